This design comes from an exercise in tuning for small area and a short achievable clock period on the open sky130 flow, not from production work.
At most, simulation tests tie the RTL to the original design; equivalence was not proved.
Order is by start time. A run may have started before the one above it ended, and the first run may already hold edits.
Not every run is shown, and edits may drop behaviour that the tests do not exercise.
Function not checked in runs 1 to 10 and 12 to 16: the RTL went through the layout flow alone.
Power and IR drop assume default switching activity.

<file path="flow/design.v">
module Adder (
	input [31:0] in_1, in_2, 
	output[31:0] out
);
  assign out = in_1 + in_2;
endmodule
module MUX(
	input[31:0] in_1, in_2, 
	input select, 
	output[31:0] out
);
  assign out = select ? in_2 : in_1;
endmodule
module Register (
	input clk, rst, write_en, 
	input[31:0] reg_in, 
	output reg[31:0] reg_out
);
  always @ (posedge clk) begin
    if (rst == 1) reg_out <= 0;
    else if (write_en) reg_out <= reg_in;
  end
endmodule
module NegRegister (
	input clk, rst, write_en, 
	input[31:0] reg_in, 
	output reg[31:0] reg_out
);
  always @ (negedge clk) begin
    if (rst == 1) reg_out <= 0;
    else if (write_en) reg_out <= reg_in;
  end
endmodule
module RegisterFile (
  input clk, rst, writeBackEn,
  input [3:0] src1, src2, Dest_wb,
  input [31:0] Result_WB,
  output [31:0] reg1, reg2
  );
  reg [31:0] registerMemory [0:15];
  integer i;
  always @ (negedge clk) begin
    if (rst) begin
      for (i = 0; i < 16; i = i + 1)
        registerMemory[i] <= i[31:0];
	    end
    else if (writeBackEn) registerMemory[Dest_wb] <= Result_WB;
  end
  assign reg1 = (registerMemory[src1]);
  assign reg2 = (registerMemory[src2]);
endmodule
module ConditionCheck (
    input[3:0] cond, 
    input[3:0] nzcv,
    output reg condOut
  );
  always @ ( * ) begin
    case (cond)
        4'b0000: begin   
            if(nzcv[2] == 1)  condOut = 1;
            else condOut = 0; 
        end
        4'b0001: begin  
            if(nzcv[2] == 0)  condOut = 1;
            else condOut = 0; 
        end
        4'b0010: begin  
            if(nzcv[1] == 1)  condOut = 1;
            else condOut = 0; 
        end 
        4'b0011: begin  
            if(nzcv[1] == 0)  condOut = 1;
            else condOut = 0; 
        end 
        4'b0100: begin  
            if(nzcv[3] == 1)  condOut = 1;
            else condOut = 0; 
        end 
        4'b0101: begin  
            if(nzcv[3] == 0)  condOut = 1;
            else condOut = 0; 
        end 
        4'b0110: begin  
            if(nzcv[0] == 1)  condOut = 1;
            else condOut = 0; 
        end 
        4'b0111: begin  
            if(nzcv[0] == 0)  condOut = 1;
            else condOut = 0; 
        end 
        4'b1000: begin  
            if(nzcv[1] == 1 && nzcv[2] == 0)  condOut = 1;
            else condOut = 0; 
        end 
        4'b1001: begin  
            if(nzcv[1] == 0 && nzcv[2] == 1)  condOut = 1;
            else condOut = 0; 
        end 
        4'b1010: begin  
            if(nzcv[3] == nzcv[0])  condOut = 1;
            else condOut = 0; 
        end 
        4'b1011: begin  
            if(nzcv[3] != nzcv[0])  condOut = 1;
            else condOut = 0; 
        end 
        4'b1100: begin  
            if(nzcv[2] == 0 && nzcv[3] == nzcv[0])  condOut = 1;
            else condOut = 0; 
        end 
        4'b1101: begin  
            if(nzcv[2] == 0 || nzcv[3] != nzcv[0])  condOut = 1;
            else condOut = 0; 
        end 
        4'b1110: begin  
            condOut = 1;  
        end 
        4'b1111: begin  
            condOut = 1;
        end
    endcase
  end
endmodule
module ControlUnit (
    input S,
    input [1:0] mode,
    input [3:0] opCode,
    output reg B,
    output reg [3:0] ExecuteCommand,
    output reg S_out, WB_Enable, mem_read, mem_write
  );
  always @ ( * ) begin
    {B, ExecuteCommand, S_out, WB_Enable, mem_read, mem_write} <= 0;
    case (mode)
      2'b00: begin
        S_out <= S;
        case (opCode)
          4'b1101: begin ExecuteCommand <= 4'b1101; WB_Enable <= 1; end
          4'b1111: begin ExecuteCommand <= 4'b1111; WB_Enable <= 1; end
          4'b0100:  begin ExecuteCommand <= 4'b0100;  WB_Enable <= 1; end
          4'b0101: begin ExecuteCommand <= 4'b0101; WB_Enable <= 1; end
          4'b0010: begin ExecuteCommand <= 4'b0010; WB_Enable <= 1; end
          4'b0110: begin ExecuteCommand <= 4'b0110; WB_Enable <= 1; end
          4'b0000: begin ExecuteCommand <= 4'b0000; WB_Enable <= 1; end
          4'b1100: begin ExecuteCommand <= 4'b1100; WB_Enable <= 1; end
          4'b0001: begin ExecuteCommand <= 4'b0001; WB_Enable <= 1; end
          4'b1010: begin ExecuteCommand <= 4'b1010; WB_Enable <= 0; end
          4'b1000: begin ExecuteCommand <= 4'b1000; WB_Enable <= 0; end
      endcase
      end
      2'b01: begin
        case (opCode)
          4'b0100: begin 
            ExecuteCommand <= S ? 4'b0100 : 4'b0100; 
            mem_write <= ~S; 
            WB_Enable <= S;  
            mem_read <= S;
          end
        endcase
      end
      2'b10: begin 
        case (opCode)
          4'b0111: begin ExecuteCommand <= 4'b0000; B <= 1; end
        endcase
      end
    endcase
  end
endmodule
module ALU (
  input [31:0] val1, val2,
  input C,
  input [3:0] exe_cmd,
  output reg[31:0] alu_out,
  output reg[3:0] nzcv
);
  parameter N = 32;
  always @ ( * ) begin
    nzcv = 4'b0;
    case (exe_cmd)
      4'b1101: alu_out = val2;
      4'b1111: alu_out = ~val2;
      4'b0100: begin
        {nzcv[1], alu_out} = val1 + val2;  
        nzcv[0] = ~(val1[N-1]^val2[N-1]) & (val1[N-1]^alu_out[N-1]);
      end
      4'b0101: begin
        {nzcv[1], alu_out} = val1 + val2 + C;  
        nzcv[0] = ~(val1[N-1]^val2[N-1]) & (val1[N-1]^alu_out[N-1]);
      end
      4'b0010: begin
        {nzcv[1], alu_out} = val1 - val2;  
        nzcv[0] = (val1[N-1]^val2[N-1]) & (val1[N-1]^alu_out[N-1]);
      end
      4'b0110: begin
        {nzcv[1], alu_out} = val1 - val2 + C - 1;  
        nzcv[0] = (val1[N-1]^val2[N-1]) & (val1[N-1]^alu_out[N-1]);
      end 
      4'b0000: alu_out = val1 & val2;
      4'b1100: alu_out = val1 | val2;
      4'b0001: alu_out = val1 ^ val2;
      4'b1010: begin
        {nzcv[1], alu_out} = val1 - val2;  
        nzcv[0] = (val1[N-1]^val2[N-1]) & (val1[N-1]^alu_out[N-1]);
      end
      4'b1000: alu_out = val1 & val2;
      4'b0100: {nzcv[1], alu_out} = val1 + val2;
      4'b0100: {nzcv[1], alu_out} = val1 + val2;
      default: alu_out = 0;
    endcase
    nzcv[3] = alu_out[31];
    nzcv[2] = (alu_out == 0);
  end
endmodule
module Val2Generate (
	input[31:0] val_rm,
	input[11:0] shift_operand,
	input los, imm,
	output[31:0] val2
);
	assign val2 = los ? {20'b0, shift_operand} :
				  imm ? {{{24'b0, shift_operand[7:0]},{24'b0, shift_operand[7:0]}} >> {{4'b0000, shift_operand[11:8]} << 1}} :
				  shift_operand[6:5] == 2'b00 ? val_rm << shift_operand[11:7]  :
				  shift_operand[6:5] == 2'b01 ? val_rm >> shift_operand[11:7]  :
				  shift_operand[6:5] == 2'b10 ? val_rm >>> shift_operand[11:7]  :
				  shift_operand[6:5] == 2'b11 ? {val_rm[0], val_rm[30:0]} :
				  32'd0;
endmodule
module ForwardingUnit(
	input [3:0] EX_Rn_in,
	input [3:0] EX_Rm_in,
	input [3:0] MEM_Rd_in,
	input [3:0] WB_Rd_in,
	input WB_EN_MEM,
	input WB_EN_WB,
	input fu_EN,
	output reg [1:0] src1_sel,
	output reg [1:0] src2_sel
);
  always @(*) begin
  		if (~fu_EN) begin
  			src1_sel <= 2'b00;
  		end else if ((WB_EN_WB == 1'b1) &&
				(WB_Rd_in === EX_Rn_in)) begin
			src1_sel <= 2'b01;
		end else if ((WB_EN_MEM == 1'b1) && (MEM_Rd_in === EX_Rn_in)) begin
			src1_sel <= 2'b10;
		end else begin
			src1_sel <= 2'b00;
		end
		if (~fu_EN) begin
  			src2_sel <= 2'b00;
  		end else if ((WB_EN_WB == 1'b1) &&
				(WB_Rd_in === EX_Rm_in)) begin
			src2_sel <= 2'b01;
		end else if ((WB_EN_MEM == 1'b1) && (MEM_Rd_in === EX_Rm_in)) begin
			src2_sel <= 2'b10;
		end else begin
			src2_sel <= 2'b00;
		end
  end
endmodule
module Forward_ALU_Mux(
  input [31:0] reg_ex_in,
  input [31:0] reg_wb_in,
  input [31:0] reg_mem_in,
  input [1:0] forward_control_in,
  output reg [31:0] reg_out
);
	always @(*) begin
		case (forward_control_in)
        2'b01 : reg_out <= reg_wb_in;
        2'b10 : reg_out <= reg_mem_in;
        default : reg_out <= reg_ex_in;
      endcase
	end
endmodule
module HazardDetectionUnit(
	  input [3:0] src1, src2,
	  input [3:0] Exe_Dest, Mem_Dest,
	  input Exe_WB_EN, Mem_WB_EN, is_imm, is_str, 
    input MEM_R_EN_EXE, 
    input fu_EN, 
	  output hazard_detected
  );
  wire src2_is_valid, exe_has_hazard, mem_has_hazard, hazard;
  assign src2_is_valid =  (~is_imm) || is_str;
  assign exe_has_hazard = fu_EN 
                          ?  MEM_R_EN_EXE && (Exe_Dest == src1 || Exe_Dest == src2)
                          : Exe_WB_EN && (src1 == Exe_Dest || (src2_is_valid && src2 == Exe_Dest));
  assign mem_has_hazard = fu_EN ? 1'b0 : Mem_WB_EN && (src1 == Mem_Dest || (src2_is_valid && src2 == Mem_Dest));
  assign hazard = (exe_has_hazard || mem_has_hazard);
  assign hazard_detected = hazard;
endmodule
module IF_Stage (
	input clk, rst, freeze, branch_taken,
	input[31:0] branch_addr,
	input[31:0] imem_data,
	output[31:0] imem_addr,
	output[31:0] pc, instruction
);
	wire[31:0] mux_out, pc_out;
	Register pcReg (
		.clk(clk),
		.rst(rst),
		.write_en(~freeze),
		.reg_in(mux_out),
		.reg_out(pc_out)
	);
	MUX ifMux (
		.in_1(pc),
		.in_2(branch_addr),
		.select(branch_taken),
		.out(mux_out)
	);
	Adder pcInc (
		.in_1(pc_out),
		.in_2(32'd1),
		.out(pc)
	);
	assign imem_addr = pc_out;
	assign instruction = imem_data;
endmodule
module IF_Stage_Reg (
	input clk, rst, freeze, flush,
	input[31:0] pc_in, instuction_in,
	output reg [31:0] pc, instruction
);
	always @ (posedge clk) begin
		if (rst) begin
			pc <= 0;
			instruction <= 0;
		end
		else begin
			if (~freeze) begin
				if (flush) begin
					instruction <= 0;
					pc <= 0;
				end
				else begin
					instruction <= instuction_in;
					pc <= pc_in;
				end
			end
		end
	end
endmodule
module ID_Stage(
	input clk, rst,
	input[31:0] instruction,
	input[31:0] result_wb,
	input write_back_in,
	input[3:0] dest_wb,
	input[3:0] sr,
	input hazard,
	output wb_en, mem_r_en, mem_w_en, b, s,
	output[3:0] exe_cmd,
	output[31:0] val_rn, val_rm,
	output imm,
	output[11:0] shift_operand,
	output[23:0] signed_imm_24,
	output[3:0] dest, src2,
	output is_str
);
	assign src2 = (instruction[24:21] == 4'b0100 && instruction[27:26] == 2'b01) 
		? instruction[15:12] 
		: (imm == 1'b0 && instruction[4] == 0) 
			? instruction[3:0] 
			: 4'b0;
	RegisterFile registerFile (
	  .clk(clk),
	  .rst(rst),
	  .writeBackEn(write_back_in),
	  .src1(instruction[19:16]),
	  .src2(src2),
	  .Dest_wb(dest_wb),
	  .Result_WB(result_wb),
	  .reg1(val_rn),
	  .reg2(val_rm)
  	);
	wire w_condOut;
  	ConditionCheck condtionCheck (
	    .cond(instruction[31:28]), 
	    .nzcv(sr),
	    .condOut(w_condOut)
  	);
	wire w_s, w_b, w_mem_w_en, w_mem_r_en, w_wb_en;
	wire [3:0] w_exe_cmd;
  	ControlUnit controlUnit (
	    .S(instruction[20]),
	    .mode(instruction[27:26]),
	    .opCode(instruction[24:21]),
	    .S_out(w_s),
	    .B(w_b),
	    .ExecuteCommand(w_exe_cmd),
	    .mem_write(w_mem_w_en),
	    .mem_read(w_mem_r_en),
	    .WB_Enable(w_wb_en)
  	);
  	assign {s, b, mem_w_en, mem_r_en, wb_en, exe_cmd} = (~w_condOut || hazard) ? 9'd0 : {w_s, w_b, w_mem_w_en, w_mem_r_en, w_wb_en, w_exe_cmd};
  	assign is_str = w_mem_w_en & w_condOut;
  	assign {imm, signed_imm_24, shift_operand, dest} = {instruction[25], instruction[23:0], instruction[11:0], instruction[15:12]};
endmodule
module ID_Stage_Reg(
	input clk, rst, flush,
	input[31:0] pc_in,
	input wb_en_in, mem_r_en_in, mem_w_en_in, 
	input b_in, s_in,
	input[3:0] exe_cmd_in,
	input[31:0] val_rn_in, val_rm_in,
	input[3:0] src1_in, src2_in,
	input imm_in,
	input[11:0] shift_operand_in,
	input[23:0] signed_imm_24_in,
	input[3:0] dest_in,
	input[3:0] sr_in,
	output reg wb_en, mem_r_en, mem_w_en, 
	output reg b, s,
	output reg[3:0] exe_cmd,
	output reg[31:0] val_rn, val_rm,
	output reg[3:0] src1_out, src2_out,
	output reg imm,
	output reg[11:0] shift_operand,
	output reg[23:0] signed_imm_24,
	output reg[3:0] dest,
	output reg[31:0] pc,
	output reg[3:0] sr
);
	always @ (posedge clk) begin
		if (rst) begin
	  		{wb_en, mem_r_en, mem_w_en, b, s, exe_cmd, val_rn, val_rm, imm, shift_operand, signed_imm_24, pc, sr, src1_out, src2_out} <= 0;
	  		dest <= 4'b1111;
		end
		else begin
			if (flush) begin
				wb_en <= 0;
				mem_r_en <= 0;
				mem_w_en <= 0;
				b <= 0;
				s <= 0;
				exe_cmd <= 0;
				val_rn <= 0;
				val_rm <= 0;
				imm <= 0;
				shift_operand <= 0;
				signed_imm_24 <= 0;
				dest <= 0;
				pc <= 0;
				sr <= 0;
				src1_out <= 0;
				src2_out <= 0;
			end
			else begin
				wb_en <= wb_en_in;
				mem_r_en <= mem_r_en_in;
				mem_w_en <= mem_w_en_in;
				b <= b_in;
				s <= s_in;
				exe_cmd <= exe_cmd_in;
				val_rn <= val_rn_in;
				val_rm <= val_rm_in;
				imm <= imm_in;
				shift_operand <= shift_operand_in;
				signed_imm_24 <= signed_imm_24_in;
				dest <= dest_in;
				pc <= pc_in;
				sr <= sr_in;
				src1_out <= src1_in;
				src2_out <= src2_in;
			end
		end
	end
endmodule
module EXEC_Stage (
	input clk,
	input[31:0] pc_in,
	input[3:0] exe_cmd,
	input mem_r_en, mem_w_en,
	input[31:0] val_rn, val_rm,
	input imm,
	input[11:0] shift_operand,
	input[23:0] signed_imm_24,
	input[3:0] sr,
	input[1:0] src1_sel, src2_sel,
	input[31:0] wb_value, mem_alu_res,
	output[31:0] alu_result, br_addr, val_rm_out,
	output[3:0] status
);
	wire [31:0] alu_1_wire;
	wire[31:0] val2;
	Val2Generate val2_gen (
		.val_rm(val_rm_out),
		.shift_operand(shift_operand),
		.los(mem_r_en | mem_w_en),
		.imm(imm),
		.val2(val2)
	);
	Adder adder (
		.in_1(pc_in),
		.in_2({{8{signed_imm_24[23]}}, signed_imm_24}),
		.out(br_addr)
	);
	ALU alu (
		.val1(alu_1_wire),
		.val2(val2),
		.C(sr[1]),
		.exe_cmd(exe_cmd),
		.alu_out(alu_result),
		.nzcv(status)
	);
	Forward_ALU_Mux lal1 (
		.reg_ex_in(val_rn), 
		.reg_wb_in(wb_value), 
		.reg_mem_in(mem_alu_res), 
		.forward_control_in(src1_sel), 
		.reg_out(alu_1_wire)
	);
	Forward_ALU_Mux lal2 (
		.reg_ex_in(val_rm), 
		.reg_wb_in(wb_value), 
		.reg_mem_in(mem_alu_res), 
		.forward_control_in(src2_sel), 
		.reg_out(val_rm_out)
	);
endmodule
module EXEC_Stage_Reg (
	input clk, rst,
	input wb_en_in, mem_r_en_in, mem_w_en_in,
	input[31:0] alu_result_in, st_val_in,
	input[3:0] dest_in,
	output reg wb_en, mem_r_en, mem_w_en,
	output reg[31:0] alu_result, st_val,
	output reg[3:0] dest
);
	always @ (posedge clk) begin
	    if (rst) begin
	      {wb_en, mem_r_en, mem_w_en, alu_result, st_val, dest} <= 0;
	    end
	    else begin
   			wb_en <= wb_en_in; 
   			mem_r_en <= mem_r_en_in; 
   			mem_w_en <= mem_w_en_in; 
   			alu_result <= alu_result_in; 
   			st_val <= st_val_in; 
   			dest <= dest_in; 
	    end
	end
endmodule
module MEM_Stage (
	input clk, rst, mem_read, mem_write,
	input[31:0] address, data,
	input[31:0] dmem_rdata,
	output[31:0] mem_result
);
	assign mem_result = (mem_read == 1) ? dmem_rdata : 0;
endmodule
module MEM_Stage_Reg (
	input clk, rst, wb_en_in, mem_r_en_in,
	input[31:0] alu_result_in, mem_read_value_in,
	input[3:0] dest_in,
	output reg wb_en, mem_r_en,
	output reg[31:0] alu_result, mem_read_value,
	output reg[3:0] dest
);
	always @ (posedge clk) begin
	    if (rst) begin
	      {wb_en, mem_r_en, alu_result, mem_read_value, dest} <= 0;
	    end
	    else begin
   			wb_en <= wb_en_in;
   			mem_r_en <= mem_r_en_in;
   			alu_result <= alu_result_in;
   			mem_read_value <= mem_read_value_in;
   			dest <= dest_in;
	    end
	end
endmodule
module WB_Stage (
	input[31:0] alu_result, mem_result,
	input mem_r_en,
	output[31:0] out
);
	assign out = (mem_r_en == 0) ? alu_result : mem_result;
endmodule
module ARMSIM(
	input CLOCK_50, rst, fu_EN,
	output[31:0] imem_addr,
	input[31:0] imem_data,
	output dmem_r_en, dmem_w_en,
	output[31:0] dmem_addr, dmem_wdata,
	input[31:0] dmem_rdata,
	output wb_en,
	output[3:0] wb_dest,
	output[31:0] wb_data
);
	wire[31:0] if_pc_out, if_instruction_out;
	wire[31:0] ifreg_instruction_out;
	wire[31:0] ifreg_pc_out;
	wire id_wb_en_out, id_mem_r_en_out, id_mem_w_en_out, id_b_out, id_s_out;
	wire[3:0] id_exe_cmd_out;
	wire[31:0] id_val_rn_out, id_val_rm_out;
	wire id_imm_out;
	wire[11:0] id_shift_operand_out;
	wire[23:0] id_signed_imm_24_out;
	wire[3:0] id_dest_out, id_src2_out;
	wire id_is_str_out;
	wire idreg_wb_en_out, idreg_mem_r_en_out, idreg_mem_w_en_out;
	wire idreg_b_out, idreg_s_out;
	wire[3:0] idreg_exe_cmd_out;
	wire[31:0] idreg_val_rn_out, idreg_val_rm_out;
	wire idreg_imm_out;
	wire[11:0] idreg_shift_operand_out;
	wire[23:0] idreg_signed_imm_24_out;
	wire[3:0] idreg_dest_out;
  	wire[31:0] idreg_pc_out;
  	wire[3:0] idreg_sr_out;
  	wire[3:0] idreg_src1_out, idreg_src2_out;
  	wire[31:0] exec_alu_result_out, exec_br_addr_out, exec_val_rm_out;
 	wire[3:0] exec_status_out;
 	wire execreg_wb_en_out, execreg_mem_r_en_out, execreg_mem_w_en_out;
	wire[31:0] execreg_alu_result_out, execreg_st_val_out;
	wire[3:0] execreg_dest_out;
	wire[31:0] mem_result_out;
	wire memreg_wb_en_out, memreg_mem_r_en_out;
	wire[31:0] memreg_alu_result_out, memreg_mem_read_value_out;
	wire[3:0] memreg_dest_out;
	wire[31:0] wb_out;
	wire[31:0] status_reg_out;
	wire[1:0] fu_src1_sel_out, fu_src2_sel_out;
	wire hazard_detected;
	HazardDetectionUnit hdu(
		.src1(ifreg_instruction_out[19:16]),
		.src2(id_src2_out),
		.Exe_Dest(idreg_dest_out),
		.Mem_Dest(execreg_dest_out),
		.Exe_WB_EN(idreg_wb_en_out),
		.Mem_WB_EN(execreg_wb_en_out),
		.is_imm(ifreg_instruction_out[25]),
		.MEM_R_EN_EXE(idreg_mem_r_en_out),
		.fu_EN(fu_EN), 
		.is_str(id_is_str_out),
 		.hazard_detected(hazard_detected)
	);
	ForwardingUnit fu (
		.EX_Rn_in(idreg_src1_out),
		.EX_Rm_in(idreg_src2_out),
		.MEM_Rd_in(execreg_dest_out),
		.WB_Rd_in(memreg_dest_out),
		.WB_EN_MEM(execreg_wb_en_out),
		.WB_EN_WB(memreg_wb_en_out),
		.fu_EN(fu_EN),
		.src1_sel(fu_src1_sel_out),
		.src2_sel(fu_src2_sel_out)
	);
	IF_Stage ifStage (
		.clk(CLOCK_50),
		.rst(rst),
		.freeze(hazard_detected),
		.branch_taken(idreg_b_out),
		.branch_addr(exec_br_addr_out),
		.imem_data(imem_data),
		.imem_addr(imem_addr),
		.pc(if_pc_out),
		.instruction(if_instruction_out)
	);
	IF_Stage_Reg ifStageReg (
		.clk(CLOCK_50),
		.rst(rst),
		.freeze(hazard_detected),
		.flush(idreg_b_out),
		.pc_in(if_pc_out),
		.instuction_in(if_instruction_out),
		.pc(ifreg_pc_out),
		.instruction(ifreg_instruction_out)
	);
	ID_Stage idStage (
		.clk(CLOCK_50), 
		.rst(rst),
		.instruction(ifreg_instruction_out),
		.result_wb(wb_out),
		.write_back_in(memreg_wb_en_out),
		.dest_wb(memreg_dest_out),
		.sr(status_reg_out[31:28]),
		.hazard(hazard_detected),
		.wb_en(id_wb_en_out),
		.mem_r_en(id_mem_r_en_out),
		.mem_w_en(id_mem_w_en_out),
		.b(id_b_out),
		.s(id_s_out),
		.exe_cmd(id_exe_cmd_out),
		.val_rn(id_val_rn_out),
		.val_rm(id_val_rm_out),
		.imm(id_imm_out),
		.shift_operand(id_shift_operand_out),
		.signed_imm_24(id_signed_imm_24_out),
		.dest(id_dest_out),
		.src2(id_src2_out),
		.is_str(id_is_str_out)
	);
	ID_Stage_Reg idStageReg (
		.clk(CLOCK_50),
		.rst(rst),
		.flush(idreg_b_out),
		.pc_in(ifreg_pc_out),
		.wb_en_in(id_wb_en_out),
		.mem_r_en_in(id_mem_r_en_out),
		.mem_w_en_in(id_mem_w_en_out), 
		.b_in(id_b_out),
		.s_in(id_s_out),
		.exe_cmd_in(id_exe_cmd_out),
		.val_rn_in(id_val_rn_out),
		.val_rm_in(id_val_rm_out),
		.imm_in(id_imm_out),
		.shift_operand_in(id_shift_operand_out),
		.signed_imm_24_in(id_signed_imm_24_out),
		.dest_in(id_dest_out),
		.sr_in(status_reg_out[31:28]),
		.src1_in(ifreg_instruction_out[19:16]),
		.src2_in(id_src2_out),
		.wb_en(idreg_wb_en_out), 
		.b(idreg_b_out),
		.s(idreg_s_out),
		.exe_cmd(idreg_exe_cmd_out),
		.val_rn(idreg_val_rn_out), 
		.val_rm(idreg_val_rm_out),
		.mem_r_en(idreg_mem_r_en_out), 
		.mem_w_en(idreg_mem_w_en_out), 
		.imm(idreg_imm_out),
		.shift_operand(idreg_shift_operand_out),
		.signed_imm_24(idreg_signed_imm_24_out),
		.dest(idreg_dest_out),
		.pc(idreg_pc_out),
		.sr(idreg_sr_out),
		.src1_out(idreg_src1_out),
		.src2_out(idreg_src2_out)
	);
	NegRegister statusReg (
		.clk(CLOCK_50),
		.rst(rst),
		.write_en(idreg_s_out),
		.reg_in({exec_status_out, 28'b0}), 
		.reg_out(status_reg_out)
	);
	EXEC_Stage execStage (
		.clk(CLOCK_50),
		.pc_in(idreg_pc_out),
		.exe_cmd(idreg_exe_cmd_out),
		.val_rn(idreg_val_rn_out),
		.val_rm(idreg_val_rm_out),
		.mem_r_en(idreg_mem_r_en_out),
		.mem_w_en(idreg_mem_w_en_out),
		.imm(idreg_imm_out),
		.shift_operand(idreg_shift_operand_out),
		.signed_imm_24(idreg_signed_imm_24_out),
		.sr(idreg_sr_out),
		.src1_sel(fu_src1_sel_out),
		.src2_sel(fu_src2_sel_out),
		.wb_value(wb_out),
		.mem_alu_res(execreg_alu_result_out),
		.alu_result(exec_alu_result_out),
		.val_rm_out(exec_val_rm_out),
		.br_addr(exec_br_addr_out),
		.status(exec_status_out)
	);
	EXEC_Stage_Reg execStageReg (
		.clk(CLOCK_50),
		.rst(rst),
		.wb_en_in(idreg_wb_en_out),
		.mem_r_en_in(idreg_mem_r_en_out),
		.mem_w_en_in(idreg_mem_w_en_out),
		.alu_result_in(exec_alu_result_out),
		.st_val_in(exec_val_rm_out),
		.dest_in(idreg_dest_out),
		.wb_en(execreg_wb_en_out),
		.mem_r_en(execreg_mem_r_en_out),
		.mem_w_en(execreg_mem_w_en_out),
		.alu_result(execreg_alu_result_out),
		.st_val(execreg_st_val_out),
		.dest(execreg_dest_out)
	);
	MEM_Stage memStage (
		.clk(CLOCK_50), 
		.rst(rst),
		.mem_read(execreg_mem_r_en_out), 
		.mem_write(execreg_mem_w_en_out),
		.address(execreg_alu_result_out), 
		.data(execreg_st_val_out),
		.dmem_rdata(dmem_rdata),
		.mem_result(mem_result_out)
	);
	MEM_Stage_Reg memStageReg (
		.clk(CLOCK_50), 
		.rst(rst), 
		.wb_en_in(execreg_wb_en_out), 
		.mem_r_en_in(execreg_mem_r_en_out),
		.alu_result_in(execreg_alu_result_out), 
		.mem_read_value_in(mem_result_out),
		.dest_in(execreg_dest_out),
		.wb_en(memreg_wb_en_out), 
		.mem_r_en(memreg_mem_r_en_out),
		.alu_result(memreg_alu_result_out), 
		.mem_read_value(memreg_mem_read_value_out),
		.dest(memreg_dest_out)
	);
	WB_Stage wbStage (
		.alu_result(memreg_alu_result_out), 
		.mem_result(memreg_mem_read_value_out),
		.mem_r_en(memreg_mem_r_en_out),
		.out(wb_out)
	);
	assign dmem_r_en = execreg_mem_r_en_out;
	assign dmem_w_en = execreg_mem_w_en_out;
	assign dmem_addr = execreg_alu_result_out;
	assign dmem_wdata = execreg_st_val_out;
	assign wb_en = memreg_wb_en_out;
	assign wb_dest = memreg_dest_out;
	assign wb_data = wb_out;
endmodule
</file>
<file path="flow/run.sh">
#!/bin/bash
# synth_recipe.tcl (not shown) runs the flow's synth.tcl, then flattens the netlist and writes it again
# the make line also repeats each setting of config.mk as NAME=value (left out here)
make -C /OpenROAD-flow-scripts/flow DESIGN_CONFIG=/design/flow/config.mk WORK_HOME=/design/flow/orfs CLKGATE_MAP_FILE= SYNTH_SCRIPT=/design/flow/synth_recipe.tcl finish
</file>
<file path="flow/config.mk">
export PLATFORM = sky130hd
export DESIGN_NAME = ARMSIM
export DESIGN_NICKNAME = ARMSIM
export VERILOG_FILES = /design/flow/design.v
export SDC_FILE = /design/flow/constraint.sdc
export NUM_CORES = 4
export LEC_CHECK = 0
export CAP_MARGIN = 20
export CORE_MARGIN = 2
export CORE_UTILIZATION = 40
export SETUP_SLACK_MARGIN = 0.5
export SLEW_MARGIN = 20
</file>
<file path="flow/constraint.sdc">
create_clock -name core_clock -period 25.0 [get_ports {CLOCK_50}]
set_input_delay 5.0000 -clock core_clock [delete_from_list [all_inputs] [get_ports {CLOCK_50}]]
set_output_delay 5.0000 -clock core_clock [all_outputs]
set_load 0.01 [all_outputs]
</file>
==> impl_results.md, run 1 <==
- Worst endpoint data arrival time: 12.35 ns
- Most instantiated library cell after synthesis: sky130_fd_sc_hd__nor2_1
- Largest net degree at the start of global routing: around 140
- Endpoints failing setup: 0
- EDFF count, synth: 512
- Total Wirelength: 282.8 mm
- Cell area after technology mapping: 55610 µm²
- Post-detailed-route via-to-cell ratio: 6.176
- Post-Layout Inst Area: just over 70000 µm²
- H-Tree Level Count: 3
- Main combinational cell family by area after synthesis: simple AND/OR/NAND/NOR gates
- Synthesis Warnings: 12
- Met2 usage: 0.5943
- Count of buffers from port buffering: approximately 200
- Number of global-route vias before repair: 55.47k
- Data required time at the worst endpoint: 13.11 ns
- Adder-cell area share of the yosys netlist: 0.03078
- Library cell contributing the largest single delay on the critical path: sky130_fd_sc_hd__or4b_4
- Wire length of the first global-routing pass: around 390 mm
- Xor and xnor fraction of the mapped netlist area: 0.02815
- Cell with the most instances on the worst path: sky130_fd_sc_hd__buf_4
- Fraction of layout instances using a drive strength above 1: 0.2267
- CP Class: primary input to register
- Post-synthesis async set-or-reset flop share: 0
- Delay of the slowest cell on the worst path: 0.62 ns
- Global-route usage over all layers: 0.3851
- Top delay family on crit path: compound AO/OA/AOI/OAI gates
- Critical Path Source Type: primary input
- Post-synthesis cell type count: between 100 and 150
- P per Cell Area: 69.57 nW/µm²
- Width of the die: 376.9 µm
- Largest vdd supply drop: 0.07098 mV
- Number of register bits inferred by synthesis: 892
- Fraction of met1 tracks used by global routing: 0.5059
- Antenna viol nets, final: 0
- Area growth from synthesis to layout: 30.81%
- Post-synthesis mux area share: 0.09457
- Worst path buffer plus inverter count: 11
- Overall die area: roughly 140000 µm²
- Setup skew after layout: 0.05829 ns
- Number of buffers created by CTS: 100
- IO Pins: 202
- Drt drc: 0
- Leakage power: between 20 and 30 nW
- Detailed placer's ending HPWL: 199.7 mm
- Clock Path Buffers: 3
- Compound-gate portion of the synthesized area: 0.1675
- Iteration count of the initial detailed-routing pass: 6
- Clock Tree Root: sky130_fd_sc_hd__clkbuf_16
- Flip-flop cell with the highest count after synthesis: sky130_fd_sc_hd__edfxtp_1
- Antenna violations before repair: 25
- Total number of placement rows: roughly 140
- Post-synth net total: 6333
- RSZ-0062 raised after global routing: no
- Run status: finished clean
- Sequential element share of the synthesized area: 0.4133
- Synthesized area per cell: slightly above 9 µm²
- Clock Sinks: 892
- Starting DRT DRC Count: 7353
- Synth top cells by count: sky130_fd_sc_hd__nor2_1, sky130_fd_sc_hd__nand2_1, sky130_fd_sc_hd__edfxtp_1
- Clock transition at the registers of the reported paths: about 0.060 ns
- Minimum setup slack among reg-to-reg paths: around 3.6 ns
- Starting density of the core: 0.4039
- Synthesized instance count: 6131
- TritonCTS clock tree: done
- Met3 routing resource usage after global routing: 0.07074
- Area post-placement: 65290 µm²
- Total core area: ~140000 µm²
- Type of the most critical hold path: register to register
- Clock latency on the worst-skew pair: 0.77 ns
- Cell type with the largest total area after synthesis: sky130_fd_sc_hd__edfxtp_1
- Pins Over Slew Limit: 0
- Remaining max-slew budget at the tightest pin: 0.1372
- DR WL/cell: 30.38 µm
- Area contributors post-synth: sky130_fd_sc_hd__edfxtp_1, sky130_fd_sc_hd__dfxtp_1, sky130_fd_sc_hd__mux4_2
- Cells after DPL: between 8k and 9k
- Routability Congestion: 1.095
- Setup TNS after final layout: 0 ns
- DR vias: 57.50k
- Total global routing overflow: 0
- Non-filler cells, final: 9309
- Top cell type's share of synthesized area: 0.2765
- Simple-Gate Fraction of Synth Area: 0.2167
- Most heavily used metal layer in global routing: met2
- Type of element capturing the critical path: register
- Hold violation total from the final report: 0
- Slew at the pin with the worst max-slew slack: 1.294 ns
- Max cap viols: 0
- Crit Path Max Fanout: 14
- Post-layout net count: 7635
- Chip height: 376.9 µm
- Fin Hold WS: 0.4485 ns
[per-layer routing]
metal | vias to the layer above | part of all wire
met5 | - | 0.00044
met2 | 3496 | 0.44
met4 | 18 | 0.067
met3 | 837 | 0.096
li1 | 25040 | -
met1 | 28100 | 0.39
[worst register-to-register path, delay by kind of cell (launching register included)]
family | cells | cell delay (ns)
buffers and inverters | 8 | 1.82
adder cells (fa/ha/maj) | 1 | 0.31
multiplexers | 2 | 1.30
flip-flops | 1 | 0.71
AND/OR/NAND/NOR | 8 | 2.55
AO/OA/AOI/OAI | 11 | 2.07
[cell families (layout without fill, tap and decap cells)]
logic type,count (synthesis),in the layout
AOI/OAI and AO/OA,1295,1295
other,0,2
DFF,892,892
muxes,294,294
xor gates and xnor gates,177,177
adders and majority gates,135,135
buffers and inverters,681,2063
and+or+nand+nor,2657,2657
[report_power, final]
group	internal (W)	switching (W)
registers	0.00161	0.0000624
logic	0.000640	0.000838
clock network	0.00101	0.000895
[state kept, by name (all words and copies together) (netlist names), 21 cells and up]
signal                               count
ifStageReg.instruction                  32
ifStage.pcReg.reg_out                   32
idStageReg.pc                           32
execStageReg.alu_result                 32
ifStageReg.pc                           32
execStageReg.st_val                     32
idStageReg.val_rn                       32
idStage.registerFile.registerMemory    512
memStageReg.mem_read_value              32
memStageReg.alu_result                  32
idStageReg.val_rm                       32
idStageReg.signed_imm_24                21
[repair_timing]
item | CTS | global route
gates cloned | 0 | 7
hold buffers | 0 | 0
buffers inserted | 5 | 48
setup endpoints to repair | 4 | 4
gates resized for setup | 68 | 201
pin swaps | 10 | 98
[path summary, 6_finish.rpt]
path	start	endpoint	cells past startpoint
worst max-delay path	fu_EN	statusReg.reg_out[30]	35
worst min-delay path	ifStageReg.pc[24]	idStageReg.pc[24]	1
worst max register to register	memStageReg.mem_r_en	statusReg.reg_out[30]	30
worst min register to register	ifStageReg.pc[24]	idStageReg.pc[24]	1
[cell type report]
cell class | instances | area, µm²
fillers | 12780 | 64920
multi-input cells | 4558 | 31630
flip-flops and latches | 892 | 23010
repair buffers | 1185 | 9756
clock buffers | 125 | 2761
clock inverters | 573 | 2655
well taps | 1794 | 2245
inverters | 180 | 679.4
diodes | 2 | 5.005
[cells in the final DEF (no fill, tap or decap), types with 109 or more instances in the layout]
cell,synthesis,layout
sky130_fd_sc_hd__buf_4,14,947
sky130_fd_sc_hd__nor2_1,901,887
sky130_fd_sc_hd__nand2_1,787,759
sky130_fd_sc_hd__inv_1,175,692
sky130_fd_sc_hd__edfxtp_1,512,512
sky130_fd_sc_hd__dfxtp_1,380,368
sky130_fd_sc_hd__nand3_1,272,264
sky130_fd_sc_hd__a21oi_1,233,220
sky130_fd_sc_hd__clkdlybuf4s50_1,0,199
sky130_fd_sc_hd__mux4_2,183,183
sky130_fd_sc_hd__and2_1,149,147
sky130_fd_sc_hd__o21ai_0,163,147
sky130_fd_sc_hd__ha_1,132,122
sky130_fd_sc_hd__nor3_1,131,120
sky130_fd_sc_hd__xnor2_1,121,111
sky130_fd_sc_hd__clkbuf_16,0,111
sky130_fd_sc_hd__and3_1,112,109
[metrics by stage]
step | total power, W | worst slack (ns) | util
floorplan | 0.002426 | 0.6388 | -
global placement | 0.003150 | -0.7347 | 0.4741
detailed placement | 0.003150 | -0.7983 | 0.4743
CTS | 0.004948 | 0.5018 | 0.5163
global route | 0.005253 | 0.5543 | 0.5284
finish | 0.005060 | 0.7582 | 0.5284
==> inputs of run 2 (changes only) <==
==> flow/design.v (replaced) <==
module ARMSIM(
	input CLOCK_50, rst, fu_EN,
	output[31:0] imem_addr,
	input[31:0] imem_data,
	output dmem_r_en, dmem_w_en,
	output[31:0] dmem_addr, dmem_wdata,
	input[31:0] dmem_rdata,
	output wb_en,
	output[3:0] wb_dest,
	output[31:0] wb_data
);
	wire clk = CLOCK_50;
	function cond_ok;
		input [3:0] c;
		input [3:0] f;  
		begin
			case (c)
				4'b0000: cond_ok = f[2];
				4'b0001: cond_ok = ~f[2];
				4'b0010: cond_ok = f[1];
				4'b0011: cond_ok = ~f[1];
				4'b0100: cond_ok = f[3];
				4'b0101: cond_ok = ~f[3];
				4'b0110: cond_ok = f[0];
				4'b0111: cond_ok = ~f[0];
				4'b1000: cond_ok = f[1] & ~f[2];
				4'b1001: cond_ok = ~f[1] & f[2];
				4'b1010: cond_ok = f[3] == f[0];
				4'b1011: cond_ok = f[3] != f[0];
				4'b1100: cond_ok = ~f[2] & (f[3] == f[0]);
				4'b1101: cond_ok = ~f[2] | (f[3] != f[0]);
				default: cond_ok = 1'b1;
			endcase
		end
	endfunction
	reg [31:0] pc;
	reg [31:0] f_ins;           
	reg fu_r;                   
	reg [3:0] sr;               
	reg x_wb, x_mr, x_mw, x_br, x_s;    
	reg [3:0] x_cond, x_dest;
	reg [31:0] x_a;             
	reg [31:0] x_bv;            
	reg [11:0] x_so;
	reg x_los, x_immdp;
	reg x_arith, x_inv, x_cinc, x_cin1;
	reg [3:0] x_tt;             
	reg x_fa_wb, x_fa_mem, x_fb_wb, x_fb_mem;
	reg m_wb, m_mr, m_mw;
	reg [3:0] m_dest;
	reg [31:0] m_alu, m_st;
	reg w_wb;
	reg [3:0] w_dest;
	reg [31:0] w_val;
	reg [31:0] rf [0:15];
	wire x_ok = cond_ok(x_cond, sr);
	wire e_wb = x_wb & x_ok;
	wire e_mr = x_mr & x_ok;
	wire e_mw = x_mw & x_ok;
	wire e_br = x_br & x_ok;
	wire e_s  = x_s & x_ok;
	wire [31:0] opa = x_fa_wb ? w_val : x_fa_mem ? m_alu : x_a;
	wire [31:0] opb = x_fb_wb ? w_val : x_fb_mem ? m_alu : x_bv;
	reg [31:0] shifted;
	always @(*) begin
		case (x_so[6:5])
			2'b00: shifted = opb << x_so[11:7];
			2'b11: shifted = {opb[0], opb[30:0]};
			default: shifted = opb >> x_so[11:7];
		endcase
	end
	wire [31:0] val2 = x_los ? {20'b0, x_so} : x_immdp ? x_bv : shifted;
	wire [31:0] b2 = x_inv ? ~val2 : val2;
	wire cin = x_cin1 | (x_cinc & sr[1]);
	wire [32:0] sum = {1'b0, opa} + {1'b0, b2} + {32'b0, cin};
	reg [31:0] lres;
	integer k;
	always @(*) begin
		for (k = 0; k < 32; k = k + 1)
			lres[k] = x_tt[{opa[k], val2[k]}];
	end
	wire [31:0] alu = x_arith ? sum[31:0] : lres;
	wire f_n = alu[31];
	wire f_z = (alu == 32'b0);
	wire f_c = x_arith & (sum[32] ^ x_inv);
	wire f_v = x_arith & ~(opa[31] ^ b2[31]) & (opa[31] ^ sum[31]);
	wire [3:0] flags = {f_n, f_z, f_c, f_v};
	wire [31:0] ins = f_ins;
	wire [1:0] mode = ins[27:26];
	wire [3:0] op = ins[24:21];
	wire i_s = ins[20];
	wire i_imm = ins[25];
	wire [3:0] src1 = ins[19:16];
	wire is_ls = (op == 4'b0100) && (mode == 2'b01);
	wire [3:0] src2 = is_ls ? ins[15:12] : (!i_imm && !ins[4]) ? ins[3:0] : 4'b0;
	wire dp = (mode == 2'b00);
	reg d_wbop;
	always @(*) begin
		case (op)
			4'b1101, 4'b1111, 4'b0100, 4'b0101, 4'b0010, 4'b0110,
			4'b0000, 4'b1100, 4'b0001: d_wbop = 1'b1;
			default: d_wbop = 1'b0;
		endcase
	end
	wire d_wb = (dp & d_wbop) | (is_ls & i_s);
	wire d_mr = is_ls & i_s;
	wire d_mw = is_ls & ~i_s;
	wire d_br = (mode == 2'b10) && (op == 4'b0111);
	wire d_s  = dp & i_s;
	reg d_arith, d_inv, d_cinc, d_cin1;
	reg [3:0] d_tt;
	always @(*) begin
		d_arith = 1'b0; d_inv = 1'b0; d_cinc = 1'b0; d_cin1 = 1'b0;
		d_tt = 4'b1000;  
		if (dp) begin
			case (op)
				4'b1101: d_tt = 4'b1010;                   
				4'b1111: d_tt = 4'b0101;                   
				4'b0100: d_arith = 1'b1;                   
				4'b0101: begin d_arith = 1'b1; d_cinc = 1'b1; end  
				4'b0010, 4'b1010: begin d_arith = 1'b1; d_inv = 1'b1; d_cin1 = 1'b1; end  
				4'b0110: begin d_arith = 1'b1; d_inv = 1'b1; d_cinc = 1'b1; end  
				4'b1100: d_tt = 4'b1110;                   
				4'b0001: d_tt = 4'b0110;                   
				default: d_tt = 4'b1000;                   
			endcase
		end else begin
			d_arith = 1'b1;  
		end
	end
	wire [31:0] rd1 = (w_wb && w_dest == src1) ? w_val : rf[src1];
	wire [31:0] rd2 = (w_wb && w_dest == src2) ? w_val : rf[src2];
	wire d_immdp = i_imm & ~is_ls;
	wire [63:0] rot2 = {24'b0, ins[7:0], 24'b0, ins[7:0]} >> {ins[11:8], 1'b0};
	wire [31:0] target = pc + {{8{ins[23]}}, ins[23:0]};
	wire x_wb_e = e_wb;
	wire fa_wb_n  = fu_r & m_wb & (m_dest == src1);
	wire fa_mem_n = fu_r & x_wb_e & (x_dest == src1) & ~fa_wb_n;
	wire fb_wb_n  = fu_r & ~d_immdp & m_wb & (m_dest == src2);
	wire fb_mem_n = fu_r & ~d_immdp & x_wb_e & (x_dest == src2) & ~fb_wb_n;
	wire d_ok_late = cond_ok(ins[31:28], e_s ? flags : sr);
	wire ex1 = (x_dest == src1), ex2 = (x_dest == src2);
	wire me1 = (m_dest == src1), me2 = (m_dest == src2);
	wire haz_early = fu_r ? (e_mr & (ex1 | ex2))
	                      : ((x_wb_e & (ex1 | (~i_imm & ex2))) | (m_wb & (me1 | (~i_imm & me2))));
	wire haz_k = ~fu_r & i_imm & d_mw & ((x_wb_e & ex2) | (m_wb & me2));
	wire hazard = haz_early | (haz_k & d_ok_late);
	integer i;
	always @(posedge clk) begin
		fu_r <= fu_EN;
		if (rst) begin
			pc <= 32'b0;
			f_ins <= 32'b0;
		end else if (!hazard) begin
			pc <= e_br ? x_a : pc + 32'd1;
			f_ins <= e_br ? 32'b0 : imem_data;
		end
		if (rst)
			sr <= 4'b0;
		else if (e_s)
			sr <= flags;
		if (rst || e_br || hazard)
			{x_wb, x_mr, x_mw, x_br, x_s} <= 5'b0;
		else
			{x_wb, x_mr, x_mw, x_br, x_s} <= {d_wb, d_mr, d_mw, d_br, d_s};
		x_cond <= ins[31:28];
		x_dest <= ins[15:12];
		x_a <= d_br ? target : rd1;
		x_bv <= d_immdp ? rot2[31:0] : rd2;
		x_so <= ins[11:0];
		x_los <= is_ls;
		x_immdp <= d_immdp;
		{x_arith, x_inv, x_cinc, x_cin1} <= {d_arith, d_inv, d_cinc, d_cin1};
		x_tt <= d_tt;
		{x_fa_wb, x_fa_mem, x_fb_wb, x_fb_mem} <= {fa_wb_n, fa_mem_n, fb_wb_n, fb_mem_n};
		if (rst)
			{m_wb, m_mr, m_mw} <= 3'b0;
		else
			{m_wb, m_mr, m_mw} <= {e_wb, e_mr, e_mw};
		m_dest <= x_dest;
		m_alu <= alu;
		m_st <= opb;
		w_wb <= rst ? 1'b0 : m_wb;
		w_dest <= m_dest;
		w_val <= m_mr ? dmem_rdata : m_alu;
		if (rst) begin
			for (i = 0; i < 16; i = i + 1)
				rf[i] <= i;
		end else if (w_wb)
			rf[w_dest] <= w_val;
	end
	assign imem_addr = pc;
	assign dmem_r_en = m_mr;
	assign dmem_w_en = m_mw;
	assign dmem_addr = m_alu;
	assign dmem_wdata = m_st;
	assign wb_en = w_wb;
	assign wb_dest = w_dest;
	assign wb_data = w_val;
endmodule
==> run 2 against run 1 <==
  * Flip-flop and latch count shrank 95
  * Critical path depth shrank 5
  * First-iteration DRC count decreased by 23%
  * Sequential share of layout area grew 5.3 points
  * Final cell count down 27%
  * Combinational power rose by 16%
  * Register-to-register slack gained 11 ns
  * Hold slack worse by 0.055 ns
  * Still clean on timing, DRC and antenna
  * Critical endpoint is now pc[0]
  * Via count fell by 22%
  * Highest routed layer unchanged
  * Cell area fell by 21%
==> impl_results.md, run 2 <==
- Leakage power: 20.13 nW
- Clock Tree Root: sky130_fd_sc_hd__clkbuf_16
- Post-detailed-route via-to-cell ratio: 6.574
- Iteration count of the initial detailed-routing pass: 8
- Antenna viol nets, final: 0
- Pins Over Slew Limit: 0
- Final cycle utilization of the critical path: 0.4098
- Clock latency on the worst-skew pair: ~0.71 ns
- Synth top cells by count: sky130_fd_sc_hd__nand2_1, sky130_fd_sc_hd__edfxtp_1, sky130_fd_sc_hd__and2_1
- Drt drc: 0
- Sequential element share of the synthesized area: 0.4177
- Total number of placement rows: between 100 and 150
- Endpoint of the worst hold-timing path: m_dest[0]
- H-Tree Level Count: 3
- Endpoints failing setup: 0
- Max cap viols: 0
- Delay of the slowest cell on the worst path: 0.73 ns
- FF-to-FF End: pc[0]
- Number of post-CTS setup repair buffers: 0
- Clock transition at the registers of the reported paths: 0.06 ns
- TritonCTS clock tree: done
- Hold path start: x_dest[0]
- P per Cell Area: 84.79 nW/µm²
- Starting DRT DRC Count: 5667
- Slew at the pin with the worst max-slew slack: 1.198 ns
- Post-synth net total: 5229
- Total Wirelength: between 200 and 250 mm
- Power consumption: 0.004849 W
- Post-synthesis async set-or-reset flop share: 0
- Total global routing overflow: 0
- Total core area: 125400 µm²
- Highest achievable clock rate: 97.61 MHz
- Setup TNS after final layout: 0 ns
- Largest register FFs: 512
- Synthesized area per cell: roughly 10 µm²
- Crit Path Max Fanout: 68
- Overall die area: 129000 µm²
- Post-layout util: 0.4561
- Minimum setup slack among reg-to-reg paths: around 15 ns
- Fraction of layout instances using a drive strength above 1: 0.1377
- Routability Congestion: 1.032
- DR vias: 44.77k
- Chip height: 359.2 µm
- Synthesis Warnings: 1
- Most instantiated library cell after synthesis: sky130_fd_sc_hd__nand2_1
- Critical Path Source Type: register
- Starting density of the core: 0.4024
- RSZ-0062 raised after global routing: no
- EDFF count, synth: a little over 500
- Number of global-route vias before repair: 42.75k
- Global-route usage over all layers: 0.3462
- Post-layout minimum cycle time: slightly above 10 ns
- Hold violation total from the final report: 0
- Hold buffer count at cts: 0
- IO Pins: about 200
- Area post-placement: 54080 µm²
- Detailed placer's ending HPWL: 155.4 mm
- # resized after CTS: 0
- DR WL/cell: approximately 34 µm
- Hold path cells: 0
- Type of the most critical hold path: register to register
- Largest register by flop count: rf
- Remaining max-slew budget at the tightest pin: 0.1788
- Post-layout net count: around 5.2k
- Data required time at the worst endpoint: 25.63 ns
- Width of the die: around 360 µm
- Clock Sinks: 797
- Synthesized instance count: 5090
- Wire length of the first global-routing pass: 323.4 mm
- Top library cells by usage in the layout, fill and taps aside: sky130_fd_sc_hd__nand2_1, sky130_fd_sc_hd__edfxtp_1, sky130_fd_sc_hd__and2_1
- Type of element capturing the critical path: register
- Largest vdd supply drop: 0.04989 mV
- Non-filler cells, final: between 6k and 7k
- Run status: finished clean
- Top cell type's share of synthesized area: 0.3046
- Register-to-Register Path Depth: 30
- Area contributors post-synth: sky130_fd_sc_hd__edfxtp_1, sky130_fd_sc_hd__dfxtp_1, sky130_fd_sc_hd__mux4_2
- Most frequent standard cell in the layout excluding fill and tap cells: sky130_fd_sc_hd__nand2_1
- Number of register bits inferred by synthesis: 797
- Antenna violations before repair: 12
- Area growth from synthesis to layout: 13.33%
- Reg-to-reg critical path startpoint: x_fb_mem
- CP Class: register to register
- Clock Path Buffers: 3
- Number of buffers created by CTS: 91
- Post-Layout Inst Area: 57200 µm²
- Setup skew after layout: roughly 0.038 ns
- Count of buffers from port buffering: 201
- Library cell contributing the largest single delay on the critical path: sky130_fd_sc_hd__dfxtp_2
- Largest net degree at the start of global routing: approximately 210
- Cells after DPL: 6634
- Post-synthesis cell type count: 90
- Worst endpoint data arrival time: 10.87 ns
- Cell type with the largest total area after synthesis: sky130_fd_sc_hd__edfxtp_1
- Cell area after technology mapping: 50470 µm²
- Flip-flop cell with the highest count after synthesis: sky130_fd_sc_hd__edfxtp_1
-- run 2: cell count changes after synthesis, moves of 74 or more --
cell                       previous run  this run
sky130_fd_sc_hd__nor2_1             901       223
sky130_fd_sc_hd__and2_1             149       421
sky130_fd_sc_hd__nand2_1            787       552
sky130_fd_sc_hd__nand3_1            272        57
sky130_fd_sc_hd__a211oi_1            70       231
sky130_fd_sc_hd__dfxtp_1            380       285
sky130_fd_sc_hd__inv_1              175        94
sky130_fd_sc_hd__and3_1             112        34
sky130_fd_sc_hd__mux2_2               9        83
-- run 2: worst max path at each step --
stage                     startpoint       end  slack (ns)  cells past startpoint
after floorplan             x_fb_mem  register       17.71                     32
after global placement       x_so[7]     pc[7]       15.15                     30
after detailed placement     x_so[7]     pc[1]       15.00                     26
after CTS                    x_so[7]    pc[14]       15.00                     26
after global routing         x_so[7]     pc[7]       14.31                     30
final                       x_fb_mem     pc[0]       14.76                     30
-- run 2: critical path, delay by kind of cell, from the launching register on --
kind | cells | cell delay [ns]
mux | 3 | 1.35
compound gates | 12 | 3.65
xor+xnor | 2 | 0.41
buf+inv | 4 | 1.65
flops | 1 | 0.73
fa+ha+maj | 2 | 0.68
simple gates | 7 | 1.60
-- run 2: kinds of logic after synthesis --
family | synth area share
multiplexers | 0.1494
XOR/XNOR | 0.01961
buffers and inverters | 0.04537
AO/OA/AOI/OAI | 0.1656
AND/OR/NAND/NOR | 0.1840
adder cells (fa/ha/maj) | 0.01830
flip-flops | 0.4177
-- run 2: final cells by class --
type,instances,area (µm²)
Antenna cell,4,10.01
Clock buffer,124,2517
Clock inverter,47,559.3
Fill cell,11750,68210
Inverter,113,424.2
Multi-Input combinational cell,3711,27240
Sequential cell,797,21100
Tap cell,1650,2064
Timing Repair Buffer,365,3276
-- run 2: power breakdown --
group          switching, W  total (W)  internal, W
registers          0.000209    0.00173      0.00152
clock network      0.000593    0.00141     0.000813
logic               0.00114    0.00171     0.000579
total               0.00194    0.00485      0.00291
-- run 2: stage by stage --
stage               worst slack, ns  hold slack (ns)
floorplan                     17.71           0.3290
global placement              15.15           0.3792
detailed placement            15.00           0.3849
CTS                           15.00           0.3965
global route                  14.31           0.4075
finish                        14.76           0.3932
-- run 2: per-layer routing --
layer	vias up	wire length, µm	track usage
met5	-	50	0
met4	8	17730	0.2236
met3	685	23220	0.07397
met2	2791	102400	0.5425
met1	22150	86320	0.4335
li1	19140	-	-
==> inputs of run 3 (changes only) <==
--- a/flow/design.v
+++ b/flow/design.v
@@ -47,3 +47,4 @@
 	reg [3:0] x_tt;             
-	reg x_fa_wb, x_fa_mem, x_fb_wb, x_fb_mem;
+	reg x_fa_mem, x_fb_mem;
+	reg x_nh;                   
 	reg m_wb, m_mr, m_mw;
@@ -55,3 +56,4 @@
 	reg [31:0] rf [0:15];
-	wire x_ok = cond_ok(x_cond, sr);
+	reg [15:0] rv;
+	wire x_ok = cond_ok(x_cond, sr) & x_nh;
 	wire e_wb = x_wb & x_ok;
@@ -61,4 +63,4 @@
 	wire e_s  = x_s & x_ok;
-	wire [31:0] opa = x_fa_wb ? w_val : x_fa_mem ? m_alu : x_a;
-	wire [31:0] opb = x_fb_wb ? w_val : x_fb_mem ? m_alu : x_bv;
+	wire [31:0] opa = x_fa_mem ? m_alu : x_a;
+	wire [31:0] opb = x_fb_mem ? m_alu : x_bv;
 	reg [31:0] shifted;
@@ -83,3 +85,4 @@
 	wire f_n = alu[31];
-	wire f_z = (alu == 32'b0);
+	wire z_arith = &(~(opa ^ b2 ^ {opa[30:0] | b2[30:0], cin}));
+	wire f_z = x_arith ? z_arith : (lres == 32'b0);
 	wire f_c = x_arith & (sum[32] ^ x_inv);
@@ -130,4 +133,7 @@
 	end
-	wire [31:0] rd1 = (w_wb && w_dest == src1) ? w_val : rf[src1];
-	wire [31:0] rd2 = (w_wb && w_dest == src2) ? w_val : rf[src2];
+	wire [31:0] rf1 = rv[src1] ? rf[src1] : {28'b0, src1};
+	wire [31:0] rf2 = rv[src2] ? rf[src2] : {28'b0, src2};
+	wire [31:0] rd1 = (w_wb && w_dest == src1) ? w_val : rf1;
+	wire [31:0] rd2 = (w_wb && w_dest == src2) ? w_val : rf2;
+	wire [31:0] wbv_n = m_mr ? dmem_rdata : m_alu;   
 	wire d_immdp = i_imm & ~is_ls;
@@ -147,3 +153,2 @@
 	wire hazard = haz_early | (haz_k & d_ok_late);
-	integer i;
 	always @(posedge clk) begin
@@ -161,3 +166,3 @@
 			sr <= flags;
-		if (rst || e_br || hazard)
+		if (rst || e_br)
 			{x_wb, x_mr, x_mw, x_br, x_s} <= 5'b0;
@@ -167,4 +172,4 @@
 		x_dest <= ins[15:12];
-		x_a <= d_br ? target : rd1;
-		x_bv <= d_immdp ? rot2[31:0] : rd2;
+		x_a <= d_br ? target : fa_wb_n ? wbv_n : rd1;
+		x_bv <= d_immdp ? rot2[31:0] : fb_wb_n ? wbv_n : rd2;
 		x_so <= ins[11:0];
@@ -174,3 +179,4 @@
 		x_tt <= d_tt;
-		{x_fa_wb, x_fa_mem, x_fb_wb, x_fb_mem} <= {fa_wb_n, fa_mem_n, fb_wb_n, fb_mem_n};
+		{x_fa_mem, x_fb_mem} <= {fa_mem_n, fb_mem_n};
+		x_nh <= ~hazard;
 		if (rst)
@@ -184,7 +190,8 @@
 		w_dest <= m_dest;
-		w_val <= m_mr ? dmem_rdata : m_alu;
-		if (rst) begin
-			for (i = 0; i < 16; i = i + 1)
-				rf[i] <= i;
-		end else if (w_wb)
+		w_val <= wbv_n;
+		if (rst)
+			rv <= 16'b0;
+		else if (w_wb)
+			rv[w_dest] <= 1'b1;
+		if (w_wb)
 			rf[w_dest] <= w_val;
--- a/flow/config.mk
+++ b/flow/config.mk
@@ -7,2 +7,3 @@
 export LEC_CHECK = 0
+export ABC_AREA = 1
 export CAP_MARGIN = 20
==> run 3 against run 2 <==
  * Clock-buffer cell count down 10
  * Area after synthesis fell by 4.9%
  * Global-route usage decreased by 2.1 points
  * Sequential share of layout area rose by 2.2 points
  * Sequential power grew 5%
  * Highest routed layer unchanged
  * Wire length down 10%
  * Maximum frequency increased by 29%
  * First-iteration DRC count increased by 7.5%
  * Cell area down 4.3%
==> impl_results.md, run 3 <==
- Crit Path Max Fanout: 76
- Most instantiated library cell after synthesis: sky130_fd_sc_hd__nand2_1
- Synthesized area per cell: about 7.9 µm²
- Sequential element share of the synthesized area: 0.4456
- Clock Path Buffers: 3
- Starting DRT DRC Count: 6092
- Iteration count of the initial detailed-routing pass: 7
- Largest vdd supply drop: 0.06171 mV
- Clock latency on the worst-skew pair: 0.72 ns
- Hold violation total from the final report: 0
- Clock Sinks: roughly 800
- Critical Path Source Type: register
- CP Class: register to register
- Overall die area: roughly 120000 µm²
- Final cycle utilization of the critical path: 0.3166
- Area contributors post-synth: sky130_fd_sc_hd__edfxtp_1, sky130_fd_sc_hd__dfxtp_1, sky130_fd_sc_hd__nand2_1
- Worst endpoint data arrival time: 8.56 ns
- Largest register by flop count: rf
- Endpoints failing setup: 0
- Cell with the most instances on the worst path: sky130_fd_sc_hd__nand2_1
- Top cell type's share of synthesized area: 0.3204
- Total core area: 119500 µm²
- DR WL/cell: 26.54 µm
- Total number of placement rows: 127
- Cell type with the largest total area after synthesis: sky130_fd_sc_hd__edfxtp_1
- H-Tree Level Count: 3
- Synth top cells by count: sky130_fd_sc_hd__nand2_1, sky130_fd_sc_hd__nand3_1, sky130_fd_sc_hd__o21ai_0
- Largest register FFs: 512
- Synthesized instance count: 6061
- Number of buffers created by CTS: 94
- Post-synth net total: between 6k and 7k
- Flip-flop cell with the highest count after synthesis: sky130_fd_sc_hd__edfxtp_1
- Number of filler instances in the final layout: 11.79k
- Number of post-CTS setup repair buffers: 0
- Post-synthesis cell type count: 62
- Pins Over Slew Limit: 0
- Count of buffers from port buffering: around 200
- RSZ-0062 raised after global routing: no
- DR vias: 47.27k
- Number of global-route vias before repair: 43.13k
- EDFF count, synth: 512
- Routability Congestion: 1.059
- Post-layout net count: a little over 6k
- Multi-input gate area: around 23000 µm²
- Antenna violations before repair: 12
- Chip height: 350.4 µm
- Global-route usage over all layers: 0.3253
- Cell area after technology mapping: 47990 µm²
- IO Pins: 202
- Run status: finished clean
- Setup TNS after final layout: 0 ns
- Non-filler cells, final: 7751
- Wire length of the first global-routing pass: 294.9 mm
- Total Wirelength: between 200 and 250 mm
- Post-synthesis async set-or-reset flop share: 0
- Post-layout minimum cycle time: 7.916 ns
- Top library cells by usage in the layout, fill and taps aside: sky130_fd_sc_hd__nand2_1, sky130_fd_sc_hd__nand3_1, sky130_fd_sc_hd__o21ai_0
- Type of the most critical hold path: register to register
- Cells after DPL: 7575
- P per Cell Area: 87.53 nW/µm²
- Width of the die: 350.4 µm
- Detailed placer's ending HPWL: 140.5 mm
- Number of register bits inferred by synthesis: 812
- Leakage power: roughly 21 nW
- Area post-placement: approximately 51000 µm²
- Starting density of the core: 0.4016
- Antenna viol nets, final: 0
- Max cap viols: 0
- Post-detailed-route via-to-cell ratio: slightly above 6
- Clock Tree Root: sky130_fd_sc_hd__clkbuf_16
- Hold buffer count at cts: 0
- # resized after CTS: 0
- Highest achievable clock rate: 126.3 MHz
- Slew at the pin with the worst max-slew slack: 1.284 ns
- Post-Layout Inst Area: around 55000 µm²
- Delay of the slowest cell on the worst path: 0.61 ns
- Largest net degree at the start of global routing: 149
- Fraction of layout instances using a drive strength above 1: 0.07266
- Remaining max-slew budget at the tightest pin: 0.1348
- Most frequent standard cell in the layout excluding fill and tap cells: sky130_fd_sc_hd__nand2_1
- Post-layout util: 0.4580
- Register Area: about 21000 µm²
- Data required time at the worst endpoint: approximately 26 ns
- Total global routing overflow: 0
- Type of element capturing the critical path: register
- Drt drc: 0
- Clock transition at the registers of the reported paths: 0.07 ns
- Library cell contributing the largest single delay on the critical path: sky130_fd_sc_hd__buf_4
- Synthesis Warnings: 1
- Area growth from synthesis to layout: 14.06%
- Setup skew after layout: 0.03903 ns
- TritonCTS clock tree: done
run 3: cell types whose count changed after synthesis, sizes merged, moves of 114 or more:
| cell | delta |
|---|---|
| a211oi | -197 |
| inv | +334 |
| mux2i | -158 |
| nand3 | +654 |
| nor2 | +243 |
| nand2 | +687 |
| nor3 | -148 |
| a21oi | +114 |
| o21ai | +503 |
| mux4 | -218 |
| and2 | -412 |
run 3: critical path, delay by kind of cell, from the launching register on:
kind | cells | cell delay [ns]
AOI/OAI and AO/OA | 9 | 2.02
xor gates and xnor gates | 1 | 0.13
buffers and inverters | 5 | 2.06
DFF | 1 | 0.31
adders and majority gates | 2 | 0.93
and+or+nand+nor | 18 | 2.30
run 3: worst paths after layout:
kind,depth (start not counted),endpoint,start,slack [ns]
worst max-delay path,35,pc[2],x_so[8],17.08
worst min register to register,0,w_dest[3],m_dest[3],0.39
worst max register to register,35,pc[2],x_so[8],17.08
worst min-delay path,0,w_dest[3],m_dest[3],0.39
run 3: per-stage QoR:
stage	power (W)	hold WS (ns)	worst slack, ns
floorplan	0.002541	0.3513	18.80
global placement	0.003281	0.3765	17.55
detailed placement	0.003278	0.3794	17.42
CTS	0.004757	0.3899	17.40
global route	0.004950	0.4003	16.62
finish	0.004791	0.3920	17.08
run 3: layout make-up:
| cell class | instances | area share |
|---|---|---|
| Multi-Input combinational cell | 4390 | 0.4271 |
| Sequential cell | 812 | 0.3910 |
| Timing Repair Buffer | 318 | 0.05304 |
| Clock buffer | 114 | 0.04798 |
| Tap cell | 1612 | 0.03685 |
| Inverter | 443 | 0.03079 |
| Clock inverter | 61 | 0.01314 |
| Antenna cell | 1 | 0.00004572 |
run 3: cell families after synthesis:
logic type | synth area share
DFF | 0.4456
buffers and inverters | 0.07131
muxes | 0.001877
AOI/OAI and AO/OA | 0.2005
adders and majority gates | 0.02863
and+or+nand+nor | 0.2303
xor gates and xnor gates | 0.02190
run 3: layer usage:
metal,GRT usage,wire length (µm)
met2,0.4916,89170
met3,0.05874,20310
met1,0.4388,83010
met5,0,100
met4,0.1826,13090
run 3: power by group:
part | switching, W | total, W | internal [W]
Clock | 0.000611 | 0.00149 | 0.000877
Combinational | 0.00104 | 0.00150 | 0.000455
Sequential | 0.000172 | 0.00181 | 0.00163
==> inputs of run 4 (changes only) <==
--- a/flow/config.mk
+++ b/flow/config.mk
@@ -7,3 +7,2 @@
 export LEC_CHECK = 0
-export ABC_AREA = 1
 export CAP_MARGIN = 20
==> run 4 against run 3 <==
  * First-iteration DRC count fell by 6.2%
  * Sequential power fell by 4%
  * Core utilization rose by 0.070 points
  * Critical path type unchanged
  * Highest routed layer unchanged
  * Non-clock buffer count rose by 16
  * Maximum frequency fell by 19%
==> impl_results.md, run 4 <==
- Run status: finished clean
- Detailed route wirelength on metal3: between 20 and 25 mm
- Clock Sinks: 812
- Top library cells by usage in the layout, fill and taps aside: sky130_fd_sc_hd__nand2_1, sky130_fd_sc_hd__edfxtp_1, sky130_fd_sc_hd__a21oi_1
- Overall die area: 125400 µm²
- Total Wirelength: 207.4 mm
- Final cycle utilization of the critical path: 0.3927
- Synthesis Warnings: 1
- Post-Layout Inst Area: roughly 56000 µm²
- Antenna viol nets, final: 0
- Count of buffers from port buffering: approximately 200
- Top cell type's share of synthesized area: 0.3135
- Starting density of the core: 0.4029
- Endpoints failing setup: 0
- Post-synthesis async set-or-reset flop share: 0
- Post-layout minimum cycle time: 9.818 ns
- Width of the die: around 350 µm
- Type of element capturing the critical path: register
- Cell type with the largest total area after synthesis: sky130_fd_sc_hd__edfxtp_1
- Number of buffers created by CTS: 90
- Reg-to-reg critical path startpoint: x_so[7]
- Synthesized instance count: 4822
- Data required time at the worst endpoint: 25.60 ns
- Worst endpoint data arrival time: 10.42 ns
- IO Pins: 202
- Number of register bits inferred by synthesis: 812
- Area post-placement: 52720 µm²
- Max cap viols: 0
- Largest register by flop count: rf
- Leakage power: 19.76 nW
- Post-synthesis cell type count: 95
- Uppermost routed layer: met5
- Largest net degree at the start of global routing: 153
- Global-route usage over all layers: 0.3206
- Largest register FFs: 512
- Chip height: between 300 and 400 µm
- Remaining max-slew budget at the tightest pin: 0.2200
- Area contributors post-synth: sky130_fd_sc_hd__edfxtp_1, sky130_fd_sc_hd__dfxtp_1, sky130_fd_sc_hd__mux4_2
- EDFF count, synth: 512
- Area growth from synthesis to layout: 13.86%
- TritonCTS clock tree: done
- Post-detailed-route via-to-cell ratio: roughly 6.4
- Clock Path Buffers: 3
- # resized after CTS: 0
- Number of filler instances in the final layout: 11.38k
- Wire length of the first global-routing pass: 293.2 mm
- Setup TNS after final layout: 0 ns
- Total number of placement rows: 128
- Antenna violations before repair: 10
- Routability Congestion: 1.058
- Sequential element share of the synthesized area: 0.4360
- Clock Tree Root: sky130_fd_sc_hd__clkbuf_16
- P per Cell Area: 77.05 nW/µm²
- Crit Path Max Fanout: 120
- Post-synth net total: 4997
- RSZ-0062 raised after global routing: no
- Total core area: 121700 µm²
- Most instantiated library cell after synthesis: sky130_fd_sc_hd__nand2_1
- Clock latency on the worst-skew pair: roughly 0.68 ns
- Hold path start: x_dest[2]
- DR WL/cell: 31.53 µm
- Total global routing overflow: 0
- Hold violation total from the final report: 0
- Cell area after technology mapping: about 49000 µm²
- DR vias: 42.27k
- Length of routed met2 wiring: 91.63 mm
- Synth top cells by count: sky130_fd_sc_hd__nand2_1, sky130_fd_sc_hd__edfxtp_1, sky130_fd_sc_hd__a21oi_1
- Synthesized area per cell: 10.17 µm²
- Most frequent standard cell in the layout excluding fill and tap cells: sky130_fd_sc_hd__nand2_1
- CP Class: register to register
- Starting DRT DRC Count: between 5k and 6k
- Post-layout net count: roughly 5.0k
- H-Tree Level Count: 3
- Critical Path Source Type: register
- Clock transition at the registers of the reported paths: 0.06 ns
- Setup skew after layout: ~0.032 ns
- Flip-flop cell with the highest count after synthesis: sky130_fd_sc_hd__edfxtp_1
- Detailed placer's ending HPWL: about 140 mm
- Fraction of layout instances using a drive strength above 1: 0.1408
- Number of post-CTS setup repair buffers: 0
- Wl on met1: ~80 mm
- Drt drc: 0
- Type of the most critical hold path: register to register
- Number of global-route vias before repair: 39.68k
- Slew at the pin with the worst max-slew slack: 1.161 ns
- Pins Over Slew Limit: 0
- Worst setup path startpoint: x_so[7]
- Hold buffer count at cts: 0
- Iteration count of the initial detailed-routing pass: 8
- Largest vdd supply drop: 0.07099 mV
- Highest achievable clock rate: 101.9 MHz
run 4: cell types whose count changed after synthesis, sizes merged, moves of 97 or more:
cell    before  now
nor2       466  204
mux2         0  102
mux4         0  223
and3         1   99
inv        430  116
nand2     1239  815
nand3      711  207
mux2i        9  173
o21ai      705  186
a311oi       0   97
run 4: critical path: stages (launching register included):
cell and delay (ns):
sky130_fd_sc_hd__dfxtp_4 0.59, sky130_fd_sc_hd__buf_4 0.81, sky130_fd_sc_hd__buf_4 0.77, sky130_fd_sc_hd__mux4_2 0.63
sky130_fd_sc_hd__a22oi_1 0.34, sky130_fd_sc_hd__nand3_1 0.22, sky130_fd_sc_hd__o2111ai_1 0.17, sky130_fd_sc_hd__o31ai_1 0.20
sky130_fd_sc_hd__a31oi_1 0.63, sky130_fd_sc_hd__xnor2_1 0.19, sky130_fd_sc_hd__ha_1 0.42, sky130_fd_sc_hd__nand3_1 0.11
sky130_fd_sc_hd__o211ai_1 0.17, sky130_fd_sc_hd__a211oi_1 0.34, sky130_fd_sc_hd__a31oi_1 0.19, sky130_fd_sc_hd__o311ai_1 0.37
sky130_fd_sc_hd__o211ai_1 0.21, sky130_fd_sc_hd__a2111o_1 0.46, sky130_fd_sc_hd__and2_1 0.19, sky130_fd_sc_hd__o311ai_1 0.65
sky130_fd_sc_hd__xnor2_1 0.22, sky130_fd_sc_hd__xnor2_1 0.16, sky130_fd_sc_hd__a31oi_1 0.19, sky130_fd_sc_hd__o2111ai_1 0.15
sky130_fd_sc_hd__o21a_4 0.26, sky130_fd_sc_hd__buf_6 0.30, sky130_fd_sc_hd__or3_1 0.42, sky130_fd_sc_hd__a31oi_1 0.17
run 4: final cells by class:
type / count / area [µm²] / area share
Multi-Input combinational cell: 3516 / 25790 / 0.4619
Clock buffer: 110 / 2432 / 0.04356
Sequential cell: 812 / 21410 / 0.3834
Inverter: 118 / 442.9 / 0.007933
Antenna cell: 3 / 7.507 / 0.0001345
Clock inverter: 59 / 659.4 / 0.01181
Tap cell: 1625 / 2033 / 0.03641
Timing Repair Buffer: 334 / 3062 / 0.05483
run 4: kinds of logic (layout without fill, tap and decap cells):
kind of cell    Yosys count  after routing  synth area share
fa+ha+maj               108            108           0.02801
flops                   812            812            0.4360
xor+xnor                149            149           0.02661
compound gates         1064           1064            0.1437
mux                     498            498            0.1611
buf+inv                 494            621           0.04294
other cells               0              3                 0
simple gates           1697           1697            0.1616
run 4: metrics by stage:
step / util / hold WS (ns) / power, W / instances / worst slack, ns
floorplan: - / 0.3291 / 0.002298 / 4822 / 18.23
global placement: 0.4330 / 0.3849 / 0.002887 / 6404 / 15.42
detailed placement: 0.4331 / 0.3823 / 0.002881 / 6404 / 15.26
CTS: 0.4585 / 0.3942 / 0.004275 / 6573 / 15.26
global route: 0.4587 / 0.4035 / 0.004417 / 6574 / 14.79
finish: 0.4587 / 0.3972 / 0.004302 / 6577 / 15.18
run 4: path summary, 6_finish.rpt:
check | endpoint | slack, ns | cells after the start
worst max-delay path | pc[0] | 15.18 | 27
worst min-delay path | m_dest[2] | 0.40 | 0
worst max register to register | pc[0] | 15.18 | 27
worst min register to register | m_dest[2] | 0.40 | 0
run 4: power breakdown:
part	switching, W	leakage [nW]	internal (W)
clock	0.000584	1.51	0.000813
combinational	0.000757	11.1	0.000421
sequential	0.000154	7.15	0.00157
total	0.00149	19.8	0.00281
run 4: per-layer routing:
metal  GRT usage  vias up
met5           0        -
met4      0.1736        4
met3     0.07177      614
met2      0.4943     2676
met1      0.4200    20790
li1            -    18190
==> inputs of run 5 (changes only) <==
--- a/flow/config.mk
+++ b/flow/config.mk
@@ -7,3 +7,4 @@
 export LEC_CHECK = 0
-export CAP_MARGIN = 20
+export ABC_AREA = 1
+export CAP_MARGIN = 50
 export CORE_MARGIN = 2
@@ -11,2 +12,2 @@
 export SETUP_SLACK_MARGIN = 0.5
-export SLEW_MARGIN = 20
+export SLEW_MARGIN = 50
==> run 5 against run 4 <==
  * Maximum frequency increased by 28%
  * Clock-buffer cell count grew 13
  * Register-to-register slack improved by 2.2 ns
  * Die area down 2.1%
  * Combinational power grew 28%
  * Via count is 12% higher
  * Final cell count increased by 18%
  * Clock power barely moved
  * Synthesized cell count rose by 26%
  * Cell area is 1.7% lower
  * Critical endpoint is now f_ins[10]
  * Largest cell class unchanged
==> impl_results.md, run 5 <==
- Run status: finished clean
- Width of the die: 350.4 µm
- Cell type with the largest total area after synthesis: sky130_fd_sc_hd__edfxtp_1
- Clock power frac: 0.299
- Data required time at the worst endpoint: 25.55 ns
- Sequential share of power: 0.382
- Switching fraction of total power: 0.3870
- Number of buffers created by CTS: 94
- Clock Tree Root: sky130_fd_sc_hd__clkbuf_16
- Total core area: 119500 µm²
- Cell with the most instances on the worst path: sky130_fd_sc_hd__nand2_1
- Wire length of the first global-routing pass: 295.4 mm
- Clock latency on the worst-skew pair: 0.72 ns
- Remaining max-slew budget at the tightest pin: 0.4474
- Routability Congestion: 1.059
- Largest vdd supply drop: 0.05812 mV
- Reg-to-reg critical path startpoint: x_fb_mem
- Hold violation total from the final report: 0
- Number of global-route vias before repair: 43.09k
- Top cell type's share of synthesized area: 0.3204
- Number of post-CTS setup repair buffers: 0
- Fin Hold WS: between 0.3 and 0.4 ns
- Total Wirelength: 206.3 mm
- Hold path start: m_dest[3]
- Library cell contributing the largest single delay on the critical path: sky130_fd_sc_hd__buf_4
- Largest register by flop count: rf
- TritonCTS clock tree: done
- Synth top cells by count: sky130_fd_sc_hd__nand2_1, sky130_fd_sc_hd__nand3_1, sky130_fd_sc_hd__o21ai_0
- RSZ-0062 raised after global routing: no
- Post-layout net count: 6242
- # resized after CTS: 0
- IO Pins: a little over 200
- Number of register bits inferred by synthesis: 812
- Slew at the pin with the worst max-slew slack: slightly above 0.8 ns
- Area contributors post-synth: sky130_fd_sc_hd__edfxtp_1, sky130_fd_sc_hd__dfxtp_1, sky130_fd_sc_hd__nand2_1
- Global-route usage over all layers: 0.3260
- EDFF count, synth: 512
- Total number of placement rows: between 100 and 150
- FF-to-FF End: f_ins[10]
- Post-layout minimum cycle time: 7.643 ns
- Hold path cells: 0
- Post-synthesis async set-or-reset flop share: 0
- DR WL/cell: 26.57 µm
- Register-to-Register Path Depth: 35
- Setup skew after layout: 0.04264 ns
- Cells after DPL: 7580
- Iteration count of the initial detailed-routing pass: 9
- Starting DRT DRC Count: around 6.4k
- Endpoints failing setup: 0
- Delay of the slowest cell on the worst path: 0.53 ns
- Most frequent standard cell in the layout excluding fill and tap cells: sky130_fd_sc_hd__nand2_1
- Clock Path Buffers: 3
- Post-detailed-route via-to-cell ratio: between 6 and 7
- Antenna viol nets, final: 0
- Largest net degree at the start of global routing: 149
- Antenna violations before repair: 5
- Minimum setup slack among reg-to-reg paths: 17.36 ns
- Type of element capturing the critical path: register
- Overall die area: 122800 µm²
- Drt drc: 0
- Largest register FFs: 512
- Total global routing overflow: 0
- Post-synth net total: between 6k and 7k
- Sequential element share of the synthesized area: 0.4456
- Pins Over Slew Limit: 0
- Endpoint of the worst hold-timing path: w_dest[3]
- Relative contribution of combinational cells to total power: 0.319
- Detailed placer's ending HPWL: 141.2 mm
- Final cycle utilization of the critical path: 0.3057
- CP Class: register to register
- Top library cells by usage in the layout, fill and taps aside: sky130_fd_sc_hd__nand2_1, sky130_fd_sc_hd__nand3_1, sky130_fd_sc_hd__o21ai_0
- Clock Sinks: 812
- Clock transition at the registers of the reported paths: 0.06 ns
- Fraction of layout instances using a drive strength above 1: 0.07497
- Crit Path Max Fanout: 53
- Type of the most critical hold path: register to register
- Hold buffer count at cts: 0
- Worst endpoint data arrival time: 8.20 ns
- Synthesized area per cell: 7.917 µm²
- Setup TNS after final layout: 0 ns
- Starting density of the core: 0.4016
- Critical Path Source Type: register
- Synthesis Warnings: 1
- Highest achievable clock rate: 130.8 MHz
- Max cap viols: 0
- DR vias: 47.50k
- Chip height: 350.4 µm
- Post-layout util: 0.4591
- Count of buffers from port buffering: 201
- Area growth from synthesis to layout: 14.33%
- H-Tree Level Count: 3
- Switching power total: around 0.0018 W
- Most instantiated library cell after synthesis: sky130_fd_sc_hd__nand2_1
- Post-synthesis cell type count: 62
- Flip-flop cell with the highest count after synthesis: sky130_fd_sc_hd__edfxtp_1
- Internal: 0.002903 W
- Leakage power: 21.26 nW
- Non-filler cells, final: 7763
- Cell area after technology mapping: 47990 µm²
- P per Cell Area: 86.31 nW/µm²
- Synthesized instance count: 6061
## run 5: per-layer routing
| layer | global-route usage | wire, µm | up-vias |
|---|---|---|---|
| li1 | - | - | 21340 |
| met1 | 0.4485 | 84180 | 22800 |
| met2 | 0.4940 | 89830 | 2830 |
| met3 | 0.04687 | 19690 | 530 |
| met4 | 0.1774 | 12570 | 6 |
| met5 | 0 | 35 | - |
## run 5: stage by stage
step                worst slack [ns]  instance area (µm²)  power (W)
finish                         17.36                54860   0.004735
global route                   16.90                54860   0.004890
CTS                            17.38                54760   0.004697
detailed placement             17.37                51620   0.003289
global placement               17.55                51380   0.003281
floorplan                      18.80                47990   0.002541
## run 5: critical path: cells and delay by family, from the launching register on
kind                     cells  cell delay [ns]
AND/OR/NAND/NOR             23             3.58
AO/OA/AOI/OAI                6             1.52
adder cells (fa/ha/maj)      2             0.93
buffers and inverters        3             0.91
flip-flops                   1             0.31
XOR/XNOR                     1             0.20
## run 5: cells by family (layout without fill, tap and decap cells)
kind of cell | after synthesis | after routing | synth area share
AND/OR/NAND/NOR | 2550 | 2550 | 0.2303
AO/OA/AOI/OAI | 1603 | 1603 | 0.2005
buffers and inverters | 859 | 947 | 0.07131
flip-flops | 812 | 812 | 0.4456
XOR/XNOR | 120 | 120 | 0.02190
adder cells (fa/ha/maj) | 108 | 108 | 0.02863
multiplexers | 9 | 9 | 0.001877
other | 0 | 2 | 0
## run 5: power by group through the flow
stage               Sequential [W]  Combinational [W]  Clock [W]
floorplan                  0.00180           0.000743          0
global placement           0.00183            0.00145          0
detailed placement         0.00183            0.00146          0
CTS                        0.00180            0.00147    0.00143
global route               0.00181            0.00160    0.00148
finish                     0.00181            0.00151    0.00142
## run 5: layout make-up
class | count | area [µm²]
inverters | 443 | 1693
diodes | 2 | 5.005
clock buffers | 123 | 2590
repair buffers | 326 | 3147
fillers | 11900 | 64630
well taps | 1612 | 2017
multi-input cells | 4390 | 23450
clock inverters | 55 | 550.5
flip-flops and latches | 812 | 21410
## run 5: worst max-delay path by stage
stage,from,to,slack [ns],depth (start not counted)
final,x_fb_mem,f_ins[10],17.36,35
after CTS,x_so[8],pc[2],17.38,35
after floorplan,rst,register,18.80,6
after global placement,x_so[8],pc[2],17.55,39
after detailed placement,x_so[8],pc[2],17.37,35
after global routing,x_so[8],f_ins[10],16.90,39
==> inputs of run 6 (changes only) <==
--- a/flow/config.mk
+++ b/flow/config.mk
@@ -8,3 +8,3 @@
 export ABC_AREA = 1
-export CAP_MARGIN = 50
+export CAP_MARGIN = 75
 export CORE_MARGIN = 2
@@ -12,2 +12,2 @@
 export SETUP_SLACK_MARGIN = 0.5
-export SLEW_MARGIN = 50
+export SLEW_MARGIN = 75
==> run 6 against run 5 <==
  * Die area unchanged
  * Flip-flop and latch count unchanged
  * Maximum frequency up 4.5%
  * Final cell count up 1.0%
  * Synthesized cell count unchanged
  * Via count up 0.71%
==> impl_results.md, run 6 <==
- Run status: finished clean
- Clock transition at the registers of the reported paths: 0.06 ns
- Top library cells by usage in the layout, fill and taps aside: sky130_fd_sc_hd__nand2_1, sky130_fd_sc_hd__nand3_1, sky130_fd_sc_hd__o21ai_0
- Largest vdd supply drop: 0.06479 mV
- # resized after CTS: 0
- Leakage power: 22.27 nW
- Width of the die: between 300 and 400 µm
- Worst path buffer plus inverter count: 4
- Remaining max-slew budget at the tightest pin: 0.7213
- Area contributors post-synth: sky130_fd_sc_hd__edfxtp_1, sky130_fd_sc_hd__dfxtp_1, sky130_fd_sc_hd__nand2_1
- Post-layout net count: 6329
- Antenna viol nets, final: 0
- Switching power total: 0.001880 W
- Wire length of the first global-routing pass: 299.3 mm
- Overall die area: approximately 120000 µm²
- Most frequent standard cell in the layout excluding fill and tap cells: sky130_fd_sc_hd__nand2_1
- Hold buffer count at cts: 0
- Type of element capturing the critical path: output port
- Adder-cell area share of the yosys netlist: 0.02863
- Compound-gate portion of the synthesized area: 0.2005
- Delay of the slowest cell on the worst path: roughly 0.58 ns
- Top cell type's share of synthesized area: 0.3204
- Power consumption: 0.004867 W
- Clock Sinks: a little over 800
- Routability Congestion: 1.059
- WP depth: 4
- Max cap viols: 0
- Endpoints failing setup: 0
- Crit Path Max Fanout: 39
- Clock power frac: 0.294
- Critical Path Source Type: register
- Number of register bits inferred by synthesis: 812
- Global-route usage over all layers: 0.3295
- Xor and xnor fraction of the mapped netlist area: 0.02190
- Register-to-Register Path Depth: 41
- Data required time at the worst endpoint: 20.00 ns
- Post-layout minimum cycle time: 7.311 ns
- Cell type with the largest total area after synthesis: sky130_fd_sc_hd__edfxtp_1
- Synth top cells by count: sky130_fd_sc_hd__nand2_1, sky130_fd_sc_hd__nand3_1, sky130_fd_sc_hd__o21ai_0
- Top delay family on crit path: buffers and inverters
- Pins Over Slew Limit: 0
- Antenna violations before repair: 11
- Sequential share of power: 0.374
- Total core area: between 100000 and 150000 µm²
- Iteration count of the initial detailed-routing pass: 8
- Worst endpoint data arrival time: 2.31 ns
- P per Cell Area: 83.91 nW/µm²
- Synthesized area per cell: slightly below 8 µm²
- Library cell contributing the largest single delay on the critical path: sky130_fd_sc_hd__clkdlybuf4s50_1
- Sequential element share of the synthesized area: 0.4456
- Most instantiated library cell after synthesis: sky130_fd_sc_hd__nand2_1
- Post-layout util: 0.4854
- Number of buffers created by CTS: 94
- Minimum setup slack among reg-to-reg paths: 18.14 ns
- Largest register by flop count: rf
- Drt drc: 0
- Type of the most critical hold path: register to register
- Fraction of layout instances using a drive strength above 1: 0.1188
- Clock Tree Root: sky130_fd_sc_hd__clkbuf_16
- FF-to-FF End: pc[5]
- Post-synthesis mux area share: 0.001877
- Setup TNS after final layout: 0 ns
- Largest net degree at the start of global routing: 76
- Cell with the most instances on the worst path: sky130_fd_sc_hd__buf_12
- Largest register FFs: approximately 510
- DR vias: roughly 48k
- RSZ-0062 raised after global routing: no
- Internal: 0.002987 W
- Detailed placer's ending HPWL: 150.1 mm
- Post-synthesis async set-or-reset flop share: 0
- Highest achievable clock rate: 136.8 MHz
- Chip height: around 350 µm
- Clock Path Buffers: 3
- Hold path cells: 0
- DR WL/cell: 26.49 µm
- Number of post-CTS setup repair buffers: 0
- Post-detailed-route via-to-cell ratio: 6.098
- IO Pins: between 200 and 250
- TritonCTS clock tree: done
- Starting DRT DRC Count: 6333
- Flip-flop cell with the highest count after synthesis: sky130_fd_sc_hd__edfxtp_1
- Synthesis Warnings: 1
- Hold violation total from the final report: 0
- Endpoint of the worst hold-timing path: w_dest[3]
- EDFF count, synth: 512
- H-Tree Level Count: 3
- Simple-Gate Fraction of Synth Area: 0.2303
- Total number of placement rows: 127
- Clock latency on the worst-skew pair: 0.71 ns
- Number of filler instances in the final layout: 11.51k
- Chain of cells forming the critical path: buf_8 -> buf_12 -> buf_12 -> clkdlybuf4s50_1
- Total Wirelength: roughly 210 mm
- Setup skew after layout: 0.05290 ns
- Area growth from synthesis to layout: 20.88%
- Main combinational cell family by area after synthesis: simple AND/OR/NAND/NOR gates
- Relative contribution of combinational cells to total power: 0.332
- Post-synthesis cell type count: 62
- Count of buffers from port buffering: 201
- Switching fraction of total power: 0.3863
- Synthesized instance count: 6061
- Slew at the pin with the worst max-slew slack: 0.4181 ns
- Number of global-route vias before repair: 43.80k
- Total global routing overflow: 0
- CP Class: register to output port
- Final cycle utilization of the critical path: 0.2924
- Hold path start: m_dest[3]
- Cell area after technology mapping: 47990 µm²
- Starting density of the core: 0.4016
- Post-synth net total: 6236
- Reg-to-reg critical path startpoint: x_so[8]
==> run 6: worst reg2reg max path, delay by kind of cell, from the launching register on <==
family / cells / cell delay [ns]
flops: 1 / 0.32
compound gates: 6 / 1.21
fa+ha+maj: 1 / 0.41
buf+inv: 7 / 1.55
simple gates: 25 / 2.88
xor+xnor: 2 / 0.41
==> run 6: worst max-delay path by stage <==
stage	to	start
after global routing	dmem_r_en	m_mr
after CTS	dmem_r_en	m_mr
after detailed placement	register	rst
after floorplan	register	rst
after global placement	pc[2]	x_so[8]
final	dmem_r_en	m_mr
==> run 6: cell type report <==
| class | instances | area, µm² | share of cell area |
|---|---|---|---|
| repair buffers | 413 | 5020 | 0.08654 |
| flip-flops and latches | 812 | 21500 | 0.3706 |
| well taps | 1612 | 2017 | 0.03477 |
| clock inverters | 53 | 578.1 | 0.009966 |
| inverters | 443 | 1750 | 0.03018 |
| clock buffers | 118 | 2606 | 0.04493 |
| multi-input cells | 4390 | 24530 | 0.4229 |
| diodes | 3 | 7.507 | 0.0001294 |
==> run 6: stage by stage <==
| step | hold WS (ns) | instance area [µm²] | cells | setup slack (ns) |
|---|---|---|---|---|
| 3_5_place_dp | 0.3697 | 54500 | 7663 | 18.18 |
| 6_report | 0.3725 | 58000 | 7844 | 17.69 |
| 2_1_floorplan | 0.3513 | 47990 | 6061 | 18.80 |
| 5_1_grt | 0.3922 | 58000 | 7841 | 17.62 |
| 3_3_place_gp | 0.3765 | 51380 | 7575 | 17.55 |
| 4_1_cts | 0.3825 | 57680 | 7834 | 17.67 |
==> run 6: power by group through the flow <==
stage / clock (W) / sequential (W) / combinational (W)
floorplan: 0 / 0.00180 / 0.000743
CTS: 0.00144 / 0.00181 / 0.00156
global route: 0.00149 / 0.00182 / 0.00171
global placement: 0 / 0.00183 / 0.00145
detailed placement: 0 / 0.00184 / 0.00156
finish: 0.00143 / 0.00182 / 0.00162
==> run 6: kinds of logic (layout without fill, tap and decap cells) <==
group	after synthesis	count (layout)
simple gates	2550	2550
fa+ha+maj	108	108
xor+xnor	120	120
buf+inv	859	1027
compound gates	1603	1603
flops	812	812
other cells	0	3
mux	9	9
==> run 6: layer usage <==
layer | wire (µm) | up-vias | global-route usage
met5 | 74 | - | 0
met4 | 11900 | 12 | 0.1704
met3 | 20260 | 501 | 0.06309
met2 | 91560 | 2803 | 0.5038
met1 | 83980 | 23010 | 0.4429
li1 | - | 21510 | -
==> inputs of run 7 (changes only) <==
==> flow/design.v (replaced) <==
module ARMSIM(
	input CLOCK_50, rst, fu_EN,
	output[31:0] imem_addr,
	input[31:0] imem_data,
	output dmem_r_en, dmem_w_en,
	output[31:0] dmem_addr, dmem_wdata,
	input[31:0] dmem_rdata,
	output wb_en,
	output[3:0] wb_dest,
	output[31:0] wb_data
);
	wire clk = CLOCK_50;
	function cond_ok;
		input [3:0] c;
		input [3:0] f;  
		begin
			case (c)
				4'b0000: cond_ok = f[2];
				4'b0001: cond_ok = ~f[2];
				4'b0010: cond_ok = f[1];
				4'b0011: cond_ok = ~f[1];
				4'b0100: cond_ok = f[3];
				4'b0101: cond_ok = ~f[3];
				4'b0110: cond_ok = f[0];
				4'b0111: cond_ok = ~f[0];
				4'b1000: cond_ok = f[1] & ~f[2];
				4'b1001: cond_ok = ~f[1] & f[2];
				4'b1010: cond_ok = f[3] == f[0];
				4'b1011: cond_ok = f[3] != f[0];
				4'b1100: cond_ok = ~f[2] & (f[3] == f[0]);
				4'b1101: cond_ok = ~f[2] | (f[3] != f[0]);
				default: cond_ok = 1'b1;
			endcase
		end
	endfunction
	reg [31:0] pc;
	reg [31:0] f_ins;           
	reg fu_r;                   
	reg [3:0] sr;               
	reg x_wb, x_mr, x_mw, x_br, x_s;    
	reg x_nh;                   
	reg [3:0] x_cond, x_dest;
	reg [31:0] x_a;             
	reg [31:0] x_bv;            
	reg [11:0] x_so;            
	reg [4:0] x_rot;            
	reg x_los;
	reg x_inv, x_cinc, x_cin1;
	reg x_sum, x_and, x_or, x_xor, x_mov;   
	reg x_fa_mem, x_fb_mem, x_fa_ld, x_fb_ld;
	reg m_wb, m_mr, m_mw, m_sel;
	reg [3:0] m_dest;
	reg [31:0] m_alu, m_st;
	reg w_wb;
	reg [3:0] w_dest;
	reg [31:0] w_val;
	reg [31:0] rf [0:15];
	reg [15:0] rv;              
	wire x_ok = cond_ok(x_cond, sr) & x_nh;
	wire e_wb = x_wb & x_ok;
	wire e_mr = x_mr & x_ok;
	wire e_mw = x_mw & x_ok;
	wire e_br = x_br & x_ok;
	wire e_s  = x_s & x_ok;
	wire [31:0] opa = x_fa_ld ? w_val : x_fa_mem ? m_alu : x_a;
	wire [31:0] opb = x_fb_ld ? w_val : x_fb_mem ? m_alu : x_bv;
	wire [63:0] rot2 = {opb, opb} >> x_rot;
	wire [4:0] sh_n = x_so[11:7];
	reg [31:0] keep;
	integer k;
	always @(*) begin
		for (k = 0; k < 32; k = k + 1)
			case (x_so[6:5])
				2'b00: keep[k] = (k >= sh_n);
				2'b11: keep[k] = 1'b1;
				default: keep[k] = (k + sh_n < 32);
			endcase
	end
	wire [31:0] shv = {(x_so[6:5] == 2'b11) ? opb[0] : rot2[31], rot2[30:0]} & keep;
	wire [31:0] val2 = x_los ? {20'b0, x_so} : shv;
	wire [31:0] b2 = x_inv ? ~val2 : val2;
	wire cin = x_cin1 | (x_cinc & sr[1]);
	wire [31:0] pg = opa ^ b2;
	wire [31:0] g0 = opa & b2;
	reg [31:0] gg, pp;
	reg [32:0] c;
	integer l, j;
	always @(*) begin
		gg = g0;
		gg[0] = gg[0] | (pg[0] & cin);
		pp = pg;
		for (l = 0; l < 5; l = l + 1)
			for (j = 0; j < 32; j = j + 1)
				if (j & (1 << l)) begin
					gg[j] = gg[j] | (pp[j] & gg[((j >> l) << l) - 1]);
					pp[j] = pp[j] & pp[((j >> l) << l) - 1];
				end
		c = {gg, cin};
	end
	wire [31:0] sum = pg ^ c[31:0];
	wire [31:0] lres = ({32{x_and}} & g0) | ({32{x_or}} & (g0 | pg))
	                 | ({32{x_xor}} & pg) | ({32{x_mov}} & b2);
	wire [31:0] alu = ({32{x_sum}} & sum) | lres;
	wire z_sum = &(~(pg ^ {opa[30:0] | b2[30:0], cin}));
	wire f_z = x_sum ? z_sum : (lres == 32'b0);
	wire f_c = x_sum & (c[32] ^ x_inv);
	wire f_v = x_sum & (c[32] ^ c[31]);
	wire [3:0] flags = {alu[31], f_z, f_c, f_v};
	wire [31:0] ins = f_ins;
	wire [1:0] mode = ins[27:26];
	wire [3:0] op = ins[24:21];
	wire i_s = ins[20];
	wire i_imm = ins[25];
	wire [3:0] src1 = ins[19:16];
	wire is_ls = (op == 4'b0100) && (mode == 2'b01);
	wire [3:0] src2 = is_ls ? ins[15:12] : (!i_imm && !ins[4]) ? ins[3:0] : 4'b0;
	wire dp = (mode == 2'b00);
	reg d_wbop;
	always @(*) begin
		case (op)
			4'b1101, 4'b1111, 4'b0100, 4'b0101, 4'b0010, 4'b0110,
			4'b0000, 4'b1100, 4'b0001: d_wbop = 1'b1;
			default: d_wbop = 1'b0;
		endcase
	end
	wire d_wb = (dp & d_wbop) | (is_ls & i_s);
	wire d_mr = is_ls & i_s;
	wire d_mw = is_ls & ~i_s;
	wire d_br = (mode == 2'b10) && (op == 4'b0111);
	wire d_s  = dp & i_s;
	reg d_inv, d_cinc, d_cin1, d_sum, d_and, d_or, d_xor, d_mov;
	always @(*) begin
		{d_inv, d_cinc, d_cin1, d_sum, d_and, d_or, d_xor, d_mov} = 8'b0;
		if (dp) begin
			case (op)
				4'b1101: d_mov = 1'b1;                                 
				4'b1111: begin d_mov = 1'b1; d_inv = 1'b1; end         
				4'b0100: d_sum = 1'b1;                                 
				4'b0101: begin d_sum = 1'b1; d_cinc = 1'b1; end        
				4'b0010, 4'b1010: begin d_sum = 1'b1; d_inv = 1'b1; d_cin1 = 1'b1; end  
				4'b0110: begin d_sum = 1'b1; d_inv = 1'b1; d_cinc = 1'b1; end  
				4'b1100: d_or = 1'b1;                                  
				4'b0001: d_xor = 1'b1;                                 
				default: d_and = 1'b1;                                 
			endcase
		end else begin
			d_sum = 1'b1;  
		end
	end
	wire d_immdp = i_imm & ~is_ls & ~d_br;
	wire [63:0] rimm = {24'b0, ins[7:0], 24'b0, ins[7:0]} >> {ins[11:8], 1'b0};
	wire d_sh0 = d_br | d_immdp;      
	wire [11:0] d_so = (d_sh0 & ~is_ls) ? 12'b0 : ins[11:0];
	wire [4:0] d_rot = (d_so[6:5] == 2'b00) ? 5'd0 - d_so[11:7] :
	                   (d_so[6:5] == 2'b11) ? 5'd0 : d_so[11:7];
	wire [31:0] wbv_n = m_sel ? dmem_rdata : m_alu;
	wire use_b = ~d_sh0 | is_ls;
	wire fa_wb_n  = fu_r & ~d_br & m_wb & (m_dest == src1);
	wire fa_mem_n = fu_r & ~d_br & e_wb & (x_dest == src1) & ~fa_wb_n;
	wire fb_wb_n  = fu_r & use_b & m_wb & (m_dest == src2);
	wire fb_mem_n = fu_r & use_b & e_wb & (x_dest == src2) & ~fb_wb_n;
	wire [15:0] dec1 = 16'b1 << src1;
	wire [15:0] dec2 = 16'b1 << src2;
	wire a_rf = ~d_br & ~fa_wb_n;
	wire b_rf = use_b & ~fb_wb_n;
	reg [31:0] a_n, b_n;
	integer r;
	always @(*) begin
		a_n = ({32{d_br}} & pc)
		    | ({32{fa_wb_n & ~m_sel}} & m_alu)
		    | ({32{a_rf & ~|(dec1 & rv)}} & {28'b0, src1});
		b_n = ({32{d_br}} & {{8{ins[23]}}, ins[23:0]})
		    | ({32{d_immdp}} & rimm[31:0])
		    | ({32{fb_wb_n & ~m_sel}} & m_alu)
		    | ({32{b_rf & ~|(dec2 & rv)}} & {28'b0, src2});
		for (r = 0; r < 16; r = r + 1) begin
			a_n = a_n | ({32{a_rf & dec1[r] & rv[r]}} & rf[r]);
			b_n = b_n | ({32{b_rf & dec2[r] & rv[r]}} & rf[r]);
		end
	end
	wire d_ok_late = cond_ok(ins[31:28], e_s ? flags : sr);
	wire ex1 = (x_dest == src1), ex2 = (x_dest == src2);
	wire me1 = (m_dest == src1), me2 = (m_dest == src2);
	wire haz_early = fu_r ? (e_mr & (ex1 | ex2))
	                      : ((e_wb & (ex1 | (~i_imm & ex2))) | (m_wb & (me1 | (~i_imm & me2))));
	wire haz_k = ~fu_r & i_imm & d_mw & ((e_wb & ex2) | (m_wb & me2));
	wire hazard = haz_early | (haz_k & d_ok_late);
	always @(posedge clk) begin
		fu_r <= fu_EN;
		if (rst) begin
			pc <= 32'b0;
			f_ins <= 32'b0;
		end else if (!hazard) begin
			pc <= e_br ? sum : pc + 32'd1;
			f_ins <= e_br ? 32'b0 : imem_data;
		end
		if (rst)
			sr <= 4'b0;
		else if (e_s)
			sr <= flags;
		if (rst || e_br)
			{x_wb, x_mr, x_mw, x_br, x_s} <= 5'b0;
		else
			{x_wb, x_mr, x_mw, x_br, x_s} <= {d_wb, d_mr, d_mw, d_br, d_s};
		x_nh <= ~hazard;
		x_cond <= ins[31:28];
		x_dest <= ins[15:12];
		x_a <= a_n;
		x_bv <= b_n;
		x_so <= d_so;
		x_rot <= d_rot;
		x_los <= is_ls;
		{x_inv, x_cinc, x_cin1} <= {d_inv, d_cinc, d_cin1};
		{x_sum, x_and, x_or, x_xor, x_mov} <= {d_sum, d_and, d_or, d_xor, d_mov};
		{x_fa_mem, x_fb_mem} <= {fa_mem_n, fb_mem_n};
		{x_fa_ld, x_fb_ld} <= {fa_wb_n & m_sel, fb_wb_n & m_sel};
		if (rst)
			{m_wb, m_mr, m_mw} <= 3'b0;
		else
			{m_wb, m_mr, m_mw} <= {e_wb, e_mr, e_mw};
		m_sel <= x_mr;
		m_dest <= x_dest;
		m_alu <= alu;
		m_st <= opb;
		if (rst)
			rv <= 16'b0;
		else if (m_wb)
			rv[m_dest] <= 1'b1;
		if (m_wb)
			rf[m_dest] <= wbv_n;
		w_wb <= rst ? 1'b0 : m_wb;
		w_dest <= m_dest;
		w_val <= wbv_n;
	end
	assign imem_addr = pc;
	assign dmem_r_en = m_mr;
	assign dmem_w_en = m_mw;
	assign dmem_addr = m_alu;
	assign dmem_wdata = m_st;
	assign wb_en = w_wb;
	assign wb_dest = w_dest;
	assign wb_data = w_val;
endmodule
--- a/flow/config.mk
+++ b/flow/config.mk
@@ -8,3 +8,3 @@
 export ABC_AREA = 1
-export CAP_MARGIN = 75
+export CAP_MARGIN = 50
 export CORE_MARGIN = 2
@@ -12,2 +12,2 @@
 export SETUP_SLACK_MARGIN = 0.5
-export SLEW_MARGIN = 75
+export SLEW_MARGIN = 50
==> run 7 against run 6 <==
  * Highest routed layer unchanged
  * Register-to-register slack worse by 1.0 ns
  * Critical endpoint is now pc[9]
  * Flip-flop and latch count is 3 higher
  * Final cell count is 16% lower
  * Non-clock buffer count is 97 lower
  * Cell area is 16% lower
  * Still clean on timing, DRC and antenna
  * Area after synthesis is 12% lower
  * Clock power is 6% lower
  * Largest power group unchanged
  * Power is 15% lower
  * Setup slack worse by 0.55 ns
  * Clock-buffer cell count is 7 higher
  * Via count is 16% lower
==> impl_results.md, run 7 <==
- Post-synth net total: between 5k and 6k
- Pins Over Slew Limit: 0
- Reg-to-reg critical path startpoint: x_fb_ld
- Width of the die: 328.8 µm
- Chip height: 328.8 µm
- Detailed placer's ending HPWL: 150.1 mm
- EDFF count, synth: just over 500
- Post-layout net count: 5249
- Crit Path Max Fanout: 59
- Fraction of layout instances using a drive strength above 1: 0.07201
- Post-detailed-route via-to-cell ratio: 6.141
- Type of element capturing the critical path: register
- Critical Path Source Type: register
- Total core area: 105000 µm²
- Cell area after technology mapping: 42200 µm²
- Post-Layout Inst Area: 49010 µm²
- Largest register by flop count: rf
- Antenna viol nets, final: 0
- Area growth from synthesis to layout: 16.13%
- Non-filler cells, final: 6562
- Data required time at the worst endpoint: 25.58 ns
- Synthesized area per cell: around 8.6 µm²
- Area contributors post-synth: sky130_fd_sc_hd__edfxtp_1, sky130_fd_sc_hd__dfxtp_1, sky130_fd_sc_hd__nand2_1
- Highest achievable clock rate: 127.2 MHz
- Iteration count of the initial detailed-routing pass: 7
- Total Wirelength: 202.6 mm
- Worst endpoint data arrival time: 8.45 ns
- Global-route usage over all layers: 0.3655
- Largest net degree at the start of global routing: 60
- Wire length of the first global-routing pass: around 280 mm
- Post-synthesis cell type count: 62
- IO Pins: between 200 and 250
- Cells after DPL: 6389
- Largest vdd supply drop: 0.04855 mV
- Number of post-CTS setup repair buffers: 0
- Hold buffer count at cts: 0
- Most frequent standard cell in the layout excluding fill and tap cells: sky130_fd_sc_hd__nand2_1
- Delay of the slowest cell on the worst path: 0.66 ns
- Library cell contributing the largest single delay on the critical path: sky130_fd_sc_hd__dfxtp_2
- Max cap viols: 0
- Endpoints failing setup: 0
- Number of global-route vias before repair: 36.93k
- Final cycle utilization of the critical path: 0.3145
- Hold violation total from the final report: 0
- Starting density of the core: 0.4020
- TritonCTS clock tree: done
- Hold path start: x_mr
- Sequential element share of the synthesized area: 0.5081
- Clock Tree Root: sky130_fd_sc_hd__clkbuf_16
- RSZ-0062 raised after global routing: no
- Antenna violations before repair: 16
- Area post-placement: 45990 µm²
- Largest register FFs: roughly 510
- Total global routing overflow: 0
- Run status: finished clean
- DR WL/cell: about 31 µm
- # resized after CTS: 0
- Synthesis Warnings: 1
- Flip-flop cell with the highest count after synthesis: sky130_fd_sc_hd__edfxtp_1
- Clock latency on the worst-skew pair: 0.70 ns
- Worst setup path startpoint: x_fb_ld
- Post-synthesis async set-or-reset flop share: 0
- Count of buffers from port buffering: 201
- Type of the most critical hold path: register to register
- Overall die area: 108100 µm²
- Synthesized instance count: between 4k and 5k
- Most instantiated library cell after synthesis: sky130_fd_sc_hd__nand2_1
- Top cell type's share of synthesized area: 0.3643
- P per Cell Area: between 80 and 90 nW/µm²
- Synth top cells by count: sky130_fd_sc_hd__nand2_1, sky130_fd_sc_hd__edfxtp_1, sky130_fd_sc_hd__nand3_1
- Leakage power: 19.14 nW
- DR vias: 40.30k
- Top library cells by usage in the layout, fill and taps aside: sky130_fd_sc_hd__nand2_1, sky130_fd_sc_hd__edfxtp_1, sky130_fd_sc_hd__nand3_1
- Clock Path Buffers: 3
- Drt drc: 0
- Number of filler instances in the final layout: 10.17k
- Number of buffers created by CTS: 90
- Cell type with the largest total area after synthesis: sky130_fd_sc_hd__edfxtp_1
- CP Class: register to register
- Clock Sinks: just over 800
- Post-layout minimum cycle time: 7.862 ns
- H-Tree Level Count: 3
- Number of register bits inferred by synthesis: about 820
- Starting DRT DRC Count: 6363
- Cell with the most instances on the worst path: sky130_fd_sc_hd__nand2_1
- Clock transition at the registers of the reported paths: 0.06 ns
- Setup TNS after final layout: 0 ns
- Remaining max-slew budget at the tightest pin: 0.4530
- Slew at the pin with the worst max-slew slack: 0.8119 ns
- Total number of placement rows: 119
- Routability Congestion: 1.044
- Setup skew after layout: 0.04038 ns
## run 7: cell types whose count changed after synthesis, moves of 118 or more
cell | before | now
sky130_fd_sc_hd__a221oi_1 | 6 | 124
sky130_fd_sc_hd__nor2_1 | 466 | 261
sky130_fd_sc_hd__a21oi_1 | 386 | 153
sky130_fd_sc_hd__clkbuf_1 | 314 | 150
sky130_fd_sc_hd__nand3_1 | 678 | 498
sky130_fd_sc_hd__o21ai_0 | 673 | 213
## run 7: power breakdown
group	total [W]	internal (W)	switching, W
clock	0.00134	0.000765	0.000577
combinational	0.00105	0.000306	0.000739
sequential	0.00175	0.00160	0.000155
total	0.00414	0.00267	0.00147
## run 7: critical path: cells and delay by family, from the launching register on
| family | cells | cell delay, ns |
|---|---|---|
| compound gates | 4 | 0.76 |
| simple gates | 33 | 4.03 |
| fa+ha+maj | 2 | 0.82 |
| flops | 1 | 0.66 |
| buf+inv | 5 | 1.41 |
## run 7: final timing paths
check / end / slack [ns] / depth (start not counted)
worst min-delay path: m_sel / 0.35 / 0
worst min register to register: m_sel / 0.35 / 0
worst max-delay path: pc[9] / 17.14 / 44
worst max register to register: pc[9] / 17.14 / 44
## run 7: metrics by stage
stage / utilization / hold slack, ns / setup WS (ns) / power (W)
2_1_floorplan: - / 0.3290 / 18.87 / 0.002197
3_3_place_gp: 0.4371 / 0.3396 / 17.12 / 0.002779
3_5_place_dp: 0.4381 / 0.3375 / 17.54 / 0.002779
4_1_cts: 0.4658 / 0.3459 / 17.52 / 0.004099
5_1_grt: 0.4668 / 0.3551 / 16.37 / 0.004242
6_report: 0.4669 / 0.3490 / 17.14 / 0.004139
## run 7: final cells by class
cell class / count / area (µm²) / share of cell area
antenna: 5 / 12.51 / 0.0002553
clock buffer: 125 / 2545 / 0.05193
clock inverter: 40 / 366.6 / 0.007480
inverter: 513 / 1933 / 0.03944
multi-input combinational: 3357 / 18040 / 0.3681
sequential: 815 / 21450 / 0.4377
tap: 1391 / 1740 / 0.03551
timing repair buffer: 316 / 2920 / 0.05959
## run 7: metal layers
metal  part of all wire  global-route usage
met1               0.38              0.4727
met2               0.44              0.5520
met3               0.12             0.08177
met4              0.072              0.2343
met5            0.00043                   0
## run 7: kinds of logic (layout without fill, tap and decap cells)
family,count (synthesis),count (layout),synth area share
AOI/OAI and AO/OA,883,883,0.1419
muxes,1,1,0.0002372
adders and majority gates,89,89,0.02746
and+or+nand+nor,2318,2318,0.2385
buffers and inverters,755,994,0.07015
DFF,815,815,0.5081
other,0,5,0
xor gates and xnor gates,66,66,0.01370
==> inputs of run 8 (changes only) <==
--- a/flow/config.mk
+++ b/flow/config.mk
@@ -8,3 +8,3 @@
 export ABC_AREA = 1
-export CAP_MARGIN = 50
+export CAP_MARGIN = 75
 export CORE_MARGIN = 2
@@ -12,2 +12,2 @@
 export SETUP_SLACK_MARGIN = 0.5
-export SLEW_MARGIN = 50
+export SLEW_MARGIN = 75
==> run 8 against run 7 <==
  * Final cell count rose by 0.90%
  * Global-route usage is 0.33 points higher
  * Area after synthesis unchanged
  * Flip-flop and latch count did not move
  * Core utilization increased by 2.4 points
  * Sequential share of layout area decreased by 2.0 points
  * Wire length up 0.78%
  * Non-clock buffer count up 60
  * Hold slack improved by 0.0043 ns
  * Clock skew about the same
  * Register-to-register slack improved by 0.98 ns
  * Critical path depth shrank 42
  * Highest routed layer unchanged
==> impl_results.md, run 8 <==
- Clock transition at the registers of the reported paths: about 0.06 ns
- Count of buffers from port buffering: 201
- Wire length of the first global-routing pass: between 200 and 300 mm
- Data required time at the worst endpoint: 20.00 ns
- Setup TNS after final layout: 0 ns
- Sequential element share of the synthesized area: 0.5081
- Fraction of met1 tracks used by global routing: 0.4708
- Starting DRT DRC Count: 6246
- Register-to-Register Path Depth: 44
- Synthesized area per cell: 8.565 µm²
- Fraction of layout instances using a drive strength above 1: 0.1333
- Remaining max-slew budget at the tightest pin: 0.7247
- Highest achievable clock rate: 145.2 MHz
- Delay of the slowest cell on the worst path: 0.60 ns
- Iteration count of the initial detailed-routing pass: 6
- Number of register bits inferred by synthesis: 815
- Clock latency on the worst-skew pair: 0.71 ns
- Largest vdd supply drop: approximately 0.052 mV
- Setup skew after layout: 0.03992 ns
- Starting density of the core: 0.4020
- H-Tree Level Count: 3
- Detailed placer's ending HPWL: 152.9 mm
- Hold buffer count at cts: 0
- Synth top cells by count: sky130_fd_sc_hd__nand2_1, sky130_fd_sc_hd__edfxtp_1, sky130_fd_sc_hd__nand3_1
- DR vias: 40.46k
- Internal: 0.002720 W
- # resized after CTS: 0
- Top delay family on crit path: buffers and inverters
- Pins Over Slew Limit: 0
- Slew at the pin with the worst max-slew slack: 0.4105 ns
- Met2 usage: 0.5623
- Clock Sinks: 815
- Post-synthesis cell type count: 62
- Relative contribution of combinational cells to total power: 0.262
- Most heavily used metal layer in global routing: met2
- WP depth: 2
- Largest register FFs: 512
- Library cell contributing the largest single delay on the critical path: sky130_fd_sc_hd__clkdlybuf4s50_1
- Max cap viols: 0
- Total number of placement rows: 119
- Non-filler cells, final: 6621
- Antenna violations before repair: 12
- Chip height: 328.8 µm
- Clock Path Buffers: 3
- Clock Tree Root: sky130_fd_sc_hd__clkbuf_16
- P per Cell Area: 82.46 nW/µm²
- Cells after DPL: 6438
- FF-to-FF End: pc[21]
- Synthesis Warnings: 1
- Post-layout minimum cycle time: 6.889 ns
- Cell type with the largest total area after synthesis: sky130_fd_sc_hd__edfxtp_1
- Routability Congestion: roughly 1.0
- Met3 routing resource usage after global routing: 0.09130
- DR WL/cell: 30.84 µm
- Switching fraction of total power: 0.3602
- Power consumption: 0.004251 W
- Setup slack after placement: 18.24 ns
- Worst setup path startpoint: m_alu[4]
- Capture point of the critical path: dmem_addr[4]
- Hold violation total from the final report: 0
- Antenna viol nets, final: 0
- Total global routing overflow: 0
- Global-route usage over all layers: 0.3687
- Width of the die: 328.8 µm
- Reg-to-reg critical path startpoint: x_fb_ld
- Post-layout net count: 5309
- Critical Path Source Type: register
- Flip-flop cell with the highest count after synthesis: sky130_fd_sc_hd__edfxtp_1
- Area contributors post-synth: sky130_fd_sc_hd__edfxtp_1, sky130_fd_sc_hd__dfxtp_1, sky130_fd_sc_hd__nand2_1
- Post-detailed-route via-to-cell ratio: 6.111
- Largest net degree at the start of global routing: 60
- Post-synthesis async set-or-reset flop share: 0
- Largest register by flop count: rf
- Type of the most critical hold path: register to register
- TritonCTS clock tree: done
- Crit Path Max Fanout: 6
- Number of post-CTS setup repair buffers: 0
- Run status: finished clean
- Post-layout worst setup margin: 18.11 ns
- Drt drc: 0
- Chain of cells forming the critical path: buf_4 -> clkdlybuf4s50_1
- Minimum setup slack among reg-to-reg paths: approximately 18 ns
- Most frequent standard cell in the layout excluding fill and tap cells: sky130_fd_sc_hd__nand2_1
- Total Wirelength: 204.2 mm
- Total core area: 105000 µm²
- Leakage power: roughly 20 nW
- CP Class: register to output port
- Type of element capturing the critical path: output port
- Clock power frac: 0.324
- Area growth from synthesis to layout: 22.17%
- Number of global-route vias before repair: 37.55k
- Endpoints failing setup: 0
- Worst path buffer plus inverter count: 2
- Sequential share of power: 0.415
- Synthesized instance count: 4927
- Overall die area: 108100 µm²
- Switching power total: 0.001531 W
- RSZ-0062 raised after global routing: no
- IO Pins: 202
- Cell area after technology mapping: 42200 µm²
- Number of buffers created by CTS: 90
- Top library cells by usage in the layout, fill and taps aside: sky130_fd_sc_hd__nand2_1, sky130_fd_sc_hd__edfxtp_1, sky130_fd_sc_hd__nand3_1
- Top cell type's share of synthesized area: 0.3643
- Worst endpoint data arrival time: approximately 1.9 ns
- Final cycle utilization of the critical path: 0.2756
- Post-synth net total: 5083
- EDFF count, synth: between 500 and 600
- Most instantiated library cell after synthesis: sky130_fd_sc_hd__nand2_1
## run 8: cell types whose count changed in the layout (fill, tap and decap cells not counted), sizes merged, moves of 4 or more
cell and delta:
buf +45, clkbuf +10, clkdlybuf4s50 +4, dlymetal6s2s +4, inv -4
## run 8: power groups by stage
stage | combinational, W | clock [W] | sequential (W)
floorplan | 0.000503 | 0 | 0.00169
global placement | 0.00101 | 0 | 0.00177
detailed placement | 0.00107 | 0 | 0.00178
CTS | 0.00108 | 0.00139 | 0.00175
global route | 0.00117 | 0.00143 | 0.00175
finish | 0.00111 | 0.00138 | 0.00176
## run 8: worst min path at each step
stage                     cells past startpoint         to      start
final                                         0      m_sel       x_mr
after detailed placement                      0      m_sel       x_mr
after global placement                        0      m_sel       x_mr
after CTS                                     0      m_sel       x_mr
after global routing                          0      m_sel       x_mr
after floorplan                               0  w_dest[2]  m_dest[2]
## run 8: kinds of logic after synthesis
family | synth area share
XOR/XNOR | 0.01370
AO/OA/AOI/OAI | 0.1419
multiplexers | 0.0002372
flip-flops | 0.5081
buffers and inverters | 0.07015
AND/OR/NAND/NOR | 0.2385
adder cells (fa/ha/maj) | 0.02746
## run 8: metrics by stage
step,instance area (µm²),hold slack (ns),utilization
2_1_floorplan,42200,0.3290,-
3_3_place_gp,45880,0.3396,0.4371
3_5_place_dp,48120,0.3374,0.4585
4_1_cts,51170,0.3545,0.4875
5_1_grt,51550,0.3536,0.4911
6_report,51560,0.3533,0.4912
## run 8: cell type report
cell class	count	area, µm²
Inverter	513	2022
Sequential cell	815	21540
Multi-Input combinational cell	3357	19410
Clock buffer	131	2589
Tap cell	1391	1740
Timing Repair Buffer	376	3789
Clock inverter	36	455.4
Fill cell	9915	53410
Antenna cell	2	5.005
## run 8: layer usage
metal / wire, µm / vias to the layer above
met3: 23330 / 545
met4: 14510 / 16
met1: 76830 / 19470
met5: 98 / -
li1: - / 17720
met2: 89440 / 2716
==> inputs of run 9 (changes only) <==
--- a/flow/design.v
+++ b/flow/design.v
@@ -89,3 +89,2 @@
 		gg = g0;
-		gg[0] = gg[0] | (pg[0] & cin);
 		pp = pg;
@@ -97,3 +96,3 @@
 				end
-		c = {gg, cin};
+		c = {gg | (pp & {32{cin}}), cin};
 	end
==> flow/flow/run.sh (new file) <==
#!/bin/bash
# The standard layout (standard.sh, standard synthesis included),
# with plain buffers on the ports instead of the delay cells that
# buffer_ports picks by itself.
set -euo pipefail
export BUFFER_PORTS_ARGS="-buffer_cell sky130_fd_sc_hd__buf_2"
bash standard.sh > standard.log 2>&1
==> flow/standard.sh (new file) <==
#!/bin/bash
# synth_recipe.tcl (not shown) runs the flow's synth.tcl, then flattens the netlist and writes it again
# the make line also repeats each setting of config.mk as NAME=value (left out here)
make -C /OpenROAD-flow-scripts/flow DESIGN_CONFIG=/design/flow/config.mk WORK_HOME=/design/flow/orfs CLKGATE_MAP_FILE= SYNTH_SCRIPT=/design/flow/synth_recipe.tcl "${@:-finish}"
removed: flow/run.sh
==> run 9 against run 8 <==
  * Still clean on timing, DRC and antenna
  * Via count is 0.40% higher
  * Combinational power is 8% lower
  * Core utilization is 0.81 points lower
  * Sequential power is 2% lower
  * Cell area is 1.7% lower
  * Power is 4.0% lower
  * Sequential share of layout area is 0.64 points higher
  * Critical path type is now register to register
  * Critical endpoint is now f_ins[18]
==> impl_results.md, run 9 <==
- Hold path start: f_ins[14]
- Cell area after technology mapping: about 42000 µm²
- Data required time at the worst endpoint: 25.53 ns
- Total core area: ~100000 µm²
- Switching fraction of total power: 0.3563
- Critical Path Source Type: register
- Endpoints failing setup: 0
- Pins Over Slew Limit: 0
- Post-layout minimum cycle time: between 6 and 7 ns
- Overall die area: about 110000 µm²
- Fin Hold WS: 0.3655 ns
- Hold path cells: 0
- Leakage power: around 20 nW
- Flip-flop cell with the highest count after synthesis: sky130_fd_sc_hd__edfxtp_1
- CP Class: register to register
- Number of post-CTS setup repair buffers: 0
- Number of buffers created by CTS: 89
- Worst endpoint data arrival time: 7.23 ns
- Post-synth net total: 5046
- Post-layout worst setup margin: roughly 18 ns
- Reg-to-reg critical path startpoint: x_fb_mem
- Largest net degree at the start of global routing: 58
- Largest register FFs: 512
- Highest achievable clock rate: 149.1 MHz
- Top cell type's share of synthesized area: 0.3644
- Clock Tree Root: sky130_fd_sc_hd__clkbuf_16
- Fraction of layout instances using a drive strength above 1: 0.1737
- Type of element capturing the critical path: register
- Synthesis Warnings: 1
- Switching power total: 0.001454 W
- Antenna violations before repair: 20
- Area growth from synthesis to layout: 20.18%
- Detailed placer's ending HPWL: 150.6 mm
- Slew at the pin with the worst max-slew slack: approximately 0.48 ns
- P per Cell Area: 80.48 nW/µm²
- Register Area: 21510 µm²
- Starting density of the core: 0.4019
- Post-detailed-route via-to-cell ratio: slightly above 6
- Drt drc: 0
- Setup skew after layout: 0.04398 ns
- Clock power frac: 0.327
- IO Pins: 202
- Largest vdd supply drop: 0.06305 mV
- Total number of placement rows: 119
- Width of the die: around 330 µm
- Most frequent standard cell in the layout excluding fill and tap cells: sky130_fd_sc_hd__nand2_1
- Wire length of the first global-routing pass: 278.7 mm
- Cell with the most instances on the worst path: sky130_fd_sc_hd__nand2_1
- Post-synthesis async set-or-reset flop share: 0
- Total global routing overflow: 0
- Global-route usage over all layers: 0.3633
- Delay of the slowest cell on the worst path: about 0.36 ns
- Antenna viol nets, final: 0
- Post-Layout Inst Area: 50700 µm²
- Synthesized area per cell: 8.610 µm²
- Run status: finished clean
- Hold violation total from the final report: 0
- Top library cells by usage in the layout, fill and taps aside: sky130_fd_sc_hd__nand2_1, sky130_fd_sc_hd__edfxtp_1, sky130_fd_sc_hd__nand3_1
- Area contributors post-synth: sky130_fd_sc_hd__edfxtp_1, sky130_fd_sc_hd__dfxtp_1, sky130_fd_sc_hd__nand2_1
- Endpoint of the worst hold-timing path: x_dest[2]
- Type of the most critical hold path: register to register
- Starting DRT DRC Count: 6296
- FF-to-FF End: f_ins[18]
- Remaining max-slew budget at the tightest pin: 0.6804
- DR WL/cell: between 30 and 40 µm
- Post-layout util: 0.4830
- Clock Path Buffers: 3
- H-Tree Level Count: 3
- Number of global-route vias before repair: 37.57k
- Sequential share of power: 0.423
- Worst path buffer plus inverter count: 6
- Iteration count of the initial detailed-routing pass: 8
- Clock latency on the worst-skew pair: 0.70 ns
- Clock Sinks: 815
- Multi-input gate area: 19530 µm²
- Setup slack after placement: 18.45 ns
- DR vias: 40.62k
- # resized after CTS: 0
- Area post-placement: about 47000 µm²
- Crit Path Max Fanout: 36
- Register-to-Register Path Depth: 40
- Total Wirelength: ~200 mm
- Synthesized instance count: 4900
- Relative contribution of combinational cells to total power: 0.251
- Synth top cells by count: sky130_fd_sc_hd__nand2_1, sky130_fd_sc_hd__edfxtp_1, sky130_fd_sc_hd__nand3_1
- Most instantiated library cell after synthesis: sky130_fd_sc_hd__nand2_1
- Chip height: 328.8 µm
- Post-layout net count: between 5k and 6k
- Number of filler instances in the final layout: 9960
- Max cap viols: 0
- Setup TNS after final layout: 0 ns
- Minimum setup slack among reg-to-reg paths: 18.29 ns
- Top delay family on crit path: simple AND/OR/NAND/NOR gates
- Clock transition at the registers of the reported paths: 0.06 ns
- Hold buffer count at cts: 0
- RSZ-0062 raised after global routing: no
- TritonCTS clock tree: done
- Library cell contributing the largest single delay on the critical path: sky130_fd_sc_hd__buf_4
- Count of buffers from port buffering: 201
- Number of register bits inferred by synthesis: 815
- Cell type with the largest total area after synthesis: sky130_fd_sc_hd__edfxtp_1
- Final cycle utilization of the critical path: 0.2684
- Sequential element share of the synthesized area: 0.5082
- EDFF count, synth: 512
- Routability Congestion: 1.039
- Post-synthesis cell type count: 64
- Largest register by flop count: rf
- Internal: 0.002627 W
## run 9: cell count changes in the layout (fill, tap and decap cells not counted), sizes merged, moves of 9 or more
cell           before   now
a211oi             60    75
buf               160   373
clkbuf            135   124
clkdlybuf4s50     204     9
clkinv             38    57
nand2            1251  1182
nand4             105    91
o2111ai            63    75
o21ai             217   239
o221ai             27    18
o22ai              63    76
## run 9: how the worst max path moves through the flow
stage                    from       endpoint  slack, ns  depth (start not counted)
floorplan                 rst         pc[29]      18.83                          6
finish               x_fb_mem      f_ins[18]      18.29                         40
global route          x_so[8]      f_ins[18]      17.80                         37
global placement      x_fb_ld         pc[22]      17.59                         37
detailed placement   x_fb_mem      f_ins[18]      18.45                         40
CTS                 m_alu[29]  dmem_addr[29]      18.40                          2
## run 9: metrics by stage
stage | instances | total power, W
2_1_floorplan | 4900 | 0.002174
4_1_cts | 6595 | 0.004023
5_1_grt | 6608 | 0.004174
3_5_place_dp | 6428 | 0.002710
3_3_place_gp | 6367 | 0.002652
6_report | 6613 | 0.004081
## run 9: layout make-up
class | count | area share
Clock inverter | 47 | 0.008513
Inverter | 513 | 0.03933
Sequential cell | 815 | 0.4242
Clock buffer | 120 | 0.04864
Timing Repair Buffer | 391 | 0.05952
Tap cell | 1391 | 0.03433
Multi-Input combinational cell | 3331 | 0.3852
Antenna cell | 5 | 0.0002468
## run 9: kinds of logic (layout without fill, tap and decap cells)
| logic type | count (synthesis) | count (layout) | share of synthesized area |
|---|---|---|---|
| other | 0 | 5 | 0 |
| buffers and inverters | 754 | 1071 | 0.06951 |
| DFF | 815 | 815 | 0.5082 |
| adders and majority gates | 79 | 79 | 0.02361 |
| xor gates and xnor gates | 78 | 78 | 0.01619 |
| AOI/OAI and AO/OA | 946 | 946 | 0.1531 |
| and+or+nand+nor | 2228 | 2228 | 0.2294 |
## run 9: power groups by stage
stage | clock (W) | combinational, W | sequential [W]
2_1_floorplan | 0 | 0.000485 | 0.00169
3_3_place_gp | 0 | 0.000911 | 0.00174
3_5_place_dp | 0 | 0.000969 | 0.00174
4_1_cts | 0.00134 | 0.000973 | 0.00171
5_1_grt | 0.00139 | 0.00107 | 0.00172
6_report | 0.00133 | 0.00102 | 0.00172
## run 9: metal layers
layer	vias to the layer above	wire, µm	GRT usage
li1	17720	-	-
met1	19490	74000	0.4566
met2	2764	87600	0.5501
met3	632	24100	0.09100
met4	22	15770	0.2478
met5	-	151	0
==> inputs of run 10 (changes only) <==
==> flow/run.sh (new file) <==
#!/bin/bash
# synth_recipe.tcl (not shown) runs the flow's synth.tcl, then flattens the netlist and writes it again
# the make line also repeats each setting of config.mk as NAME=value (left out here)
make -C /OpenROAD-flow-scripts/flow DESIGN_CONFIG=/design/flow/config.mk WORK_HOME=/design/flow/orfs CLKGATE_MAP_FILE= SYNTH_SCRIPT=/design/flow/synth_recipe.tcl finish
removed: flow/flow/run.sh
removed: flow/standard.sh
==> run 10 against run 9 <==
  * Sequential power hardly changed
  * Core utilization is 1.1 points higher
  * Power is 1.2% higher
  * Maximum frequency is 2.4% lower
  * Wire length is 0.43% higher
  * Register-to-register slack better by 0.09 ns
  * Clock-buffer cell count is 7 higher
  * Still clean
  * Final cell count hardly changed
==> impl_results.md, run 10 <==
- Chip height: roughly 330 µm
- Synthesis Warnings: 1
- Post-synthesis cell type count: 64
- Cells after DPL: approximately 6.4k
- Most frequent standard cell in the layout excluding fill and tap cells: sky130_fd_sc_hd__nand2_1
- Largest vdd supply drop: 0.06597 mV
- Largest register FFs: 512
- Post-synthesis async set-or-reset flop share: 0
- Top delay family on crit path: buffers and inverters
- Routability Congestion: around 1.0
- Clock latency on the worst-skew pair: ~0.7 ns
- Library cell contributing the largest single delay on the critical path: sky130_fd_sc_hd__clkdlybuf4s50_1
- Cell type with the largest total area after synthesis: sky130_fd_sc_hd__edfxtp_1
- Number of register bits inferred by synthesis: 815
- Run status: finished clean
- Count of buffers from port buffering: 201
- Largest register by flop count: rf
- Post-detailed-route via-to-cell ratio: just over 6
- Clock transition at the registers of the reported paths: 0.06 ns
- RSZ-0062 raised after global routing: no
- Crit Path Max Fanout: 6
- Max cap viols: 0
- IO Pins: 202
- H-Tree Level Count: 3
- Clock Sinks: around 820
- DR WL/cell: 30.61 µm
- Chain of cells forming the critical path: clkdlybuf4s50_1
- Width of the die: 328.8 µm
- Post-layout net count: 5290
- Type of the most critical hold path: register to register
- Area contributors post-synth: sky130_fd_sc_hd__edfxtp_1, sky130_fd_sc_hd__dfxtp_1, sky130_fd_sc_hd__nand2_1
- # resized after CTS: 0
- Sequential element share of the synthesized area: 0.5082
- Slew at the pin with the worst max-slew slack: 0.4234 ns
- Worst endpoint data arrival time: roughly 1.9 ns
- Flip-flop cell with the highest count after synthesis: sky130_fd_sc_hd__edfxtp_1
- Total core area: 105000 µm²
- Setup skew after layout: 0.03196 ns
- Hold buffer count at cts: 0
- EDFF count, synth: 512
- Synthesized area per cell: 8.610 µm²
- Synthesized instance count: 4900
- Wire length of the first global-routing pass: 280.8 mm
- Post-layout minimum cycle time: 6.875 ns
- Leakage power: 19.78 nW
- Number of global-route vias before repair: 37.66k
- Antenna violations before repair: 18
- Drt drc: 0
- Hold violation total from the final report: 0
- Pins Over Slew Limit: 0
- Setup TNS after final layout: 0 ns
- Post-synth net total: 5046
- Total Wirelength: 202.5 mm
- Data required time at the worst endpoint: 20.00 ns
- Top library cells by usage in the layout, fill and taps aside: sky130_fd_sc_hd__nand2_1, sky130_fd_sc_hd__edfxtp_1, sky130_fd_sc_hd__nand3_1
- Global-route usage over all layers: 0.3657
- Remaining max-slew budget at the tightest pin: 0.7177
- Largest net degree at the start of global routing: 58
- Synth top cells by count: sky130_fd_sc_hd__nand2_1, sky130_fd_sc_hd__edfxtp_1, sky130_fd_sc_hd__nand3_1
- Minimum setup slack among reg-to-reg paths: 18.38 ns
- Delay of the slowest cell on the worst path: 0.61 ns
- Clock Path Buffers: 3
- Detailed placer's ending HPWL: 152.3 mm
- Power consumption: roughly 0.0041 W
- Highest achievable clock rate: 145.4 MHz
- Non-filler cells, final: around 6.6k
- Area growth from synthesis to layout: 22.86%
- Endpoints failing setup: 0
- Cell area after technology mapping: 42190 µm²
- Type of element capturing the critical path: output port
- Starting density of the core: 0.4019
- Overall die area: 108100 µm²
- Post-layout util: 0.4938
- Final cycle utilization of the critical path: 0.2750
- DR vias: 40.65k
- Total number of placement rows: 119
- CP Class: register to output port
- Number of buffers created by CTS: ~90
- P per Cell Area: 79.70 nW/µm²
- Fraction of layout instances using a drive strength above 1: 0.1366
- Top cell type's share of synthesized area: 0.3644
- Worst path buffer plus inverter count: 1
- Clock Tree Root: sky130_fd_sc_hd__clkbuf_16
- Fin Hold WS: roughly 0.35 ns
- Iteration count of the initial detailed-routing pass: 7
- Most instantiated library cell after synthesis: sky130_fd_sc_hd__nand2_1
- Critical Path Source Type: register
- Number of post-CTS setup repair buffers: 0
- Starting DRT DRC Count: 6272
- Antenna viol nets, final: 0
- TritonCTS clock tree: done
- Total global routing overflow: 0
run 10: cell families after synthesis:
kind of cell | Yosys count | share of synthesized area
fa+ha+maj | 79 | 0.02361
buf+inv | 754 | 0.06951
flops | 815 | 0.5082
xor+xnor | 78 | 0.01619
compound gates | 946 | 0.1531
simple gates | 2228 | 0.2294
run 10: area by class of cell:
type / count / area, µm²
fillers: 9885 / 53130
repair buffers: 394 / 4091
flip-flops and latches: 815 / 21520
clock inverters: 40 / 424.2
inverters: 513 / 1987
well taps: 1391 / 1740
clock buffers: 127 / 2536
diodes: 4 / 10.01
multi-input cells: 3331 / 19520
run 10: final timing paths:
kind | from | end | depth (start not counted)
max | m_alu[26] | dmem_addr[26] | 1
min | x_mr | m_sel | 0
max reg2reg | x_so[6] | f_ins[17] | 36
min reg2reg | x_mr | m_sel | 0
run 10: report_power, final:
group / internal [W] / total [W] / switching (W) / leakage [nW]
Combinational: 0.000324 / 0.00106 / 0.000740 / 11.2
Sequential: 0.00159 / 0.00173 / 0.000134 / 7.17
Clock: 0.000763 / 0.00134 / 0.000575 / 1.44
Total: 0.00268 / 0.00413 / 0.00145 / 19.8
run 10: layer usage:
metal | GRT usage | share of wire | routed length (µm)
met1 | 0.4554 | 0.37 | 74750
met2 | 0.5543 | 0.44 | 88810
met3 | 0.1055 | 0.12 | 24220
met4 | 0.2360 | 0.072 | 14570
met5 | 0 | 0.00065 | 131
run 10: metrics by stage:
| step | worst slack (ns) | cell area [µm²] |
|---|---|---|
| 6_report | 18.12 | 51840 |
| 5_1_grt | 17.89 | 51830 |
| 4_1_cts | 18.12 | 51380 |
| 3_5_place_dp | 18.55 | 48420 |
| 3_3_place_gp | 17.53 | 45950 |
| 2_1_floorplan | 18.83 | 42190 |
==> inputs of run 11 (changes only) <==
--- a/flow/design.v
+++ b/flow/design.v
@@ -37,2 +37,4 @@
 	reg [31:0] f_ins;           
+	reg [31:0] f_prev;          
+	reg f_stall;                
 	reg fu_r;                   
@@ -107,3 +109,3 @@
 	wire [3:0] flags = {alu[31], f_z, f_c, f_v};
-	wire [31:0] ins = f_ins;
+	wire [31:0] ins = f_stall ? f_prev : f_ins;
 	wire [1:0] mode = ins[27:26];
@@ -188,9 +190,9 @@
 		fu_r <= fu_EN;
-		if (rst) begin
+		if (rst)
 			pc <= 32'b0;
-			f_ins <= 32'b0;
-		end else if (!hazard) begin
+		else if (!hazard)
 			pc <= e_br ? sum : pc + 32'd1;
-			f_ins <= e_br ? 32'b0 : imem_data;
-		end
+		f_ins <= (rst || e_br) ? 32'b0 : imem_data;
+		f_prev <= ins;
+		f_stall <= ~rst & hazard;
 		if (rst)
==> flow/flow/run.sh (new file) <==
#!/bin/bash
# The standard layout (standard.sh, standard synthesis included),
# with plain buffers on the ports instead of the delay cells that
# buffer_ports picks by itself.
set -euo pipefail
export BUFFER_PORTS_ARGS="-buffer_cell sky130_fd_sc_hd__buf_2"
bash standard.sh > standard.log 2>&1
==> flow/standard.sh (new file) <==
#!/bin/bash
# synth_recipe.tcl (not shown) runs the flow's synth.tcl, then flattens the netlist and writes it again
# the make line also repeats each setting of config.mk as NAME=value (left out here)
make -C /OpenROAD-flow-scripts/flow DESIGN_CONFIG=/design/flow/config.mk WORK_HOME=/design/flow/orfs CLKGATE_MAP_FILE= SYNTH_SCRIPT=/design/flow/synth_recipe.tcl "${@:-finish}"
removed: flow/run.sh
==> run 11 against run 10 <==
  * Clock-buffer cell count down 13
  * Critical path depth grew 1
  * Via count is 3.5% higher
  * Area after synthesis increased by 2.0%
  * Power increased by 10%
  * Core utilization is 0.95 points lower
  * Critical path type unchanged
==> impl_results.md, run 11 <==
- Run status: finished clean
- Worst setup path startpoint: m_alu[14]
- Relative contribution of combinational cells to total power: 0.291
- Flip-flop cell with the highest count after synthesis: sky130_fd_sc_hd__edfxtp_1
- Routability Congestion: 1.041
- Highest achievable clock rate: 151.8 MHz
- H-Tree Level Count: 3
- Worst endpoint data arrival time: 1.59 ns
- Clock Tree Root: sky130_fd_sc_hd__clkbuf_16
- Data required time at the worst endpoint: 20.00 ns
- RSZ-0062 raised after global routing: no
- Clock Sinks: approximately 840
- Post-layout net count: 5503
- Number of global-route vias before repair: 38.62k
- TritonCTS clock tree: done
- Clock latency on the worst-skew pair: 0.70 ns
- Width of the die: roughly 330 µm
- Switching fraction of total power: 0.3797
- Antenna viol nets, final: 0
- Top cell type's share of synthesized area: 0.3573
- Area growth from synthesis to layout: 20.31%
- Largest vdd supply drop: around 0.050 mV
- Chain of cells forming the critical path: buf_4 -> buf_2
- Clock power frac: 0.307
- Remaining max-slew budget at the tightest pin: 0.6807
- Most instantiated library cell after synthesis: sky130_fd_sc_hd__nand2_1
- Synth top cells by count: sky130_fd_sc_hd__nand2_1, sky130_fd_sc_hd__edfxtp_1, sky130_fd_sc_hd__inv_1
- CP Class: register to output port
- P per Cell Area: between 80 and 90 nW/µm²
- Synthesis Warnings: 1
- Antenna violations before repair: 30
- Area contributors post-synth: sky130_fd_sc_hd__edfxtp_1, sky130_fd_sc_hd__dfxtp_1, sky130_fd_sc_hd__nand2_1
- Max cap viols: 0
- Global-route usage over all layers: 0.3799
- Total number of placement rows: 120
- Post-synthesis cell type count: 65
- Type of element capturing the critical path: output port
- Sequential share of power: 0.402
- Synthesized instance count: 5112
- Starting DRT DRC Count: approximately 6.4k
- Number of post-CTS setup repair buffers: 0
- Slew at the pin with the worst max-slew slack: 0.4739 ns
- Endpoints failing setup: 0
- EDFF count, synth: 512
- Largest register FFs: 512
- Setup skew after layout: 0.03656 ns
- Largest register by flop count: rf
- Register-to-Register Path Depth: 37
- Overall die area: 110200 µm²
- Crit Path Max Fanout: 5
- Total core area: 106900 µm²
- Largest net degree at the start of global routing: 58
- Hold buffer count at cts: 0
- Fraction of layout instances using a drive strength above 1: 0.1731
- Detailed placer's ending HPWL: 158.5 mm
- Clock transition at the registers of the reported paths: about 0.060 ns
- Iteration count of the initial detailed-routing pass: 8
- DR vias: 42.06k
- Cell area after technology mapping: 43040 µm²
- Leakage power: 20.90 nW
- FF-to-FF End: f_stall
- Pins Over Slew Limit: 0
- Wire length of the first global-routing pass: 296.0 mm
- Hold violation total from the final report: 0
- Reg-to-reg critical path startpoint: x_so[6]
- Clock Path Buffers: 3
- Delay of the slowest cell on the worst path: roughly 0.4 ns
- Count of buffers from port buffering: roughly 200
- Library cell contributing the largest single delay on the critical path: sky130_fd_sc_hd__dfxtp_1
- Minimum setup slack among reg-to-reg paths: 18.56 ns
- Capture point of the critical path: dmem_addr[14]
- Post-detailed-route via-to-cell ratio: about 6.1
- Switching power total: ~0.0017 W
- Number of register bits inferred by synthesis: 839
- IO Pins: a little over 200
- # resized after CTS: 0
- Sequential element share of the synthesized area: 0.5094
- Final cycle utilization of the critical path: 0.2635
- Number of buffers created by CTS: 92
- Post-Layout Inst Area: between 50000 and 60000 µm²
- Setup TNS after final layout: 0 ns
- Post-synthesis async set-or-reset flop share: 0
- Area post-placement: a little under 50000 µm²
- Total Wirelength: around 220 mm
- Post-layout minimum cycle time: 6.586 ns
- Cell type with the largest total area after synthesis: sky130_fd_sc_hd__edfxtp_1
- Post-synth net total: 5256
- Internal: approximately 0.0028 W
- DR WL/cell: 31.46 µm
- Type of the most critical hold path: register to register
- Top library cells by usage in the layout, fill and taps aside: sky130_fd_sc_hd__nand2_1, sky130_fd_sc_hd__edfxtp_1, sky130_fd_sc_hd__nand3_1
- Total global routing overflow: 0
- Starting density of the core: 0.4026
- Critical Path Source Type: register
- Synthesized area per cell: 8.419 µm²
- Most frequent standard cell in the layout excluding fill and tap cells: sky130_fd_sc_hd__nand2_1
- Chip height: between 300 and 400 µm
- Drt drc: 0
[run 11: changes by cell type after synthesis, sizes merged, moves of 23 or more]
| cell | delta |
|---|---|
| nand2 | +143 |
| inv | +36 |
| clkbuf | -23 |
| a211oi | -30 |
| dfxtp | +24 |
| a221oi | -25 |
| nor2 | +42 |
| a21oi | +39 |
[run 11: kinds of logic after synthesis]
| family | synth area share |
|---|---|
| adders and majority gates | 0.02256 |
| buffers and inverters | 0.07172 |
| AOI/OAI and AO/OA | 0.1381 |
| and+or+nand+nor | 0.2458 |
| DFF | 0.5094 |
| xor gates and xnor gates | 0.01241 |
[run 11: power by group through the flow]
stage | Clock [W] | Sequential, W | Combinational (W)
after floorplan | 0 | 0.00178 | 0.000627
after global placement | 0 | 0.00185 | 0.00119
after detailed placement | 0 | 0.00185 | 0.00127
after CTS | 0.00141 | 0.00182 | 0.00127
after global routing | 0.00146 | 0.00183 | 0.00139
final | 0.00140 | 0.00183 | 0.00133
[run 11: worst min-delay path by stage]
| stage | startpoint | to | slack (ns) | cells after the start |
|---|---|---|---|---|
| floorplan | m_dest[2] | w_dest[2] | 0.33 | 0 |
| global placement | x_mr | m_sel | 0.34 | 0 |
| detailed placement | x_mr | m_sel | 0.34 | 0 |
| CTS | x_mr | m_sel | 0.35 | 0 |
| global route | x_mr | m_sel | 0.36 | 0 |
| finish | x_mr | m_sel | 0.35 | 0 |
[run 11: area by class of cell]
cell class	instances	area, µm²
repair buffers	393	3069
inverters	545	2197
clock buffers	114	2497
clock inverters	56	549.3
flip-flops and latches	839	21990
fillers	10250	55120
multi-input cells	3488	19700
diodes	11	27.53
well taps	1403	1755
[run 11: metrics by stage]
stage / utilization / setup slack, ns / hold slack, ns / instances / total power (W)
after global placement: 0.4272 / 17.22 / 0.3430 / 6579 / 0.003038
after CTS: 0.4807 / 18.42 / 0.3529 / 6831 / 0.004495
after global routing: 0.4841 / 18.05 / 0.3632 / 6839 / 0.004678
final: 0.4844 / 18.41 / 0.3530 / 6849 / 0.004562
after floorplan: - / 18.90 / 0.3290 / 5112 / 0.002403
after detailed placement: 0.4522 / 18.55 / 0.3387 / 6661 / 0.003114
[run 11: worst max-delay path: cells and delay by family (launching register included)]
kind     cells  cell delay (ns)
buf+inv      2             0.49
flops        1             0.40
[run 11: metal layers]
metal,global-route usage,vias up,part of all wire
met5,0,-,0.00047
met4,0.2572,14,0.080
met3,0.1075,676,0.12
met2,0.5760,3030,0.43
met1,0.4703,20070,0.36
li1,-,18270,-
==> inputs of run 12 (changes only) <==
--- a/flow/design.v
+++ b/flow/design.v
@@ -48,2 +48,3 @@
 	reg [4:0] x_rot;            
+	reg x_lsl, x_t11;           
 	reg x_los;
@@ -74,9 +75,5 @@
 		for (k = 0; k < 32; k = k + 1)
-			case (x_so[6:5])
-				2'b00: keep[k] = (k >= sh_n);
-				2'b11: keep[k] = 1'b1;
-				default: keep[k] = (k + sh_n < 32);
-			endcase
-	end
-	wire [31:0] shv = {(x_so[6:5] == 2'b11) ? opb[0] : rot2[31], rot2[30:0]} & keep;
+			keep[k] = x_t11 | (x_lsl ? (k >= sh_n) : (k + sh_n < 32));
+	end
+	wire [31:0] shv = {x_t11 ? opb[0] : rot2[31], rot2[30:0]} & keep;
 	wire [31:0] val2 = x_los ? {20'b0, x_so} : shv;
@@ -212,2 +209,4 @@
 		x_rot <= d_rot;
+		x_lsl <= (d_so[6:5] == 2'b00);
+		x_t11 <= (d_so[6:5] == 2'b11);
 		x_los <= is_ls;
==> flow/flow/run.sh (replaced) <==
#!/bin/bash
# The standard layout with two changes after the standard synthesis:
# the ports get plain buffers (buf_2), and the delay cells are kept out of
# the buffering that placement and repair do (they are slow buffers).
set -euo pipefail
bash standard.sh synth > synth.log 2>&1
export BUFFER_PORTS_ARGS="-buffer_cell sky130_fd_sc_hd__buf_2"
export DONT_USE_CELLS="sky130_fd_sc_hd__clkdlybuf4s15_1 sky130_fd_sc_hd__clkdlybuf4s15_2 sky130_fd_sc_hd__clkdlybuf4s18_1 sky130_fd_sc_hd__clkdlybuf4s18_2 sky130_fd_sc_hd__clkdlybuf4s25_1 sky130_fd_sc_hd__clkdlybuf4s25_2 sky130_fd_sc_hd__clkdlybuf4s50_1 sky130_fd_sc_hd__clkdlybuf4s50_2 sky130_fd_sc_hd__dlygate4sd1_1 sky130_fd_sc_hd__dlygate4sd2_1 sky130_fd_sc_hd__dlygate4sd3_1 sky130_fd_sc_hd__dlymetal6s2s_1 sky130_fd_sc_hd__dlymetal6s4s_1 sky130_fd_sc_hd__dlymetal6s6s_1"
bash standard.sh > layout.log 2>&1
==> run 12 against run 11 <==
  * Setup slack got worse by 0.13 ns
  * Die area rose by 0.32%
  * Global-route usage fell by 2.3 points
  * Cell area fell by 0.51%
  * Wire length fell by 5.8%
  * Area after synthesis rose by 0.33%
  * Register-to-register slack got worse by 0.28 ns
  * Clock skew rose by 0.018 ns
  * Combinational power fell by 41%
  * Sequential share of layout area rose by 0.32 points
  * Sequential power fell by 5%
  * Critical path type is now register to register
==> impl_results.md, run 12 <==
- Hold buffer count at cts: 0
- Setup skew after layout: 0.05436 ns
- Post-layout minimum cycle time: 6.721 ns
- Switching power total: 0.001304 W
- Drt drc: 0
- Antenna violations before repair: 18
- Number of post-CTS setup repair buffers: 0
- Relative contribution of combinational cells to total power: 0.199
- Final cycle utilization of the critical path: 0.2688
- Type of element capturing the critical path: register
- Top delay family on crit path: simple AND/OR/NAND/NOR gates
- Run status: finished clean
- Total global routing overflow: 0
- Width of the die: 332.5 µm
- Number of global-route vias before repair: 38.56k
- Largest register FFs: a little over 500
- Slew at the pin with the worst max-slew slack: 0.4254 ns
- Post-layout net count: 5467
- Number of buffers created by CTS: slightly below 90
- Number of register bits inferred by synthesis: 841
- DR vias: approximately 42k
- Leakage power: 20.89 nW
- Delay of the slowest cell on the worst path: 0.55 ns
- Flip-flop cell with the highest count after synthesis: sky130_fd_sc_hd__edfxtp_1
- Type of the most critical hold path: register to register
- Sequential share of power: 0.445
- Largest net degree at the start of global routing: 48
- Total Wirelength: approximately 200 mm
- Internal: 0.002607 W
- Total core area: 107100 µm²
- TritonCTS clock tree: done
- Clock latency on the worst-skew pair: 0.73 ns
- Sequential element share of the synthesized area: 0.5086
- EDFF count, synth: 512
- Starting density of the core: 0.4033
- Cell with the most instances on the worst path: sky130_fd_sc_hd__nand2_1
- Reg-to-reg critical path startpoint: x_fb_ld
- Post-synth net total: 5247
- H-Tree Level Count: 3
- Overall die area: about 110000 µm²
- Routability Congestion: between 1 and 1.5
- Synthesized area per cell: about 8.5 µm²
- Crit Path Max Fanout: between 40 and 50
- Synth top cells by count: sky130_fd_sc_hd__nand2_1, sky130_fd_sc_hd__inv_1, sky130_fd_sc_hd__edfxtp_1
- Iteration count of the initial detailed-routing pass: 7
- Switching fraction of total power: 0.3334
- Endpoints failing setup: 0
- CP Class: register to register
- Post-synthesis async set-or-reset flop share: 0
- Max cap viols: 0
- Total number of placement rows: 120
- DR WL/cell: 29.84 µm
- Post-detailed-route via-to-cell ratio: approximately 6.1
- Data required time at the worst endpoint: 25.65 ns
- Remaining max-slew budget at the tightest pin: 0.7145
- Count of buffers from port buffering: 201
- Critical Path Source Type: register
- Detailed placer's ending HPWL: between 100 and 150 mm
- Wire length of the first global-routing pass: around 280 mm
- Hold path start: x_mr
- Starting DRT DRC Count: approximately 6.7k
- Clock power frac: 0.355
- Cell type with the largest total area after synthesis: sky130_fd_sc_hd__edfxtp_1
- Fraction of layout instances using a drive strength above 1: 0.1702
- Synthesized instance count: between 5k and 6k
- Largest vdd supply drop: 0.05601 mV
- Clock transition at the registers of the reported paths: 0.06 ns
- P per Cell Area: 75.93 nW/µm²
- IO Pins: 202
- Worst endpoint data arrival time: 7.38 ns
- Area growth from synthesis to layout: 19.31%
- Worst setup path startpoint: x_fb_ld
- Area contributors post-synth: sky130_fd_sc_hd__edfxtp_1, sky130_fd_sc_hd__dfxtp_1, sky130_fd_sc_hd__nand2_1
- Setup TNS after final layout: 0 ns
- Pins Over Slew Limit: 0
- Most instantiated library cell after synthesis: sky130_fd_sc_hd__nand2_1
- Clock Sinks: 841
- Top cell type's share of synthesized area: 0.3561
- # resized after CTS: 0
- Clock Tree Root: sky130_fd_sc_hd__clkbuf_16
- Largest register by flop count: rf
- Highest achievable clock rate: 148.8 MHz
- Most frequent standard cell in the layout excluding fill and tap cells: sky130_fd_sc_hd__nand2_1
- Post-synthesis cell type count: a little under 70
- Post-layout util: 0.4812
- Cell area after technology mapping: 43180 µm²
- RSZ-0062 raised after global routing: no
- Synthesis Warnings: 1
- Top library cells by usage in the layout, fill and taps aside: sky130_fd_sc_hd__nand2_1, sky130_fd_sc_hd__edfxtp_1, sky130_fd_sc_hd__inv_1
- Global-route usage over all layers: 0.3573
- Library cell contributing the largest single delay on the critical path: sky130_fd_sc_hd__dfxtp_4
- Clock Path Buffers: 3
- Chip height: between 300 and 400 µm
- Worst path buffer plus inverter count: 6
- Antenna viol nets, final: 0
- Hold violation total from the final report: 0
==> run 12: cell types whose count changed after synthesis, sizes merged, moves of 8 or more <==
cell / change
a21oi: -50
o2111ai: -10
clkbuf: -22
buf: +20
nor2: +50
nand2: -66
inv: +20
o22ai: +21
nand4: -10
o211ai: +8
==> run 12: layout make-up <==
cell class	count	area, µm²
multi-input cells	3458	19530
clock buffers	116	2462
fillers	10200	55540
inverters	564	2250
flip-flops and latches	841	22040
well taps	1403	1755
diodes	6	15.01
clock inverters	48	558.0
repair buffers	367	2909
==> run 12: logic make-up (layout without fill, tap and decap cells) <==
logic type | count (synthesis) | count (layout) | share of synthesized area
compound gates | 881 | 881 | 0.1340
xor+xnor | 73 | 73 | 0.01498
fa+ha+maj | 79 | 79 | 0.02307
buf+inv | 802 | 1095 | 0.07491
flops | 841 | 841 | 0.5086
mux | 2 | 2 | 0.0004637
other cells | 0 | 6 | 0
simple gates | 2423 | 2423 | 0.2439
==> run 12: through the flow <==
stage	instances	instance area, µm²	hold WS (ns)	total power, W	setup WS, ns
after detailed placement	6623	48150	0.3417	0.002506	18.52
final	6803	51510	0.3487	0.003912	18.28
after global routing	6797	51500	0.3529	0.004005	17.79
after CTS	6787	51170	0.3500	0.003870	18.49
after floorplan	5101	43180	0.3308	0.002092	19.04
after global placement	6560	45660	0.3429	0.002457	17.73
==> run 12: final timing paths <==
path / end / slack, ns / depth (start not counted)
setup / recovery: pc[18] / 18.28 / 39
hold / removal: m_sel / 0.35 / 0
setup reg to reg: pc[18] / 18.28 / 39
hold reg to reg: m_sel / 0.35 / 0
==> run 12: power groups by stage <==
stage,logic [W],registers (W),clock network (W)
2_1_floorplan,0.000396,0.00170,0
3_3_place_gp,0.000698,0.00176,0
3_5_place_dp,0.000745,0.00176,0
4_1_cts,0.000749,0.00173,0.00139
5_1_grt,0.000823,0.00174,0.00144
6_report,0.000779,0.00174,0.00139
==> run 12: per-layer routing <==
| layer | track usage | routed length (µm) | vias up |
|---|---|---|---|
| met1 | 0.4422 | 73410 | 19620 |
| met5 | 0 | 17 | - |
| met4 | 0.2696 | 17810 | 4 |
| met2 | 0.5302 | 85720 | 3155 |
| li1 | - | - | 18120 |
| met3 | 0.09911 | 26080 | 769 |
==> inputs of run 13 (changes only) <==
--- a/flow/config.mk
+++ b/flow/config.mk
@@ -11,2 +11,3 @@
 export CORE_UTILIZATION = 40
+export CTS_BUF_LIST = sky130_fd_sc_hd__clkbuf_8
 export SETUP_SLACK_MARGIN = 0.5
==> run 13 against run 12 <==
  * Maximum frequency grew 0.43%
  * Hold slack gained 0.0074 ns
  * Still clean on timing, DRC and antenna
  * Synthesized cell count is the same
  * Largest power group unchanged
  * Via count grew 0.41%
  * Flip-flop and latch count is the same
  * Clock skew grew 0.0098 ns
  * Clock-buffer cell count grew 51
  * Non-clock buffer count grew 1
  * Sequential power is essentially flat
  * Highest routed layer unchanged
==> impl_results.md, run 13 <==
- Leakage power: 21.09 nW
- Area contributors post-synth: sky130_fd_sc_hd__edfxtp_1, sky130_fd_sc_hd__dfxtp_1, sky130_fd_sc_hd__nand2_1
- Top delay family on crit path: flip-flops
- Total global routing overflow: 0
- Detailed placer's ending HPWL: 148.0 mm
- Synth top cells by count: sky130_fd_sc_hd__nand2_1, sky130_fd_sc_hd__inv_1, sky130_fd_sc_hd__edfxtp_1
- Worst path buffer plus inverter count: 1
- Non-filler cells, final: just under 7k
- Most frequent standard cell in the layout excluding fill and tap cells: sky130_fd_sc_hd__nand2_1
- Max cap viols: 0
- Run status: finished clean
- Routability Congestion: approximately 1.0
- Width of the die: 332.5 µm
- Data required time at the worst endpoint: ~20 ns
- Highest achievable clock rate: approximately 150 MHz
- Hold buffer count at cts: 0
- H-Tree Level Count: 4
- Total number of placement rows: 120
- Global-route usage over all layers: 0.3596
- Setup TNS after final layout: 0 ns
- Type of the most critical hold path: register to register
- DR WL/cell: ~30 µm
- Delay of the slowest cell on the worst path: 0.57 ns
- Number of buffers created by CTS: 144
- Pins Over Slew Limit: 0
- Remaining max-slew budget at the tightest pin: 0.6565
- Starting density of the core: 0.4033
- Number of register bits inferred by synthesis: 841
- Most instantiated library cell after synthesis: sky130_fd_sc_hd__nand2_1
- RSZ-0062 raised after global routing: no
- Flip-flop cell with the highest count after synthesis: sky130_fd_sc_hd__edfxtp_1
- Drt drc: 0
- Critical Path Source Type: register
- Slew at the pin with the worst max-slew slack: slightly above 0.5 ns
- Cell area after technology mapping: 43180 µm²
- CP Class: register to output port
- Post-synth net total: 5247
- Synthesis Warnings: 1
- Area growth from synthesis to layout: 19.26%
- Crit Path Max Fanout: 6
- DR vias: 41.83k
- TritonCTS clock tree: done
- Antenna violations before repair: 21
- Wire length of the first global-routing pass: 284.2 mm
- Post-Layout Inst Area: 51490 µm²
- Clock transition at the registers of the reported paths: approximately 0.070 ns
- Post-synthesis async set-or-reset flop share: 0
- Post-detailed-route via-to-cell ratio: about 6
- Largest net degree at the start of global routing: 48
- Endpoints failing setup: 0
- Area post-placement: 48150 µm²
- EDFF count, synth: about 510
- Number of global-route vias before repair: 39.04k
- Setup skew after layout: 0.06415 ns
- Final cycle utilization of the critical path: 0.2677
- Type of element capturing the critical path: output port
- Synthesized instance count: 5101
- Worst endpoint data arrival time: 1.69 ns
- Synthesized area per cell: 8.464 µm²
- Post-synthesis cell type count: between 60 and 70
- IO Pins: 202
- Starting DRT DRC Count: 6609
- Largest register by flop count: rf
- Overall die area: 110600 µm²
- Clock latency on the worst-skew pair: 0.89 ns
- Chip height: 332.5 µm
- Count of buffers from port buffering: between 200 and 250
- Largest register FFs: 512
- Cell type with the largest total area after synthesis: sky130_fd_sc_hd__edfxtp_1
- Post-layout net count: approximately 5.5k
- Cells after DPL: approximately 6.6k
- Antenna viol nets, final: 0
- Clock Path Buffers: 3
- Largest vdd supply drop: 0.05718 mV
- Top cell type's share of synthesized area: 0.3561
- Hold violation total from the final report: 0
- Post-layout minimum cycle time: 6.692 ns
- Clock Tree Root: sky130_fd_sc_hd__clkbuf_8
- P per Cell Area: 74.35 nW/µm²
- Iteration count of the initial detailed-routing pass: 6
- Library cell contributing the largest single delay on the critical path: sky130_fd_sc_hd__dfxtp_2
- Total Wirelength: 203.6 mm
- Clock Sinks: 841
- Sequential element share of the synthesized area: 0.5086
- Number of post-CTS setup repair buffers: 0
- # resized after CTS: 0
- Chain of cells forming the critical path: buf_2
- Fraction of layout instances using a drive strength above 1: 0.1780
- Total core area: 107100 µm²
- Top library cells by usage in the layout, fill and taps aside: sky130_fd_sc_hd__nand2_1, sky130_fd_sc_hd__inv_1, sky130_fd_sc_hd__edfxtp_1
run 13: cell types whose count changed in the layout (fill, tap and decap cells not counted), sizes merged, moves of 2 or more:
cell | before | now
inv | 563 | 600
clkinv | 40 | 48
diode | 6 | 8
clkbuf | 117 | 169
clkinvlp | 2 | 5
run 13: logic make-up after synthesis:
group	count (synthesis)	share of synthesized area
flip-flops	841	0.5086
XOR/XNOR	73	0.01498
adder cells (fa/ha/maj)	79	0.02307
buffers and inverters	802	0.07491
AND/OR/NAND/NOR	2423	0.2439
AO/OA/AOI/OAI	881	0.1340
multiplexers	2	0.0004637
run 13: power by group:
group,internal [W],switching [W]
registers,0.00161,0.000129
logic,0.000215,0.000564
clock network,0.000688,0.000617
total,0.00252,0.00131
run 13: metrics by stage:
stage	power (W)	util	hold WS, ns	setup WS (ns)
finish	0.003829	0.4810	0.3561	18.31
global route	0.003928	0.4808	0.3645	17.79
CTS	0.003788	0.4775	0.3544	18.31
detailed placement	0.002506	0.4498	0.3417	18.52
global placement	0.002457	0.4265	0.3429	17.73
floorplan	0.002092	-	0.3308	19.04
run 13: final timing paths:
check | slack [ns] | startpoint | cells after the start | endpoint
hold reg to reg | 0.36 | x_dest[0] | 0 | m_dest[0]
setup reg to reg | 18.31 | x_fb_mem | 39 | pc[23]
setup / recovery | 18.31 | m_alu[30] | 1 | dmem_addr[30]
hold / removal | 0.36 | x_dest[0] | 0 | m_dest[0]
run 13: routing by layer:
metal / part of all wire / track usage / vias to the layer above
li1: - / - / 18270
met1: 0.36 / 0.4419 / 19680
met2: 0.42 / 0.5337 / 3074
met3: 0.12 / 0.1026 / 793
met4: 0.089 / 0.2748 / 14
met5: 0.00047 / 0 / -
run 13: cell type report:
type / count / area (µm²)
Timing Repair Buffer: 368 / 2934
Fill cell: 10310 / 55560
Sequential cell: 841 / 22040
Antenna cell: 8 / 20.02
Tap cell: 1403 / 1755
Inverter: 564 / 2248
Clock buffer: 167 / 2298
Clock inverter: 96 / 664.4
Multi-Input combinational cell: 3458 / 19540
==> inputs of run 14 (changes only) <==
--- a/flow/config.mk
+++ b/flow/config.mk
@@ -7,3 +7,2 @@
 export LEC_CHECK = 0
-export ABC_AREA = 1
 export CAP_MARGIN = 75
@@ -11,3 +10,2 @@
 export CORE_UTILIZATION = 40
-export CTS_BUF_LIST = sky130_fd_sc_hd__clkbuf_8
 export SETUP_SLACK_MARGIN = 0.5
==> run 14 against run 13 <==
  * Power is 0.56% lower
  * Critical path depth grew 32
  * Combinational power decreased by 7.8%
  * Via count down 7.4%
  * First-iteration DRC count increased by 19%
  * Global-route usage is 0.34 points higher
  * Die area is 0.97% lower
  * Sequential share of layout area down 0.57 points
==> impl_results.md, run 14 <==
- Run status: finished clean
- P per Cell Area: 72.58 nW/µm²
- Leakage power: 19.09 nW
- Top delay family on crit path: compound AO/OA/AOI/OAI gates
- Critical Path Source Type: register
- Max cap viols: 0
- IO Pins: 202
- Reg-to-reg critical path startpoint: x_fb_mem
- Delay of the slowest cell on the worst path: 0.57 ns
- Number of post-CTS setup repair buffers: 0
- Iteration count of the initial detailed-routing pass: 14
- Total number of placement rows: 119
- Total core area: 105700 µm²
- Worst path buffer plus inverter count: 10
- Starting DRT DRC Count: 7837
- Clock transition at the registers of the reported paths: 0.06 ns
- Flip-flop cell with the highest count after synthesis: sky130_fd_sc_hd__edfxtp_1
- Detailed placer's ending HPWL: 147.0 mm
- Crit Path Max Fanout: 28
- Synthesis Warnings: 1
- Wire length of the first global-routing pass: 280.1 mm
- Post-synth net total: 3985
- Hold violation total from the final report: 0
- Final cycle utilization of the critical path: 0.3276
- Synthesized area per cell: 11.14 µm²
- Clock Tree Root: sky130_fd_sc_hd__clkbuf_16
- Post-synthesis cell type count: 90
- Largest vdd supply drop: 0.05614 mV
- Routability Congestion: 1.008
- Top library cells by usage in the layout, fill and taps aside: sky130_fd_sc_hd__edfxtp_1, sky130_fd_sc_hd__nand2_1, sky130_fd_sc_hd__a22oi_1
- Total global routing overflow: 0
- Synth top cells by count: sky130_fd_sc_hd__edfxtp_1, sky130_fd_sc_hd__dfxtp_1, sky130_fd_sc_hd__nand2_1
- H-Tree Level Count: 3
- Clock Sinks: ~840
- Global-route usage over all layers: 0.3630
- Type of element capturing the critical path: register
- Cells after DPL: 5363
- Chip height: 330.9 µm
- Most frequent standard cell in the layout excluding fill and tap cells: sky130_fd_sc_hd__edfxtp_1
- Number of filler instances in the final layout: 9301
- Sequential element share of the synthesized area: 0.5137
- TritonCTS clock tree: done
- Largest register FFs: 512
- RSZ-0062 raised after global routing: no
- Multi-input gate area: 20500 µm²
- Antenna violations before repair: 26
- Number of register bits inferred by synthesis: 841
- Library cell contributing the largest single delay on the critical path: sky130_fd_sc_hd__clkdlybuf4s50_1
- Top cell type's share of synthesized area: 0.3596
- Number of global-route vias before repair: 36.07k
- Highest achievable clock rate: 122.1 MHz
- CP Class: register to register
- Post-layout net count: 4222
- Post-layout minimum cycle time: 8.190 ns
- Hold buffer count at cts: 0
- Clock Path Buffers: 3
- Type of the most critical hold path: register to register
- Count of buffers from port buffering: roughly 200
- Drt drc: 0
- Clock latency on the worst-skew pair: 0.71 ns
- Cell area after technology mapping: 42750 µm²
- Setup skew after layout: approximately 0.067 ns
- Setup TNS after final layout: 0 ns
- Non-filler cells, final: about 5.6k
- Total Wirelength: between 200 and 250 mm
- Fin Hold WS: ~0.36 ns
- Worst setup path startpoint: x_fb_mem
- Area growth from synthesis to layout: 22.70%
- # resized after CTS: 0
- Remaining max-slew budget at the tightest pin: 0.6916
- Pins Over Slew Limit: 0
- DR vias: around 39k
- Largest register by flop count: rf
- Slew at the pin with the worst max-slew slack: between 0.4 and 0.5 ns
- Cell type with the largest total area after synthesis: sky130_fd_sc_hd__edfxtp_1
- Area contributors post-synth: sky130_fd_sc_hd__edfxtp_1, sky130_fd_sc_hd__dfxtp_1, sky130_fd_sc_hd__a22oi_1
- Most instantiated library cell after synthesis: sky130_fd_sc_hd__edfxtp_1
- EDFF count, synth: between 500 and 600
- Number of buffers created by CTS: 87
- Post-synthesis async set-or-reset flop share: 0
- Power consumption: 0.003807 W
- Overall die area: 109500 µm²
- Worst endpoint data arrival time: 8.75 ns
- Largest net degree at the start of global routing: 65
- Antenna viol nets, final: 0
- Post-detailed-route via-to-cell ratio: 6.977
- Register Area: 22150 µm²
- Width of the die: approximately 330 µm
- DR WL/cell: around 37 µm
- Starting density of the core: 0.4044
- Hold path start: x_mr
- Endpoints failing setup: 0
- Data required time at the worst endpoint: 25.56 ns
- Synthesized instance count: 3839
- Fraction of layout instances using a drive strength above 1: 0.2585
## run 14: cell types whose count changed after synthesis, moves of 89 or more
cell and change:
sky130_fd_sc_hd__clkbuf_1 +128, sky130_fd_sc_hd__inv_1 -388, sky130_fd_sc_hd__and3_1 +89, sky130_fd_sc_hd__o21ai_0 -99, sky130_fd_sc_hd__nand3_1 -392, sky130_fd_sc_hd__nor2_1 -144
sky130_fd_sc_hd__mux2i_1 +135, sky130_fd_sc_hd__nand2_1 -970, sky130_fd_sc_hd__a22oi_1 +253, sky130_fd_sc_hd__a222oi_1 +134
## run 14: layout make-up
type	count	area share
flip-flops and latches	841	0.4223
multi-input cells	2549	0.3909
repair buffers	452	0.08384
clock buffers	120	0.04844
well taps	1391	0.03318
inverters	145	0.01083
clock inverters	44	0.009946
diodes	13	0.0006201
## run 14: logic make-up after synthesis
group	count (synthesis)	synth area share
compound gates	1108	0.1939
simple gates	947	0.1089
flops	841	0.5137
buf+inv	449	0.04071
mux	306	0.09713
xor+xnor	109	0.02233
fa+ha+maj	79	0.02330
## run 14: final timing paths
check / to / slack, ns / depth (start not counted)
setup reg to reg: pc[16] / 16.81 / 33
hold reg to reg: m_sel / 0.36 / 0
setup / recovery: pc[16] / 16.81 / 33
hold / removal: m_sel / 0.36 / 0
## run 14: per-stage QoR
step	setup WS, ns	utilization	cell area (µm²)
6_report	16.81	0.4962	52460
5_1_grt	16.53	0.4959	52430
4_1_cts	16.77	0.4915	51960
3_5_place_dp	16.85	0.4625	48900
3_3_place_gp	16.38	0.4272	45160
2_1_floorplan	18.18	-	42750
## run 14: per-layer routing
layer,global-route usage,vias up,share of wire
met5,0,-,0.00081
met4,0.2378,26,0.081
met3,0.1388,874,0.15
met2,0.5391,3401,0.43
met1,0.4395,18860,0.34
li1,-,15600,-
## run 14: report_power, final
part           total (W)  leakage (nW)  internal [W]  switching [W]
clock network    0.00138          1.51      0.000801       0.000582
registers        0.00171          7.47       0.00158       0.000128
logic           0.000718          10.1      0.000246       0.000471
==> inputs of run 15 (changes only) <==
--- a/flow/design.v
+++ b/flow/design.v
@@ -52,3 +52,3 @@
 	reg x_sum, x_and, x_or, x_xor, x_mov;   
-	reg x_fa_mem, x_fb_mem, x_fa_ld, x_fb_ld;
+	reg x_fa_mem, x_fb_mem, x_fa_wb, x_fb_wb;
 	reg m_wb, m_mr, m_mw, m_sel;
@@ -67,4 +67,4 @@
 	wire e_s  = x_s & x_ok;
-	wire [31:0] opa = x_fa_ld ? w_val : x_fa_mem ? m_alu : x_a;
-	wire [31:0] opb = x_fb_ld ? w_val : x_fb_mem ? m_alu : x_bv;
+	wire [31:0] opa = x_fa_wb ? w_val : x_fa_mem ? m_alu : x_a;
+	wire [31:0] opb = x_fb_wb ? w_val : x_fb_mem ? m_alu : x_bv;
 	wire [63:0] rot2 = {opb, opb} >> x_rot;
@@ -161,4 +161,4 @@
 	wire [15:0] dec2 = 16'b1 << src2;
-	wire a_rf = ~d_br & ~fa_wb_n;
-	wire b_rf = use_b & ~fb_wb_n;
+	wire a_rf = ~d_br;
+	wire b_rf = use_b;
 	reg [31:0] a_n, b_n;
@@ -167,3 +167,2 @@
 		a_n = ({32{d_br}} & pc)
-		    | ({32{fa_wb_n & ~m_sel}} & m_alu)
 		    | ({32{a_rf & ~|(dec1 & rv)}} & {28'b0, src1});
@@ -171,3 +170,2 @@
 		    | ({32{d_immdp}} & rimm[31:0])
-		    | ({32{fb_wb_n & ~m_sel}} & m_alu)
 		    | ({32{b_rf & ~|(dec2 & rv)}} & {28'b0, src2});
@@ -215,3 +213,3 @@
 		{x_fa_mem, x_fb_mem} <= {fa_mem_n, fb_mem_n};
-		{x_fa_ld, x_fb_ld} <= {fa_wb_n & m_sel, fb_wb_n & m_sel};
+		{x_fa_wb, x_fb_wb} <= {fa_wb_n, fb_wb_n};
 		if (rst)
--- a/flow/config.mk
+++ b/flow/config.mk
@@ -7,2 +7,3 @@
 export LEC_CHECK = 0
+export ABC_AREA = 1
 export CAP_MARGIN = 75
==> run 15 against run 14 <==
  * Maximum frequency grew 24%
  * Die area shrank 0.73%
  * Sequential share of layout area grew 0.71 points
  * First-iteration DRC count shrank 21%
  * Clock power is essentially flat
  * Hold slack gained 0.0099 ns
  * Flip-flop and latch count is the same
  * Highest routed layer unchanged
==> impl_results.md, run 15 <==
- Run status: finished clean
- Number of buffers created by CTS: 92
- Synthesis Warnings: 1
- Wire length of the first global-routing pass: around 270 mm
- Synthesized instance count: 4967
- Post-layout net count: 5360
- Most frequent standard cell in the layout excluding fill and tap cells: sky130_fd_sc_hd__nand2_1
- Routability Congestion: 1.074
- Cell type with the largest total area after synthesis: sky130_fd_sc_hd__edfxtp_1
- Most instantiated library cell after synthesis: sky130_fd_sc_hd__nand2_1
- Largest vdd supply drop: 0.07110 mV
- Synthesized area per cell: 8.544 µm²
- Total core area: 105300 µm²
- Number of global-route vias before repair: 36.88k
- Clock Path Buffers: 3
- DR WL/cell: 29.37 µm
- Final cycle utilization of the critical path: 0.2651
- Met3 routing resource usage after global routing: 0.08936
- Critical Path Source Type: register
- Data required time at the worst endpoint: roughly 26 ns
- Max cap viols: 0
- Library cell contributing the largest single delay on the critical path: sky130_fd_sc_hd__or2_1
- Antenna violations before repair: 11
- Crit Path Max Fanout: 42
- TritonCTS clock tree: done
- Hold buffer count at cts: 0
- Clock transition at the registers of the reported paths: 0.06 ns
- CP Class: register to register
- DR vias: about 40k
- Total Wirelength: 196.3 mm
- Count of buffers from port buffering: roughly 200
- Post-layout minimum cycle time: 6.627 ns
- Area growth from synthesis to layout: 20.83%
- Largest register FFs: between 500 and 600
- Cell area after technology mapping: 42440 µm²
- Leakage power: approximately 21 nW
- Pins Over Slew Limit: 0
- Clock latency on the worst-skew pair: 0.70 ns
- Synth top cells by count: sky130_fd_sc_hd__nand2_1, sky130_fd_sc_hd__inv_1, sky130_fd_sc_hd__edfxtp_1
- Highest achievable clock rate: approximately 150 MHz
- Top library cells by usage in the layout, fill and taps aside: sky130_fd_sc_hd__nand2_1, sky130_fd_sc_hd__edfxtp_1, sky130_fd_sc_hd__nand3_1
- Post-synthesis cell type count: 56
- Hold violation total from the final report: 0
- Worst endpoint data arrival time: around 7.3 ns
- Post-synthesis async set-or-reset flop share: 0
- Fraction of layout instances using a drive strength above 1: 0.1715
- Endpoints failing setup: 0
- # resized after CTS: 0
- Met2 usage: 0.5403
- Type of element capturing the critical path: register
- Width of the die: 329.7 µm
- Fraction of met1 tracks used by global routing: 0.4519
- EDFF count, synth: between 500 and 600
- Remaining max-slew budget at the tightest pin: 0.7150
- Sequential element share of the synthesized area: 0.5175
- Setup TNS after final layout: 0 ns
- P per Cell Area: 76.57 nW/µm²
- Starting DRT DRC Count: 6190
- H-Tree Level Count: 3
- Clock Tree Root: sky130_fd_sc_hd__clkbuf_16
- Antenna viol nets, final: 0
- Iteration count of the initial detailed-routing pass: 6
- IO Pins: 202
- Post-layout util: 0.4871
- Number of register bits inferred by synthesis: 841
- RSZ-0062 raised after global routing: no
- Detailed placer's ending HPWL: approximately 140 mm
- Total number of placement rows: 119
- Overall die area: 108700 µm²
- Type of the most critical hold path: register to register
- Flip-flop cell with the highest count after synthesis: sky130_fd_sc_hd__edfxtp_1
- Delay of the slowest cell on the worst path: 0.42 ns
- Clock Sinks: 841
- Top cell type's share of synthesized area: 0.3623
- Global-route usage over all layers: 0.3535
- Post-detailed-route via-to-cell ratio: 6.045
- Post-synth net total: slightly above 5k
- Largest net degree at the start of global routing: 52
- Number of filler instances in the final layout: roughly 9.9k
- Setup slack after placement: 18.66 ns
- Most heavily used metal layer in global routing: met2
- Starting density of the core: 0.4031
- Largest register by flop count: rf
- Slew at the pin with the worst max-slew slack: 0.4249 ns
- Setup skew after layout: 0.04165 ns
- Number of post-CTS setup repair buffers: 0
- Cell with the most instances on the worst path: sky130_fd_sc_hd__nand2_1
- Post-layout worst setup margin: 18.37 ns
- Total global routing overflow: 0
- Area contributors post-synth: sky130_fd_sc_hd__edfxtp_1, sky130_fd_sc_hd__dfxtp_1, sky130_fd_sc_hd__nand2_1
- Drt drc: 0
- Chip height: 329.7 µm
## run 15: changes by cell type after synthesis, moves of 134 or more
cell and change:
sky130_fd_sc_hd__nand2_1 +906, sky130_fd_sc_hd__nand3_1 +406, sky130_fd_sc_hd__mux2i_1 -137, sky130_fd_sc_hd__a222oi_1 -134, sky130_fd_sc_hd__a22oi_1 -236, sky130_fd_sc_hd__inv_1 +387
## run 15: cell type report
type,count,area (µm²),share of cell area
sequential,841,22020,0.4293
multi-input combinational,3330,19150,0.3734
timing repair buffer,404,3196,0.06232
clock buffer,121,2616,0.05102
inverter,545,2112,0.04119
tap,1391,1740,0.03394
clock inverter,49,444.2,0.008662
antenna,3,7.507,0.0001464
## run 15: path summary, 6_finish.rpt
path / slack, ns / cells after the start / to / from
setup / recovery: 18.37 / 37 / pc[1] / x_fb_wb
hold / removal: 0.37 / 0 / m_dest[0] / x_dest[0]
setup reg to reg: 18.37 / 37 / pc[1] / x_fb_wb
hold reg to reg: 0.37 / 0 / m_dest[0] / x_dest[0]
## run 15: per-layer routing
metal  part of all wire  wire length, µm
met2               0.44            85700
met3               0.12            23790
met5            0.00019               37
met1               0.37            73210
met4              0.069            13570
## run 15: report_power, final
group	internal (W)	switching (W)
Sequential	0.00161	0.000100
Combinational	0.000227	0.000597
Clock	0.000800	0.000593
Total	0.00264	0.00129
## run 15: per-stage QoR
stage / total power, W / instances / cell area, µm² / hold slack [ns]
after global routing: 0.004023 / 6681 / 51270 / 0.3749
after CTS: 0.003889 / 6660 / 50730 / 0.3697
after floorplan: 0.002065 / 4967 / 42440 / 0.3290
after global placement: 0.002460 / 6424 / 45240 / 0.3706
final: 0.003926 / 6684 / 51280 / 0.3671
after detailed placement: 0.002516 / 6490 / 47670 / 0.3569
## run 15: critical path: cells and delay by family (launching register included)
family / cells / cell delay, ns
buf+inv: 6 / 1.18
compound gates: 2 / 0.43
xor+xnor: 1 / 0.23
simple gates: 27 / 3.98
flops: 1 / 0.33
fa+ha+maj: 1 / 0.32
## run 15: cell families after synthesis
logic type,count (synthesis),share of synthesized area
flops,841,0.5175
fa+ha+maj,79,0.02347
xor+xnor,70,0.01462
mux,4,0.001061
buf+inv,796,0.07232
simple gates,2310,0.2349
compound gates,867,0.1361
==> inputs of run 16 (changes only) <==
--- a/flow/config.mk
+++ b/flow/config.mk
@@ -8,3 +8,3 @@
 export ABC_AREA = 1
-export CAP_MARGIN = 75
+export CAP_MARGIN = 60
 export CORE_MARGIN = 2
@@ -12,2 +12,2 @@
 export SETUP_SLACK_MARGIN = 0.5
-export SLEW_MARGIN = 75
+export SLEW_MARGIN = 60
==> run 16 against run 15 <==
  * Setup slack lost 0.32 ns
  * Power increased by 0.66%
  * Via count down 1.7%
  * Area after synthesis unchanged
  * First-iteration DRC count decreased by 5.2%
  * Core utilization down 2.1 points
  * Maximum frequency down 4.5%
  * Clock power increased by 6%
  * Wire length shrank 0.86%
  * Critical path type unchanged
  * Largest cell class unchanged
  * Largest power group unchanged
==> impl_results.md, run 16 <==
- Number of post-CTS setup repair buffers: 0
- Run status: finished clean
- Most instantiated library cell after synthesis: sky130_fd_sc_hd__nand2_1
- Post-synth net total: 5113
- Flip-flop cell with the highest count after synthesis: sky130_fd_sc_hd__edfxtp_1
- Clock Path Buffers: 3
- Endpoints failing setup: 0
- Sequential element share of the synthesized area: 0.5175
- Setup skew after layout: 0.05692 ns
- Area contributors post-synth: sky130_fd_sc_hd__edfxtp_1, sky130_fd_sc_hd__dfxtp_1, sky130_fd_sc_hd__nand2_1
- EDFF count, synth: 512
- Routability Congestion: 1.074
- Count of buffers from port buffering: between 200 and 250
- TritonCTS clock tree: done
- Overall die area: between 100000 and 150000 µm²
- Antenna violations before repair: 14
- Most frequent standard cell in the layout excluding fill and tap cells: sky130_fd_sc_hd__nand2_1
- Area growth from synthesis to layout: 15.67%
- Max cap viols: 0
- Delay of the slowest cell on the worst path: about 0.48 ns
- Post-synthesis async set-or-reset flop share: 0
- Leakage power: 19.78 nW
- Total Wirelength: approximately 200 mm
- Hold violation total from the final report: 0
- Number of register bits inferred by synthesis: 841
- Data required time at the worst endpoint: 25.64 ns
- Largest register FFs: 512
- Remaining max-slew budget at the tightest pin: 0.5637
- Width of the die: around 330 µm
- Wire length of the first global-routing pass: around 270 mm
- Hold buffer count at cts: 0
- Synthesis Warnings: 1
- Cells after DPL: 6435
- # resized after CTS: 0
- Internal: ~0.0027 W
- Chip height: about 330 µm
- Post-layout worst setup margin: 18.06 ns
- Total core area: about 110000 µm²
- Post-detailed-route via-to-cell ratio: about 6
- Number of buffers created by CTS: just over 90
- Fraction of layout instances using a drive strength above 1: 0.1255
- DR WL/cell: 29.42 µm
- Clock Tree Root: sky130_fd_sc_hd__clkbuf_16
- Largest net degree at the start of global routing: 62
- Post-synthesis cell type count: 56
- P per Cell Area: around 81 nW/µm²
- Starting DRT DRC Count: 5866
- Global-route usage over all layers: 0.3503
- Library cell contributing the largest single delay on the critical path: sky130_fd_sc_hd__nand4_1
- Largest register by flop count: rf
- Clock latency on the worst-skew pair: 0.72 ns
- Top cell type's share of synthesized area: 0.3623
- Largest vdd supply drop: 0.07001 mV
- Critical Path Source Type: register
- Antenna viol nets, final: 0
- Sequential share of power: 0.432
- Switching power total: 0.001289 W
- Highest achievable clock rate: 144.0 MHz
- Non-filler cells, final: about 6.6k
- Type of element capturing the critical path: register
- Crit Path Max Fanout: 33
- Cell with the most instances on the worst path: sky130_fd_sc_hd__nand2_1
- Pins Over Slew Limit: 0
- Iteration count of the initial detailed-routing pass: 6
- Synthesized instance count: 4967
- CP Class: register to register
- Total number of placement rows: 119
- DR vias: between 30k and 40k
- Total global routing overflow: 0
- Switching fraction of total power: 0.3261
- Starting density of the core: 0.4031
- RSZ-0062 raised after global routing: no
- Synthesized area per cell: 8.544 µm²
- Final cycle utilization of the critical path: 0.2777
- Synth top cells by count: sky130_fd_sc_hd__nand2_1, sky130_fd_sc_hd__inv_1, sky130_fd_sc_hd__edfxtp_1
- Drt drc: 0
- Top library cells by usage in the layout, fill and taps aside: sky130_fd_sc_hd__nand2_1, sky130_fd_sc_hd__inv_1, sky130_fd_sc_hd__edfxtp_1
- Setup slack after placement: approximately 18 ns
- Relative contribution of combinational cells to total power: 0.197
- Post-layout net count: 5290
- Post-layout minimum cycle time: 6.942 ns
- Slew at the pin with the worst max-slew slack: 0.6502 ns
- Cell area after technology mapping: 42440 µm²
- Type of the most critical hold path: register to register
- Cell type with the largest total area after synthesis: sky130_fd_sc_hd__edfxtp_1
- Number of global-route vias before repair: 36.26k
- Worst endpoint data arrival time: about 7.6 ns
- Detailed placer's ending HPWL: 140.9 mm
- IO Pins: 202
- Clock transition at the registers of the reported paths: ~0.06 ns
- Clock Sinks: between 800 and 900
- H-Tree Level Count: 3
- Setup TNS after final layout: 0 ns
- Clock power frac: 0.371
==> run 16: cell types whose count changed in the layout (fill, tap and decap cells not counted), moves of 17 or more <==
cell,before,now
sky130_fd_sc_hd__dfxtp_1,291,321
sky130_fd_sc_hd__buf_8,33,2
sky130_fd_sc_hd__o21ai_0,144,169
sky130_fd_sc_hd__dfxtp_2,35,5
sky130_fd_sc_hd__nor3_2,22,4
sky130_fd_sc_hd__o2111ai_1,63,80
sky130_fd_sc_hd__buf_4,73,106
sky130_fd_sc_hd__nor3_1,45,63
==> run 16: kinds of logic after synthesis <==
group                    Yosys count  share of synthesized area
AND/OR/NAND/NOR                 2310                     0.2349
flip-flops                       841                     0.5175
multiplexers                       4                   0.001061
AO/OA/AOI/OAI                    867                     0.1361
XOR/XNOR                          70                    0.01462
buffers and inverters            796                    0.07232
adder cells (fa/ha/maj)           79                    0.02347
==> run 16: power by group through the flow <==
| stage | clock (W) | sequential [W] | combinational, W |
|---|---|---|---|
| floorplan | 0 | 0.00169 | 0.000378 |
| global placement | 0 | 0.00173 | 0.000728 |
| detailed placement | 0 | 0.00173 | 0.000743 |
| CTS | 0.00147 | 0.00170 | 0.000746 |
| global route | 0.00153 | 0.00170 | 0.000819 |
| finish | 0.00147 | 0.00171 | 0.000779 |
==> run 16: critical path: cells and delay by family (launching register included) <==
kind / cells / cell delay, ns
xor gates and xnor gates: 1 / 0.21
buffers and inverters: 8 / 1.75
and+or+nand+nor: 25 / 3.86
adders and majority gates: 1 / 0.32
DFF: 1 / 0.30
AOI/OAI and AO/OA: 2 / 0.36
==> run 16: area by class of cell <==
class,instances,area [µm²]
antenna,3,7.507
timing repair buffer,333,2096
multi-input combinational,3330,17970
clock inverter,64,822.0
sequential,841,21980
fill,10170,56180
tap,1391,1740
clock buffer,108,2414
inverter,545,2063
==> run 16: final timing paths <==
check,slack (ns),cells past startpoint,from,endpoint
worst min register to register,0.38,0,x_dest[0],m_dest[0]
worst min-delay path,0.38,0,x_dest[0],m_dest[0]
worst max-delay path,18.06,37,x_rot[0],pc[1]
worst max register to register,18.06,37,x_rot[0],pc[1]
==> run 16: routing by layer <==
| metal | part of all wire | up-vias | track usage | wire length [µm] |
|---|---|---|---|---|
| met5 | 0.00097 | - | 0.009130 | 189 |
| met4 | 0.070 | 10 | 0.2166 | 13680 |
| met3 | 0.12 | 443 | 0.08684 | 22890 |
| met2 | 0.43 | 2577 | 0.5264 | 84280 |
| met1 | 0.38 | 19100 | 0.4530 | 73580 |
| li1 | - | 17600 | - | - |
==> run 16: through the flow <==
step           hold WS [ns]  area, µm²  total power (W)  utilization
3_5_place_dp         0.3615      45720         0.002473       0.4343
3_3_place_gp         0.3706      45240         0.002460       0.4298
6_report             0.3792      49090         0.003952       0.4663
4_1_cts              0.3781      48960         0.003919       0.4651
2_1_floorplan        0.3290      42440         0.002065            -
5_1_grt              0.3878      49080         0.004053       0.4663
==> inputs of run 17 (changes only) <==
--- a/flow/design.v
+++ b/flow/design.v
@@ -176,3 +176,2 @@
 	end
-	wire d_ok_late = cond_ok(ins[31:28], e_s ? flags : sr);
 	wire ex1 = (x_dest == src1), ex2 = (x_dest == src2);
@@ -182,3 +181,6 @@
 	wire haz_k = ~fu_r & i_imm & d_mw & ((e_wb & ex2) | (m_wb & me2));
-	wire hazard = haz_early | (haz_k & d_ok_late);
+	wire haz_e = haz_early | (haz_k & ~e_s & cond_ok(ins[31:28], sr));
+	wire haz_l = haz_k & e_s & cond_ok(ins[31:28], flags);
+	wire hazard = haz_e | haz_l;
+	wire [31:0] pc_h = haz_e ? pc : e_br ? sum : pc + 32'd1;
 	always @(posedge clk) begin
@@ -187,4 +189,4 @@
 			pc <= 32'b0;
-		else if (!hazard)
-			pc <= e_br ? sum : pc + 32'd1;
+		else
+			pc <= haz_l ? pc : pc_h;
 		f_ins <= (rst || e_br) ? 32'b0 : imem_data;
--- a/flow/config.mk
+++ b/flow/config.mk
@@ -8,3 +8,3 @@
 export ABC_AREA = 1
-export CAP_MARGIN = 60
+export CAP_MARGIN = 75
 export CORE_MARGIN = 2
@@ -12,2 +12,2 @@
 export SETUP_SLACK_MARGIN = 0.5
-export SLEW_MARGIN = 60
+export SLEW_MARGIN = 75
==> run 17 against run 16 <==
  * Still clean
  * Clock skew decreased by 0.023 ns
  * Wire length is 0.31% higher
  * Synthesized cell count is 1.3% higher
  * Clock-buffer cell count rose by 18
  * Core utilization is 1.7 points higher
  * Cell area up 5.2%
  * Register-to-register slack improved by 0.51 ns
  * Area after synthesis is 1.0% higher
  * Global-route usage is 0.62 points lower
  * Clock power decreased by 5%
  * First-iteration DRC count up 1.3%
  * Largest cell class unchanged
  * Largest power group unchanged
==> impl_results.md, run 17 <==
- Top library cells by usage in the layout, fill and taps aside: sky130_fd_sc_hd__nand2_1, sky130_fd_sc_hd__inv_1, sky130_fd_sc_hd__edfxtp_1
- FF-to-FF End: pc[29]
- Number of register bits inferred by synthesis: around 840
- Post-synth net total: 5177
- Simple-Gate Fraction of Synth Area: 0.2306
- Fraction of layout instances using a drive strength above 1: 0.1682
- DR vias: 40.71k
- Leakage power: 20.88 nW
- Register Area: 22010 µm²
- Crit Path Max Fanout: 3
- Most heavily used metal layer in global routing: met2
- Starting DRT DRC Count: 5944
- Routability Congestion: 0.9999
- Total Wirelength: 195.2 mm
- Main combinational cell family by area after synthesis: simple AND/OR/NAND/NOR gates
- Final cycle utilization of the critical path: 0.2586
- Minimum setup slack among reg-to-reg paths: 18.57 ns
- Chip height: 331.4 µm
- Post-layout worst setup margin: 18.54 ns
- Area growth from synthesis to layout: 20.41%
- Sequential element share of the synthesized area: 0.5122
- EDFF count, synth: 512
- Library cell contributing the largest single delay on the critical path: sky130_fd_sc_hd__dfxtp_1
- Xor and xnor fraction of the mapped netlist area: 0.01675
- IO Pins: 202
- Number of buffers created by CTS: 91
- Setup slack after placement: about 19 ns
- Chain of cells forming the critical path: buf_2
- Fraction of met1 tracks used by global routing: 0.4344
- Pins Over Slew Limit: 0
- CP Class: register to output port
- Worst endpoint data arrival time: 1.47 ns
- P per Cell Area: 81.75 nW/µm²
- Synthesized instance count: 5031
- Multi-input gate area: 19290 µm²
- Wire length of the first global-routing pass: 272.5 mm
- Largest register by flop count: rf
- Clock transition at the registers of the reported paths: 0.07 ns
- # resized after CTS: 0
- Cell type with the largest total area after synthesis: sky130_fd_sc_hd__edfxtp_1
- Cell area after technology mapping: approximately 43000 µm²
- Global-route usage over all layers: 0.3441
- Total core area: 106800 µm²
- Highest achievable clock rate: 154.7 MHz
- Register-to-Register Path Depth: 37
- Starting density of the core: 0.4016
- Antenna violations before repair: 16
- Hold violation total from the final report: 0
- Max cap viols: 0
- Clock Tree Root: sky130_fd_sc_hd__clkbuf_16
- Setup skew after layout: around 0.034 ns
- Synthesized area per cell: 8.522 µm²
- Synth top cells by count: sky130_fd_sc_hd__nand2_1, sky130_fd_sc_hd__inv_1, sky130_fd_sc_hd__edfxtp_1
- Number of post-CTS setup repair buffers: 0
- Post-layout minimum cycle time: ~6.5 ns
- Reg-to-reg critical path startpoint: x_fb_mem
- Top cell type's share of synthesized area: 0.3586
- Remaining max-slew budget at the tightest pin: 0.7172
- Compound-gate portion of the synthesized area: 0.1389
- Run status: finished clean
- Overall die area: 109800 µm²
- Data required time at the worst endpoint: ~20 ns
- Iteration count of the initial detailed-routing pass: 6
- Post-synthesis mux area share: 0.0004669
- RSZ-0062 raised after global routing: no
- Critical Path Source Type: register
- Detailed placer's ending HPWL: 144.4 mm
- Total global routing overflow: 0
- Adder-cell area share of the yosys netlist: 0.02323
- Worst setup path startpoint: m_alu[12]
- WP depth: 1
- Clock latency on the worst-skew pair: about 0.7 ns
- Number of filler instances in the final layout: 10.09k
- Post-synthesis cell type count: 66
- Area contributors post-synth: sky130_fd_sc_hd__edfxtp_1, sky130_fd_sc_hd__dfxtp_1, sky130_fd_sc_hd__nand2_1
- Setup TNS after final layout: 0 ns
- Delay of the slowest cell on the worst path: 0.55 ns
- Slew at the pin with the worst max-slew slack: 0.4237 ns
- Synthesis Warnings: 1
- Worst path buffer plus inverter count: 1
- Endpoints failing setup: 0
- Flip-flop cell with the highest count after synthesis: sky130_fd_sc_hd__edfxtp_1
- Clock Sinks: 841
- Capture point of the critical path: dmem_addr[12]
- Top delay family on crit path: flip-flops
- Post-synthesis async set-or-reset flop share: 0
- Type of element capturing the critical path: output port
- DR WL/cell: 28.86 µm
- Met3 routing resource usage after global routing: 0.07524
- Antenna viol nets, final: 0
- Hold buffer count at cts: 0
- Most instantiated library cell after synthesis: sky130_fd_sc_hd__nand2_1
- Number of global-route vias before repair: 37.70k
- Met2 usage: 0.5359
- Clock Path Buffers: 3
- Post-detailed-route via-to-cell ratio: roughly 6.0
- Post-layout net count: 5427
- Type of the most critical hold path: register to register
- Most frequent standard cell in the layout excluding fill and tap cells: sky130_fd_sc_hd__nand2_1
- Count of buffers from port buffering: 201
- Drt drc: 0
- H-Tree Level Count: 3
- Total number of placement rows: 120
- TritonCTS clock tree: done
- Largest vdd supply drop: 0.05364 mV
- Largest register FFs: roughly 500
- Largest net degree at the start of global routing: 66
- Width of the die: around 330 µm
==> run 17: cell types whose count changed in the layout (fill, tap and decap cells not counted), moves of 30 or more <==
cell and change:
sky130_fd_sc_hd__nand2_1 -60, sky130_fd_sc_hd__o21ai_0 +32, sky130_fd_sc_hd__nor2_1 -60, sky130_fd_sc_hd__o2111ai_1 -49, sky130_fd_sc_hd__a221oi_1 -39, sky130_fd_sc_hd__inv_1 +30, sky130_fd_sc_hd__o22ai_1 +36
==> run 17: kinds of logic after synthesis <==
family,Yosys count
AOI/OAI and AO/OA,918
adders and majority gates,79
DFF,841
muxes,2
buffers and inverters,857
xor gates and xnor gates,82
and+or+nand+nor,2252
==> run 17: per-layer routing <==
metal	vias up	wire, µm
li1	17980	-
met1	19510	72800
met2	2642	85700
met3	561	22310
met4	16	14300
met5	-	115
==> run 17: cell type report <==
type	instances	area share
Clock inverter	43	0.008459
Clock buffer	126	0.05102
Antenna cell	4	0.0001939
Tap cell	1403	0.03401
Inverter	609	0.04605
Multi-Input combinational cell	3333	0.3736
Timing Repair Buffer	405	0.06030
Sequential cell	841	0.4263
==> run 17: metrics by stage <==
| step | hold slack (ns) | util | instances | power, W | area [µm²] |
|---|---|---|---|---|---|
| finish | 0.3605 | 0.4836 | 6764 | 0.004220 | 51620 |
| CTS | 0.3546 | 0.4797 | 6751 | 0.004181 | 51210 |
| detailed placement | 0.3593 | 0.4509 | 6582 | 0.002799 | 48140 |
| global placement | 0.3611 | 0.4278 | 6508 | 0.002729 | 45670 |
| global route | 0.3647 | 0.4835 | 6760 | 0.004335 | 51610 |
| floorplan | 0.3290 | - | 5031 | 0.002254 | 42870 |
==> run 17: worst min-delay path by stage <==
stage	from	endpoint	slack, ns	cells after the start
finish	x_dest[1]	m_dest[1]	0.36	0
global route	x_dest[1]	m_dest[1]	0.36	0
CTS	x_dest[1]	m_dest[1]	0.35	0
detailed placement	x_mr	m_sel	0.36	0
global placement	x_mr	m_sel	0.36	0
floorplan	m_dest[2]	w_dest[2]	0.33	0
==> run 17: report_power, final <==
group	switching [W]	internal [W]	leakage [nW]	total (W)
clock network	0.000591	0.000811	1.51	0.00140
registers	0.0000995	0.00165	7.38	0.00175
logic	0.000771	0.000300	12.0	0.00107
total	0.00146	0.00276	20.9	0.00422
==> inputs of run 18 (changes only) <==
--- a/flow/config.mk
+++ b/flow/config.mk
@@ -11,2 +11,4 @@
 export CORE_UTILIZATION = 40
+export CTS_CLUSTER_DIAMETER = 100
+export CTS_CLUSTER_SIZE = 30
 export SETUP_SLACK_MARGIN = 0.5
==> run 18 against run 17 <==
  * Critical path depth up 36
  * Wire length shrank 0.65%
  * Power is 13% lower
  * Die area unchanged
  * Sequential share of layout area increased by 1.4 points
  * Final cell count down 1.4%
  * Largest power group unchanged
  * Core utilization is 1.6 points lower
  * Still clean
  * Non-clock buffer count decreased by 1
  * Sequential power is essentially flat
==> impl_results.md, run 18 <==
- Critical Path Source Type: register
- Endpoints failing setup: 0
- FF-to-FF End: pc[29]
- Cell with the most instances on the worst path: sky130_fd_sc_hd__nand3_1
- H-Tree Level Count: 2
- Cells after DPL: 6582
- Post-synthesis async set-or-reset flop share: 0
- Synthesis Warnings: 1
- Starting density of the core: 0.4016
- DR vias: about 40k
- Largest vdd supply drop: 0.05311 mV
- Clock latency on the worst-skew pair: 0.68 ns
- Post-layout util: 0.4679
- Switching power total: 0.001385 W
- Delay of the slowest cell on the worst path: 0.39 ns
- Sequential share of power: 0.476
- Synthesized area per cell: 8.522 µm²
- Remaining max-slew budget at the tightest pin: 0.7152
- Endpoint of the worst hold-timing path: m_dest[2]
- Flip-flop cell with the highest count after synthesis: sky130_fd_sc_hd__edfxtp_1
- Type of element capturing the critical path: register
- Fin Hold WS: 0.3735 ns
- Width of the die: around 330 µm
- Leakage power: 20.02 nW
- Pins Over Slew Limit: 0
- Largest net degree at the start of global routing: 66
- Total Wirelength: 194.0 mm
- Iteration count of the initial detailed-routing pass: 7
- Detailed placer's ending HPWL: around 140 mm
- # resized after CTS: 0
- Non-filler cells, final: approximately 6.7k
- TritonCTS clock tree: done
- RSZ-0062 raised after global routing: no
- Sequential element share of the synthesized area: 0.5122
- Number of buffers created by CTS: 41
- Post-synth net total: 5177
- Internal: 0.002281 W
- Data required time at the worst endpoint: 25.58 ns
- Total global routing overflow: 0
- Post-layout net count: 5376
- Largest register by flop count: rf
- Clock Path Buffers: 3
- Top cell type's share of synthesized area: 0.3586
- Clock power frac: 0.231
- Number of filler instances in the final layout: just over 10k
- Number of post-CTS setup repair buffers: 0
- Max cap viols: 0
- Antenna viol nets, final: 0
- Worst endpoint data arrival time: slightly above 7 ns
- Largest register FFs: 512
- Most instantiated library cell after synthesis: sky130_fd_sc_hd__nand2_1
- Relative contribution of combinational cells to total power: 0.292
- Hold path cells: 0
- Run status: finished clean
- Setup skew after layout: 0.05444 ns
- Number of global-route vias before repair: 37.24k
- Total core area: ~110000 µm²
- Setup TNS after final layout: 0 ns
- Clock Tree Root: sky130_fd_sc_hd__clkbuf_16
- Hold buffer count at cts: 0
- Overall die area: ~110000 µm²
- Register-to-Register Path Depth: 37
- P per Cell Area: 73.40 nW/µm²
- Power consumption: 0.003666 W
- IO Pins: around 200
- Highest achievable clock rate: 154.0 MHz
- Synth top cells by count: sky130_fd_sc_hd__nand2_1, sky130_fd_sc_hd__inv_1, sky130_fd_sc_hd__edfxtp_1
- Hold path start: x_dest[2]
- Switching fraction of total power: 0.3778
- CP Class: register to register
- Number of register bits inferred by synthesis: 841
- Slew at the pin with the worst max-slew slack: 0.4264 ns
- Clock Sinks: roughly 840
- Drt drc: 0
- Minimum setup slack among reg-to-reg paths: 18.51 ns
- Area growth from synthesis to layout: 16.50%
- Most frequent standard cell in the layout excluding fill and tap cells: sky130_fd_sc_hd__nand2_1
- Synthesized instance count: 5031
- Fraction of layout instances using a drive strength above 1: 0.1551
- Post-layout minimum cycle time: 6.493 ns
- Global-route usage over all layers: 0.3404
- Multi-input gate area: 19300 µm²
- Chip height: 331.4 µm
- Hold violation total from the final report: 0
- Final cycle utilization of the critical path: 0.2597
- Routability Congestion: 0.9999
- Post-synthesis cell type count: 66
- Crit Path Max Fanout: 33
- Cell type with the largest total area after synthesis: sky130_fd_sc_hd__edfxtp_1
- Top library cells by usage in the layout, fill and taps aside: sky130_fd_sc_hd__nand2_1, sky130_fd_sc_hd__inv_1, sky130_fd_sc_hd__edfxtp_1
- Register Area: approximately 22000 µm²
- Post-detailed-route via-to-cell ratio: 6.061
- DR WL/cell: 29.09 µm
- Area contributors post-synth: sky130_fd_sc_hd__edfxtp_1, sky130_fd_sc_hd__dfxtp_1, sky130_fd_sc_hd__nand2_1
- Library cell contributing the largest single delay on the critical path: sky130_fd_sc_hd__ha_1
- Count of buffers from port buffering: ~200
- Antenna violations before repair: 17
- Total number of placement rows: 120
- Starting DRT DRC Count: 6225
- Reg-to-reg critical path startpoint: x_fb_mem
- Type of the most critical hold path: register to register
- Wire length of the first global-routing pass: 269.9 mm
- Clock transition at the registers of the reported paths: 0.12 ns
- EDFF count, synth: 512
- Cell area after technology mapping: 42870 µm²
run 18: worst max-delay path by stage:
stage / cells past startpoint / startpoint / slack, ns / to
floorplan: 5 / rst / 19.18 / pc[10]
global placement: 4 / rst / 17.49 / x_mw
detailed placement: 37 / x_fb_mem / 18.64 / pc[27]
CTS: 1 / pc[0] / 18.56 / imem_addr[0]
global route: 37 / x_fb_mem / 18.02 / pc[27]
finish: 37 / x_fb_mem / 18.51 / pc[29]
run 18: area by class of cell:
| class | instances | area share |
|---|---|---|
| inverter | 609 | 0.04765 |
| multi-input combinational | 3333 | 0.3863 |
| clock buffer | 56 | 0.02167 |
| clock inverter | 18 | 0.006138 |
| timing repair buffer | 404 | 0.06223 |
| sequential | 841 | 0.4406 |
| tap | 1403 | 0.03515 |
| antenna | 4 | 0.0002004 |
run 18: cells by family (layout without fill, tap and decap cells):
logic type / after synthesis / count (layout) / share of synthesized area
flops: 841 / 841 / 0.5122
xor+xnor: 82 / 82 / 0.01675
other cells: 0 / 4 / 0
simple gates: 2252 / 2252 / 0.2306
fa+ha+maj: 79 / 79 / 0.02323
compound gates: 918 / 918 / 0.1389
mux: 2 / 2 / 0.0004670
buf+inv: 857 / 1087 / 0.07781
run 18: layer usage:
metal	wire, µm	vias to the layer above	GRT usage
met3	22880	575	0.07413
li1	-	17840	-
met2	85220	2651	0.5310
met4	14350	6	0.2090
met5	36	-	0
met1	71490	19340	0.4320
run 18: worst max-delay path: cells and delay by family (launching register included):
kind	cells	cell delay, ns
flops	1	0.34
compound gates	4	0.91
simple gates	26	3.79
fa+ha+maj	1	0.39
buf+inv	6	0.96
run 18: power by group through the flow:
stage | Clock (W) | Sequential, W | Combinational [W]
2_1_floorplan | 0 | 0.00174 | 0.000513
3_3_place_gp | 0 | 0.00177 | 0.000955
3_5_place_dp | 0 | 0.00177 | 0.00103
4_1_cts | 0.000851 | 0.00174 | 0.00103
5_1_grt | 0.000900 | 0.00175 | 0.00113
6_report | 0.000848 | 0.00175 | 0.00107
run 18: through the flow:
step                area (µm²)  setup slack, ns
finish                   49950            18.51
global route             49940            18.02
CTS                      49530            18.56
detailed placement       48140            18.64
global placement         45670            17.49
floorplan                42870            19.18
==> inputs of run 19 (changes only) <==
--- a/flow/config.mk
+++ b/flow/config.mk
@@ -10,5 +10,3 @@
 export CORE_MARGIN = 2
-export CORE_UTILIZATION = 40
-export CTS_CLUSTER_DIAMETER = 100
-export CTS_CLUSTER_SIZE = 30
+export CORE_UTILIZATION = 50
 export SETUP_SLACK_MARGIN = 0.5
==> run 19 against run 18 <==
  * Still clean on timing, DRC and antenna
  * Maximum frequency is 0.54% higher
  * Synthesized cell count stayed put
  * Combinational power hardly changed
  * Power is 16% higher
  * First-iteration DRC count is 2.6% lower
  * Non-clock buffer count is 7 lower
  * Global-route usage is 7.6 points higher
  * Wire length is 2.8% lower
  * Hold slack worse by 0.014 ns
  * Clock skew is 0.0097 ns lower
  * Critical path type is now register to output port
  * Critical endpoint is now dmem_addr[17]
  * Largest power group unchanged
==> impl_results.md, run 19 <==
- Drt drc: 0
- Delay of the slowest cell on the worst path: approximately 0.57 ns
- Register-to-Register Path Depth: 36
- Total core area: 85010 µm²
- FF-to-FF End: pc[29]
- Pins Over Slew Limit: 0
- Area growth from synthesis to layout: 19.76%
- Minimum setup slack among reg-to-reg paths: 18.95 ns
- Clock Sinks: 841
- TritonCTS clock tree: done
- Worst path buffer plus inverter count: 1
- Largest register by flop count: rf
- Flip-flop cell with the highest count after synthesis: sky130_fd_sc_hd__edfxtp_1
- Number of register bits inferred by synthesis: 841
- Starting DRT DRC Count: 6065
- Largest vdd supply drop: 0.07697 mV
- Routability Congestion: between 1 and 1.5
- Endpoints failing setup: 0
- Setup skew after layout: 0.04474 ns
- Max cap viols: 0
- Hold violation total from the final report: 0
- Clock Tree Root: sky130_fd_sc_hd__clkbuf_16
- Slew at the pin with the worst max-slew slack: 0.4211 ns
- Crit Path Max Fanout: 3
- # resized after CTS: 0
- Setup TNS after final layout: 0 ns
- Final cycle utilization of the critical path: 0.2583
- Chip height: 296.8 µm
- Type of element capturing the critical path: output port
- Number of filler instances in the final layout: 7384
- Antenna violations before repair: 16
- Power consumption: ~0.0043 W
- Met2 usage: 0.6275
- P per Cell Area: 82.80 nW/µm²
- Top library cells by usage in the layout, fill and taps aside: sky130_fd_sc_hd__nand2_1, sky130_fd_sc_hd__inv_1, sky130_fd_sc_hd__edfxtp_1
- Largest net degree at the start of global routing: 66
- Sequential element share of the synthesized area: 0.5122
- Post-Layout Inst Area: 51340 µm²
- Remaining max-slew budget at the tightest pin: 0.7189
- EDFF count, synth: about 510
- DR WL/cell: 28.98 µm
- Post-synthesis cell type count: 66
- Most heavily used metal layer in global routing: met2
- Capture point of the critical path: dmem_addr[17]
- Chain of cells forming the critical path: buf_2
- Detailed placer's ending HPWL: around 140 mm
- Overall die area: 88100 µm²
- Type of the most critical hold path: register to register
- Library cell contributing the largest single delay on the critical path: sky130_fd_sc_hd__dfxtp_1
- Register Area: about 22000 µm²
- Worst setup path startpoint: m_alu[17]
- Count of buffers from port buffering: 201
- Synthesized instance count: roughly 5k
- Hold path cells: 0
- Synth top cells by count: sky130_fd_sc_hd__nand2_1, sky130_fd_sc_hd__inv_1, sky130_fd_sc_hd__edfxtp_1
- Post-detailed-route via-to-cell ratio: 6.236
- Starting density of the core: 0.5043
- Global-route usage over all layers: 0.4164
- Antenna viol nets, final: 0
- Met3 routing resource usage after global routing: 0.08902
- Clock latency on the worst-skew pair: around 0.71 ns
- Number of post-CTS setup repair buffers: 0
- Leakage power: 20.95 nW
- Wire length of the first global-routing pass: 265.2 mm
- Area contributors post-synth: sky130_fd_sc_hd__edfxtp_1, sky130_fd_sc_hd__dfxtp_1, sky130_fd_sc_hd__nand2_1
- Hold buffer count at cts: 0
- Highest achievable clock rate: 154.8 MHz
- Worst endpoint data arrival time: 1.46 ns
- Post-layout minimum cycle time: 6.458 ns
- Top delay family on crit path: flip-flops
- Data required time at the worst endpoint: ~20 ns
- Most frequent standard cell in the layout excluding fill and tap cells: sky130_fd_sc_hd__nand2_1
- Reg-to-reg critical path startpoint: x_fb_wb
- Post-synthesis async set-or-reset flop share: 0
- Synthesized area per cell: 8.522 µm²
- H-Tree Level Count: 3
- Fraction of layout instances using a drive strength above 1: 0.1668
- Width of the die: 296.8 µm
- Largest register FFs: 512
- Cell area after technology mapping: 42870 µm²
- Total global routing overflow: 0
- Critical Path Source Type: register
- CP Class: register to output port
- IO Pins: around 200
- RSZ-0062 raised after global routing: no
- Top cell type's share of synthesized area: 0.3586
- Post-layout net count: 5420
- Most instantiated library cell after synthesis: sky130_fd_sc_hd__nand2_1
- Fin Hold WS: 0.3593 ns
- Iteration count of the initial detailed-routing pass: 8
- Clock Path Buffers: 3
- Synthesis Warnings: 1
- Area post-placement: roughly 48000 µm²
- Multi-input gate area: approximately 19000 µm²
- Cell type with the largest total area after synthesis: sky130_fd_sc_hd__edfxtp_1
- Post-layout util: 0.6040
- Total number of placement rows: 107
- Number of buffers created by CTS: 92
- Run status: finished clean
- Post-synth net total: 5177
- DR vias: 40.56k
- Number of global-route vias before repair: 36.51k
- Total Wirelength: 188.5 mm
- Clock transition at the registers of the reported paths: about 0.070 ns
- Fraction of met1 tracks used by global routing: 0.5546
- WP depth: 1
-- run 19: cell counts after synthesis --
No cell type changed its count.
-- run 19: how the worst min path moves through the flow --
| stage | from | end |
|---|---|---|
| finish | x_mr | m_sel |
| global route | x_mr | m_sel |
| CTS | x_mr | m_sel |
| detailed placement | x_mr | m_sel |
| global placement | x_mr | m_sel |
| floorplan | m_dest[2] | w_dest[2] |
-- run 19: where the power goes --
part	internal, W	leakage (nW)	total (W)	switching, W
Combinational	0.000299	12.0	0.00104	0.000744
Sequential	0.00165	7.38	0.00176	0.000114
Clock	0.000842	1.57	0.00145	0.000604
-- run 19: cells by family after synthesis --
logic type | after synthesis | share of synthesized area
buf+inv | 857 | 0.07781
fa+ha+maj | 79 | 0.02323
simple gates | 2252 | 0.2306
xor+xnor | 82 | 0.01675
mux | 2 | 0.0004670
flops | 841 | 0.5122
compound gates | 918 | 0.1389
-- run 19: cell type report --
| cell class | instances | area share |
|---|---|---|
| well taps | 1144 | 0.02788 |
| clock buffers | 111 | 0.04852 |
| multi-input cells | 3333 | 0.3751 |
| flip-flops and latches | 841 | 0.4287 |
| clock inverters | 63 | 0.01423 |
| inverters | 609 | 0.04642 |
| repair buffers | 397 | 0.05892 |
| diodes | 5 | 0.0002437 |
-- run 19: layer usage --
layer	up-vias	routed length [µm]
li1	17970	-
met1	19320	70980
met3	511	22420
met4	14	12850
met5	-	84
met2	2736	82120
-- run 19: through the flow --
step | instances | worst slack (ns)
after detailed placement | 6310 | 18.82
after global placement | 6251 | 17.45
after floorplan | 5031 | 19.18
after global routing | 6498 | 18.46
final | 6503 | 18.54
after CTS | 6484 | 18.54
==> inputs of run 20 (changes only) <==
--- a/flow/design.v
+++ b/flow/design.v
@@ -67,4 +67,4 @@
 	wire e_s  = x_s & x_ok;
-	wire [31:0] opa = x_fa_wb ? w_val : x_fa_mem ? m_alu : x_a;
-	wire [31:0] opb = x_fb_wb ? w_val : x_fb_mem ? m_alu : x_bv;
+	wire [31:0] opa = x_a | ({32{x_fa_wb}} & w_val) | ({32{x_fa_mem}} & m_alu);
+	wire [31:0] opb = x_bv | ({32{x_fb_wb}} & w_val) | ({32{x_fb_mem}} & m_alu);
 	wire [63:0] rot2 = {opb, opb} >> x_rot;
@@ -161,4 +161,4 @@
 	wire [15:0] dec2 = 16'b1 << src2;
-	wire a_rf = ~d_br;
-	wire b_rf = use_b;
+	wire a_rf = ~d_br & ~fa_wb_n & ~fa_mem_n;
+	wire b_rf = use_b & ~fb_wb_n & ~fb_mem_n;
 	reg [31:0] a_n, b_n;
--- a/flow/config.mk
+++ b/flow/config.mk
@@ -11,2 +11,4 @@
 export CORE_UTILIZATION = 50
+export CTS_CLUSTER_DIAMETER = 80
+export CTS_CLUSTER_SIZE = 24
 export SETUP_SLACK_MARGIN = 0.5
==> run 20 against run 19 <==
  * Wire length grew 7.5%
  * Combinational power shrank 27%
  * Largest power group unchanged
  * Synthesized cell count shrank 2.4%
  * Still clean
  * Flip-flop and latch count is the same
  * Hold slack lost 0.0089 ns
  * Clock-buffer cell count shrank 40
  * Clock power shrank 38%
==> impl_results.md, run 20 <==
- Synthesis Warnings: 1
- Number of register bits inferred by synthesis: 841
- Iteration count of the initial detailed-routing pass: 9
- Most instantiated library cell after synthesis: sky130_fd_sc_hd__nand2_1
- Routability Congestion: 1.066
- Non-filler cells, final: roughly 6.2k
- Endpoints failing setup: 0
- Type of the most critical hold path: register to register
- Number of buffers created by CTS: 47
- Total number of placement rows: 107
- # resized after CTS: 0
- EDFF count, synth: 512
- TritonCTS clock tree: done
- Global-route usage over all layers: 0.4542
- Starting DRT DRC Count: 6455
- CP Class: register to register
- Clock Path Buffers: 3
- Area contributors post-synth: sky130_fd_sc_hd__edfxtp_1, sky130_fd_sc_hd__dfxtp_1, sky130_fd_sc_hd__nand2_1
- Largest vdd supply drop: 0.06805 mV
- Antenna violations before repair: 21
- Synthesized instance count: 4908
- Most frequent standard cell in the layout excluding fill and tap cells: sky130_fd_sc_hd__nand2_1
- Clock power frac: 0.265
- Count of buffers from port buffering: ~200
- Switching power total: 0.001175 W
- Switching fraction of total power: 0.3484
- Chip height: 296.1 µm
- Remaining max-slew budget at the tightest pin: 0.7179
- Post-layout minimum cycle time: 6.549 ns
- Setup skew after layout: 0.06385 ns
- Critical Path Source Type: register
- Width of the die: 296.1 µm
- Fraction of layout instances using a drive strength above 1: 0.1474
- Post-detailed-route via-to-cell ratio: 6.485
- Top library cells by usage in the layout, fill and taps aside: sky130_fd_sc_hd__nand2_1, sky130_fd_sc_hd__nand3_1, sky130_fd_sc_hd__edfxtp_1
- Wire length of the first global-routing pass: between 200 and 300 mm
- Reg-to-reg critical path startpoint: x_rot[0]
- Slew at the pin with the worst max-slew slack: 0.4226 ns
- Leakage power: 19.45 nW
- Hold buffer count at cts: 0
- Synth top cells by count: sky130_fd_sc_hd__nand2_1, sky130_fd_sc_hd__nand3_1, sky130_fd_sc_hd__edfxtp_1
- Crit Path Max Fanout: 38
- Delay of the slowest cell on the worst path: 0.35 ns
- Post-layout net count: 5204
- Post-synthesis cell type count: 68
- Total global routing overflow: 0
- Starting density of the core: 0.5027
- Total Wirelength: 202.6 mm
- Worst path buffer plus inverter count: 8
- Sequential element share of the synthesized area: 0.5146
- Top cell type's share of synthesized area: 0.3603
- Synthesized area per cell: 8.694 µm²
- Area growth from synthesis to layout: 13.83%
- Overall die area: 87700 µm²
- RSZ-0062 raised after global routing: no
- Clock latency on the worst-skew pair: 0.71 ns
- Run status: finished clean
- Max cap viols: 0
- Cell with the most instances on the worst path: sky130_fd_sc_hd__nand3_1
- Flip-flop cell with the highest count after synthesis: sky130_fd_sc_hd__edfxtp_1
- Detailed placer's ending HPWL: 143.9 mm
- DR vias: 40.50k
- Cell type with the largest total area after synthesis: sky130_fd_sc_hd__edfxtp_1
- Largest net degree at the start of global routing: 52
- Largest register FFs: just over 500
- Clock Tree Root: sky130_fd_sc_hd__clkbuf_16
- Post-synth net total: roughly 5k
- Pins Over Slew Limit: 0
- Drt drc: 0
- Largest register by flop count: rf
- Post-synthesis async set-or-reset flop share: 0
- Type of element capturing the critical path: register
- Final cycle utilization of the critical path: 0.2619
- DR WL/cell: 32.43 µm
- Number of global-route vias before repair: roughly 37k
- Hold path start: x_mr
- Highest achievable clock rate: 152.7 MHz
- Internal: about 0.0022 W
- Worst setup path startpoint: x_rot[0]
- Clock Sinks: 841
- Top delay family on crit path: simple AND/OR/NAND/NOR gates
- Antenna viol nets, final: 0
- Data required time at the worst endpoint: 25.56 ns
- Hold violation total from the final report: 0
- Clock transition at the registers of the reported paths: 0.10 ns
- Number of post-CTS setup repair buffers: 0
- Cell area after technology mapping: 42670 µm²
- Sequential share of power: 0.508
- Setup TNS after final layout: 0 ns
- Total core area: 84880 µm²
- H-Tree Level Count: 2
- Worst endpoint data arrival time: 7.11 ns
- Library cell contributing the largest single delay on the critical path: sky130_fd_sc_hd__ha_1
- P per Cell Area: 69.41 nW/µm²
- Relative contribution of combinational cells to total power: 0.227
- Cells after DPL: 6147
- IO Pins: 202
-- run 20: changes by cell type after synthesis, sizes merged, moves of 21 or more --
cell | before | now
inv | 597 | 487
nand2 | 1134 | 1201
o21ai | 290 | 182
a2111oi | 33 | 4
mux2 | 0 | 32
clkbuf | 143 | 112
a22oi | 25 | 71
o221ai | 29 | 8
and2 | 42 | 0
o22ai | 95 | 56
o211ai | 58 | 33
nand4 | 125 | 216
nor2 | 291 | 316
-- run 20: worst register-to-register path, delay by kind of cell (launching register included) --
| family | cells | cell delay (ns) |
|---|---|---|
| and+or+nand+nor | 25 | 4.05 |
| buffers and inverters | 8 | 1.47 |
| xor gates and xnor gates | 1 | 0.27 |
| DFF | 1 | 0.32 |
| adders and majority gates | 1 | 0.35 |
-- run 20: area by class of cell --
class | instances | area (µm²)
clock inverters | 16 | 250.2
flip-flops and latches | 841 | 22030
repair buffers | 336 | 2674
diodes | 5 | 12.51
fillers | 7751 | 36300
inverters | 491 | 2007
clock buffers | 71 | 1296
well taps | 1144 | 1431
multi-input cells | 3341 | 18880
-- run 20: cells by family after synthesis --
logic type | Yosys count | synth area share
xor+xnor | 84 | 0.01724
flops | 841 | 0.5146
fa+ha+maj | 79 | 0.02334
buf+inv | 726 | 0.07043
compound gates | 743 | 0.1150
mux | 33 | 0.008679
simple gates | 2402 | 0.2507
-- run 20: worst paths after layout --
check	to	slack [ns]	cells after the start
max	f_stall	18.45	35
min	m_sel	0.35	0
max reg2reg	f_stall	18.45	35
min reg2reg	m_sel	0.35	0
-- run 20: power groups by stage --
stage          Sequential [W]  Combinational [W]  Clock, W
2_1_floorplan         0.00169           0.000386         0
6_report              0.00171           0.000764  0.000893
3_5_place_dp          0.00174           0.000723         0
4_1_cts               0.00171           0.000726  0.000891
5_1_grt               0.00171           0.000802  0.000940
3_3_place_gp          0.00174           0.000692         0
-- run 20: per-stage QoR --
stage | setup slack (ns) | total power, W | util | hold WS, ns | instance area [µm²]
finish | 18.45 | 0.003372 | 0.5723 | 0.3504 | 48570
global route | 18.09 | 0.003452 | 0.5721 | 0.3590 | 48560
CTS | 18.53 | 0.003322 | 0.5694 | 0.3559 | 48330
global placement | 17.75 | 0.002428 | 0.5258 | 0.3325 | 44630
floorplan | 19.33 | 0.002071 | - | 0.3290 | 42670
detailed placement | 18.62 | 0.002460 | 0.5512 | 0.3394 | 46780
-- run 20: per-layer routing --
layer	vias to the layer above	wire length (µm)	GRT usage
met5	-	94	0
met4	14	18000	0.3336
met2	2976	86430	0.6801
li1	17430	-	-
met3	799	25860	0.1275
met1	19280	72170	0.5613
==> inputs of run 21 (changes only) <==
--- a/flow/config.mk
+++ b/flow/config.mk
@@ -8,3 +8,3 @@
 export ABC_AREA = 1
-export CAP_MARGIN = 75
+export CAP_MARGIN = 65
 export CORE_MARGIN = 2
@@ -14,2 +14,2 @@
 export SETUP_SLACK_MARGIN = 0.5
-export SLEW_MARGIN = 75
+export SLEW_MARGIN = 65
==> run 21 against run 20 <==
  * Still clean on timing, DRC and antenna
  * First-iteration DRC count is 1.3% higher
  * Die area stayed put
  * Register-to-register slack worse by 0.28 ns
  * Flip-flop and latch count stayed put
  * Critical path type unchanged
  * Critical endpoint unchanged
  * Largest power group unchanged
  * Highest routed layer unchanged
==> impl_results.md, run 21 <==
- Top cell type's share of synthesized area: 0.3603
- Overall die area: 87700 µm²
- Max cap viols: 0
- H-Tree Level Count: 2
- Antenna viol nets, final: 0
- Detailed placer's ending HPWL: roughly 140 mm
- Number of register bits inferred by synthesis: roughly 840
- Total Wirelength: 202.1 mm
- Post-synth net total: 5054
- Type of the most critical hold path: register to register
- Top library cells by usage in the layout, fill and taps aside: sky130_fd_sc_hd__nand2_1, sky130_fd_sc_hd__nand3_1, sky130_fd_sc_hd__edfxtp_1
- Hold buffer count at cts: 0
- Starting density of the core: 0.5027
- Total number of placement rows: 107
- Most instantiated library cell after synthesis: sky130_fd_sc_hd__nand2_1
- Cell with the most instances on the worst path: sky130_fd_sc_hd__nand2_1
- DR WL/cell: approximately 33 µm
- Area growth from synthesis to layout: 10.06%
- Remaining max-slew budget at the tightest pin: 0.6005
- Clock Sinks: 841
- Endpoints failing setup: 0
- Count of buffers from port buffering: 201
- Clock Path Buffers: 3
- P per Cell Area: around 71 nW/µm²
- Worst endpoint data arrival time: around 7.4 ns
- Setup TNS after final layout: 0 ns
- Clock transition at the registers of the reported paths: 0.09 ns
- Synthesis Warnings: 1
- CP Class: register to register
- Cells after DPL: ~6.1k
- Post-synthesis cell type count: 68
- Starting DRT DRC Count: 6536
- Total core area: 84880 µm²
- Delay of the slowest cell on the worst path: between 0.4 and 0.5 ns
- Critical Path Source Type: register
- Total global routing overflow: 0
- # resized after CTS: 0
- Antenna violations before repair: 15
- Routability Congestion: 1.066
- Chip height: 296.1 µm
- TritonCTS clock tree: done
- Width of the die: 296.1 µm
- Slew at the pin with the worst max-slew slack: 0.5930 ns
- Wire length of the first global-routing pass: 276.8 mm
- Post-detailed-route via-to-cell ratio: 6.444
- Drt drc: 0
- Post-layout minimum cycle time: 6.825 ns
- Run status: finished clean
- Sequential element share of the synthesized area: 0.5146
- Clock Tree Root: sky130_fd_sc_hd__clkbuf_16
- Most frequent standard cell in the layout excluding fill and tap cells: sky130_fd_sc_hd__nand2_1
- Largest net degree at the start of global routing: 52
- Highest achievable clock rate: 146.5 MHz
- Non-filler cells, final: around 6.2k
- Post-layout net count: approximately 5.2k
- Synth top cells by count: sky130_fd_sc_hd__nand2_1, sky130_fd_sc_hd__nand3_1, sky130_fd_sc_hd__edfxtp_1
- Pins Over Slew Limit: 0
- DR vias: 39.94k
- Area contributors post-synth: sky130_fd_sc_hd__edfxtp_1, sky130_fd_sc_hd__dfxtp_1, sky130_fd_sc_hd__nand2_1
- Leakage power: 18.91 nW
- IO Pins: 202
- Largest vdd supply drop: 0.08265 mV
- Number of post-CTS setup repair buffers: 0
- EDFF count, synth: 512
- Number of buffers created by CTS: 47
- Flip-flop cell with the highest count after synthesis: sky130_fd_sc_hd__edfxtp_1
- Clock latency on the worst-skew pair: between 0.6 and 0.7 ns
- Largest register by flop count: rf
- Crit Path Max Fanout: 33
- Hold violation total from the final report: 0
- Setup skew after layout: approximately 0.040 ns
- Synthesized instance count: 4908
- Largest register FFs: 512
- Data required time at the worst endpoint: 25.55 ns
- Type of element capturing the critical path: register
- Cell type with the largest total area after synthesis: sky130_fd_sc_hd__edfxtp_1
- Global-route usage over all layers: 0.4528
- Final cycle utilization of the critical path: 0.2730
- Fraction of layout instances using a drive strength above 1: 0.1157
- Number of filler instances in the final layout: 7812
- Synthesized area per cell: approximately 8.7 µm²
- Iteration count of the initial detailed-routing pass: 8
- RSZ-0062 raised after global routing: no
- Fin Hold WS: around 0.35 ns
- Number of global-route vias before repair: 36.88k
- Post-synthesis async set-or-reset flop share: 0
- Library cell contributing the largest single delay on the critical path: sky130_fd_sc_hd__buf_4
- Cell area after technology mapping: 42670 µm²
-- run 21: cell count changes in the layout (fill, tap and decap cells not counted), moves of 15 or more --
cell                      before  now
sky130_fd_sc_hd__mux2_2        6   32
sky130_fd_sc_hd__buf_8        36   10
sky130_fd_sc_hd__nor3_1       58   78
sky130_fd_sc_hd__nor3_2       29   11
sky130_fd_sc_hd__buf_4        20   40
sky130_fd_sc_hd__mux2_4       26    0
sky130_fd_sc_hd__dfxtp_2      40   11
sky130_fd_sc_hd__dfxtp_1     285  317
sky130_fd_sc_hd__buf_12       19    4
-- run 21: layout make-up --
cell class                      instances  area [µm²]  area share
Antenna cell                            6       15.01   0.0003197
Inverter                              491        1942     0.04135
Multi-Input combinational cell       3341       18120      0.3858
Timing Repair Buffer                  287        1918     0.04084
Clock inverter                         16       242.7    0.005168
Tap cell                             1144        1431     0.03048
Sequential cell                       841       21980      0.4680
Clock buffer                           71        1318     0.02805
-- run 21: path summary, 6_finish.rpt --
| check | from | end | slack, ns | cells past startpoint |
|---|---|---|---|---|
| setup / recovery | x_rot[0] | f_stall | 18.18 | 36 |
| hold / removal | x_mr | m_sel | 0.35 | 0 |
| setup reg to reg | x_rot[0] | f_stall | 18.18 | 36 |
| hold reg to reg | x_mr | m_sel | 0.35 | 0 |
-- run 21: cells by family (layout without fill, tap and decap cells) --
| logic type | Yosys count | in the layout | share of synthesized area |
|---|---|---|---|
| other cells | 0 | 6 | 0 |
| mux | 33 | 33 | 0.008679 |
| simple gates | 2402 | 2402 | 0.2507 |
| flops | 841 | 841 | 0.5146 |
| compound gates | 743 | 743 | 0.1150 |
| fa+ha+maj | 79 | 79 | 0.02334 |
| xor+xnor | 84 | 84 | 0.01724 |
| buf+inv | 726 | 865 | 0.07043 |
-- run 21: metal layers --
metal | wire, µm | global-route usage
met1 | 72390 | 0.5608
met3 | 26160 | 0.1333
met2 | 86690 | 0.6787
met4 | 16730 | 0.3174
met5 | 105 | 0
-- run 21: per-stage QoR --
| stage | setup slack, ns | utilization | power, W | area, µm² |
|---|---|---|---|---|
| after CTS | 18.32 | 0.5519 | 0.003299 | 46840 |
| final | 18.18 | 0.5533 | 0.003343 | 46970 |
| after global placement | 17.75 | 0.5258 | 0.002428 | 44630 |
| after detailed placement | 18.35 | 0.5335 | 0.002431 | 45280 |
| after floorplan | 19.33 | - | 0.002071 | 42670 |
| after global routing | 17.80 | 0.5531 | 0.003424 | 46950 |
-- run 21: where the power goes --
part	leakage (nW)	internal, W	switching (W)
registers	7.37	0.00160	0.000108
logic	10.8	0.000190	0.000542
clock network	0.747	0.000387	0.000512
total	18.9	0.00218	0.00116
-- run 21: critical path: cells and delay by family (launching register included) --
| family | cells | cell delay [ns] |
|---|---|---|
| simple gates | 27 | 4.28 |
| buf+inv | 7 | 1.43 |
| fa+ha+maj | 1 | 0.40 |
| flops | 1 | 0.32 |
| xor+xnor | 1 | 0.23 |
==> inputs of run 22 (changes only) <==
--- a/flow/design.v
+++ b/flow/design.v
@@ -67,4 +67,4 @@
 	wire e_s  = x_s & x_ok;
-	wire [31:0] opa = x_a | ({32{x_fa_wb}} & w_val) | ({32{x_fa_mem}} & m_alu);
-	wire [31:0] opb = x_bv | ({32{x_fb_wb}} & w_val) | ({32{x_fb_mem}} & m_alu);
+	wire [31:0] opa = x_fa_wb ? w_val : x_fa_mem ? m_alu : x_a;
+	wire [31:0] opb = x_fb_wb ? w_val : x_fb_mem ? m_alu : x_bv;
 	wire [63:0] rot2 = {opb, opb} >> x_rot;
@@ -161,4 +161,4 @@
 	wire [15:0] dec2 = 16'b1 << src2;
-	wire a_rf = ~d_br & ~fa_wb_n & ~fa_mem_n;
-	wire b_rf = use_b & ~fb_wb_n & ~fb_mem_n;
+	wire a_rf = ~d_br;
+	wire b_rf = use_b;
 	reg [31:0] a_n, b_n;
--- a/flow/config.mk
+++ b/flow/config.mk
@@ -8,3 +8,3 @@
 export ABC_AREA = 1
-export CAP_MARGIN = 65
+export CAP_MARGIN = 75
 export CORE_MARGIN = 2
@@ -14,2 +14,2 @@
 export SETUP_SLACK_MARGIN = 0.5
-export SLEW_MARGIN = 65
+export SLEW_MARGIN = 75
==> run 22 against run 21 <==
  * Core utilization is 3.2 points higher
  * Global-route usage fell by 3.9 points
  * Register-to-register slack gained 0.77 ns
  * Die area grew 0.46%
  * Power grew 12%
  * Final cell count increased by 3.6%
  * First-iteration DRC count fell by 8.8%
  * Clock-buffer cell count shrank 2
  * Sequential share of layout area decreased by 2.6 points
  * Largest cell class unchanged
  * Highest routed layer unchanged
==> impl_results.md, run 22 <==
- Type of the most critical hold path: register to register
- Most instantiated library cell after synthesis: sky130_fd_sc_hd__nand2_1
- Most frequent standard cell in the layout excluding fill and tap cells: sky130_fd_sc_hd__nand2_1
- Clock transition at the registers of the reported paths: 0.10 ns
- Sequential element share of the synthesized area: 0.5122
- Post-detailed-route via-to-cell ratio: 6.255
- Clock latency on the worst-skew pair: about 0.7 ns
- Largest register by flop count: rf
- Post-synth net total: 5177
- Post-layout net count: 5373
- Post-synthesis async set-or-reset flop share: 0
- Max cap viols: 0
- Number of post-CTS setup repair buffers: 0
- Endpoints failing setup: 0
- Leakage power: 20.14 nW
- Antenna viol nets, final: 0
- Flip-flop cell with the highest count after synthesis: sky130_fd_sc_hd__edfxtp_1
- H-Tree Level Count: 2
- DR WL/cell: 29.24 µm
- Library cell contributing the largest single delay on the critical path: sky130_fd_sc_hd__dfxtp_1
- Number of register bits inferred by synthesis: 841
- Count of buffers from port buffering: 201
- Sequential share of power: 0.470
- Type of element capturing the critical path: output port
- Antenna violations before repair: 17
- Clock Path Buffers: 3
- Post-synthesis cell type count: 66
- Area contributors post-synth: sky130_fd_sc_hd__edfxtp_1, sky130_fd_sc_hd__dfxtp_1, sky130_fd_sc_hd__nand2_1
- Hold buffer count at cts: 0
- Total number of placement rows: ~110
- Clock power frac: 0.250
- Clock Tree Root: sky130_fd_sc_hd__clkbuf_16
- Synth top cells by count: sky130_fd_sc_hd__nand2_1, sky130_fd_sc_hd__inv_1, sky130_fd_sc_hd__edfxtp_1
- Slew at the pin with the worst max-slew slack: slightly above 0.4 ns
- Power consumption: ~0.0037 W
- Iteration count of the initial detailed-routing pass: 6
- EDFF count, synth: 512
- Hold violation total from the final report: 0
- Total Wirelength: 187.6 mm
- DR vias: about 40k
- Data required time at the worst endpoint: 20.00 ns
- Top library cells by usage in the layout, fill and taps aside: sky130_fd_sc_hd__nand2_1, sky130_fd_sc_hd__inv_1, sky130_fd_sc_hd__edfxtp_1
- Number of buffers created by CTS: 48
- Worst endpoint data arrival time: between 1 and 1.5 ns
- Relative contribution of combinational cells to total power: 0.279
- P per Cell Area: between 70 and 80 nW/µm²
- Post-layout minimum cycle time: 6.425 ns
- Run status: finished clean
- Routability Congestion: between 1 and 1.5
- Fraction of layout instances using a drive strength above 1: 0.1544
- Pins Over Slew Limit: 0
- Starting DRT DRC Count: 5963
- Total global routing overflow: 0
- Detailed placer's ending HPWL: 139.1 mm
- IO Pins: 202
- Setup skew after layout: 0.05287 ns
- Top delay family on crit path: flip-flops
- CP Class: register to output port
- Largest net degree at the start of global routing: 66
- Delay of the slowest cell on the worst path: 0.52 ns
- # resized after CTS: 0
- Highest achievable clock rate: between 150 and 200 MHz
- Starting density of the core: 0.5043
- Worst path buffer plus inverter count: 1
- Largest vdd supply drop: around 0.074 mV
- Final cycle utilization of the critical path: 0.2570
- Setup TNS after final layout: 0 ns
- TritonCTS clock tree: done
- Chip height: 296.8 µm
- Switching power total: around 0.0014 W
- Top cell type's share of synthesized area: 0.3586
- Drt drc: 0
- Width of the die: 296.8 µm
- Internal: 0.002359 W
- Remaining max-slew budget at the tightest pin: 0.7210
- RSZ-0062 raised after global routing: no
- Overall die area: about 88000 µm²
- Clock Sinks: 841
- Synthesized instance count: 5031
- Chain of cells forming the critical path: buf_2
- Cell area after technology mapping: 42870 µm²
- Area growth from synthesis to layout: 16.05%
- Synthesis Warnings: 1
- Global-route usage over all layers: 0.4139
- Largest register FFs: 512
- Cell type with the largest total area after synthesis: sky130_fd_sc_hd__edfxtp_1
- Synthesized area per cell: 8.522 µm²
- Crit Path Max Fanout: 6
- Switching fraction of total power: 0.3695
- Number of global-route vias before repair: about 36k
- Wire length of the first global-routing pass: 263.8 mm
- Total core area: 85010 µm²
- Critical Path Source Type: register
==> run 22: changes by cell type in the layout (fill, tap and decap cells not counted), sizes merged, moves of 42 or more <==
| cell | before | now |
|---|---|---|
| and2 | 0 | 42 |
| nand2 | 1201 | 1134 |
| o21ai | 182 | 290 |
| inv | 496 | 603 |
| a22oi | 71 | 25 |
| nand4 | 216 | 125 |
| buf | 286 | 379 |
==> run 22: worst paths after layout <==
kind / startpoint / endpoint / slack, ns / depth (start not counted)
hold / removal: x_mr / m_sel / 0.36 / 0
hold reg to reg: x_mr / m_sel / 0.36 / 0
setup reg to reg: x_fb_wb / pc[27] / 18.94 / 36
setup / recovery: pc[8] / imem_addr[8] / 18.58 / 1
==> run 22: metrics by stage <==
step                utilization  area (µm²)  setup WS [ns]  instances  hold slack [ns]
floorplan                     -       42870          19.18       5031           0.3290
global placement         0.5332       45320          17.45       6251           0.3402
detailed placement       0.5598       47590          18.82       6310           0.3513
CTS                      0.5792       49240          18.53       6399           0.3649
global route             0.5850       49740          18.44       6410           0.3758
finish                   0.5853       49750          18.58       6417           0.3618
==> run 22: cell type report <==
class / count / area (µm²)
multi-input cells: 3333 / 19280
inverters: 609 / 2384
repair buffers: 394 / 2978
clock inverters: 20 / 330.3
well taps: 1144 / 1431
flip-flops and latches: 841 / 22010
diodes: 7 / 17.52
fillers: 7497 / 35260
clock buffers: 69 / 1321
==> run 22: cells by family (layout without fill, tap and decap cells) <==
kind of cell | after synthesis | after routing | synth area share
AND/OR/NAND/NOR | 2252 | 2252 | 0.2306
multiplexers | 2 | 2 | 0.0004670
flip-flops | 841 | 841 | 0.5122
buffers and inverters | 857 | 1092 | 0.07781
XOR/XNOR | 82 | 82 | 0.01675
other | 0 | 7 | 0
AO/OA/AOI/OAI | 918 | 918 | 0.1389
adder cells (fa/ha/maj) | 79 | 79 | 0.02323
==> run 22: power groups by stage <==
stage	Sequential [W]	Combinational (W)	Clock (W)
after floorplan	0.00174	0.000513	0
after global placement	0.00178	0.000924	0
after detailed placement	0.00178	0.000994	0
after CTS	0.00175	0.000999	0.000937
after global routing	0.00176	0.00111	0.000985
final	0.00176	0.00105	0.000937
==> run 22: worst register-to-register path: cells and delay by family (launching register included) <==
family                     cells  cell delay, ns
DFF                            1            0.32
AOI/OAI and AO/OA              4            0.81
buffers and inverters          6            0.87
adders and majority gates      1            0.20
and+or+nand+nor               25            3.83
==> run 22: layer usage <==
layer | up-vias | GRT usage | share of wire
met4 | 18 | 0.2336 | 0.069
met2 | 2644 | 0.6252 | 0.43
met1 | 19140 | 0.5531 | 0.38
met5 | - | 0 | 0.00068
met3 | 514 | 0.08844 | 0.12
li1 | 17830 | - | -
==> inputs of run 23 (changes only) <==
--- a/flow/design.v
+++ b/flow/design.v
@@ -67,4 +67,4 @@
 	wire e_s  = x_s & x_ok;
-	wire [31:0] opa = x_fa_wb ? w_val : x_fa_mem ? m_alu : x_a;
-	wire [31:0] opb = x_fb_wb ? w_val : x_fb_mem ? m_alu : x_bv;
+	wire [31:0] opa = x_a | ({32{x_fa_wb}} & w_val) | ({32{x_fa_mem}} & m_alu);
+	wire [31:0] opb = x_bv | ({32{x_fb_wb}} & w_val) | ({32{x_fb_mem}} & m_alu);
 	wire [63:0] rot2 = {opb, opb} >> x_rot;
@@ -161,4 +161,4 @@
 	wire [15:0] dec2 = 16'b1 << src2;
-	wire a_rf = ~d_br;
-	wire b_rf = use_b;
+	wire a_rf = ~d_br & ~fa_wb_n & ~fa_mem_n;
+	wire b_rf = use_b & ~fb_wb_n & ~fb_mem_n;
 	reg [31:0] a_n, b_n;
--- a/flow/config.mk
+++ b/flow/config.mk
@@ -8,3 +8,3 @@
 export ABC_AREA = 1
-export CAP_MARGIN = 75
+export CAP_MARGIN = 85
 export CORE_MARGIN = 2
@@ -14,2 +14,2 @@
 export SETUP_SLACK_MARGIN = 0.5
-export SLEW_MARGIN = 75
+export SLEW_MARGIN = 85
==> run 23 against run 22 <==
  * Still clean on timing, DRC and antenna
  * Hold slack barely moved
  * Register-to-register slack got worse by 4.0 ns
  * Clock-buffer cell count rose by 3
  * Wire length rose by 13%
  * Area after synthesis fell by 0.47%
  * Non-clock buffer count rose by 316
  * Cell area rose by 15%
  * Flip-flop and latch count did not move
  * Final cell count rose by 3.1%
  * Highest routed layer unchanged
==> impl_results.md, run 23 <==
- Power consumption: roughly 0.0036 W
- Hold path start: x_mr
- Drt drc: 0
- Total number of placement rows: ~110
- Worst endpoint data arrival time: 10.56 ns
- CP Class: register to register
- Number of register bits inferred by synthesis: 841
- Cells after DPL: 6493
- Antenna violations before repair: 20
- Post-synthesis cell type count: 68
- Remaining max-slew budget at the tightest pin: 0.8091
- DR vias: 42.88k
- DR WL/cell: roughly 32 µm
- Synthesized instance count: between 4k and 5k
- Antenna viol nets, final: 0
- Hold buffer count at cts: 0
- Type of the most critical hold path: register to register
- Setup TNS after final layout: 0 ns
- Number of post-CTS setup repair buffers: 0
- Area contributors post-synth: sky130_fd_sc_hd__edfxtp_1, sky130_fd_sc_hd__dfxtp_1, sky130_fd_sc_hd__nand2_1
- Setup skew after layout: ~0.041 ns
- Leakage power: between 20 and 25 nW
- Overall die area: 87700 µm²
- Critical Path Source Type: register
- Post-layout minimum cycle time: 10.04 ns
- Top cell type's share of synthesized area: 0.3603
- Routability Congestion: roughly 1.1
- Starting density of the core: 0.5027
- Final cycle utilization of the critical path: 0.4018
- Clock transition at the registers of the reported paths: between 0.1 and 0.15 ns
- Area growth from synthesis to layout: 34.30%
- Number of buffers created by CTS: 45
- Fraction of layout instances using a drive strength above 1: 0.2885
- Wire length of the first global-routing pass: 291.7 mm
- Clock Path Buffers: 3
- Synthesized area per cell: 8.694 µm²
- Total global routing overflow: 0
- Endpoints failing setup: 0
- Max cap viols: 0
- Post-layout util: 0.6752
- Reg-to-reg critical path startpoint: f_stall
- P per Cell Area: 62.01 nW/µm²
- Delay of the slowest cell on the worst path: 0.56 ns
- Total core area: 84880 µm²
- Largest register by flop count: rf
- Number of global-route vias before repair: about 40k
- Count of buffers from port buffering: roughly 200
- Largest net degree at the start of global routing: 36
- Largest register FFs: 512
- Post-synthesis async set-or-reset flop share: 0
- Clock latency on the worst-skew pair: around 0.7 ns
- Register-to-Register Path Depth: 37
- Crit Path Max Fanout: 29
- IO Pins: 202
- Data required time at the worst endpoint: 25.51 ns
- Type of element capturing the critical path: register
- Synthesis Warnings: 1
- Clock Tree Root: sky130_fd_sc_hd__clkbuf_16
- # resized after CTS: 0
- Top library cells by usage in the layout, fill and taps aside: sky130_fd_sc_hd__nand2_1, sky130_fd_sc_hd__edfxtp_1, sky130_fd_sc_hd__nand3_1
- Post-layout net count: 5576
- H-Tree Level Count: 2
- Endpoint of the worst hold-timing path: m_sel
- Hold violation total from the final report: 0
- Total Wirelength: 211.4 mm
- FF-to-FF End: x_a[1]
- Highest achievable clock rate: 99.56 MHz
- Width of the die: roughly 300 µm
- EDFF count, synth: 512
- Clock Sinks: 841
- TritonCTS clock tree: done
- Pins Over Slew Limit: 0
- Minimum setup slack among reg-to-reg paths: 14.96 ns
- Global-route usage over all layers: 0.4721
- Flip-flop cell with the highest count after synthesis: sky130_fd_sc_hd__edfxtp_1
- Post-detailed-route via-to-cell ratio: 6.479
- Slew at the pin with the worst max-slew slack: 0.2840 ns
- Synth top cells by count: sky130_fd_sc_hd__nand2_1, sky130_fd_sc_hd__nand3_1, sky130_fd_sc_hd__edfxtp_1
- Chip height: 296.1 µm
- Non-filler cells, final: between 6k and 7k
- Detailed placer's ending HPWL: 163.0 mm
- Cell with the most instances on the worst path: sky130_fd_sc_hd__clkdlybuf4s50_1
- Starting DRT DRC Count: 6609
- Iteration count of the initial detailed-routing pass: 6
- Most instantiated library cell after synthesis: sky130_fd_sc_hd__nand2_1
- Library cell contributing the largest single delay on the critical path: sky130_fd_sc_hd__clkdlybuf4s50_1
- Most frequent standard cell in the layout excluding fill and tap cells: sky130_fd_sc_hd__nand2_1
- Number of filler instances in the final layout: 6611
- Run status: finished clean
- Cell area after technology mapping: between 40000 and 50000 µm²
- Post-synth net total: 5054
- Hold path cells: 0
- Sequential element share of the synthesized area: 0.5146
- RSZ-0062 raised after global routing: no
- Largest vdd supply drop: 0.07896 mV
- Cell type with the largest total area after synthesis: sky130_fd_sc_hd__edfxtp_1
run 23: changes by cell type after synthesis, sizes merged, moves of 32 or more:
| cell | before | now |
|---|---|---|
| inv | 597 | 487 |
| o21ai | 290 | 182 |
| nand4 | 125 | 216 |
| nand2 | 1134 | 1201 |
| a22oi | 25 | 71 |
| and2 | 42 | 0 |
| o22ai | 95 | 56 |
| mux2 | 0 | 32 |
run 23: worst max path at each step:
stage / slack (ns) / to / cells past startpoint / from
global route: 14.80 / x_a[1] / 37 / f_stall
detailed placement: 18.45 / pc[30] / 35 / x_rot[0]
global placement: 17.75 / f_stall / 34 / x_lsl
finish: 14.96 / x_a[1] / 37 / f_stall
CTS: 18.40 / pc[30] / 30 / x_so[9]
floorplan: 19.33 / x_br / 4 / rst
run 23: cell families after synthesis:
group / synth area share
buf+inv: 0.07043
xor+xnor: 0.01724
simple gates: 0.2507
mux: 0.008679
fa+ha+maj: 0.02334
compound gates: 0.1150
flops: 0.5146
run 23: power by group:
part / leakage (nW) / total [W] / switching (W) / internal (W)
logic: 14.8 / 0.000969 / 0.000638 / 0.000332
clock network: 0.679 / 0.000859 / 0.000501 / 0.000357
registers: 7.41 / 0.00173 / 0.000114 / 0.00161
run 23: cell type report:
type,count,area [µm²],area share
sequential,841,22190,0.3872
tap,1144,1431,0.02498
timing repair buffer,710,7038,0.1228
clock buffer,72,1227,0.02142
antenna,7,17.52,0.0003057
inverter,491,2135,0.03725
multi-input combinational,3341,23060,0.4024
clock inverter,12,209.0,0.003646
run 23: routing by layer:
metal / vias to the layer above / track usage / share of wire
li1: 18160 / - / -
met1: 20460 / 0.5800 / 0.35
met2: 3311 / 0.7146 / 0.43
met3: 934 / 0.1277 / 0.12
met4: 14 / 0.3475 / 0.094
met5: - / 0 / 0.00058
run 23: worst max-delay path: cells and delay by family, from the launching register on:
kind | cells | cell delay, ns
AO/OA/AOI/OAI | 4 | 0.60
buffers and inverters | 23 | 7.54
flip-flops | 1 | 0.42
AND/OR/NAND/NOR | 10 | 1.29
run 23: metrics by stage:
step	cell area, µm²	setup WS [ns]	hold slack [ns]
2_1_floorplan	42670	19.33	0.3290
3_3_place_gp	44630	17.75	0.3325
3_5_place_dp	54290	18.45	0.3408
4_1_cts	55730	18.40	0.3647
5_1_grt	57290	14.80	0.3769
6_report	57310	14.96	0.3616
==> inputs of run 24 (changes only) <==
--- a/flow/config.mk
+++ b/flow/config.mk
@@ -8,3 +8,3 @@
 export ABC_AREA = 1
-export CAP_MARGIN = 85
+export CAP_MARGIN = 75
 export CORE_MARGIN = 2
@@ -13,3 +13,4 @@
 export CTS_CLUSTER_SIZE = 24
+export PLACE_DENSITY = 0.72
 export SETUP_SLACK_MARGIN = 0.5
-export SLEW_MARGIN = 85
+export SLEW_MARGIN = 75
==> run 24 against run 23 <==
  * Clock skew is 0.0040 ns higher
  * Maximum frequency is 55% higher
  * Combinational power is 22% lower
  * First-iteration DRC count is 1.7% higher
  * Critical path depth is 36 lower
  * Cell area is 15% lower
  * Area after synthesis stayed put
  * Flip-flop and latch count stayed put
  * Setup slack better by 3.6 ns
  * Non-clock buffer count is 381 lower
==> impl_results.md, run 24 <==
- Hold violation total from the final report: 0
- Max cap viols: 0
- Data required time at the worst endpoint: 20.00 ns
- Post-detailed-route via-to-cell ratio: ~6.5
- Type of element capturing the critical path: output port
- Most frequent standard cell in the layout excluding fill and tap cells: sky130_fd_sc_hd__nand2_1
- TritonCTS clock tree: done
- Met3 routing resource usage after global routing: 0.1407
- RSZ-0062 raised after global routing: no
- Hold path cells: 0
- Clock Sinks: 841
- Crit Path Max Fanout: 4
- Fraction of layout instances using a drive strength above 1: 0.1454
- Sequential element share of the synthesized area: 0.5146
- Starting DRT DRC Count: 6721
- Hold buffer count at cts: 0
- Setup TNS after final layout: 0 ns
- Cell area after technology mapping: between 40000 and 50000 µm²
- Largest register FFs: 512
- Register Area: 22020 µm²
- Number of filler instances in the final layout: 7414
- Total number of placement rows: around 110
- Wire length of the first global-routing pass: 262.4 mm
- Overall die area: between 80000 and 90000 µm²
- Largest register by flop count: rf
- Critical Path Source Type: register
- Remaining max-slew budget at the tightest pin: 0.7210
- Final cycle utilization of the critical path: 0.2593
- Top library cells by usage in the layout, fill and taps aside: sky130_fd_sc_hd__nand2_1, sky130_fd_sc_hd__edfxtp_1, sky130_fd_sc_hd__nand3_1
- Number of buffers created by CTS: 47
- Starting density of the core: 0.5027
- Delay of the slowest cell on the worst path: 0.58 ns
- Run status: finished clean
- Width of the die: 296.1 µm
- Register-to-Register Path Depth: 35
- Post-synth net total: 5054
- Endpoint of the worst hold-timing path: m_sel
- Worst endpoint data arrival time: 1.48 ns
- Multi-input gate area: 18910 µm²
- Clock Tree Root: sky130_fd_sc_hd__clkbuf_16
- Number of register bits inferred by synthesis: 841
- Total core area: 84880 µm²
- Largest vdd supply drop: 0.05944 mV
- P per Cell Area: 68.97 nW/µm²
- CP Class: register to output port
- Chain of cells forming the critical path: buf_2
- Synthesis Warnings: 1
- Highest achievable clock rate: ~150 MHz
- Clock latency on the worst-skew pair: a little under 0.7 ns
- Slew at the pin with the worst max-slew slack: 0.4185 ns
- Pins Over Slew Limit: 0
- Most instantiated library cell after synthesis: sky130_fd_sc_hd__nand2_1
- Detailed placer's ending HPWL: 132.8 mm
- Library cell contributing the largest single delay on the critical path: sky130_fd_sc_hd__dfxtp_1
- Iteration count of the initial detailed-routing pass: 11
- Total global routing overflow: 0
- # resized after CTS: 0
- Post-layout net count: 5197
- IO Pins: 202
- EDFF count, synth: between 500 and 600
- Power consumption: 0.003350 W
- Setup skew after layout: 0.04542 ns
- Post-synthesis async set-or-reset flop share: 0
- Most heavily used metal layer in global routing: met2
- Type of the most critical hold path: register to register
- DR vias: 40.66k
- Drt drc: 0
- Number of post-CTS setup repair buffers: 0
- Chip height: 296.1 µm
- Number of global-route vias before repair: 37.48k
- Cell type with the largest total area after synthesis: sky130_fd_sc_hd__edfxtp_1
- Top cell type's share of synthesized area: 0.3603
- Minimum setup slack among reg-to-reg paths: 18.60 ns
- Antenna viol nets, final: 0
- Largest net degree at the start of global routing: 54
- Leakage power: 19.43 nW
- Clock transition at the registers of the reported paths: around 0.10 ns
- Synthesized area per cell: 8.694 µm²
- Reg-to-reg critical path startpoint: x_rot[0]
- Clock Path Buffers: 3
- Met2 usage: 0.6165
- DR WL/cell: 30.24 µm
- H-Tree Level Count: 2
- Post-layout minimum cycle time: 6.483 ns
- Total Wirelength: 188.6 mm
- Area contributors post-synth: sky130_fd_sc_hd__edfxtp_1, sky130_fd_sc_hd__dfxtp_1, sky130_fd_sc_hd__nand2_1
- Routability Congestion: roughly 1.1
- Fraction of met1 tracks used by global routing: 0.5009
- Flip-flop cell with the highest count after synthesis: sky130_fd_sc_hd__edfxtp_1
- Post-synthesis cell type count: 68
- Synth top cells by count: sky130_fd_sc_hd__nand2_1, sky130_fd_sc_hd__nand3_1, sky130_fd_sc_hd__edfxtp_1
- Count of buffers from port buffering: 201
- FF-to-FF End: pc[16]
- Endpoints failing setup: 0
- Antenna violations before repair: 12
- Hold path start: x_mr
- Area growth from synthesis to layout: 13.81%
- Top delay family on crit path: flip-flops
- Synthesized instance count: 4908
- Worst path buffer plus inverter count: 1
- Global-route usage over all layers: 0.4194
-- run 24: cell counts after synthesis --
No cell type changed its count.
-- run 24: layout make-up --
type / instances / share of cell area
sequential: 841 / 0.4534
multi-input combinational: 3341 / 0.3894
timing repair buffer: 329 / 0.05356
inverter: 491 / 0.04225
tap: 1144 / 0.02947
clock buffer: 61 / 0.02530
clock inverter: 21 / 0.006286
antenna: 7 / 0.0003607
-- run 24: cell families after synthesis --
group                    count (synthesis)  synth area share
multiplexers                            33          0.008679
adder cells (fa/ha/maj)                 79           0.02334
buffers and inverters                  726           0.07043
XOR/XNOR                                84           0.01724
flip-flops                             841            0.5146
AO/OA/AOI/OAI                          743            0.1150
AND/OR/NAND/NOR                       2402            0.2507
-- run 24: routing by layer --
| metal | wire length [µm] | part of all wire |
|---|---|---|
| met1 | 63500 | 0.34 |
| met2 | 78820 | 0.42 |
| met3 | 27570 | 0.15 |
| met4 | 18660 | 0.099 |
| met5 | 34 | 0.00018 |
-- run 24: worst max path at each step --
stage | startpoint | slack, ns | cells after the start | to
floorplan | rst | 19.33 | 4 | x_br
global placement | x_lsl | 17.50 | 33 | pc[14]
detailed placement | x_rot[0] | 18.73 | 34 | pc[16]
CTS | m_alu[23] | 18.51 | 1 | dmem_addr[23]
global route | x_rot[0] | 18.29 | 35 | pc[9]
finish | m_alu[4] | 18.52 | 1 | dmem_addr[4]
-- run 24: where the power goes --
group	internal, W	leakage [nW]	switching, W
logic	0.000209	11.3	0.000545
clock network	0.000388	0.732	0.000506
registers	0.00160	7.38	0.0000967
-- run 24: per-stage QoR --
step / cell area (µm²) / util / hold WS [ns] / setup slack, ns / instances
4_1_cts: 48120 / 0.5669 / 0.3530 / 18.51 / 6207
3_3_place_gp: 44530 / 0.5246 / 0.3413 / 17.50 / 6076
2_1_floorplan: 42670 / - / 0.3290 / 19.33 / 4908
3_5_place_dp: 46590 / 0.5489 / 0.3378 / 18.73 / 6125
6_report: 48570 / 0.5722 / 0.3521 / 18.52 / 6235
5_1_grt: 48550 / 0.5720 / 0.3569 / 18.29 / 6228
==> inputs of run 25 (changes only) <==
--- a/flow/design.v
+++ b/flow/design.v
@@ -47,3 +47,3 @@
 	reg [11:0] x_so;            
-	reg [4:0] x_rot;            
+	reg [4:0] x_rot, x_rot2;    
 	reg x_lsl, x_t11;           
@@ -69,3 +69,13 @@
 	wire [31:0] opb = x_bv | ({32{x_fb_wb}} & w_val) | ({32{x_fb_mem}} & m_alu);
-	wire [63:0] rot2 = {opb, opb} >> x_rot;
+	reg [31:0] rot2, rt;
+	integer st, kk;
+	always @(*) begin
+		rot2 = opb;
+		for (st = 0; st < 5; st = st + 1) begin
+			rt = rot2;
+			for (kk = 0; kk < 32; kk = kk + 1)
+				if (kk < 16 ? x_rot[st] : x_rot2[st])
+					rot2[kk] = rt[(kk + (1 << st)) % 32];
+		end
+	end
 	wire [4:0] sh_n = x_so[11:7];
@@ -209,2 +219,3 @@
 		x_rot <= d_rot;
+		x_rot2 <= is_ls ? 5'd0 : d_rot;
 		x_lsl <= (d_so[6:5] == 2'b00);
==> run 25 against run 24 <==
  * Still clean
  * Clock-buffer cell count is 7 higher
  * Via count is 1.6% higher
  * Critical path depth stayed put
  * Cell area is 1.1% higher
  * Non-clock buffer count grew 19
  * Critical endpoint is now imem_addr[3]
==> impl_results.md, run 25 <==
- Xor and xnor fraction of the mapped netlist area: 0.01551
- Starting DRT DRC Count: 7043
- FF-to-FF End: pc[0]
- Hold violation total from the final report: 0
- Starting density of the core: 0.5041
- Crit Path Max Fanout: 7
- Detailed route wirelength on metal3: 27.32 mm
- Type of element capturing the critical path: output port
- Wl on met1: around 67 mm
- Number of global-route vias before repair: roughly 38k
- Overall die area: 88200 µm²
- Setup skew after layout: 0.03690 ns
- RSZ-0062 raised after global routing: no
- Non-filler cells, final: 6392
- Data required time at the worst endpoint: 20.00 ns
- Adder-cell area share of the yosys netlist: 0.02321
- Top cell type's share of synthesized area: 0.3582
- Length of routed met2 wiring: 82.59 mm
- Largest net degree at the start of global routing: 43
- TritonCTS clock tree: done
- Post-synthesis async set-or-reset flop share: 0
- DR vias: about 41k
- Chain of cells forming the critical path: buf_2
- Iteration count of the initial detailed-routing pass: 7
- Antenna violations before repair: 27
- Simple-Gate Fraction of Synth Area: 0.2435
- Top delay family on crit path: flip-flops
- Area contributors post-synth: sky130_fd_sc_hd__edfxtp_1, sky130_fd_sc_hd__dfxtp_1, sky130_fd_sc_hd__nand2_1
- # resized after CTS: 0
- Remaining max-slew budget at the tightest pin: 0.6760
- Leakage power: 19.94 nW
- Count of buffers from port buffering: 201
- Highest achievable clock rate: 155.1 MHz
- Post-layout worst setup margin: 18.55 ns
- Largest vdd supply drop: ~0.078 mV
- Setup slack after placement: 18.74 ns
- Worst path buffer plus inverter count: 1
- Post-layout minimum cycle time: about 6.4 ns
- Routability Congestion: 1.072
- EDFF count, synth: 512
- IO Pins: 202
- Post-synthesis cell type count: 68
- Top library cells by usage in the layout, fill and taps aside: sky130_fd_sc_hd__nand2_1, sky130_fd_sc_hd__nand3_1, sky130_fd_sc_hd__inv_1
- Minimum setup slack among reg-to-reg paths: ~19 ns
- Type of the most critical hold path: register to register
- Synthesis Warnings: 1
- Antenna viol nets, final: 0
- Number of post-CTS setup repair buffers: 0
- Area post-placement: 47280 µm²
- Setup TNS after final layout: 0 ns
- Chip height: 297.0 µm
- Global-route usage over all layers: 0.4290
- Area growth from synthesis to layout: 14.41%
- Clock transition at the registers of the reported paths: 0.10 ns
- Endpoint of the worst hold-timing path: m_sel
- Slew at the pin with the worst max-slew slack: ~0.48 ns
- Endpoints failing setup: 0
- Max cap viols: 0
- Clock Path Buffers: 3
- Worst endpoint data arrival time: 1.45 ns
- Flip-flop cell with the highest count after synthesis: sky130_fd_sc_hd__edfxtp_1
- Library cell contributing the largest single delay on the critical path: sky130_fd_sc_hd__dfxtp_2
- Most instantiated library cell after synthesis: sky130_fd_sc_hd__nand2_1
- CP Class: register to output port
- Sequential element share of the synthesized area: 0.5140
- H-Tree Level Count: 2
- Clock Sinks: 846
- Hold path start: x_mr
- Register-to-Register Path Depth: 36
- Hold path cells: 0
- Post-synthesis mux area share: 0.008862
- Post-detailed-route via-to-cell ratio: about 6.5
- Number of buffers created by CTS: 46
- Pins Over Slew Limit: 0
- Post-synth net total: 5165
- Delay of the slowest cell on the worst path: roughly 0.59 ns
- Post-layout net count: ~5.4k
- Largest register FFs: 512
- DR WL/cell: 30.49 µm
- Cell type with the largest total area after synthesis: sky130_fd_sc_hd__edfxtp_1
- Main combinational cell family by area after synthesis: simple AND/OR/NAND/NOR gates
- Number of filler instances in the final layout: 7523
- Clock latency on the worst-skew pair: 0.68 ns
- Uppermost routed layer: met5
- Cells after DPL: 6296
- Drt drc: 0
- Total Wirelength: 194.9 mm
- Most frequent standard cell in the layout excluding fill and tap cells: sky130_fd_sc_hd__nand2_1
- Cell area after technology mapping: 42920 µm²
- Hold buffer count at cts: 0
- Total core area: 85150 µm²
- Synth top cells by count: sky130_fd_sc_hd__nand2_1, sky130_fd_sc_hd__inv_1, sky130_fd_sc_hd__nand3_1
- Clock Tree Root: sky130_fd_sc_hd__clkbuf_16
- Synthesized instance count: ~5k
- Number of register bits inferred by synthesis: 846
- P per Cell Area: 75.76 nW/µm²
- Largest register by flop count: rf
- Fraction of layout instances using a drive strength above 1: 0.1511
- Total global routing overflow: 0
- Detailed placer's ending HPWL: 143.5 mm
- Total number of placement rows: 107
- Width of the die: 297.0 µm
- Compound-gate portion of the synthesized area: 0.1197
- Final cycle utilization of the critical path: 0.2580
- Wire length of the first global-routing pass: 272.5 mm
- Reg-to-reg critical path startpoint: x_fb_wb
- Post-Layout Inst Area: about 50000 µm²
- Critical Path Source Type: register
- Run status: finished clean
- Synthesized area per cell: about 8.6 µm²
run 25: stage by stage:
stage	hold slack (ns)	total power (W)	utilization
2_1_floorplan	0.3290	0.002282	-
3_3_place_gp	0.3340	0.002748	0.5309
3_5_place_dp	0.3320	0.002802	0.5553
4_1_cts	0.3394	0.003642	0.5727
5_1_grt	0.3527	0.003798	0.5765
6_report	0.3407	0.003720	0.5767
run 25: area by class of cell:
type                    count  area, µm²  share of cell area
clock buffers              68       1255             0.02556
diodes                      6      15.01           0.0003058
flip-flops and latches    846      22130              0.4507
repair buffers            348       2750             0.05601
well taps                1144       1431             0.02915
clock inverters            18      225.2            0.004586
multi-input cells        3354      18940              0.3857
inverters                 608       2356             0.04798
run 25: kinds of logic after synthesis:
kind of cell	Yosys count
and+or+nand+nor	2370
DFF	846
buffers and inverters	819
AOI/OAI and AO/OA	795
adders and majority gates	79
xor gates and xnor gates	76
muxes	34
run 25: worst max-delay path by stage:
| stage | startpoint | end | slack, ns | cells past startpoint |
|---|---|---|---|---|
| 3_3_place_gp | x_rot[4] | pc[28] | 18.30 | 30 |
| 3_5_place_dp | x_rot[0] | pc[11] | 18.74 | 35 |
| 5_1_grt | x_rot[0] | pc[0] | 18.25 | 35 |
| 4_1_cts | pc[3] | imem_addr[3] | 18.56 | 1 |
| 2_1_floorplan | rst | pc[31] | 19.19 | 5 |
| 6_report | pc[3] | imem_addr[3] | 18.55 | 1 |
run 25: where the power goes:
group / leakage [nW] / internal, W / total [W] / switching, W
clock: 0.711 / 0.000368 / 0.000875 / 0.000506
combinational: 11.8 / 0.000293 / 0.00105 / 0.000757
sequential: 7.43 / 0.00166 / 0.00180 / 0.000139
total: 19.9 / 0.00232 / 0.00372 / 0.00140
run 25: per-layer routing:
metal	up-vias	track usage
li1	17710	-
met4	14	0.3077
met2	3325	0.6434
met1	19490	0.5345
met5	-	0
met3	775	0.1182
==> inputs of run 26 (changes only) <==
--- a/flow/config.mk
+++ b/flow/config.mk
@@ -8,3 +8,3 @@
 export ABC_AREA = 1
-export CAP_MARGIN = 75
+export CAP_MARGIN = 65
 export CORE_MARGIN = 2
@@ -15,2 +15,2 @@
 export SETUP_SLACK_MARGIN = 0.5
-export SLEW_MARGIN = 75
+export SLEW_MARGIN = 65
==> run 26 against run 25 <==
  * Synthesized cell count unchanged
  * Die area is the same
  * Setup slack worse by 0.095 ns
  * Still clean
==> impl_results.md, run 26 <==
- Remaining max-slew budget at the tightest pin: 0.6070
- Post-detailed-route via-to-cell ratio: between 6 and 7
- Compound-gate portion of the synthesized area: 0.1197
- Area contributors post-synth: sky130_fd_sc_hd__edfxtp_1, sky130_fd_sc_hd__dfxtp_1, sky130_fd_sc_hd__nand2_1
- Width of the die: 297.0 µm
- Library cell contributing the largest single delay on the critical path: sky130_fd_sc_hd__dfxtp_1
- Worst path buffer plus inverter count: 1
- Run status: finished clean
- Sequential element share of the synthesized area: 0.5140
- Clock Path Buffers: 3
- Fin Hold WS: 0.3515 ns
- Leakage power: roughly 19 nW
- Total core area: 85150 µm²
- Main combinational cell family by area after synthesis: simple AND/OR/NAND/NOR gates
- Area growth from synthesis to layout: 10.74%
- Overall die area: 88200 µm²
- Clock power frac: 0.245
- Simple-Gate Fraction of Synth Area: 0.2435
- Chip height: 297.0 µm
- Synth top cells by count: sky130_fd_sc_hd__nand2_1, sky130_fd_sc_hd__inv_1, sky130_fd_sc_hd__nand3_1
- Iteration count of the initial detailed-routing pass: 9
- RSZ-0062 raised after global routing: no
- Post-layout minimum cycle time: 6.545 ns
- IO Pins: 202
- TritonCTS clock tree: done
- Relative contribution of combinational cells to total power: 0.270
- Starting density of the core: 0.5041
- CP Class: register to output port
- Delay of the slowest cell on the worst path: 0.65 ns
- Reg-to-reg critical path startpoint: x_fb_wb
- Antenna violations before repair: 23
- Total global routing overflow: 0
- Post-synthesis mux area share: 0.008862
- Clock latency on the worst-skew pair: slightly below 0.7 ns
- Crit Path Max Fanout: 5
- Worst setup path startpoint: pc[29]
- Endpoints failing setup: 0
- Synthesis Warnings: 1
- Switching power total: 0.001378 W
- Number of global-route vias before repair: ~38k
- Cell type with the largest total area after synthesis: sky130_fd_sc_hd__edfxtp_1
- Largest register by flop count: rf
- Count of buffers from port buffering: 201
- # resized after CTS: 0
- Max cap viols: 0
- Worst endpoint data arrival time: ~1.5 ns
- H-Tree Level Count: 2
- Top cell type's share of synthesized area: 0.3582
- Setup TNS after final layout: 0 ns
- Hold path start: x_mr
- Clock transition at the registers of the reported paths: approximately 0.10 ns
- Top delay family on crit path: flip-flops
- Number of register bits inferred by synthesis: 846
- Highest achievable clock rate: about 150 MHz
- Data required time at the worst endpoint: 20.00 ns
- Clock Sinks: 846
- Pins Over Slew Limit: 0
- Switching fraction of total power: 0.3723
- Sequential share of power: 0.484
- Global-route usage over all layers: 0.4249
- EDFF count, synth: 512
- Number of buffers created by CTS: 46
- Type of element capturing the critical path: output port
- Internal: 0.002322 W
- Adder-cell area share of the yosys netlist: 0.02321
- Post-synth net total: 5165
- P per Cell Area: 77.85 nW/µm²
- Post-synthesis async set-or-reset flop share: 0
- Starting DRT DRC Count: 7087
- Drt drc: 0
- Synthesized instance count: 5019
- Final cycle utilization of the critical path: 0.2618
- Largest register FFs: 512
- Chain of cells forming the critical path: buf_2
- Most instantiated library cell after synthesis: sky130_fd_sc_hd__nand2_1
- Antenna viol nets, final: 0
- Setup skew after layout: 0.04240 ns
- Cell area after technology mapping: 42920 µm²
- Top library cells by usage in the layout, fill and taps aside: sky130_fd_sc_hd__nand2_1, sky130_fd_sc_hd__inv_1, sky130_fd_sc_hd__nand3_1
- Slew at the pin with the worst max-slew slack: 0.5833 ns
- Fraction of layout instances using a drive strength above 1: 0.1193
- Detailed placer's ending HPWL: roughly 140 mm
- Number of post-CTS setup repair buffers: 0
- Hold violation total from the final report: 0
- Synthesized area per cell: 8.551 µm²
- Total Wirelength: around 190 mm
- Critical Path Source Type: register
- Post-layout net count: 5307
- Flip-flop cell with the highest count after synthesis: sky130_fd_sc_hd__edfxtp_1
- Post-synthesis cell type count: 68
- Type of the most critical hold path: register to register
- Wire length of the first global-routing pass: approximately 270 mm
- Number of filler instances in the final layout: 7782
- Total number of placement rows: 107
- Largest vdd supply drop: slightly above 0.07 mV
- DR vias: 41.01k
- Hold buffer count at cts: 0
- Clock Tree Root: sky130_fd_sc_hd__clkbuf_16
- DR WL/cell: 30.40 µm
- Routability Congestion: 1.072
- Most frequent standard cell in the layout excluding fill and tap cells: sky130_fd_sc_hd__nand2_1
- Xor and xnor fraction of the mapped netlist area: 0.01551
- Largest net degree at the start of global routing: 43
==> run 26: changes by cell type in the layout (fill, tap and decap cells not counted), moves of 11 or more <==
cell                       change
sky130_fd_sc_hd__nor3_1       +13
sky130_fd_sc_hd__o21ai_0      +15
sky130_fd_sc_hd__mux2_2       +31
sky130_fd_sc_hd__buf_8        -36
sky130_fd_sc_hd__inv_1        +16
sky130_fd_sc_hd__buf_4        +21
sky130_fd_sc_hd__mux2_4       -31
sky130_fd_sc_hd__a211oi_4     -12
sky130_fd_sc_hd__dfxtp_2      -30
sky130_fd_sc_hd__dfxtp_1      +31
sky130_fd_sc_hd__nand2_1      +12
sky130_fd_sc_hd__nor2_1       +11
==> run 26: cell families after synthesis <==
kind of cell	count (synthesis)
simple gates	2370
mux	34
buf+inv	819
xor+xnor	76
fa+ha+maj	79
flops	846
compound gates	795
==> run 26: power by group through the flow <==
stage | combinational (W) | sequential [W] | clock, W
final | 0.00100 | 0.00179 | 0.000908
after floorplan | 0.000528 | 0.00175 | 0
after CTS | 0.000953 | 0.00178 | 0.000903
after global routing | 0.00105 | 0.00179 | 0.000952
after global placement | 0.000933 | 0.00181 | 0
after detailed placement | 0.000950 | 0.00181 | 0
==> run 26: cell type report <==
class	instances	area, µm²	area share
Sequential cell	846	22090	0.4648
Antenna cell	8	20.02	0.0004212
Timing Repair Buffer	305	1962	0.04128
Multi-Input combinational cell	3354	18150	0.3818
Clock buffer	68	1286	0.02706
Clock inverter	17	282.8	0.005950
Inverter	608	2310	0.04860
Tap cell	1144	1431	0.03012
==> run 26: worst reg2reg max path: cells and delay by family, from the launching register on <==
family / cells / cell delay [ns]
compound gates: 2 / 0.28
simple gates: 29 / 4.86
buf+inv: 3 / 0.48
fa+ha+maj: 1 / 0.40
flops: 1 / 0.32
==> run 26: final timing paths <==
path | endpoint | slack [ns] | cells past startpoint
min reg2reg | m_sel | 0.35 | 0
max | imem_addr[29] | 18.46 | 1
min | m_sel | 0.35 | 0
max reg2reg | pc[13] | 18.61 | 35
==> run 26: through the flow <==
stage	setup WS, ns	cell area [µm²]	utilization	total power, W	cells
CTS	18.49	47340	0.5560	0.003636	6338
global route	18.22	47510	0.5579	0.003787	6342
detailed placement	18.72	45770	0.5376	0.002763	6253
floorplan	19.19	42920	-	0.002282	5019
global placement	18.30	45210	0.5309	0.002748	6239
finish	18.46	47530	0.5582	0.003700	6350
==> run 26: metal layers <==
layer | share of wire | vias to the layer above | GRT usage
met3 | 0.14 | 763 | 0.1234
met5 | 0.00048 | - | 0
li1 | - | 17630 | -
met1 | 0.35 | 19300 | 0.5282
met2 | 0.43 | 3305 | 0.6395
met4 | 0.083 | 14 | 0.2922
==> inputs of run 27 (changes only) <==
--- a/flow/config.mk
+++ b/flow/config.mk
@@ -8,3 +8,3 @@
 export ABC_AREA = 1
-export CAP_MARGIN = 65
+export CAP_MARGIN = 55
 export CORE_MARGIN = 2
@@ -15,2 +15,2 @@
 export SETUP_SLACK_MARGIN = 0.5
-export SLEW_MARGIN = 65
+export SLEW_MARGIN = 55
==> run 27 against run 26 <==
  * Sequential power hardly changed
  * Still clean on timing, DRC and antenna
  * Register-to-register slack worse by 0.10 ns
  * Synthesized cell count stayed put
  * Highest routed layer unchanged
  * Cell area decreased by 0.91%
  * Clock skew is 0.017 ns higher
  * Critical endpoint is now imem_addr[31]
==> impl_results.md, run 27 <==
- Clock Sinks: about 850
- P per Cell Area: 78.04 nW/µm²
- Minimum setup slack among reg-to-reg paths: 18.51 ns
- Total core area: ~85000 µm²
- Top cell type's share of synthesized area: 0.3582
- Critical Path Source Type: register
- Run status: finished clean
- Cell type with the largest total area after synthesis: sky130_fd_sc_hd__edfxtp_1
- Number of buffers created by CTS: between 40 and 50
- Delay of the slowest cell on the worst path: roughly 0.73 ns
- Antenna viol nets, final: 0
- Global-route usage over all layers: 0.4241
- Data required time at the worst endpoint: around 20 ns
- Post-synthesis cell type count: slightly below 70
- Area growth from synthesis to layout: 9.734%
- IO Pins: 202
- CP Class: register to output port
- H-Tree Level Count: 2
- TritonCTS clock tree: done
- Library cell contributing the largest single delay on the critical path: sky130_fd_sc_hd__dfxtp_1
- Top library cells by usage in the layout, fill and taps aside: sky130_fd_sc_hd__nand2_1, sky130_fd_sc_hd__inv_1, sky130_fd_sc_hd__nand3_1
- Post-Layout Inst Area: 47100 µm²
- Synthesis Warnings: 1
- Number of post-CTS setup repair buffers: 0
- Clock Tree Root: sky130_fd_sc_hd__clkbuf_16
- Post-detailed-route via-to-cell ratio: 6.417
- RSZ-0062 raised after global routing: no
- Number of filler instances in the final layout: 7746
- Leakage power: 19.26 nW
- Type of element capturing the critical path: output port
- Remaining max-slew budget at the tightest pin: 0.5097
- Largest register by flop count: rf
- Post-layout minimum cycle time: approximately 6.6 ns
- Chip height: approximately 300 µm
- Number of global-route vias before repair: ~38k
- Hold violation total from the final report: 0
- Starting DRT DRC Count: around 6.9k
- Clock transition at the registers of the reported paths: ~0.1 ns
- Pins Over Slew Limit: 0
- Worst endpoint data arrival time: between 1.5 and 2 ns
- Post-synthesis async set-or-reset flop share: 0
- Most frequent standard cell in the layout excluding fill and tap cells: sky130_fd_sc_hd__nand2_1
- Flip-flop cell with the highest count after synthesis: sky130_fd_sc_hd__edfxtp_1
- DR WL/cell: 30.49 µm
- Total Wirelength: 193.1 mm
- EDFF count, synth: 512
- Post-synth net total: slightly above 5k
- Clock Path Buffers: 3
- Starting density of the core: 0.5041
- Iteration count of the initial detailed-routing pass: 10
- Crit Path Max Fanout: 4
- Max cap viols: 0
- Antenna violations before repair: 23
- Setup TNS after final layout: 0 ns
- Width of the die: 297.0 µm
- Synthesized area per cell: 8.551 µm²
- Detailed placer's ending HPWL: 138.2 mm
- Largest vdd supply drop: 0.06911 mV
- Highest achievable clock rate: around 150 MHz
- Total global routing overflow: 0
- Register Area: between 20000 and 25000 µm²
- Sequential element share of the synthesized area: 0.5140
- Drt drc: 0
- Overall die area: 88200 µm²
- Clock latency on the worst-skew pair: 0.69 ns
- Setup skew after layout: 0.05921 ns
- Slew at the pin with the worst max-slew slack: 0.7311 ns
- Multi-input gate area: 17950 µm²
- Wire length of the first global-routing pass: 269.7 mm
- Number of register bits inferred by synthesis: 846
- Largest net degree at the start of global routing: between 40 and 50
- Fraction of layout instances using a drive strength above 1: 0.1066
- Post-layout net count: 5297
- Routability Congestion: between 1 and 1.5
- Most instantiated library cell after synthesis: sky130_fd_sc_hd__nand2_1
- Power consumption: 0.003675 W
- Count of buffers from port buffering: 201
- Area contributors post-synth: sky130_fd_sc_hd__edfxtp_1, sky130_fd_sc_hd__dfxtp_1, sky130_fd_sc_hd__nand2_1
- Final cycle utilization of the critical path: 0.2658
- Area post-placement: 45450 µm²
- Synth top cells by count: sky130_fd_sc_hd__nand2_1, sky130_fd_sc_hd__inv_1, sky130_fd_sc_hd__nand3_1
- Total number of placement rows: 107
- Hold buffer count at cts: 0
- Worst path buffer plus inverter count: 1
- Chain of cells forming the critical path: buf_2
- Cell area after technology mapping: approximately 43000 µm²
- Top delay family on crit path: flip-flops
- Synthesized instance count: about 5k
- DR vias: 40.64k
- Endpoints failing setup: 0
- Largest register FFs: 512
- Type of the most critical hold path: register to register
- # resized after CTS: 0
## run 27: cell types whose count changed in the layout (fill, tap and decap cells not counted), moves of 6 or more
cell | previous run | this run
sky130_fd_sc_hd__clkinv_1 | 6 | 14
sky130_fd_sc_hd__o21ai_0 | 176 | 182
sky130_fd_sc_hd__buf_6 | 28 | 8
sky130_fd_sc_hd__inv_2 | 38 | 25
sky130_fd_sc_hd__inv_1 | 553 | 565
sky130_fd_sc_hd__buf_4 | 65 | 80
## run 27: routing by layer
layer  vias to the layer above  global-route usage  wire length, µm
met5                         -                   0              124
met4                        18              0.2973            16780
met3                       735              0.1274            26760
met2                      3098              0.6347            81580
met1                     19200              0.5254            67910
li1                      17590                   -                -
## run 27: cells by family after synthesis
family	synth area share
compound gates	0.1197
xor+xnor	0.01551
fa+ha+maj	0.02321
buf+inv	0.07524
flops	0.5140
mux	0.008863
simple gates	0.2435
## run 27: worst paths after layout
kind                                from       endpoint  depth (start not counted)
worst min-delay path                x_mr          m_sel                          0
worst min register to register      x_mr          m_sel                          0
worst max register to register  x_rot[0]         pc[28]                         34
worst max-delay path              pc[31]  imem_addr[31]                          1
## run 27: final cells by class
class	instances	share of cell area
antenna	4	0.0002125
clock buffer	63	0.02580
clock inverter	20	0.006775
inverter	608	0.04875
multi-input combinational	3354	0.3811
sequential	846	0.4688
tap	1144	0.03039
timing repair buffer	295	0.03815
## run 27: power by group
group / switching (W) / internal (W) / total (W) / leakage, nW
logic: 0.000728 / 0.000258 / 0.000987 / 11.1
clock network: 0.000506 / 0.000391 / 0.000897 / 0.738
registers: 0.000137 / 0.00165 / 0.00179 / 7.42
## run 27: stage by stage
step,hold slack [ns],setup slack (ns),util,std cells
6_report,0.3403,18.36,0.5531,6334
5_1_grt,0.3459,18.20,0.5530,6330
4_1_cts,0.3367,18.40,0.5518,6327
3_5_place_dp,0.3316,18.63,0.5338,6244
3_3_place_gp,0.3340,18.30,0.5309,6239
2_1_floorplan,0.3290,19.19,-,5019
==> inputs of run 28 (changes only) <==
--- a/flow/design.v
+++ b/flow/design.v
@@ -47,3 +47,3 @@
 	reg [11:0] x_so;            
-	reg [4:0] x_rot, x_rot2;    
+	reg [4:0] x_rot;            
 	reg x_lsl, x_t11;           
@@ -69,13 +69,3 @@
 	wire [31:0] opb = x_bv | ({32{x_fb_wb}} & w_val) | ({32{x_fb_mem}} & m_alu);
-	reg [31:0] rot2, rt;
-	integer st, kk;
-	always @(*) begin
-		rot2 = opb;
-		for (st = 0; st < 5; st = st + 1) begin
-			rt = rot2;
-			for (kk = 0; kk < 32; kk = kk + 1)
-				if (kk < 16 ? x_rot[st] : x_rot2[st])
-					rot2[kk] = rt[(kk + (1 << st)) % 32];
-		end
-	end
+	wire [63:0] rot2 = {opb, opb} >> x_rot;
 	wire [4:0] sh_n = x_so[11:7];
@@ -219,3 +209,2 @@
 		x_rot <= d_rot;
-		x_rot2 <= is_ls ? 5'd0 : d_rot;
 		x_lsl <= (d_so[6:5] == 2'b00);
--- a/flow/config.mk
+++ b/flow/config.mk
@@ -8,3 +8,3 @@
 export ABC_AREA = 1
-export CAP_MARGIN = 55
+export CAP_MARGIN = 65
 export CORE_MARGIN = 2
@@ -15,2 +15,2 @@
 export SETUP_SLACK_MARGIN = 0.5
-export SLEW_MARGIN = 55
+export SLEW_MARGIN = 65
==> run 28 against run 27 <==
  * Flip-flop and latch count fell by 5
  * Via count fell by 0.86%
  * Combinational power fell by 27%
  * Maximum frequency fell by 7.0%
  * Final cell count fell by 2.5%
  * Synthesized cell count fell by 2.2%
  * Highest routed layer unchanged
  * Clock skew fell by 0.011 ns
  * Critical path depth rose by 33
  * Hold slack improved by 0.011 ns
  * Die area fell by 0.57%
  * Critical path type is now register to register
==> impl_results.md, run 28 <==
- Cell with the most instances on the worst path: sky130_fd_sc_hd__nand2_1
- TritonCTS clock tree: done
- Internal: ~0.0022 W
- Final cycle utilization of the critical path: 0.2859
- DR WL/cell: between 30 and 40 µm
- Width of the die: 296.1 µm
- Antenna viol nets, final: 0
- Number of register bits inferred by synthesis: 841
- Total number of placement rows: 107
- Number of global-route vias before repair: 37.28k
- Most frequent standard cell in the layout excluding fill and tap cells: sky130_fd_sc_hd__nand2_1
- Highest achievable clock rate: 139.9 MHz
- Starting density of the core: 0.5027
- Clock latency on the worst-skew pair: ~0.69 ns
- IO Pins: just over 200
- Run status: finished clean
- Number of buffers created by CTS: 47
- Count of buffers from port buffering: 201
- Relative contribution of combinational cells to total power: 0.217
- Largest vdd supply drop: 0.05367 mV
- P per Cell Area: between 70 and 80 nW/µm²
- CP Class: register to register
- Largest net degree at the start of global routing: 64
- Critical Path Source Type: register
- Post-synthesis async set-or-reset flop share: 0
- Routability Congestion: 1.138
- Leakage power: 18.77 nW
- Hold violation total from the final report: 0
- Sequential element share of the synthesized area: 0.5146
- Slew at the pin with the worst max-slew slack: 0.5961 ns
- Clock power frac: 0.274
- Library cell contributing the largest single delay on the critical path: sky130_fd_sc_hd__ha_1
- Delay of the slowest cell on the worst path: 0.45 ns
- Iteration count of the initial detailed-routing pass: 7
- Clock Tree Root: sky130_fd_sc_hd__clkbuf_16
- H-Tree Level Count: 2
- Top library cells by usage in the layout, fill and taps aside: sky130_fd_sc_hd__nand2_1, sky130_fd_sc_hd__nand3_1, sky130_fd_sc_hd__edfxtp_1
- Number of post-CTS setup repair buffers: 0
- Type of element capturing the critical path: register
- Post-synthesis cell type count: 68
- Remaining max-slew budget at the tightest pin: 0.6021
- Most instantiated library cell after synthesis: sky130_fd_sc_hd__nand2_1
- Overall die area: roughly 88000 µm²
- Global-route usage over all layers: 0.4169
- Type of the most critical hold path: register to register
- Largest register FFs: roughly 510
- Largest register by flop count: rf
- Fraction of layout instances using a drive strength above 1: 0.1126
- Sequential share of power: 0.509
- Total global routing overflow: 0
- Wire length of the first global-routing pass: 260.7 mm
- Setup skew after layout: 0.04787 ns
- Endpoints failing setup: 0
- # resized after CTS: 0
- Switching power total: 0.001141 W
- Total core area: 84880 µm²
- Synthesized instance count: between 4k and 5k
- Top cell type's share of synthesized area: 0.3603
- Pins Over Slew Limit: 0
- Power consumption: 0.003333 W
- Detailed placer's ending HPWL: 127.9 mm
- Synthesis Warnings: 1
- Chip height: just under 300 µm
- Area contributors post-synth: sky130_fd_sc_hd__edfxtp_1, sky130_fd_sc_hd__dfxtp_1, sky130_fd_sc_hd__nand2_1
- Synthesized area per cell: 8.694 µm²
- Max cap viols: 0
- Post-layout minimum cycle time: around 7.1 ns
- Area growth from synthesis to layout: 9.615%
- Starting DRT DRC Count: 7114
- Clock Path Buffers: 3
- Setup slack after placement: about 18 ns
- Drt drc: 0
- Hold buffer count at cts: 0
- Data required time at the worst endpoint: 25.57 ns
- Clock Sinks: 841
- Crit Path Max Fanout: 38
- EDFF count, synth: 512
- Antenna violations before repair: 11
- Switching fraction of total power: 0.3422
- Cell area after technology mapping: 42670 µm²
- RSZ-0062 raised after global routing: no
- Post-layout net count: 5136
- Cell type with the largest total area after synthesis: sky130_fd_sc_hd__edfxtp_1
- Post-detailed-route via-to-cell ratio: 6.528
- Synth top cells by count: sky130_fd_sc_hd__nand2_1, sky130_fd_sc_hd__nand3_1, sky130_fd_sc_hd__edfxtp_1
- Clock transition at the registers of the reported paths: 0.10 ns
- Post-layout worst setup margin: 17.85 ns
- Worst endpoint data arrival time: roughly 7.7 ns
- Post-synth net total: between 5k and 6k
- DR vias: around 40k
- Total Wirelength: 187.5 mm
- Setup TNS after final layout: 0 ns
- Flip-flop cell with the highest count after synthesis: sky130_fd_sc_hd__edfxtp_1
run 28: final timing paths:
path	start	end	slack (ns)	depth (start not counted)
setup / recovery	x_rot[0]	pc[21]	17.85	34
hold / removal	x_mr	m_sel	0.35	0
setup reg to reg	x_rot[0]	pc[21]	17.85	34
hold reg to reg	x_mr	m_sel	0.35	0
run 28: cell families after synthesis:
family | share of synthesized area
compound gates | 0.1150
mux | 0.008679
buf+inv | 0.07043
flops | 0.5146
fa+ha+maj | 0.02334
xor+xnor | 0.01724
simple gates | 0.2507
run 28: power by group through the flow:
stage / registers [W] / clock network [W] / logic (W)
after detailed placement: 0.00172 / 0 / 0.000679
final: 0.00170 / 0.000912 / 0.000723
after global placement: 0.00172 / 0 / 0.000669
after floorplan: 0.00169 / 0 / 0.000386
after CTS: 0.00169 / 0.000903 / 0.000682
after global routing: 0.00169 / 0.000955 / 0.000757
run 28: layout make-up:
class                   count  area (µm²)
fillers                  7648       38100
flip-flops and latches    841       21980
multi-input cells        3341       18150
inverters                 491        1967
repair buffers            268        1663
well taps                1144        1431
clock buffers              64        1240
clock inverters            20       339.1
diodes                      4       10.01
run 28: critical path: cells and delay by family, from the launching register on:
kind / cells / cell delay (ns)
simple gates: 26 / 4.48
buf+inv: 6 / 1.35
fa+ha+maj: 1 / 0.45
xor+xnor: 1 / 0.35
flops: 1 / 0.31
run 28: per-layer routing:
layer / share of wire / track usage / vias up
met5: 0.00014 / 0 / -
met4: 0.097 / 0.3246 / 4
met3: 0.14 / 0.1306 / 865
met2: 0.42 / 0.6197 / 3349
met1: 0.34 / 0.5032 / 18790
li1: - / - / 17290
run 28: per-stage QoR:
stage	utilization	area, µm²	hold WS (ns)	instances
floorplan	-	42670	0.3290	4908
global placement	0.5246	44530	0.3413	6076
detailed placement	0.5307	45040	0.3364	6082
CTS	0.5493	46620	0.3514	6166
global route	0.5510	46760	0.3553	6169
finish	0.5511	46770	0.3512	6173
==> inputs of run 29 (changes only) <==
--- a/flow/design.v
+++ b/flow/design.v
@@ -47,3 +47,3 @@
 	reg [11:0] x_so;            
-	reg [4:0] x_rot;            
+	reg [4:0] x_rot, x_rot2;    
 	reg x_lsl, x_t11;           
@@ -69,3 +69,13 @@
 	wire [31:0] opb = x_bv | ({32{x_fb_wb}} & w_val) | ({32{x_fb_mem}} & m_alu);
-	wire [63:0] rot2 = {opb, opb} >> x_rot;
+	reg [31:0] rot2, rt;
+	integer st, kk;
+	always @(*) begin
+		rot2 = opb;
+		for (st = 0; st < 5; st = st + 1) begin
+			rt = rot2;
+			for (kk = 0; kk < 32; kk = kk + 1)
+				if (kk < 16 ? x_rot[st] : x_rot2[st])
+					rot2[kk] = rt[(kk + (1 << st)) % 32];
+		end
+	end
 	wire [4:0] sh_n = x_so[11:7];
@@ -209,2 +219,3 @@
 		x_rot <= d_rot;
+		x_rot2 <= is_ls ? 5'd0 : d_rot;
 		x_lsl <= (d_so[6:5] == 2'b00);
--- a/flow/config.mk
+++ b/flow/config.mk
@@ -13,3 +13,3 @@
 export CTS_CLUSTER_SIZE = 24
-export PLACE_DENSITY = 0.72
+export PLACE_DENSITY = 0.8
 export SETUP_SLACK_MARGIN = 0.5
==> run 29 against run 28 <==
  * Setup slack better by 0.62 ns
  * Still clean on timing, DRC and antenna
  * Combinational power rose by 38%
  * Largest cell class unchanged
  * Flip-flop and latch count up 5
  * Highest routed layer unchanged
==> impl_results.md, run 29 <==
- Sequential element share of the synthesized area: 0.5140
- IO Pins: 202
- Clock transition at the registers of the reported paths: 0.09 ns
- Remaining max-slew budget at the tightest pin: 0.5745
- Fin Hold WS: 0.3487 ns
- CP Class: register to output port
- Most frequent standard cell in the layout excluding fill and tap cells: sky130_fd_sc_hd__nand2_1
- Largest net degree at the start of global routing: 43
- DR vias: 41.18k
- Largest register FFs: 512
- Setup skew after layout: 0.05196 ns
- Antenna viol nets, final: 0
- Setup TNS after final layout: 0 ns
- Total global routing overflow: 0
- Highest achievable clock rate: between 150 and 200 MHz
- Type of element capturing the critical path: output port
- Most instantiated library cell after synthesis: sky130_fd_sc_hd__nand2_1
- Flip-flop cell with the highest count after synthesis: sky130_fd_sc_hd__edfxtp_1
- Post-layout net count: 5301
- Cell type with the largest total area after synthesis: sky130_fd_sc_hd__edfxtp_1
- Largest vdd supply drop: 0.07132 mV
- Pins Over Slew Limit: 0
- RSZ-0062 raised after global routing: no
- Global-route usage over all layers: 0.4217
- Area contributors post-synth: sky130_fd_sc_hd__edfxtp_1, sky130_fd_sc_hd__dfxtp_1, sky130_fd_sc_hd__nand2_1
- Overall die area: ~88000 µm²
- Detailed route wirelength on metal3: ~28 mm
- Wl on met1: ~64 mm
- Total number of placement rows: 107
- # resized after CTS: 0
- Max cap viols: 0
- Library cell contributing the largest single delay on the critical path: sky130_fd_sc_hd__dfxtp_1
- Post-synth net total: 5165
- P per Cell Area: 76.75 nW/µm²
- Cell area after technology mapping: 42920 µm²
- Clock Tree Root: sky130_fd_sc_hd__clkbuf_16
- Non-filler cells, final: 6340
- Run status: finished clean
- Drt drc: 0
- Area growth from synthesis to layout: 10.85%
- Number of global-route vias before repair: 38.22k
- Post-synthesis async set-or-reset flop share: 0
- EDFF count, synth: 512
- Number of post-CTS setup repair buffers: 0
- Synthesized area per cell: 8.551 µm²
- Wire length of the first global-routing pass: 269.0 mm
- Data required time at the worst endpoint: ~20 ns
- Iteration count of the initial detailed-routing pass: 10
- H-Tree Level Count: 2
- Slew at the pin with the worst max-slew slack: 0.6372 ns
- Fraction of layout instances using a drive strength above 1: 0.1202
- Total core area: around 85000 µm²
- Antenna violations before repair: 12
- Synthesized instance count: 5019
- Critical Path Source Type: register
- Post-Layout Inst Area: about 48000 µm²
- Delay of the slowest cell on the worst path: 0.64 ns
- Post-synthesis cell type count: 68
- Top delay family on crit path: flip-flops
- Type of the most critical hold path: register to register
- Synthesis Warnings: 1
- DR WL/cell: between 30 and 40 µm
- Starting density of the core: 0.5041
- Top library cells by usage in the layout, fill and taps aside: sky130_fd_sc_hd__nand2_1, sky130_fd_sc_hd__inv_1, sky130_fd_sc_hd__nand3_1
- Top cell type's share of synthesized area: 0.3582
- Clock latency on the worst-skew pair: 0.68 ns
- Number of register bits inferred by synthesis: 846
- Worst path buffer plus inverter count: 1
- Area post-placement: 45790 µm²
- Chain of cells forming the critical path: buf_2
- Number of filler instances in the final layout: 7568
- Clock Path Buffers: 3
- Hold buffer count at cts: 0
- Width of the die: around 300 µm
- Length of routed met2 wiring: around 80 mm
- Post-layout minimum cycle time: between 6 and 7 ns
- Hold violation total from the final report: 0
- Number of buffers created by CTS: between 40 and 50
- Detailed placer's ending HPWL: around 140 mm
- Clock Sinks: 846
- TritonCTS clock tree: done
- Routability Congestion: 1.117
- Crit Path Max Fanout: 6
- Final cycle utilization of the critical path: 0.2609
- Leakage power: ~19 nW
- Worst endpoint data arrival time: 1.52 ns
- Synth top cells by count: sky130_fd_sc_hd__nand2_1, sky130_fd_sc_hd__inv_1, sky130_fd_sc_hd__nand3_1
- Power consumption: around 0.0037 W
- Endpoints failing setup: 0
- Register Area: 22100 µm²
- Count of buffers from port buffering: approximately 200
- Largest register by flop count: rf
- Post-detailed-route via-to-cell ratio: 6.495
- Total Wirelength: 191.9 mm
- Starting DRT DRC Count: 7187
- Multi-input gate area: roughly 18000 µm²
- Uppermost routed layer: met5
- Cells after DPL: 6245
- Chip height: 297.0 µm
==> run 29: report_power, final <==
| group | internal (W) | leakage [nW] | switching [W] |
|---|---|---|---|
| Combinational | 0.000267 | 11.2 | 0.000732 |
| Clock | 0.000374 | 0.711 | 0.000493 |
| Sequential | 0.00166 | 7.42 | 0.000131 |
| Total | 0.00230 | 19.4 | 0.00136 |
==> run 29: stage by stage <==
step,utilization,setup WS (ns)
3_3_place_gp,0.5301,18.30
4_1_cts,0.5554,18.44
6_report,0.5587,18.48
2_1_floorplan,-,19.19
3_5_place_dp,0.5378,18.66
5_1_grt,0.5586,18.30
==> run 29: metal layers <==
| metal | up-vias | global-route usage |
|---|---|---|
| met3 | 963 | 0.1518 |
| li1 | 17600 | - |
| met2 | 3461 | 0.6330 |
| met4 | 12 | 0.3189 |
| met1 | 19140 | 0.4950 |
| met5 | - | 0 |
==> run 29: worst register-to-register path, delay by kind of cell (launching register included) <==
family | cells | cell delay [ns]
buffers and inverters | 3 | 0.52
flip-flops | 1 | 0.32
AO/OA/AOI/OAI | 2 | 0.26
adder cells (fa/ha/maj) | 1 | 0.41
AND/OR/NAND/NOR | 29 | 4.95
==> run 29: cell families after synthesis <==
group                    after synthesis  synth area share
multiplexers                          34          0.008863
flip-flops                           846            0.5140
AND/OR/NAND/NOR                     2370            0.2435
adder cells (fa/ha/maj)               79           0.02321
XOR/XNOR                              76           0.01551
buffers and inverters                819           0.07524
AO/OA/AOI/OAI                        795            0.1197
==> run 29: layout make-up <==
class,count,share of cell area
sequential,846,0.4644
tap,1144,0.03009
inverter,608,0.04857
multi-input combinational,3354,0.3837
timing repair buffer,299,0.04147
clock buffer,68,0.02680
clock inverter,16,0.004681
antenna,5,0.0002630
==> run 29: path summary, 6_finish.rpt <==
kind	start	end	slack [ns]	depth (start not counted)
setup / recovery	pc[6]	imem_addr[6]	18.48	1
hold / removal	x_mr	m_sel	0.35	0
setup reg to reg	x_fb_wb	pc[1]	18.51	35
hold reg to reg	x_mr	m_sel	0.35	0
==> inputs of run 30 (changes only) <==
--- a/flow/config.mk
+++ b/flow/config.mk
@@ -10,6 +10,6 @@
 export CORE_MARGIN = 2
-export CORE_UTILIZATION = 50
+export CORE_UTILIZATION = 55
 export CTS_CLUSTER_DIAMETER = 80
 export CTS_CLUSTER_SIZE = 24
-export PLACE_DENSITY = 0.8
+export PLACE_DENSITY = 0.72
 export SETUP_SLACK_MARGIN = 0.5
==> run 30 against run 29 <==
  * Synthesized cell count is the same
  * Area after synthesis did not move
  * Wire length increased by 1.4%
  * Sequential power hardly changed
  * First-iteration DRC count fell by 1.8%
  * Critical endpoint is now imem_addr[13]
  * Largest cell class unchanged
  * Largest power group unchanged
==> impl_results.md, run 30 <==
- Run status: finished clean
- Worst path buffer plus inverter count: 1
- Clock Tree Root: sky130_fd_sc_hd__clkbuf_16
- RSZ-0062 raised after global routing: no
- Post-synth net total: 5165
- Largest net degree at the start of global routing: 43
- Clock Path Buffers: 3
- Number of register bits inferred by synthesis: between 800 and 900
- Pins Over Slew Limit: 0
- Slew at the pin with the worst max-slew slack: 0.6370 ns
- Synthesized area per cell: 8.551 µm²
- Chain of cells forming the critical path: buf_2
- Hold buffer count at cts: 0
- Largest register by flop count: rf
- Routability Congestion: 1.092
- Adder-cell area share of the yosys netlist: 0.02321
- Global-route usage over all layers: 0.4689
- Fraction of layout instances using a drive strength above 1: 0.1186
- Type of the most critical hold path: register to register
- DR WL/cell: 31.14 µm
- Drt drc: 0
- Cells after DPL: 6153
- Library cell contributing the largest single delay on the critical path: sky130_fd_sc_hd__dfxtp_1
- Post-layout worst setup margin: 18.43 ns
- Most instantiated library cell after synthesis: sky130_fd_sc_hd__nand2_1
- Overall die area: ~80000 µm²
- Total global routing overflow: 0
- Post-layout minimum cycle time: 6.570 ns
- Post-synthesis mux area share: 0.008862
- # resized after CTS: 0
- Iteration count of the initial detailed-routing pass: 9
- Sequential element share of the synthesized area: 0.5140
- Fin Hold WS: 0.3471 ns
- Clock transition at the registers of the reported paths: 0.09 ns
- Synth top cells by count: sky130_fd_sc_hd__nand2_1, sky130_fd_sc_hd__inv_1, sky130_fd_sc_hd__nand3_1
- Delay of the slowest cell on the worst path: 0.69 ns
- Compound-gate portion of the synthesized area: 0.1197
- Area post-placement: 45660 µm²
- Cell area after technology mapping: roughly 43000 µm²
- Crit Path Max Fanout: 4
- DR vias: 41.39k
- Total number of placement rows: 102
- Largest vdd supply drop: roughly 0.074 mV
- Number of global-route vias before repair: 37.82k
- Post-detailed-route via-to-cell ratio: between 6 and 7
- Area growth from synthesis to layout: 10.48%
- Remaining max-slew budget at the tightest pin: 0.5728
- Xor and xnor fraction of the mapped netlist area: 0.01551
- Synthesis Warnings: 1
- Main combinational cell family by area after synthesis: simple AND/OR/NAND/NOR gates
- Top cell type's share of synthesized area: 0.3582
- Post-Layout Inst Area: 47420 µm²
- Non-filler cells, final: 6248
- Antenna violations before repair: 17
- Data required time at the worst endpoint: approximately 20 ns
- Area contributors post-synth: sky130_fd_sc_hd__edfxtp_1, sky130_fd_sc_hd__dfxtp_1, sky130_fd_sc_hd__nand2_1
- Highest achievable clock rate: 152.2 MHz
- Chip height: 283.3 µm
- Total Wirelength: 194.6 mm
- EDFF count, synth: around 500
- Setup skew after layout: 0.05018 ns
- Leakage power: 19.40 nW
- Number of buffers created by CTS: 47
- Final cycle utilization of the critical path: 0.2628
- Top library cells by usage in the layout, fill and taps aside: sky130_fd_sc_hd__nand2_1, sky130_fd_sc_hd__inv_1, sky130_fd_sc_hd__nand3_1
- Cell type with the largest total area after synthesis: sky130_fd_sc_hd__edfxtp_1
- Clock latency on the worst-skew pair: about 0.67 ns
- TritonCTS clock tree: done
- Endpoints failing setup: 0
- Setup TNS after final layout: 0 ns
- P per Cell Area: 76.97 nW/µm²
- IO Pins: 202
- Type of element capturing the critical path: output port
- CP Class: register to output port
- Detailed placer's ending HPWL: 138.7 mm
- Width of the die: 283.3 µm
- Starting density of the core: 0.5549
- Total core area: roughly 77000 µm²
- Critical Path Source Type: register
- Max cap viols: 0
- Count of buffers from port buffering: 201
- Setup slack after placement: 18.59 ns
- Hold violation total from the final report: 0
- Post-synthesis async set-or-reset flop share: 0
- Wire length of the first global-routing pass: ~270 mm
- Clock Sinks: 846
- Post-layout net count: 5315
- Largest register FFs: between 500 and 600
- Most frequent standard cell in the layout excluding fill and tap cells: sky130_fd_sc_hd__nand2_1
- Top delay family on crit path: flip-flops
- Antenna viol nets, final: 0
- Worst endpoint data arrival time: 1.57 ns
- Starting DRT DRC Count: 7056
- Number of post-CTS setup repair buffers: 0
- H-Tree Level Count: 2
- Simple-Gate Fraction of Synth Area: 0.2435
- Flip-flop cell with the highest count after synthesis: sky130_fd_sc_hd__edfxtp_1
- Synthesized instance count: 5019
- Post-synthesis cell type count: 68
run 30: cell counts after synthesis:
Identical to the previous run, type by type.
run 30: metrics by stage:
stage | power, W | util
after floorplan | 0.002282 | -
after CTS | 0.003578 | 0.6098
after global placement | 0.002727 | 0.5832
after global routing | 0.003728 | 0.6130
after detailed placement | 0.002736 | 0.5903
final | 0.003650 | 0.6131
run 30: worst paths after layout:
check,slack [ns],to,from,cells after the start
min reg2reg,0.35,m_sel,x_mr,0
max reg2reg,18.52,pc[17],x_fb_wb,36
min,0.35,m_sel,x_mr,0
max,18.43,imem_addr[13],pc[13],1
run 30: cell type report:
cell class / count / area, µm²
sequential: 846 / 22080
multi-input combinational: 3354 / 18110
clock buffer: 64 / 1240
fill: 6738 / 29920
antenna: 5 / 12.51
clock inverter: 19 / 269.0
tap: 1040 / 1301
inverter: 608 / 2301
timing repair buffer: 312 / 2106
run 30: worst register-to-register path: cells and delay by family, from the launching register on:
kind                       cells  cell delay (ns)
buffers and inverters          5             1.19
adders and majority gates      1             0.39
AOI/OAI and AO/OA              2             0.38
DFF                            1             0.32
and+or+nand+nor               28             4.15
run 30: per-layer routing:
layer	part of all wire	track usage	wire, µm	up-vias
met4	0.093	0.3570	18180	8
met5	0.00030	0	58	-
met3	0.15	0.1432	28950	879
li1	-	-	-	17630
met2	0.42	0.6873	80940	3496
met1	0.34	0.5813	66460	19370
run 30: cells by family (layout without fill, tap and decap cells):
kind of cell | count (synthesis) | count (layout)
compound gates | 795 | 795
xor+xnor | 76 | 76
fa+ha+maj | 79 | 79
buf+inv | 819 | 1003
flops | 846 | 846
mux | 34 | 34
other cells | 0 | 5
simple gates | 2370 | 2370
run 30: where the power goes:
group          total [W]  switching [W]  internal [W]
Clock           0.000876       0.000506      0.000369
Combinational   0.000999       0.000733      0.000265
Sequential       0.00178       0.000120       0.00165

afterwards: timing with drivers on the ports:
The results above use ideal ports. As a check the final layouts listed here were re-extracted and re-timed, cells and wires unchanged.
Step 1, drivers: a clkbuf_16 drives CLOCK_50 and a buf_2 each remaining input, both assumed.
Step 2 times the ports against the registers' clock, not the clock port: input delays grow and output delays shrink by t, the midpoint of the rising clock arrivals with the driver on.
Three values: ideal ports, drivers, drivers and shift; two values: the first two.
run | t (ns) | setup WS [ns] | worst setup path after step 2 | clock arrival spread, ns | slew at the worst register clock pin (ns)
run 2 | 0.766 | 14.756 / 14.756 / 14.756 | register to register | 0.039 / 0.039 | 0.07 / 0.07
run 3 | 0.780 | 17.084 / 17.084 / 17.084 | register to register | 0.041 / 0.041 | 0.07 / 0.07
run 4 | 0.741 | 15.182 / 15.182 / 15.182 | register to register | 0.035 / 0.034 | 0.07 / 0.07
run 5 | 0.787 | 17.357 / 17.357 / 17.357 | register to register | 0.044 / 0.044 | 0.07 / 0.07
run 6 | 0.771 | 17.689 / 17.603 / 18.142 | register to register | 0.056 / 0.056 | 0.07 / 0.07
run 7 | 0.752 | 17.138 / 17.138 / 17.138 | register to register | 0.046 / 0.046 | 0.07 / 0.07
run 8 | 0.762 | 18.111 / 18.043 / 18.118 | register to register | 0.048 / 0.047 | 0.07 / 0.07
run 9 | 0.756 | 18.291 / 18.291 / 18.291 | register to register | 0.047 / 0.047 | 0.07 / 0.07
run 10 | 0.770 | 18.124 / 18.042 / 18.381 | register to register | 0.033 / 0.032 | 0.07 / 0.07
run 11 | 0.760 | 18.414 / 18.333 / 18.563 | register to register | 0.037 / 0.037 | 0.07 / 0.07
run 12 | 0.770 | 18.279 / 18.279 / 18.279 | register to register | 0.055 / 0.055 | 0.07 / 0.07
run 13 | 0.944 | 18.308 / 18.229 / 18.310 | register to register | 0.069 / 0.069 | 0.07 / 0.07
run 14 | 0.744 | 16.810 / 16.810 / 16.810 | register to register | 0.078 / 0.079 | 0.07 / 0.07
run 15 | 0.750 | 18.373 / 18.373 / 18.373 | register to register | 0.044 / 0.045 | 0.07 / 0.07
run 16 | 0.756 | 18.058 / 18.058 / 18.058 | register to register | 0.058 / 0.058 | 0.07 / 0.07
run 17 | 0.750 | 18.535 / 18.466 / 18.572 | register to register | 0.042 / 0.042 | 0.07 / 0.07
run 18 | 0.727 | 18.507 / 18.487 / 18.507 | register to register | 0.054 / 0.054 | 0.12 / 0.12
run 19 | 0.760 | 18.542 / 18.466 / 18.911 | input to register | 0.048 / 0.049 | 0.07 / 0.07
run 20 | 0.748 | 18.451 / 18.446 / 18.451 | register to register | 0.067 / 0.067 | 0.10 / 0.10
run 21 | 0.742 | 18.175 / 18.175 / 18.175 | register to register | 0.046 / 0.046 | 0.11 / 0.11
run 22 | 0.740 | 18.575 / 18.503 / 18.930 | input to register | 0.055 / 0.055 | 0.11 / 0.11
run 23 | 0.748 | 14.956 / 14.956 / 14.956 | register to register | 0.043 / 0.043 | 0.11 / 0.11
run 24 | 0.732 | 18.517 / 18.448 / 18.595 | register to register | 0.048 / 0.047 | 0.10 / 0.10
run 25 | 0.726 | 18.551 / 18.484 / 18.608 | register to register | 0.037 / 0.036 | 0.10 / 0.10
run 26 | 0.727 | 18.455 / 18.389 / 18.606 | register to register | 0.044 / 0.044 | 0.11 / 0.11
run 27 | 0.728 | 18.356 / 18.290 / 18.506 | register to register | 0.063 / 0.063 | 0.10 / 0.10
run 28 | 0.728 | 17.854 / 17.854 / 17.854 | register to register | 0.065 / 0.065 | 0.10 / 0.10
run 29 | 0.720 | 18.477 / 18.409 / 18.512 | register to register | 0.053 / 0.053 | 0.10 / 0.10
run 30 | 0.716 | 18.430 / 18.358 / 18.518 | register to register | 0.053 / 0.053 | 0.10 / 0.10
After both steps setup and hold are still met in every run listed.
